What follows belongs to an exercise in optimizing a design on an open flow for small area; a production flow would make more cautious choices. RTL that was checked went through simulation tests only; none was proved equivalent to the original. The runs stand in the order in which they began. Some may have run side by side, so a run need not build on the results above it, and the first need not be the original design. Some runs may be left out. An edit can pass the tests and still lose a function that they never use. Function not checked in runs 1 to 3: the RTL went through the layout flow alone.

<file path="design/flow/design.v">
module flip_flop
    #(
        parameter N = 16
    )(
        input  CLK,EN,NRST,
        input  [ N - 1 :0 ] in,
        output reg [ N - 1 : 0] out_reg
    );
        always@(posedge CLK or negedge NRST)
            if(!NRST) 
                out_reg <= 'b0;
            else if(EN)
                out_reg <= in  ;
            else
                out_reg <= out_reg;
endmodule
module MUL_sign 
#(
        parameter WIDTH = 16
)(
    input  signed  [ WIDTH   - 1 : 0 ] i_MUL_A,i_MUL_B,
    output signed  [ 2*WIDTH - 1 : 0 ] o_PRODUCT
);
    assign o_PRODUCT = i_MUL_A * i_MUL_B ;
endmodule
module Adder_sign#
    (
        parameter  WIDTH = 16
    )(
        input  signed [WIDTH -1 : 0 ] i_ADD_A,i_ADD_B,
        output signed [WIDTH -1 : 0 ] o_SUM
    );
    assign o_SUM =  i_ADD_A + i_ADD_B;
endmodule
module MatrixMultiplier
    #(
        parameter WIDTH = 16
    )(
        input                            NRST,CLK,START,
        input      signed [WIDTH - 1: 0] A,B,
        output     signed [2*WIDTH  : 0] OUT,
        output                           OUT_STROBE
    );
    localparam IDLE       = 4'b0000;
    localparam MUL_STAGE1 = 4'b0010;
    localparam MUL_STAGE2 = 4'b0100;
    localparam OUT_STAGE  = 4'b1000;
    reg [3:0] Current_State,Next_State;
    reg EN1,EN2,EN3 ;
    wire signed  [2*WIDTH - 1 : 0] MUL_PRODUCT ;
    wire signed  [2*WIDTH     : 0] SUM         ;
    wire  signed  [2*WIDTH - 1 : 0] MUL_PRODUCT_REG0,MUL_PRODUCT_REG1;
    reg out_valid ;
    reg out_strobe_q ;
    always@( posedge CLK or negedge NRST ) begin:Strobe_reg
        if(!NRST)
            out_strobe_q <= 1'b0 ;
        else
            out_strobe_q <= out_valid ;
    end
    assign OUT_STROBE = out_strobe_q;
    always@( posedge CLK or negedge NRST ) begin:State_transfer
        if(!NRST)
            Current_State <= IDLE ;
        else
            Current_State <= Next_State;
    end
    always @(*) begin:State_Comb
        case(Current_State)
        IDLE       : begin Next_State    = START ? MUL_STAGE1 : IDLE ;
            {EN1,EN2,EN3} = 3'b000 ;
            out_valid = 1'b0;
        end
        MUL_STAGE1 : begin Next_State    = MUL_STAGE2 ;
            {EN1,EN2,EN3} =  3'b100 ;
            out_valid = 1'b0;
        end
        MUL_STAGE2 :begin Next_State = OUT_STAGE ;
            {EN1,EN2,EN3} =  3'b110 ;
            out_valid = 1'b0;
        end
        OUT_STAGE  :begin Next_State = MUL_STAGE1 ;
            {EN1,EN2,EN3} =  3'b001 ;
            out_valid = 1'b1;
        end
        default    :begin Next_State = IDLE ;
            {EN1,EN2,EN3} =  3'b000 ;
            out_valid = 1'b0;
        end
        endcase
        end
    wire [ WIDTH   - 1 : 0 ] i_MUL_A;
    wire [ WIDTH   - 1 : 0 ] i_MUL_B;
    wire [ 2*WIDTH - 1 : 0 ] o_PRODUCT;
    assign {i_MUL_A,i_MUL_B} = {A,B};
    MUL_sign #(
        .WIDTH(WIDTH)
    )
    u_MUL_sign (
        .i_MUL_A  (i_MUL_A[WIDTH-1:0]),
        .i_MUL_B  (i_MUL_B[WIDTH-1:0]),
        .o_PRODUCT(o_PRODUCT[2*WIDTH-1:0])
    );
    assign MUL_PRODUCT = o_PRODUCT;
    localparam MUL_REG_N = 2*WIDTH;
    flip_flop #(
        .N(MUL_REG_N)
    )
    u_filp_flop_mulreg0 (
        .CLK    (CLK),
        .EN     (EN1),
        .NRST   (NRST),
        .in     (MUL_PRODUCT),
        .out_reg(MUL_PRODUCT_REG0)
    );
    flip_flop #(
        .N(MUL_REG_N)
    )
    u_filp_flop_mulreg1 (
        .CLK    (CLK),
        .EN     (EN2),
        .NRST   (NRST),
        .in     (MUL_PRODUCT_REG0),
        .out_reg(MUL_PRODUCT_REG1)
    );
    localparam ADD_WIDTH = 2*WIDTH + 1;
    Adder_sign #(
        .WIDTH(ADD_WIDTH)
    )
    u_Adder_sign (
        .i_ADD_A({MUL_PRODUCT_REG0[MUL_REG_N-1],MUL_PRODUCT_REG0}),
        .i_ADD_B({MUL_PRODUCT_REG1[MUL_REG_N-1],MUL_PRODUCT_REG1}),
        .o_SUM  (SUM)
    );
    flip_flop #(
        .N(ADD_WIDTH)
    )
    u_flip_flop (
        .CLK    (CLK),
        .EN     (EN3),
        .NRST   (NRST),
        .in     (SUM),
        .out_reg(OUT)
    );
endmodule
</file>
<file path="design/flow/run.sh">
#!/bin/bash
# synth_recipe.tcl (not shown) runs the flow's synth.tcl, then flattens the netlist and writes it again
# the make line also repeats each setting of config.mk as NAME=value (left out here)
make -C /OpenROAD-flow-scripts/flow DESIGN_CONFIG=/design/flow/config.mk WORK_HOME=/design/flow/orfs CLKGATE_MAP_FILE= SYNTH_SCRIPT=/design/flow/synth_recipe.tcl finish
</file>
<file path="design/flow/config.mk">
export PLATFORM = sky130hd
export DESIGN_NAME = MatrixMultiplier
export DESIGN_NICKNAME = MatrixMultiplier
export VERILOG_FILES = /design/flow/design.v
export SDC_FILE = /design/flow/constraint.sdc
export NUM_CORES = 4
export LEC_CHECK = 0
export CAP_MARGIN = 20
export CORE_MARGIN = 2
export CORE_UTILIZATION = 40
export SLEW_MARGIN = 20
</file>
<file path="design/flow/constraint.sdc">
create_clock -name core_clock -period 7.5 [get_ports {CLK}]
set_input_delay 1.5000 -clock core_clock [delete_from_list [all_inputs] [get_ports {CLK}]]
set_output_delay 1.5000 -clock core_clock [all_outputs]
set_load 0.01 [all_outputs]
</file>
==> results of run 1 <==
[placed cells by master, fill, tap and decap left out, drive strengths merged, types with 4 or more instances in the layout]
cell / instances
a31oi: 7
o21a: 11
buf: 99
and3: 8
inv: 302
a211oi: 15
nand2b: 7
o21bai: 9
clkbuf: 10
and2: 130
nand2: 200
a21oi: 51
fa: 263
dfrtp: 101
mux2: 32
ha: 114
o21ai: 61
xnor2: 31
nor3b: 7
a211o: 6
nor2: 48
o31ai: 11
nor4: 4
dlymetal6s2s: 5
a21o: 22
clkdlybuf4s50: 62
nand3: 17
xor2: 19
or3: 7
nor3: 8
nand4: 5
o211ai: 7
[how the worst max path moves through the flow]
| stage | from | end | slack, ns | cells past startpoint |
|---|---|---|---|---|
| after floorplan | A[15] | u_filp_flop_mulreg0.out_reg[31] | 0.33 | 19 |
| after global placement | B[6] | u_filp_flop_mulreg0.out_reg[28] | -0.06 | 21 |
| after detailed placement | B[4] | u_filp_flop_mulreg0.out_reg[24] | -0.18 | 21 |
| after CTS | B[4] | u_filp_flop_mulreg0.out_reg[24] | 0.17 | 21 |
| after global routing | B[4] | u_filp_flop_mulreg0.out_reg[26] | -0.08 | 22 |
| final | B[1] | u_filp_flop_mulreg0.out_reg[22] | 0.26 | 22 |
[critical path, stage by stage]
cell	delay (ns)
clkdlybuf4s50_1	0.51
buf_12	0.14
nand2_1	0.08
fa_1	0.52
fa_1	0.53
fa_1	0.54
inv_1	0.07
fa_1	0.48
fa_1	0.49
inv_1	0.05
fa_1	0.47
inv_1	0.04
ha_1	0.28
a21o_1	0.20
a21o_1	0.19
a221oi_2	0.27
o211ai_1	0.25
buf_4	0.21
a211o_1	0.25
a21oi_1	0.19
xnor2_1	0.14
o21ai_1	0.07
[what timing repair did]
item,in CTS,in global routing
resized for setup,0,9
endpoints found under the setup margin,0,7
setup buffers,0,2
[cell type report]
| type | instances | area (µm²) |
|---|---|---|
| Fill cell | 3606 | 19600 |
| Sequential cell | 101 | 2530 |
| Multi-Input combinational cell | 1134 | 11200 |
| Clock inverter | 6 | 86.3 |
| Tap cell | 468 | 586 |
| Clock buffer | 10 | 229 |
| Timing Repair Buffer | 166 | 1450 |
| Inverter | 302 | 1130 |
[kinds of logic after synthesis]
family / Yosys count / synth area share (%)
buf+inv: 354 / 8.87
mux: 32 / 2.40
compound gates: 223 / 9.67
simple gates: 452 / 14.8
xor+xnor: 50 / 2.92
flops: 101 / 16.8
fa+ha+maj: 377 / 44.6
[stage by stage]
step | instance area (µm²) | std cells | worst slack, ns | hold WS (ns) | util [%]
after floorplan | 15000 | 1589 | 0.329 | 0.441 | -
after global placement | 16800 | 2169 | -0.0579 | 0.460 | 45.8
after detailed placement | 16800 | 2169 | -0.181 | 0.465 | 45.8
after CTS | 17200 | 2185 | 0.173 | 0.481 | 46.6
after global routing | 17200 | 2187 | -0.0779 | 0.508 | 46.8
final | 17200 | 2187 | 0.258 | 0.472 | 46.8
[layer usage]
| metal | GRT usage, % | part of all wire, % |
|---|---|---|
| met1 | 26.1 | 50 |
| met4 | 3.06 | 1.1 |
| met5 | 0 | 0 |
| met3 | 1.92 | 3.0 |
| met2 | 30.2 | 46 |
==> results.ini, run 1 <==
[status]
status=finished clean

[sta]
report.final.hold_viol_count=0
final-setup-viol-count=0
timing_max_transition_violations_final=0
setup-tns-final_ns=0
clock_period_minus_worst_slack_ns=7.24
tightestPinTransition_ns=0.657
finalClockSkew_ns=0.00816
finalCritPeriodShare_pct=96.6
maxClockFrequency_ghz=0.138
relSlewSlack_pct=56.2

[floorplanning]
start_util_pct=40.8
core_region_area_um2=36800
die_w_um=198
die_outline_height_um=198
core.rowCount=70
design.die.area_um2=39100
design.portCount=69

[hold_path]
hold_end=u_flip_flop.out_reg[0]
min-delay-path-class=flip-flop to flip-flop
hp-start=u_flip_flop.out_reg[0]
worst_hold_path.num_cells=2

[global_route]
antenna_found_initial=0
grt_pass1_vias=11600
overflow=0
grt_use_total_pct=18.2
grt_first_pass_wirelength_um=57600
largest_net_degree_at_the_start_of_global_routing=68

[clock_tree]
cts_buffer_depth=2
cts_root_buffer=clkbuf_16
cts-hold-fix-buffers=0
htreeDepth=3
tritoncts=done
clock-sinks=101
clkSlewWorstSetupHoldPaths_ns=0.07
insertion_delay_ns=0.34
number_of_buffers_created_by_cts=9

[setup_path]
critical_path.max_fanout=10
timing.critical_path.to_type=flip-flop
critical_path_class=input port to flip-flop
worstSetupStartpointType=input port
critPathRequiredTime_ns=7.72
critical_path_arrival_ns=7.46
startpoint_of_the_most_critical_register_to_register_path=u_filp_flop_mulreg0.out_reg[0]
reg2reg_to=u_flip_flop.out_reg[30]
timing.reg2reg.worst_path_depth=11
setup.reg_to_reg.worst_slack_ns=4.71

[routing]
final_antenna_net_count=0
post_drt_wl_per_cell_um=15.3
overall_routed_net_length_um=33600
drc_violations_left=0
initial_drt_pass_iterations=6
routed_vias_inst=4.97
via_count=10900
detailedRoute.firstIterationViolations=494

[synth]
synth_edf_count=0
synthesis.area_per_instance_um2=9.45
synth_async_sr_flop_share_pct=100
post-synth-top-area-cell=fa_1
yosys_register_bits=101
yosys.cell_count.top_type=inv_1
post_synth_num_cell_types=65
seq_area_frac_synth_pct=16.8
synth_warnings=3
synthesis.instances=1589
ys.flop_type=dfrtp_1
yosys.area.top_type_share_pct=35.1
synth_top_cells_by_area=fa_1 35%, dfrtp_1 17%, ha_1 9.5%, inv_1 7.5%, and2_1 5.4%
mappedNetlistArea_um2=15000
ys_top_cells_by_count=301 x inv_1, 263 x fa_1, 200 x nand2_1, 130 x and2_1, 114 x ha_1

[cells_and_area]
inserted_diodes=0
synthToLayoutAreaGrowth_pct=14.5
fin_nets=2126
fraction_of_layout_cells_with_a_size_suffix_above_1_pct=9.66
largest_reg_flops=33

[placed_design]
detailed_placement_wirelength_estimate_um=28800
globalplace.congestion=0.884
place.port_buffers=68

[run]
max_cap_viol_count=0

Power of run 1 is left out: the tool's default activity adds up to more than one toggle a clock period on the data nets, which glitch-free logic cannot reach.
==> run 2, diff against run 1 <==
==> design/flow/design.v (replaced) <==
module MatrixMultiplier
    #(
        parameter WIDTH = 16
    )(
        input                            NRST,CLK,START,
        input      signed [WIDTH - 1: 0] A,B,
        output     signed [2*WIDTH  : 0] OUT,
        output                           OUT_STROBE
    );
  reg s1, s0;
  always @(posedge CLK or negedge NRST)
    if (!NRST) begin
      s1 <= 1'b0; s0 <= 1'b0;
    end else begin
      s1 <= s1 ^ s0;
      s0 <= s1 | (~s0 & START);
    end
  wire p1 = ~s1 & s0;
  assign OUT_STROBE = s1 & s0;
  reg [2*WIDTH:0] Q;
  wire pp1 = ~(A[0] & B[0]);
  wire pp2 = ~(A[0] & B[1]);
  wire pp3 = ~(A[0] & B[2]);
  wire pp4 = ~(A[0] & B[3]);
  wire pp5 = ~(A[0] & B[4]);
  wire pp6 = ~(A[0] & B[5]);
  wire pp7 = ~(A[0] & B[6]);
  wire pp8 = ~(A[0] & B[7]);
  wire pp9 = ~(A[0] & B[8]);
  wire pp10 = ~(A[0] & B[9]);
  wire pp11 = ~(A[0] & B[10]);
  wire pp12 = ~(A[0] & B[11]);
  wire pp13 = ~(A[0] & B[12]);
  wire pp14 = ~(A[0] & B[13]);
  wire pp15 = ~(A[0] & B[14]);
  wire pp16 = A[0] & B[15];
  wire pp17 = ~(A[1] & B[0]);
  wire pp18 = ~(A[1] & B[1]);
  wire pp19 = ~(A[1] & B[2]);
  wire pp20 = ~(A[1] & B[3]);
  wire pp21 = ~(A[1] & B[4]);
  wire pp22 = ~(A[1] & B[5]);
  wire pp23 = ~(A[1] & B[6]);
  wire pp24 = ~(A[1] & B[7]);
  wire pp25 = ~(A[1] & B[8]);
  wire pp26 = ~(A[1] & B[9]);
  wire pp27 = ~(A[1] & B[10]);
  wire pp28 = ~(A[1] & B[11]);
  wire pp29 = ~(A[1] & B[12]);
  wire pp30 = ~(A[1] & B[13]);
  wire pp31 = ~(A[1] & B[14]);
  wire pp32 = A[1] & B[15];
  wire pp33 = ~(A[2] & B[0]);
  wire pp34 = ~(A[2] & B[1]);
  wire pp35 = ~(A[2] & B[2]);
  wire pp36 = ~(A[2] & B[3]);
  wire pp37 = ~(A[2] & B[4]);
  wire pp38 = ~(A[2] & B[5]);
  wire pp39 = ~(A[2] & B[6]);
  wire pp40 = ~(A[2] & B[7]);
  wire pp41 = ~(A[2] & B[8]);
  wire pp42 = ~(A[2] & B[9]);
  wire pp43 = ~(A[2] & B[10]);
  wire pp44 = ~(A[2] & B[11]);
  wire pp45 = ~(A[2] & B[12]);
  wire pp46 = ~(A[2] & B[13]);
  wire pp47 = ~(A[2] & B[14]);
  wire pp48 = A[2] & B[15];
  wire pp49 = ~(A[3] & B[0]);
  wire pp50 = ~(A[3] & B[1]);
  wire pp51 = ~(A[3] & B[2]);
  wire pp52 = ~(A[3] & B[3]);
  wire pp53 = ~(A[3] & B[4]);
  wire pp54 = ~(A[3] & B[5]);
  wire pp55 = ~(A[3] & B[6]);
  wire pp56 = ~(A[3] & B[7]);
  wire pp57 = ~(A[3] & B[8]);
  wire pp58 = ~(A[3] & B[9]);
  wire pp59 = ~(A[3] & B[10]);
  wire pp60 = ~(A[3] & B[11]);
  wire pp61 = ~(A[3] & B[12]);
  wire pp62 = ~(A[3] & B[13]);
  wire pp63 = ~(A[3] & B[14]);
  wire pp64 = A[3] & B[15];
  wire pp65 = ~(A[4] & B[0]);
  wire pp66 = ~(A[4] & B[1]);
  wire pp67 = ~(A[4] & B[2]);
  wire pp68 = ~(A[4] & B[3]);
  wire pp69 = ~(A[4] & B[4]);
  wire pp70 = ~(A[4] & B[5]);
  wire pp71 = ~(A[4] & B[6]);
  wire pp72 = ~(A[4] & B[7]);
  wire pp73 = ~(A[4] & B[8]);
  wire pp74 = ~(A[4] & B[9]);
  wire pp75 = ~(A[4] & B[10]);
  wire pp76 = ~(A[4] & B[11]);
  wire pp77 = ~(A[4] & B[12]);
  wire pp78 = ~(A[4] & B[13]);
  wire pp79 = ~(A[4] & B[14]);
  wire pp80 = A[4] & B[15];
  wire pp81 = ~(A[5] & B[0]);
  wire pp82 = ~(A[5] & B[1]);
  wire pp83 = ~(A[5] & B[2]);
  wire pp84 = ~(A[5] & B[3]);
  wire pp85 = ~(A[5] & B[4]);
  wire pp86 = ~(A[5] & B[5]);
  wire pp87 = ~(A[5] & B[6]);
  wire pp88 = ~(A[5] & B[7]);
  wire pp89 = ~(A[5] & B[8]);
  wire pp90 = ~(A[5] & B[9]);
  wire pp91 = ~(A[5] & B[10]);
  wire pp92 = ~(A[5] & B[11]);
  wire pp93 = ~(A[5] & B[12]);
  wire pp94 = ~(A[5] & B[13]);
  wire pp95 = ~(A[5] & B[14]);
  wire pp96 = A[5] & B[15];
  wire pp97 = ~(A[6] & B[0]);
  wire pp98 = ~(A[6] & B[1]);
  wire pp99 = ~(A[6] & B[2]);
  wire pp100 = ~(A[6] & B[3]);
  wire pp101 = ~(A[6] & B[4]);
  wire pp102 = ~(A[6] & B[5]);
  wire pp103 = ~(A[6] & B[6]);
  wire pp104 = ~(A[6] & B[7]);
  wire pp105 = ~(A[6] & B[8]);
  wire pp106 = ~(A[6] & B[9]);
  wire pp107 = ~(A[6] & B[10]);
  wire pp108 = ~(A[6] & B[11]);
  wire pp109 = ~(A[6] & B[12]);
  wire pp110 = ~(A[6] & B[13]);
  wire pp111 = ~(A[6] & B[14]);
  wire pp112 = A[6] & B[15];
  wire pp113 = ~(A[7] & B[0]);
  wire pp114 = ~(A[7] & B[1]);
  wire pp115 = ~(A[7] & B[2]);
  wire pp116 = ~(A[7] & B[3]);
  wire pp117 = ~(A[7] & B[4]);
  wire pp118 = ~(A[7] & B[5]);
  wire pp119 = ~(A[7] & B[6]);
  wire pp120 = ~(A[7] & B[7]);
  wire pp121 = ~(A[7] & B[8]);
  wire pp122 = ~(A[7] & B[9]);
  wire pp123 = ~(A[7] & B[10]);
  wire pp124 = ~(A[7] & B[11]);
  wire pp125 = ~(A[7] & B[12]);
  wire pp126 = ~(A[7] & B[13]);
  wire pp127 = ~(A[7] & B[14]);
  wire pp128 = A[7] & B[15];
  wire pp129 = ~(A[8] & B[0]);
  wire pp130 = ~(A[8] & B[1]);
  wire pp131 = ~(A[8] & B[2]);
  wire pp132 = ~(A[8] & B[3]);
  wire pp133 = ~(A[8] & B[4]);
  wire pp134 = ~(A[8] & B[5]);
  wire pp135 = ~(A[8] & B[6]);
  wire pp136 = ~(A[8] & B[7]);
  wire pp137 = ~(A[8] & B[8]);
  wire pp138 = ~(A[8] & B[9]);
  wire pp139 = ~(A[8] & B[10]);
  wire pp140 = ~(A[8] & B[11]);
  wire pp141 = ~(A[8] & B[12]);
  wire pp142 = ~(A[8] & B[13]);
  wire pp143 = ~(A[8] & B[14]);
  wire pp144 = A[8] & B[15];
  wire pp145 = ~(A[9] & B[0]);
  wire pp146 = ~(A[9] & B[1]);
  wire pp147 = ~(A[9] & B[2]);
  wire pp148 = ~(A[9] & B[3]);
  wire pp149 = ~(A[9] & B[4]);
  wire pp150 = ~(A[9] & B[5]);
  wire pp151 = ~(A[9] & B[6]);
  wire pp152 = ~(A[9] & B[7]);
  wire pp153 = ~(A[9] & B[8]);
  wire pp154 = ~(A[9] & B[9]);
  wire pp155 = ~(A[9] & B[10]);
  wire pp156 = ~(A[9] & B[11]);
  wire pp157 = ~(A[9] & B[12]);
  wire pp158 = ~(A[9] & B[13]);
  wire pp159 = ~(A[9] & B[14]);
  wire pp160 = A[9] & B[15];
  wire pp161 = ~(A[10] & B[0]);
  wire pp162 = ~(A[10] & B[1]);
  wire pp163 = ~(A[10] & B[2]);
  wire pp164 = ~(A[10] & B[3]);
  wire pp165 = ~(A[10] & B[4]);
  wire pp166 = ~(A[10] & B[5]);
  wire pp167 = ~(A[10] & B[6]);
  wire pp168 = ~(A[10] & B[7]);
  wire pp169 = ~(A[10] & B[8]);
  wire pp170 = ~(A[10] & B[9]);
  wire pp171 = ~(A[10] & B[10]);
  wire pp172 = ~(A[10] & B[11]);
  wire pp173 = ~(A[10] & B[12]);
  wire pp174 = ~(A[10] & B[13]);
  wire pp175 = ~(A[10] & B[14]);
  wire pp176 = A[10] & B[15];
  wire pp177 = ~(A[11] & B[0]);
  wire pp178 = ~(A[11] & B[1]);
  wire pp179 = ~(A[11] & B[2]);
  wire pp180 = ~(A[11] & B[3]);
  wire pp181 = ~(A[11] & B[4]);
  wire pp182 = ~(A[11] & B[5]);
  wire pp183 = ~(A[11] & B[6]);
  wire pp184 = ~(A[11] & B[7]);
  wire pp185 = ~(A[11] & B[8]);
  wire pp186 = ~(A[11] & B[9]);
  wire pp187 = ~(A[11] & B[10]);
  wire pp188 = ~(A[11] & B[11]);
  wire pp189 = ~(A[11] & B[12]);
  wire pp190 = ~(A[11] & B[13]);
  wire pp191 = ~(A[11] & B[14]);
  wire pp192 = A[11] & B[15];
  wire pp193 = ~(A[12] & B[0]);
  wire pp194 = ~(A[12] & B[1]);
  wire pp195 = ~(A[12] & B[2]);
  wire pp196 = ~(A[12] & B[3]);
  wire pp197 = ~(A[12] & B[4]);
  wire pp198 = ~(A[12] & B[5]);
  wire pp199 = ~(A[12] & B[6]);
  wire pp200 = ~(A[12] & B[7]);
  wire pp201 = ~(A[12] & B[8]);
  wire pp202 = ~(A[12] & B[9]);
  wire pp203 = ~(A[12] & B[10]);
  wire pp204 = ~(A[12] & B[11]);
  wire pp205 = ~(A[12] & B[12]);
  wire pp206 = ~(A[12] & B[13]);
  wire pp207 = ~(A[12] & B[14]);
  wire pp208 = A[12] & B[15];
  wire pp209 = ~(A[13] & B[0]);
  wire pp210 = ~(A[13] & B[1]);
  wire pp211 = ~(A[13] & B[2]);
  wire pp212 = ~(A[13] & B[3]);
  wire pp213 = ~(A[13] & B[4]);
  wire pp214 = ~(A[13] & B[5]);
  wire pp215 = ~(A[13] & B[6]);
  wire pp216 = ~(A[13] & B[7]);
  wire pp217 = ~(A[13] & B[8]);
  wire pp218 = ~(A[13] & B[9]);
  wire pp219 = ~(A[13] & B[10]);
  wire pp220 = ~(A[13] & B[11]);
  wire pp221 = ~(A[13] & B[12]);
  wire pp222 = ~(A[13] & B[13]);
  wire pp223 = ~(A[13] & B[14]);
  wire pp224 = A[13] & B[15];
  wire pp225 = ~(A[14] & B[0]);
  wire pp226 = ~(A[14] & B[1]);
  wire pp227 = ~(A[14] & B[2]);
  wire pp228 = ~(A[14] & B[3]);
  wire pp229 = ~(A[14] & B[4]);
  wire pp230 = ~(A[14] & B[5]);
  wire pp231 = ~(A[14] & B[6]);
  wire pp232 = ~(A[14] & B[7]);
  wire pp233 = ~(A[14] & B[8]);
  wire pp234 = ~(A[14] & B[9]);
  wire pp235 = ~(A[14] & B[10]);
  wire pp236 = ~(A[14] & B[11]);
  wire pp237 = ~(A[14] & B[12]);
  wire pp238 = ~(A[14] & B[13]);
  wire pp239 = ~(A[14] & B[14]);
  wire pp240 = A[14] & B[15];
  wire pp241 = A[15] & B[0];
  wire pp242 = A[15] & B[1];
  wire pp243 = A[15] & B[2];
  wire pp244 = A[15] & B[3];
  wire pp245 = A[15] & B[4];
  wire pp246 = A[15] & B[5];
  wire pp247 = A[15] & B[6];
  wire pp248 = A[15] & B[7];
  wire pp249 = A[15] & B[8];
  wire pp250 = A[15] & B[9];
  wire pp251 = A[15] & B[10];
  wire pp252 = A[15] & B[11];
  wire pp253 = A[15] & B[12];
  wire pp254 = A[15] & B[13];
  wire pp255 = A[15] & B[14];
  wire pp256 = ~(A[15] & B[15]);
  wire m257 = p1 | ~Q[0];
  wire m258 = ~(p1 | Q[1]);
  wire m259 = p1 | ~Q[2];
  wire m260 = p1 | ~Q[3];
  wire m261 = p1 | ~Q[4];
  wire m262 = p1 | ~Q[5];
  wire m263 = p1 | ~Q[6];
  wire m264 = p1 | ~Q[7];
  wire m265 = p1 | ~Q[8];
  wire m266 = p1 | ~Q[9];
  wire m267 = p1 | ~Q[10];
  wire m268 = p1 | ~Q[11];
  wire m269 = p1 | ~Q[12];
  wire m270 = p1 | ~Q[13];
  wire m271 = p1 | ~Q[14];
  wire m272 = p1 | ~Q[15];
  wire m273 = p1 | ~Q[16];
  wire m274 = ~(p1 | Q[17]);
  wire m275 = ~(p1 | Q[18]);
  wire m276 = ~(p1 | Q[19]);
  wire m277 = ~(p1 | Q[20]);
  wire m278 = ~(p1 | Q[21]);
  wire m279 = ~(p1 | Q[22]);
  wire m280 = ~(p1 | Q[23]);
  wire m281 = ~(p1 | Q[24]);
  wire m282 = ~(p1 | Q[25]);
  wire m283 = ~(p1 | Q[26]);
  wire m284 = ~(p1 | Q[27]);
  wire m285 = ~(p1 | Q[28]);
  wire m286 = ~(p1 | Q[29]);
  wire m287 = ~(p1 | Q[30]);
  wire m288 = ~(p1 | Q[31]);
  wire m289 = p1 | ~Q[32];
  wire s290 = m269 ^ pp103;
  wire c291 = m269 & pp103;
  wire s292 = m270 ^ pp104 ^ pp119;
  wire c293 = (m270 & pp104) | (pp119 & (m270 ^ pp104));
  wire s294 = pp134 ^ pp14;
  wire c295 = pp134 & pp14;
  wire s296 = m271 ^ pp105 ^ pp120;
  wire c297 = (m271 & pp105) | (pp120 & (m271 ^ pp105));
  wire s298 = pp135 ^ pp15 ^ pp150;
  wire c299 = (pp135 & pp15) | (pp150 & (pp135 ^ pp15));
  wire s300 = pp165 ^ pp180;
  wire c301 = pp165 & pp180;
  wire s302 = m272 ^ pp106 ^ pp121;
  wire c303 = (m272 & pp106) | (pp121 & (m272 ^ pp106));
  wire s304 = pp136 ^ pp151 ^ pp16;
  wire c305 = (pp136 & pp151) | (pp16 & (pp136 ^ pp151));
  wire s306 = pp166 ^ pp181 ^ pp196;
  wire c307 = (pp166 & pp181) | (pp196 & (pp166 ^ pp181));
  wire s308 = pp211 ^ pp226;
  wire c309 = pp211 & pp226;
  wire s310 = m273 ^ pp107 ^ pp122;
  wire c311 = (m273 & pp107) | (pp122 & (m273 ^ pp107));
  wire s312 = pp137 ^ pp152 ^ pp167;
  wire c313 = (pp137 & pp152) | (pp167 & (pp137 ^ pp152));
  wire s314 = pp182 ^ pp197 ^ pp212;
  wire c315 = (pp182 & pp197) | (pp212 & (pp182 ^ pp197));
  wire s316 = pp227 ^ pp242;
  wire c317 = pp227 & pp242;
  wire s318 = m274 ^ pp108 ^ pp123;
  wire c319 = (m274 & pp108) | (pp123 & (m274 ^ pp108));
  wire s320 = pp138 ^ pp153 ^ pp168;
  wire c321 = (pp138 & pp153) | (pp168 & (pp138 ^ pp153));
  wire s322 = pp183 ^ pp198 ^ pp213;
  wire c323 = (pp183 & pp198) | (pp213 & (pp183 ^ pp198));
  wire s324 = m275 ^ pp109 ^ pp124;
  wire c325 = (m275 & pp109) | (pp124 & (m275 ^ pp109));
  wire s326 = pp139 ^ pp154 ^ pp169;
  wire c327 = (pp139 & pp154) | (pp169 & (pp139 ^ pp154));
  wire s328 = m276 ^ pp110 ^ pp125;
  wire c329 = (m276 & pp110) | (pp125 & (m276 ^ pp110));
  wire s330 = m265 ^ pp114;
  wire c331 = m265 & pp114;
  wire s332 = m266 ^ pp10 ^ pp100;
  wire c333 = (m266 & pp10) | (pp100 & (m266 ^ pp10));
  wire s334 = pp115 ^ pp130;
  wire c335 = pp115 & pp130;
  wire s336 = m267 ^ pp101 ^ pp11;
  wire c337 = (m267 & pp101) | (pp11 & (m267 ^ pp101));
  wire s338 = pp116 ^ pp131 ^ pp146;
  wire c339 = (pp116 & pp131) | (pp146 & (pp116 ^ pp131));
  wire s340 = pp161 ^ pp26;
  wire c341 = pp161 & pp26;
  wire s342 = m268 ^ pp102 ^ pp117;
  wire c343 = (m268 & pp102) | (pp117 & (m268 ^ pp102));
  wire s344 = pp12 ^ pp132 ^ pp147;
  wire c345 = (pp12 & pp132) | (pp147 & (pp12 ^ pp132));
  wire s346 = pp162 ^ pp177 ^ pp27;
  wire c347 = (pp162 & pp177) | (pp27 & (pp162 ^ pp177));
  wire s348 = pp42 ^ pp57;
  wire c349 = pp42 & pp57;
  wire s350 = pp118 ^ pp13 ^ pp133;
  wire c351 = (pp118 & pp13) | (pp133 & (pp118 ^ pp13));
  wire s352 = pp148 ^ pp163 ^ pp178;
  wire c353 = (pp148 & pp163) | (pp178 & (pp148 ^ pp163));
  wire s354 = pp193 ^ pp28 ^ pp43;
  wire c355 = (pp193 & pp28) | (pp43 & (pp193 ^ pp28));
  wire s356 = pp58 ^ pp73 ^ pp88;
  wire c357 = (pp58 & pp73) | (pp88 & (pp58 ^ pp73));
  wire s358 = pp149 ^ pp164 ^ pp179;
  wire c359 = (pp149 & pp164) | (pp179 & (pp149 ^ pp164));
  wire s360 = pp194 ^ pp209 ^ pp29;
  wire c361 = (pp194 & pp209) | (pp29 & (pp194 ^ pp209));
  wire s362 = pp44 ^ pp59 ^ pp74;
  wire c363 = (pp44 & pp59) | (pp74 & (pp44 ^ pp59));
  wire s364 = pp89 ^ c291 ^ s294;
  wire c365 = (pp89 & c291) | (s294 & (pp89 ^ c291));
  wire s366 = pp195 ^ pp210 ^ pp225;
  wire c367 = (pp195 & pp210) | (pp225 & (pp195 ^ pp210));
  wire s368 = pp30 ^ pp45 ^ pp60;
  wire c369 = (pp30 & pp45) | (pp60 & (pp30 ^ pp45));
  wire s370 = pp75 ^ pp90 ^ c295;
  wire c371 = (pp75 & pp90) | (c295 & (pp75 ^ pp90));
  wire s372 = s300 ^ c293 ^ s296;
  wire c373 = (s300 & c293) | (s296 & (s300 ^ c293));
  wire s374 = pp241 ^ pp31 ^ pp46;
  wire c375 = (pp241 & pp31) | (pp46 & (pp241 ^ pp31));
  wire s376 = pp61 ^ pp76 ^ pp91;
  wire c377 = (pp61 & pp76) | (pp91 & (pp61 ^ pp76));
  wire s378 = c301 ^ s308 ^ c297;
  wire c379 = (c301 & s308) | (c297 & (c301 ^ s308));
  wire s380 = c299 ^ s302 ^ s304;
  wire c381 = (c299 & s302) | (s304 & (c299 ^ s302));
  wire s382 = pp32 ^ pp47 ^ pp62;
  wire c383 = (pp32 & pp47) | (pp62 & (pp32 ^ pp47));
  wire s384 = pp77 ^ pp92 ^ c309;
  wire c385 = (pp77 & pp92) | (c309 & (pp77 ^ pp92));
  wire s386 = s316 ^ c303 ^ c305;
  wire c387 = (s316 & c303) | (c305 & (s316 ^ c303));
  wire s388 = c307 ^ s310 ^ s312;
  wire c389 = (c307 & s310) | (s312 & (c307 ^ s310));
  wire s390 = pp228 ^ pp243 ^ pp48;
  wire c391 = (pp228 & pp243) | (pp48 & (pp228 ^ pp243));
  wire s392 = pp63 ^ pp78 ^ pp93;
  wire c393 = (pp63 & pp78) | (pp93 & (pp63 ^ pp78));
  wire s394 = c317 ^ c311 ^ c313;
  wire c395 = (c317 & c311) | (c313 & (c317 ^ c311));
  wire s396 = c315 ^ s318 ^ s320;
  wire c397 = (c315 & s318) | (s320 & (c315 ^ s318));
  wire s398 = pp184 ^ pp199 ^ pp214;
  wire c399 = (pp184 & pp199) | (pp214 & (pp184 ^ pp199));
  wire s400 = pp229 ^ pp244 ^ pp64;
  wire c401 = (pp229 & pp244) | (pp64 & (pp229 ^ pp244));
  wire s402 = pp79 ^ pp94 ^ c319;
  wire c403 = (pp79 & pp94) | (c319 & (pp79 ^ pp94));
  wire s404 = c321 ^ c323 ^ s324;
  wire c405 = (c321 & c323) | (s324 & (c321 ^ c323));
  wire s406 = pp140 ^ pp155 ^ pp170;
  wire c407 = (pp140 & pp155) | (pp170 & (pp140 ^ pp155));
  wire s408 = pp185 ^ pp200 ^ pp215;
  wire c409 = (pp185 & pp200) | (pp215 & (pp185 ^ pp200));
  wire s410 = pp230 ^ pp245 ^ pp80;
  wire c411 = (pp230 & pp245) | (pp80 & (pp230 ^ pp245));
  wire s412 = pp95 ^ c325 ^ c327;
  wire c413 = (pp95 & c325) | (c327 & (pp95 ^ c325));
  wire s414 = m277 ^ pp111 ^ pp126;
  wire c415 = (m277 & pp111) | (pp126 & (m277 ^ pp111));
  wire s416 = pp141 ^ pp156 ^ pp171;
  wire c417 = (pp141 & pp156) | (pp171 & (pp141 ^ pp156));
  wire s418 = pp186 ^ pp201 ^ pp216;
  wire c419 = (pp186 & pp201) | (pp216 & (pp186 ^ pp201));
  wire s420 = pp231 ^ pp246 ^ pp96;
  wire c421 = (pp231 & pp246) | (pp96 & (pp231 ^ pp246));
  wire s422 = m278 ^ pp112 ^ pp127;
  wire c423 = (m278 & pp112) | (pp127 & (m278 ^ pp112));
  wire s424 = pp142 ^ pp157 ^ pp172;
  wire c425 = (pp142 & pp157) | (pp172 & (pp142 ^ pp157));
  wire s426 = pp187 ^ pp202 ^ pp217;
  wire c427 = (pp187 & pp202) | (pp217 & (pp187 ^ pp202));
  wire s428 = m279 ^ pp128 ^ pp143;
  wire c429 = (m279 & pp128) | (pp143 & (m279 ^ pp128));
  wire s430 = pp158 ^ pp173 ^ pp188;
  wire c431 = (pp158 & pp173) | (pp188 & (pp158 ^ pp173));
  wire s432 = m280 ^ pp144 ^ pp159;
  wire c433 = (m280 & pp144) | (pp159 & (m280 ^ pp144));
  wire s434 = m262 ^ pp21;
  wire c435 = m262 & pp21;
  wire s436 = m263 ^ pp22 ^ pp37;
  wire c437 = (m263 & pp22) | (pp37 & (m263 ^ pp22));
  wire s438 = pp52 ^ pp67;
  wire c439 = pp52 & pp67;
  wire s440 = m264 ^ pp113 ^ pp23;
  wire c441 = (m264 & pp113) | (pp23 & (m264 ^ pp113));
  wire s442 = pp38 ^ pp53 ^ pp68;
  wire c443 = (pp38 & pp53) | (pp68 & (pp38 ^ pp53));
  wire s444 = pp8 ^ pp83;
  wire c445 = pp8 & pp83;
  wire s446 = pp129 ^ pp24 ^ pp39;
  wire c447 = (pp129 & pp24) | (pp39 & (pp129 ^ pp24));
  wire s448 = pp54 ^ pp69 ^ pp84;
  wire c449 = (pp54 & pp69) | (pp84 & (pp54 ^ pp69));
  wire s450 = pp9 ^ pp99 ^ s330;
  wire c451 = (pp9 & pp99) | (s330 & (pp9 ^ pp99));
  wire s452 = pp145 ^ pp25 ^ pp40;
  wire c453 = (pp145 & pp25) | (pp40 & (pp145 ^ pp25));
  wire s454 = pp55 ^ pp70 ^ pp85;
  wire c455 = (pp55 & pp70) | (pp85 & (pp55 ^ pp70));
  wire s456 = c331 ^ s334 ^ s332;
  wire c457 = (c331 & s334) | (s332 & (c331 ^ s334));
  wire s458 = pp41 ^ pp56 ^ pp71;
  wire c459 = (pp41 & pp56) | (pp71 & (pp41 ^ pp56));
  wire s460 = pp86 ^ c335 ^ s340;
  wire c461 = (pp86 & c335) | (s340 & (pp86 ^ c335));
  wire s462 = c333 ^ s336 ^ s338;
  wire c463 = (c333 & s336) | (s338 & (c333 ^ s336));
  wire s464 = pp72 ^ pp87 ^ c341;
  wire c465 = (pp72 & pp87) | (c341 & (pp72 ^ pp87));
  wire s466 = s348 ^ c337 ^ c339;
  wire c467 = (s348 & c337) | (c339 & (s348 ^ c337));
  wire s468 = s342 ^ s344 ^ s346;
  wire c469 = (s342 & s344) | (s346 & (s342 ^ s344));
  wire s470 = c349 ^ s290 ^ c343;
  wire c471 = (c349 & s290) | (c343 & (c349 ^ s290));
  wire s472 = c345 ^ c347 ^ s350;
  wire c473 = (c345 & c347) | (s350 & (c345 ^ c347));
  wire s474 = s352 ^ s354 ^ s356;
  wire c475 = (s352 & s354) | (s356 & (s352 ^ s354));
  wire s476 = c351 ^ c353 ^ c355;
  wire c477 = (c351 & c353) | (c355 & (c351 ^ c353));
  wire s478 = c357 ^ s292 ^ s358;
  wire c479 = (c357 & s292) | (s358 & (c357 ^ s292));
  wire s480 = s360 ^ s362 ^ s364;
  wire c481 = (s360 & s362) | (s364 & (s360 ^ s362));
  wire s482 = c359 ^ c361 ^ c363;
  wire c483 = (c359 & c361) | (c363 & (c359 ^ c361));
  wire s484 = s298 ^ s366 ^ s368;
  wire c485 = (s298 & s366) | (s368 & (s298 ^ s366));
  wire s486 = c365 ^ s370 ^ s372;
  wire c487 = (c365 & s370) | (s372 & (c365 ^ s370));
  wire s488 = c367 ^ c369 ^ s306;
  wire c489 = (c367 & c369) | (s306 & (c367 ^ c369));
  wire s490 = s374 ^ s376 ^ c371;
  wire c491 = (s374 & s376) | (c371 & (s374 ^ s376));
  wire s492 = c373 ^ s378 ^ s380;
  wire c493 = (c373 & s378) | (s380 & (c373 ^ s378));
  wire s494 = c375 ^ c377 ^ s314;
  wire c495 = (c375 & c377) | (s314 & (c375 ^ c377));
  wire s496 = s382 ^ s384 ^ c379;
  wire c497 = (s382 & s384) | (c379 & (s382 ^ s384));
  wire s498 = c381 ^ s386 ^ s388;
  wire c499 = (c381 & s386) | (s388 & (c381 ^ s386));
  wire s500 = c383 ^ s322 ^ s390;
  wire c501 = (c383 & s322) | (s390 & (c383 ^ s322));
  wire s502 = s392 ^ c385 ^ c387;
  wire c503 = (s392 & c385) | (c387 & (s392 ^ c385));
  wire s504 = c389 ^ s394 ^ s396;
  wire c505 = (c389 & s394) | (s396 & (c389 ^ s394));
  wire s506 = c391 ^ c393 ^ s326;
  wire c507 = (c391 & c393) | (s326 & (c391 ^ c393));
  wire s508 = s398 ^ s400 ^ c395;
  wire c509 = (s398 & s400) | (c395 & (s398 ^ s400));
  wire s510 = c397 ^ s402 ^ s404;
  wire c511 = (c397 & s402) | (s404 & (c397 ^ s402));
  wire s512 = c399 ^ c401 ^ s328;
  wire c513 = (c399 & c401) | (s328 & (c399 ^ c401));
  wire s514 = s406 ^ s408 ^ s410;
  wire c515 = (s406 & s408) | (s410 & (s406 ^ s408));
  wire s516 = c403 ^ c405 ^ s412;
  wire c517 = (c403 & c405) | (s412 & (c403 ^ c405));
  wire s518 = c329 ^ c407 ^ c409;
  wire c519 = (c329 & c407) | (c409 & (c329 ^ c407));
  wire s520 = c411 ^ s414 ^ s416;
  wire c521 = (c411 & s414) | (s416 & (c411 ^ s414));
  wire s522 = s418 ^ s420 ^ c413;
  wire c523 = (s418 & s420) | (c413 & (s418 ^ s420));
  wire s524 = pp232 ^ pp247 ^ c415;
  wire c525 = (pp232 & pp247) | (c415 & (pp232 ^ pp247));
  wire s526 = c417 ^ c419 ^ c421;
  wire c527 = (c417 & c419) | (c421 & (c417 ^ c419));
  wire s528 = s422 ^ s424 ^ s426;
  wire c529 = (s422 & s424) | (s426 & (s422 ^ s424));
  wire s530 = pp203 ^ pp218 ^ pp233;
  wire c531 = (pp203 & pp218) | (pp233 & (pp203 ^ pp218));
  wire s532 = pp248 ^ c423 ^ c425;
  wire c533 = (pp248 & c423) | (c425 & (pp248 ^ c423));
  wire s534 = c427 ^ s428 ^ s430;
  wire c535 = (c427 & s428) | (s430 & (c427 ^ s428));
  wire s536 = pp174 ^ pp189 ^ pp204;
  wire c537 = (pp174 & pp189) | (pp204 & (pp174 ^ pp189));
  wire s538 = pp219 ^ pp234 ^ pp249;
  wire c539 = (pp219 & pp234) | (pp249 & (pp219 ^ pp234));
  wire s540 = c429 ^ c431 ^ s432;
  wire c541 = (c429 & c431) | (s432 & (c429 ^ c431));
  wire s542 = m281 ^ pp160 ^ pp175;
  wire c543 = (m281 & pp160) | (pp175 & (m281 ^ pp160));
  wire s544 = pp190 ^ pp205 ^ pp220;
  wire c545 = (pp190 & pp205) | (pp220 & (pp190 ^ pp205));
  wire s546 = pp235 ^ pp250 ^ c433;
  wire c547 = (pp235 & pp250) | (c433 & (pp235 ^ pp250));
  wire s548 = m282 ^ pp176 ^ pp191;
  wire c549 = (m282 & pp176) | (pp191 & (m282 ^ pp176));
  wire s550 = pp206 ^ pp221 ^ pp236;
  wire c551 = (pp206 & pp221) | (pp236 & (pp206 ^ pp221));
  wire s552 = m283 ^ pp192 ^ pp207;
  wire c553 = (m283 & pp192) | (pp207 & (m283 ^ pp192));
  wire s554 = m260 ^ pp19;
  wire c555 = m260 & pp19;
  wire s556 = m261 ^ pp20 ^ pp35;
  wire c557 = (m261 & pp20) | (pp35 & (m261 ^ pp20));
  wire s558 = pp5 ^ pp50;
  wire c559 = pp5 & pp50;
  wire s560 = pp36 ^ pp51 ^ pp6;
  wire c561 = (pp36 & pp51) | (pp6 & (pp36 ^ pp51));
  wire s562 = pp66 ^ pp81 ^ s434;
  wire c563 = (pp66 & pp81) | (s434 & (pp66 ^ pp81));
  wire s564 = pp7 ^ pp82 ^ pp97;
  wire c565 = (pp7 & pp82) | (pp97 & (pp7 ^ pp82));
  wire s566 = c435 ^ s438 ^ s436;
  wire c567 = (c435 & s438) | (s436 & (c435 ^ s438));
  wire s568 = pp98 ^ c439 ^ s444;
  wire c569 = (pp98 & c439) | (s444 & (pp98 ^ c439));
  wire s570 = c437 ^ s440 ^ s442;
  wire c571 = (c437 & s440) | (s442 & (c437 ^ s440));
  wire s572 = c445 ^ c441 ^ c443;
  wire c573 = (c445 & c441) | (c443 & (c445 ^ c441));
  wire s574 = s446 ^ s448 ^ s450;
  wire c575 = (s446 & s448) | (s450 & (s446 ^ s448));
  wire s576 = c447 ^ c449 ^ s452;
  wire c577 = (c447 & c449) | (s452 & (c447 ^ c449));
  wire s578 = s454 ^ c451 ^ s456;
  wire c579 = (s454 & c451) | (s456 & (s454 ^ c451));
  wire s580 = c453 ^ c455 ^ s458;
  wire c581 = (c453 & c455) | (s458 & (c453 ^ c455));
  wire s582 = s460 ^ c457 ^ s462;
  wire c583 = (s460 & c457) | (s462 & (s460 ^ c457));
  wire s584 = c459 ^ c461 ^ s464;
  wire c585 = (c459 & c461) | (s464 & (c459 ^ c461));
  wire s586 = c463 ^ s466 ^ s468;
  wire c587 = (c463 & s466) | (s468 & (c463 ^ s466));
  wire s588 = c465 ^ c467 ^ c469;
  wire c589 = (c465 & c467) | (c469 & (c465 ^ c467));
  wire s590 = s470 ^ s472 ^ s474;
  wire c591 = (s470 & s472) | (s474 & (s470 ^ s472));
  wire s592 = c471 ^ c473 ^ c475;
  wire c593 = (c471 & c473) | (c475 & (c471 ^ c473));
  wire s594 = s476 ^ s478 ^ s480;
  wire c595 = (s476 & s478) | (s480 & (s476 ^ s478));
  wire s596 = c477 ^ c479 ^ s482;
  wire c597 = (c477 & c479) | (s482 & (c477 ^ c479));
  wire s598 = s484 ^ c481 ^ s486;
  wire c599 = (s484 & c481) | (s486 & (s484 ^ c481));
  wire s600 = c483 ^ c485 ^ s488;
  wire c601 = (c483 & c485) | (s488 & (c483 ^ c485));
  wire s602 = s490 ^ c487 ^ s492;
  wire c603 = (s490 & c487) | (s492 & (s490 ^ c487));
  wire s604 = c489 ^ s494 ^ c491;
  wire c605 = (c489 & s494) | (c491 & (c489 ^ s494));
  wire s606 = s496 ^ c493 ^ s498;
  wire c607 = (s496 & c493) | (s498 & (s496 ^ c493));
  wire s608 = c495 ^ s500 ^ c497;
  wire c609 = (c495 & s500) | (c497 & (c495 ^ s500));
  wire s610 = s502 ^ c499 ^ s504;
  wire c611 = (s502 & c499) | (s504 & (s502 ^ c499));
  wire s612 = c501 ^ s506 ^ c503;
  wire c613 = (c501 & s506) | (c503 & (c501 ^ s506));
  wire s614 = s508 ^ c505 ^ s510;
  wire c615 = (s508 & c505) | (s510 & (s508 ^ c505));
  wire s616 = c507 ^ s512 ^ s514;
  wire c617 = (c507 & s512) | (s514 & (c507 ^ s512));
  wire s618 = c509 ^ c511 ^ s516;
  wire c619 = (c509 & c511) | (s516 & (c509 ^ c511));
  wire s620 = c513 ^ c515 ^ s518;
  wire c621 = (c513 & c515) | (s518 & (c513 ^ c515));
  wire s622 = s520 ^ c517 ^ s522;
  wire c623 = (s520 & c517) | (s522 & (s520 ^ c517));
  wire s624 = c519 ^ c521 ^ s524;
  wire c625 = (c519 & c521) | (s524 & (c519 ^ c521));
  wire s626 = s526 ^ s528 ^ c523;
  wire c627 = (s526 & s528) | (c523 & (s526 ^ s528));
  wire s628 = s530 ^ c525 ^ c527;
  wire c629 = (s530 & c525) | (c527 & (s530 ^ c525));
  wire s630 = c529 ^ s532 ^ s534;
  wire c631 = (c529 & s532) | (s534 & (c529 ^ s532));
  wire s632 = c531 ^ s536 ^ s538;
  wire c633 = (c531 & s536) | (s538 & (c531 ^ s536));
  wire s634 = c533 ^ c535 ^ s540;
  wire c635 = (c533 & c535) | (s540 & (c533 ^ c535));
  wire s636 = c537 ^ c539 ^ s542;
  wire c637 = (c537 & c539) | (s542 & (c537 ^ c539));
  wire s638 = s544 ^ c541 ^ s546;
  wire c639 = (s544 & c541) | (s546 & (s544 ^ c541));
  wire s640 = pp251 ^ c543 ^ c545;
  wire c641 = (pp251 & c543) | (c545 & (pp251 ^ c543));
  wire s642 = s548 ^ s550 ^ c547;
  wire c643 = (s548 & s550) | (c547 & (s548 ^ s550));
  wire s644 = pp222 ^ pp237 ^ pp252;
  wire c645 = (pp222 & pp237) | (pp252 & (pp222 ^ pp237));
  wire s646 = c549 ^ c551 ^ s552;
  wire c647 = (c549 & c551) | (s552 & (c549 ^ c551));
  wire s648 = m284 ^ pp208 ^ pp223;
  wire c649 = (m284 & pp208) | (pp223 & (m284 ^ pp208));
  wire s650 = pp238 ^ pp253 ^ c553;
  wire c651 = (pp238 & pp253) | (c553 & (pp238 ^ pp253));
  wire s652 = m285 ^ pp224 ^ pp239;
  wire c653 = (m285 & pp224) | (pp239 & (m285 ^ pp224));
  wire s654 = m259 ^ pp18;
  wire c655 = m259 & pp18;
  wire s656 = pp34 ^ pp4 ^ pp49;
  wire c657 = (pp34 & pp4) | (pp49 & (pp34 ^ pp4));
  wire s658 = pp65 ^ c555 ^ s558;
  wire c659 = (pp65 & c555) | (s558 & (pp65 ^ c555));
  wire s660 = c559 ^ c557 ^ s560;
  wire c661 = (c559 & c557) | (s560 & (c559 ^ c557));
  wire s662 = c561 ^ s564 ^ c563;
  wire c663 = (c561 & s564) | (c563 & (c561 ^ s564));
  wire s664 = c565 ^ s568 ^ c567;
  wire c665 = (c565 & s568) | (c567 & (c565 ^ s568));
  wire s666 = c569 ^ c571 ^ s572;
  wire c667 = (c569 & c571) | (s572 & (c569 ^ c571));
  wire s668 = c573 ^ s576 ^ c575;
  wire c669 = (c573 & s576) | (c575 & (c573 ^ s576));
  wire s670 = c577 ^ s580 ^ c579;
  wire c671 = (c577 & s580) | (c579 & (c577 ^ s580));
  wire s672 = c581 ^ s584 ^ c583;
  wire c673 = (c581 & s584) | (c583 & (c581 ^ s584));
  wire s674 = c585 ^ c587 ^ s588;
  wire c675 = (c585 & c587) | (s588 & (c585 ^ c587));
  wire s676 = c589 ^ c591 ^ s592;
  wire c677 = (c589 & c591) | (s592 & (c589 ^ c591));
  wire s678 = c593 ^ s596 ^ c595;
  wire c679 = (c593 & s596) | (c595 & (c593 ^ s596));
  wire s680 = c597 ^ s600 ^ c599;
  wire c681 = (c597 & s600) | (c599 & (c597 ^ s600));
  wire s682 = c601 ^ s604 ^ c603;
  wire c683 = (c601 & s604) | (c603 & (c601 ^ s604));
  wire s684 = c605 ^ s608 ^ c607;
  wire c685 = (c605 & s608) | (c607 & (c605 ^ s608));
  wire s686 = c609 ^ s612 ^ c611;
  wire c687 = (c609 & s612) | (c611 & (c609 ^ s612));
  wire s688 = s616 ^ c613 ^ c615;
  wire c689 = (s616 & c613) | (c615 & (s616 ^ c613));
  wire s690 = c617 ^ s620 ^ c619;
  wire c691 = (c617 & s620) | (c619 & (c617 ^ s620));
  wire s692 = c621 ^ s624 ^ c623;
  wire c693 = (c621 & s624) | (c623 & (c621 ^ s624));
  wire s694 = c625 ^ s628 ^ s630;
  wire c695 = (c625 & s628) | (s630 & (c625 ^ s628));
  wire s696 = s632 ^ c629 ^ c631;
  wire c697 = (s632 & c629) | (c631 & (s632 ^ c629));
  wire s698 = c633 ^ s636 ^ c635;
  wire c699 = (c633 & s636) | (c635 & (c633 ^ s636));
  wire s700 = c637 ^ s640 ^ c639;
  wire c701 = (c637 & s640) | (c639 & (c637 ^ s640));
  wire s702 = s644 ^ c641 ^ s646;
  wire c703 = (s644 & c641) | (s646 & (s644 ^ c641));
  wire s704 = c645 ^ s648 ^ c647;
  wire c705 = (c645 & s648) | (c647 & (c645 ^ s648));
  wire s706 = pp254 ^ c649 ^ s652;
  wire c707 = (pp254 & c649) | (s652 & (pp254 ^ c649));
  wire s708 = m286 ^ pp240 ^ pp255;
  wire c709 = (m286 & pp240) | (pp255 & (m286 ^ pp240));
  wire s710 = m258 ^ pp17;
  wire c711 = m258 & pp17;
  wire s712 = pp3 ^ pp33 ^ s654;
  wire c713 = (pp3 & pp33) | (s654 & (pp3 ^ pp33));
  wire s714 = c655 ^ s554 ^ s656;
  wire c715 = (c655 & s554) | (s656 & (c655 ^ s554));
  wire s716 = c657 ^ s556 ^ s658;
  wire c717 = (c657 & s556) | (s658 & (c657 ^ s556));
  wire s718 = c659 ^ s562 ^ s660;
  wire c719 = (c659 & s562) | (s660 & (c659 ^ s562));
  wire s720 = c661 ^ s566 ^ s662;
  wire c721 = (c661 & s566) | (s662 & (c661 ^ s566));
  wire s722 = s570 ^ c663 ^ s664;
  wire c723 = (s570 & c663) | (s664 & (s570 ^ c663));
  wire s724 = s574 ^ c665 ^ s666;
  wire c725 = (s574 & c665) | (s666 & (s574 ^ c665));
  wire s726 = c667 ^ s578 ^ s668;
  wire c727 = (c667 & s578) | (s668 & (c667 ^ s578));
  wire s728 = s582 ^ c669 ^ s670;
  wire c729 = (s582 & c669) | (s670 & (s582 ^ c669));
  wire s730 = s586 ^ c671 ^ s672;
  wire c731 = (s586 & c671) | (s672 & (s586 ^ c671));
  wire s732 = s590 ^ c673 ^ s674;
  wire c733 = (s590 & c673) | (s674 & (s590 ^ c673));
  wire s734 = s594 ^ c675 ^ s676;
  wire c735 = (s594 & c675) | (s676 & (s594 ^ c675));
  wire s736 = c677 ^ s598 ^ s678;
  wire c737 = (c677 & s598) | (s678 & (c677 ^ s598));
  wire s738 = s602 ^ c679 ^ s680;
  wire c739 = (s602 & c679) | (s680 & (s602 ^ c679));
  wire s740 = s606 ^ c681 ^ s682;
  wire c741 = (s606 & c681) | (s682 & (s606 ^ c681));
  wire s742 = s610 ^ c683 ^ s684;
  wire c743 = (s610 & c683) | (s684 & (s610 ^ c683));
  wire s744 = s614 ^ c685 ^ s686;
  wire c745 = (s614 & c685) | (s686 & (s614 ^ c685));
  wire s746 = s618 ^ c687 ^ s688;
  wire c747 = (s618 & c687) | (s688 & (s618 ^ c687));
  wire s748 = s622 ^ c689 ^ s690;
  wire c749 = (s622 & c689) | (s690 & (s622 ^ c689));
  wire s750 = s626 ^ c691 ^ s692;
  wire c751 = (s626 & c691) | (s692 & (s626 ^ c691));
  wire s752 = c627 ^ s694 ^ c693;
  wire c753 = (c627 & s694) | (c693 & (c627 ^ s694));
  wire s754 = s634 ^ c695 ^ s696;
  wire c755 = (s634 & c695) | (s696 & (s634 ^ c695));
  wire s756 = s638 ^ c697 ^ s698;
  wire c757 = (s638 & c697) | (s698 & (s638 ^ c697));
  wire s758 = s642 ^ c699 ^ s700;
  wire c759 = (s642 & c699) | (s700 & (s642 ^ c699));
  wire s760 = c643 ^ s702 ^ c701;
  wire c761 = (c643 & s702) | (c701 & (c643 ^ s702));
  wire s762 = s650 ^ c703 ^ s704;
  wire c763 = (s650 & c703) | (s704 & (s650 ^ c703));
  wire s764 = c651 ^ s706 ^ c705;
  wire c765 = (c651 & s706) | (c705 & (c651 ^ s706));
  wire s766 = c653 ^ s708 ^ c707;
  wire c767 = (c653 & s708) | (c707 & (c653 ^ s708));
  wire s768 = m287 ^ pp256 ^ c709;
  wire c769 = (m287 & pp256) | (c709 & (m287 ^ pp256));
  wire s770 = m257 ^ pp1;
  wire c771 = m257 & pp1;
  wire s772 = s710 ^ pp2;
  wire c773 = s710 & pp2;
  wire s774 = c711 ^ s712;
  wire c775 = c711 & s712;
  wire s776 = c713 ^ s714;
  wire c777 = c713 & s714;
  wire s778 = c715 ^ s716;
  wire c779 = c715 & s716;
  wire s780 = c717 ^ s718;
  wire c781 = c717 & s718;
  wire s782 = c719 ^ s720;
  wire c783 = c719 & s720;
  wire s784 = c721 ^ s722;
  wire c785 = c721 & s722;
  wire s786 = c723 ^ s724;
  wire c787 = c723 & s724;
  wire s788 = c725 ^ s726;
  wire c789 = c725 & s726;
  wire s790 = c727 ^ s728;
  wire c791 = c727 & s728;
  wire s792 = c729 ^ s730;
  wire c793 = c729 & s730;
  wire s794 = c731 ^ s732;
  wire c795 = c731 & s732;
  wire s796 = c733 ^ s734;
  wire c797 = c733 & s734;
  wire s798 = c735 ^ s736;
  wire c799 = c735 & s736;
  wire s800 = c737 ^ s738;
  wire c801 = c737 & s738;
  wire s802 = c739 ^ s740;
  wire c803 = c739 & s740;
  wire s804 = c741 ^ s742;
  wire c805 = c741 & s742;
  wire s806 = c743 ^ s744;
  wire c807 = c743 & s744;
  wire s808 = c745 ^ s746;
  wire c809 = c745 & s746;
  wire s810 = c747 ^ s748;
  wire c811 = c747 & s748;
  wire s812 = c749 ^ s750;
  wire c813 = c749 & s750;
  wire s814 = c751 ^ s752;
  wire c815 = c751 & s752;
  wire s816 = c753 ^ s754;
  wire c817 = c753 & s754;
  wire s818 = c755 ^ s756;
  wire c819 = c755 & s756;
  wire s820 = c757 ^ s758;
  wire c821 = c757 & s758;
  wire s822 = c759 ^ s760;
  wire c823 = c759 & s760;
  wire s824 = c761 ^ s762;
  wire c825 = c761 & s762;
  wire s826 = c763 ^ s764;
  wire c827 = c763 & s764;
  wire s828 = c765 ^ s766;
  wire c829 = c765 & s766;
  wire s830 = c767 ^ s768;
  wire c831 = c767 & s768;
  wire s832 = c769 ^ m288;
  wire c833 = c769 & m288;
  wire G834 = c773 | (s772 & c771);
  wire G835 = c777 | (s776 & c775);
  wire P836 = s776 & s774;
  wire G837 = c781 | (s780 & c779);
  wire P838 = s780 & s778;
  wire G839 = c785 | (s784 & c783);
  wire P840 = s784 & s782;
  wire G841 = c789 | (s788 & c787);
  wire P842 = s788 & s786;
  wire G843 = c793 | (s792 & c791);
  wire P844 = s792 & s790;
  wire G845 = c797 | (s796 & c795);
  wire P846 = s796 & s794;
  wire G847 = c801 | (s800 & c799);
  wire P848 = s800 & s798;
  wire G849 = c805 | (s804 & c803);
  wire P850 = s804 & s802;
  wire G851 = c809 | (s808 & c807);
  wire P852 = s808 & s806;
  wire G853 = c813 | (s812 & c811);
  wire P854 = s812 & s810;
  wire G855 = c817 | (s816 & c815);
  wire P856 = s816 & s814;
  wire G857 = c821 | (s820 & c819);
  wire P858 = s820 & s818;
  wire G859 = c825 | (s824 & c823);
  wire P860 = s824 & s822;
  wire G861 = c829 | (s828 & c827);
  wire P862 = s828 & s826;
  wire G863 = c833 | (s832 & c831);
  wire P864 = s832 & s830;
  wire G865 = c775 | (s774 & G834);
  wire G866 = G835 | (P836 & G834);
  wire G867 = c783 | (s782 & G837);
  wire P868 = s782 & P838;
  wire G869 = G839 | (P840 & G837);
  wire P870 = P840 & P838;
  wire G871 = c791 | (s790 & G841);
  wire P872 = s790 & P842;
  wire G873 = G843 | (P844 & G841);
  wire P874 = P844 & P842;
  wire G875 = c799 | (s798 & G845);
  wire P876 = s798 & P846;
  wire G877 = G847 | (P848 & G845);
  wire P878 = P848 & P846;
  wire G879 = c807 | (s806 & G849);
  wire P880 = s806 & P850;
  wire G881 = G851 | (P852 & G849);
  wire P882 = P852 & P850;
  wire G883 = c815 | (s814 & G853);
  wire P884 = s814 & P854;
  wire G885 = G855 | (P856 & G853);
  wire P886 = P856 & P854;
  wire G887 = c823 | (s822 & G857);
  wire P888 = s822 & P858;
  wire G889 = G859 | (P860 & G857);
  wire P890 = P860 & P858;
  wire G891 = c831 | (s830 & G861);
  wire P892 = s830 & P862;
  wire G893 = G863 | (P864 & G861);
  wire P894 = P864 & P862;
  wire G895 = c779 | (s778 & G866);
  wire G896 = G837 | (P838 & G866);
  wire G897 = G867 | (P868 & G866);
  wire G898 = G869 | (P870 & G866);
  wire G899 = c795 | (s794 & G873);
  wire P900 = s794 & P874;
  wire G901 = G845 | (P846 & G873);
  wire P902 = P846 & P874;
  wire G903 = G875 | (P876 & G873);
  wire P904 = P876 & P874;
  wire G905 = G877 | (P878 & G873);
  wire P906 = P878 & P874;
  wire G907 = c811 | (s810 & G881);
  wire P908 = s810 & P882;
  wire G909 = G853 | (P854 & G881);
  wire P910 = P854 & P882;
  wire G911 = G883 | (P884 & G881);
  wire P912 = P884 & P882;
  wire G913 = G885 | (P886 & G881);
  wire P914 = P886 & P882;
  wire G915 = c827 | (s826 & G889);
  wire P916 = s826 & P890;
  wire G917 = G861 | (P862 & G889);
  wire P918 = P862 & P890;
  wire G919 = G891 | (P892 & G889);
  wire P920 = P892 & P890;
  wire G921 = G893 | (P894 & G889);
  wire P922 = P894 & P890;
  wire G923 = c787 | (s786 & G898);
  wire G924 = G841 | (P842 & G898);
  wire G925 = G871 | (P872 & G898);
  wire G926 = G873 | (P874 & G898);
  wire G927 = G899 | (P900 & G898);
  wire G928 = G901 | (P902 & G898);
  wire G929 = G903 | (P904 & G898);
  wire G930 = G905 | (P906 & G898);
  wire G931 = c819 | (s818 & G913);
  wire P932 = s818 & P914;
  wire G933 = G857 | (P858 & G913);
  wire P934 = P858 & P914;
  wire G935 = G887 | (P888 & G913);
  wire P936 = P888 & P914;
  wire G937 = G889 | (P890 & G913);
  wire P938 = P890 & P914;
  wire G939 = G915 | (P916 & G913);
  wire P940 = P916 & P914;
  wire G941 = G917 | (P918 & G913);
  wire P942 = P918 & P914;
  wire G943 = G919 | (P920 & G913);
  wire P944 = P920 & P914;
  wire G945 = G921 | (P922 & G913);
  wire P946 = P922 & P914;
  wire G947 = c803 | (s802 & G930);
  wire G948 = G849 | (P850 & G930);
  wire G949 = G879 | (P880 & G930);
  wire G950 = G881 | (P882 & G930);
  wire G951 = G907 | (P908 & G930);
  wire G952 = G909 | (P910 & G930);
  wire G953 = G911 | (P912 & G930);
  wire G954 = G913 | (P914 & G930);
  wire G955 = G931 | (P932 & G930);
  wire G956 = G933 | (P934 & G930);
  wire G957 = G935 | (P936 & G930);
  wire G958 = G937 | (P938 & G930);
  wire G959 = G939 | (P940 & G930);
  wire G960 = G941 | (P942 & G930);
  wire G961 = G943 | (P944 & G930);
  wire G962 = G945 | (P946 & G930);
  wire G963 = 1'b0 | (m289 & G962);
  wire S964 = s772 ^ c771;
  wire S965 = s774 ^ G834;
  wire S966 = s776 ^ G865;
  wire S967 = s778 ^ G866;
  wire S968 = s780 ^ G895;
  wire S969 = s782 ^ G896;
  wire S970 = s784 ^ G897;
  wire S971 = s786 ^ G898;
  wire S972 = s788 ^ G923;
  wire S973 = s790 ^ G924;
  wire S974 = s792 ^ G925;
  wire S975 = s794 ^ G926;
  wire S976 = s796 ^ G927;
  wire S977 = s798 ^ G928;
  wire S978 = s800 ^ G929;
  wire S979 = s802 ^ G930;
  wire S980 = s804 ^ G947;
  wire S981 = s806 ^ G948;
  wire S982 = s808 ^ G949;
  wire S983 = s810 ^ G950;
  wire S984 = s812 ^ G951;
  wire S985 = s814 ^ G952;
  wire S986 = s816 ^ G953;
  wire S987 = s818 ^ G954;
  wire S988 = s820 ^ G955;
  wire S989 = s822 ^ G956;
  wire S990 = s824 ^ G957;
  wire S991 = s826 ^ G958;
  wire S992 = s828 ^ G959;
  wire S993 = s830 ^ G960;
  wire S994 = s832 ^ G961;
  wire S995 = m289 ^ G962;
  wire [2*WIDTH:0] S = {S995, S994, S993, S992, S991, S990, S989, S988, S987, S986, S985, S984, S983, S982, S981, S980, S979, S978, S977, S976, S975, S974, S973, S972, S971, S970, S969, S968, S967, S966, S965, S964, s770};
  always @(posedge CLK)
    Q <= ~S;
  assign OUT = Q;
endmodule
==> results.ini, run 2 <==
[synth]
synth_top_cells_by_area=fa_1 50%, inv_1 11%, dfxtp_1 7.2%, nand2_1 6.8%, and2_1 6.8%
post_synth_num_cell_types=35
synthesis.area_per_instance_um2=9.14
yosys.cell_count.top_type=inv_1
synthesis.instances=998
ys_top_cells_by_count=256 x inv_1, 229 x fa_1, 166 x nand2_1, 99 x and2_1, 49 x ha_1
mappedNetlistArea_um2=9120
synth_async_sr_flop_share_pct=5.71
yosys_register_bits=35
synth_warnings=1
ys.flop_type=dfxtp_1
seq_area_frac_synth_pct=7.79
post-synth-top-area-cell=fa_1
synth_edf_count=0
yosys.area.top_type_share_pct=50.3

[cells_and_area]
nFillCells=2198
largest_reg_flops=33
inserted_diodes=0
synthToLayoutAreaGrowth_pct=15.6
most-common-layout-cells=256 x inv_1, 229 x fa_1, 166 x nand2_1, 99 x and2_1, 67 x clkdlybuf4s50_1
final_cell_count_no_fill=1371
fin_nets=1398
layout_commonest_cell=inv_1
fraction_of_layout_cells_with_a_size_suffix_above_1_pct=6.72

[run]
max_cap_viol_count=0

[placed_design]
placedCellCount=1363
detailed_placement_wirelength_estimate_um=20000
globalplace.congestion=0.836
place.port_buffers=68

[global_route]
grt_first_pass_wirelength_um=38900
grt_use_total_pct=21.3
largest_net_degree_at_the_start_of_global_routing=19
antenna_found_initial=0
overflow=0
grt_pass1_vias=7320

[clock_tree]
cts_resized=0
insertion_delay_ns=0.31
tritoncts=done
cts_root_buffer=clkbuf_16
cts_buffer_depth=2
post-cts-setup-buffers=0
clock-sinks=35
cts-hold-fix-buffers=0
htreeDepth=2
clkSlewWorstSetupHoldPaths_ns=0.07
number_of_buffers_created_by_cts=5

[sta]
final-setup-viol-count=0
tightestPinTransition_ns=0.742
report.final.hold_viol_count=0
relSlewSlack_pct=50.5
finalClockSkew_ns=0.0123
setup-tns-final_ns=0
grt_setup_unrepaired=no
maxClockFrequency_ghz=0.140
clock_period_minus_worst_slack_ns=7.13
finalCritPeriodShare_pct=95.0
timing_max_transition_violations_final=0

[setup_path]
worstSetupStartpointType=input port
critical_path_arrival_ns=7.32
crit_path_cell_chain=clkdlybuf4s50_1, and2_1, fa_1, fa_1, inv_1, fa_1, inv_1, fa_1, fa_1, fa_1, inv_1, ha_1, nand4_1, nor2_1, nand2_1, a211o_1, a21boi_4, a31oi_4, o211ai_2, a21oi_1, xor2_1
critPathRequiredTime_ns=7.69
critPathMostFrequentCell=fa_1
timing.critical_path.to_type=flip-flop
critPathBufInv=4
cpPeakStageDelay_ns=0.63
cell_class_contributing_the_biggest_share_of_worst_path_delay=adder cells
critical_path.max_fanout=10
critical_path_class=input port to flip-flop
crit_slowest_cell=clkdlybuf4s50_1

[routing]
detailedRoute.firstIterationViolations=252
final_antenna_net_count=0
initial_drt_pass_iterations=6
drc_violations_left=0
overall_routed_net_length_um=23400
via_count=6539
routed_vias_inst=4.77
post_drt_wl_per_cell_um=17.1

[floorplanning]
die_w_um=155
design.die.area_um2=24000
core_region_area_um2=22500
die_outline_height_um=155
start_util_pct=40.5
core.rowCount=55
design.portCount=69

[status]
status=finished clean

[hold_path]
min-delay-path-class=flip-flop to flip-flop

==> run 2: cell count changes in the layout (fill, tap and decap cells not counted), sizes merged, moves of 34 or more <==
cell	previous run	this run
dfrtp	101	2
ha	114	49
o21ai	61	7
buf	99	47
inv	302	257
fa	263	229
nand2	200	166
==> run 2: final timing paths <==
check,slack [ns],end,depth (start not counted),from
worst max register to register,1.10,Q[31],23,s1
max in group asynchronous,6.03,s1,1,NRST
worst min-delay path,0.51,s0,1,s0
min in group asynchronous,1.35,s0,1,NRST
worst max-delay path,0.37,Q[31],21,A[7]
worst min register to register,0.51,s0,1,s0
==> run 2: stage by stage <==
| stage | hold slack [ns] | cell area [µm²] | setup WS [ns] | utilization [%] |
|---|---|---|---|---|
| after floorplan | 0.454 | 9120 | 0.938 | - |
| after global placement | 0.486 | 10400 | 0.0687 | 46.2 |
| after detailed placement | 0.510 | 10400 | 0.0119 | 46.2 |
| after CTS | 0.519 | 10500 | 0.313 | 46.8 |
| after global routing | 0.529 | 10500 | 0.0482 | 46.9 |
| final | 0.507 | 10500 | 0.375 | 46.9 |
==> run 2: layout make-up <==
class	count	area (µm²)	area share, %
clock inverter	3	23.8	0.225
clock buffer	5	125	1.19
timing repair buffer	115	1050	9.95
multi-input combinational	672	7320	69.4
tap	285	357	3.38
inverter	256	961	9.11
sequential	35	711	6.74
==> run 2: per-layer routing <==
layer  part of all wire (%)  routed length, µm  track usage [%]  vias up
li1                       -                  -                -     3010
met1                     44              10300             29.0     3339
met2                     49              11500             36.3      164
met3                    4.5               1050             2.79       26
met4                    1.9                451             5.16        0
met5                      0                  0                0        -
==> run 2: kinds of logic (layout without fill, tap and decap cells) <==
logic type / after synthesis / count (layout) / synth area share, %
adder cells (fa/ha/maj): 278 / 278 / 57.0
XOR/XNOR: 26 / 26 / 2.50
AND/OR/NAND/NOR: 321 / 321 / 17.0
AO/OA/AOI/OAI: 47 / 47 / 3.73
buffers and inverters: 291 / 379 / 12.0
flip-flops: 35 / 35 / 7.79
Power of run 2 is left out for the same reason.
==> run 3, diff against run 2 <==
--- a/design/flow/design.v
+++ b/design/flow/design.v
@@ -882,138 +882,92 @@
   wire P862 = s828 & s826;
   wire G863 = c833 | (s832 & c831);
   wire P864 = s832 & s830;
-  wire G865 = c775 | (s774 & G834);
-  wire G866 = G835 | (P836 & G834);
-  wire G867 = c783 | (s782 & G837);
-  wire P868 = s782 & P838;
-  wire G869 = G839 | (P840 & G837);
-  wire P870 = P840 & P838;
-  wire G871 = c791 | (s790 & G841);
-  wire P872 = s790 & P842;
-  wire G873 = G843 | (P844 & G841);
-  wire P874 = P844 & P842;
-  wire G875 = c799 | (s798 & G845);
-  wire P876 = s798 & P846;
-  wire G877 = G847 | (P848 & G845);
-  wire P878 = P848 & P846;
-  wire G879 = c807 | (s806 & G849);
-  wire P880 = s806 & P850;
-  wire G881 = G851 | (P852 & G849);
-  wire P882 = P852 & P850;
-  wire G883 = c815 | (s814 & G853);
-  wire P884 = s814 & P854;
-  wire G885 = G855 | (P856 & G853);
-  wire P886 = P856 & P854;
-  wire G887 = c823 | (s822 & G857);
-  wire P888 = s822 & P858;
-  wire G889 = G859 | (P860 & G857);
-  wire P890 = P860 & P858;
-  wire G891 = c831 | (s830 & G861);
-  wire P892 = s830 & P862;
-  wire G893 = G863 | (P864 & G861);
-  wire P894 = P864 & P862;
-  wire G895 = c779 | (s778 & G866);
-  wire G896 = G837 | (P838 & G866);
-  wire G897 = G867 | (P868 & G866);
-  wire G898 = G869 | (P870 & G866);
-  wire G899 = c795 | (s794 & G873);
-  wire P900 = s794 & P874;
-  wire G901 = G845 | (P846 & G873);
-  wire P902 = P846 & P874;
-  wire G903 = G875 | (P876 & G873);
-  wire P904 = P876 & P874;
-  wire G905 = G877 | (P878 & G873);
-  wire P906 = P878 & P874;
-  wire G907 = c811 | (s810 & G881);
-  wire P908 = s810 & P882;
-  wire G909 = G853 | (P854 & G881);
-  wire P910 = P854 & P882;
-  wire G911 = G883 | (P884 & G881);
-  wire P912 = P884 & P882;
-  wire G913 = G885 | (P886 & G881);
-  wire P914 = P886 & P882;
-  wire G915 = c827 | (s826 & G889);
-  wire P916 = s826 & P890;
-  wire G917 = G861 | (P862 & G889);
-  wire P918 = P862 & P890;
-  wire G919 = G891 | (P892 & G889);
-  wire P920 = P892 & P890;
-  wire G921 = G893 | (P894 & G889);
-  wire P922 = P894 & P890;
-  wire G923 = c787 | (s786 & G898);
-  wire G924 = G841 | (P842 & G898);
-  wire G925 = G871 | (P872 & G898);
-  wire G926 = G873 | (P874 & G898);
-  wire G927 = G899 | (P900 & G898);
-  wire G928 = G901 | (P902 & G898);
-  wire G929 = G903 | (P904 & G898);
-  wire G930 = G905 | (P906 & G898);
-  wire G931 = c819 | (s818 & G913);
-  wire P932 = s818 & P914;
-  wire G933 = G857 | (P858 & G913);
-  wire P934 = P858 & P914;
-  wire G935 = G887 | (P888 & G913);
-  wire P936 = P888 & P914;
-  wire G937 = G889 | (P890 & G913);
-  wire P938 = P890 & P914;
-  wire G939 = G915 | (P916 & G913);
-  wire P940 = P916 & P914;
-  wire G941 = G917 | (P918 & G913);
-  wire P942 = P918 & P914;
-  wire G943 = G919 | (P920 & G913);
-  wire P944 = P920 & P914;
-  wire G945 = G921 | (P922 & G913);
-  wire P946 = P922 & P914;
-  wire G947 = c803 | (s802 & G930);
-  wire G948 = G849 | (P850 & G930);
-  wire G949 = G879 | (P880 & G930);
-  wire G950 = G881 | (P882 & G930);
-  wire G951 = G907 | (P908 & G930);
-  wire G952 = G909 | (P910 & G930);
-  wire G953 = G911 | (P912 & G930);
-  wire G954 = G913 | (P914 & G930);
-  wire G955 = G931 | (P932 & G930);
-  wire G956 = G933 | (P934 & G930);
-  wire G957 = G935 | (P936 & G930);
-  wire G958 = G937 | (P938 & G930);
-  wire G959 = G939 | (P940 & G930);
-  wire G960 = G941 | (P942 & G930);
-  wire G961 = G943 | (P944 & G930);
-  wire G962 = G945 | (P946 & G930);
-  wire G963 = 1'b0 | (m289 & G962);
-  wire S964 = s772 ^ c771;
-  wire S965 = s774 ^ G834;
-  wire S966 = s776 ^ G865;
-  wire S967 = s778 ^ G866;
-  wire S968 = s780 ^ G895;
-  wire S969 = s782 ^ G896;
-  wire S970 = s784 ^ G897;
-  wire S971 = s786 ^ G898;
-  wire S972 = s788 ^ G923;
-  wire S973 = s790 ^ G924;
-  wire S974 = s792 ^ G925;
-  wire S975 = s794 ^ G926;
-  wire S976 = s796 ^ G927;
-  wire S977 = s798 ^ G928;
-  wire S978 = s800 ^ G929;
-  wire S979 = s802 ^ G930;
-  wire S980 = s804 ^ G947;
-  wire S981 = s806 ^ G948;
-  wire S982 = s808 ^ G949;
-  wire S983 = s810 ^ G950;
-  wire S984 = s812 ^ G951;
-  wire S985 = s814 ^ G952;
-  wire S986 = s816 ^ G953;
-  wire S987 = s818 ^ G954;
-  wire S988 = s820 ^ G955;
-  wire S989 = s822 ^ G956;
-  wire S990 = s824 ^ G957;
-  wire S991 = s826 ^ G958;
-  wire S992 = s828 ^ G959;
-  wire S993 = s830 ^ G960;
-  wire S994 = s832 ^ G961;
-  wire S995 = m289 ^ G962;
-  wire [2*WIDTH:0] S = {S995, S994, S993, S992, S991, S990, S989, S988, S987, S986, S985, S984, S983, S982, S981, S980, S979, S978, S977, S976, S975, S974, S973, S972, S971, S970, S969, S968, S967, S966, S965, S964, s770};
+  wire G865 = G835 | (P836 & G834);
+  wire G866 = G839 | (P840 & G837);
+  wire P867 = P840 & P838;
+  wire G868 = G843 | (P844 & G841);
+  wire P869 = P844 & P842;
+  wire G870 = G847 | (P848 & G845);
+  wire P871 = P848 & P846;
+  wire G872 = G851 | (P852 & G849);
+  wire P873 = P852 & P850;
+  wire G874 = G855 | (P856 & G853);
+  wire P875 = P856 & P854;
+  wire G876 = G859 | (P860 & G857);
+  wire P877 = P860 & P858;
+  wire G878 = G863 | (P864 & G861);
+  wire P879 = P864 & P862;
+  wire G880 = G866 | (P867 & G865);
+  wire G881 = G870 | (P871 & G868);
+  wire P882 = P871 & P869;
+  wire G883 = G874 | (P875 & G872);
+  wire P884 = P875 & P873;
+  wire G885 = G878 | (P879 & G876);
+  wire P886 = P879 & P877;
+  wire G887 = G881 | (P882 & G880);
+  wire G888 = G885 | (P886 & G883);
+  wire P889 = P886 & P884;
+  wire G890 = G888 | (P889 & G887);
+  wire G891 = G883 | (P884 & G887);
+  wire G892 = G868 | (P869 & G880);
+  wire G893 = G872 | (P873 & G887);
+  wire G894 = G876 | (P877 & G891);
+  wire G895 = G837 | (P838 & G865);
+  wire G896 = G841 | (P842 & G880);
+  wire G897 = G845 | (P846 & G892);
+  wire G898 = G849 | (P850 & G887);
+  wire G899 = G853 | (P854 & G893);
+  wire G900 = G857 | (P858 & G891);
+  wire G901 = G861 | (P862 & G894);
+  wire G902 = c775 | (s774 & G834);
+  wire G903 = c779 | (s778 & G865);
+  wire G904 = c783 | (s782 & G895);
+  wire G905 = c787 | (s786 & G880);
+  wire G906 = c791 | (s790 & G896);
+  wire G907 = c795 | (s794 & G892);
+  wire G908 = c799 | (s798 & G897);
+  wire G909 = c803 | (s802 & G887);
+  wire G910 = c807 | (s806 & G898);
+  wire G911 = c811 | (s810 & G893);
+  wire G912 = c815 | (s814 & G899);
+  wire G913 = c819 | (s818 & G891);
+  wire G914 = c823 | (s822 & G900);
+  wire G915 = c827 | (s826 & G894);
+  wire G916 = c831 | (s830 & G901);
+  wire G917 = 1'b0 | (m289 & G890);
+  wire S918 = s772 ^ c771;
+  wire S919 = s774 ^ G834;
+  wire S920 = s776 ^ G902;
+  wire S921 = s778 ^ G865;
+  wire S922 = s780 ^ G903;
+  wire S923 = s782 ^ G895;
+  wire S924 = s784 ^ G904;
+  wire S925 = s786 ^ G880;
+  wire S926 = s788 ^ G905;
+  wire S927 = s790 ^ G896;
+  wire S928 = s792 ^ G906;
+  wire S929 = s794 ^ G892;
+  wire S930 = s796 ^ G907;
+  wire S931 = s798 ^ G897;
+  wire S932 = s800 ^ G908;
+  wire S933 = s802 ^ G887;
+  wire S934 = s804 ^ G909;
+  wire S935 = s806 ^ G898;
+  wire S936 = s808 ^ G910;
+  wire S937 = s810 ^ G893;
+  wire S938 = s812 ^ G911;
+  wire S939 = s814 ^ G899;
+  wire S940 = s816 ^ G912;
+  wire S941 = s818 ^ G891;
+  wire S942 = s820 ^ G913;
+  wire S943 = s822 ^ G900;
+  wire S944 = s824 ^ G914;
+  wire S945 = s826 ^ G894;
+  wire S946 = s828 ^ G915;
+  wire S947 = s830 ^ G901;
+  wire S948 = s832 ^ G916;
+  wire S949 = m289 ^ G890;
+  wire [2*WIDTH:0] S = {S949, S948, S947, S946, S945, S944, S943, S942, S941, S940, S939, S938, S937, S936, S935, S934, S933, S932, S931, S930, S929, S928, S927, S926, S925, S924, S923, S922, S921, S920, S919, S918, s770};
   always @(posedge CLK)
     Q <= ~S;
   assign OUT = Q;
==> results.ini, run 3 <==
[hold_path]
min-delay-path-class=flip-flop to flip-flop
hp-start=s0
worst_hold_path.num_cells=1
hold_end=s0

[sta]
relSlewSlack_pct=66.4
final-setup-viol-count=0
finalCritPeriodShare_pct=95.8
maxClockFrequency_ghz=0.139
tightestPinTransition_ns=0.499
setup-tns-final_ns=0
grt_setup_unrepaired=no
finalClockSkew_ns=0.0162
report.final.hold_viol_count=0
timing_max_transition_violations_final=0
clock_period_minus_worst_slack_ns=7.19

[synth]
ys.flop_type=dfxtp_1
synth_top_cells_by_area=fa_1 52%, inv_1 11%, dfxtp_1 7.1%, and2_1 6.9%, ha_1 6.6%
ys_top_cells_by_count=269 x inv_1, 240 x fa_1, 163 x nand2_1, 103 x and2_1, 49 x ha_1
synth_edf_count=0
post-synth-top-area-cell=fa_1
synthesis.area_per_instance_um2=9.21
synthesis.instances=1009
yosys.area.top_type_share_pct=51.7
synth_async_sr_flop_share_pct=5.71
seq_area_frac_synth_pct=7.65
yosys.cell_count.top_type=inv_1
mappedNetlistArea_um2=9290
synth_warnings=1
yosys_register_bits=35
post_synth_num_cell_types=38

[setup_path]
worstSetupStartpointType=input port
critPathRequiredTime_ns=7.70
timing.reg2reg.worst_path_depth=22
reg2reg_to=Q[26]
critical_path_class=input port to flip-flop
cpPeakStageDelay_ns=0.65
critical_path_arrival_ns=7.38
critical_path.max_fanout=8
crit_slowest_cell=clkdlybuf4s50_1
timing.critical_path.to_type=flip-flop
crit_path_cell_chain=clkdlybuf4s50_1, and2_1, fa_1, fa_1, inv_1, fa_1, fa_1, inv_1, fa_1, fa_1, inv_1, ha_1, a21oi_1, o21ai_1, a221oi_2, buf_4, o31ai_4, buf_4, a31oi_1, fa_1
critPathBufInv=6
critPathMostFrequentCell=fa_1
cell_class_contributing_the_biggest_share_of_worst_path_delay=adder cells
setup.reg_to_reg.worst_slack_ns=1.06
startpoint_of_the_most_critical_register_to_register_path=s1

[cells_and_area]
fin_nets=1445
post-route-util_pct=48.1
largest_reg_flops=33
fraction_of_layout_cells_with_a_size_suffix_above_1_pct=8.65
nFillCells=2208
synthToLayoutAreaGrowth_pct=17.6
most-common-layout-cells=269 x inv_1, 240 x fa_1, 163 x nand2_1, 103 x and2_1, 71 x buf_4
layout_commonest_cell=inv_1

[clock_tree]
cts_buffer_depth=2
tritoncts=done
number_of_buffers_created_by_cts=5
insertion_delay_ns=0.31
htreeDepth=2
clock-sinks=35
cts_resized=0
clkSlewWorstSetupHoldPaths_ns=0.08
post-cts-setup-buffers=0
cts_root_buffer=clkbuf_16
cts-hold-fix-buffers=0

[global_route]
globalRouteMet1Util_pct=29.9
grt_first_pass_wirelength_um=40500
largest_net_degree_at_the_start_of_global_routing=16
grt_use_total_pct=22.1
gr-max-usage-layer=met2
overflow=0
met2_usage_pct=36.9
grt_use_met3_pct=2.85
grt_pass1_vias=7468
antenna_found_initial=1

[routing]
via_count=6834
drc_violations_left=0
initial_drt_pass_iterations=5
routed_vias_inst=4.85
post_drt_wl_per_cell_um=17.7
overall_routed_net_length_um=25000
detailedRoute.firstIterationViolations=416
final_antenna_net_count=0

[run]
max_cap_viol_count=0

[placed_design]
globalplace.congestion=0.911
place.port_buffers=68
detailed_placement_wirelength_estimate_um=21200

[floorplanning]
start_util_pct=40.9
core_region_area_um2=22700
core.rowCount=55
die_outline_height_um=156
design.die.area_um2=24500
die_w_um=156
design.portCount=69

[status]
status=finished clean

-- run 3: cell count changes in the layout (fill, tap and decap cells not counted), sizes merged, moves of 4 or more --
cell | before | now
a21oi | 19 | 15
xnor2 | 12 | 3
buf | 47 | 72
inv | 257 | 271
and2 | 99 | 103
fa | 229 | 240
-- run 3: per-layer routing --
metal | up-vias | wire length (µm) | part of all wire (%)
li1 | 3086 | - | -
met1 | 3506 | 10800 | 43
met2 | 201 | 11900 | 48
met3 | 41 | 1400 | 5.6
met4 | 0 | 844 | 3.4
met5 | - | 0 | 0
-- run 3: logic make-up after synthesis --
| family | count (synthesis) | share of synthesized area [%] |
|---|---|---|
| fa+ha+maj | 289 | 58.3 |
| compound gates | 45 | 3.45 |
| buf+inv | 305 | 12.3 |
| flops | 35 | 7.65 |
| xor+xnor | 16 | 1.51 |
| simple gates | 319 | 16.8 |
-- run 3: cell type report --
type,count,area [µm²],area share (%)
Inverter,270,1010,9.27
Clock inverter,3,47.5,0.435
Sequential cell,35,711,6.50
Tap cell,285,357,3.26
Timing Repair Buffer,140,1230,11.3
Antenna cell,1,2.50,0.0229
Clock buffer,5,125,1.14
Multi-Input combinational cell,669,7440,68.1
-- run 3: worst register-to-register path: stages, from the launching register on --
cell,delay [ns]
dfrtp_1,0.36
inv_1,0.06
ha_1,0.38
buf_4,0.26
or2_2,0.32
fa_1,0.54
inv_1,0.05
fa_1,0.50
fa_1,0.44
fa_1,0.37
inv_1,0.07
fa_1,0.42
fa_1,0.49
inv_1,0.04
ha_1,0.32
a21oi_1,0.16
o21ai_1,0.16
a221oi_2,0.30
buf_4,0.21
o31ai_4,0.11
buf_4,0.15
a31oi_1,0.19
fa_1,0.43
-- run 3: worst max-delay path by stage --
| stage | start | end | slack (ns) | cells after the start |
|---|---|---|---|---|
| global placement | A[11] | Q[26] | 0.03 | 20 |
| finish | A[11] | Q[26] | 0.31 | 20 |
| detailed placement | A[11] | Q[26] | 0.005 | 20 |
| CTS | A[11] | Q[26] | 0.33 | 20 |
| floorplan | A[8] | Q[31] | 0.84 | 22 |
| global route | A[6] | Q[31] | 0.01 | 22 |
-- run 3: through the flow --
stage	cell area, µm²	setup WS (ns)	std cells	hold slack (ns)
after floorplan	9290	0.844	1009	0.454
after global placement	10800	0.0344	1399	0.483
after detailed placement	10800	0.00457	1399	0.489
after CTS	10900	0.325	1407	0.499
after global routing	10900	0.0102	1408	0.551
final	10900	0.313	1408	0.495
Power of run 3 is left out for the same reason.
==> run 4, diff against run 3 <==
==> design/flow/design.v (replaced) <==
module mm_fa(input a, b, c, output s, co);
  assign s  = a ^ b ^ c;
  assign co = (a & b) | (c & (a ^ b));
endmodule
module mm_ha(input a, b, output s, co);
  assign s  = a ^ b;
  assign co = a & b;
endmodule
module MatrixMultiplier
    #(
        parameter WIDTH = 16
    )(
        input                            NRST,CLK,START,
        input      signed [WIDTH - 1: 0] A,B,
        output     signed [2*WIDTH  : 0] OUT,
        output                           OUT_STROBE
    );
  reg s1, s0;
  always @(posedge CLK or negedge NRST)
    if (!NRST) begin
      s1 <= 1'b0; s0 <= 1'b0;
    end else begin
      s1 <= s1 ^ s0;
      s0 <= s1 | (~s0 & START);
    end
  wire p1 = ~s1 & s0;
  assign OUT_STROBE = s1 & s0;
  reg [2*WIDTH:0] Q;
  wire [WIDTH-1:0] nA = ~A, nB = ~B;
  wire pp1 = nA[0] | nB[0];
  wire pp2 = nA[0] | nB[1];
  wire pp3 = nA[0] | nB[2];
  wire pp4 = nA[0] | nB[3];
  wire pp5 = nA[0] | nB[4];
  wire pp6 = nA[0] | nB[5];
  wire pp7 = nA[0] | nB[6];
  wire pp8 = nA[0] | nB[7];
  wire pp9 = nA[0] | nB[8];
  wire pp10 = nA[0] | nB[9];
  wire pp11 = nA[0] | nB[10];
  wire pp12 = nA[0] | nB[11];
  wire pp13 = nA[0] | nB[12];
  wire pp14 = nA[0] | nB[13];
  wire pp15 = nA[0] | nB[14];
  wire pp16 = A[0] & B[15];
  wire pp17 = nA[1] | nB[0];
  wire pp18 = nA[1] | nB[1];
  wire pp19 = nA[1] | nB[2];
  wire pp20 = nA[1] | nB[3];
  wire pp21 = nA[1] | nB[4];
  wire pp22 = nA[1] | nB[5];
  wire pp23 = nA[1] | nB[6];
  wire pp24 = nA[1] | nB[7];
  wire pp25 = nA[1] | nB[8];
  wire pp26 = nA[1] | nB[9];
  wire pp27 = nA[1] | nB[10];
  wire pp28 = nA[1] | nB[11];
  wire pp29 = nA[1] | nB[12];
  wire pp30 = nA[1] | nB[13];
  wire pp31 = nA[1] | nB[14];
  wire pp32 = A[1] & B[15];
  wire pp33 = nA[2] | nB[0];
  wire pp34 = nA[2] | nB[1];
  wire pp35 = nA[2] | nB[2];
  wire pp36 = nA[2] | nB[3];
  wire pp37 = nA[2] | nB[4];
  wire pp38 = nA[2] | nB[5];
  wire pp39 = nA[2] | nB[6];
  wire pp40 = nA[2] | nB[7];
  wire pp41 = nA[2] | nB[8];
  wire pp42 = nA[2] | nB[9];
  wire pp43 = nA[2] | nB[10];
  wire pp44 = nA[2] | nB[11];
  wire pp45 = nA[2] | nB[12];
  wire pp46 = nA[2] | nB[13];
  wire pp47 = nA[2] | nB[14];
  wire pp48 = A[2] & B[15];
  wire pp49 = nA[3] | nB[0];
  wire pp50 = nA[3] | nB[1];
  wire pp51 = nA[3] | nB[2];
  wire pp52 = nA[3] | nB[3];
  wire pp53 = nA[3] | nB[4];
  wire pp54 = nA[3] | nB[5];
  wire pp55 = nA[3] | nB[6];
  wire pp56 = nA[3] | nB[7];
  wire pp57 = nA[3] | nB[8];
  wire pp58 = nA[3] | nB[9];
  wire pp59 = nA[3] | nB[10];
  wire pp60 = nA[3] | nB[11];
  wire pp61 = nA[3] | nB[12];
  wire pp62 = nA[3] | nB[13];
  wire pp63 = nA[3] | nB[14];
  wire pp64 = A[3] & B[15];
  wire pp65 = nA[4] | nB[0];
  wire pp66 = nA[4] | nB[1];
  wire pp67 = nA[4] | nB[2];
  wire pp68 = nA[4] | nB[3];
  wire pp69 = nA[4] | nB[4];
  wire pp70 = nA[4] | nB[5];
  wire pp71 = nA[4] | nB[6];
  wire pp72 = nA[4] | nB[7];
  wire pp73 = nA[4] | nB[8];
  wire pp74 = nA[4] | nB[9];
  wire pp75 = nA[4] | nB[10];
  wire pp76 = nA[4] | nB[11];
  wire pp77 = nA[4] | nB[12];
  wire pp78 = nA[4] | nB[13];
  wire pp79 = nA[4] | nB[14];
  wire pp80 = A[4] & B[15];
  wire pp81 = nA[5] | nB[0];
  wire pp82 = nA[5] | nB[1];
  wire pp83 = nA[5] | nB[2];
  wire pp84 = nA[5] | nB[3];
  wire pp85 = nA[5] | nB[4];
  wire pp86 = nA[5] | nB[5];
  wire pp87 = nA[5] | nB[6];
  wire pp88 = nA[5] | nB[7];
  wire pp89 = nA[5] | nB[8];
  wire pp90 = nA[5] | nB[9];
  wire pp91 = nA[5] | nB[10];
  wire pp92 = nA[5] | nB[11];
  wire pp93 = nA[5] | nB[12];
  wire pp94 = nA[5] | nB[13];
  wire pp95 = nA[5] | nB[14];
  wire pp96 = A[5] & B[15];
  wire pp97 = nA[6] | nB[0];
  wire pp98 = nA[6] | nB[1];
  wire pp99 = nA[6] | nB[2];
  wire pp100 = nA[6] | nB[3];
  wire pp101 = nA[6] | nB[4];
  wire pp102 = nA[6] | nB[5];
  wire pp103 = nA[6] | nB[6];
  wire pp104 = nA[6] | nB[7];
  wire pp105 = nA[6] | nB[8];
  wire pp106 = nA[6] | nB[9];
  wire pp107 = nA[6] | nB[10];
  wire pp108 = nA[6] | nB[11];
  wire pp109 = nA[6] | nB[12];
  wire pp110 = nA[6] | nB[13];
  wire pp111 = nA[6] | nB[14];
  wire pp112 = A[6] & B[15];
  wire pp113 = nA[7] | nB[0];
  wire pp114 = nA[7] | nB[1];
  wire pp115 = nA[7] | nB[2];
  wire pp116 = nA[7] | nB[3];
  wire pp117 = nA[7] | nB[4];
  wire pp118 = nA[7] | nB[5];
  wire pp119 = nA[7] | nB[6];
  wire pp120 = nA[7] | nB[7];
  wire pp121 = nA[7] | nB[8];
  wire pp122 = nA[7] | nB[9];
  wire pp123 = nA[7] | nB[10];
  wire pp124 = nA[7] | nB[11];
  wire pp125 = nA[7] | nB[12];
  wire pp126 = nA[7] | nB[13];
  wire pp127 = nA[7] | nB[14];
  wire pp128 = A[7] & B[15];
  wire pp129 = nA[8] | nB[0];
  wire pp130 = nA[8] | nB[1];
  wire pp131 = nA[8] | nB[2];
  wire pp132 = nA[8] | nB[3];
  wire pp133 = nA[8] | nB[4];
  wire pp134 = nA[8] | nB[5];
  wire pp135 = nA[8] | nB[6];
  wire pp136 = nA[8] | nB[7];
  wire pp137 = nA[8] | nB[8];
  wire pp138 = nA[8] | nB[9];
  wire pp139 = nA[8] | nB[10];
  wire pp140 = nA[8] | nB[11];
  wire pp141 = nA[8] | nB[12];
  wire pp142 = nA[8] | nB[13];
  wire pp143 = nA[8] | nB[14];
  wire pp144 = A[8] & B[15];
  wire pp145 = nA[9] | nB[0];
  wire pp146 = nA[9] | nB[1];
  wire pp147 = nA[9] | nB[2];
  wire pp148 = nA[9] | nB[3];
  wire pp149 = nA[9] | nB[4];
  wire pp150 = nA[9] | nB[5];
  wire pp151 = nA[9] | nB[6];
  wire pp152 = nA[9] | nB[7];
  wire pp153 = nA[9] | nB[8];
  wire pp154 = nA[9] | nB[9];
  wire pp155 = nA[9] | nB[10];
  wire pp156 = nA[9] | nB[11];
  wire pp157 = nA[9] | nB[12];
  wire pp158 = nA[9] | nB[13];
  wire pp159 = nA[9] | nB[14];
  wire pp160 = A[9] & B[15];
  wire pp161 = nA[10] | nB[0];
  wire pp162 = nA[10] | nB[1];
  wire pp163 = nA[10] | nB[2];
  wire pp164 = nA[10] | nB[3];
  wire pp165 = nA[10] | nB[4];
  wire pp166 = nA[10] | nB[5];
  wire pp167 = nA[10] | nB[6];
  wire pp168 = nA[10] | nB[7];
  wire pp169 = nA[10] | nB[8];
  wire pp170 = nA[10] | nB[9];
  wire pp171 = nA[10] | nB[10];
  wire pp172 = nA[10] | nB[11];
  wire pp173 = nA[10] | nB[12];
  wire pp174 = nA[10] | nB[13];
  wire pp175 = nA[10] | nB[14];
  wire pp176 = A[10] & B[15];
  wire pp177 = nA[11] | nB[0];
  wire pp178 = nA[11] | nB[1];
  wire pp179 = nA[11] | nB[2];
  wire pp180 = nA[11] | nB[3];
  wire pp181 = nA[11] | nB[4];
  wire pp182 = nA[11] | nB[5];
  wire pp183 = nA[11] | nB[6];
  wire pp184 = nA[11] | nB[7];
  wire pp185 = nA[11] | nB[8];
  wire pp186 = nA[11] | nB[9];
  wire pp187 = nA[11] | nB[10];
  wire pp188 = nA[11] | nB[11];
  wire pp189 = nA[11] | nB[12];
  wire pp190 = nA[11] | nB[13];
  wire pp191 = nA[11] | nB[14];
  wire pp192 = A[11] & B[15];
  wire pp193 = nA[12] | nB[0];
  wire pp194 = nA[12] | nB[1];
  wire pp195 = nA[12] | nB[2];
  wire pp196 = nA[12] | nB[3];
  wire pp197 = nA[12] | nB[4];
  wire pp198 = nA[12] | nB[5];
  wire pp199 = nA[12] | nB[6];
  wire pp200 = nA[12] | nB[7];
  wire pp201 = nA[12] | nB[8];
  wire pp202 = nA[12] | nB[9];
  wire pp203 = nA[12] | nB[10];
  wire pp204 = nA[12] | nB[11];
  wire pp205 = nA[12] | nB[12];
  wire pp206 = nA[12] | nB[13];
  wire pp207 = nA[12] | nB[14];
  wire pp208 = A[12] & B[15];
  wire pp209 = nA[13] | nB[0];
  wire pp210 = nA[13] | nB[1];
  wire pp211 = nA[13] | nB[2];
  wire pp212 = nA[13] | nB[3];
  wire pp213 = nA[13] | nB[4];
  wire pp214 = nA[13] | nB[5];
  wire pp215 = nA[13] | nB[6];
  wire pp216 = nA[13] | nB[7];
  wire pp217 = nA[13] | nB[8];
  wire pp218 = nA[13] | nB[9];
  wire pp219 = nA[13] | nB[10];
  wire pp220 = nA[13] | nB[11];
  wire pp221 = nA[13] | nB[12];
  wire pp222 = nA[13] | nB[13];
  wire pp223 = nA[13] | nB[14];
  wire pp224 = A[13] & B[15];
  wire pp225 = nA[14] | nB[0];
  wire pp226 = nA[14] | nB[1];
  wire pp227 = nA[14] | nB[2];
  wire pp228 = nA[14] | nB[3];
  wire pp229 = nA[14] | nB[4];
  wire pp230 = nA[14] | nB[5];
  wire pp231 = nA[14] | nB[6];
  wire pp232 = nA[14] | nB[7];
  wire pp233 = nA[14] | nB[8];
  wire pp234 = nA[14] | nB[9];
  wire pp235 = nA[14] | nB[10];
  wire pp236 = nA[14] | nB[11];
  wire pp237 = nA[14] | nB[12];
  wire pp238 = nA[14] | nB[13];
  wire pp239 = nA[14] | nB[14];
  wire pp240 = A[14] & B[15];
  wire pp241 = A[15] & B[0];
  wire pp242 = A[15] & B[1];
  wire pp243 = A[15] & B[2];
  wire pp244 = A[15] & B[3];
  wire pp245 = A[15] & B[4];
  wire pp246 = A[15] & B[5];
  wire pp247 = A[15] & B[6];
  wire pp248 = A[15] & B[7];
  wire pp249 = A[15] & B[8];
  wire pp250 = A[15] & B[9];
  wire pp251 = A[15] & B[10];
  wire pp252 = A[15] & B[11];
  wire pp253 = A[15] & B[12];
  wire pp254 = A[15] & B[13];
  wire pp255 = A[15] & B[14];
  wire pp256 = nA[15] | nB[15];
  wire m257 = p1 | ~Q[0];
  wire m258 = ~(p1 | Q[1]);
  wire m259 = p1 | ~Q[2];
  wire m260 = p1 | ~Q[3];
  wire m261 = p1 | ~Q[4];
  wire m262 = p1 | ~Q[5];
  wire m263 = p1 | ~Q[6];
  wire m264 = p1 | ~Q[7];
  wire m265 = p1 | ~Q[8];
  wire m266 = p1 | ~Q[9];
  wire m267 = p1 | ~Q[10];
  wire m268 = p1 | ~Q[11];
  wire m269 = p1 | ~Q[12];
  wire m270 = p1 | ~Q[13];
  wire m271 = p1 | ~Q[14];
  wire m272 = p1 | ~Q[15];
  wire m273 = p1 | ~Q[16];
  wire m274 = ~(p1 | Q[17]);
  wire m275 = ~(p1 | Q[18]);
  wire m276 = ~(p1 | Q[19]);
  wire m277 = ~(p1 | Q[20]);
  wire m278 = ~(p1 | Q[21]);
  wire m279 = ~(p1 | Q[22]);
  wire m280 = ~(p1 | Q[23]);
  wire m281 = ~(p1 | Q[24]);
  wire m282 = ~(p1 | Q[25]);
  wire m283 = ~(p1 | Q[26]);
  wire m284 = ~(p1 | Q[27]);
  wire m285 = ~(p1 | Q[28]);
  wire m286 = ~(p1 | Q[29]);
  wire m287 = ~(p1 | Q[30]);
  wire m288 = ~(p1 | Q[31]);
  wire m289 = p1 | ~Q[32];
  wire s290, c291;
  mm_ha u_s290 (.a(m269), .b(pp103), .s(s290), .co(c291));
  wire s292, c293;
  mm_fa u_s292 (.a(m270), .b(pp104), .c(pp119), .s(s292), .co(c293));
  wire s294, c295;
  mm_ha u_s294 (.a(pp134), .b(pp14), .s(s294), .co(c295));
  wire s296, c297;
  mm_fa u_s296 (.a(m271), .b(pp105), .c(pp120), .s(s296), .co(c297));
  wire s298, c299;
  mm_fa u_s298 (.a(pp135), .b(pp15), .c(pp150), .s(s298), .co(c299));
  wire s300, c301;
  mm_ha u_s300 (.a(pp165), .b(pp180), .s(s300), .co(c301));
  wire s302, c303;
  mm_fa u_s302 (.a(m272), .b(pp106), .c(pp121), .s(s302), .co(c303));
  wire s304, c305;
  mm_fa u_s304 (.a(pp136), .b(pp151), .c(pp16), .s(s304), .co(c305));
  wire s306, c307;
  mm_fa u_s306 (.a(pp166), .b(pp181), .c(pp196), .s(s306), .co(c307));
  wire s308, c309;
  mm_ha u_s308 (.a(pp211), .b(pp226), .s(s308), .co(c309));
  wire s310, c311;
  mm_fa u_s310 (.a(m273), .b(pp107), .c(pp122), .s(s310), .co(c311));
  wire s312, c313;
  mm_fa u_s312 (.a(pp137), .b(pp152), .c(pp167), .s(s312), .co(c313));
  wire s314, c315;
  mm_fa u_s314 (.a(pp182), .b(pp197), .c(pp212), .s(s314), .co(c315));
  wire s316, c317;
  mm_ha u_s316 (.a(pp227), .b(pp242), .s(s316), .co(c317));
  wire s318, c319;
  mm_fa u_s318 (.a(m274), .b(pp108), .c(pp123), .s(s318), .co(c319));
  wire s320, c321;
  mm_fa u_s320 (.a(pp138), .b(pp153), .c(pp168), .s(s320), .co(c321));
  wire s322, c323;
  mm_fa u_s322 (.a(pp183), .b(pp198), .c(pp213), .s(s322), .co(c323));
  wire s324, c325;
  mm_fa u_s324 (.a(m275), .b(pp109), .c(pp124), .s(s324), .co(c325));
  wire s326, c327;
  mm_fa u_s326 (.a(pp139), .b(pp154), .c(pp169), .s(s326), .co(c327));
  wire s328, c329;
  mm_fa u_s328 (.a(m276), .b(pp110), .c(pp125), .s(s328), .co(c329));
  wire s330, c331;
  mm_ha u_s330 (.a(m265), .b(pp114), .s(s330), .co(c331));
  wire s332, c333;
  mm_fa u_s332 (.a(m266), .b(pp10), .c(pp100), .s(s332), .co(c333));
  wire s334, c335;
  mm_ha u_s334 (.a(pp115), .b(pp130), .s(s334), .co(c335));
  wire s336, c337;
  mm_fa u_s336 (.a(m267), .b(pp101), .c(pp11), .s(s336), .co(c337));
  wire s338, c339;
  mm_fa u_s338 (.a(pp116), .b(pp131), .c(pp146), .s(s338), .co(c339));
  wire s340, c341;
  mm_ha u_s340 (.a(pp161), .b(pp26), .s(s340), .co(c341));
  wire s342, c343;
  mm_fa u_s342 (.a(m268), .b(pp102), .c(pp117), .s(s342), .co(c343));
  wire s344, c345;
  mm_fa u_s344 (.a(pp12), .b(pp132), .c(pp147), .s(s344), .co(c345));
  wire s346, c347;
  mm_fa u_s346 (.a(pp162), .b(pp177), .c(pp27), .s(s346), .co(c347));
  wire s348, c349;
  mm_ha u_s348 (.a(pp42), .b(pp57), .s(s348), .co(c349));
  wire s350, c351;
  mm_fa u_s350 (.a(pp118), .b(pp13), .c(pp133), .s(s350), .co(c351));
  wire s352, c353;
  mm_fa u_s352 (.a(pp148), .b(pp163), .c(pp178), .s(s352), .co(c353));
  wire s354, c355;
  mm_fa u_s354 (.a(pp193), .b(pp28), .c(pp43), .s(s354), .co(c355));
  wire s356, c357;
  mm_fa u_s356 (.a(pp58), .b(pp73), .c(pp88), .s(s356), .co(c357));
  wire s358, c359;
  mm_fa u_s358 (.a(pp149), .b(pp164), .c(pp179), .s(s358), .co(c359));
  wire s360, c361;
  mm_fa u_s360 (.a(pp194), .b(pp209), .c(pp29), .s(s360), .co(c361));
  wire s362, c363;
  mm_fa u_s362 (.a(pp44), .b(pp59), .c(pp74), .s(s362), .co(c363));
  wire s364, c365;
  mm_fa u_s364 (.a(pp89), .b(c291), .c(s294), .s(s364), .co(c365));
  wire s366, c367;
  mm_fa u_s366 (.a(pp195), .b(pp210), .c(pp225), .s(s366), .co(c367));
  wire s368, c369;
  mm_fa u_s368 (.a(pp30), .b(pp45), .c(pp60), .s(s368), .co(c369));
  wire s370, c371;
  mm_fa u_s370 (.a(pp75), .b(pp90), .c(c295), .s(s370), .co(c371));
  wire s372, c373;
  mm_fa u_s372 (.a(s300), .b(c293), .c(s296), .s(s372), .co(c373));
  wire s374, c375;
  mm_fa u_s374 (.a(pp241), .b(pp31), .c(pp46), .s(s374), .co(c375));
  wire s376, c377;
  mm_fa u_s376 (.a(pp61), .b(pp76), .c(pp91), .s(s376), .co(c377));
  wire s378, c379;
  mm_fa u_s378 (.a(c301), .b(s308), .c(c297), .s(s378), .co(c379));
  wire s380, c381;
  mm_fa u_s380 (.a(c299), .b(s302), .c(s304), .s(s380), .co(c381));
  wire s382, c383;
  mm_fa u_s382 (.a(pp32), .b(pp47), .c(pp62), .s(s382), .co(c383));
  wire s384, c385;
  mm_fa u_s384 (.a(pp77), .b(pp92), .c(c309), .s(s384), .co(c385));
  wire s386, c387;
  mm_fa u_s386 (.a(s316), .b(c303), .c(c305), .s(s386), .co(c387));
  wire s388, c389;
  mm_fa u_s388 (.a(c307), .b(s310), .c(s312), .s(s388), .co(c389));
  wire s390, c391;
  mm_fa u_s390 (.a(pp228), .b(pp243), .c(pp48), .s(s390), .co(c391));
  wire s392, c393;
  mm_fa u_s392 (.a(pp63), .b(pp78), .c(pp93), .s(s392), .co(c393));
  wire s394, c395;
  mm_fa u_s394 (.a(c317), .b(c311), .c(c313), .s(s394), .co(c395));
  wire s396, c397;
  mm_fa u_s396 (.a(c315), .b(s318), .c(s320), .s(s396), .co(c397));
  wire s398, c399;
  mm_fa u_s398 (.a(pp184), .b(pp199), .c(pp214), .s(s398), .co(c399));
  wire s400, c401;
  mm_fa u_s400 (.a(pp229), .b(pp244), .c(pp64), .s(s400), .co(c401));
  wire s402, c403;
  mm_fa u_s402 (.a(pp79), .b(pp94), .c(c319), .s(s402), .co(c403));
  wire s404, c405;
  mm_fa u_s404 (.a(c321), .b(c323), .c(s324), .s(s404), .co(c405));
  wire s406, c407;
  mm_fa u_s406 (.a(pp140), .b(pp155), .c(pp170), .s(s406), .co(c407));
  wire s408, c409;
  mm_fa u_s408 (.a(pp185), .b(pp200), .c(pp215), .s(s408), .co(c409));
  wire s410, c411;
  mm_fa u_s410 (.a(pp230), .b(pp245), .c(pp80), .s(s410), .co(c411));
  wire s412, c413;
  mm_fa u_s412 (.a(pp95), .b(c325), .c(c327), .s(s412), .co(c413));
  wire s414, c415;
  mm_fa u_s414 (.a(m277), .b(pp111), .c(pp126), .s(s414), .co(c415));
  wire s416, c417;
  mm_fa u_s416 (.a(pp141), .b(pp156), .c(pp171), .s(s416), .co(c417));
  wire s418, c419;
  mm_fa u_s418 (.a(pp186), .b(pp201), .c(pp216), .s(s418), .co(c419));
  wire s420, c421;
  mm_fa u_s420 (.a(pp231), .b(pp246), .c(pp96), .s(s420), .co(c421));
  wire s422, c423;
  mm_fa u_s422 (.a(m278), .b(pp112), .c(pp127), .s(s422), .co(c423));
  wire s424, c425;
  mm_fa u_s424 (.a(pp142), .b(pp157), .c(pp172), .s(s424), .co(c425));
  wire s426, c427;
  mm_fa u_s426 (.a(pp187), .b(pp202), .c(pp217), .s(s426), .co(c427));
  wire s428, c429;
  mm_fa u_s428 (.a(m279), .b(pp128), .c(pp143), .s(s428), .co(c429));
  wire s430, c431;
  mm_fa u_s430 (.a(pp158), .b(pp173), .c(pp188), .s(s430), .co(c431));
  wire s432, c433;
  mm_fa u_s432 (.a(m280), .b(pp144), .c(pp159), .s(s432), .co(c433));
  wire s434, c435;
  mm_ha u_s434 (.a(m262), .b(pp21), .s(s434), .co(c435));
  wire s436, c437;
  mm_fa u_s436 (.a(m263), .b(pp22), .c(pp37), .s(s436), .co(c437));
  wire s438, c439;
  mm_ha u_s438 (.a(pp52), .b(pp67), .s(s438), .co(c439));
  wire s440, c441;
  mm_fa u_s440 (.a(m264), .b(pp113), .c(pp23), .s(s440), .co(c441));
  wire s442, c443;
  mm_fa u_s442 (.a(pp38), .b(pp53), .c(pp68), .s(s442), .co(c443));
  wire s444, c445;
  mm_ha u_s444 (.a(pp8), .b(pp83), .s(s444), .co(c445));
  wire s446, c447;
  mm_fa u_s446 (.a(pp129), .b(pp24), .c(pp39), .s(s446), .co(c447));
  wire s448, c449;
  mm_fa u_s448 (.a(pp54), .b(pp69), .c(pp84), .s(s448), .co(c449));
  wire s450, c451;
  mm_fa u_s450 (.a(pp9), .b(pp99), .c(s330), .s(s450), .co(c451));
  wire s452, c453;
  mm_fa u_s452 (.a(pp145), .b(pp25), .c(pp40), .s(s452), .co(c453));
  wire s454, c455;
  mm_fa u_s454 (.a(pp55), .b(pp70), .c(pp85), .s(s454), .co(c455));
  wire s456, c457;
  mm_fa u_s456 (.a(c331), .b(s334), .c(s332), .s(s456), .co(c457));
  wire s458, c459;
  mm_fa u_s458 (.a(pp41), .b(pp56), .c(pp71), .s(s458), .co(c459));
  wire s460, c461;
  mm_fa u_s460 (.a(pp86), .b(c335), .c(s340), .s(s460), .co(c461));
  wire s462, c463;
  mm_fa u_s462 (.a(c333), .b(s336), .c(s338), .s(s462), .co(c463));
  wire s464, c465;
  mm_fa u_s464 (.a(pp72), .b(pp87), .c(c341), .s(s464), .co(c465));
  wire s466, c467;
  mm_fa u_s466 (.a(s348), .b(c337), .c(c339), .s(s466), .co(c467));
  wire s468, c469;
  mm_fa u_s468 (.a(s342), .b(s344), .c(s346), .s(s468), .co(c469));
  wire s470, c471;
  mm_fa u_s470 (.a(c349), .b(s290), .c(c343), .s(s470), .co(c471));
  wire s472, c473;
  mm_fa u_s472 (.a(c345), .b(c347), .c(s350), .s(s472), .co(c473));
  wire s474, c475;
  mm_fa u_s474 (.a(s352), .b(s354), .c(s356), .s(s474), .co(c475));
  wire s476, c477;
  mm_fa u_s476 (.a(c351), .b(c353), .c(c355), .s(s476), .co(c477));
  wire s478, c479;
  mm_fa u_s478 (.a(c357), .b(s292), .c(s358), .s(s478), .co(c479));
  wire s480, c481;
  mm_fa u_s480 (.a(s360), .b(s362), .c(s364), .s(s480), .co(c481));
  wire s482, c483;
  mm_fa u_s482 (.a(c359), .b(c361), .c(c363), .s(s482), .co(c483));
  wire s484, c485;
  mm_fa u_s484 (.a(s298), .b(s366), .c(s368), .s(s484), .co(c485));
  wire s486, c487;
  mm_fa u_s486 (.a(c365), .b(s370), .c(s372), .s(s486), .co(c487));
  wire s488, c489;
  mm_fa u_s488 (.a(c367), .b(c369), .c(s306), .s(s488), .co(c489));
  wire s490, c491;
  mm_fa u_s490 (.a(s374), .b(s376), .c(c371), .s(s490), .co(c491));
  wire s492, c493;
  mm_fa u_s492 (.a(c373), .b(s378), .c(s380), .s(s492), .co(c493));
  wire s494, c495;
  mm_fa u_s494 (.a(c375), .b(c377), .c(s314), .s(s494), .co(c495));
  wire s496, c497;
  mm_fa u_s496 (.a(s382), .b(s384), .c(c379), .s(s496), .co(c497));
  wire s498, c499;
  mm_fa u_s498 (.a(c381), .b(s386), .c(s388), .s(s498), .co(c499));
  wire s500, c501;
  mm_fa u_s500 (.a(c383), .b(s322), .c(s390), .s(s500), .co(c501));
  wire s502, c503;
  mm_fa u_s502 (.a(s392), .b(c385), .c(c387), .s(s502), .co(c503));
  wire s504, c505;
  mm_fa u_s504 (.a(c389), .b(s394), .c(s396), .s(s504), .co(c505));
  wire s506, c507;
  mm_fa u_s506 (.a(c391), .b(c393), .c(s326), .s(s506), .co(c507));
  wire s508, c509;
  mm_fa u_s508 (.a(s398), .b(s400), .c(c395), .s(s508), .co(c509));
  wire s510, c511;
  mm_fa u_s510 (.a(c397), .b(s402), .c(s404), .s(s510), .co(c511));
  wire s512, c513;
  mm_fa u_s512 (.a(c399), .b(c401), .c(s328), .s(s512), .co(c513));
  wire s514, c515;
  mm_fa u_s514 (.a(s406), .b(s408), .c(s410), .s(s514), .co(c515));
  wire s516, c517;
  mm_fa u_s516 (.a(c403), .b(c405), .c(s412), .s(s516), .co(c517));
  wire s518, c519;
  mm_fa u_s518 (.a(c329), .b(c407), .c(c409), .s(s518), .co(c519));
  wire s520, c521;
  mm_fa u_s520 (.a(c411), .b(s414), .c(s416), .s(s520), .co(c521));
  wire s522, c523;
  mm_fa u_s522 (.a(s418), .b(s420), .c(c413), .s(s522), .co(c523));
  wire s524, c525;
  mm_fa u_s524 (.a(pp232), .b(pp247), .c(c415), .s(s524), .co(c525));
  wire s526, c527;
  mm_fa u_s526 (.a(c417), .b(c419), .c(c421), .s(s526), .co(c527));
  wire s528, c529;
  mm_fa u_s528 (.a(s422), .b(s424), .c(s426), .s(s528), .co(c529));
  wire s530, c531;
  mm_fa u_s530 (.a(pp203), .b(pp218), .c(pp233), .s(s530), .co(c531));
  wire s532, c533;
  mm_fa u_s532 (.a(pp248), .b(c423), .c(c425), .s(s532), .co(c533));
  wire s534, c535;
  mm_fa u_s534 (.a(c427), .b(s428), .c(s430), .s(s534), .co(c535));
  wire s536, c537;
  mm_fa u_s536 (.a(pp174), .b(pp189), .c(pp204), .s(s536), .co(c537));
  wire s538, c539;
  mm_fa u_s538 (.a(pp219), .b(pp234), .c(pp249), .s(s538), .co(c539));
  wire s540, c541;
  mm_fa u_s540 (.a(c429), .b(c431), .c(s432), .s(s540), .co(c541));
  wire s542, c543;
  mm_fa u_s542 (.a(m281), .b(pp160), .c(pp175), .s(s542), .co(c543));
  wire s544, c545;
  mm_fa u_s544 (.a(pp190), .b(pp205), .c(pp220), .s(s544), .co(c545));
  wire s546, c547;
  mm_fa u_s546 (.a(pp235), .b(pp250), .c(c433), .s(s546), .co(c547));
  wire s548, c549;
  mm_fa u_s548 (.a(m282), .b(pp176), .c(pp191), .s(s548), .co(c549));
  wire s550, c551;
  mm_fa u_s550 (.a(pp206), .b(pp221), .c(pp236), .s(s550), .co(c551));
  wire s552, c553;
  mm_fa u_s552 (.a(m283), .b(pp192), .c(pp207), .s(s552), .co(c553));
  wire s554, c555;
  mm_ha u_s554 (.a(m260), .b(pp19), .s(s554), .co(c555));
  wire s556, c557;
  mm_fa u_s556 (.a(m261), .b(pp20), .c(pp35), .s(s556), .co(c557));
  wire s558, c559;
  mm_ha u_s558 (.a(pp5), .b(pp50), .s(s558), .co(c559));
  wire s560, c561;
  mm_fa u_s560 (.a(pp36), .b(pp51), .c(pp6), .s(s560), .co(c561));
  wire s562, c563;
  mm_fa u_s562 (.a(pp66), .b(pp81), .c(s434), .s(s562), .co(c563));
  wire s564, c565;
  mm_fa u_s564 (.a(pp7), .b(pp82), .c(pp97), .s(s564), .co(c565));
  wire s566, c567;
  mm_fa u_s566 (.a(c435), .b(s438), .c(s436), .s(s566), .co(c567));
  wire s568, c569;
  mm_fa u_s568 (.a(pp98), .b(c439), .c(s444), .s(s568), .co(c569));
  wire s570, c571;
  mm_fa u_s570 (.a(c437), .b(s440), .c(s442), .s(s570), .co(c571));
  wire s572, c573;
  mm_fa u_s572 (.a(c445), .b(c441), .c(c443), .s(s572), .co(c573));
  wire s574, c575;
  mm_fa u_s574 (.a(s446), .b(s448), .c(s450), .s(s574), .co(c575));
  wire s576, c577;
  mm_fa u_s576 (.a(c447), .b(c449), .c(s452), .s(s576), .co(c577));
  wire s578, c579;
  mm_fa u_s578 (.a(s454), .b(c451), .c(s456), .s(s578), .co(c579));
  wire s580, c581;
  mm_fa u_s580 (.a(c453), .b(c455), .c(s458), .s(s580), .co(c581));
  wire s582, c583;
  mm_fa u_s582 (.a(s460), .b(c457), .c(s462), .s(s582), .co(c583));
  wire s584, c585;
  mm_fa u_s584 (.a(c459), .b(c461), .c(s464), .s(s584), .co(c585));
  wire s586, c587;
  mm_fa u_s586 (.a(c463), .b(s466), .c(s468), .s(s586), .co(c587));
  wire s588, c589;
  mm_fa u_s588 (.a(c465), .b(c467), .c(c469), .s(s588), .co(c589));
  wire s590, c591;
  mm_fa u_s590 (.a(s470), .b(s472), .c(s474), .s(s590), .co(c591));
  wire s592, c593;
  mm_fa u_s592 (.a(c471), .b(c473), .c(c475), .s(s592), .co(c593));
  wire s594, c595;
  mm_fa u_s594 (.a(s476), .b(s478), .c(s480), .s(s594), .co(c595));
  wire s596, c597;
  mm_fa u_s596 (.a(c477), .b(c479), .c(s482), .s(s596), .co(c597));
  wire s598, c599;
  mm_fa u_s598 (.a(s484), .b(c481), .c(s486), .s(s598), .co(c599));
  wire s600, c601;
  mm_fa u_s600 (.a(c483), .b(c485), .c(s488), .s(s600), .co(c601));
  wire s602, c603;
  mm_fa u_s602 (.a(s490), .b(c487), .c(s492), .s(s602), .co(c603));
  wire s604, c605;
  mm_fa u_s604 (.a(c489), .b(s494), .c(c491), .s(s604), .co(c605));
  wire s606, c607;
  mm_fa u_s606 (.a(s496), .b(c493), .c(s498), .s(s606), .co(c607));
  wire s608, c609;
  mm_fa u_s608 (.a(c495), .b(s500), .c(c497), .s(s608), .co(c609));
  wire s610, c611;
  mm_fa u_s610 (.a(s502), .b(c499), .c(s504), .s(s610), .co(c611));
  wire s612, c613;
  mm_fa u_s612 (.a(c501), .b(s506), .c(c503), .s(s612), .co(c613));
  wire s614, c615;
  mm_fa u_s614 (.a(s508), .b(c505), .c(s510), .s(s614), .co(c615));
  wire s616, c617;
  mm_fa u_s616 (.a(c507), .b(s512), .c(s514), .s(s616), .co(c617));
  wire s618, c619;
  mm_fa u_s618 (.a(c509), .b(c511), .c(s516), .s(s618), .co(c619));
  wire s620, c621;
  mm_fa u_s620 (.a(c513), .b(c515), .c(s518), .s(s620), .co(c621));
  wire s622, c623;
  mm_fa u_s622 (.a(s520), .b(c517), .c(s522), .s(s622), .co(c623));
  wire s624, c625;
  mm_fa u_s624 (.a(c519), .b(c521), .c(s524), .s(s624), .co(c625));
  wire s626, c627;
  mm_fa u_s626 (.a(s526), .b(s528), .c(c523), .s(s626), .co(c627));
  wire s628, c629;
  mm_fa u_s628 (.a(s530), .b(c525), .c(c527), .s(s628), .co(c629));
  wire s630, c631;
  mm_fa u_s630 (.a(c529), .b(s532), .c(s534), .s(s630), .co(c631));
  wire s632, c633;
  mm_fa u_s632 (.a(c531), .b(s536), .c(s538), .s(s632), .co(c633));
  wire s634, c635;
  mm_fa u_s634 (.a(c533), .b(c535), .c(s540), .s(s634), .co(c635));
  wire s636, c637;
  mm_fa u_s636 (.a(c537), .b(c539), .c(s542), .s(s636), .co(c637));
  wire s638, c639;
  mm_fa u_s638 (.a(s544), .b(c541), .c(s546), .s(s638), .co(c639));
  wire s640, c641;
  mm_fa u_s640 (.a(pp251), .b(c543), .c(c545), .s(s640), .co(c641));
  wire s642, c643;
  mm_fa u_s642 (.a(s548), .b(s550), .c(c547), .s(s642), .co(c643));
  wire s644, c645;
  mm_fa u_s644 (.a(pp222), .b(pp237), .c(pp252), .s(s644), .co(c645));
  wire s646, c647;
  mm_fa u_s646 (.a(c549), .b(c551), .c(s552), .s(s646), .co(c647));
  wire s648, c649;
  mm_fa u_s648 (.a(m284), .b(pp208), .c(pp223), .s(s648), .co(c649));
  wire s650, c651;
  mm_fa u_s650 (.a(pp238), .b(pp253), .c(c553), .s(s650), .co(c651));
  wire s652, c653;
  mm_fa u_s652 (.a(m285), .b(pp224), .c(pp239), .s(s652), .co(c653));
  wire s654, c655;
  mm_ha u_s654 (.a(m259), .b(pp18), .s(s654), .co(c655));
  wire s656, c657;
  mm_fa u_s656 (.a(pp34), .b(pp4), .c(pp49), .s(s656), .co(c657));
  wire s658, c659;
  mm_fa u_s658 (.a(pp65), .b(c555), .c(s558), .s(s658), .co(c659));
  wire s660, c661;
  mm_fa u_s660 (.a(c559), .b(c557), .c(s560), .s(s660), .co(c661));
  wire s662, c663;
  mm_fa u_s662 (.a(c561), .b(s564), .c(c563), .s(s662), .co(c663));
  wire s664, c665;
  mm_fa u_s664 (.a(c565), .b(s568), .c(c567), .s(s664), .co(c665));
  wire s666, c667;
  mm_fa u_s666 (.a(c569), .b(c571), .c(s572), .s(s666), .co(c667));
  wire s668, c669;
  mm_fa u_s668 (.a(c573), .b(s576), .c(c575), .s(s668), .co(c669));
  wire s670, c671;
  mm_fa u_s670 (.a(c577), .b(s580), .c(c579), .s(s670), .co(c671));
  wire s672, c673;
  mm_fa u_s672 (.a(c581), .b(s584), .c(c583), .s(s672), .co(c673));
  wire s674, c675;
  mm_fa u_s674 (.a(c585), .b(c587), .c(s588), .s(s674), .co(c675));
  wire s676, c677;
  mm_fa u_s676 (.a(c589), .b(c591), .c(s592), .s(s676), .co(c677));
  wire s678, c679;
  mm_fa u_s678 (.a(c593), .b(s596), .c(c595), .s(s678), .co(c679));
  wire s680, c681;
  mm_fa u_s680 (.a(c597), .b(s600), .c(c599), .s(s680), .co(c681));
  wire s682, c683;
  mm_fa u_s682 (.a(c601), .b(s604), .c(c603), .s(s682), .co(c683));
  wire s684, c685;
  mm_fa u_s684 (.a(c605), .b(s608), .c(c607), .s(s684), .co(c685));
  wire s686, c687;
  mm_fa u_s686 (.a(c609), .b(s612), .c(c611), .s(s686), .co(c687));
  wire s688, c689;
  mm_fa u_s688 (.a(s616), .b(c613), .c(c615), .s(s688), .co(c689));
  wire s690, c691;
  mm_fa u_s690 (.a(c617), .b(s620), .c(c619), .s(s690), .co(c691));
  wire s692, c693;
  mm_fa u_s692 (.a(c621), .b(s624), .c(c623), .s(s692), .co(c693));
  wire s694, c695;
  mm_fa u_s694 (.a(c625), .b(s628), .c(s630), .s(s694), .co(c695));
  wire s696, c697;
  mm_fa u_s696 (.a(s632), .b(c629), .c(c631), .s(s696), .co(c697));
  wire s698, c699;
  mm_fa u_s698 (.a(c633), .b(s636), .c(c635), .s(s698), .co(c699));
  wire s700, c701;
  mm_fa u_s700 (.a(c637), .b(s640), .c(c639), .s(s700), .co(c701));
  wire s702, c703;
  mm_fa u_s702 (.a(s644), .b(c641), .c(s646), .s(s702), .co(c703));
  wire s704, c705;
  mm_fa u_s704 (.a(c645), .b(s648), .c(c647), .s(s704), .co(c705));
  wire s706, c707;
  mm_fa u_s706 (.a(pp254), .b(c649), .c(s652), .s(s706), .co(c707));
  wire s708, c709;
  mm_fa u_s708 (.a(m286), .b(pp240), .c(pp255), .s(s708), .co(c709));
  wire s710, c711;
  mm_ha u_s710 (.a(m258), .b(pp17), .s(s710), .co(c711));
  wire s712, c713;
  mm_fa u_s712 (.a(pp3), .b(pp33), .c(s654), .s(s712), .co(c713));
  wire s714, c715;
  mm_fa u_s714 (.a(c655), .b(s554), .c(s656), .s(s714), .co(c715));
  wire s716, c717;
  mm_fa u_s716 (.a(c657), .b(s556), .c(s658), .s(s716), .co(c717));
  wire s718, c719;
  mm_fa u_s718 (.a(c659), .b(s562), .c(s660), .s(s718), .co(c719));
  wire s720, c721;
  mm_fa u_s720 (.a(c661), .b(s566), .c(s662), .s(s720), .co(c721));
  wire s722, c723;
  mm_fa u_s722 (.a(s570), .b(c663), .c(s664), .s(s722), .co(c723));
  wire s724, c725;
  mm_fa u_s724 (.a(s574), .b(c665), .c(s666), .s(s724), .co(c725));
  wire s726, c727;
  mm_fa u_s726 (.a(c667), .b(s578), .c(s668), .s(s726), .co(c727));
  wire s728, c729;
  mm_fa u_s728 (.a(s582), .b(c669), .c(s670), .s(s728), .co(c729));
  wire s730, c731;
  mm_fa u_s730 (.a(s586), .b(c671), .c(s672), .s(s730), .co(c731));
  wire s732, c733;
  mm_fa u_s732 (.a(s590), .b(c673), .c(s674), .s(s732), .co(c733));
  wire s734, c735;
  mm_fa u_s734 (.a(s594), .b(c675), .c(s676), .s(s734), .co(c735));
  wire s736, c737;
  mm_fa u_s736 (.a(c677), .b(s598), .c(s678), .s(s736), .co(c737));
  wire s738, c739;
  mm_fa u_s738 (.a(s602), .b(c679), .c(s680), .s(s738), .co(c739));
  wire s740, c741;
  mm_fa u_s740 (.a(s606), .b(c681), .c(s682), .s(s740), .co(c741));
  wire s742, c743;
  mm_fa u_s742 (.a(s610), .b(c683), .c(s684), .s(s742), .co(c743));
  wire s744, c745;
  mm_fa u_s744 (.a(s614), .b(c685), .c(s686), .s(s744), .co(c745));
  wire s746, c747;
  mm_fa u_s746 (.a(s618), .b(c687), .c(s688), .s(s746), .co(c747));
  wire s748, c749;
  mm_fa u_s748 (.a(s622), .b(c689), .c(s690), .s(s748), .co(c749));
  wire s750, c751;
  mm_fa u_s750 (.a(s626), .b(c691), .c(s692), .s(s750), .co(c751));
  wire s752, c753;
  mm_fa u_s752 (.a(c627), .b(s694), .c(c693), .s(s752), .co(c753));
  wire s754, c755;
  mm_fa u_s754 (.a(s634), .b(c695), .c(s696), .s(s754), .co(c755));
  wire s756, c757;
  mm_fa u_s756 (.a(s638), .b(c697), .c(s698), .s(s756), .co(c757));
  wire s758, c759;
  mm_fa u_s758 (.a(s642), .b(c699), .c(s700), .s(s758), .co(c759));
  wire s760, c761;
  mm_fa u_s760 (.a(c643), .b(s702), .c(c701), .s(s760), .co(c761));
  wire s762, c763;
  mm_fa u_s762 (.a(s650), .b(c703), .c(s704), .s(s762), .co(c763));
  wire s764, c765;
  mm_fa u_s764 (.a(c651), .b(s706), .c(c705), .s(s764), .co(c765));
  wire s766, c767;
  mm_fa u_s766 (.a(c653), .b(s708), .c(c707), .s(s766), .co(c767));
  wire s768, c769;
  mm_fa u_s768 (.a(m287), .b(pp256), .c(c709), .s(s768), .co(c769));
  wire s770, c771;
  mm_ha u_s770 (.a(m257), .b(pp1), .s(s770), .co(c771));
  wire s772, c773;
  mm_ha u_s772 (.a(s710), .b(pp2), .s(s772), .co(c773));
  wire s774, c775;
  mm_ha u_s774 (.a(c711), .b(s712), .s(s774), .co(c775));
  wire s776, c777;
  mm_ha u_s776 (.a(c713), .b(s714), .s(s776), .co(c777));
  wire s778, c779;
  mm_ha u_s778 (.a(c715), .b(s716), .s(s778), .co(c779));
  wire s780, c781;
  mm_ha u_s780 (.a(c717), .b(s718), .s(s780), .co(c781));
  wire s782, c783;
  mm_ha u_s782 (.a(c719), .b(s720), .s(s782), .co(c783));
  wire s784, c785;
  mm_ha u_s784 (.a(c721), .b(s722), .s(s784), .co(c785));
  wire s786, c787;
  mm_ha u_s786 (.a(c723), .b(s724), .s(s786), .co(c787));
  wire s788, c789;
  mm_ha u_s788 (.a(c725), .b(s726), .s(s788), .co(c789));
  wire s790, c791;
  mm_ha u_s790 (.a(c727), .b(s728), .s(s790), .co(c791));
  wire s792, c793;
  mm_ha u_s792 (.a(c729), .b(s730), .s(s792), .co(c793));
  wire s794, c795;
  mm_ha u_s794 (.a(c731), .b(s732), .s(s794), .co(c795));
  wire s796, c797;
  mm_ha u_s796 (.a(c733), .b(s734), .s(s796), .co(c797));
  wire s798, c799;
  mm_ha u_s798 (.a(c735), .b(s736), .s(s798), .co(c799));
  wire s800, c801;
  mm_ha u_s800 (.a(c737), .b(s738), .s(s800), .co(c801));
  wire s802, c803;
  mm_ha u_s802 (.a(c739), .b(s740), .s(s802), .co(c803));
  wire s804, c805;
  mm_ha u_s804 (.a(c741), .b(s742), .s(s804), .co(c805));
  wire s806, c807;
  mm_ha u_s806 (.a(c743), .b(s744), .s(s806), .co(c807));
  wire s808, c809;
  mm_ha u_s808 (.a(c745), .b(s746), .s(s808), .co(c809));
  wire s810, c811;
  mm_ha u_s810 (.a(c747), .b(s748), .s(s810), .co(c811));
  wire s812, c813;
  mm_ha u_s812 (.a(c749), .b(s750), .s(s812), .co(c813));
  wire s814, c815;
  mm_ha u_s814 (.a(c751), .b(s752), .s(s814), .co(c815));
  wire s816, c817;
  mm_ha u_s816 (.a(c753), .b(s754), .s(s816), .co(c817));
  wire s818, c819;
  mm_ha u_s818 (.a(c755), .b(s756), .s(s818), .co(c819));
  wire s820, c821;
  mm_ha u_s820 (.a(c757), .b(s758), .s(s820), .co(c821));
  wire s822, c823;
  mm_ha u_s822 (.a(c759), .b(s760), .s(s822), .co(c823));
  wire s824, c825;
  mm_ha u_s824 (.a(c761), .b(s762), .s(s824), .co(c825));
  wire s826, c827;
  mm_ha u_s826 (.a(c763), .b(s764), .s(s826), .co(c827));
  wire s828, c829;
  mm_ha u_s828 (.a(c765), .b(s766), .s(s828), .co(c829));
  wire s830, c831;
  mm_ha u_s830 (.a(c767), .b(s768), .s(s830), .co(c831));
  wire s832, c833;
  mm_ha u_s832 (.a(c769), .b(m288), .s(s832), .co(c833));
  wire G834 = c773 | (s772 & c771);
  wire G835 = c777 | (s776 & c775);
  wire P836 = s776 & s774;
  wire G837 = c781 | (s780 & c779);
  wire P838 = s780 & s778;
  wire G839 = c785 | (s784 & c783);
  wire P840 = s784 & s782;
  wire G841 = c789 | (s788 & c787);
  wire P842 = s788 & s786;
  wire G843 = c793 | (s792 & c791);
  wire P844 = s792 & s790;
  wire G845 = c797 | (s796 & c795);
  wire P846 = s796 & s794;
  wire G847 = c801 | (s800 & c799);
  wire P848 = s800 & s798;
  wire G849 = c805 | (s804 & c803);
  wire P850 = s804 & s802;
  wire G851 = c809 | (s808 & c807);
  wire P852 = s808 & s806;
  wire G853 = c813 | (s812 & c811);
  wire P854 = s812 & s810;
  wire G855 = c817 | (s816 & c815);
  wire P856 = s816 & s814;
  wire G857 = c821 | (s820 & c819);
  wire P858 = s820 & s818;
  wire G859 = c825 | (s824 & c823);
  wire P860 = s824 & s822;
  wire G861 = c829 | (s828 & c827);
  wire P862 = s828 & s826;
  wire G863 = c833 | (s832 & c831);
  wire P864 = s832 & s830;
  wire G865 = c775 | (s774 & G834);
  wire G866 = G835 | (P836 & G834);
  wire G867 = c783 | (s782 & G837);
  wire P868 = s782 & P838;
  wire G869 = G839 | (P840 & G837);
  wire P870 = P840 & P838;
  wire G871 = c791 | (s790 & G841);
  wire P872 = s790 & P842;
  wire G873 = G843 | (P844 & G841);
  wire P874 = P844 & P842;
  wire G875 = c799 | (s798 & G845);
  wire P876 = s798 & P846;
  wire G877 = G847 | (P848 & G845);
  wire P878 = P848 & P846;
  wire G879 = c807 | (s806 & G849);
  wire P880 = s806 & P850;
  wire G881 = G851 | (P852 & G849);
  wire P882 = P852 & P850;
  wire G883 = c815 | (s814 & G853);
  wire P884 = s814 & P854;
  wire G885 = G855 | (P856 & G853);
  wire P886 = P856 & P854;
  wire G887 = c823 | (s822 & G857);
  wire P888 = s822 & P858;
  wire G889 = G859 | (P860 & G857);
  wire P890 = P860 & P858;
  wire G891 = c831 | (s830 & G861);
  wire P892 = s830 & P862;
  wire G893 = G863 | (P864 & G861);
  wire P894 = P864 & P862;
  wire G895 = c779 | (s778 & G866);
  wire G896 = G837 | (P838 & G866);
  wire G897 = G867 | (P868 & G866);
  wire G898 = G869 | (P870 & G866);
  wire G899 = c795 | (s794 & G873);
  wire P900 = s794 & P874;
  wire G901 = G845 | (P846 & G873);
  wire P902 = P846 & P874;
  wire G903 = G875 | (P876 & G873);
  wire P904 = P876 & P874;
  wire G905 = G877 | (P878 & G873);
  wire P906 = P878 & P874;
  wire G907 = c811 | (s810 & G881);
  wire P908 = s810 & P882;
  wire G909 = G853 | (P854 & G881);
  wire P910 = P854 & P882;
  wire G911 = G883 | (P884 & G881);
  wire P912 = P884 & P882;
  wire G913 = G885 | (P886 & G881);
  wire P914 = P886 & P882;
  wire G915 = c827 | (s826 & G889);
  wire P916 = s826 & P890;
  wire G917 = G861 | (P862 & G889);
  wire P918 = P862 & P890;
  wire G919 = G891 | (P892 & G889);
  wire P920 = P892 & P890;
  wire G921 = G893 | (P894 & G889);
  wire P922 = P894 & P890;
  wire G923 = c787 | (s786 & G898);
  wire G924 = G841 | (P842 & G898);
  wire G925 = G871 | (P872 & G898);
  wire G926 = G873 | (P874 & G898);
  wire G927 = G899 | (P900 & G898);
  wire G928 = G901 | (P902 & G898);
  wire G929 = G903 | (P904 & G898);
  wire G930 = G905 | (P906 & G898);
  wire G931 = c819 | (s818 & G913);
  wire P932 = s818 & P914;
  wire G933 = G857 | (P858 & G913);
  wire P934 = P858 & P914;
  wire G935 = G887 | (P888 & G913);
  wire P936 = P888 & P914;
  wire G937 = G889 | (P890 & G913);
  wire P938 = P890 & P914;
  wire G939 = G915 | (P916 & G913);
  wire P940 = P916 & P914;
  wire G941 = G917 | (P918 & G913);
  wire P942 = P918 & P914;
  wire G943 = G919 | (P920 & G913);
  wire P944 = P920 & P914;
  wire G945 = G921 | (P922 & G913);
  wire P946 = P922 & P914;
  wire G947 = c803 | (s802 & G930);
  wire G948 = G849 | (P850 & G930);
  wire G949 = G879 | (P880 & G930);
  wire G950 = G881 | (P882 & G930);
  wire G951 = G907 | (P908 & G930);
  wire G952 = G909 | (P910 & G930);
  wire G953 = G911 | (P912 & G930);
  wire G954 = G913 | (P914 & G930);
  wire G955 = G931 | (P932 & G930);
  wire G956 = G933 | (P934 & G930);
  wire G957 = G935 | (P936 & G930);
  wire G958 = G937 | (P938 & G930);
  wire G959 = G939 | (P940 & G930);
  wire G960 = G941 | (P942 & G930);
  wire G961 = G943 | (P944 & G930);
  wire G962 = G945 | (P946 & G930);
  wire G963 = 1'b0 | (m289 & G962);
  wire S964 = s772 ^ c771;
  wire S965 = s774 ^ G834;
  wire S966 = s776 ^ G865;
  wire S967 = s778 ^ G866;
  wire S968 = s780 ^ G895;
  wire S969 = s782 ^ G896;
  wire S970 = s784 ^ G897;
  wire S971 = s786 ^ G898;
  wire S972 = s788 ^ G923;
  wire S973 = s790 ^ G924;
  wire S974 = s792 ^ G925;
  wire S975 = s794 ^ G926;
  wire S976 = s796 ^ G927;
  wire S977 = s798 ^ G928;
  wire S978 = s800 ^ G929;
  wire S979 = s802 ^ G930;
  wire S980 = s804 ^ G947;
  wire S981 = s806 ^ G948;
  wire S982 = s808 ^ G949;
  wire S983 = s810 ^ G950;
  wire S984 = s812 ^ G951;
  wire S985 = s814 ^ G952;
  wire S986 = s816 ^ G953;
  wire S987 = s818 ^ G954;
  wire S988 = s820 ^ G955;
  wire S989 = s822 ^ G956;
  wire S990 = s824 ^ G957;
  wire S991 = s826 ^ G958;
  wire S992 = s828 ^ G959;
  wire S993 = s830 ^ G960;
  wire S994 = s832 ^ G961;
  wire S995 = m289 ^ G962;
  wire [2*WIDTH:0] S = {S995, S994, S993, S992, S991, S990, S989, S988, S987, S986, S985, S984, S983, S982, S981, S980, S979, S978, S977, S976, S975, S974, S973, S972, S971, S970, S969, S968, S967, S966, S965, S964, s770};
  always @(posedge CLK)
    Q <= ~S;
  assign OUT = Q;
endmodule
--- a/design/flow/config.mk
+++ b/design/flow/config.mk
@@ -9,3 +9,4 @@
 export CORE_MARGIN = 2
 export CORE_UTILIZATION = 40
 export SLEW_MARGIN = 20
+export SYNTH_HIERARCHICAL = 1
==> results.ini, run 4 <==
[synth]
mappedNetlistArea_um2=8190
yosys_register_bits=35
synth_top_cells_by_area=fa_1 55%, nand2_1 11%, ha_1 8.4%, dfxtp_1 8.1%, and2_1 2.3%
yosys.area.top_type_share_pct=54.7
synthesis.instances=784
synthesis.area_per_instance_um2=10.4
synth_edf_count=0
seq_area_frac_synth_pct=8.68
post-synth-top-area-cell=fa_1
ys.flop_type=dfxtp_1
synth_warnings=7
post_synth_num_cell_types=48
ys_top_cells_by_count=243 x nand2_1, 224 x fa_1, 55 x ha_1, 35 x clkbuf_1, 33 x dfxtp_1
yosys.cell_count.top_type=nand2_1
synth_async_sr_flop_share_pct=5.71

[sta]
tightestPinTransition_ns=0.650
whs_ns=0.505
finalClockSkew_ns=0.0115
report.final.hold_viol_count=0
finalWorstSetupSlack_ns=0.577
finalCritPeriodShare_pct=92.3
final-setup-viol-count=0
clock_period_minus_worst_slack_ns=6.92
maxClockFrequency_ghz=0.144
setup-tns-final_ns=0
grt_setup_unrepaired=no
relSlewSlack_pct=56.6
timing_max_transition_violations_final=0

[routing]
detailedRoute.firstIterationViolations=471
final_antenna_net_count=0
via_count=6078
routed_vias_inst=5.31
post_drt_wl_per_cell_um=21.2
overall_routed_net_length_um=24300
drc_violations_left=0
initial_drt_pass_iterations=5

[clock_tree]
cts-hold-fix-buffers=0
cts_root_buffer=clkbuf_16
insertion_delay_ns=0.31
clock-sinks=35
number_of_buffers_created_by_cts=5
cts_resized=0
post-cts-setup-buffers=0
tritoncts=done
cts_buffer_depth=2
clkSlewWorstSetupHoldPaths_ns=0.07
htreeDepth=2

[cells_and_area]
nFillCells=1970
inserted_diodes=0
fin_nets=1187
fraction_of_layout_cells_with_a_size_suffix_above_1_pct=8.58
most-common-layout-cells=243 x nand2_1, 224 x fa_1, 68 x clkdlybuf4s50_1, 55 x ha_1, 49 x buf_4
post-route-util_pct=47.7
sequential_cell_area_um2=711
largest_reg_flops=33
multiInputGateArea_um2=7290
layout_commonest_cell=nand2_1
synthToLayoutAreaGrowth_pct=17.5

[setup_path]
setup.reg_to_reg.worst_slack_ns=1.64
crit_path_cell_chain=clkdlybuf4s50_1, buf_4, nand2_1, fa_1, fa_1, fa_1, fa_1, fa_1, fa_1, ha_1, a21oi_1, o211ai_1, nand2_1, a21oi_1, o311ai_4, o21ai_1, xnor2_1
reg2reg_to=Q[25]
critical_path_class=input port to flip-flop
critical_path.max_fanout=8
critPathMostFrequentCell=fa_1
worstSetupStartpointType=input port
cpPeakStageDelay_ns=0.79
timing.reg2reg.worst_path_depth=18
critical_path_arrival_ns=7.12
startpoint_of_the_most_critical_register_to_register_path=s1
timing.critical_path.to_type=flip-flop
crit_slowest_cell=clkdlybuf4s50_1
critPathRequiredTime_ns=7.69

[floorplanning]
core.rowCount=52
core_region_area_um2=20200
die_w_um=147
die_outline_height_um=147
start_util_pct=40.6
design.portCount=69
design.die.area_um2=21600

[hold_path]
hold_end=s0
worst_hold_path.num_cells=1
min-delay-path-class=flip-flop to flip-flop
hp-start=s0

[global_route]
grt_pass1_vias=6915
overflow=0
grt_use_total_pct=23.8
largest_net_degree_at_the_start_of_global_routing=34
antenna_found_initial=0
grt_first_pass_wirelength_um=38600

[placed_design]
place.port_buffers=68
globalplace.congestion=0.904
post-place-ws_ns=0.312
detailed_placement_wirelength_estimate_um=19900

[status]
status=finished clean

[run]
max_cap_viol_count=0

## run 4: worst max path at each step
stage	slack, ns	cells past startpoint	endpoint	start
after floorplan	1.30	15	Q[32]	A[11]
after global placement	0.32	16	Q[32]	A[7]
after detailed placement	0.31	17	Q[32]	A[7]
after CTS	0.62	17	Q[31]	A[7]
after global routing	0.37	17	Q[21]	A[6]
final	0.58	17	Q[32]	A[6]
## run 4: cells by family after synthesis
| family | Yosys count | share of synthesized area [%] |
|---|---|---|
| xor+xnor | 23 | 2.46 |
| fa+ha+maj | 279 | 63.1 |
| flops | 35 | 8.68 |
| simple gates | 344 | 18.1 |
| compound gates | 53 | 5.25 |
| buf+inv | 50 | 2.38 |
## run 4: worst max-delay path: cells and delay by family
family                     cells  cell delay (ns)
buffers and inverters          2             1.05
adders and majority gates      7             3.17
AOI/OAI and AO/OA              5             1.08
and+or+nand+nor                2             0.18
xor gates and xnor gates       1             0.13
## run 4: layout make-up
class                           instances  share of cell area [%]
Multi-Input combinational cell        699                    75.7
Tap cell                              270                    3.51
Clock buffer                            5                    1.30
Sequential cell                        35                    7.38
Clock inverter                          3                   0.494
Inverter                               14                   0.546
Timing Repair Buffer                  118                    11.1
## run 4: stage by stage
| step | instances | area (µm²) |
|---|---|---|
| finish | 1144 | 9630 |
| CTS | 1144 | 9630 |
| global route | 1144 | 9630 |
| floorplan | 784 | 8190 |
| global placement | 1136 | 9460 |
| detailed placement | 1136 | 9460 |
## run 4: modules after synthesis (local to each module, per instance)
| module | times used | cell area (µm²) | flip-flops and latches |
|---|---|---|---|
| MatrixMultiplier | 1 | 3110 | 35 |
| mm_ha | 48 | 12.5 | 0 |
| mm_fa | 224 | 20.0 | 0 |
## run 4: routing by layer
layer  wire length, µm  track usage, %  vias up
met3              1510            3.32       41
met2             12100            40.6      256
li1                  -               -     2637
met4               676            7.26        0
met5                 0               0        -
met1             10000            31.8     3144
Power of run 4 is left out for the same reason.
==> run 5, diff against run 4 <==
--- a/design/flow/design.v
+++ b/design/flow/design.v
@@ -799,15 +799,15 @@
   wire s770, c771;
   mm_ha u_s770 (.a(m257), .b(pp1), .s(s770), .co(c771));
   wire s772, c773;
-  mm_ha u_s772 (.a(s710), .b(pp2), .s(s772), .co(c773));
+  mm_fa u_s772 (.a(pp2), .b(c771), .c(s710), .s(s772), .co(c773));
   wire s774, c775;
-  mm_ha u_s774 (.a(c711), .b(s712), .s(s774), .co(c775));
+  mm_fa u_s774 (.a(c711), .b(c773), .c(s712), .s(s774), .co(c775));
   wire s776, c777;
-  mm_ha u_s776 (.a(c713), .b(s714), .s(s776), .co(c777));
+  mm_fa u_s776 (.a(c713), .b(s714), .c(c775), .s(s776), .co(c777));
   wire s778, c779;
-  mm_ha u_s778 (.a(c715), .b(s716), .s(s778), .co(c779));
+  mm_fa u_s778 (.a(c715), .b(s716), .c(c777), .s(s778), .co(c779));
   wire s780, c781;
-  mm_ha u_s780 (.a(c717), .b(s718), .s(s780), .co(c781));
+  mm_fa u_s780 (.a(c717), .b(s718), .c(c779), .s(s780), .co(c781));
   wire s782, c783;
   mm_ha u_s782 (.a(c719), .b(s720), .s(s782), .co(c783));
   wire s784, c785;
@@ -860,169 +860,103 @@
   mm_ha u_s830 (.a(c767), .b(s768), .s(s830), .co(c831));
   wire s832, c833;
   mm_ha u_s832 (.a(c769), .b(m288), .s(s832), .co(c833));
-  wire G834 = c773 | (s772 & c771);
-  wire G835 = c777 | (s776 & c775);
-  wire P836 = s776 & s774;
-  wire G837 = c781 | (s780 & c779);
-  wire P838 = s780 & s778;
-  wire G839 = c785 | (s784 & c783);
-  wire P840 = s784 & s782;
-  wire G841 = c789 | (s788 & c787);
-  wire P842 = s788 & s786;
-  wire G843 = c793 | (s792 & c791);
-  wire P844 = s792 & s790;
-  wire G845 = c797 | (s796 & c795);
-  wire P846 = s796 & s794;
-  wire G847 = c801 | (s800 & c799);
-  wire P848 = s800 & s798;
-  wire G849 = c805 | (s804 & c803);
-  wire P850 = s804 & s802;
-  wire G851 = c809 | (s808 & c807);
-  wire P852 = s808 & s806;
-  wire G853 = c813 | (s812 & c811);
-  wire P854 = s812 & s810;
-  wire G855 = c817 | (s816 & c815);
-  wire P856 = s816 & s814;
-  wire G857 = c821 | (s820 & c819);
-  wire P858 = s820 & s818;
-  wire G859 = c825 | (s824 & c823);
-  wire P860 = s824 & s822;
-  wire G861 = c829 | (s828 & c827);
-  wire P862 = s828 & s826;
-  wire G863 = c833 | (s832 & c831);
-  wire P864 = s832 & s830;
-  wire G865 = c775 | (s774 & G834);
-  wire G866 = G835 | (P836 & G834);
-  wire G867 = c783 | (s782 & G837);
-  wire P868 = s782 & P838;
-  wire G869 = G839 | (P840 & G837);
-  wire P870 = P840 & P838;
-  wire G871 = c791 | (s790 & G841);
-  wire P872 = s790 & P842;
-  wire G873 = G843 | (P844 & G841);
-  wire P874 = P844 & P842;
-  wire G875 = c799 | (s798 & G845);
-  wire P876 = s798 & P846;
-  wire G877 = G847 | (P848 & G845);
-  wire P878 = P848 & P846;
-  wire G879 = c807 | (s806 & G849);
-  wire P880 = s806 & P850;
-  wire G881 = G851 | (P852 & G849);
-  wire P882 = P852 & P850;
-  wire G883 = c815 | (s814 & G853);
-  wire P884 = s814 & P854;
-  wire G885 = G855 | (P856 & G853);
-  wire P886 = P856 & P854;
-  wire G887 = c823 | (s822 & G857);
-  wire P888 = s822 & P858;
-  wire G889 = G859 | (P860 & G857);
-  wire P890 = P860 & P858;
-  wire G891 = c831 | (s830 & G861);
-  wire P892 = s830 & P862;
-  wire G893 = G863 | (P864 & G861);
-  wire P894 = P864 & P862;
-  wire G895 = c779 | (s778 & G866);
-  wire G896 = G837 | (P838 & G866);
-  wire G897 = G867 | (P868 & G866);
-  wire G898 = G869 | (P870 & G866);
-  wire G899 = c795 | (s794 & G873);
-  wire P900 = s794 & P874;
-  wire G901 = G845 | (P846 & G873);
-  wire P902 = P846 & P874;
-  wire G903 = G875 | (P876 & G873);
-  wire P904 = P876 & P874;
-  wire G905 = G877 | (P878 & G873);
-  wire P906 = P878 & P874;
-  wire G907 = c811 | (s810 & G881);
-  wire P908 = s810 & P882;
-  wire G909 = G853 | (P854 & G881);
-  wire P910 = P854 & P882;
-  wire G911 = G883 | (P884 & G881);
-  wire P912 = P884 & P882;
-  wire G913 = G885 | (P886 & G881);
-  wire P914 = P886 & P882;
-  wire G915 = c827 | (s826 & G889);
-  wire P916 = s826 & P890;
-  wire G917 = G861 | (P862 & G889);
-  wire P918 = P862 & P890;
-  wire G919 = G891 | (P892 & G889);
-  wire P920 = P892 & P890;
-  wire G921 = G893 | (P894 & G889);
-  wire P922 = P894 & P890;
-  wire G923 = c787 | (s786 & G898);
-  wire G924 = G841 | (P842 & G898);
-  wire G925 = G871 | (P872 & G898);
-  wire G926 = G873 | (P874 & G898);
-  wire G927 = G899 | (P900 & G898);
-  wire G928 = G901 | (P902 & G898);
-  wire G929 = G903 | (P904 & G898);
-  wire G930 = G905 | (P906 & G898);
-  wire G931 = c819 | (s818 & G913);
-  wire P932 = s818 & P914;
-  wire G933 = G857 | (P858 & G913);
-  wire P934 = P858 & P914;
-  wire G935 = G887 | (P888 & G913);
-  wire P936 = P888 & P914;
-  wire G937 = G889 | (P890 & G913);
-  wire P938 = P890 & P914;
-  wire G939 = G915 | (P916 & G913);
-  wire P940 = P916 & P914;
-  wire G941 = G917 | (P918 & G913);
-  wire P942 = P918 & P914;
-  wire G943 = G919 | (P920 & G913);
-  wire P944 = P920 & P914;
-  wire G945 = G921 | (P922 & G913);
-  wire P946 = P922 & P914;
-  wire G947 = c803 | (s802 & G930);
-  wire G948 = G849 | (P850 & G930);
-  wire G949 = G879 | (P880 & G930);
-  wire G950 = G881 | (P882 & G930);
-  wire G951 = G907 | (P908 & G930);
-  wire G952 = G909 | (P910 & G930);
-  wire G953 = G911 | (P912 & G930);
-  wire G954 = G913 | (P914 & G930);
-  wire G955 = G931 | (P932 & G930);
-  wire G956 = G933 | (P934 & G930);
-  wire G957 = G935 | (P936 & G930);
-  wire G958 = G937 | (P938 & G930);
-  wire G959 = G939 | (P940 & G930);
-  wire G960 = G941 | (P942 & G930);
-  wire G961 = G943 | (P944 & G930);
-  wire G962 = G945 | (P946 & G930);
-  wire G963 = 1'b0 | (m289 & G962);
-  wire S964 = s772 ^ c771;
-  wire S965 = s774 ^ G834;
-  wire S966 = s776 ^ G865;
-  wire S967 = s778 ^ G866;
-  wire S968 = s780 ^ G895;
-  wire S969 = s782 ^ G896;
-  wire S970 = s784 ^ G897;
-  wire S971 = s786 ^ G898;
-  wire S972 = s788 ^ G923;
-  wire S973 = s790 ^ G924;
-  wire S974 = s792 ^ G925;
-  wire S975 = s794 ^ G926;
-  wire S976 = s796 ^ G927;
-  wire S977 = s798 ^ G928;
-  wire S978 = s800 ^ G929;
-  wire S979 = s802 ^ G930;
-  wire S980 = s804 ^ G947;
-  wire S981 = s806 ^ G948;
-  wire S982 = s808 ^ G949;
-  wire S983 = s810 ^ G950;
-  wire S984 = s812 ^ G951;
-  wire S985 = s814 ^ G952;
-  wire S986 = s816 ^ G953;
-  wire S987 = s818 ^ G954;
-  wire S988 = s820 ^ G955;
-  wire S989 = s822 ^ G956;
-  wire S990 = s824 ^ G957;
-  wire S991 = s826 ^ G958;
-  wire S992 = s828 ^ G959;
-  wire S993 = s830 ^ G960;
-  wire S994 = s832 ^ G961;
-  wire S995 = m289 ^ G962;
-  wire [2*WIDTH:0] S = {S995, S994, S993, S992, S991, S990, S989, S988, S987, S986, S985, S984, S983, S982, S981, S980, S979, S978, S977, S976, S975, S974, S973, S972, S971, S970, S969, S968, S967, S966, S965, S964, s770};
+  wire G834 = c783 | (s782 & c781);
+  wire G835 = c787 | (s786 & c785);
+  wire P836 = s786 & s784;
+  wire G837 = c791 | (s790 & c789);
+  wire P838 = s790 & s788;
+  wire G839 = c795 | (s794 & c793);
+  wire P840 = s794 & s792;
+  wire G841 = c799 | (s798 & c797);
+  wire P842 = s798 & s796;
+  wire G843 = c803 | (s802 & c801);
+  wire P844 = s802 & s800;
+  wire G845 = c807 | (s806 & c805);
+  wire P846 = s806 & s804;
+  wire G847 = c811 | (s810 & c809);
+  wire P848 = s810 & s808;
+  wire G849 = c815 | (s814 & c813);
+  wire P850 = s814 & s812;
+  wire G851 = c819 | (s818 & c817);
+  wire P852 = s818 & s816;
+  wire G853 = c823 | (s822 & c821);
+  wire P854 = s822 & s820;
+  wire G855 = c827 | (s826 & c825);
+  wire P856 = s826 & s824;
+  wire G857 = c831 | (s830 & c829);
+  wire P858 = s830 & s828;
+  wire G859 = 1'b0 | (m289 & c833);
+  wire P860 = m289 & s832;
+  wire G861 = G835 | (P836 & G834);
+  wire G862 = G839 | (P840 & G837);
+  wire P863 = P840 & P838;
+  wire G864 = G843 | (P844 & G841);
+  wire P865 = P844 & P842;
+  wire G866 = G847 | (P848 & G845);
+  wire P867 = P848 & P846;
+  wire G868 = G851 | (P852 & G849);
+  wire P869 = P852 & P850;
+  wire G870 = G855 | (P856 & G853);
+  wire P871 = P856 & P854;
+  wire G872 = G859 | (P860 & G857);
+  wire P873 = P860 & P858;
+  wire G874 = G862 | (P863 & G861);
+  wire G875 = G866 | (P867 & G864);
+  wire P876 = P867 & P865;
+  wire G877 = G870 | (P871 & G868);
+  wire P878 = P871 & P869;
+  wire G879 = G875 | (P876 & G874);
+  wire G880 = G877 | (P878 & G879);
+  wire G881 = G864 | (P865 & G874);
+  wire G882 = G868 | (P869 & G879);
+  wire G883 = G872 | (P873 & G880);
+  wire G884 = G837 | (P838 & G861);
+  wire G885 = G841 | (P842 & G874);
+  wire G886 = G845 | (P846 & G881);
+  wire G887 = G849 | (P850 & G879);
+  wire G888 = G853 | (P854 & G882);
+  wire G889 = G857 | (P858 & G880);
+  wire G890 = c785 | (s784 & G834);
+  wire G891 = c789 | (s788 & G861);
+  wire G892 = c793 | (s792 & G884);
+  wire G893 = c797 | (s796 & G874);
+  wire G894 = c801 | (s800 & G885);
+  wire G895 = c805 | (s804 & G881);
+  wire G896 = c809 | (s808 & G886);
+  wire G897 = c813 | (s812 & G879);
+  wire G898 = c817 | (s816 & G887);
+  wire G899 = c821 | (s820 & G882);
+  wire G900 = c825 | (s824 & G888);
+  wire G901 = c829 | (s828 & G880);
+  wire G902 = c833 | (s832 & G889);
+  wire S903 = s782 ^ c781;
+  wire S904 = s784 ^ G834;
+  wire S905 = s786 ^ G890;
+  wire S906 = s788 ^ G861;
+  wire S907 = s790 ^ G891;
+  wire S908 = s792 ^ G884;
+  wire S909 = s794 ^ G892;
+  wire S910 = s796 ^ G874;
+  wire S911 = s798 ^ G893;
+  wire S912 = s800 ^ G885;
+  wire S913 = s802 ^ G894;
+  wire S914 = s804 ^ G881;
+  wire S915 = s806 ^ G895;
+  wire S916 = s808 ^ G886;
+  wire S917 = s810 ^ G896;
+  wire S918 = s812 ^ G879;
+  wire S919 = s814 ^ G897;
+  wire S920 = s816 ^ G887;
+  wire S921 = s818 ^ G898;
+  wire S922 = s820 ^ G882;
+  wire S923 = s822 ^ G899;
+  wire S924 = s824 ^ G888;
+  wire S925 = s826 ^ G900;
+  wire S926 = s828 ^ G880;
+  wire S927 = s830 ^ G901;
+  wire S928 = s832 ^ G889;
+  wire S929 = m289 ^ G902;
+  wire [2*WIDTH:0] S = {S929, S928, S927, S926, S925, S924, S923, S922, S921, S920, S919, S918, S917, S916, S915, S914, S913, S912, S911, S910, S909, S908, S907, S906, S905, S904, S903, s780, s778, s776, s774, s772, s770};
   always @(posedge CLK)
     Q <= ~S;
   assign OUT = Q;
==> design/flow/flow/run.sh (new file) <==
#!/bin/bash
# The standard ORFS layout (standard.sh, standard synthesis unchanged), except that
# buffer_ports gives every input and output port a sky130_fd_sc_hd__buf_2 instead of the
# delay buffer it picks by default. The full make output goes to standard_flow.log here.
set -euo pipefail
bash standard.sh "BUFFER_PORTS_ARGS=-buffer_cell sky130_fd_sc_hd__buf_2" finish > standard_flow.log 2>&1
==> design/flow/standard.sh (new file) <==
#!/bin/bash
# synth_recipe.tcl (not shown) runs the flow's synth.tcl, then flattens the netlist and writes it again
# the make line also repeats each setting of config.mk as NAME=value (left out here)
make -C /OpenROAD-flow-scripts/flow DESIGN_CONFIG=/design/flow/config.mk WORK_HOME=/design/flow/orfs CLKGATE_MAP_FILE= SYNTH_SCRIPT=/design/flow/synth_recipe.tcl "${@:-finish}"
--- a/design/flow/config.mk
+++ b/design/flow/config.mk
@@ -8,5 +8,6 @@
 export CAP_MARGIN = 20
 export CORE_MARGIN = 2
 export CORE_UTILIZATION = 40
+export CTS_BUF_LIST = sky130_fd_sc_hd__clkbuf_4 sky130_fd_sc_hd__clkbuf_8
 export SLEW_MARGIN = 20
 export SYNTH_HIERARCHICAL = 1
removed: design/flow/run.sh
==> results.ini, run 5 <==
[placed_design]
place.port_buffers=68
globalplace.congestion=0.844
postPlaceCellArea_um2=8550
detailed_placement_wirelength_estimate_um=16700

[routing]
via_count=5573
initial_drt_pass_iterations=5
post_drt_wl_per_cell_um=19.8
routed_vias_inst=5.25
detailedRoute.firstIterationViolations=283
final_antenna_net_count=0
overall_routed_net_length_um=21000
drc_violations_left=0

[clock_tree]
cts_buffer_depth=2
cts_root_buffer=clkbuf_8
post-cts-setup-buffers=0
cts-hold-fix-buffers=0
tritoncts=done
insertion_delay_ns=0.34
htreeDepth=2
cts_resized=0
clkSlewWorstSetupHoldPaths_ns=0.10
number_of_buffers_created_by_cts=5
clock-sinks=35

[synth]
synthesis.instances=751
synth_warnings=7
yosys.cell_count.top_type=nand2_1
synth_async_sr_flop_share_pct=5.71
ys.flop_type=dfxtp_1
mappedNetlistArea_um2=7980
synth_top_cells_by_area=fa_1 57%, nand2_1 11%, ha_1 9.3%, dfxtp_1 8.3%, and2_1 2.4%
post-synth-top-area-cell=fa_1
ys_top_cells_by_count=232 x nand2_1, 229 x fa_1, 59 x ha_1, 35 x clkbuf_1, 34 x nor2_1
seq_area_frac_synth_pct=8.91
synth_edf_count=0
synthesis.area_per_instance_um2=10.6
yosys_register_bits=35
yosys.area.top_type_share_pct=57.5
post_synth_num_cell_types=34

[setup_path]
critical_path.max_fanout=16
worstSetupStartpointType=input port
timing.critical_path.to_type=flip-flop
critical_path_class=input port to flip-flop
critical_path_arrival_ns=6.65
critPathRequiredTime_ns=7.77

[floorplanning]
design.die.area_um2=21100
start_util_pct=40.8
die_outline_height_um=145
design.portCount=69
core.rowCount=51
core_region_area_um2=19500
die_w_um=145

[cells_and_area]
layout_commonest_cell=nand2_1
most-common-layout-cells=232 x nand2_1, 229 x fa_1, 68 x buf_2, 59 x ha_1, 34 x nor2_1
fraction_of_layout_cells_with_a_size_suffix_above_1_pct=11.3
synthToLayoutAreaGrowth_pct=8.60
inserted_diodes=0
fin_nets=1118
postLayoutCellArea_um2=8660
largest_reg_flops=33
post-route-util_pct=44.4

[sta]
tightestPinTransition_ns=0.802
report.final.hold_viol_count=0
relSlewSlack_pct=46.5
grt_setup_unrepaired=no
setup-tns-final_ns=0
timing_max_transition_violations_final=0
whs_ns=0.507
clock_period_minus_worst_slack_ns=6.39
finalCritPeriodShare_pct=85.1
maxClockFrequency_ghz=0.157
finalClockSkew_ns=0.0177
final-setup-viol-count=0

[global_route]
grt_use_total_pct=21.3
largest_net_degree_at_the_start_of_global_routing=22
antenna_found_initial=1
overflow=0
grt_pass1_vias=6372
grt_first_pass_wirelength_um=34800

[hold_path]
min-delay-path-class=flip-flop to flip-flop

[status]
status=finished clean

[run]
max_cap_viol_count=0

-- run 5: cell count changes in the layout (fill, tap and decap cells not counted), moves of 7 or more --
cell	before	now
buf_2	0	68
buf_4	49	4
clkdlybuf4s50_1	68	0
inv_1	14	28
nand2_1	243	232
nor2_1	27	34
xnor2_1	13	1
-- run 5: cell families (layout without fill, tap and decap cells) --
group | after synthesis | in the layout | share of synthesized area (%)
compound gates | 30 | 30 | 3.07
flops | 35 | 35 | 8.91
xor+xnor | 13 | 13 | 1.43
buf+inv | 63 | 108 | 2.96
fa+ha+maj | 288 | 288 | 66.7
simple gates | 322 | 322 | 16.9
-- run 5: cell type report --
class / instances / area (µm²)
clock buffer: 5 / 68.8
clock inverter: 3 / 46.3
fill: 1960 / 10900
inverter: 28 / 105
multi-input combinational: 653 / 7030
sequential: 35 / 711
tap: 265 / 332
timing repair buffer: 72 / 370
-- run 5: layer usage --
| layer | track usage, % | vias up | wire length [µm] |
|---|---|---|---|
| met3 | 3.65 | 41 | 1170 |
| met4 | 7.60 | 2 | 745 |
| li1 | - | 2397 | - |
| met1 | 28.2 | 2934 | 8950 |
| met2 | 35.5 | 199 | 10100 |
| met5 | 0 | - | 7 |
-- run 5: path summary, 6_finish.rpt --
kind	start	endpoint	slack [ns]	cells past startpoint
worst max-delay path	A[0]	Q[28]	1.11	18
worst min-delay path	s0	s0	0.51	1
worst max register to register	s1	Q[28]	1.44	19
worst min register to register	s0	s0	0.51	1
max in group asynchronous	NRST	s0	6.47	1
min in group asynchronous	NRST	s1	0.93	1
-- run 5: through the flow --
step	setup WS, ns	std cells
floorplan	1.16	751
global placement	0.793	1053
detailed placement	0.773	1053
CTS	1.12	1061
global route	0.849	1061
finish	1.11	1061
-- run 5: Yosys stat by module, one instance, submodules excluded --
module | flip-flops and latches | area, µm²
mm_ha | 0 | 12.5
mm_fa | 0 | 20.0
MatrixMultiplier | 35 | 2850
-- run 5: critical path, cell delays in order --
cell and delay (ns):
buf_2 0.33, nand2_1 0.21, fa_1 0.46, fa_1 0.56, fa_1 0.43, fa_1 0.40
fa_1 0.51, fa_1 0.41, ha_1 0.34, a21oi_2 0.20, o21bai_1 0.10, a211o_1 0.24
a31o_4 0.26, a21boi_2 0.16, o21ai_1 0.09, ha_1 0.18, nor2_1 0.12, xor2_1 0.14
Power of run 5 is left out for the same reason.
==> run 6, diff against run 5 <==
==> design/flow/design.v (replaced) <==
module mm_fa(input a, b, c, output s, co);
  assign s  = a ^ b ^ c;
  assign co = (a & b) | (c & (a ^ b));
endmodule
module mm_ha(input a, b, output s, co);
  assign s  = a ^ b;
  assign co = a & b;
endmodule
module mm_benc(input b1, b0, bm1, output one, two, neg, twop, ot);
  assign one  = b0 ^ bm1;
  assign two  = (b1 & ~b0 & ~bm1) | (~b1 & b0 & bm1);
  assign neg  = b1 | (~b0 & ~bm1);
  assign twop = ~b1 & b0 & bm1;
  assign ot   = one | two;
endmodule
module mm_xnor(input a, b, output y);
  assign y = ~(a ^ b);
endmodule
module mm_aoi(input p, x, q, z, output v);
  assign v = ~((p & x) | (q & z));
endmodule
module MatrixMultiplier
    #(
        parameter WIDTH = 16
    )(
        input                            NRST,CLK,START,
        input      signed [WIDTH - 1: 0] A,B,
        output     signed [2*WIDTH  : 0] OUT,
        output                           OUT_STROBE
    );
  reg s1, s0;
  always @(posedge CLK or negedge NRST)
    if (!NRST) begin
      s1 <= 1'b0; s0 <= 1'b0;
    end else begin
      s1 <= s1 ^ s0;
      s0 <= s1 | (~s0 & START);
    end
  wire p1 = ~s1 & s0;
  assign OUT_STROBE = s1 & s0;
  reg [2*WIDTH:0] Q;
  wire [WIDTH-1:0] nA = ~A, nB = ~B;
  wire one1, two2, neg3, twop4, ot5;
  mm_benc u_one1 (.b1(B[1]), .b0(B[0]), .bm1(1'b0), .one(one1), .two(two2), .neg(neg3), .twop(twop4), .ot(ot5));
  wire y6;
  mm_xnor u_y6 (.a(A[0]), .b(neg3), .y(y6));
  wire y7;
  mm_xnor u_y7 (.a(A[1]), .b(neg3), .y(y7));
  wire y8;
  mm_xnor u_y8 (.a(A[2]), .b(neg3), .y(y8));
  wire y9;
  mm_xnor u_y9 (.a(A[3]), .b(neg3), .y(y9));
  wire y10;
  mm_xnor u_y10 (.a(A[4]), .b(neg3), .y(y10));
  wire y11;
  mm_xnor u_y11 (.a(A[5]), .b(neg3), .y(y11));
  wire y12;
  mm_xnor u_y12 (.a(A[6]), .b(neg3), .y(y12));
  wire y13;
  mm_xnor u_y13 (.a(A[7]), .b(neg3), .y(y13));
  wire y14;
  mm_xnor u_y14 (.a(A[8]), .b(neg3), .y(y14));
  wire y15;
  mm_xnor u_y15 (.a(A[9]), .b(neg3), .y(y15));
  wire y16;
  mm_xnor u_y16 (.a(A[10]), .b(neg3), .y(y16));
  wire y17;
  mm_xnor u_y17 (.a(A[11]), .b(neg3), .y(y17));
  wire y18;
  mm_xnor u_y18 (.a(A[12]), .b(neg3), .y(y18));
  wire y19;
  mm_xnor u_y19 (.a(A[13]), .b(neg3), .y(y19));
  wire y20;
  mm_xnor u_y20 (.a(A[14]), .b(neg3), .y(y20));
  wire y21;
  mm_xnor u_y21 (.a(A[15]), .b(neg3), .y(y21));
  wire pp22;
  mm_aoi u_pp22 (.p(one1), .x(y6), .q(twop4), .z(1'b1), .v(pp22));
  wire pp23;
  mm_aoi u_pp23 (.p(one1), .x(y7), .q(two2), .z(y6), .v(pp23));
  wire pp24;
  mm_aoi u_pp24 (.p(one1), .x(y8), .q(two2), .z(y7), .v(pp24));
  wire pp25;
  mm_aoi u_pp25 (.p(one1), .x(y9), .q(two2), .z(y8), .v(pp25));
  wire pp26;
  mm_aoi u_pp26 (.p(one1), .x(y10), .q(two2), .z(y9), .v(pp26));
  wire pp27;
  mm_aoi u_pp27 (.p(one1), .x(y11), .q(two2), .z(y10), .v(pp27));
  wire pp28;
  mm_aoi u_pp28 (.p(one1), .x(y12), .q(two2), .z(y11), .v(pp28));
  wire pp29;
  mm_aoi u_pp29 (.p(one1), .x(y13), .q(two2), .z(y12), .v(pp29));
  wire pp30;
  mm_aoi u_pp30 (.p(one1), .x(y14), .q(two2), .z(y13), .v(pp30));
  wire pp31;
  mm_aoi u_pp31 (.p(one1), .x(y15), .q(two2), .z(y14), .v(pp31));
  wire pp32;
  mm_aoi u_pp32 (.p(one1), .x(y16), .q(two2), .z(y15), .v(pp32));
  wire pp33;
  mm_aoi u_pp33 (.p(one1), .x(y17), .q(two2), .z(y16), .v(pp33));
  wire pp34;
  mm_aoi u_pp34 (.p(one1), .x(y18), .q(two2), .z(y17), .v(pp34));
  wire pp35;
  mm_aoi u_pp35 (.p(one1), .x(y19), .q(two2), .z(y18), .v(pp35));
  wire pp36;
  mm_aoi u_pp36 (.p(one1), .x(y20), .q(two2), .z(y19), .v(pp36));
  wire pp37;
  mm_aoi u_pp37 (.p(one1), .x(y21), .q(two2), .z(y20), .v(pp37));
  wire pp38 = y21 & ot5;
  wire one39, two40, neg41, twop42, ot43;
  mm_benc u_one39 (.b1(B[3]), .b0(B[2]), .bm1(B[1]), .one(one39), .two(two40), .neg(neg41), .twop(twop42), .ot(ot43));
  wire y44;
  mm_xnor u_y44 (.a(A[0]), .b(neg41), .y(y44));
  wire y45;
  mm_xnor u_y45 (.a(A[1]), .b(neg41), .y(y45));
  wire y46;
  mm_xnor u_y46 (.a(A[2]), .b(neg41), .y(y46));
  wire y47;
  mm_xnor u_y47 (.a(A[3]), .b(neg41), .y(y47));
  wire y48;
  mm_xnor u_y48 (.a(A[4]), .b(neg41), .y(y48));
  wire y49;
  mm_xnor u_y49 (.a(A[5]), .b(neg41), .y(y49));
  wire y50;
  mm_xnor u_y50 (.a(A[6]), .b(neg41), .y(y50));
  wire y51;
  mm_xnor u_y51 (.a(A[7]), .b(neg41), .y(y51));
  wire y52;
  mm_xnor u_y52 (.a(A[8]), .b(neg41), .y(y52));
  wire y53;
  mm_xnor u_y53 (.a(A[9]), .b(neg41), .y(y53));
  wire y54;
  mm_xnor u_y54 (.a(A[10]), .b(neg41), .y(y54));
  wire y55;
  mm_xnor u_y55 (.a(A[11]), .b(neg41), .y(y55));
  wire y56;
  mm_xnor u_y56 (.a(A[12]), .b(neg41), .y(y56));
  wire y57;
  mm_xnor u_y57 (.a(A[13]), .b(neg41), .y(y57));
  wire y58;
  mm_xnor u_y58 (.a(A[14]), .b(neg41), .y(y58));
  wire y59;
  mm_xnor u_y59 (.a(A[15]), .b(neg41), .y(y59));
  wire pp60;
  mm_aoi u_pp60 (.p(one39), .x(y44), .q(twop42), .z(1'b1), .v(pp60));
  wire pp61;
  mm_aoi u_pp61 (.p(one39), .x(y45), .q(two40), .z(y44), .v(pp61));
  wire pp62;
  mm_aoi u_pp62 (.p(one39), .x(y46), .q(two40), .z(y45), .v(pp62));
  wire pp63;
  mm_aoi u_pp63 (.p(one39), .x(y47), .q(two40), .z(y46), .v(pp63));
  wire pp64;
  mm_aoi u_pp64 (.p(one39), .x(y48), .q(two40), .z(y47), .v(pp64));
  wire pp65;
  mm_aoi u_pp65 (.p(one39), .x(y49), .q(two40), .z(y48), .v(pp65));
  wire pp66;
  mm_aoi u_pp66 (.p(one39), .x(y50), .q(two40), .z(y49), .v(pp66));
  wire pp67;
  mm_aoi u_pp67 (.p(one39), .x(y51), .q(two40), .z(y50), .v(pp67));
  wire pp68;
  mm_aoi u_pp68 (.p(one39), .x(y52), .q(two40), .z(y51), .v(pp68));
  wire pp69;
  mm_aoi u_pp69 (.p(one39), .x(y53), .q(two40), .z(y52), .v(pp69));
  wire pp70;
  mm_aoi u_pp70 (.p(one39), .x(y54), .q(two40), .z(y53), .v(pp70));
  wire pp71;
  mm_aoi u_pp71 (.p(one39), .x(y55), .q(two40), .z(y54), .v(pp71));
  wire pp72;
  mm_aoi u_pp72 (.p(one39), .x(y56), .q(two40), .z(y55), .v(pp72));
  wire pp73;
  mm_aoi u_pp73 (.p(one39), .x(y57), .q(two40), .z(y56), .v(pp73));
  wire pp74;
  mm_aoi u_pp74 (.p(one39), .x(y58), .q(two40), .z(y57), .v(pp74));
  wire pp75;
  mm_aoi u_pp75 (.p(one39), .x(y59), .q(two40), .z(y58), .v(pp75));
  wire pp76 = y59 & ot43;
  wire one77, two78, neg79, twop80, ot81;
  mm_benc u_one77 (.b1(B[5]), .b0(B[4]), .bm1(B[3]), .one(one77), .two(two78), .neg(neg79), .twop(twop80), .ot(ot81));
  wire y82;
  mm_xnor u_y82 (.a(A[0]), .b(neg79), .y(y82));
  wire y83;
  mm_xnor u_y83 (.a(A[1]), .b(neg79), .y(y83));
  wire y84;
  mm_xnor u_y84 (.a(A[2]), .b(neg79), .y(y84));
  wire y85;
  mm_xnor u_y85 (.a(A[3]), .b(neg79), .y(y85));
  wire y86;
  mm_xnor u_y86 (.a(A[4]), .b(neg79), .y(y86));
  wire y87;
  mm_xnor u_y87 (.a(A[5]), .b(neg79), .y(y87));
  wire y88;
  mm_xnor u_y88 (.a(A[6]), .b(neg79), .y(y88));
  wire y89;
  mm_xnor u_y89 (.a(A[7]), .b(neg79), .y(y89));
  wire y90;
  mm_xnor u_y90 (.a(A[8]), .b(neg79), .y(y90));
  wire y91;
  mm_xnor u_y91 (.a(A[9]), .b(neg79), .y(y91));
  wire y92;
  mm_xnor u_y92 (.a(A[10]), .b(neg79), .y(y92));
  wire y93;
  mm_xnor u_y93 (.a(A[11]), .b(neg79), .y(y93));
  wire y94;
  mm_xnor u_y94 (.a(A[12]), .b(neg79), .y(y94));
  wire y95;
  mm_xnor u_y95 (.a(A[13]), .b(neg79), .y(y95));
  wire y96;
  mm_xnor u_y96 (.a(A[14]), .b(neg79), .y(y96));
  wire y97;
  mm_xnor u_y97 (.a(A[15]), .b(neg79), .y(y97));
  wire pp98;
  mm_aoi u_pp98 (.p(one77), .x(y82), .q(twop80), .z(1'b1), .v(pp98));
  wire pp99;
  mm_aoi u_pp99 (.p(one77), .x(y83), .q(two78), .z(y82), .v(pp99));
  wire pp100;
  mm_aoi u_pp100 (.p(one77), .x(y84), .q(two78), .z(y83), .v(pp100));
  wire pp101;
  mm_aoi u_pp101 (.p(one77), .x(y85), .q(two78), .z(y84), .v(pp101));
  wire pp102;
  mm_aoi u_pp102 (.p(one77), .x(y86), .q(two78), .z(y85), .v(pp102));
  wire pp103;
  mm_aoi u_pp103 (.p(one77), .x(y87), .q(two78), .z(y86), .v(pp103));
  wire pp104;
  mm_aoi u_pp104 (.p(one77), .x(y88), .q(two78), .z(y87), .v(pp104));
  wire pp105;
  mm_aoi u_pp105 (.p(one77), .x(y89), .q(two78), .z(y88), .v(pp105));
  wire pp106;
  mm_aoi u_pp106 (.p(one77), .x(y90), .q(two78), .z(y89), .v(pp106));
  wire pp107;
  mm_aoi u_pp107 (.p(one77), .x(y91), .q(two78), .z(y90), .v(pp107));
  wire pp108;
  mm_aoi u_pp108 (.p(one77), .x(y92), .q(two78), .z(y91), .v(pp108));
  wire pp109;
  mm_aoi u_pp109 (.p(one77), .x(y93), .q(two78), .z(y92), .v(pp109));
  wire pp110;
  mm_aoi u_pp110 (.p(one77), .x(y94), .q(two78), .z(y93), .v(pp110));
  wire pp111;
  mm_aoi u_pp111 (.p(one77), .x(y95), .q(two78), .z(y94), .v(pp111));
  wire pp112;
  mm_aoi u_pp112 (.p(one77), .x(y96), .q(two78), .z(y95), .v(pp112));
  wire pp113;
  mm_aoi u_pp113 (.p(one77), .x(y97), .q(two78), .z(y96), .v(pp113));
  wire pp114 = y97 & ot81;
  wire one115, two116, neg117, twop118, ot119;
  mm_benc u_one115 (.b1(B[7]), .b0(B[6]), .bm1(B[5]), .one(one115), .two(two116), .neg(neg117), .twop(twop118), .ot(ot119));
  wire y120;
  mm_xnor u_y120 (.a(A[0]), .b(neg117), .y(y120));
  wire y121;
  mm_xnor u_y121 (.a(A[1]), .b(neg117), .y(y121));
  wire y122;
  mm_xnor u_y122 (.a(A[2]), .b(neg117), .y(y122));
  wire y123;
  mm_xnor u_y123 (.a(A[3]), .b(neg117), .y(y123));
  wire y124;
  mm_xnor u_y124 (.a(A[4]), .b(neg117), .y(y124));
  wire y125;
  mm_xnor u_y125 (.a(A[5]), .b(neg117), .y(y125));
  wire y126;
  mm_xnor u_y126 (.a(A[6]), .b(neg117), .y(y126));
  wire y127;
  mm_xnor u_y127 (.a(A[7]), .b(neg117), .y(y127));
  wire y128;
  mm_xnor u_y128 (.a(A[8]), .b(neg117), .y(y128));
  wire y129;
  mm_xnor u_y129 (.a(A[9]), .b(neg117), .y(y129));
  wire y130;
  mm_xnor u_y130 (.a(A[10]), .b(neg117), .y(y130));
  wire y131;
  mm_xnor u_y131 (.a(A[11]), .b(neg117), .y(y131));
  wire y132;
  mm_xnor u_y132 (.a(A[12]), .b(neg117), .y(y132));
  wire y133;
  mm_xnor u_y133 (.a(A[13]), .b(neg117), .y(y133));
  wire y134;
  mm_xnor u_y134 (.a(A[14]), .b(neg117), .y(y134));
  wire y135;
  mm_xnor u_y135 (.a(A[15]), .b(neg117), .y(y135));
  wire pp136;
  mm_aoi u_pp136 (.p(one115), .x(y120), .q(twop118), .z(1'b1), .v(pp136));
  wire pp137;
  mm_aoi u_pp137 (.p(one115), .x(y121), .q(two116), .z(y120), .v(pp137));
  wire pp138;
  mm_aoi u_pp138 (.p(one115), .x(y122), .q(two116), .z(y121), .v(pp138));
  wire pp139;
  mm_aoi u_pp139 (.p(one115), .x(y123), .q(two116), .z(y122), .v(pp139));
  wire pp140;
  mm_aoi u_pp140 (.p(one115), .x(y124), .q(two116), .z(y123), .v(pp140));
  wire pp141;
  mm_aoi u_pp141 (.p(one115), .x(y125), .q(two116), .z(y124), .v(pp141));
  wire pp142;
  mm_aoi u_pp142 (.p(one115), .x(y126), .q(two116), .z(y125), .v(pp142));
  wire pp143;
  mm_aoi u_pp143 (.p(one115), .x(y127), .q(two116), .z(y126), .v(pp143));
  wire pp144;
  mm_aoi u_pp144 (.p(one115), .x(y128), .q(two116), .z(y127), .v(pp144));
  wire pp145;
  mm_aoi u_pp145 (.p(one115), .x(y129), .q(two116), .z(y128), .v(pp145));
  wire pp146;
  mm_aoi u_pp146 (.p(one115), .x(y130), .q(two116), .z(y129), .v(pp146));
  wire pp147;
  mm_aoi u_pp147 (.p(one115), .x(y131), .q(two116), .z(y130), .v(pp147));
  wire pp148;
  mm_aoi u_pp148 (.p(one115), .x(y132), .q(two116), .z(y131), .v(pp148));
  wire pp149;
  mm_aoi u_pp149 (.p(one115), .x(y133), .q(two116), .z(y132), .v(pp149));
  wire pp150;
  mm_aoi u_pp150 (.p(one115), .x(y134), .q(two116), .z(y133), .v(pp150));
  wire pp151;
  mm_aoi u_pp151 (.p(one115), .x(y135), .q(two116), .z(y134), .v(pp151));
  wire pp152 = y135 & ot119;
  wire one153, two154, neg155, twop156, ot157;
  mm_benc u_one153 (.b1(B[9]), .b0(B[8]), .bm1(B[7]), .one(one153), .two(two154), .neg(neg155), .twop(twop156), .ot(ot157));
  wire y158;
  mm_xnor u_y158 (.a(A[0]), .b(neg155), .y(y158));
  wire y159;
  mm_xnor u_y159 (.a(A[1]), .b(neg155), .y(y159));
  wire y160;
  mm_xnor u_y160 (.a(A[2]), .b(neg155), .y(y160));
  wire y161;
  mm_xnor u_y161 (.a(A[3]), .b(neg155), .y(y161));
  wire y162;
  mm_xnor u_y162 (.a(A[4]), .b(neg155), .y(y162));
  wire y163;
  mm_xnor u_y163 (.a(A[5]), .b(neg155), .y(y163));
  wire y164;
  mm_xnor u_y164 (.a(A[6]), .b(neg155), .y(y164));
  wire y165;
  mm_xnor u_y165 (.a(A[7]), .b(neg155), .y(y165));
  wire y166;
  mm_xnor u_y166 (.a(A[8]), .b(neg155), .y(y166));
  wire y167;
  mm_xnor u_y167 (.a(A[9]), .b(neg155), .y(y167));
  wire y168;
  mm_xnor u_y168 (.a(A[10]), .b(neg155), .y(y168));
  wire y169;
  mm_xnor u_y169 (.a(A[11]), .b(neg155), .y(y169));
  wire y170;
  mm_xnor u_y170 (.a(A[12]), .b(neg155), .y(y170));
  wire y171;
  mm_xnor u_y171 (.a(A[13]), .b(neg155), .y(y171));
  wire y172;
  mm_xnor u_y172 (.a(A[14]), .b(neg155), .y(y172));
  wire y173;
  mm_xnor u_y173 (.a(A[15]), .b(neg155), .y(y173));
  wire pp174;
  mm_aoi u_pp174 (.p(one153), .x(y158), .q(twop156), .z(1'b1), .v(pp174));
  wire pp175;
  mm_aoi u_pp175 (.p(one153), .x(y159), .q(two154), .z(y158), .v(pp175));
  wire pp176;
  mm_aoi u_pp176 (.p(one153), .x(y160), .q(two154), .z(y159), .v(pp176));
  wire pp177;
  mm_aoi u_pp177 (.p(one153), .x(y161), .q(two154), .z(y160), .v(pp177));
  wire pp178;
  mm_aoi u_pp178 (.p(one153), .x(y162), .q(two154), .z(y161), .v(pp178));
  wire pp179;
  mm_aoi u_pp179 (.p(one153), .x(y163), .q(two154), .z(y162), .v(pp179));
  wire pp180;
  mm_aoi u_pp180 (.p(one153), .x(y164), .q(two154), .z(y163), .v(pp180));
  wire pp181;
  mm_aoi u_pp181 (.p(one153), .x(y165), .q(two154), .z(y164), .v(pp181));
  wire pp182;
  mm_aoi u_pp182 (.p(one153), .x(y166), .q(two154), .z(y165), .v(pp182));
  wire pp183;
  mm_aoi u_pp183 (.p(one153), .x(y167), .q(two154), .z(y166), .v(pp183));
  wire pp184;
  mm_aoi u_pp184 (.p(one153), .x(y168), .q(two154), .z(y167), .v(pp184));
  wire pp185;
  mm_aoi u_pp185 (.p(one153), .x(y169), .q(two154), .z(y168), .v(pp185));
  wire pp186;
  mm_aoi u_pp186 (.p(one153), .x(y170), .q(two154), .z(y169), .v(pp186));
  wire pp187;
  mm_aoi u_pp187 (.p(one153), .x(y171), .q(two154), .z(y170), .v(pp187));
  wire pp188;
  mm_aoi u_pp188 (.p(one153), .x(y172), .q(two154), .z(y171), .v(pp188));
  wire pp189;
  mm_aoi u_pp189 (.p(one153), .x(y173), .q(two154), .z(y172), .v(pp189));
  wire pp190 = y173 & ot157;
  wire one191, two192, neg193, twop194, ot195;
  mm_benc u_one191 (.b1(B[11]), .b0(B[10]), .bm1(B[9]), .one(one191), .two(two192), .neg(neg193), .twop(twop194), .ot(ot195));
  wire y196;
  mm_xnor u_y196 (.a(A[0]), .b(neg193), .y(y196));
  wire y197;
  mm_xnor u_y197 (.a(A[1]), .b(neg193), .y(y197));
  wire y198;
  mm_xnor u_y198 (.a(A[2]), .b(neg193), .y(y198));
  wire y199;
  mm_xnor u_y199 (.a(A[3]), .b(neg193), .y(y199));
  wire y200;
  mm_xnor u_y200 (.a(A[4]), .b(neg193), .y(y200));
  wire y201;
  mm_xnor u_y201 (.a(A[5]), .b(neg193), .y(y201));
  wire y202;
  mm_xnor u_y202 (.a(A[6]), .b(neg193), .y(y202));
  wire y203;
  mm_xnor u_y203 (.a(A[7]), .b(neg193), .y(y203));
  wire y204;
  mm_xnor u_y204 (.a(A[8]), .b(neg193), .y(y204));
  wire y205;
  mm_xnor u_y205 (.a(A[9]), .b(neg193), .y(y205));
  wire y206;
  mm_xnor u_y206 (.a(A[10]), .b(neg193), .y(y206));
  wire y207;
  mm_xnor u_y207 (.a(A[11]), .b(neg193), .y(y207));
  wire y208;
  mm_xnor u_y208 (.a(A[12]), .b(neg193), .y(y208));
  wire y209;
  mm_xnor u_y209 (.a(A[13]), .b(neg193), .y(y209));
  wire y210;
  mm_xnor u_y210 (.a(A[14]), .b(neg193), .y(y210));
  wire y211;
  mm_xnor u_y211 (.a(A[15]), .b(neg193), .y(y211));
  wire pp212;
  mm_aoi u_pp212 (.p(one191), .x(y196), .q(twop194), .z(1'b1), .v(pp212));
  wire pp213;
  mm_aoi u_pp213 (.p(one191), .x(y197), .q(two192), .z(y196), .v(pp213));
  wire pp214;
  mm_aoi u_pp214 (.p(one191), .x(y198), .q(two192), .z(y197), .v(pp214));
  wire pp215;
  mm_aoi u_pp215 (.p(one191), .x(y199), .q(two192), .z(y198), .v(pp215));
  wire pp216;
  mm_aoi u_pp216 (.p(one191), .x(y200), .q(two192), .z(y199), .v(pp216));
  wire pp217;
  mm_aoi u_pp217 (.p(one191), .x(y201), .q(two192), .z(y200), .v(pp217));
  wire pp218;
  mm_aoi u_pp218 (.p(one191), .x(y202), .q(two192), .z(y201), .v(pp218));
  wire pp219;
  mm_aoi u_pp219 (.p(one191), .x(y203), .q(two192), .z(y202), .v(pp219));
  wire pp220;
  mm_aoi u_pp220 (.p(one191), .x(y204), .q(two192), .z(y203), .v(pp220));
  wire pp221;
  mm_aoi u_pp221 (.p(one191), .x(y205), .q(two192), .z(y204), .v(pp221));
  wire pp222;
  mm_aoi u_pp222 (.p(one191), .x(y206), .q(two192), .z(y205), .v(pp222));
  wire pp223;
  mm_aoi u_pp223 (.p(one191), .x(y207), .q(two192), .z(y206), .v(pp223));
  wire pp224;
  mm_aoi u_pp224 (.p(one191), .x(y208), .q(two192), .z(y207), .v(pp224));
  wire pp225;
  mm_aoi u_pp225 (.p(one191), .x(y209), .q(two192), .z(y208), .v(pp225));
  wire pp226;
  mm_aoi u_pp226 (.p(one191), .x(y210), .q(two192), .z(y209), .v(pp226));
  wire pp227;
  mm_aoi u_pp227 (.p(one191), .x(y211), .q(two192), .z(y210), .v(pp227));
  wire pp228 = y211 & ot195;
  wire one229, two230, neg231, twop232, ot233;
  mm_benc u_one229 (.b1(B[13]), .b0(B[12]), .bm1(B[11]), .one(one229), .two(two230), .neg(neg231), .twop(twop232), .ot(ot233));
  wire y234;
  mm_xnor u_y234 (.a(A[0]), .b(neg231), .y(y234));
  wire y235;
  mm_xnor u_y235 (.a(A[1]), .b(neg231), .y(y235));
  wire y236;
  mm_xnor u_y236 (.a(A[2]), .b(neg231), .y(y236));
  wire y237;
  mm_xnor u_y237 (.a(A[3]), .b(neg231), .y(y237));
  wire y238;
  mm_xnor u_y238 (.a(A[4]), .b(neg231), .y(y238));
  wire y239;
  mm_xnor u_y239 (.a(A[5]), .b(neg231), .y(y239));
  wire y240;
  mm_xnor u_y240 (.a(A[6]), .b(neg231), .y(y240));
  wire y241;
  mm_xnor u_y241 (.a(A[7]), .b(neg231), .y(y241));
  wire y242;
  mm_xnor u_y242 (.a(A[8]), .b(neg231), .y(y242));
  wire y243;
  mm_xnor u_y243 (.a(A[9]), .b(neg231), .y(y243));
  wire y244;
  mm_xnor u_y244 (.a(A[10]), .b(neg231), .y(y244));
  wire y245;
  mm_xnor u_y245 (.a(A[11]), .b(neg231), .y(y245));
  wire y246;
  mm_xnor u_y246 (.a(A[12]), .b(neg231), .y(y246));
  wire y247;
  mm_xnor u_y247 (.a(A[13]), .b(neg231), .y(y247));
  wire y248;
  mm_xnor u_y248 (.a(A[14]), .b(neg231), .y(y248));
  wire y249;
  mm_xnor u_y249 (.a(A[15]), .b(neg231), .y(y249));
  wire pp250;
  mm_aoi u_pp250 (.p(one229), .x(y234), .q(twop232), .z(1'b1), .v(pp250));
  wire pp251;
  mm_aoi u_pp251 (.p(one229), .x(y235), .q(two230), .z(y234), .v(pp251));
  wire pp252;
  mm_aoi u_pp252 (.p(one229), .x(y236), .q(two230), .z(y235), .v(pp252));
  wire pp253;
  mm_aoi u_pp253 (.p(one229), .x(y237), .q(two230), .z(y236), .v(pp253));
  wire pp254;
  mm_aoi u_pp254 (.p(one229), .x(y238), .q(two230), .z(y237), .v(pp254));
  wire pp255;
  mm_aoi u_pp255 (.p(one229), .x(y239), .q(two230), .z(y238), .v(pp255));
  wire pp256;
  mm_aoi u_pp256 (.p(one229), .x(y240), .q(two230), .z(y239), .v(pp256));
  wire pp257;
  mm_aoi u_pp257 (.p(one229), .x(y241), .q(two230), .z(y240), .v(pp257));
  wire pp258;
  mm_aoi u_pp258 (.p(one229), .x(y242), .q(two230), .z(y241), .v(pp258));
  wire pp259;
  mm_aoi u_pp259 (.p(one229), .x(y243), .q(two230), .z(y242), .v(pp259));
  wire pp260;
  mm_aoi u_pp260 (.p(one229), .x(y244), .q(two230), .z(y243), .v(pp260));
  wire pp261;
  mm_aoi u_pp261 (.p(one229), .x(y245), .q(two230), .z(y244), .v(pp261));
  wire pp262;
  mm_aoi u_pp262 (.p(one229), .x(y246), .q(two230), .z(y245), .v(pp262));
  wire pp263;
  mm_aoi u_pp263 (.p(one229), .x(y247), .q(two230), .z(y246), .v(pp263));
  wire pp264;
  mm_aoi u_pp264 (.p(one229), .x(y248), .q(two230), .z(y247), .v(pp264));
  wire pp265;
  mm_aoi u_pp265 (.p(one229), .x(y249), .q(two230), .z(y248), .v(pp265));
  wire pp266 = y249 & ot233;
  wire one267, two268, neg269, twop270, ot271;
  mm_benc u_one267 (.b1(B[15]), .b0(B[14]), .bm1(B[13]), .one(one267), .two(two268), .neg(neg269), .twop(twop270), .ot(ot271));
  wire y272;
  mm_xnor u_y272 (.a(A[0]), .b(neg269), .y(y272));
  wire y273;
  mm_xnor u_y273 (.a(A[1]), .b(neg269), .y(y273));
  wire y274;
  mm_xnor u_y274 (.a(A[2]), .b(neg269), .y(y274));
  wire y275;
  mm_xnor u_y275 (.a(A[3]), .b(neg269), .y(y275));
  wire y276;
  mm_xnor u_y276 (.a(A[4]), .b(neg269), .y(y276));
  wire y277;
  mm_xnor u_y277 (.a(A[5]), .b(neg269), .y(y277));
  wire y278;
  mm_xnor u_y278 (.a(A[6]), .b(neg269), .y(y278));
  wire y279;
  mm_xnor u_y279 (.a(A[7]), .b(neg269), .y(y279));
  wire y280;
  mm_xnor u_y280 (.a(A[8]), .b(neg269), .y(y280));
  wire y281;
  mm_xnor u_y281 (.a(A[9]), .b(neg269), .y(y281));
  wire y282;
  mm_xnor u_y282 (.a(A[10]), .b(neg269), .y(y282));
  wire y283;
  mm_xnor u_y283 (.a(A[11]), .b(neg269), .y(y283));
  wire y284;
  mm_xnor u_y284 (.a(A[12]), .b(neg269), .y(y284));
  wire y285;
  mm_xnor u_y285 (.a(A[13]), .b(neg269), .y(y285));
  wire y286;
  mm_xnor u_y286 (.a(A[14]), .b(neg269), .y(y286));
  wire y287;
  mm_xnor u_y287 (.a(A[15]), .b(neg269), .y(y287));
  wire pp288;
  mm_aoi u_pp288 (.p(one267), .x(y272), .q(twop270), .z(1'b1), .v(pp288));
  wire pp289;
  mm_aoi u_pp289 (.p(one267), .x(y273), .q(two268), .z(y272), .v(pp289));
  wire pp290;
  mm_aoi u_pp290 (.p(one267), .x(y274), .q(two268), .z(y273), .v(pp290));
  wire pp291;
  mm_aoi u_pp291 (.p(one267), .x(y275), .q(two268), .z(y274), .v(pp291));
  wire pp292;
  mm_aoi u_pp292 (.p(one267), .x(y276), .q(two268), .z(y275), .v(pp292));
  wire pp293;
  mm_aoi u_pp293 (.p(one267), .x(y277), .q(two268), .z(y276), .v(pp293));
  wire pp294;
  mm_aoi u_pp294 (.p(one267), .x(y278), .q(two268), .z(y277), .v(pp294));
  wire pp295;
  mm_aoi u_pp295 (.p(one267), .x(y279), .q(two268), .z(y278), .v(pp295));
  wire pp296;
  mm_aoi u_pp296 (.p(one267), .x(y280), .q(two268), .z(y279), .v(pp296));
  wire pp297;
  mm_aoi u_pp297 (.p(one267), .x(y281), .q(two268), .z(y280), .v(pp297));
  wire pp298;
  mm_aoi u_pp298 (.p(one267), .x(y282), .q(two268), .z(y281), .v(pp298));
  wire pp299;
  mm_aoi u_pp299 (.p(one267), .x(y283), .q(two268), .z(y282), .v(pp299));
  wire pp300;
  mm_aoi u_pp300 (.p(one267), .x(y284), .q(two268), .z(y283), .v(pp300));
  wire pp301;
  mm_aoi u_pp301 (.p(one267), .x(y285), .q(two268), .z(y284), .v(pp301));
  wire pp302;
  mm_aoi u_pp302 (.p(one267), .x(y286), .q(two268), .z(y285), .v(pp302));
  wire pp303;
  mm_aoi u_pp303 (.p(one267), .x(y287), .q(two268), .z(y286), .v(pp303));
  wire pp304 = y287 & ot271;
  wire m305 = ~p1 & Q[0];
  wire m306 = ~p1 & Q[1];
  wire m307 = ~p1 & Q[2];
  wire m308 = ~p1 & Q[3];
  wire m309 = ~p1 & Q[4];
  wire m310 = ~p1 & Q[5];
  wire m311 = ~p1 & Q[6];
  wire m312 = ~p1 & Q[7];
  wire m313 = ~p1 & Q[8];
  wire m314 = ~p1 & Q[9];
  wire m315 = ~p1 & Q[10];
  wire m316 = ~p1 & Q[11];
  wire m317 = ~p1 & Q[12];
  wire m318 = ~p1 & Q[13];
  wire m319 = ~p1 & Q[14];
  wire m320 = ~p1 & Q[15];
  wire m321 = ~p1 & Q[16];
  wire m322 = p1 | Q[17];
  wire m323 = p1 | Q[18];
  wire m324 = ~p1 & Q[19];
  wire m325 = p1 | Q[20];
  wire m326 = ~p1 & Q[21];
  wire m327 = p1 | Q[22];
  wire m328 = ~p1 & Q[23];
  wire m329 = p1 | Q[24];
  wire m330 = ~p1 & Q[25];
  wire m331 = p1 | Q[26];
  wire m332 = ~p1 & Q[27];
  wire m333 = p1 | Q[28];
  wire m334 = ~p1 & Q[29];
  wire m335 = p1 | Q[30];
  wire m336 = ~p1 & Q[31];
  wire m337 = p1 | Q[32];
  wire s338, c339;
  mm_ha u_s338 (.a(m319), .b(neg269), .s(s338), .co(c339));
  wire s340, c341;
  mm_ha u_s340 (.a(m320), .b(pp109), .s(s340), .co(c341));
  wire s342, c343;
  mm_ha u_s342 (.a(m321), .b(pp110), .s(s342), .co(c343));
  wire s344, c345;
  mm_ha u_s344 (.a(m313), .b(neg155), .s(s344), .co(c345));
  wire s346, c347;
  mm_ha u_s346 (.a(m314), .b(pp103), .s(s346), .co(c347));
  wire s348, c349;
  mm_fa u_s348 (.a(m315), .b(neg193), .c(pp104), .s(s348), .co(c349));
  wire s350, c351;
  mm_ha u_s350 (.a(pp140), .b(pp176), .s(s350), .co(c351));
  wire s352, c353;
  mm_fa u_s352 (.a(m316), .b(pp105), .c(pp141), .s(s352), .co(c353));
  wire s354, c355;
  mm_ha u_s354 (.a(pp177), .b(pp213), .s(s354), .co(c355));
  wire s356, c357;
  mm_fa u_s356 (.a(m317), .b(neg231), .c(pp106), .s(s356), .co(c357));
  wire s358, c359;
  mm_fa u_s358 (.a(pp142), .b(pp178), .c(pp214), .s(s358), .co(c359));
  wire s360, c361;
  mm_ha u_s360 (.a(pp250), .b(pp34), .s(s360), .co(c361));
  wire s362, c363;
  mm_fa u_s362 (.a(m318), .b(pp107), .c(pp143), .s(s362), .co(c363));
  wire s364, c365;
  mm_fa u_s364 (.a(pp179), .b(pp215), .c(pp251), .s(s364), .co(c365));
  wire s366, c367;
  mm_ha u_s366 (.a(pp35), .b(pp71), .s(s366), .co(c367));
  wire s368, c369;
  mm_fa u_s368 (.a(s338), .b(pp108), .c(pp144), .s(s368), .co(c369));
  wire s370, c371;
  mm_fa u_s370 (.a(pp180), .b(pp216), .c(pp252), .s(s370), .co(c371));
  wire s372, c373;
  mm_fa u_s372 (.a(pp288), .b(pp36), .c(pp72), .s(s372), .co(c373));
  wire s374, c375;
  mm_fa u_s374 (.a(c339), .b(pp145), .c(pp181), .s(s374), .co(c375));
  wire s376, c377;
  mm_fa u_s376 (.a(pp217), .b(pp253), .c(pp289), .s(s376), .co(c377));
  wire s378, c379;
  mm_fa u_s378 (.a(pp37), .b(pp73), .c(s340), .s(s378), .co(c379));
  wire s380, c381;
  mm_fa u_s380 (.a(pp146), .b(pp182), .c(pp218), .s(s380), .co(c381));
  wire s382, c383;
  mm_fa u_s382 (.a(pp254), .b(pp290), .c(pp38), .s(s382), .co(c383));
  wire s384, c385;
  mm_fa u_s384 (.a(pp74), .b(c341), .c(s342), .s(s384), .co(c385));
  wire s386, c387;
  mm_fa u_s386 (.a(m322), .b(pp111), .c(pp147), .s(s386), .co(c387));
  wire s388, c389;
  mm_fa u_s388 (.a(pp183), .b(pp219), .c(pp255), .s(s388), .co(c389));
  wire s390, c391;
  mm_fa u_s390 (.a(pp291), .b(pp75), .c(c343), .s(s390), .co(c391));
  wire s392, c393;
  mm_fa u_s392 (.a(m323), .b(pp112), .c(pp148), .s(s392), .co(c393));
  wire s394, c395;
  mm_fa u_s394 (.a(pp184), .b(pp220), .c(pp256), .s(s394), .co(c395));
  wire s396, c397;
  mm_ha u_s396 (.a(pp292), .b(pp76), .s(s396), .co(c397));
  wire s398, c399;
  mm_fa u_s398 (.a(m324), .b(pp113), .c(pp149), .s(s398), .co(c399));
  wire s400, c401;
  mm_fa u_s400 (.a(pp185), .b(pp221), .c(pp257), .s(s400), .co(c401));
  wire s402, c403;
  mm_fa u_s402 (.a(m325), .b(pp114), .c(pp150), .s(s402), .co(c403));
  wire s404, c405;
  mm_ha u_s404 (.a(pp186), .b(pp222), .s(s404), .co(c405));
  wire s406, c407;
  mm_fa u_s406 (.a(m326), .b(pp151), .c(pp187), .s(s406), .co(c407));
  wire s408, c409;
  mm_ha u_s408 (.a(m327), .b(pp152), .s(s408), .co(c409));
  wire s410, c411;
  mm_ha u_s410 (.a(m309), .b(neg79), .s(s410), .co(c411));
  wire s412, c413;
  mm_ha u_s412 (.a(m310), .b(pp27), .s(s412), .co(c413));
  wire s414, c415;
  mm_fa u_s414 (.a(m311), .b(neg117), .c(pp100), .s(s414), .co(c415));
  wire s416, c417;
  mm_ha u_s416 (.a(pp136), .b(pp28), .s(s416), .co(c417));
  wire s418, c419;
  mm_fa u_s418 (.a(m312), .b(pp101), .c(pp137), .s(s418), .co(c419));
  wire s420, c421;
  mm_ha u_s420 (.a(pp29), .b(pp65), .s(s420), .co(c421));
  wire s422, c423;
  mm_fa u_s422 (.a(s344), .b(pp102), .c(pp138), .s(s422), .co(c423));
  wire s424, c425;
  mm_fa u_s424 (.a(pp174), .b(pp30), .c(pp66), .s(s424), .co(c425));
  wire s426, c427;
  mm_fa u_s426 (.a(c345), .b(pp139), .c(pp175), .s(s426), .co(c427));
  wire s428, c429;
  mm_fa u_s428 (.a(pp31), .b(pp67), .c(s346), .s(s428), .co(c429));
  wire s430, c431;
  mm_fa u_s430 (.a(pp212), .b(pp32), .c(pp68), .s(s430), .co(c431));
  wire s432, c433;
  mm_fa u_s432 (.a(c347), .b(s350), .c(s348), .s(s432), .co(c433));
  wire s434, c435;
  mm_fa u_s434 (.a(pp33), .b(pp69), .c(c351), .s(s434), .co(c435));
  wire s436, c437;
  mm_fa u_s436 (.a(s354), .b(c349), .c(s352), .s(s436), .co(c437));
  wire s438, c439;
  mm_fa u_s438 (.a(pp70), .b(c355), .c(s360), .s(s438), .co(c439));
  wire s440, c441;
  mm_fa u_s440 (.a(c353), .b(s356), .c(s358), .s(s440), .co(c441));
  wire s442, c443;
  mm_fa u_s442 (.a(c361), .b(s366), .c(c357), .s(s442), .co(c443));
  wire s444, c445;
  mm_fa u_s444 (.a(c359), .b(s362), .c(s364), .s(s444), .co(c445));
  wire s446, c447;
  mm_fa u_s446 (.a(c367), .b(c363), .c(c365), .s(s446), .co(c447));
  wire s448, c449;
  mm_fa u_s448 (.a(s368), .b(s370), .c(s372), .s(s448), .co(c449));
  wire s450, c451;
  mm_fa u_s450 (.a(c369), .b(c371), .c(c373), .s(s450), .co(c451));
  wire s452, c453;
  mm_fa u_s452 (.a(s374), .b(s376), .c(s378), .s(s452), .co(c453));
  wire s454, c455;
  mm_fa u_s454 (.a(c375), .b(c377), .c(s380), .s(s454), .co(c455));
  wire s456, c457;
  mm_fa u_s456 (.a(s382), .b(c379), .c(s384), .s(s456), .co(c457));
  wire s458, c459;
  mm_fa u_s458 (.a(c381), .b(c383), .c(s386), .s(s458), .co(c459));
  wire s460, c461;
  mm_fa u_s460 (.a(s388), .b(c385), .c(s390), .s(s460), .co(c461));
  wire s462, c463;
  mm_fa u_s462 (.a(s396), .b(c387), .c(c389), .s(s462), .co(c463));
  wire s464, c465;
  mm_fa u_s464 (.a(s392), .b(s394), .c(c391), .s(s464), .co(c465));
  wire s466, c467;
  mm_fa u_s466 (.a(pp293), .b(c397), .c(c393), .s(s466), .co(c467));
  wire s468, c469;
  mm_fa u_s468 (.a(c395), .b(s398), .c(s400), .s(s468), .co(c469));
  wire s470, c471;
  mm_fa u_s470 (.a(pp258), .b(pp294), .c(s404), .s(s470), .co(c471));
  wire s472, c473;
  mm_fa u_s472 (.a(c399), .b(c401), .c(s402), .s(s472), .co(c473));
  wire s474, c475;
  mm_fa u_s474 (.a(pp223), .b(pp259), .c(pp295), .s(s474), .co(c475));
  wire s476, c477;
  mm_fa u_s476 (.a(c405), .b(c403), .c(s406), .s(s476), .co(c477));
  wire s478, c479;
  mm_fa u_s478 (.a(pp188), .b(pp224), .c(pp260), .s(s478), .co(c479));
  wire s480, c481;
  mm_fa u_s480 (.a(pp296), .b(s408), .c(c407), .s(s480), .co(c481));
  wire s482, c483;
  mm_fa u_s482 (.a(m328), .b(pp189), .c(pp225), .s(s482), .co(c483));
  wire s484, c485;
  mm_fa u_s484 (.a(pp261), .b(pp297), .c(c409), .s(s484), .co(c485));
  wire s486, c487;
  mm_fa u_s486 (.a(m329), .b(pp190), .c(pp226), .s(s486), .co(c487));
  wire s488, c489;
  mm_ha u_s488 (.a(pp262), .b(pp298), .s(s488), .co(c489));
  wire s490, c491;
  mm_fa u_s490 (.a(m330), .b(pp227), .c(pp263), .s(s490), .co(c491));
  wire s492, c493;
  mm_ha u_s492 (.a(m331), .b(pp228), .s(s492), .co(c493));
  wire s494, c495;
  mm_ha u_s494 (.a(m307), .b(neg41), .s(s494), .co(c495));
  wire s496, c497;
  mm_ha u_s496 (.a(m308), .b(pp25), .s(s496), .co(c497));
  wire s498, c499;
  mm_fa u_s498 (.a(s410), .b(pp26), .c(pp62), .s(s498), .co(c499));
  wire s500, c501;
  mm_fa u_s500 (.a(c411), .b(pp63), .c(pp99), .s(s500), .co(c501));
  wire s502, c503;
  mm_fa u_s502 (.a(pp64), .b(c413), .c(s416), .s(s502), .co(c503));
  wire s504, c505;
  mm_fa u_s504 (.a(c417), .b(s420), .c(c415), .s(s504), .co(c505));
  wire s506, c507;
  mm_fa u_s506 (.a(c421), .b(c419), .c(s422), .s(s506), .co(c507));
  wire s508, c509;
  mm_fa u_s508 (.a(c423), .b(c425), .c(s426), .s(s508), .co(c509));
  wire s510, c511;
  mm_fa u_s510 (.a(c427), .b(s430), .c(c429), .s(s510), .co(c511));
  wire s512, c513;
  mm_fa u_s512 (.a(c431), .b(s434), .c(c433), .s(s512), .co(c513));
  wire s514, c515;
  mm_fa u_s514 (.a(c435), .b(s438), .c(c437), .s(s514), .co(c515));
  wire s516, c517;
  mm_fa u_s516 (.a(c439), .b(c441), .c(s442), .s(s516), .co(c517));
  wire s518, c519;
  mm_fa u_s518 (.a(c443), .b(c445), .c(s446), .s(s518), .co(c519));
  wire s520, c521;
  mm_fa u_s520 (.a(c447), .b(c449), .c(s450), .s(s520), .co(c521));
  wire s522, c523;
  mm_fa u_s522 (.a(c451), .b(s454), .c(c453), .s(s522), .co(c523));
  wire s524, c525;
  mm_fa u_s524 (.a(c455), .b(s458), .c(c457), .s(s524), .co(c525));
  wire s526, c527;
  mm_fa u_s526 (.a(c459), .b(s462), .c(c461), .s(s526), .co(c527));
  wire s528, c529;
  mm_fa u_s528 (.a(c463), .b(s466), .c(s468), .s(s528), .co(c529));
  wire s530, c531;
  mm_fa u_s530 (.a(s470), .b(c467), .c(c469), .s(s530), .co(c531));
  wire s532, c533;
  mm_fa u_s532 (.a(s474), .b(c471), .c(c473), .s(s532), .co(c533));
  wire s534, c535;
  mm_fa u_s534 (.a(c475), .b(s478), .c(c477), .s(s534), .co(c535));
  wire s536, c537;
  mm_fa u_s536 (.a(c479), .b(s482), .c(s484), .s(s536), .co(c537));
  wire s538, c539;
  mm_fa u_s538 (.a(s488), .b(c483), .c(s486), .s(s538), .co(c539));
  wire s540, c541;
  mm_fa u_s540 (.a(pp299), .b(c489), .c(c487), .s(s540), .co(c541));
  wire s542, c543;
  mm_fa u_s542 (.a(pp264), .b(pp300), .c(s492), .s(s542), .co(c543));
  wire s544, c545;
  mm_fa u_s544 (.a(m332), .b(pp265), .c(pp301), .s(s544), .co(c545));
  wire s546, c547;
  mm_ha u_s546 (.a(m333), .b(pp266), .s(s546), .co(c547));
  wire s548, c549;
  mm_ha u_s548 (.a(m305), .b(neg3), .s(s548), .co(c549));
  wire s550, c551;
  mm_ha u_s550 (.a(m306), .b(pp23), .s(s550), .co(c551));
  wire s552, c553;
  mm_fa u_s552 (.a(s494), .b(pp24), .c(pp60), .s(s552), .co(c553));
  wire s554, c555;
  mm_fa u_s554 (.a(c495), .b(pp61), .c(s496), .s(s554), .co(c555));
  wire s556, c557;
  mm_fa u_s556 (.a(pp98), .b(c497), .c(s498), .s(s556), .co(c557));
  wire s558, c559;
  mm_fa u_s558 (.a(s412), .b(c499), .c(s500), .s(s558), .co(c559));
  wire s560, c561;
  mm_fa u_s560 (.a(c501), .b(s414), .c(s502), .s(s560), .co(c561));
  wire s562, c563;
  mm_fa u_s562 (.a(s418), .b(c503), .c(s504), .s(s562), .co(c563));
  wire s564, c565;
  mm_fa u_s564 (.a(s424), .b(c505), .c(s506), .s(s564), .co(c565));
  wire s566, c567;
  mm_fa u_s566 (.a(s428), .b(c507), .c(s508), .s(s566), .co(c567));
  wire s568, c569;
  mm_fa u_s568 (.a(c509), .b(s432), .c(s510), .s(s568), .co(c569));
  wire s570, c571;
  mm_fa u_s570 (.a(s436), .b(c511), .c(s512), .s(s570), .co(c571));
  wire s572, c573;
  mm_fa u_s572 (.a(s440), .b(c513), .c(s514), .s(s572), .co(c573));
  wire s574, c575;
  mm_fa u_s574 (.a(s444), .b(c515), .c(s516), .s(s574), .co(c575));
  wire s576, c577;
  mm_fa u_s576 (.a(s448), .b(c517), .c(s518), .s(s576), .co(c577));
  wire s578, c579;
  mm_fa u_s578 (.a(s452), .b(c519), .c(s520), .s(s578), .co(c579));
  wire s580, c581;
  mm_fa u_s580 (.a(s456), .b(c521), .c(s522), .s(s580), .co(c581));
  wire s582, c583;
  mm_fa u_s582 (.a(s460), .b(c523), .c(s524), .s(s582), .co(c583));
  wire s584, c585;
  mm_fa u_s584 (.a(s464), .b(c525), .c(s526), .s(s584), .co(c585));
  wire s586, c587;
  mm_fa u_s586 (.a(c465), .b(s528), .c(c527), .s(s586), .co(c587));
  wire s588, c589;
  mm_fa u_s588 (.a(s472), .b(c529), .c(s530), .s(s588), .co(c589));
  wire s590, c591;
  mm_fa u_s590 (.a(s476), .b(c531), .c(s532), .s(s590), .co(c591));
  wire s592, c593;
  mm_fa u_s592 (.a(s480), .b(c533), .c(s534), .s(s592), .co(c593));
  wire s594, c595;
  mm_fa u_s594 (.a(c481), .b(s536), .c(c535), .s(s594), .co(c595));
  wire s596, c597;
  mm_fa u_s596 (.a(c485), .b(s538), .c(c537), .s(s596), .co(c597));
  wire s598, c599;
  mm_fa u_s598 (.a(s490), .b(c539), .c(s540), .s(s598), .co(c599));
  wire s600, c601;
  mm_fa u_s600 (.a(c491), .b(s542), .c(c541), .s(s600), .co(c601));
  wire s602, c603;
  mm_fa u_s602 (.a(c493), .b(s544), .c(c543), .s(s602), .co(c603));
  wire s604, c605;
  mm_fa u_s604 (.a(pp302), .b(s546), .c(c545), .s(s604), .co(c605));
  wire s606, c607;
  mm_fa u_s606 (.a(m334), .b(pp303), .c(c547), .s(s606), .co(c607));
  wire s608, c609;
  mm_ha u_s608 (.a(m335), .b(pp304), .s(s608), .co(c609));
  wire s610, c611;
  mm_ha u_s610 (.a(s548), .b(pp22), .s(s610), .co(c611));
  wire s612, c613;
  mm_fa u_s612 (.a(c549), .b(c611), .c(s550), .s(s612), .co(c613));
  wire s614, c615;
  mm_fa u_s614 (.a(c551), .b(s552), .c(c613), .s(s614), .co(c615));
  wire s616, c617;
  mm_fa u_s616 (.a(c553), .b(s554), .c(c615), .s(s616), .co(c617));
  wire s618, c619;
  mm_fa u_s618 (.a(c555), .b(s556), .c(c617), .s(s618), .co(c619));
  wire s620, c621;
  mm_fa u_s620 (.a(c557), .b(s558), .c(c619), .s(s620), .co(c621));
  wire s622, c623;
  mm_ha u_s622 (.a(c559), .b(s560), .s(s622), .co(c623));
  wire s624, c625;
  mm_ha u_s624 (.a(c561), .b(s562), .s(s624), .co(c625));
  wire s626, c627;
  mm_ha u_s626 (.a(c563), .b(s564), .s(s626), .co(c627));
  wire s628, c629;
  mm_ha u_s628 (.a(c565), .b(s566), .s(s628), .co(c629));
  wire s630, c631;
  mm_ha u_s630 (.a(c567), .b(s568), .s(s630), .co(c631));
  wire s632, c633;
  mm_ha u_s632 (.a(c569), .b(s570), .s(s632), .co(c633));
  wire s634, c635;
  mm_ha u_s634 (.a(c571), .b(s572), .s(s634), .co(c635));
  wire s636, c637;
  mm_ha u_s636 (.a(c573), .b(s574), .s(s636), .co(c637));
  wire s638, c639;
  mm_ha u_s638 (.a(c575), .b(s576), .s(s638), .co(c639));
  wire s640, c641;
  mm_ha u_s640 (.a(c577), .b(s578), .s(s640), .co(c641));
  wire s642, c643;
  mm_ha u_s642 (.a(c579), .b(s580), .s(s642), .co(c643));
  wire s644, c645;
  mm_ha u_s644 (.a(c581), .b(s582), .s(s644), .co(c645));
  wire s646, c647;
  mm_ha u_s646 (.a(c583), .b(s584), .s(s646), .co(c647));
  wire s648, c649;
  mm_ha u_s648 (.a(c585), .b(s586), .s(s648), .co(c649));
  wire s650, c651;
  mm_ha u_s650 (.a(c587), .b(s588), .s(s650), .co(c651));
  wire s652, c653;
  mm_ha u_s652 (.a(c589), .b(s590), .s(s652), .co(c653));
  wire s654, c655;
  mm_ha u_s654 (.a(c591), .b(s592), .s(s654), .co(c655));
  wire s656, c657;
  mm_ha u_s656 (.a(c593), .b(s594), .s(s656), .co(c657));
  wire s658, c659;
  mm_ha u_s658 (.a(c595), .b(s596), .s(s658), .co(c659));
  wire s660, c661;
  mm_ha u_s660 (.a(c597), .b(s598), .s(s660), .co(c661));
  wire s662, c663;
  mm_ha u_s662 (.a(c599), .b(s600), .s(s662), .co(c663));
  wire s664, c665;
  mm_ha u_s664 (.a(c601), .b(s602), .s(s664), .co(c665));
  wire s666, c667;
  mm_ha u_s666 (.a(c603), .b(s604), .s(s666), .co(c667));
  wire s668, c669;
  mm_ha u_s668 (.a(c605), .b(s606), .s(s668), .co(c669));
  wire s670, c671;
  mm_ha u_s670 (.a(c607), .b(s608), .s(s670), .co(c671));
  wire s672, c673;
  mm_ha u_s672 (.a(c609), .b(m336), .s(s672), .co(c673));
  wire G674 = c623 | (s622 & c621);
  wire G675 = c627 | (s626 & c625);
  wire P676 = s626 & s624;
  wire G677 = c631 | (s630 & c629);
  wire P678 = s630 & s628;
  wire G679 = c635 | (s634 & c633);
  wire P680 = s634 & s632;
  wire G681 = c639 | (s638 & c637);
  wire P682 = s638 & s636;
  wire G683 = c643 | (s642 & c641);
  wire P684 = s642 & s640;
  wire G685 = c647 | (s646 & c645);
  wire P686 = s646 & s644;
  wire G687 = c651 | (s650 & c649);
  wire P688 = s650 & s648;
  wire G689 = c655 | (s654 & c653);
  wire P690 = s654 & s652;
  wire G691 = c659 | (s658 & c657);
  wire P692 = s658 & s656;
  wire G693 = c663 | (s662 & c661);
  wire P694 = s662 & s660;
  wire G695 = c667 | (s666 & c665);
  wire P696 = s666 & s664;
  wire G697 = c671 | (s670 & c669);
  wire P698 = s670 & s668;
  wire G699 = 1'b0 | (m337 & c673);
  wire P700 = m337 & s672;
  wire G701 = G675 | (P676 & G674);
  wire G702 = G679 | (P680 & G677);
  wire P703 = P680 & P678;
  wire G704 = G683 | (P684 & G681);
  wire P705 = P684 & P682;
  wire G706 = G687 | (P688 & G685);
  wire P707 = P688 & P686;
  wire G708 = G691 | (P692 & G689);
  wire P709 = P692 & P690;
  wire G710 = G695 | (P696 & G693);
  wire P711 = P696 & P694;
  wire G712 = G699 | (P700 & G697);
  wire P713 = P700 & P698;
  wire G714 = G702 | (P703 & G701);
  wire G715 = G706 | (P707 & G704);
  wire P716 = P707 & P705;
  wire G717 = G710 | (P711 & G708);
  wire P718 = P711 & P709;
  wire G719 = G715 | (P716 & G714);
  wire G720 = G717 | (P718 & G719);
  wire G721 = G704 | (P705 & G714);
  wire G722 = G708 | (P709 & G719);
  wire G723 = G712 | (P713 & G720);
  wire G724 = G677 | (P678 & G701);
  wire G725 = G681 | (P682 & G714);
  wire G726 = G685 | (P686 & G721);
  wire G727 = G689 | (P690 & G719);
  wire G728 = G693 | (P694 & G722);
  wire G729 = G697 | (P698 & G720);
  wire G730 = c625 | (s624 & G674);
  wire G731 = c629 | (s628 & G701);
  wire G732 = c633 | (s632 & G724);
  wire G733 = c637 | (s636 & G714);
  wire G734 = c641 | (s640 & G725);
  wire G735 = c645 | (s644 & G721);
  wire G736 = c649 | (s648 & G726);
  wire G737 = c653 | (s652 & G719);
  wire G738 = c657 | (s656 & G727);
  wire G739 = c661 | (s660 & G722);
  wire G740 = c665 | (s664 & G728);
  wire G741 = c669 | (s668 & G720);
  wire G742 = c673 | (s672 & G729);
  wire S743 = s622 ^ c621;
  wire S744 = s624 ^ G674;
  wire S745 = s626 ^ G730;
  wire S746 = s628 ^ G701;
  wire S747 = s630 ^ G731;
  wire S748 = s632 ^ G724;
  wire S749 = s634 ^ G732;
  wire S750 = s636 ^ G714;
  wire S751 = s638 ^ G733;
  wire S752 = s640 ^ G725;
  wire S753 = s642 ^ G734;
  wire S754 = s644 ^ G721;
  wire S755 = s646 ^ G735;
  wire S756 = s648 ^ G726;
  wire S757 = s650 ^ G736;
  wire S758 = s652 ^ G719;
  wire S759 = s654 ^ G737;
  wire S760 = s656 ^ G727;
  wire S761 = s658 ^ G738;
  wire S762 = s660 ^ G722;
  wire S763 = s662 ^ G739;
  wire S764 = s664 ^ G728;
  wire S765 = s666 ^ G740;
  wire S766 = s668 ^ G720;
  wire S767 = s670 ^ G741;
  wire S768 = s672 ^ G729;
  wire S769 = m337 ^ G742;
  wire [2*WIDTH:0] S = {S769, S768, S767, S766, S765, S764, S763, S762, S761, S760, S759, S758, S757, S756, S755, S754, S753, S752, S751, S750, S749, S748, S747, S746, S745, S744, S743, s620, s618, s616, s614, s612, s610};
  always @(posedge CLK)
    Q <= S;
  assign OUT = Q;
endmodule
==> design/flow/flow/run.sh (replaced) <==
#!/bin/bash
# Layout flow: the standard ORFS flow (standard.sh, standard synthesis unchanged) with two
# changes:
#  1. after synthesis, flow/downsize.py sets the combinational cells ABC upsized back to their
#     drive-strength-1 variant (same footprint and function); repair_design / repair_timing in
#     the later steps size up again where timing needs it. Flip-flops are not touched.
#  2. buffer_ports gives every input and output port a sky130_fd_sc_hd__buf_2 instead of the
#     delay buffer it picks by default.
# Each step's full output goes to a log file in this folder.
set -euo pipefail
ARGS=("BUFFER_PORTS_ARGS=-buffer_cell sky130_fd_sc_hd__buf_2")
R=orfs/results/${FLOW_PLATFORM:-sky130hd}/MatrixMultiplier/base
bash standard.sh "${ARGS[@]}" synth > flow_synth.log 2>&1
python3 flow/downsize.py "$FLOW_HOME/platforms/sky130hd/lib/sky130_fd_sc_hd__tt_025C_1v80.lib" \
  "$R/1_2_yosys.v" > flow_downsize.log 2>&1
rm -f "$R/1_synth.odb"
bash standard.sh "${ARGS[@]}" finish > flow_finish.log 2>&1
==> design/flow/flow/downsize.py (new file) <==
#!/usr/bin/env python3
"""Set every combinational cell of a Yosys netlist to the drive strength 1 (or 0) variant of
the same footprint in the liberty file: ABC sizes cells for a delay target far below the real
one. The flow's repair_design and repair_timing size cells up again where timing needs it.
Flip-flops, buffers, inverters and clock cells are left as they are.
usage: downsize.py LIBERTY NETLIST"""
import re, sys
lib, net = sys.argv[1], sys.argv[2]
txt = open(lib).read()
heads = list(re.finditer(r'\bcell\s*\(\s*"?(sky130_fd_sc_hd__\w+)"?\s*\)', txt))
foot = {}
for k, m in enumerate(heads):
    end = heads[k + 1].start() if k + 1 < len(heads) else len(txt)
    f = re.search(r'cell_footprint\s*:\s*"?([^";]+)', txt[m.end():end])
    if f:
        foot[m.group(1)] = f.group(1).strip()
SKIP = re.compile(r'sky130_fd_sc_hd__(df|sdf|edf|dl|sedf|clk|buf|inv|conb|tap|fill|decap|ha|fa)')
def smallest(cell):
    mm = re.match(r'(sky130_fd_sc_hd__[a-z0-9]+)_(\d+)$', cell)
    if not mm or cell not in foot or SKIP.match(cell):
        return cell
    for s in ('1', '0'):
        c = f"{mm.group(1)}_{s}"
        if int(s) < int(mm.group(2)) and c in foot and foot[c] == foot[cell]:
            return c
    return cell
src = open(net).read()
count = {}
def sub(m):
    c = m.group(2); n = smallest(c)
    if n != c:
        count[(c, n)] = count.get((c, n), 0) + 1
    return m.group(1) + n + m.group(3)
out = re.sub(r'^(\s*)(sky130_fd_sc_hd__\w+)(\s)', sub, src, flags=re.M)
for (c, n), k in sorted(count.items()):
    print(f"{c} -> {n}: {k}")
open(net, 'w').write(out)
==> results.ini, run 6 <==
[cells_and_area]
inserted_diodes=0
most-common-layout-cells=140 x xnor2_1, 128 x a22oi_1, 117 x fa_1, 75 x ha_1, 68 x buf_2
layout_commonest_cell=xnor2_1
largest_reg_flops=33
fin_nets=1012
nFillCells=1754
fraction_of_layout_cells_with_a_size_suffix_above_1_pct=12.1
synthToLayoutAreaGrowth_pct=12.2

[placed_design]
place.port_buffers=68
globalplace.congestion=0.878
detailed_placement_wirelength_estimate_um=16000

[sta]
report.final.hold_viol_count=0
tightestPinTransition_ns=0.928
relSlewSlack_pct=38.1
maxClockFrequency_ghz=0.148
final-setup-viol-count=0
clock_period_minus_worst_slack_ns=6.75
finalClockSkew_ns=0.00786
grt_setup_unrepaired=no
finalCritPeriodShare_pct=90.0
timing_max_transition_violations_final=0
setup-tns-final_ns=0

[synth]
synthesis.instances=685
synthesis.area_per_instance_um2=10.5
mappedNetlistArea_um2=7210
synth_warnings=7

[floorplanning]
die_w_um=138
core_region_area_um2=17800
design.portCount=69
die_outline_height_um=138
core.rowCount=49
start_util_pct=40.4
design.die.area_um2=19100

[setup_path]
critPathMostFrequentCell=fa_1
crit_path_cell_chain=buf_2, inv_1, ha_1, or2_0, buf_4, xnor2_1, a22oi_1, fa_1, fa_1, fa_1, fa_1, fa_1, ha_1, o211ai_1, nand2_1, a31o_1, a31o_1, a21oi_1, a31oi_1, ha_1, nor2_1, xor2_1
critical_path_arrival_ns=7.01
crit_slowest_cell=fa_1
timing.critical_path.to_type=flip-flop
startpoint_of_the_most_critical_register_to_register_path=s1
critical_path.max_fanout=14
cpPeakStageDelay_ns=0.51
worstSetupStartpointType=input port
critical_path_class=input port to flip-flop
source_of_the_critical_timing_path=B[0]
critPathRequiredTime_ns=7.76

[routing]
drc_violations_left=0
post_drt_wl_per_cell_um=19.3
overall_routed_net_length_um=19600
via_count=5600
initial_drt_pass_iterations=6
detailedRoute.firstIterationViolations=527
final_antenna_net_count=0
routed_vias_inst=5.52

[clock_tree]
clock-sinks=35
cts_buffer_depth=2
cts_root_buffer=clkbuf_8
tritoncts=done
cts_resized=0
cts-hold-fix-buffers=0
clkSlewWorstSetupHoldPaths_ns=0.08
htreeDepth=2
post-cts-setup-buffers=0
insertion_delay_ns=0.32
number_of_buffers_created_by_cts=5

[global_route]
largest_net_degree_at_the_start_of_global_routing=18
grt_use_total_pct=21.2
overflow=0
grt_first_pass_wirelength_um=32300
grt_pass1_vias=6080
antenna_found_initial=1

[run]
max_cap_viol_count=0

[hold_path]
hp-start=s0
min-delay-path-class=flip-flop to flip-flop

[status]
status=finished clean

-- run 6: layer usage --
layer  up-vias  share of wire, %  global-route usage (%)
met5         -             0.036                       0
met3        27               6.0                    3.60
met2       208                47                    34.5
met4         2               1.9                    5.37
li1       2643                 -                       -
met1      2720                45                    29.6
-- run 6: layout make-up --
type                    instances  area [µm²]  area share, %
inverters                      40         150           1.86
flip-flops and latches         35         711           8.78
repair buffers                 87         483           5.97
multi-input cells             616        6370           78.8
clock buffers                   5        68.8          0.851
well taps                     229         287           3.54
clock inverters                 3        20.0          0.247
-- run 6: stage by stage --
step,worst slack [ns],hold slack (ns),std cells,util (%),cell area (µm²)
floorplan,0.786,0.454,694,-,7240
global placement,0.407,0.479,1007,44.8,8000
detailed placement,0.427,0.482,1007,44.8,8000
CTS,0.736,0.495,1015,45.3,8090
global route,0.410,0.533,1015,45.3,8090
finish,0.749,0.494,1015,45.3,8090
-- run 6: path summary, 6_finish.rpt --
path                            endpoint  slack [ns]  depth (start not counted)
worst max-delay path               Q[32]        0.75                         22
max in group asynchronous             s0        6.47                          1
min in group asynchronous             s1        0.94                          1
worst min-delay path                  s0        0.49                          1
worst min register to register        s0        0.49                          1
worst max register to register     Q[32]        1.63                         20
-- run 6: worst max-delay path: cells and delay by family --
family / cells / cell delay, ns
buf+inv: 3 / 0.42
xor+xnor: 2 / 0.39
fa+ha+maj: 8 / 2.76
compound gates: 6 / 1.38
simple gates: 3 / 0.53
Power of run 6 is left out for the same reason.
==> run 7, diff against run 6 <==
--- a/design/flow/design.v
+++ b/design/flow/design.v
@@ -6,11 +6,11 @@
   assign s  = a ^ b;
   assign co = a & b;
 endmodule
-module mm_benc(input b1, b0, bm1, output one, two, neg, twop, ot);
+module mm_benc(input b1, b0, bm1, output one, two, neg, nneg, ot);
   assign one  = b0 ^ bm1;
   assign two  = (b1 & ~b0 & ~bm1) | (~b1 & b0 & bm1);
-  assign neg  = b1 | (~b0 & ~bm1);
-  assign twop = ~b1 & b0 & bm1;
+  assign neg  = ~b1 | (b0 & bm1);
+  assign nneg = b1 & ~(b0 & bm1);
   assign ot   = one | two;
 endmodule
 module mm_xnor(input a, b, output y);
@@ -19,6 +19,10 @@
 module mm_aoi(input p, x, q, z, output v);
   assign v = ~((p & x) | (q & z));
 endmodule
+module mm_phase(input s1, s0, output p1, np1);
+  assign p1  = ~s1 & s0;
+  assign np1 = ~p1;
+endmodule
 module MatrixMultiplier
     #(
         parameter WIDTH = 16
@@ -36,12 +40,16 @@
       s1 <= s1 ^ s0;
       s0 <= s1 | (~s0 & START);
     end
-  wire p1 = ~s1 & s0;
+  wire p1, np1;
+  mm_phase u_phase (.s1(s1), .s0(s0), .p1(p1), .np1(np1));
   assign OUT_STROBE = s1 & s0;
   reg [2*WIDTH:0] Q;
   wire [WIDTH-1:0] nA = ~A, nB = ~B;
-  wire one1, two2, neg3, twop4, ot5;
-  mm_benc u_one1 (.b1(B[1]), .b0(B[0]), .bm1(1'b0), .one(one1), .two(two2), .neg(neg3), .twop(twop4), .ot(ot5));
+  wire one1 = B[0];
+  wire two2 = B[1] & ~B[0];
+  wire neg3 = ~B[1];
+  wire twop4 = B[1];
+  wire ot5 = B[0] | B[1];
   wire y6;
   mm_xnor u_y6 (.a(A[0]), .b(neg3), .y(y6));
   wire y7;
@@ -74,8 +82,7 @@
   mm_xnor u_y20 (.a(A[14]), .b(neg3), .y(y20));
   wire y21;
   mm_xnor u_y21 (.a(A[15]), .b(neg3), .y(y21));
-  wire pp22;
-  mm_aoi u_pp22 (.p(one1), .x(y6), .q(twop4), .z(1'b1), .v(pp22));
+  wire pp22 = ~((one1 & y6) | (two2 & twop4));
   wire pp23;
   mm_aoi u_pp23 (.p(one1), .x(y7), .q(two2), .z(y6), .v(pp23));
   wire pp24;
@@ -108,7 +115,7 @@
   mm_aoi u_pp37 (.p(one1), .x(y21), .q(two2), .z(y20), .v(pp37));
   wire pp38 = y21 & ot5;
   wire one39, two40, neg41, twop42, ot43;
-  mm_benc u_one39 (.b1(B[3]), .b0(B[2]), .bm1(B[1]), .one(one39), .two(two40), .neg(neg41), .twop(twop42), .ot(ot43));
+  mm_benc u_one39 (.b1(B[3]), .b0(B[2]), .bm1(B[1]), .one(one39), .two(two40), .neg(neg41), .nneg(twop42), .ot(ot43));
   wire y44;
   mm_xnor u_y44 (.a(A[0]), .b(neg41), .y(y44));
   wire y45;
@@ -141,8 +148,7 @@
   mm_xnor u_y58 (.a(A[14]), .b(neg41), .y(y58));
   wire y59;
   mm_xnor u_y59 (.a(A[15]), .b(neg41), .y(y59));
-  wire pp60;
-  mm_aoi u_pp60 (.p(one39), .x(y44), .q(twop42), .z(1'b1), .v(pp60));
+  wire pp60 = ~((one39 & y44) | (two40 & twop42));
   wire pp61;
   mm_aoi u_pp61 (.p(one39), .x(y45), .q(two40), .z(y44), .v(pp61));
   wire pp62;
@@ -175,7 +181,7 @@
   mm_aoi u_pp75 (.p(one39), .x(y59), .q(two40), .z(y58), .v(pp75));
   wire pp76 = y59 & ot43;
   wire one77, two78, neg79, twop80, ot81;
-  mm_benc u_one77 (.b1(B[5]), .b0(B[4]), .bm1(B[3]), .one(one77), .two(two78), .neg(neg79), .twop(twop80), .ot(ot81));
+  mm_benc u_one77 (.b1(B[5]), .b0(B[4]), .bm1(B[3]), .one(one77), .two(two78), .neg(neg79), .nneg(twop80), .ot(ot81));
   wire y82;
   mm_xnor u_y82 (.a(A[0]), .b(neg79), .y(y82));
   wire y83;
@@ -208,8 +214,7 @@
   mm_xnor u_y96 (.a(A[14]), .b(neg79), .y(y96));
   wire y97;
   mm_xnor u_y97 (.a(A[15]), .b(neg79), .y(y97));
-  wire pp98;
-  mm_aoi u_pp98 (.p(one77), .x(y82), .q(twop80), .z(1'b1), .v(pp98));
+  wire pp98 = ~((one77 & y82) | (two78 & twop80));
   wire pp99;
   mm_aoi u_pp99 (.p(one77), .x(y83), .q(two78), .z(y82), .v(pp99));
   wire pp100;
@@ -242,7 +247,7 @@
   mm_aoi u_pp113 (.p(one77), .x(y97), .q(two78), .z(y96), .v(pp113));
   wire pp114 = y97 & ot81;
   wire one115, two116, neg117, twop118, ot119;
-  mm_benc u_one115 (.b1(B[7]), .b0(B[6]), .bm1(B[5]), .one(one115), .two(two116), .neg(neg117), .twop(twop118), .ot(ot119));
+  mm_benc u_one115 (.b1(B[7]), .b0(B[6]), .bm1(B[5]), .one(one115), .two(two116), .neg(neg117), .nneg(twop118), .ot(ot119));
   wire y120;
   mm_xnor u_y120 (.a(A[0]), .b(neg117), .y(y120));
   wire y121;
@@ -275,8 +280,7 @@
   mm_xnor u_y134 (.a(A[14]), .b(neg117), .y(y134));
   wire y135;
   mm_xnor u_y135 (.a(A[15]), .b(neg117), .y(y135));
-  wire pp136;
-  mm_aoi u_pp136 (.p(one115), .x(y120), .q(twop118), .z(1'b1), .v(pp136));
+  wire pp136 = ~((one115 & y120) | (two116 & twop118));
   wire pp137;
   mm_aoi u_pp137 (.p(one115), .x(y121), .q(two116), .z(y120), .v(pp137));
   wire pp138;
@@ -309,7 +313,7 @@
   mm_aoi u_pp151 (.p(one115), .x(y135), .q(two116), .z(y134), .v(pp151));
   wire pp152 = y135 & ot119;
   wire one153, two154, neg155, twop156, ot157;
-  mm_benc u_one153 (.b1(B[9]), .b0(B[8]), .bm1(B[7]), .one(one153), .two(two154), .neg(neg155), .twop(twop156), .ot(ot157));
+  mm_benc u_one153 (.b1(B[9]), .b0(B[8]), .bm1(B[7]), .one(one153), .two(two154), .neg(neg155), .nneg(twop156), .ot(ot157));
   wire y158;
   mm_xnor u_y158 (.a(A[0]), .b(neg155), .y(y158));
   wire y159;
@@ -342,8 +346,7 @@
   mm_xnor u_y172 (.a(A[14]), .b(neg155), .y(y172));
   wire y173;
   mm_xnor u_y173 (.a(A[15]), .b(neg155), .y(y173));
-  wire pp174;
-  mm_aoi u_pp174 (.p(one153), .x(y158), .q(twop156), .z(1'b1), .v(pp174));
+  wire pp174 = ~((one153 & y158) | (two154 & twop156));
   wire pp175;
   mm_aoi u_pp175 (.p(one153), .x(y159), .q(two154), .z(y158), .v(pp175));
   wire pp176;
@@ -376,7 +379,7 @@
   mm_aoi u_pp189 (.p(one153), .x(y173), .q(two154), .z(y172), .v(pp189));
   wire pp190 = y173 & ot157;
   wire one191, two192, neg193, twop194, ot195;
-  mm_benc u_one191 (.b1(B[11]), .b0(B[10]), .bm1(B[9]), .one(one191), .two(two192), .neg(neg193), .twop(twop194), .ot(ot195));
+  mm_benc u_one191 (.b1(B[11]), .b0(B[10]), .bm1(B[9]), .one(one191), .two(two192), .neg(neg193), .nneg(twop194), .ot(ot195));
   wire y196;
   mm_xnor u_y196 (.a(A[0]), .b(neg193), .y(y196));
   wire y197;
@@ -409,8 +412,7 @@
   mm_xnor u_y210 (.a(A[14]), .b(neg193), .y(y210));
   wire y211;
   mm_xnor u_y211 (.a(A[15]), .b(neg193), .y(y211));
-  wire pp212;
-  mm_aoi u_pp212 (.p(one191), .x(y196), .q(twop194), .z(1'b1), .v(pp212));
+  wire pp212 = ~((one191 & y196) | (two192 & twop194));
   wire pp213;
   mm_aoi u_pp213 (.p(one191), .x(y197), .q(two192), .z(y196), .v(pp213));
   wire pp214;
@@ -443,7 +445,7 @@
   mm_aoi u_pp227 (.p(one191), .x(y211), .q(two192), .z(y210), .v(pp227));
   wire pp228 = y211 & ot195;
   wire one229, two230, neg231, twop232, ot233;
-  mm_benc u_one229 (.b1(B[13]), .b0(B[12]), .bm1(B[11]), .one(one229), .two(two230), .neg(neg231), .twop(twop232), .ot(ot233));
+  mm_benc u_one229 (.b1(B[13]), .b0(B[12]), .bm1(B[11]), .one(one229), .two(two230), .neg(neg231), .nneg(twop232), .ot(ot233));
   wire y234;
   mm_xnor u_y234 (.a(A[0]), .b(neg231), .y(y234));
   wire y235;
@@ -476,8 +478,7 @@
   mm_xnor u_y248 (.a(A[14]), .b(neg231), .y(y248));
   wire y249;
   mm_xnor u_y249 (.a(A[15]), .b(neg231), .y(y249));
-  wire pp250;
-  mm_aoi u_pp250 (.p(one229), .x(y234), .q(twop232), .z(1'b1), .v(pp250));
+  wire pp250 = ~((one229 & y234) | (two230 & twop232));
   wire pp251;
   mm_aoi u_pp251 (.p(one229), .x(y235), .q(two230), .z(y234), .v(pp251));
   wire pp252;
@@ -510,7 +511,7 @@
   mm_aoi u_pp265 (.p(one229), .x(y249), .q(two230), .z(y248), .v(pp265));
   wire pp266 = y249 & ot233;
   wire one267, two268, neg269, twop270, ot271;
-  mm_benc u_one267 (.b1(B[15]), .b0(B[14]), .bm1(B[13]), .one(one267), .two(two268), .neg(neg269), .twop(twop270), .ot(ot271));
+  mm_benc u_one267 (.b1(B[15]), .b0(B[14]), .bm1(B[13]), .one(one267), .two(two268), .neg(neg269), .nneg(twop270), .ot(ot271));
   wire y272;
   mm_xnor u_y272 (.a(A[0]), .b(neg269), .y(y272));
   wire y273;
@@ -543,8 +544,7 @@
   mm_xnor u_y286 (.a(A[14]), .b(neg269), .y(y286));
   wire y287;
   mm_xnor u_y287 (.a(A[15]), .b(neg269), .y(y287));
-  wire pp288;
-  mm_aoi u_pp288 (.p(one267), .x(y272), .q(twop270), .z(1'b1), .v(pp288));
+  wire pp288 = ~((one267 & y272) | (two268 & twop270));
   wire pp289;
   mm_aoi u_pp289 (.p(one267), .x(y273), .q(two268), .z(y272), .v(pp289));
   wire pp290;
@@ -576,39 +576,39 @@
   wire pp303;
   mm_aoi u_pp303 (.p(one267), .x(y287), .q(two268), .z(y286), .v(pp303));
   wire pp304 = y287 & ot271;
-  wire m305 = ~p1 & Q[0];
-  wire m306 = ~p1 & Q[1];
-  wire m307 = ~p1 & Q[2];
-  wire m308 = ~p1 & Q[3];
-  wire m309 = ~p1 & Q[4];
-  wire m310 = ~p1 & Q[5];
-  wire m311 = ~p1 & Q[6];
-  wire m312 = ~p1 & Q[7];
-  wire m313 = ~p1 & Q[8];
-  wire m314 = ~p1 & Q[9];
-  wire m315 = ~p1 & Q[10];
-  wire m316 = ~p1 & Q[11];
-  wire m317 = ~p1 & Q[12];
-  wire m318 = ~p1 & Q[13];
-  wire m319 = ~p1 & Q[14];
-  wire m320 = ~p1 & Q[15];
-  wire m321 = ~p1 & Q[16];
-  wire m322 = p1 | Q[17];
-  wire m323 = p1 | Q[18];
-  wire m324 = ~p1 & Q[19];
-  wire m325 = p1 | Q[20];
-  wire m326 = ~p1 & Q[21];
-  wire m327 = p1 | Q[22];
-  wire m328 = ~p1 & Q[23];
-  wire m329 = p1 | Q[24];
-  wire m330 = ~p1 & Q[25];
-  wire m331 = p1 | Q[26];
-  wire m332 = ~p1 & Q[27];
-  wire m333 = p1 | Q[28];
-  wire m334 = ~p1 & Q[29];
-  wire m335 = p1 | Q[30];
-  wire m336 = ~p1 & Q[31];
-  wire m337 = p1 | Q[32];
+  wire m305 = ~(np1 & Q[0]);
+  wire m306 = ~(np1 & Q[1]);
+  wire m307 = ~(np1 & Q[2]);
+  wire m308 = ~(np1 & Q[3]);
+  wire m309 = ~(np1 & Q[4]);
+  wire m310 = ~(np1 & Q[5]);
+  wire m311 = ~(np1 & Q[6]);
+  wire m312 = ~(np1 & Q[7]);
+  wire m313 = ~(np1 & Q[8]);
+  wire m314 = ~(np1 & Q[9]);
+  wire m315 = ~(np1 & Q[10]);
+  wire m316 = ~(np1 & Q[11]);
+  wire m317 = ~(np1 & Q[12]);
+  wire m318 = ~(np1 & Q[13]);
+  wire m319 = ~(np1 & Q[14]);
+  wire m320 = ~(np1 & Q[15]);
+  wire m321 = ~(np1 & Q[16]);
+  wire m322 = ~(p1 | Q[17]);
+  wire m323 = ~(np1 & Q[18]);
+  wire m324 = ~(p1 | Q[19]);
+  wire m325 = ~(np1 & Q[20]);
+  wire m326 = ~(p1 | Q[21]);
+  wire m327 = ~(np1 & Q[22]);
+  wire m328 = ~(p1 | Q[23]);
+  wire m329 = ~(np1 & Q[24]);
+  wire m330 = ~(p1 | Q[25]);
+  wire m331 = ~(np1 & Q[26]);
+  wire m332 = ~(p1 | Q[27]);
+  wire m333 = ~(np1 & Q[28]);
+  wire m334 = ~(p1 | Q[29]);
+  wire m335 = ~(np1 & Q[30]);
+  wire m336 = ~(p1 | Q[31]);
+  wire m337 = ~(np1 & Q[32]);
   wire s338, c339;
   mm_ha u_s338 (.a(m319), .b(neg269), .s(s338), .co(c339));
   wire s340, c341;
@@ -1043,6 +1043,6 @@
   wire S769 = m337 ^ G742;
   wire [2*WIDTH:0] S = {S769, S768, S767, S766, S765, S764, S763, S762, S761, S760, S759, S758, S757, S756, S755, S754, S753, S752, S751, S750, S749, S748, S747, S746, S745, S744, S743, s620, s618, s616, s614, s612, s610};
   always @(posedge CLK)
-    Q <= S;
+    Q <= ~S;
   assign OUT = Q;
 endmodule
==> design/flow/flow/downsize.py (replaced) <==
#!/usr/bin/env python3
"""Set every combinational cell of a Yosys netlist to its drive strength 1 (or 0) variant of
the same footprint in the liberty file, where that variant is smaller: ABC sizes cells for a
delay target far below the real one. The flow's repair_design and repair_timing size cells up again where timing needs it.
Flip-flops, buffers, inverters and clock cells are left as they are.
usage: downsize.py LIBERTY NETLIST"""
import re, sys
lib, net = sys.argv[1], sys.argv[2]
txt = open(lib).read()
heads = list(re.finditer(r'\bcell\s*\(\s*"?(sky130_fd_sc_hd__\w+)"?\s*\)', txt))
foot = {}
area = {}
for k, m in enumerate(heads):
    end = heads[k + 1].start() if k + 1 < len(heads) else len(txt)
    f = re.search(r'cell_footprint\s*:\s*"?([^";]+)', txt[m.end():end])
    a = re.search(r'\barea\s*:\s*([0-9.]+)', txt[m.end():end])
    if f and a:
        foot[m.group(1)] = f.group(1).strip()
        area[m.group(1)] = float(a.group(1))
SKIP = re.compile(r'sky130_fd_sc_hd__(df|sdf|edf|dl|sedf|clk|buf|inv|conb|tap|fill|decap|ha|fa)')
def smallest(cell):
    mm = re.match(r'(sky130_fd_sc_hd__[a-z0-9]+)_(\d+)$', cell)
    if not mm or cell not in foot or SKIP.match(cell):
        return cell
    for s in ('1', '0'):
        c = f"{mm.group(1)}_{s}"
        if c in foot and foot[c] == foot[cell] and area[c] < area[cell]:
            return c
    return cell
src = open(net).read()
count = {}
def sub(m):
    c = m.group(2); n = smallest(c)
    if n != c:
        count[(c, n)] = count.get((c, n), 0) + 1
    return m.group(1) + n + m.group(3)
out = re.sub(r'^(\s*)(sky130_fd_sc_hd__\w+)(\s)', sub, src, flags=re.M)
for (c, n), k in sorted(count.items()):
    print(f"{c} -> {n}: {k}")
open(net, 'w').write(out)
==> results.ini, run 7 <==
[routing]
final_antenna_net_count=0
via_count=5806
initial_drt_pass_iterations=6
drc_violations_left=0
routed_vias_inst=5.79
overall_routed_net_length_um=20000
post_drt_wl_per_cell_um=20.0
detailedRoute.firstIterationViolations=544

[setup_path]
cpPeakStageDelay_ns=0.52
critical_path.max_fanout=14
critPathRequiredTime_ns=7.75
critPathMostFrequentCell=fa_1
critPathBufInv=2
critical_path_arrival_ns=7.06
timing.critical_path.to_type=flip-flop
crit_slowest_cell=inv_1
cell_class_contributing_the_biggest_share_of_worst_path_delay=adder cells
critical_path_class=input port to flip-flop
worstSetupStartpointType=input port
source_of_the_critical_timing_path=B[7]
startpoint_of_the_most_critical_register_to_register_path=s1
crit_path_cell_chain=buf_2, ha_1, and2b_1, inv_1, xnor2_1, a22oi_1, fa_1, fa_1, fa_1, fa_1, ha_1, a21oi_1, a21boi_0, a211o_1, a31o_1, a21oi_1, a311oi_1, ha_1, nor2_1, xor2_1

[sta]
maxClockFrequency_ghz=0.147
finalClockSkew_ns=0.0159
relSlewSlack_pct=41.3
final-setup-viol-count=0
finalCritPeriodShare_pct=90.8
clock_period_minus_worst_slack_ns=6.81
report.final.hold_viol_count=0
timing_max_transition_violations_final=0
tightestPinTransition_ns=0.878
setup-tns-final_ns=0
grt_setup_unrepaired=no

[floorplanning]
design.die.area_um2=18800
core.rowCount=48
design.portCount=69
start_util_pct=41.0
die_outline_height_um=137
core_region_area_um2=17300
die_w_um=137

[synth]
synth_warnings=7
synthesis.instances=681
synthesis.area_per_instance_um2=10.4
mappedNetlistArea_um2=7090

[global_route]
grt_first_pass_wirelength_um=31900
overflow=0
grt_pass1_vias=6009
antenna_found_initial=0
grt_use_total_pct=22.4
largest_net_degree_at_the_start_of_global_routing=19

[cells_and_area]
fraction_of_layout_cells_with_a_size_suffix_above_1_pct=13.0
layout_commonest_cell=xnor2_1
fin_nets=1001
synthToLayoutAreaGrowth_pct=12.6
inserted_diodes=0
most-common-layout-cells=128 x xnor2_1, 127 x a22oi_1, 117 x fa_1, 73 x ha_1, 68 x buf_2
largest_reg_flops=33

[clock_tree]
cts-hold-fix-buffers=0
clkSlewWorstSetupHoldPaths_ns=0.07
insertion_delay_ns=0.33
cts_buffer_depth=2
cts_root_buffer=clkbuf_8
cts_resized=0
clock-sinks=35
post-cts-setup-buffers=0
htreeDepth=2
number_of_buffers_created_by_cts=5
tritoncts=done

[run]
max_cap_viol_count=0

[placed_design]
place.port_buffers=68
globalplace.congestion=0.922
detailed_placement_wirelength_estimate_um=16300

[hold_path]
hp-start=Q[32]
min-delay-path-class=flip-flop to flip-flop

[status]
status=finished clean

## run 7: cell type report
type / instances / area (µm²)
Timing Repair Buffer: 92 / 520
Inverter: 41 / 154
Tap cell: 225 / 282
Multi-Input combinational cell: 601 / 6210
Fill cell: 1674 / 9320
Clock buffer: 8 / 104
Sequential cell: 35 / 711
## run 7: stage by stage
step | hold slack [ns] | util [%] | cells | instance area, µm² | worst slack (ns)
after floorplan | 0.469 | - | 681 | 7090 | 1.07
after global placement | 0.471 | 45.5 | 994 | 7880 | 0.469
after detailed placement | 0.470 | 45.5 | 994 | 7880 | 0.401
after CTS | 0.480 | 46.1 | 1002 | 7980 | 0.725
after global routing | 0.493 | 46.1 | 1002 | 7980 | 0.431
final | 0.474 | 46.1 | 1002 | 7980 | 0.693
## run 7: path summary, 6_finish.rpt
kind | slack [ns] | cells after the start | endpoint
max in group asynchronous | 6.45 | 1 | s1
max | 0.69 | 20 | Q[32]
min | 0.47 | 2 | Q[32]
min reg2reg | 0.47 | 2 | Q[32]
max reg2reg | 1.63 | 19 | Q[32]
min in group asynchronous | 0.96 | 1 | s0
## run 7: worst reg2reg max path, cell delays in order (launching register included)
cell	delay, ns
dfrtp_1	0.39
nand2b_1	0.59
nand2_1	0.12
ha_1	0.33
ha_1	0.22
fa_1	0.42
fa_1	0.41
fa_1	0.40
fa_1	0.40
fa_1	0.40
ha_1	0.22
o211ai_1	0.16
nand2_1	0.11
a31o_1	0.32
a31o_1	0.34
a21oi_1	0.32
a311oi_1	0.16
ha_1	0.22
nor2_1	0.15
xor2_1	0.14
## run 7: routing by layer
metal | routed length (µm) | track usage [%] | vias to the layer above | share of wire [%]
met5 | 0 | 0 | - | 0
met4 | 384 | 6.47 | 0 | 1.9
met1 | 8770 | 32.2 | 2875 | 44
met2 | 9310 | 35.5 | 280 | 47
li1 | - | - | 2623 | -
met3 | 1540 | 2.48 | 28 | 7.7
Power of run 7 is left out for the same reason.
==> run 8, diff against run 7 <==
--- a/design/flow/design.v
+++ b/design/flow/design.v
@@ -610,438 +610,482 @@
   wire m336 = ~(p1 | Q[31]);
   wire m337 = ~(np1 & Q[32]);
   wire s338, c339;
-  mm_ha u_s338 (.a(m319), .b(neg269), .s(s338), .co(c339));
+  mm_fa u_s338 (.a(m305), .b(neg3), .c(pp22), .s(s338), .co(c339));
   wire s340, c341;
-  mm_ha u_s340 (.a(m320), .b(pp109), .s(s340), .co(c341));
+  mm_fa u_s340 (.a(m306), .b(pp23), .c(c339), .s(s340), .co(c341));
   wire s342, c343;
-  mm_ha u_s342 (.a(m321), .b(pp110), .s(s342), .co(c343));
+  mm_fa u_s342 (.a(m307), .b(neg41), .c(pp24), .s(s342), .co(c343));
   wire s344, c345;
-  mm_ha u_s344 (.a(m313), .b(neg155), .s(s344), .co(c345));
+  mm_fa u_s344 (.a(pp60), .b(s342), .c(c341), .s(s344), .co(c345));
   wire s346, c347;
-  mm_ha u_s346 (.a(m314), .b(pp103), .s(s346), .co(c347));
+  mm_fa u_s346 (.a(m308), .b(pp25), .c(pp61), .s(s346), .co(c347));
   wire s348, c349;
-  mm_fa u_s348 (.a(m315), .b(neg193), .c(pp104), .s(s348), .co(c349));
+  mm_fa u_s348 (.a(c343), .b(s346), .c(c345), .s(s348), .co(c349));
   wire s350, c351;
-  mm_ha u_s350 (.a(pp140), .b(pp176), .s(s350), .co(c351));
+  mm_fa u_s350 (.a(m309), .b(neg79), .c(pp26), .s(s350), .co(c351));
   wire s352, c353;
-  mm_fa u_s352 (.a(m316), .b(pp105), .c(pp141), .s(s352), .co(c353));
+  mm_fa u_s352 (.a(pp62), .b(pp98), .c(c347), .s(s352), .co(c353));
   wire s354, c355;
-  mm_ha u_s354 (.a(pp177), .b(pp213), .s(s354), .co(c355));
+  mm_fa u_s354 (.a(s350), .b(s352), .c(c349), .s(s354), .co(c355));
   wire s356, c357;
-  mm_fa u_s356 (.a(m317), .b(neg231), .c(pp106), .s(s356), .co(c357));
+  mm_fa u_s356 (.a(m310), .b(pp27), .c(pp63), .s(s356), .co(c357));
   wire s358, c359;
-  mm_fa u_s358 (.a(pp142), .b(pp178), .c(pp214), .s(s358), .co(c359));
+  mm_fa u_s358 (.a(pp99), .b(c351), .c(s356), .s(s358), .co(c359));
   wire s360, c361;
-  mm_ha u_s360 (.a(pp250), .b(pp34), .s(s360), .co(c361));
+  mm_ha u_s360 (.a(c353), .b(s358), .s(s360), .co(c361));
   wire s362, c363;
-  mm_fa u_s362 (.a(m318), .b(pp107), .c(pp143), .s(s362), .co(c363));
+  mm_fa u_s362 (.a(m311), .b(neg117), .c(pp100), .s(s362), .co(c363));
   wire s364, c365;
-  mm_fa u_s364 (.a(pp179), .b(pp215), .c(pp251), .s(s364), .co(c365));
+  mm_fa u_s364 (.a(pp136), .b(pp28), .c(pp64), .s(s364), .co(c365));
   wire s366, c367;
-  mm_ha u_s366 (.a(pp35), .b(pp71), .s(s366), .co(c367));
+  mm_fa u_s366 (.a(c357), .b(s362), .c(s364), .s(s366), .co(c367));
   wire s368, c369;
-  mm_fa u_s368 (.a(s338), .b(pp108), .c(pp144), .s(s368), .co(c369));
+  mm_fa u_s368 (.a(c359), .b(s366), .c(c361), .s(s368), .co(c369));
   wire s370, c371;
-  mm_fa u_s370 (.a(pp180), .b(pp216), .c(pp252), .s(s370), .co(c371));
+  mm_fa u_s370 (.a(m312), .b(pp101), .c(pp137), .s(s370), .co(c371));
   wire s372, c373;
-  mm_fa u_s372 (.a(pp288), .b(pp36), .c(pp72), .s(s372), .co(c373));
+  mm_fa u_s372 (.a(pp29), .b(pp65), .c(c363), .s(s372), .co(c373));
   wire s374, c375;
-  mm_fa u_s374 (.a(c339), .b(pp145), .c(pp181), .s(s374), .co(c375));
+  mm_fa u_s374 (.a(c365), .b(s370), .c(c367), .s(s374), .co(c375));
   wire s376, c377;
-  mm_fa u_s376 (.a(pp217), .b(pp253), .c(pp289), .s(s376), .co(c377));
+  mm_fa u_s376 (.a(s372), .b(s374), .c(c369), .s(s376), .co(c377));
   wire s378, c379;
-  mm_fa u_s378 (.a(pp37), .b(pp73), .c(s340), .s(s378), .co(c379));
+  mm_fa u_s378 (.a(m313), .b(neg155), .c(pp102), .s(s378), .co(c379));
   wire s380, c381;
-  mm_fa u_s380 (.a(pp146), .b(pp182), .c(pp218), .s(s380), .co(c381));
+  mm_fa u_s380 (.a(pp138), .b(pp174), .c(pp30), .s(s380), .co(c381));
   wire s382, c383;
-  mm_fa u_s382 (.a(pp254), .b(pp290), .c(pp38), .s(s382), .co(c383));
+  mm_fa u_s382 (.a(pp66), .b(c371), .c(s378), .s(s382), .co(c383));
   wire s384, c385;
-  mm_fa u_s384 (.a(pp74), .b(c341), .c(s342), .s(s384), .co(c385));
+  mm_fa u_s384 (.a(s380), .b(c373), .c(s382), .s(s384), .co(c385));
   wire s386, c387;
-  mm_fa u_s386 (.a(m322), .b(pp111), .c(pp147), .s(s386), .co(c387));
+  mm_fa u_s386 (.a(c375), .b(s384), .c(c377), .s(s386), .co(c387));
   wire s388, c389;
-  mm_fa u_s388 (.a(pp183), .b(pp219), .c(pp255), .s(s388), .co(c389));
+  mm_fa u_s388 (.a(m314), .b(pp103), .c(pp139), .s(s388), .co(c389));
   wire s390, c391;
-  mm_fa u_s390 (.a(pp291), .b(pp75), .c(c343), .s(s390), .co(c391));
+  mm_fa u_s390 (.a(pp175), .b(pp31), .c(pp67), .s(s390), .co(c391));
   wire s392, c393;
-  mm_fa u_s392 (.a(m323), .b(pp112), .c(pp148), .s(s392), .co(c393));
+  mm_fa u_s392 (.a(c379), .b(c381), .c(s388), .s(s392), .co(c393));
   wire s394, c395;
-  mm_fa u_s394 (.a(pp184), .b(pp220), .c(pp256), .s(s394), .co(c395));
+  mm_fa u_s394 (.a(s390), .b(c383), .c(s392), .s(s394), .co(c395));
   wire s396, c397;
-  mm_ha u_s396 (.a(pp292), .b(pp76), .s(s396), .co(c397));
+  mm_fa u_s396 (.a(c385), .b(s394), .c(c387), .s(s396), .co(c397));
   wire s398, c399;
-  mm_fa u_s398 (.a(m324), .b(pp113), .c(pp149), .s(s398), .co(c399));
+  mm_fa u_s398 (.a(m315), .b(neg193), .c(pp104), .s(s398), .co(c399));
   wire s400, c401;
-  mm_fa u_s400 (.a(pp185), .b(pp221), .c(pp257), .s(s400), .co(c401));
+  mm_fa u_s400 (.a(pp140), .b(pp176), .c(pp212), .s(s400), .co(c401));
   wire s402, c403;
-  mm_fa u_s402 (.a(m325), .b(pp114), .c(pp150), .s(s402), .co(c403));
+  mm_fa u_s402 (.a(pp32), .b(pp68), .c(c389), .s(s402), .co(c403));
   wire s404, c405;
-  mm_ha u_s404 (.a(pp186), .b(pp222), .s(s404), .co(c405));
+  mm_fa u_s404 (.a(c391), .b(s398), .c(s400), .s(s404), .co(c405));
   wire s406, c407;
-  mm_fa u_s406 (.a(m326), .b(pp151), .c(pp187), .s(s406), .co(c407));
+  mm_fa u_s406 (.a(c393), .b(s402), .c(s404), .s(s406), .co(c407));
   wire s408, c409;
-  mm_ha u_s408 (.a(m327), .b(pp152), .s(s408), .co(c409));
+  mm_ha u_s408 (.a(c395), .b(s406), .s(s408), .co(c409));
   wire s410, c411;
-  mm_ha u_s410 (.a(m309), .b(neg79), .s(s410), .co(c411));
+  mm_fa u_s410 (.a(m316), .b(pp105), .c(pp141), .s(s410), .co(c411));
   wire s412, c413;
-  mm_ha u_s412 (.a(m310), .b(pp27), .s(s412), .co(c413));
+  mm_fa u_s412 (.a(pp177), .b(pp213), .c(pp33), .s(s412), .co(c413));
   wire s414, c415;
-  mm_fa u_s414 (.a(m311), .b(neg117), .c(pp100), .s(s414), .co(c415));
+  mm_fa u_s414 (.a(pp69), .b(c399), .c(c401), .s(s414), .co(c415));
   wire s416, c417;
-  mm_ha u_s416 (.a(pp136), .b(pp28), .s(s416), .co(c417));
+  mm_fa u_s416 (.a(s410), .b(s412), .c(c403), .s(s416), .co(c417));
   wire s418, c419;
-  mm_fa u_s418 (.a(m312), .b(pp101), .c(pp137), .s(s418), .co(c419));
+  mm_fa u_s418 (.a(c405), .b(s414), .c(s416), .s(s418), .co(c419));
   wire s420, c421;
-  mm_ha u_s420 (.a(pp29), .b(pp65), .s(s420), .co(c421));
+  mm_fa u_s420 (.a(c407), .b(c409), .c(s418), .s(s420), .co(c421));
   wire s422, c423;
-  mm_fa u_s422 (.a(s344), .b(pp102), .c(pp138), .s(s422), .co(c423));
+  mm_fa u_s422 (.a(m317), .b(neg231), .c(pp106), .s(s422), .co(c423));
   wire s424, c425;
-  mm_fa u_s424 (.a(pp174), .b(pp30), .c(pp66), .s(s424), .co(c425));
+  mm_fa u_s424 (.a(pp142), .b(pp178), .c(pp214), .s(s424), .co(c425));
   wire s426, c427;
-  mm_fa u_s426 (.a(c345), .b(pp139), .c(pp175), .s(s426), .co(c427));
+  mm_fa u_s426 (.a(pp250), .b(pp34), .c(pp70), .s(s426), .co(c427));
   wire s428, c429;
-  mm_fa u_s428 (.a(pp31), .b(pp67), .c(s346), .s(s428), .co(c429));
+  mm_fa u_s428 (.a(c411), .b(c413), .c(s422), .s(s428), .co(c429));
   wire s430, c431;
-  mm_fa u_s430 (.a(pp212), .b(pp32), .c(pp68), .s(s430), .co(c431));
+  mm_fa u_s430 (.a(s424), .b(s426), .c(c415), .s(s430), .co(c431));
   wire s432, c433;
-  mm_fa u_s432 (.a(c347), .b(s350), .c(s348), .s(s432), .co(c433));
+  mm_fa u_s432 (.a(s428), .b(c417), .c(s430), .s(s432), .co(c433));
   wire s434, c435;
-  mm_fa u_s434 (.a(pp33), .b(pp69), .c(c351), .s(s434), .co(c435));
+  mm_fa u_s434 (.a(c419), .b(s432), .c(c421), .s(s434), .co(c435));
   wire s436, c437;
-  mm_fa u_s436 (.a(s354), .b(c349), .c(s352), .s(s436), .co(c437));
+  mm_fa u_s436 (.a(m318), .b(pp107), .c(pp143), .s(s436), .co(c437));
   wire s438, c439;
-  mm_fa u_s438 (.a(pp70), .b(c355), .c(s360), .s(s438), .co(c439));
+  mm_fa u_s438 (.a(pp179), .b(pp215), .c(pp251), .s(s438), .co(c439));
   wire s440, c441;
-  mm_fa u_s440 (.a(c353), .b(s356), .c(s358), .s(s440), .co(c441));
+  mm_fa u_s440 (.a(pp35), .b(pp71), .c(c423), .s(s440), .co(c441));
   wire s442, c443;
-  mm_fa u_s442 (.a(c361), .b(s366), .c(c357), .s(s442), .co(c443));
+  mm_fa u_s442 (.a(c425), .b(c427), .c(s436), .s(s442), .co(c443));
   wire s444, c445;
-  mm_fa u_s444 (.a(c359), .b(s362), .c(s364), .s(s444), .co(c445));
+  mm_fa u_s444 (.a(s438), .b(c429), .c(s440), .s(s444), .co(c445));
   wire s446, c447;
-  mm_fa u_s446 (.a(c367), .b(c363), .c(c365), .s(s446), .co(c447));
+  mm_fa u_s446 (.a(s442), .b(c431), .c(s444), .s(s446), .co(c447));
   wire s448, c449;
-  mm_fa u_s448 (.a(s368), .b(s370), .c(s372), .s(s448), .co(c449));
+  mm_fa u_s448 (.a(c433), .b(s446), .c(c435), .s(s448), .co(c449));
   wire s450, c451;
-  mm_fa u_s450 (.a(c369), .b(c371), .c(c373), .s(s450), .co(c451));
+  mm_fa u_s450 (.a(m319), .b(neg269), .c(pp108), .s(s450), .co(c451));
   wire s452, c453;
-  mm_fa u_s452 (.a(s374), .b(s376), .c(s378), .s(s452), .co(c453));
+  mm_fa u_s452 (.a(pp144), .b(pp180), .c(pp216), .s(s452), .co(c453));
   wire s454, c455;
-  mm_fa u_s454 (.a(c375), .b(c377), .c(s380), .s(s454), .co(c455));
+  mm_fa u_s454 (.a(pp252), .b(pp288), .c(pp36), .s(s454), .co(c455));
   wire s456, c457;
-  mm_fa u_s456 (.a(s382), .b(c379), .c(s384), .s(s456), .co(c457));
+  mm_fa u_s456 (.a(pp72), .b(c437), .c(c439), .s(s456), .co(c457));
   wire s458, c459;
-  mm_fa u_s458 (.a(c381), .b(c383), .c(s386), .s(s458), .co(c459));
+  mm_fa u_s458 (.a(s450), .b(s452), .c(s454), .s(s458), .co(c459));
   wire s460, c461;
-  mm_fa u_s460 (.a(s388), .b(c385), .c(s390), .s(s460), .co(c461));
+  mm_fa u_s460 (.a(c441), .b(c443), .c(s456), .s(s460), .co(c461));
   wire s462, c463;
-  mm_fa u_s462 (.a(s396), .b(c387), .c(c389), .s(s462), .co(c463));
+  mm_fa u_s462 (.a(s458), .b(c445), .c(s460), .s(s462), .co(c463));
   wire s464, c465;
-  mm_fa u_s464 (.a(s392), .b(s394), .c(c391), .s(s464), .co(c465));
+  mm_ha u_s464 (.a(c447), .b(s462), .s(s464), .co(c465));
   wire s466, c467;
-  mm_fa u_s466 (.a(pp293), .b(c397), .c(c393), .s(s466), .co(c467));
+  mm_fa u_s466 (.a(m320), .b(pp109), .c(pp145), .s(s466), .co(c467));
   wire s468, c469;
-  mm_fa u_s468 (.a(c395), .b(s398), .c(s400), .s(s468), .co(c469));
+  mm_fa u_s468 (.a(pp181), .b(pp217), .c(pp253), .s(s468), .co(c469));
   wire s470, c471;
-  mm_fa u_s470 (.a(pp258), .b(pp294), .c(s404), .s(s470), .co(c471));
+  mm_fa u_s470 (.a(pp289), .b(pp37), .c(pp73), .s(s470), .co(c471));
   wire s472, c473;
-  mm_fa u_s472 (.a(c399), .b(c401), .c(s402), .s(s472), .co(c473));
+  mm_fa u_s472 (.a(c451), .b(c453), .c(c455), .s(s472), .co(c473));
   wire s474, c475;
-  mm_fa u_s474 (.a(pp223), .b(pp259), .c(pp295), .s(s474), .co(c475));
+  mm_fa u_s474 (.a(s466), .b(s468), .c(s470), .s(s474), .co(c475));
   wire s476, c477;
-  mm_fa u_s476 (.a(c405), .b(c403), .c(s406), .s(s476), .co(c477));
+  mm_fa u_s476 (.a(c457), .b(c459), .c(s472), .s(s476), .co(c477));
   wire s478, c479;
-  mm_fa u_s478 (.a(pp188), .b(pp224), .c(pp260), .s(s478), .co(c479));
+  mm_fa u_s478 (.a(s474), .b(c461), .c(s476), .s(s478), .co(c479));
   wire s480, c481;
-  mm_fa u_s480 (.a(pp296), .b(s408), .c(c407), .s(s480), .co(c481));
+  mm_fa u_s480 (.a(c463), .b(s478), .c(c465), .s(s480), .co(c481));
   wire s482, c483;
-  mm_fa u_s482 (.a(m328), .b(pp189), .c(pp225), .s(s482), .co(c483));
+  mm_fa u_s482 (.a(m321), .b(pp110), .c(pp146), .s(s482), .co(c483));
   wire s484, c485;
-  mm_fa u_s484 (.a(pp261), .b(pp297), .c(c409), .s(s484), .co(c485));
+  mm_fa u_s484 (.a(pp182), .b(pp218), .c(pp254), .s(s484), .co(c485));
   wire s486, c487;
-  mm_fa u_s486 (.a(m329), .b(pp190), .c(pp226), .s(s486), .co(c487));
+  mm_fa u_s486 (.a(pp290), .b(pp38), .c(pp74), .s(s486), .co(c487));
   wire s488, c489;
-  mm_ha u_s488 (.a(pp262), .b(pp298), .s(s488), .co(c489));
+  mm_fa u_s488 (.a(c467), .b(c469), .c(c471), .s(s488), .co(c489));
   wire s490, c491;
-  mm_fa u_s490 (.a(m330), .b(pp227), .c(pp263), .s(s490), .co(c491));
+  mm_fa u_s490 (.a(s482), .b(s484), .c(s486), .s(s490), .co(c491));
   wire s492, c493;
-  mm_ha u_s492 (.a(m331), .b(pp228), .s(s492), .co(c493));
+  mm_fa u_s492 (.a(c473), .b(c475), .c(s488), .s(s492), .co(c493));
   wire s494, c495;
-  mm_ha u_s494 (.a(m307), .b(neg41), .s(s494), .co(c495));
+  mm_fa u_s494 (.a(s490), .b(c477), .c(s492), .s(s494), .co(c495));
   wire s496, c497;
-  mm_ha u_s496 (.a(m308), .b(pp25), .s(s496), .co(c497));
+  mm_fa u_s496 (.a(c479), .b(s494), .c(c481), .s(s496), .co(c497));
   wire s498, c499;
-  mm_fa u_s498 (.a(s410), .b(pp26), .c(pp62), .s(s498), .co(c499));
+  mm_fa u_s498 (.a(m322), .b(pp111), .c(pp147), .s(s498), .co(c499));
   wire s500, c501;
-  mm_fa u_s500 (.a(c411), .b(pp63), .c(pp99), .s(s500), .co(c501));
+  mm_fa u_s500 (.a(pp183), .b(pp219), .c(pp255), .s(s500), .co(c501));
   wire s502, c503;
-  mm_fa u_s502 (.a(pp64), .b(c413), .c(s416), .s(s502), .co(c503));
+  mm_fa u_s502 (.a(pp291), .b(pp75), .c(c483), .s(s502), .co(c503));
   wire s504, c505;
-  mm_fa u_s504 (.a(c417), .b(s420), .c(c415), .s(s504), .co(c505));
+  mm_fa u_s504 (.a(c485), .b(c487), .c(s498), .s(s504), .co(c505));
   wire s506, c507;
-  mm_fa u_s506 (.a(c421), .b(c419), .c(s422), .s(s506), .co(c507));
+  mm_fa u_s506 (.a(s500), .b(c489), .c(c491), .s(s506), .co(c507));
   wire s508, c509;
-  mm_fa u_s508 (.a(c423), .b(c425), .c(s426), .s(s508), .co(c509));
+  mm_fa u_s508 (.a(s502), .b(s504), .c(c493), .s(s508), .co(c509));
   wire s510, c511;
-  mm_fa u_s510 (.a(c427), .b(s430), .c(c429), .s(s510), .co(c511));
+  mm_fa u_s510 (.a(s506), .b(c495), .c(s508), .s(s510), .co(c511));
   wire s512, c513;
-  mm_fa u_s512 (.a(c431), .b(s434), .c(c433), .s(s512), .co(c513));
+  mm_fa u_s512 (.a(m323), .b(pp112), .c(pp148), .s(s512), .co(c513));
   wire s514, c515;
-  mm_fa u_s514 (.a(c435), .b(s438), .c(c437), .s(s514), .co(c515));
+  mm_fa u_s514 (.a(pp184), .b(pp220), .c(pp256), .s(s514), .co(c515));
   wire s516, c517;
-  mm_fa u_s516 (.a(c439), .b(c441), .c(s442), .s(s516), .co(c517));
+  mm_fa u_s516 (.a(pp292), .b(pp76), .c(c499), .s(s516), .co(c517));
   wire s518, c519;
-  mm_fa u_s518 (.a(c443), .b(c445), .c(s446), .s(s518), .co(c519));
+  mm_fa u_s518 (.a(c501), .b(s512), .c(s514), .s(s518), .co(c519));
   wire s520, c521;
-  mm_fa u_s520 (.a(c447), .b(c449), .c(s450), .s(s520), .co(c521));
+  mm_fa u_s520 (.a(c503), .b(c505), .c(s516), .s(s520), .co(c521));
   wire s522, c523;
-  mm_fa u_s522 (.a(c451), .b(s454), .c(c453), .s(s522), .co(c523));
+  mm_fa u_s522 (.a(s518), .b(c507), .c(s520), .s(s522), .co(c523));
   wire s524, c525;
-  mm_fa u_s524 (.a(c455), .b(s458), .c(c457), .s(s524), .co(c525));
+  mm_fa u_s524 (.a(c509), .b(s522), .c(c511), .s(s524), .co(c525));
   wire s526, c527;
-  mm_fa u_s526 (.a(c459), .b(s462), .c(c461), .s(s526), .co(c527));
+  mm_fa u_s526 (.a(m324), .b(pp113), .c(pp149), .s(s526), .co(c527));
   wire s528, c529;
-  mm_fa u_s528 (.a(c463), .b(s466), .c(s468), .s(s528), .co(c529));
+  mm_fa u_s528 (.a(pp185), .b(pp221), .c(pp257), .s(s528), .co(c529));
   wire s530, c531;
-  mm_fa u_s530 (.a(s470), .b(c467), .c(c469), .s(s530), .co(c531));
+  mm_fa u_s530 (.a(pp293), .b(c513), .c(c515), .s(s530), .co(c531));
   wire s532, c533;
-  mm_fa u_s532 (.a(s474), .b(c471), .c(c473), .s(s532), .co(c533));
+  mm_fa u_s532 (.a(s526), .b(s528), .c(c517), .s(s532), .co(c533));
   wire s534, c535;
-  mm_fa u_s534 (.a(c475), .b(s478), .c(c477), .s(s534), .co(c535));
+  mm_fa u_s534 (.a(c519), .b(s530), .c(c521), .s(s534), .co(c535));
   wire s536, c537;
-  mm_fa u_s536 (.a(c479), .b(s482), .c(s484), .s(s536), .co(c537));
+  mm_fa u_s536 (.a(s532), .b(c523), .c(s534), .s(s536), .co(c537));
   wire s538, c539;
-  mm_fa u_s538 (.a(s488), .b(c483), .c(s486), .s(s538), .co(c539));
+  mm_fa u_s538 (.a(m325), .b(pp114), .c(pp150), .s(s538), .co(c539));
   wire s540, c541;
-  mm_fa u_s540 (.a(pp299), .b(c489), .c(c487), .s(s540), .co(c541));
+  mm_fa u_s540 (.a(pp186), .b(pp222), .c(pp258), .s(s540), .co(c541));
   wire s542, c543;
-  mm_fa u_s542 (.a(pp264), .b(pp300), .c(s492), .s(s542), .co(c543));
+  mm_fa u_s542 (.a(pp294), .b(c527), .c(c529), .s(s542), .co(c543));
   wire s544, c545;
-  mm_fa u_s544 (.a(m332), .b(pp265), .c(pp301), .s(s544), .co(c545));
+  mm_fa u_s544 (.a(s538), .b(s540), .c(c531), .s(s544), .co(c545));
   wire s546, c547;
-  mm_ha u_s546 (.a(m333), .b(pp266), .s(s546), .co(c547));
+  mm_fa u_s546 (.a(s542), .b(c533), .c(s544), .s(s546), .co(c547));
   wire s548, c549;
-  mm_ha u_s548 (.a(m305), .b(neg3), .s(s548), .co(c549));
+  mm_fa u_s548 (.a(c535), .b(s546), .c(c537), .s(s548), .co(c549));
   wire s550, c551;
-  mm_ha u_s550 (.a(m306), .b(pp23), .s(s550), .co(c551));
+  mm_fa u_s550 (.a(m326), .b(pp151), .c(pp187), .s(s550), .co(c551));
   wire s552, c553;
-  mm_fa u_s552 (.a(s494), .b(pp24), .c(pp60), .s(s552), .co(c553));
+  mm_fa u_s552 (.a(pp223), .b(pp259), .c(pp295), .s(s552), .co(c553));
   wire s554, c555;
-  mm_fa u_s554 (.a(c495), .b(pp61), .c(s496), .s(s554), .co(c555));
+  mm_fa u_s554 (.a(c539), .b(c541), .c(s550), .s(s554), .co(c555));
   wire s556, c557;
-  mm_fa u_s556 (.a(pp98), .b(c497), .c(s498), .s(s556), .co(c557));
+  mm_fa u_s556 (.a(s552), .b(c543), .c(s554), .s(s556), .co(c557));
   wire s558, c559;
-  mm_fa u_s558 (.a(s412), .b(c499), .c(s500), .s(s558), .co(c559));
+  mm_fa u_s558 (.a(c545), .b(s556), .c(c547), .s(s558), .co(c559));
   wire s560, c561;
-  mm_fa u_s560 (.a(c501), .b(s414), .c(s502), .s(s560), .co(c561));
+  mm_fa u_s560 (.a(m327), .b(pp152), .c(pp188), .s(s560), .co(c561));
   wire s562, c563;
-  mm_fa u_s562 (.a(s418), .b(c503), .c(s504), .s(s562), .co(c563));
+  mm_fa u_s562 (.a(pp224), .b(pp260), .c(pp296), .s(s562), .co(c563));
   wire s564, c565;
-  mm_fa u_s564 (.a(s424), .b(c505), .c(s506), .s(s564), .co(c565));
+  mm_fa u_s564 (.a(c551), .b(c553), .c(s560), .s(s564), .co(c565));
   wire s566, c567;
-  mm_fa u_s566 (.a(s428), .b(c507), .c(s508), .s(s566), .co(c567));
+  mm_fa u_s566 (.a(s562), .b(c555), .c(s564), .s(s566), .co(c567));
   wire s568, c569;
-  mm_fa u_s568 (.a(c509), .b(s432), .c(s510), .s(s568), .co(c569));
+  mm_fa u_s568 (.a(c557), .b(s566), .c(c559), .s(s568), .co(c569));
   wire s570, c571;
-  mm_fa u_s570 (.a(s436), .b(c511), .c(s512), .s(s570), .co(c571));
+  mm_fa u_s570 (.a(m328), .b(pp189), .c(pp225), .s(s570), .co(c571));
   wire s572, c573;
-  mm_fa u_s572 (.a(s440), .b(c513), .c(s514), .s(s572), .co(c573));
+  mm_fa u_s572 (.a(pp261), .b(pp297), .c(c561), .s(s572), .co(c573));
   wire s574, c575;
-  mm_fa u_s574 (.a(s444), .b(c515), .c(s516), .s(s574), .co(c575));
+  mm_fa u_s574 (.a(c563), .b(s570), .c(c565), .s(s574), .co(c575));
   wire s576, c577;
-  mm_fa u_s576 (.a(s448), .b(c517), .c(s518), .s(s576), .co(c577));
+  mm_fa u_s576 (.a(s572), .b(c567), .c(s574), .s(s576), .co(c577));
   wire s578, c579;
-  mm_fa u_s578 (.a(s452), .b(c519), .c(s520), .s(s578), .co(c579));
+  mm_fa u_s578 (.a(m329), .b(pp190), .c(pp226), .s(s578), .co(c579));
   wire s580, c581;
-  mm_fa u_s580 (.a(s456), .b(c521), .c(s522), .s(s580), .co(c581));
+  mm_fa u_s580 (.a(pp262), .b(pp298), .c(c571), .s(s580), .co(c581));
   wire s582, c583;
-  mm_fa u_s582 (.a(s460), .b(c523), .c(s524), .s(s582), .co(c583));
+  mm_fa u_s582 (.a(s578), .b(c573), .c(s580), .s(s582), .co(c583));
   wire s584, c585;
-  mm_fa u_s584 (.a(s464), .b(c525), .c(s526), .s(s584), .co(c585));
+  mm_fa u_s584 (.a(c575), .b(s582), .c(c577), .s(s584), .co(c585));
   wire s586, c587;
-  mm_fa u_s586 (.a(c465), .b(s528), .c(c527), .s(s586), .co(c587));
+  mm_fa u_s586 (.a(m330), .b(pp227), .c(pp263), .s(s586), .co(c587));
   wire s588, c589;
-  mm_fa u_s588 (.a(s472), .b(c529), .c(s530), .s(s588), .co(c589));
+  mm_fa u_s588 (.a(pp299), .b(c579), .c(s586), .s(s588), .co(c589));
   wire s590, c591;
-  mm_fa u_s590 (.a(s476), .b(c531), .c(s532), .s(s590), .co(c591));
+  mm_fa u_s590 (.a(c581), .b(s588), .c(c583), .s(s590), .co(c591));
   wire s592, c593;
-  mm_fa u_s592 (.a(s480), .b(c533), .c(s534), .s(s592), .co(c593));
+  mm_fa u_s592 (.a(m331), .b(pp228), .c(pp264), .s(s592), .co(c593));
   wire s594, c595;
-  mm_fa u_s594 (.a(c481), .b(s536), .c(c535), .s(s594), .co(c595));
+  mm_fa u_s594 (.a(pp300), .b(c587), .c(s592), .s(s594), .co(c595));
   wire s596, c597;
-  mm_fa u_s596 (.a(c485), .b(s538), .c(c537), .s(s596), .co(c597));
+  mm_fa u_s596 (.a(c589), .b(s594), .c(c591), .s(s596), .co(c597));
   wire s598, c599;
-  mm_fa u_s598 (.a(s490), .b(c539), .c(s540), .s(s598), .co(c599));
+  mm_fa u_s598 (.a(m332), .b(pp265), .c(pp301), .s(s598), .co(c599));
   wire s600, c601;
-  mm_fa u_s600 (.a(c491), .b(s542), .c(c541), .s(s600), .co(c601));
+  mm_fa u_s600 (.a(c593), .b(s598), .c(c595), .s(s600), .co(c601));
   wire s602, c603;
-  mm_fa u_s602 (.a(c493), .b(s544), .c(c543), .s(s602), .co(c603));
+  mm_fa u_s602 (.a(m333), .b(pp266), .c(pp302), .s(s602), .co(c603));
   wire s604, c605;
-  mm_fa u_s604 (.a(pp302), .b(s546), .c(c545), .s(s604), .co(c605));
+  mm_fa u_s604 (.a(c599), .b(s602), .c(c601), .s(s604), .co(c605));
   wire s606, c607;
-  mm_fa u_s606 (.a(m334), .b(pp303), .c(c547), .s(s606), .co(c607));
+  mm_fa u_s606 (.a(m334), .b(pp303), .c(c603), .s(s606), .co(c607));
   wire s608, c609;
-  mm_ha u_s608 (.a(m335), .b(pp304), .s(s608), .co(c609));
+  mm_fa u_s608 (.a(m335), .b(pp304), .c(c607), .s(s608), .co(c609));
   wire s610, c611;
-  mm_ha u_s610 (.a(s548), .b(pp22), .s(s610), .co(c611));
+  mm_ha u_s610 (.a(s360), .b(c355), .s(s610), .co(c611));
   wire s612, c613;
-  mm_fa u_s612 (.a(c549), .b(c611), .c(s550), .s(s612), .co(c613));
+  mm_ha u_s612 (.a(s408), .b(c397), .s(s612), .co(c613));
   wire s614, c615;
-  mm_fa u_s614 (.a(c551), .b(s552), .c(c613), .s(s614), .co(c615));
+  mm_ha u_s614 (.a(s464), .b(c449), .s(s614), .co(c615));
   wire s616, c617;
-  mm_fa u_s616 (.a(c553), .b(s554), .c(c615), .s(s616), .co(c617));
+  mm_ha u_s616 (.a(s510), .b(c497), .s(s616), .co(c617));
   wire s618, c619;
-  mm_fa u_s618 (.a(c555), .b(s556), .c(c617), .s(s618), .co(c619));
+  mm_ha u_s618 (.a(s536), .b(c525), .s(s618), .co(c619));
   wire s620, c621;
-  mm_fa u_s620 (.a(c557), .b(s558), .c(c619), .s(s620), .co(c621));
+  mm_ha u_s620 (.a(s558), .b(c549), .s(s620), .co(c621));
   wire s622, c623;
-  mm_ha u_s622 (.a(c559), .b(s560), .s(s622), .co(c623));
+  mm_ha u_s622 (.a(s576), .b(c569), .s(s622), .co(c623));
   wire s624, c625;
-  mm_ha u_s624 (.a(c561), .b(s562), .s(s624), .co(c625));
+  mm_ha u_s624 (.a(s590), .b(c585), .s(s624), .co(c625));
   wire s626, c627;
-  mm_ha u_s626 (.a(c563), .b(s564), .s(s626), .co(c627));
+  mm_ha u_s626 (.a(s600), .b(c597), .s(s626), .co(c627));
   wire s628, c629;
-  mm_ha u_s628 (.a(c565), .b(s566), .s(s628), .co(c629));
+  mm_ha u_s628 (.a(s606), .b(c605), .s(s628), .co(c629));
   wire s630, c631;
-  mm_ha u_s630 (.a(c567), .b(s568), .s(s630), .co(c631));
-  wire s632, c633;
-  mm_ha u_s632 (.a(c569), .b(s570), .s(s632), .co(c633));
-  wire s634, c635;
-  mm_ha u_s634 (.a(c571), .b(s572), .s(s634), .co(c635));
-  wire s636, c637;
-  mm_ha u_s636 (.a(c573), .b(s574), .s(s636), .co(c637));
-  wire s638, c639;
-  mm_ha u_s638 (.a(c575), .b(s576), .s(s638), .co(c639));
-  wire s640, c641;
-  mm_ha u_s640 (.a(c577), .b(s578), .s(s640), .co(c641));
-  wire s642, c643;
-  mm_ha u_s642 (.a(c579), .b(s580), .s(s642), .co(c643));
-  wire s644, c645;
-  mm_ha u_s644 (.a(c581), .b(s582), .s(s644), .co(c645));
-  wire s646, c647;
-  mm_ha u_s646 (.a(c583), .b(s584), .s(s646), .co(c647));
-  wire s648, c649;
-  mm_ha u_s648 (.a(c585), .b(s586), .s(s648), .co(c649));
-  wire s650, c651;
-  mm_ha u_s650 (.a(c587), .b(s588), .s(s650), .co(c651));
-  wire s652, c653;
-  mm_ha u_s652 (.a(c589), .b(s590), .s(s652), .co(c653));
-  wire s654, c655;
-  mm_ha u_s654 (.a(c591), .b(s592), .s(s654), .co(c655));
-  wire s656, c657;
-  mm_ha u_s656 (.a(c593), .b(s594), .s(s656), .co(c657));
-  wire s658, c659;
-  mm_ha u_s658 (.a(c595), .b(s596), .s(s658), .co(c659));
-  wire s660, c661;
-  mm_ha u_s660 (.a(c597), .b(s598), .s(s660), .co(c661));
-  wire s662, c663;
-  mm_ha u_s662 (.a(c599), .b(s600), .s(s662), .co(c663));
-  wire s664, c665;
-  mm_ha u_s664 (.a(c601), .b(s602), .s(s664), .co(c665));
-  wire s666, c667;
-  mm_ha u_s666 (.a(c603), .b(s604), .s(s666), .co(c667));
-  wire s668, c669;
-  mm_ha u_s668 (.a(c605), .b(s606), .s(s668), .co(c669));
-  wire s670, c671;
-  mm_ha u_s670 (.a(c607), .b(s608), .s(s670), .co(c671));
-  wire s672, c673;
-  mm_ha u_s672 (.a(c609), .b(m336), .s(s672), .co(c673));
-  wire G674 = c623 | (s622 & c621);
-  wire G675 = c627 | (s626 & c625);
-  wire P676 = s626 & s624;
-  wire G677 = c631 | (s630 & c629);
-  wire P678 = s630 & s628;
-  wire G679 = c635 | (s634 & c633);
-  wire P680 = s634 & s632;
-  wire G681 = c639 | (s638 & c637);
-  wire P682 = s638 & s636;
-  wire G683 = c643 | (s642 & c641);
-  wire P684 = s642 & s640;
-  wire G685 = c647 | (s646 & c645);
-  wire P686 = s646 & s644;
-  wire G687 = c651 | (s650 & c649);
-  wire P688 = s650 & s648;
-  wire G689 = c655 | (s654 & c653);
-  wire P690 = s654 & s652;
-  wire G691 = c659 | (s658 & c657);
-  wire P692 = s658 & s656;
-  wire G693 = c663 | (s662 & c661);
-  wire P694 = s662 & s660;
-  wire G695 = c667 | (s666 & c665);
-  wire P696 = s666 & s664;
-  wire G697 = c671 | (s670 & c669);
-  wire P698 = s670 & s668;
-  wire G699 = 1'b0 | (m337 & c673);
-  wire P700 = m337 & s672;
-  wire G701 = G675 | (P676 & G674);
-  wire G702 = G679 | (P680 & G677);
-  wire P703 = P680 & P678;
-  wire G704 = G683 | (P684 & G681);
-  wire P705 = P684 & P682;
-  wire G706 = G687 | (P688 & G685);
-  wire P707 = P688 & P686;
-  wire G708 = G691 | (P692 & G689);
-  wire P709 = P692 & P690;
-  wire G710 = G695 | (P696 & G693);
-  wire P711 = P696 & P694;
-  wire G712 = G699 | (P700 & G697);
-  wire P713 = P700 & P698;
-  wire G714 = G702 | (P703 & G701);
-  wire G715 = G706 | (P707 & G704);
-  wire P716 = P707 & P705;
-  wire G717 = G710 | (P711 & G708);
-  wire P718 = P711 & P709;
-  wire G719 = G715 | (P716 & G714);
-  wire G720 = G717 | (P718 & G719);
-  wire G721 = G704 | (P705 & G714);
-  wire G722 = G708 | (P709 & G719);
-  wire G723 = G712 | (P713 & G720);
-  wire G724 = G677 | (P678 & G701);
-  wire G725 = G681 | (P682 & G714);
-  wire G726 = G685 | (P686 & G721);
-  wire G727 = G689 | (P690 & G719);
-  wire G728 = G693 | (P694 & G722);
-  wire G729 = G697 | (P698 & G720);
-  wire G730 = c625 | (s624 & G674);
-  wire G731 = c629 | (s628 & G701);
-  wire G732 = c633 | (s632 & G724);
-  wire G733 = c637 | (s636 & G714);
-  wire G734 = c641 | (s640 & G725);
-  wire G735 = c645 | (s644 & G721);
-  wire G736 = c649 | (s648 & G726);
-  wire G737 = c653 | (s652 & G719);
-  wire G738 = c657 | (s656 & G727);
-  wire G739 = c661 | (s660 & G722);
-  wire G740 = c665 | (s664 & G728);
-  wire G741 = c669 | (s668 & G720);
-  wire G742 = c673 | (s672 & G729);
-  wire S743 = s622 ^ c621;
-  wire S744 = s624 ^ G674;
-  wire S745 = s626 ^ G730;
-  wire S746 = s628 ^ G701;
-  wire S747 = s630 ^ G731;
-  wire S748 = s632 ^ G724;
-  wire S749 = s634 ^ G732;
-  wire S750 = s636 ^ G714;
-  wire S751 = s638 ^ G733;
-  wire S752 = s640 ^ G725;
-  wire S753 = s642 ^ G734;
-  wire S754 = s644 ^ G721;
-  wire S755 = s646 ^ G735;
-  wire S756 = s648 ^ G726;
-  wire S757 = s650 ^ G736;
-  wire S758 = s652 ^ G719;
-  wire S759 = s654 ^ G737;
-  wire S760 = s656 ^ G727;
-  wire S761 = s658 ^ G738;
-  wire S762 = s660 ^ G722;
-  wire S763 = s662 ^ G739;
-  wire S764 = s664 ^ G728;
-  wire S765 = s666 ^ G740;
-  wire S766 = s668 ^ G720;
-  wire S767 = s670 ^ G741;
-  wire S768 = s672 ^ G729;
-  wire S769 = m337 ^ G742;
-  wire [2*WIDTH:0] S = {S769, S768, S767, S766, S765, S764, S763, S762, S761, S760, S759, S758, S757, S756, S755, S754, S753, S752, S751, S750, S749, S748, S747, S746, S745, S744, S743, s620, s618, s616, s614, s612, s610};
+  mm_ha u_s630 (.a(m336), .b(c609), .s(s630), .co(c631));
+  wire G632 = 1'b0 | (s368 & c611);
+  wire G633 = 1'b0 | (s386 & 1'b0);
+  wire P634 = s386 & s376;
+  wire G635 = c613 | (s612 & 1'b0);
+  wire P636 = s612 & s396;
+  wire G637 = 1'b0 | (s434 & 1'b0);
+  wire P638 = s434 & s420;
+  wire G639 = c615 | (s614 & 1'b0);
+  wire P640 = s614 & s448;
+  wire G641 = 1'b0 | (s496 & 1'b0);
+  wire P642 = s496 & s480;
+  wire G643 = 1'b0 | (s524 & c617);
+  wire P644 = s524 & s616;
+  wire G645 = 1'b0 | (s548 & c619);
+  wire P646 = s548 & s618;
+  wire G647 = 1'b0 | (s568 & c621);
+  wire P648 = s568 & s620;
+  wire G649 = 1'b0 | (s584 & c623);
+  wire P650 = s584 & s622;
+  wire G651 = 1'b0 | (s596 & c625);
+  wire P652 = s596 & s624;
+  wire G653 = 1'b0 | (s604 & c627);
+  wire P654 = s604 & s626;
+  wire G655 = 1'b0 | (s608 & c629);
+  wire P656 = s608 & s628;
+  wire G657 = 1'b0 | (m337 & c631);
+  wire P658 = m337 & s630;
+  wire G659 = 1'b0 | (s376 & G632);
+  wire G660 = G633 | (P634 & G632);
+  wire G661 = 1'b0 | (s420 & G635);
+  wire P662 = s420 & P636;
+  wire G663 = G637 | (P638 & G635);
+  wire P664 = P638 & P636;
+  wire G665 = 1'b0 | (s480 & G639);
+  wire P666 = s480 & P640;
+  wire G667 = G641 | (P642 & G639);
+  wire P668 = P642 & P640;
+  wire G669 = c619 | (s618 & G643);
+  wire P670 = s618 & P644;
+  wire G671 = G645 | (P646 & G643);
+  wire P672 = P646 & P644;
+  wire G673 = c623 | (s622 & G647);
+  wire P674 = s622 & P648;
+  wire G675 = G649 | (P650 & G647);
+  wire P676 = P650 & P648;
+  wire G677 = c627 | (s626 & G651);
+  wire P678 = s626 & P652;
+  wire G679 = G653 | (P654 & G651);
+  wire P680 = P654 & P652;
+  wire G681 = c631 | (s630 & G655);
+  wire P682 = s630 & P656;
+  wire G683 = G657 | (P658 & G655);
+  wire P684 = P658 & P656;
+  wire G685 = 1'b0 | (s396 & G660);
+  wire G686 = G635 | (P636 & G660);
+  wire G687 = G661 | (P662 & G660);
+  wire G688 = G663 | (P664 & G660);
+  wire G689 = c617 | (s616 & G667);
+  wire P690 = s616 & P668;
+  wire G691 = G643 | (P644 & G667);
+  wire P692 = P644 & P668;
+  wire G693 = G669 | (P670 & G667);
+  wire P694 = P670 & P668;
+  wire G695 = G671 | (P672 & G667);
+  wire P696 = P672 & P668;
+  wire G697 = c625 | (s624 & G675);
+  wire P698 = s624 & P676;
+  wire G699 = G651 | (P652 & G675);
+  wire P700 = P652 & P676;
+  wire G701 = G677 | (P678 & G675);
+  wire P702 = P678 & P676;
+  wire G703 = G679 | (P680 & G675);
+  wire P704 = P680 & P676;
+  wire G705 = 1'b0 | (s448 & G688);
+  wire G706 = G639 | (P640 & G688);
+  wire G707 = G665 | (P666 & G688);
+  wire G708 = G667 | (P668 & G688);
+  wire G709 = G689 | (P690 & G688);
+  wire G710 = G691 | (P692 & G688);
+  wire G711 = G693 | (P694 & G688);
+  wire G712 = G695 | (P696 & G688);
+  wire G713 = c629 | (s628 & G703);
+  wire P714 = s628 & P704;
+  wire G715 = G655 | (P656 & G703);
+  wire P716 = P656 & P704;
+  wire G717 = G681 | (P682 & G703);
+  wire P718 = P682 & P704;
+  wire G719 = G683 | (P684 & G703);
+  wire P720 = P684 & P704;
+  wire G721 = c621 | (s620 & G712);
+  wire G722 = G647 | (P648 & G712);
+  wire G723 = G673 | (P674 & G712);
+  wire G724 = G675 | (P676 & G712);
+  wire G725 = G697 | (P698 & G712);
+  wire G726 = G699 | (P700 & G712);
+  wire G727 = G701 | (P702 & G712);
+  wire G728 = G703 | (P704 & G712);
+  wire G729 = G713 | (P714 & G712);
+  wire G730 = G715 | (P716 & G712);
+  wire G731 = G717 | (P718 & G712);
+  wire G732 = G719 | (P720 & G712);
+  wire xn734;
+  mm_xnor u_xn734 (.a(s368), .b(c611), .y(xn734));
+  wire S733 = ~xn734;
+  wire xn736;
+  mm_xnor u_xn736 (.a(s376), .b(G632), .y(xn736));
+  wire S735 = ~xn736;
+  wire xn738;
+  mm_xnor u_xn738 (.a(s386), .b(G659), .y(xn738));
+  wire S737 = ~xn738;
+  wire xn740;
+  mm_xnor u_xn740 (.a(s396), .b(G660), .y(xn740));
+  wire S739 = ~xn740;
+  wire xn742;
+  mm_xnor u_xn742 (.a(s612), .b(G685), .y(xn742));
+  wire S741 = ~xn742;
+  wire xn744;
+  mm_xnor u_xn744 (.a(s420), .b(G686), .y(xn744));
+  wire S743 = ~xn744;
+  wire xn746;
+  mm_xnor u_xn746 (.a(s434), .b(G687), .y(xn746));
+  wire S745 = ~xn746;
+  wire xn748;
+  mm_xnor u_xn748 (.a(s448), .b(G688), .y(xn748));
+  wire S747 = ~xn748;
+  wire xn750;
+  mm_xnor u_xn750 (.a(s614), .b(G705), .y(xn750));
+  wire S749 = ~xn750;
+  wire xn752;
+  mm_xnor u_xn752 (.a(s480), .b(G706), .y(xn752));
+  wire S751 = ~xn752;
+  wire xn754;
+  mm_xnor u_xn754 (.a(s496), .b(G707), .y(xn754));
+  wire S753 = ~xn754;
+  wire xn756;
+  mm_xnor u_xn756 (.a(s616), .b(G708), .y(xn756));
+  wire S755 = ~xn756;
+  wire xn758;
+  mm_xnor u_xn758 (.a(s524), .b(G709), .y(xn758));
+  wire S757 = ~xn758;
+  wire xn760;
+  mm_xnor u_xn760 (.a(s618), .b(G710), .y(xn760));
+  wire S759 = ~xn760;
+  wire xn762;
+  mm_xnor u_xn762 (.a(s548), .b(G711), .y(xn762));
+  wire S761 = ~xn762;
+  wire xn764;
+  mm_xnor u_xn764 (.a(s620), .b(G712), .y(xn764));
+  wire S763 = ~xn764;
+  wire xn766;
+  mm_xnor u_xn766 (.a(s568), .b(G721), .y(xn766));
+  wire S765 = ~xn766;
+  wire xn768;
+  mm_xnor u_xn768 (.a(s622), .b(G722), .y(xn768));
+  wire S767 = ~xn768;
+  wire xn770;
+  mm_xnor u_xn770 (.a(s584), .b(G723), .y(xn770));
+  wire S769 = ~xn770;
+  wire xn772;
+  mm_xnor u_xn772 (.a(s624), .b(G724), .y(xn772));
+  wire S771 = ~xn772;
+  wire xn774;
+  mm_xnor u_xn774 (.a(s596), .b(G725), .y(xn774));
+  wire S773 = ~xn774;
+  wire xn776;
+  mm_xnor u_xn776 (.a(s626), .b(G726), .y(xn776));
+  wire S775 = ~xn776;
+  wire xn778;
+  mm_xnor u_xn778 (.a(s604), .b(G727), .y(xn778));
+  wire S777 = ~xn778;
+  wire xn780;
+  mm_xnor u_xn780 (.a(s628), .b(G728), .y(xn780));
+  wire S779 = ~xn780;
+  wire xn782;
+  mm_xnor u_xn782 (.a(s608), .b(G729), .y(xn782));
+  wire S781 = ~xn782;
+  wire xn784;
+  mm_xnor u_xn784 (.a(s630), .b(G730), .y(xn784));
+  wire S783 = ~xn784;
+  wire xn786;
+  mm_xnor u_xn786 (.a(m337), .b(G731), .y(xn786));
+  wire S785 = ~xn786;
+  wire [2*WIDTH:0] S = {S785, S783, S781, S779, S777, S775, S773, S771, S769, S767, S765, S763, S761, S759, S757, S755, S753, S751, S749, S747, S745, S743, S741, S739, S737, S735, S733, s610, s354, s348, s344, s340, s338};
   always @(posedge CLK)
     Q <= ~S;
   assign OUT = Q;
--- a/design/flow/config.mk
+++ b/design/flow/config.mk
@@ -7,7 +7,7 @@
 export LEC_CHECK = 0
 export CAP_MARGIN = 20
 export CORE_MARGIN = 2
-export CORE_UTILIZATION = 40
+export CORE_UTILIZATION = 60
 export CTS_BUF_LIST = sky130_fd_sc_hd__clkbuf_4 sky130_fd_sc_hd__clkbuf_8
 export SLEW_MARGIN = 20
 export SYNTH_HIERARCHICAL = 1
==> results.ini, run 8 <==
[setup_path]
critPathRequiredTime_ns=7.73
crit_slowest_cell=o21ai_0
critical_path_class=input port to flip-flop
critical_path_arrival_ns=7.44
startpoint_of_the_most_critical_register_to_register_path=s1
critPathBufInv=4
crit_path_cell_chain=buf_2, ha_1, and2b_1, inv_1, buf_4, buf_4, xnor2_1, a22oi_1, fa_1, fa_1, fa_1, fa_1, fa_1, fa_1, ha_1, and3_1, o21ai_0, o21ai_1, o21ai_1, o21ai_1, xnor2_1
cpPeakStageDelay_ns=0.48
setup.reg_to_reg.worst_slack_ns=1.33
critPathMostFrequentCell=fa_1
critical_path.max_fanout=8
cell_class_contributing_the_biggest_share_of_worst_path_delay=adder cells
timing.reg2reg.worst_path_depth=18
worstSetupStartpointType=input port
timing.critical_path.to_type=flip-flop
reg2reg_to=Q[24]

[clock_tree]
clock-sinks=35
tritoncts=done
post-cts-setup-buffers=0
clkSlewWorstSetupHoldPaths_ns=0.07
cts-hold-fix-buffers=0
htreeDepth=2
insertion_delay_ns=0.32
cts_resized=0
number_of_buffers_created_by_cts=5
cts_root_buffer=clkbuf_8
cts_buffer_depth=2

[run]
max_cap_viol_count=0

[synth]
synthesis.instances=633
synth_warnings=7
mappedNetlistArea_um2=6820
synthesis.area_per_instance_um2=10.8

[hold_path]
min-delay-path-class=flip-flop to flip-flop
hp-start=Q[32]
hold_end=Q[32]
worst_hold_path.num_cells=2

[routing]
overall_routed_net_length_um=19300
routed_vias_inst=6.27
drc_violations_left=0
initial_drt_pass_iterations=6
detailedRoute.firstIterationViolations=420
final_antenna_net_count=0
via_count=5516
post_drt_wl_per_cell_um=22.0

[cells_and_area]
inserted_diodes=0
most-common-layout-cells=155 x xnor2_1, 133 x fa_1, 127 x a22oi_1, 68 x buf_2, 38 x nand2_1
largest_reg_flops=33
fin_nets=929
synthToLayoutAreaGrowth_pct=13.4
layout_commonest_cell=xnor2_1
fraction_of_layout_cells_with_a_size_suffix_above_1_pct=15.7

[floorplanning]
core_region_area_um2=11000
die_w_um=111
design.portCount=69
design.die.area_um2=12200
die_outline_height_um=111
core.rowCount=38
start_util_pct=62.1

[placed_design]
detailed_placement_wirelength_estimate_um=16000
place.port_buffers=68
globalplace.congestion=0.929

[status]
status=finished clean

[sta]
maxClockFrequency_ghz=0.139
timing_max_transition_violations_final=0
setup-tns-final_ns=0
clock_period_minus_worst_slack_ns=7.21
report.final.hold_viol_count=0
finalCritPeriodShare_pct=96.1
final-setup-viol-count=0
relSlewSlack_pct=38.8
grt_setup_unrepaired=no
tightestPinTransition_ns=0.918
finalClockSkew_ns=0.0144

[global_route]
grt_pass1_vias=5860
antenna_found_initial=0
largest_net_degree_at_the_start_of_global_routing=19
overflow=0
grt_first_pass_wirelength_um=31300
grt_use_total_pct=33.2

## run 8: cell type report
type                            instances  area [µm²]
Multi-Input combinational cell        568        5990
Tap cell                              140         175
Clock buffer                            6        76.3
Inverter                               26        97.6
Clock inverter                          2        60.1
Sequential cell                        35         711
Timing Repair Buffer                  103         616
Fill cell                             888        3260
## run 8: routing by layer
metal	vias to the layer above	track usage, %	routed length, µm
li1	2470	-	-
met1	2791	43.8	7880
met5	-	0	0
met4	0	9.58	567
met3	38	4.23	1030
met2	217	57.8	9860
## run 8: stage by stage
| stage | hold WS, ns | cells | util [%] | setup slack [ns] | cell area [µm²] |
|---|---|---|---|---|---|
| final | 0.489 | 880 | 70.4 | 0.295 | 7730 |
| after global routing | 0.537 | 880 | 70.4 | 0.123 | 7730 |
| after CTS | 0.491 | 880 | 70.4 | 0.418 | 7730 |
| after detailed placement | 0.480 | 872 | 69.1 | 0.0972 | 7590 |
| after global placement | 0.469 | 872 | 69.1 | 0.123 | 7590 |
| after floorplan | 0.469 | 633 | - | 0.612 | 6820 |
## run 8: worst max path at each step
| stage | startpoint | slack [ns] | cells after the start | endpoint |
|---|---|---|---|---|
| 2_1_floorplan | B[6] | 0.61 | 19 | Q[24] |
| 3_3_place_gp | B[7] | 0.12 | 20 | Q[28] |
| 3_5_place_dp | B[7] | 0.1 | 20 | Q[28] |
| 4_1_cts | B[5] | 0.42 | 21 | Q[24] |
| 5_1_grt | B[5] | 0.12 | 21 | Q[24] |
| 6_report | B[10] | 0.29 | 21 | Q[28] |
## run 8: worst reg2reg max path, cell delays in order (launching register included)
cell	delay, ns
dfrtp_1	0.38
nand2b_1	0.73
buf_4	0.34
nand2_1	0.12
fa_1	0.45
fa_1	0.42
fa_1	0.56
fa_1	0.41
ha_1	0.21
fa_1	0.37
fa_1	0.37
ha_1	0.31
and3_1	0.19
a41oi_1	0.30
o31ai_1	0.13
buf_4	0.18
a31oi_1	0.30
o21bai_1	0.13
xnor2_1	0.14
Power of run 8 is left out for the same reason.
==> run 9, diff against run 8 <==
--- a/design/flow/design.v
+++ b/design/flow/design.v
@@ -16,6 +16,9 @@
 module mm_xnor(input a, b, output y);
   assign y = ~(a ^ b);
 endmodule
+module mm_xor(input a, b, output y);
+  assign y = a ^ b;
+endmodule
 module mm_aoi(input p, x, q, z, output v);
   assign v = ~((p & x) | (q & z));
 endmodule
@@ -51,37 +54,37 @@
   wire twop4 = B[1];
   wire ot5 = B[0] | B[1];
   wire y6;
-  mm_xnor u_y6 (.a(A[0]), .b(neg3), .y(y6));
+  mm_xor u_y6 (.a(A[0]), .b(twop4), .y(y6));
   wire y7;
-  mm_xnor u_y7 (.a(A[1]), .b(neg3), .y(y7));
+  mm_xor u_y7 (.a(A[1]), .b(twop4), .y(y7));
   wire y8;
-  mm_xnor u_y8 (.a(A[2]), .b(neg3), .y(y8));
+  mm_xor u_y8 (.a(A[2]), .b(twop4), .y(y8));
   wire y9;
-  mm_xnor u_y9 (.a(A[3]), .b(neg3), .y(y9));
+  mm_xor u_y9 (.a(A[3]), .b(twop4), .y(y9));
   wire y10;
-  mm_xnor u_y10 (.a(A[4]), .b(neg3), .y(y10));
+  mm_xor u_y10 (.a(A[4]), .b(twop4), .y(y10));
   wire y11;
-  mm_xnor u_y11 (.a(A[5]), .b(neg3), .y(y11));
+  mm_xor u_y11 (.a(A[5]), .b(twop4), .y(y11));
   wire y12;
-  mm_xnor u_y12 (.a(A[6]), .b(neg3), .y(y12));
+  mm_xor u_y12 (.a(A[6]), .b(twop4), .y(y12));
   wire y13;
-  mm_xnor u_y13 (.a(A[7]), .b(neg3), .y(y13));
+  mm_xor u_y13 (.a(A[7]), .b(twop4), .y(y13));
   wire y14;
-  mm_xnor u_y14 (.a(A[8]), .b(neg3), .y(y14));
+  mm_xor u_y14 (.a(A[8]), .b(twop4), .y(y14));
   wire y15;
-  mm_xnor u_y15 (.a(A[9]), .b(neg3), .y(y15));
+  mm_xor u_y15 (.a(A[9]), .b(twop4), .y(y15));
   wire y16;
-  mm_xnor u_y16 (.a(A[10]), .b(neg3), .y(y16));
+  mm_xor u_y16 (.a(A[10]), .b(twop4), .y(y16));
   wire y17;
-  mm_xnor u_y17 (.a(A[11]), .b(neg3), .y(y17));
+  mm_xor u_y17 (.a(A[11]), .b(twop4), .y(y17));
   wire y18;
-  mm_xnor u_y18 (.a(A[12]), .b(neg3), .y(y18));
+  mm_xor u_y18 (.a(A[12]), .b(twop4), .y(y18));
   wire y19;
-  mm_xnor u_y19 (.a(A[13]), .b(neg3), .y(y19));
+  mm_xor u_y19 (.a(A[13]), .b(twop4), .y(y19));
   wire y20;
-  mm_xnor u_y20 (.a(A[14]), .b(neg3), .y(y20));
+  mm_xor u_y20 (.a(A[14]), .b(twop4), .y(y20));
   wire y21;
-  mm_xnor u_y21 (.a(A[15]), .b(neg3), .y(y21));
+  mm_xor u_y21 (.a(A[15]), .b(twop4), .y(y21));
   wire pp22 = ~((one1 & y6) | (two2 & twop4));
   wire pp23;
   mm_aoi u_pp23 (.p(one1), .x(y7), .q(two2), .z(y6), .v(pp23));
@@ -117,37 +120,37 @@
   wire one39, two40, neg41, twop42, ot43;
   mm_benc u_one39 (.b1(B[3]), .b0(B[2]), .bm1(B[1]), .one(one39), .two(two40), .neg(neg41), .nneg(twop42), .ot(ot43));
   wire y44;
-  mm_xnor u_y44 (.a(A[0]), .b(neg41), .y(y44));
+  mm_xor u_y44 (.a(A[0]), .b(twop42), .y(y44));
   wire y45;
-  mm_xnor u_y45 (.a(A[1]), .b(neg41), .y(y45));
+  mm_xor u_y45 (.a(A[1]), .b(twop42), .y(y45));
   wire y46;
-  mm_xnor u_y46 (.a(A[2]), .b(neg41), .y(y46));
+  mm_xor u_y46 (.a(A[2]), .b(twop42), .y(y46));
   wire y47;
-  mm_xnor u_y47 (.a(A[3]), .b(neg41), .y(y47));
+  mm_xor u_y47 (.a(A[3]), .b(twop42), .y(y47));
   wire y48;
-  mm_xnor u_y48 (.a(A[4]), .b(neg41), .y(y48));
+  mm_xor u_y48 (.a(A[4]), .b(twop42), .y(y48));
   wire y49;
-  mm_xnor u_y49 (.a(A[5]), .b(neg41), .y(y49));
+  mm_xor u_y49 (.a(A[5]), .b(twop42), .y(y49));
   wire y50;
-  mm_xnor u_y50 (.a(A[6]), .b(neg41), .y(y50));
+  mm_xor u_y50 (.a(A[6]), .b(twop42), .y(y50));
   wire y51;
-  mm_xnor u_y51 (.a(A[7]), .b(neg41), .y(y51));
+  mm_xor u_y51 (.a(A[7]), .b(twop42), .y(y51));
   wire y52;
-  mm_xnor u_y52 (.a(A[8]), .b(neg41), .y(y52));
+  mm_xor u_y52 (.a(A[8]), .b(twop42), .y(y52));
   wire y53;
-  mm_xnor u_y53 (.a(A[9]), .b(neg41), .y(y53));
+  mm_xor u_y53 (.a(A[9]), .b(twop42), .y(y53));
   wire y54;
-  mm_xnor u_y54 (.a(A[10]), .b(neg41), .y(y54));
+  mm_xor u_y54 (.a(A[10]), .b(twop42), .y(y54));
   wire y55;
-  mm_xnor u_y55 (.a(A[11]), .b(neg41), .y(y55));
+  mm_xor u_y55 (.a(A[11]), .b(twop42), .y(y55));
   wire y56;
-  mm_xnor u_y56 (.a(A[12]), .b(neg41), .y(y56));
+  mm_xor u_y56 (.a(A[12]), .b(twop42), .y(y56));
   wire y57;
-  mm_xnor u_y57 (.a(A[13]), .b(neg41), .y(y57));
+  mm_xor u_y57 (.a(A[13]), .b(twop42), .y(y57));
   wire y58;
-  mm_xnor u_y58 (.a(A[14]), .b(neg41), .y(y58));
+  mm_xor u_y58 (.a(A[14]), .b(twop42), .y(y58));
   wire y59;
-  mm_xnor u_y59 (.a(A[15]), .b(neg41), .y(y59));
+  mm_xor u_y59 (.a(A[15]), .b(twop42), .y(y59));
   wire pp60 = ~((one39 & y44) | (two40 & twop42));
   wire pp61;
   mm_aoi u_pp61 (.p(one39), .x(y45), .q(two40), .z(y44), .v(pp61));
@@ -183,37 +186,37 @@
   wire one77, two78, neg79, twop80, ot81;
   mm_benc u_one77 (.b1(B[5]), .b0(B[4]), .bm1(B[3]), .one(one77), .two(two78), .neg(neg79), .nneg(twop80), .ot(ot81));
   wire y82;
-  mm_xnor u_y82 (.a(A[0]), .b(neg79), .y(y82));
+  mm_xor u_y82 (.a(A[0]), .b(twop80), .y(y82));
   wire y83;
-  mm_xnor u_y83 (.a(A[1]), .b(neg79), .y(y83));
+  mm_xor u_y83 (.a(A[1]), .b(twop80), .y(y83));
   wire y84;
-  mm_xnor u_y84 (.a(A[2]), .b(neg79), .y(y84));
+  mm_xor u_y84 (.a(A[2]), .b(twop80), .y(y84));
   wire y85;
-  mm_xnor u_y85 (.a(A[3]), .b(neg79), .y(y85));
+  mm_xor u_y85 (.a(A[3]), .b(twop80), .y(y85));
   wire y86;
-  mm_xnor u_y86 (.a(A[4]), .b(neg79), .y(y86));
+  mm_xor u_y86 (.a(A[4]), .b(twop80), .y(y86));
   wire y87;
-  mm_xnor u_y87 (.a(A[5]), .b(neg79), .y(y87));
+  mm_xor u_y87 (.a(A[5]), .b(twop80), .y(y87));
   wire y88;
-  mm_xnor u_y88 (.a(A[6]), .b(neg79), .y(y88));
+  mm_xor u_y88 (.a(A[6]), .b(twop80), .y(y88));
   wire y89;
-  mm_xnor u_y89 (.a(A[7]), .b(neg79), .y(y89));
+  mm_xor u_y89 (.a(A[7]), .b(twop80), .y(y89));
   wire y90;
-  mm_xnor u_y90 (.a(A[8]), .b(neg79), .y(y90));
+  mm_xor u_y90 (.a(A[8]), .b(twop80), .y(y90));
   wire y91;
-  mm_xnor u_y91 (.a(A[9]), .b(neg79), .y(y91));
+  mm_xor u_y91 (.a(A[9]), .b(twop80), .y(y91));
   wire y92;
-  mm_xnor u_y92 (.a(A[10]), .b(neg79), .y(y92));
+  mm_xor u_y92 (.a(A[10]), .b(twop80), .y(y92));
   wire y93;
-  mm_xnor u_y93 (.a(A[11]), .b(neg79), .y(y93));
+  mm_xor u_y93 (.a(A[11]), .b(twop80), .y(y93));
   wire y94;
-  mm_xnor u_y94 (.a(A[12]), .b(neg79), .y(y94));
+  mm_xor u_y94 (.a(A[12]), .b(twop80), .y(y94));
   wire y95;
-  mm_xnor u_y95 (.a(A[13]), .b(neg79), .y(y95));
+  mm_xor u_y95 (.a(A[13]), .b(twop80), .y(y95));
   wire y96;
-  mm_xnor u_y96 (.a(A[14]), .b(neg79), .y(y96));
+  mm_xor u_y96 (.a(A[14]), .b(twop80), .y(y96));
   wire y97;
-  mm_xnor u_y97 (.a(A[15]), .b(neg79), .y(y97));
+  mm_xor u_y97 (.a(A[15]), .b(twop80), .y(y97));
   wire pp98 = ~((one77 & y82) | (two78 & twop80));
   wire pp99;
   mm_aoi u_pp99 (.p(one77), .x(y83), .q(two78), .z(y82), .v(pp99));
@@ -249,37 +252,37 @@
   wire one115, two116, neg117, twop118, ot119;
   mm_benc u_one115 (.b1(B[7]), .b0(B[6]), .bm1(B[5]), .one(one115), .two(two116), .neg(neg117), .nneg(twop118), .ot(ot119));
   wire y120;
-  mm_xnor u_y120 (.a(A[0]), .b(neg117), .y(y120));
+  mm_xor u_y120 (.a(A[0]), .b(twop118), .y(y120));
   wire y121;
-  mm_xnor u_y121 (.a(A[1]), .b(neg117), .y(y121));
+  mm_xor u_y121 (.a(A[1]), .b(twop118), .y(y121));
   wire y122;
-  mm_xnor u_y122 (.a(A[2]), .b(neg117), .y(y122));
+  mm_xor u_y122 (.a(A[2]), .b(twop118), .y(y122));
   wire y123;
-  mm_xnor u_y123 (.a(A[3]), .b(neg117), .y(y123));
+  mm_xor u_y123 (.a(A[3]), .b(twop118), .y(y123));
   wire y124;
-  mm_xnor u_y124 (.a(A[4]), .b(neg117), .y(y124));
+  mm_xor u_y124 (.a(A[4]), .b(twop118), .y(y124));
   wire y125;
-  mm_xnor u_y125 (.a(A[5]), .b(neg117), .y(y125));
+  mm_xor u_y125 (.a(A[5]), .b(twop118), .y(y125));
   wire y126;
-  mm_xnor u_y126 (.a(A[6]), .b(neg117), .y(y126));
+  mm_xor u_y126 (.a(A[6]), .b(twop118), .y(y126));
   wire y127;
-  mm_xnor u_y127 (.a(A[7]), .b(neg117), .y(y127));
+  mm_xor u_y127 (.a(A[7]), .b(twop118), .y(y127));
   wire y128;
-  mm_xnor u_y128 (.a(A[8]), .b(neg117), .y(y128));
+  mm_xor u_y128 (.a(A[8]), .b(twop118), .y(y128));
   wire y129;
-  mm_xnor u_y129 (.a(A[9]), .b(neg117), .y(y129));
+  mm_xor u_y129 (.a(A[9]), .b(twop118), .y(y129));
   wire y130;
-  mm_xnor u_y130 (.a(A[10]), .b(neg117), .y(y130));
+  mm_xor u_y130 (.a(A[10]), .b(twop118), .y(y130));
   wire y131;
-  mm_xnor u_y131 (.a(A[11]), .b(neg117), .y(y131));
+  mm_xor u_y131 (.a(A[11]), .b(twop118), .y(y131));
   wire y132;
-  mm_xnor u_y132 (.a(A[12]), .b(neg117), .y(y132));
+  mm_xor u_y132 (.a(A[12]), .b(twop118), .y(y132));
   wire y133;
-  mm_xnor u_y133 (.a(A[13]), .b(neg117), .y(y133));
+  mm_xor u_y133 (.a(A[13]), .b(twop118), .y(y133));
   wire y134;
-  mm_xnor u_y134 (.a(A[14]), .b(neg117), .y(y134));
+  mm_xor u_y134 (.a(A[14]), .b(twop118), .y(y134));
   wire y135;
-  mm_xnor u_y135 (.a(A[15]), .b(neg117), .y(y135));
+  mm_xor u_y135 (.a(A[15]), .b(twop118), .y(y135));
   wire pp136 = ~((one115 & y120) | (two116 & twop118));
   wire pp137;
   mm_aoi u_pp137 (.p(one115), .x(y121), .q(two116), .z(y120), .v(pp137));
@@ -315,37 +318,37 @@
   wire one153, two154, neg155, twop156, ot157;
   mm_benc u_one153 (.b1(B[9]), .b0(B[8]), .bm1(B[7]), .one(one153), .two(two154), .neg(neg155), .nneg(twop156), .ot(ot157));
   wire y158;
-  mm_xnor u_y158 (.a(A[0]), .b(neg155), .y(y158));
+  mm_xor u_y158 (.a(A[0]), .b(twop156), .y(y158));
   wire y159;
-  mm_xnor u_y159 (.a(A[1]), .b(neg155), .y(y159));
+  mm_xor u_y159 (.a(A[1]), .b(twop156), .y(y159));
   wire y160;
-  mm_xnor u_y160 (.a(A[2]), .b(neg155), .y(y160));
+  mm_xor u_y160 (.a(A[2]), .b(twop156), .y(y160));
   wire y161;
-  mm_xnor u_y161 (.a(A[3]), .b(neg155), .y(y161));
+  mm_xor u_y161 (.a(A[3]), .b(twop156), .y(y161));
   wire y162;
-  mm_xnor u_y162 (.a(A[4]), .b(neg155), .y(y162));
+  mm_xor u_y162 (.a(A[4]), .b(twop156), .y(y162));
   wire y163;
-  mm_xnor u_y163 (.a(A[5]), .b(neg155), .y(y163));
+  mm_xor u_y163 (.a(A[5]), .b(twop156), .y(y163));
   wire y164;
-  mm_xnor u_y164 (.a(A[6]), .b(neg155), .y(y164));
+  mm_xor u_y164 (.a(A[6]), .b(twop156), .y(y164));
   wire y165;
-  mm_xnor u_y165 (.a(A[7]), .b(neg155), .y(y165));
+  mm_xor u_y165 (.a(A[7]), .b(twop156), .y(y165));
   wire y166;
-  mm_xnor u_y166 (.a(A[8]), .b(neg155), .y(y166));
+  mm_xor u_y166 (.a(A[8]), .b(twop156), .y(y166));
   wire y167;
-  mm_xnor u_y167 (.a(A[9]), .b(neg155), .y(y167));
+  mm_xor u_y167 (.a(A[9]), .b(twop156), .y(y167));
   wire y168;
-  mm_xnor u_y168 (.a(A[10]), .b(neg155), .y(y168));
+  mm_xor u_y168 (.a(A[10]), .b(twop156), .y(y168));
   wire y169;
-  mm_xnor u_y169 (.a(A[11]), .b(neg155), .y(y169));
+  mm_xor u_y169 (.a(A[11]), .b(twop156), .y(y169));
   wire y170;
-  mm_xnor u_y170 (.a(A[12]), .b(neg155), .y(y170));
+  mm_xor u_y170 (.a(A[12]), .b(twop156), .y(y170));
   wire y171;
-  mm_xnor u_y171 (.a(A[13]), .b(neg155), .y(y171));
+  mm_xor u_y171 (.a(A[13]), .b(twop156), .y(y171));
   wire y172;
-  mm_xnor u_y172 (.a(A[14]), .b(neg155), .y(y172));
+  mm_xor u_y172 (.a(A[14]), .b(twop156), .y(y172));
   wire y173;
-  mm_xnor u_y173 (.a(A[15]), .b(neg155), .y(y173));
+  mm_xor u_y173 (.a(A[15]), .b(twop156), .y(y173));
   wire pp174 = ~((one153 & y158) | (two154 & twop156));
   wire pp175;
   mm_aoi u_pp175 (.p(one153), .x(y159), .q(two154), .z(y158), .v(pp175));
@@ -381,37 +384,37 @@
   wire one191, two192, neg193, twop194, ot195;
   mm_benc u_one191 (.b1(B[11]), .b0(B[10]), .bm1(B[9]), .one(one191), .two(two192), .neg(neg193), .nneg(twop194), .ot(ot195));
   wire y196;
-  mm_xnor u_y196 (.a(A[0]), .b(neg193), .y(y196));
+  mm_xor u_y196 (.a(A[0]), .b(twop194), .y(y196));
   wire y197;
-  mm_xnor u_y197 (.a(A[1]), .b(neg193), .y(y197));
+  mm_xor u_y197 (.a(A[1]), .b(twop194), .y(y197));
   wire y198;
-  mm_xnor u_y198 (.a(A[2]), .b(neg193), .y(y198));
+  mm_xor u_y198 (.a(A[2]), .b(twop194), .y(y198));
   wire y199;
-  mm_xnor u_y199 (.a(A[3]), .b(neg193), .y(y199));
+  mm_xor u_y199 (.a(A[3]), .b(twop194), .y(y199));
   wire y200;
-  mm_xnor u_y200 (.a(A[4]), .b(neg193), .y(y200));
+  mm_xor u_y200 (.a(A[4]), .b(twop194), .y(y200));
   wire y201;
-  mm_xnor u_y201 (.a(A[5]), .b(neg193), .y(y201));
+  mm_xor u_y201 (.a(A[5]), .b(twop194), .y(y201));
   wire y202;
-  mm_xnor u_y202 (.a(A[6]), .b(neg193), .y(y202));
+  mm_xor u_y202 (.a(A[6]), .b(twop194), .y(y202));
   wire y203;
-  mm_xnor u_y203 (.a(A[7]), .b(neg193), .y(y203));
+  mm_xor u_y203 (.a(A[7]), .b(twop194), .y(y203));
   wire y204;
-  mm_xnor u_y204 (.a(A[8]), .b(neg193), .y(y204));
+  mm_xor u_y204 (.a(A[8]), .b(twop194), .y(y204));
   wire y205;
-  mm_xnor u_y205 (.a(A[9]), .b(neg193), .y(y205));
+  mm_xor u_y205 (.a(A[9]), .b(twop194), .y(y205));
   wire y206;
-  mm_xnor u_y206 (.a(A[10]), .b(neg193), .y(y206));
+  mm_xor u_y206 (.a(A[10]), .b(twop194), .y(y206));
   wire y207;
-  mm_xnor u_y207 (.a(A[11]), .b(neg193), .y(y207));
+  mm_xor u_y207 (.a(A[11]), .b(twop194), .y(y207));
   wire y208;
-  mm_xnor u_y208 (.a(A[12]), .b(neg193), .y(y208));
+  mm_xor u_y208 (.a(A[12]), .b(twop194), .y(y208));
   wire y209;
-  mm_xnor u_y209 (.a(A[13]), .b(neg193), .y(y209));
+  mm_xor u_y209 (.a(A[13]), .b(twop194), .y(y209));
   wire y210;
-  mm_xnor u_y210 (.a(A[14]), .b(neg193), .y(y210));
+  mm_xor u_y210 (.a(A[14]), .b(twop194), .y(y210));
   wire y211;
-  mm_xnor u_y211 (.a(A[15]), .b(neg193), .y(y211));
+  mm_xor u_y211 (.a(A[15]), .b(twop194), .y(y211));
   wire pp212 = ~((one191 & y196) | (two192 & twop194));
   wire pp213;
   mm_aoi u_pp213 (.p(one191), .x(y197), .q(two192), .z(y196), .v(pp213));
@@ -447,37 +450,37 @@
   wire one229, two230, neg231, twop232, ot233;
   mm_benc u_one229 (.b1(B[13]), .b0(B[12]), .bm1(B[11]), .one(one229), .two(two230), .neg(neg231), .nneg(twop232), .ot(ot233));
   wire y234;
-  mm_xnor u_y234 (.a(A[0]), .b(neg231), .y(y234));
+  mm_xor u_y234 (.a(A[0]), .b(twop232), .y(y234));
   wire y235;
-  mm_xnor u_y235 (.a(A[1]), .b(neg231), .y(y235));
+  mm_xor u_y235 (.a(A[1]), .b(twop232), .y(y235));
   wire y236;
-  mm_xnor u_y236 (.a(A[2]), .b(neg231), .y(y236));
+  mm_xor u_y236 (.a(A[2]), .b(twop232), .y(y236));
   wire y237;
-  mm_xnor u_y237 (.a(A[3]), .b(neg231), .y(y237));
+  mm_xor u_y237 (.a(A[3]), .b(twop232), .y(y237));
   wire y238;
-  mm_xnor u_y238 (.a(A[4]), .b(neg231), .y(y238));
+  mm_xor u_y238 (.a(A[4]), .b(twop232), .y(y238));
   wire y239;
-  mm_xnor u_y239 (.a(A[5]), .b(neg231), .y(y239));
+  mm_xor u_y239 (.a(A[5]), .b(twop232), .y(y239));
   wire y240;
-  mm_xnor u_y240 (.a(A[6]), .b(neg231), .y(y240));
+  mm_xor u_y240 (.a(A[6]), .b(twop232), .y(y240));
   wire y241;
-  mm_xnor u_y241 (.a(A[7]), .b(neg231), .y(y241));
+  mm_xor u_y241 (.a(A[7]), .b(twop232), .y(y241));
   wire y242;
-  mm_xnor u_y242 (.a(A[8]), .b(neg231), .y(y242));
+  mm_xor u_y242 (.a(A[8]), .b(twop232), .y(y242));
   wire y243;
-  mm_xnor u_y243 (.a(A[9]), .b(neg231), .y(y243));
+  mm_xor u_y243 (.a(A[9]), .b(twop232), .y(y243));
   wire y244;
-  mm_xnor u_y244 (.a(A[10]), .b(neg231), .y(y244));
+  mm_xor u_y244 (.a(A[10]), .b(twop232), .y(y244));
   wire y245;
-  mm_xnor u_y245 (.a(A[11]), .b(neg231), .y(y245));
+  mm_xor u_y245 (.a(A[11]), .b(twop232), .y(y245));
   wire y246;
-  mm_xnor u_y246 (.a(A[12]), .b(neg231), .y(y246));
+  mm_xor u_y246 (.a(A[12]), .b(twop232), .y(y246));
   wire y247;
-  mm_xnor u_y247 (.a(A[13]), .b(neg231), .y(y247));
+  mm_xor u_y247 (.a(A[13]), .b(twop232), .y(y247));
   wire y248;
-  mm_xnor u_y248 (.a(A[14]), .b(neg231), .y(y248));
+  mm_xor u_y248 (.a(A[14]), .b(twop232), .y(y248));
   wire y249;
-  mm_xnor u_y249 (.a(A[15]), .b(neg231), .y(y249));
+  mm_xor u_y249 (.a(A[15]), .b(twop232), .y(y249));
   wire pp250 = ~((one229 & y234) | (two230 & twop232));
   wire pp251;
   mm_aoi u_pp251 (.p(one229), .x(y235), .q(two230), .z(y234), .v(pp251));
@@ -513,37 +516,37 @@
   wire one267, two268, neg269, twop270, ot271;
   mm_benc u_one267 (.b1(B[15]), .b0(B[14]), .bm1(B[13]), .one(one267), .two(two268), .neg(neg269), .nneg(twop270), .ot(ot271));
   wire y272;
-  mm_xnor u_y272 (.a(A[0]), .b(neg269), .y(y272));
+  mm_xor u_y272 (.a(A[0]), .b(twop270), .y(y272));
   wire y273;
-  mm_xnor u_y273 (.a(A[1]), .b(neg269), .y(y273));
+  mm_xor u_y273 (.a(A[1]), .b(twop270), .y(y273));
   wire y274;
-  mm_xnor u_y274 (.a(A[2]), .b(neg269), .y(y274));
+  mm_xor u_y274 (.a(A[2]), .b(twop270), .y(y274));
   wire y275;
-  mm_xnor u_y275 (.a(A[3]), .b(neg269), .y(y275));
+  mm_xor u_y275 (.a(A[3]), .b(twop270), .y(y275));
   wire y276;
-  mm_xnor u_y276 (.a(A[4]), .b(neg269), .y(y276));
+  mm_xor u_y276 (.a(A[4]), .b(twop270), .y(y276));
   wire y277;
-  mm_xnor u_y277 (.a(A[5]), .b(neg269), .y(y277));
+  mm_xor u_y277 (.a(A[5]), .b(twop270), .y(y277));
   wire y278;
-  mm_xnor u_y278 (.a(A[6]), .b(neg269), .y(y278));
+  mm_xor u_y278 (.a(A[6]), .b(twop270), .y(y278));
   wire y279;
-  mm_xnor u_y279 (.a(A[7]), .b(neg269), .y(y279));
+  mm_xor u_y279 (.a(A[7]), .b(twop270), .y(y279));
   wire y280;
-  mm_xnor u_y280 (.a(A[8]), .b(neg269), .y(y280));
+  mm_xor u_y280 (.a(A[8]), .b(twop270), .y(y280));
   wire y281;
-  mm_xnor u_y281 (.a(A[9]), .b(neg269), .y(y281));
+  mm_xor u_y281 (.a(A[9]), .b(twop270), .y(y281));
   wire y282;
-  mm_xnor u_y282 (.a(A[10]), .b(neg269), .y(y282));
+  mm_xor u_y282 (.a(A[10]), .b(twop270), .y(y282));
   wire y283;
-  mm_xnor u_y283 (.a(A[11]), .b(neg269), .y(y283));
+  mm_xor u_y283 (.a(A[11]), .b(twop270), .y(y283));
   wire y284;
-  mm_xnor u_y284 (.a(A[12]), .b(neg269), .y(y284));
+  mm_xor u_y284 (.a(A[12]), .b(twop270), .y(y284));
   wire y285;
-  mm_xnor u_y285 (.a(A[13]), .b(neg269), .y(y285));
+  mm_xor u_y285 (.a(A[13]), .b(twop270), .y(y285));
   wire y286;
-  mm_xnor u_y286 (.a(A[14]), .b(neg269), .y(y286));
+  mm_xor u_y286 (.a(A[14]), .b(twop270), .y(y286));
   wire y287;
-  mm_xnor u_y287 (.a(A[15]), .b(neg269), .y(y287));
+  mm_xor u_y287 (.a(A[15]), .b(twop270), .y(y287));
   wire pp288 = ~((one267 & y272) | (two268 & twop270));
   wire pp289;
   mm_aoi u_pp289 (.p(one267), .x(y273), .q(two268), .z(y272), .v(pp289));
@@ -632,7 +635,7 @@
   wire s358, c359;
   mm_fa u_s358 (.a(pp99), .b(c351), .c(s356), .s(s358), .co(c359));
   wire s360, c361;
-  mm_ha u_s360 (.a(c353), .b(s358), .s(s360), .co(c361));
+  mm_fa u_s360 (.a(c353), .b(s358), .c(c355), .s(s360), .co(c361));
   wire s362, c363;
   mm_fa u_s362 (.a(m311), .b(neg117), .c(pp100), .s(s362), .co(c363));
   wire s364, c365;
@@ -648,7 +651,7 @@
   wire s374, c375;
   mm_fa u_s374 (.a(c365), .b(s370), .c(c367), .s(s374), .co(c375));
   wire s376, c377;
-  mm_fa u_s376 (.a(s372), .b(s374), .c(c369), .s(s376), .co(c377));
+  mm_ha u_s376 (.a(s372), .b(s374), .s(s376), .co(c377));
   wire s378, c379;
   mm_fa u_s378 (.a(m313), .b(neg155), .c(pp102), .s(s378), .co(c379));
   wire s380, c381;
@@ -680,7 +683,7 @@
   wire s406, c407;
   mm_fa u_s406 (.a(c393), .b(s402), .c(s404), .s(s406), .co(c407));
   wire s408, c409;
-  mm_ha u_s408 (.a(c395), .b(s406), .s(s408), .co(c409));
+  mm_fa u_s408 (.a(c395), .b(s406), .c(c397), .s(s408), .co(c409));
   wire s410, c411;
   mm_fa u_s410 (.a(m316), .b(pp105), .c(pp141), .s(s410), .co(c411));
   wire s412, c413;
@@ -692,7 +695,7 @@
   wire s418, c419;
   mm_fa u_s418 (.a(c405), .b(s414), .c(s416), .s(s418), .co(c419));
   wire s420, c421;
-  mm_fa u_s420 (.a(c407), .b(c409), .c(s418), .s(s420), .co(c421));
+  mm_ha u_s420 (.a(c407), .b(s418), .s(s420), .co(c421));
   wire s422, c423;
   mm_fa u_s422 (.a(m317), .b(neg231), .c(pp106), .s(s422), .co(c423));
   wire s424, c425;
@@ -806,9 +809,9 @@
   wire s532, c533;
   mm_fa u_s532 (.a(s526), .b(s528), .c(c517), .s(s532), .co(c533));
   wire s534, c535;
-  mm_fa u_s534 (.a(c519), .b(s530), .c(c521), .s(s534), .co(c535));
+  mm_fa u_s534 (.a(c519), .b(s530), .c(s532), .s(s534), .co(c535));
   wire s536, c537;
-  mm_fa u_s536 (.a(s532), .b(c523), .c(s534), .s(s536), .co(c537));
+  mm_fa u_s536 (.a(c521), .b(s534), .c(c523), .s(s536), .co(c537));
   wire s538, c539;
   mm_fa u_s538 (.a(m325), .b(pp114), .c(pp150), .s(s538), .co(c539));
   wire s540, c541;
@@ -882,9 +885,9 @@
   wire s608, c609;
   mm_fa u_s608 (.a(m335), .b(pp304), .c(c607), .s(s608), .co(c609));
   wire s610, c611;
-  mm_ha u_s610 (.a(s360), .b(c355), .s(s610), .co(c611));
+  mm_ha u_s610 (.a(s376), .b(c369), .s(s610), .co(c611));
   wire s612, c613;
-  mm_ha u_s612 (.a(s408), .b(c397), .s(s612), .co(c613));
+  mm_ha u_s612 (.a(s420), .b(c409), .s(s612), .co(c613));
   wire s614, c615;
   mm_ha u_s614 (.a(s464), .b(c449), .s(s614), .co(c615));
   wire s616, c617;
@@ -903,189 +906,179 @@
   mm_ha u_s628 (.a(s606), .b(c605), .s(s628), .co(c629));
   wire s630, c631;
   mm_ha u_s630 (.a(m336), .b(c609), .s(s630), .co(c631));
-  wire G632 = 1'b0 | (s368 & c611);
-  wire G633 = 1'b0 | (s386 & 1'b0);
-  wire P634 = s386 & s376;
+  wire G632 = c611 | (s610 & 1'b0);
+  wire G633 = 1'b0 | (s396 & 1'b0);
+  wire P634 = s396 & s386;
   wire G635 = c613 | (s612 & 1'b0);
-  wire P636 = s612 & s396;
-  wire G637 = 1'b0 | (s434 & 1'b0);
-  wire P638 = s434 & s420;
-  wire G639 = c615 | (s614 & 1'b0);
-  wire P640 = s614 & s448;
-  wire G641 = 1'b0 | (s496 & 1'b0);
-  wire P642 = s496 & s480;
-  wire G643 = 1'b0 | (s524 & c617);
-  wire P644 = s524 & s616;
-  wire G645 = 1'b0 | (s548 & c619);
-  wire P646 = s548 & s618;
-  wire G647 = 1'b0 | (s568 & c621);
-  wire P648 = s568 & s620;
-  wire G649 = 1'b0 | (s584 & c623);
-  wire P650 = s584 & s622;
-  wire G651 = 1'b0 | (s596 & c625);
-  wire P652 = s596 & s624;
-  wire G653 = 1'b0 | (s604 & c627);
-  wire P654 = s604 & s626;
-  wire G655 = 1'b0 | (s608 & c629);
-  wire P656 = s608 & s628;
-  wire G657 = 1'b0 | (m337 & c631);
-  wire P658 = m337 & s630;
-  wire G659 = 1'b0 | (s376 & G632);
-  wire G660 = G633 | (P634 & G632);
-  wire G661 = 1'b0 | (s420 & G635);
-  wire P662 = s420 & P636;
-  wire G663 = G637 | (P638 & G635);
-  wire P664 = P638 & P636;
-  wire G665 = 1'b0 | (s480 & G639);
-  wire P666 = s480 & P640;
-  wire G667 = G641 | (P642 & G639);
-  wire P668 = P642 & P640;
-  wire G669 = c619 | (s618 & G643);
-  wire P670 = s618 & P644;
-  wire G671 = G645 | (P646 & G643);
-  wire P672 = P646 & P644;
-  wire G673 = c623 | (s622 & G647);
-  wire P674 = s622 & P648;
-  wire G675 = G649 | (P650 & G647);
-  wire P676 = P650 & P648;
-  wire G677 = c627 | (s626 & G651);
-  wire P678 = s626 & P652;
-  wire G679 = G653 | (P654 & G651);
-  wire P680 = P654 & P652;
-  wire G681 = c631 | (s630 & G655);
-  wire P682 = s630 & P656;
-  wire G683 = G657 | (P658 & G655);
-  wire P684 = P658 & P656;
-  wire G685 = 1'b0 | (s396 & G660);
-  wire G686 = G635 | (P636 & G660);
-  wire G687 = G661 | (P662 & G660);
-  wire G688 = G663 | (P664 & G660);
-  wire G689 = c617 | (s616 & G667);
-  wire P690 = s616 & P668;
-  wire G691 = G643 | (P644 & G667);
-  wire P692 = P644 & P668;
-  wire G693 = G669 | (P670 & G667);
-  wire P694 = P670 & P668;
-  wire G695 = G671 | (P672 & G667);
-  wire P696 = P672 & P668;
-  wire G697 = c625 | (s624 & G675);
-  wire P698 = s624 & P676;
-  wire G699 = G651 | (P652 & G675);
-  wire P700 = P652 & P676;
-  wire G701 = G677 | (P678 & G675);
-  wire P702 = P678 & P676;
-  wire G703 = G679 | (P680 & G675);
-  wire P704 = P680 & P676;
-  wire G705 = 1'b0 | (s448 & G688);
-  wire G706 = G639 | (P640 & G688);
-  wire G707 = G665 | (P666 & G688);
-  wire G708 = G667 | (P668 & G688);
-  wire G709 = G689 | (P690 & G688);
-  wire G710 = G691 | (P692 & G688);
-  wire G711 = G693 | (P694 & G688);
-  wire G712 = G695 | (P696 & G688);
-  wire G713 = c629 | (s628 & G703);
-  wire P714 = s628 & P704;
-  wire G715 = G655 | (P656 & G703);
-  wire P716 = P656 & P704;
-  wire G717 = G681 | (P682 & G703);
-  wire P718 = P682 & P704;
-  wire G719 = G683 | (P684 & G703);
-  wire P720 = P684 & P704;
-  wire G721 = c621 | (s620 & G712);
-  wire G722 = G647 | (P648 & G712);
-  wire G723 = G673 | (P674 & G712);
-  wire G724 = G675 | (P676 & G712);
-  wire G725 = G697 | (P698 & G712);
-  wire G726 = G699 | (P700 & G712);
-  wire G727 = G701 | (P702 & G712);
-  wire G728 = G703 | (P704 & G712);
-  wire G729 = G713 | (P714 & G712);
-  wire G730 = G715 | (P716 & G712);
-  wire G731 = G717 | (P718 & G712);
-  wire G732 = G719 | (P720 & G712);
-  wire xn734;
-  mm_xnor u_xn734 (.a(s368), .b(c611), .y(xn734));
-  wire S733 = ~xn734;
-  wire xn736;
-  mm_xnor u_xn736 (.a(s376), .b(G632), .y(xn736));
-  wire S735 = ~xn736;
-  wire xn738;
-  mm_xnor u_xn738 (.a(s386), .b(G659), .y(xn738));
-  wire S737 = ~xn738;
-  wire xn740;
-  mm_xnor u_xn740 (.a(s396), .b(G660), .y(xn740));
-  wire S739 = ~xn740;
-  wire xn742;
-  mm_xnor u_xn742 (.a(s612), .b(G685), .y(xn742));
-  wire S741 = ~xn742;
-  wire xn744;
-  mm_xnor u_xn744 (.a(s420), .b(G686), .y(xn744));
-  wire S743 = ~xn744;
-  wire xn746;
-  mm_xnor u_xn746 (.a(s434), .b(G687), .y(xn746));
-  wire S745 = ~xn746;
-  wire xn748;
-  mm_xnor u_xn748 (.a(s448), .b(G688), .y(xn748));
-  wire S747 = ~xn748;
-  wire xn750;
-  mm_xnor u_xn750 (.a(s614), .b(G705), .y(xn750));
-  wire S749 = ~xn750;
-  wire xn752;
-  mm_xnor u_xn752 (.a(s480), .b(G706), .y(xn752));
-  wire S751 = ~xn752;
-  wire xn754;
-  mm_xnor u_xn754 (.a(s496), .b(G707), .y(xn754));
-  wire S753 = ~xn754;
-  wire xn756;
-  mm_xnor u_xn756 (.a(s616), .b(G708), .y(xn756));
-  wire S755 = ~xn756;
-  wire xn758;
-  mm_xnor u_xn758 (.a(s524), .b(G709), .y(xn758));
-  wire S757 = ~xn758;
-  wire xn760;
-  mm_xnor u_xn760 (.a(s618), .b(G710), .y(xn760));
-  wire S759 = ~xn760;
-  wire xn762;
-  mm_xnor u_xn762 (.a(s548), .b(G711), .y(xn762));
-  wire S761 = ~xn762;
-  wire xn764;
-  mm_xnor u_xn764 (.a(s620), .b(G712), .y(xn764));
-  wire S763 = ~xn764;
-  wire xn766;
-  mm_xnor u_xn766 (.a(s568), .b(G721), .y(xn766));
-  wire S765 = ~xn766;
-  wire xn768;
-  mm_xnor u_xn768 (.a(s622), .b(G722), .y(xn768));
-  wire S767 = ~xn768;
-  wire xn770;
-  mm_xnor u_xn770 (.a(s584), .b(G723), .y(xn770));
-  wire S769 = ~xn770;
-  wire xn772;
-  mm_xnor u_xn772 (.a(s624), .b(G724), .y(xn772));
-  wire S771 = ~xn772;
-  wire xn774;
-  mm_xnor u_xn774 (.a(s596), .b(G725), .y(xn774));
-  wire S773 = ~xn774;
-  wire xn776;
-  mm_xnor u_xn776 (.a(s626), .b(G726), .y(xn776));
-  wire S775 = ~xn776;
-  wire xn778;
-  mm_xnor u_xn778 (.a(s604), .b(G727), .y(xn778));
-  wire S777 = ~xn778;
-  wire xn780;
-  mm_xnor u_xn780 (.a(s628), .b(G728), .y(xn780));
-  wire S779 = ~xn780;
-  wire xn782;
-  mm_xnor u_xn782 (.a(s608), .b(G729), .y(xn782));
-  wire S781 = ~xn782;
-  wire xn784;
-  mm_xnor u_xn784 (.a(s630), .b(G730), .y(xn784));
-  wire S783 = ~xn784;
-  wire xn786;
-  mm_xnor u_xn786 (.a(m337), .b(G731), .y(xn786));
-  wire S785 = ~xn786;
-  wire [2*WIDTH:0] S = {S785, S783, S781, S779, S777, S775, S773, S771, S769, S767, S765, S763, S761, S759, S757, S755, S753, S751, S749, S747, S745, S743, S741, S739, S737, S735, S733, s610, s354, s348, s344, s340, s338};
+  wire P636 = s612 & s408;
+  wire G637 = 1'b0 | (s448 & 1'b0);
+  wire P638 = s448 & s434;
+  wire G639 = 1'b0 | (s480 & c615);
+  wire P640 = s480 & s614;
+  wire G641 = c617 | (s616 & 1'b0);
+  wire P642 = s616 & s496;
+  wire G643 = c619 | (s618 & 1'b0);
+  wire P644 = s618 & s524;
+  wire G645 = c621 | (s620 & 1'b0);
+  wire P646 = s620 & s548;
+  wire G647 = c623 | (s622 & 1'b0);
+  wire P648 = s622 & s568;
+  wire G649 = c625 | (s624 & 1'b0);
+  wire P650 = s624 & s584;
+  wire G651 = c627 | (s626 & 1'b0);
+  wire P652 = s626 & s596;
+  wire G653 = c629 | (s628 & 1'b0);
+  wire P654 = s628 & s604;
+  wire G655 = c631 | (s630 & 1'b0);
+  wire P656 = s630 & s608;
+  wire G657 = 1'b0 | (s386 & G632);
+  wire G658 = G633 | (P634 & G632);
+  wire G659 = 1'b0 | (s434 & G635);
+  wire P660 = s434 & P636;
+  wire G661 = G637 | (P638 & G635);
+  wire P662 = P638 & P636;
+  wire G663 = 1'b0 | (s496 & G639);
+  wire P664 = s496 & P640;
+  wire G665 = G641 | (P642 & G639);
+  wire P666 = P642 & P640;
+  wire G667 = 1'b0 | (s548 & G643);
+  wire P668 = s548 & P644;
+  wire G669 = G645 | (P646 & G643);
+  wire P670 = P646 & P644;
+  wire G671 = 1'b0 | (s584 & G647);
+  wire P672 = s584 & P648;
+  wire G673 = G649 | (P650 & G647);
+  wire P674 = P650 & P648;
+  wire G675 = 1'b0 | (s604 & G651);
+  wire P676 = s604 & P652;
+  wire G677 = G653 | (P654 & G651);
+  wire P678 = P654 & P652;
+  wire G679 = 1'b0 | (m337 & G655);
+  wire P680 = m337 & P656;
+  wire G681 = 1'b0 | (s408 & G658);
+  wire G682 = G635 | (P636 & G658);
+  wire G683 = G659 | (P660 & G658);
+  wire G684 = G661 | (P662 & G658);
+  wire G685 = 1'b0 | (s524 & G665);
+  wire P686 = s524 & P666;
+  wire G687 = G643 | (P644 & G665);
+  wire P688 = P644 & P666;
+  wire G689 = G667 | (P668 & G665);
+  wire P690 = P668 & P666;
+  wire G691 = G669 | (P670 & G665);
+  wire P692 = P670 & P666;
+  wire G693 = 1'b0 | (s596 & G673);
+  wire P694 = s596 & P674;
+  wire G695 = G651 | (P652 & G673);
+  wire P696 = P652 & P674;
+  wire G697 = G675 | (P676 & G673);
+  wire P698 = P676 & P674;
+  wire G699 = G677 | (P678 & G673);
+  wire P700 = P678 & P674;
+  wire G701 = c615 | (s614 & G684);
+  wire G702 = G639 | (P640 & G684);
+  wire G703 = G663 | (P664 & G684);
+  wire G704 = G665 | (P666 & G684);
+  wire G705 = G685 | (P686 & G684);
+  wire G706 = G687 | (P688 & G684);
+  wire G707 = G689 | (P690 & G684);
+  wire G708 = G691 | (P692 & G684);
+  wire G709 = 1'b0 | (s608 & G699);
+  wire P710 = s608 & P700;
+  wire G711 = G655 | (P656 & G699);
+  wire P712 = P656 & P700;
+  wire G713 = G679 | (P680 & G699);
+  wire P714 = P680 & P700;
+  wire G715 = 1'b0 | (s568 & G708);
+  wire G716 = G647 | (P648 & G708);
+  wire G717 = G671 | (P672 & G708);
+  wire G718 = G673 | (P674 & G708);
+  wire G719 = G693 | (P694 & G708);
+  wire G720 = G695 | (P696 & G708);
+  wire G721 = G697 | (P698 & G708);
+  wire G722 = G699 | (P700 & G708);
+  wire G723 = G709 | (P710 & G708);
+  wire G724 = G711 | (P712 & G708);
+  wire G725 = G713 | (P714 & G708);
+  wire xn727;
+  mm_xnor u_xn727 (.a(s610), .b(1'b0), .y(xn727));
+  wire S726 = ~xn727;
+  wire xn729;
+  mm_xnor u_xn729 (.a(s386), .b(G632), .y(xn729));
+  wire S728 = ~xn729;
+  wire xn731;
+  mm_xnor u_xn731 (.a(s396), .b(G657), .y(xn731));
+  wire S730 = ~xn731;
+  wire xn733;
+  mm_xnor u_xn733 (.a(s408), .b(G658), .y(xn733));
+  wire S732 = ~xn733;
+  wire xn735;
+  mm_xnor u_xn735 (.a(s612), .b(G681), .y(xn735));
+  wire S734 = ~xn735;
+  wire xn737;
+  mm_xnor u_xn737 (.a(s434), .b(G682), .y(xn737));
+  wire S736 = ~xn737;
+  wire xn739;
+  mm_xnor u_xn739 (.a(s448), .b(G683), .y(xn739));
+  wire S738 = ~xn739;
+  wire xn741;
+  mm_xnor u_xn741 (.a(s614), .b(G684), .y(xn741));
+  wire S740 = ~xn741;
+  wire xn743;
+  mm_xnor u_xn743 (.a(s480), .b(G701), .y(xn743));
+  wire S742 = ~xn743;
+  wire xn745;
+  mm_xnor u_xn745 (.a(s496), .b(G702), .y(xn745));
+  wire S744 = ~xn745;
+  wire xn747;
+  mm_xnor u_xn747 (.a(s616), .b(G703), .y(xn747));
+  wire S746 = ~xn747;
+  wire xn749;
+  mm_xnor u_xn749 (.a(s524), .b(G704), .y(xn749));
+  wire S748 = ~xn749;
+  wire xn751;
+  mm_xnor u_xn751 (.a(s618), .b(G705), .y(xn751));
+  wire S750 = ~xn751;
+  wire xn753;
+  mm_xnor u_xn753 (.a(s548), .b(G706), .y(xn753));
+  wire S752 = ~xn753;
+  wire xn755;
+  mm_xnor u_xn755 (.a(s620), .b(G707), .y(xn755));
+  wire S754 = ~xn755;
+  wire xn757;
+  mm_xnor u_xn757 (.a(s568), .b(G708), .y(xn757));
+  wire S756 = ~xn757;
+  wire xn759;
+  mm_xnor u_xn759 (.a(s622), .b(G715), .y(xn759));
+  wire S758 = ~xn759;
+  wire xn761;
+  mm_xnor u_xn761 (.a(s584), .b(G716), .y(xn761));
+  wire S760 = ~xn761;
+  wire xn763;
+  mm_xnor u_xn763 (.a(s624), .b(G717), .y(xn763));
+  wire S762 = ~xn763;
+  wire xn765;
+  mm_xnor u_xn765 (.a(s596), .b(G718), .y(xn765));
+  wire S764 = ~xn765;
+  wire xn767;
+  mm_xnor u_xn767 (.a(s626), .b(G719), .y(xn767));
+  wire S766 = ~xn767;
+  wire xn769;
+  mm_xnor u_xn769 (.a(s604), .b(G720), .y(xn769));
+  wire S768 = ~xn769;
+  wire xn771;
+  mm_xnor u_xn771 (.a(s628), .b(G721), .y(xn771));
+  wire S770 = ~xn771;
+  wire xn773;
+  mm_xnor u_xn773 (.a(s608), .b(G722), .y(xn773));
+  wire S772 = ~xn773;
+  wire xn775;
+  mm_xnor u_xn775 (.a(s630), .b(G723), .y(xn775));
+  wire S774 = ~xn775;
+  wire xn777;
+  mm_xnor u_xn777 (.a(m337), .b(G724), .y(xn777));
+  wire S776 = ~xn777;
+  wire [2*WIDTH:0] S = {S776, S774, S772, S770, S768, S766, S764, S762, S760, S758, S756, S754, S752, S750, S748, S746, S744, S742, S740, S738, S736, S734, S732, S730, S728, S726, s368, s360, s354, s348, s344, s340, s338};
   always @(posedge CLK)
     Q <= ~S;
   assign OUT = Q;
==> results.ini, run 9 <==
[sta]
clock_period_minus_worst_slack_ns=7.10
relSlewSlack_pct=39.2
finalClockSkew_ns=0.00954
whs_ns=0.503
finalCritPeriodShare_pct=94.6
timing_max_transition_violations_final=0
tightestPinTransition_ns=0.912
maxClockFrequency_ghz=0.141
report.final.hold_viol_count=0
grt_setup_unrepaired=no
setup-tns-final_ns=0
final-setup-viol-count=0

[placed_design]
place.port_buffers=68
globalplace.congestion=0.988
postPlaceCellArea_um2=7490
detailed_placement_wirelength_estimate_um=15300

[setup_path]
reg2reg_to=Q[32]
critical_path.max_fanout=10
cpPeakStageDelay_ns=0.52
critPathRequiredTime_ns=7.75
timing.reg2reg.worst_path_depth=17
startpoint_of_the_most_critical_register_to_register_path=s1
setup.reg_to_reg.worst_slack_ns=1.59
crit_slowest_cell=and2b_1
timing.critical_path.to_type=flip-flop
critPathMostFrequentCell=fa_1
critical_path_arrival_ns=7.35
crit_path_cell_chain=buf_2, ha_1, and2b_1, buf_4, xor2_1, a22oi_1, fa_1, fa_1, fa_1, fa_1, ha_1, fa_1, fa_1, ha_1, nand4_1, o211ai_1, a41oi_1, o21bai_1, and2_1, xnor2_1
critical_path_class=input port to flip-flop
worstSetupStartpointType=input port

[clock_tree]
cts-hold-fix-buffers=0
clock-sinks=35
cts_resized=0
cts_buffer_depth=2
htreeDepth=2
tritoncts=done
insertion_delay_ns=0.33
post-cts-setup-buffers=0
clkSlewWorstSetupHoldPaths_ns=0.08
number_of_buffers_created_by_cts=5
cts_root_buffer=clkbuf_8

[hold_path]
hold_end=Q[32]
hp-start=Q[32]
min-delay-path-class=flip-flop to flip-flop
worst_hold_path.num_cells=2

[synth]
synthesis.instances=630
synth_warnings=7
mappedNetlistArea_um2=6780
synthesis.area_per_instance_um2=10.8

[global_route]
antenna_found_initial=0
grt_first_pass_wirelength_um=29900
grt_use_total_pct=33.5
largest_net_degree_at_the_start_of_global_routing=22
overflow=0
grt_pass1_vias=5778

[status]
status=finished clean

[routing]
routed_vias_inst=6.25
post_drt_wl_per_cell_um=21.4
detailedRoute.firstIterationViolations=376
via_count=5436
overall_routed_net_length_um=18600
initial_drt_pass_iterations=5
final_antenna_net_count=0
drc_violations_left=0

[cells_and_area]
postLayoutCellArea_um2=7580
inserted_diodes=0
fraction_of_layout_cells_with_a_size_suffix_above_1_pct=14.4
synthToLayoutAreaGrowth_pct=11.8
most-common-layout-cells=133 x fa_1, 128 x xor2_1, 127 x a22oi_1, 68 x buf_2, 37 x nand2_1
layout_commonest_cell=fa_1
fin_nets=919
largest_reg_flops=33

[run]
max_cap_viol_count=0

[floorplanning]
die_w_um=110
core.rowCount=38
die_outline_height_um=110
design.die.area_um2=12200
start_util_pct=62.0
core_region_area_um2=10900
design.portCount=69

## run 9: area by class of cell
| cell class | count | area, µm² |
|---|---|---|
| multi-input combinational | 564 | 5950 |
| inverter | 27 | 101 |
| fill | 892 | 3360 |
| clock inverter | 2 | 12.5 |
| timing repair buffer | 96 | 551 |
| tap | 140 | 175 |
| clock buffer | 6 | 76.3 |
| sequential | 35 | 711 |
## run 9: worst max-delay path, delay by kind of cell
family	cells	cell delay, ns
xor gates and xnor gates	2	0.33
AOI/OAI and AO/OA	4	1.05
buffers and inverters	2	0.37
and+or+nand+nor	3	0.81
adders and majority gates	9	3.27
## run 9: per-stage QoR
step | util [%] | cells | worst slack, ns
6_report | 69.3 | 870 | 0.402
5_1_grt | 69.3 | 870 | 0.108
4_1_cts | 69.3 | 870 | 0.498
3_5_place_dp | 68.5 | 862 | 0.191
3_3_place_gp | 68.5 | 862 | 0.335
2_1_floorplan | - | 630 | 0.443
## run 9: layer usage
| layer | track usage, % | wire length (µm) | vias up |
|---|---|---|---|
| met5 | 0 | 0 | - |
| met4 | 14.1 | 675 | 0 |
| met3 | 4.17 | 982 | 49 |
| met2 | 57.4 | 9470 | 217 |
| met1 | 43.2 | 7490 | 2748 |
| li1 | - | - | 2422 |
## run 9: worst max path at each step
stage	slack [ns]	start	to	cells past startpoint
2_1_floorplan	0.44	B[6]	Q[32]	18
3_3_place_gp	0.34	B[5]	Q[21]	20
3_5_place_dp	0.19	B[5]	Q[21]	20
4_1_cts	0.50	B[5]	Q[21]	20
5_1_grt	0.11	B[5]	Q[21]	20
6_report	0.40	B[5]	Q[21]	20
Power of run 9 is left out for the same reason.
==> run 10, diff against run 9 <==
==> design/flow/flow/run.sh (replaced) <==
#!/bin/bash
# Layout flow: the standard ORFS flow (standard.sh, standard synthesis unchanged) with
# these changes:
#  1. after synthesis, flow/downsize.py sets the combinational cells ABC upsized back to their
#     drive-strength-1 variant (same footprint and function); repair_design / repair_timing in
#     the later steps size up again where timing needs it. Flip-flops are not touched.
#  2. buffer_ports gives every input and output port a sky130_fd_sc_hd__buf_2 instead of the
#     delay buffer it picks by default; after global placement, flow/portbuf.tcl sets the
#     output port buffers, and the input port buffers that feed few cells, to buf_1.
# Each step's full output goes to a log file in this folder.
set -euo pipefail
ARGS=("BUFFER_PORTS_ARGS=-buffer_cell sky130_fd_sc_hd__buf_2")
R=orfs/results/${FLOW_PLATFORM:-sky130hd}/MatrixMultiplier/base
bash standard.sh "${ARGS[@]}" synth > flow_synth.log 2>&1
python3 flow/downsize.py "$FLOW_HOME/platforms/sky130hd/lib/sky130_fd_sc_hd__tt_025C_1v80.lib" \
  "$R/1_2_yosys.v" > flow_downsize.log 2>&1
rm -f "$R/1_synth.odb"
bash standard.sh "${ARGS[@]}" 3_3_place_gp > flow_place_gp.log 2>&1
PORTBUF_ODB="$R/3_3_place_gp.odb" openroad -no_init -exit flow/portbuf.tcl > flow_portbuf.log 2>&1
bash standard.sh "${ARGS[@]}" finish > flow_finish.log 2>&1
==> design/flow/flow/portbuf.tcl (new file) <==
# Gives the port buffers that buffer_ports inserted (all sky130_fd_sc_hd__buf_2) a smaller
# drive where a smaller one does: sky130_fd_sc_hd__buf_1 on every output port (each drives only
# the port's load) and on the inputs that feed few cells. The following repair_design and
# repair_timing steps size them up again where needed. Every port keeps its buffer.
# usage: openroad -no_init -exit portbuf.tcl  (env PORTBUF_ODB = the odb to edit in place)
set odb $::env(PORTBUF_ODB)
read_db $odb
set db [ord::get_db]
set block [ord::get_db_block]
set small [$db findMaster sky130_fd_sc_hd__buf_1]
set n 0
foreach inst [$block getInsts] {
  set name [$inst getName]
  set master [[$inst getMaster] getName]
  if { $master ne "sky130_fd_sc_hd__buf_2" } { continue }
  if { [string match "output*" $name] } {
    $inst swapMaster $small
    incr n
  } elseif { [string match "input*" $name] } {
    set out [$inst findITerm X]
    set net [$out getNet]
    if { $net ne "NULL" && [llength [$net getITerms]] <= 5 } {
      $inst swapMaster $small
      incr n
    }
  }
}
puts "portbuf: $n port buffers set to sky130_fd_sc_hd__buf_1"
write_db $odb
==> results.ini, run 10 <==
[routing]
post_drt_wl_per_cell_um=21.6
initial_drt_pass_iterations=5
overall_routed_net_length_um=18800
final_antenna_net_count=0
routed_vias_inst=6.34
drc_violations_left=0
via_count=5514
detailedRoute.firstIterationViolations=431

[sta]
grt_setup_unrepaired=no
setup-tns-final_ns=0
finalCritPeriodShare_pct=94.4
tightestPinTransition_ns=0.891
timing_max_transition_violations_final=0
clock_period_minus_worst_slack_ns=7.08
report.final.hold_viol_count=0
final-setup-viol-count=0
maxClockFrequency_ghz=0.141
finalClockSkew_ns=0.00845
relSlewSlack_pct=40.6

[clock_tree]
tritoncts=done
post-cts-setup-buffers=0
cts-hold-fix-buffers=0
cts_root_buffer=clkbuf_8
cts_buffer_depth=2
clock-sinks=35
number_of_buffers_created_by_cts=5
cts_resized=0
insertion_delay_ns=0.33
htreeDepth=2
clkSlewWorstSetupHoldPaths_ns=0.08

[setup_path]
timing.critical_path.depth=20
critical_path_arrival_ns=7.33
worstSetupStartpointType=input port
crit_path_cell_chain=buf_2, ha_1, and2b_1, buf_4, xor2_1, a22oi_1, fa_1, fa_1, fa_1, fa_1, ha_1, fa_1, fa_1, ha_1, nand4_1, o211ai_1, a41oi_1, o21bai_1, and2_1, xnor2_1
critical_path_class=input port to flip-flop
critPathBufInv=2
timing.critical_path.to_type=flip-flop
cell_class_contributing_the_biggest_share_of_worst_path_delay=adder cells
crit_slowest_cell=and2b_1
critical_path.max_fanout=10
critPathRequiredTime_ns=7.75
cpPeakStageDelay_ns=0.51
critPathMostFrequentCell=fa_1
timing.reg2reg.worst_path_depth=17

[floorplanning]
design.die.area_um2=12200
core.rowCount=38
die_w_um=110
core_region_area_um2=10900
start_util_pct=62.0
die_outline_height_um=110
design.portCount=69

[placed_design]
place.port_buffers=68
postPlaceCellArea_um2=7430
globalplace.congestion=0.988
detailed_placement_wirelength_estimate_um=15300
placedCellCount=862

[cells_and_area]
largest_reg_flops=33
sequential_cell_area_um2=711
fraction_of_layout_cells_with_a_size_suffix_above_1_pct=8.22
final_cell_count_no_fill=870
most-common-layout-cells=133 x fa_1, 128 x xor2_1, 127 x a22oi_1, 45 x buf_1, 37 x nand2_1
layout_commonest_cell=fa_1
inserted_diodes=0
multiInputGateArea_um2=5950
fin_nets=919
postLayoutCellArea_um2=7520
synthToLayoutAreaGrowth_pct=11.0
nFillCells=918

[hold_path]
min-delay-path-class=flip-flop to flip-flop
worst_hold_path.num_cells=2

[global_route]
largest_net_degree_at_the_start_of_global_routing=22
antenna_found_initial=0
grt_use_total_pct=33.8
overflow=0
grt_first_pass_wirelength_um=30000
grt_pass1_vias=5731

[status]
status=finished clean

[synth]
synthesis.area_per_instance_um2=10.8
synthesis.instances=630
mappedNetlistArea_um2=6780
synth_warnings=7

[run]
max_cap_viol_count=0

-- run 10: routing by layer --
| layer | track usage (%) | up-vias | share of wire, % |
|---|---|---|---|
| li1 | - | 2427 | - |
| met1 | 43.5 | 2815 | 40 |
| met2 | 56.6 | 230 | 50 |
| met3 | 6.00 | 42 | 5.8 |
| met4 | 13.6 | 0 | 3.6 |
| met5 | 0 | - | 0 |
-- run 10: through the flow --
stage | util, % | worst slack [ns] | hold slack, ns
final | 68.8 | 0.421 | 0.497
after global routing | 68.8 | 0.149 | 0.511
after CTS | 68.8 | 0.487 | 0.499
after detailed placement | 68.0 | 0.162 | 0.487
after global placement | 68.5 | 0.335 | 0.479
after floorplan | - | 0.443 | 0.469
-- run 10: final timing paths --
kind | slack, ns | end | startpoint
setup reg to reg | 1.57 | Q[32] | s1
setup / recovery | 0.42 | Q[21] | B[5]
min in group asynchronous | 0.95 | s1 | NRST
hold / removal | 0.50 | Q[32] | Q[32]
hold reg to reg | 0.50 | Q[32] | Q[32]
max in group asynchronous | 6.43 | s0 | NRST
-- run 10: tightest hold or removal path, cell delays in order (launching register included) --
cell and delay, ns:
dfxtp_1 0.32, nand2_1 0.08, xnor2_1 0.06
-- run 10: cell type report --
type	instances	area share [%]
multi-input combinational	564	79.1
clock inverter	2	0.166
clock buffer	6	1.01
inverter	27	1.35
tap	140	2.33
timing repair buffer	96	6.57
sequential	35	9.45
Power of run 10 is left out for the same reason.
==> run 11, diff against run 10 <==
--- a/design/flow/config.mk
+++ b/design/flow/config.mk
@@ -9,5 +9,6 @@
 export CORE_MARGIN = 2
 export CORE_UTILIZATION = 60
 export CTS_BUF_LIST = sky130_fd_sc_hd__clkbuf_4 sky130_fd_sc_hd__clkbuf_8
+export GPL_TIMING_DRIVEN = 0
 export SLEW_MARGIN = 20
 export SYNTH_HIERARCHICAL = 1
==> results.ini, run 11 <==
[status]
status=finished clean

[setup_path]
critPathMostFrequentCell=fa_1
critical_path.max_fanout=22
critical_path_arrival_ns=7.39
crit_path_cell_chain=clkbuf_4, ha_1, and2b_2, xor2_1, a22oi_1, fa_1, fa_1, fa_1, ha_1, fa_1, fa_1, fa_1, ha_1, nand4_1, o21ai_1, a211oi_4, o21ai_1, a31o_1, xnor2_1
cpPeakStageDelay_ns=0.51
critPathRequiredTime_ns=7.71
critical_path_class=input port to flip-flop
timing.critical_path.to_type=flip-flop
crit_slowest_cell=and2b_2
cell_class_contributing_the_biggest_share_of_worst_path_delay=adder cells
critPathBufInv=1
worstSetupStartpointType=input port

[global_route]
overflow=0
grt_first_pass_wirelength_um=28000
largest_net_degree_at_the_start_of_global_routing=23
grt_pass1_vias=5595
grt_use_total_pct=31.2
antenna_found_initial=0

[sta]
maxClockFrequency_ghz=0.139
tightestPinTransition_ns=0.903
finalCritPeriodShare_pct=95.8
timing_max_transition_violations_final=0
relSlewSlack_pct=39.8
final-setup-viol-count=0
clock_period_minus_worst_slack_ns=7.18
grt_setup_unrepaired=no
whs_ns=0.490
report.final.hold_viol_count=0
finalClockSkew_ns=0.00362

[synth]
synthesis.instances=630
mappedNetlistArea_um2=6780
synthesis.area_per_instance_um2=10.8
synth_warnings=7

[placed_design]
place.port_buffers=68
globalplace.congestion=0.906
detailed_placement_wirelength_estimate_um=14000
placedCellCount=838

[hold_path]
min-delay-path-class=flip-flop to flip-flop

[floorplanning]
start_util_pct=62.0
die_outline_height_um=110
design.die.area_um2=12200
core.rowCount=38
die_w_um=110
design.portCount=69
core_region_area_um2=10900

[cells_and_area]
fraction_of_layout_cells_with_a_size_suffix_above_1_pct=6.81
largest_reg_flops=33
inserted_diodes=0
fin_nets=895
most-common-layout-cells=133 x fa_1, 128 x xor2_1, 127 x a22oi_1, 44 x buf_1, 37 x nand2_1
layout_commonest_cell=fa_1
final_cell_count_no_fill=845
synthToLayoutAreaGrowth_pct=9.39
post-route-util_pct=67.8

[clock_tree]
cts_root_buffer=clkbuf_8
cts-hold-fix-buffers=0
clock-sinks=35
insertion_delay_ns=0.32
number_of_buffers_created_by_cts=5
htreeDepth=2
cts_buffer_depth=2
clkSlewWorstSetupHoldPaths_ns=0.08
tritoncts=done

[run]
max_cap_viol_count=0

[routing]
final_antenna_net_count=0
drc_violations_left=0
post_drt_wl_per_cell_um=20.9
routed_vias_inst=6.27
detailedRoute.firstIterationViolations=601
via_count=5296
initial_drt_pass_iterations=7
overall_routed_net_length_um=17600

==> run 11: cell type report <==
type | instances | area [µm²]
Clock buffer | 6 | 76.3
Clock inverter | 1 | 30.0
Inverter | 27 | 101
Tap cell | 140 | 175
Multi-Input combinational cell | 564 | 6020
Buffer | 4 | 15.0
Sequential cell | 35 | 711
Timing Repair Buffer | 68 | 288
Fill cell | 912 | 3520
==> run 11: worst paths after layout <==
check | startpoint | end | slack [ns] | cells after the start
setup / recovery | B[1] | Q[32] | 0.32 | 19
hold / removal | Q[32] | Q[32] | 0.49 | 2
setup reg to reg | s1 | Q[32] | 1.16 | 18
hold reg to reg | Q[32] | Q[32] | 0.49 | 2
max in group asynchronous | NRST | s1 | 6.43 | 1
min in group asynchronous | NRST | s0 | 0.95 | 1
==> run 11: tightest hold or removal path: stages (launching register included) <==
cell and delay [ns]:
dfxtp_1 0.31, nand2_1 0.08, xnor2_1 0.06
==> run 11: what timing repair did <==
item | in CTS | in global routing
pin swaps | 0 | 1
setup endpoints to repair | 12 | 9
gates resized for setup | 5 | 7
setup buffers | 0 | 0
==> run 11: layer usage <==
layer / track usage [%] / vias to the layer above / routed length, µm
li1: - / 2374 / -
met1: 40.5 / 2655 / 7140
met2: 52.9 / 220 / 8790
met3: 5.23 / 47 / 1150
met4: 11.2 / 0 / 552
met5: 0 / - / 0
==> run 11: stage by stage <==
step                      TNS (ns)  instance area, µm²  setup slack, ns
after floorplan                  0                6780            0.443
after global placement       -5.85                7300           -0.728
after detailed placement     -7.59                7270           -0.877
after CTS                        0                7390          0.00289
after global routing             0                7420           0.0729
final                            0                7420            0.317
Power of run 11 is left out for the same reason.
==> run 12, diff against run 11 <==
--- a/design/flow/config.mk
+++ b/design/flow/config.mk
@@ -10,5 +10,6 @@
 export CORE_UTILIZATION = 60
 export CTS_BUF_LIST = sky130_fd_sc_hd__clkbuf_4 sky130_fd_sc_hd__clkbuf_8
 export GPL_TIMING_DRIVEN = 0
+export PLACE_DENSITY = 0.8
 export SLEW_MARGIN = 20
 export SYNTH_HIERARCHICAL = 1
==> results.ini, run 12 <==
[setup_path]
cpPeakStageDelay_ns=0.56
critical_path_arrival_ns=7.52
timing.critical_path.to_type=flip-flop
worstSetupStartpointType=input port
critical_path.max_fanout=22
critPathMostFrequentCell=fa_1
cell_class_contributing_the_biggest_share_of_worst_path_delay=adder cells
reg2reg_to=Q[32]
crit_path_cell_chain=clkbuf_4, ha_1, and2b_2, xor2_1, a22oi_1, fa_1, fa_1, fa_1, fa_1, ha_1, fa_1, fa_1, ha_1, nand3_1, nor3_1, a211oi_2, o21ai_1, a31o_1, xnor2_1
critPathRequiredTime_ns=7.72
critical_path_class=input port to flip-flop
setup.reg_to_reg.worst_slack_ns=1.14
critPathBufInv=1
startpoint_of_the_most_critical_register_to_register_path=s1
timing.reg2reg.worst_path_depth=18
crit_slowest_cell=a211oi_2

[global_route]
overflow=0
grt_use_total_pct=31.8
largest_net_degree_at_the_start_of_global_routing=23
antenna_found_initial=0
grt_pass1_vias=5827
grt_first_pass_wirelength_um=28800

[synth]
synthesis.instances=630
synth_warnings=7
synthesis.area_per_instance_um2=10.8
mappedNetlistArea_um2=6780

[sta]
finalWorstSetupSlack_ns=0.202
setup-tns-final_ns=0
tightestPinTransition_ns=0.841
grt_setup_unrepaired=no
clock_period_minus_worst_slack_ns=7.30
timing_max_transition_violations_final=0
final-setup-viol-count=0
finalClockSkew_ns=0.00989
maxClockFrequency_ghz=0.137
finalCritPeriodShare_pct=97.3
relSlewSlack_pct=43.9
report.final.hold_viol_count=0

[placed_design]
detailed_placement_wirelength_estimate_um=14400
post-place-ws_ns=-0.851
place.port_buffers=68
postPlaceCellArea_um2=7270
globalplace.congestion=0.949

[floorplanning]
core_region_area_um2=10900
start_util_pct=62.0
design.portCount=69
die_outline_height_um=110
die_w_um=110
design.die.area_um2=12200
core.rowCount=38

[routing]
final_antenna_net_count=0
routed_vias_inst=6.55
initial_drt_pass_iterations=7
overall_routed_net_length_um=18100
detailedRoute.firstIterationViolations=649
post_drt_wl_per_cell_um=21.4
via_count=5541
drc_violations_left=0

[clock_tree]
cts-hold-fix-buffers=0
clkSlewWorstSetupHoldPaths_ns=0.08
htreeDepth=2
cts_buffer_depth=2
post-cts-setup-buffers=0
cts_resized=5
number_of_buffers_created_by_cts=5
clock-sinks=35
insertion_delay_ns=0.32
cts_root_buffer=clkbuf_8
tritoncts=done

[hold_path]
worst_hold_path.num_cells=2
hp-start=Q[32]
min-delay-path-class=flip-flop to flip-flop
hold_end=Q[32]

[cells_and_area]
most-common-layout-cells=133 x fa_1, 128 x xor2_1, 127 x a22oi_1, 44 x buf_1, 37 x nand2_1
inserted_diodes=0
largest_reg_flops=33
postLayoutCellArea_um2=7390
post-route-util_pct=67.6
synthToLayoutAreaGrowth_pct=9.02
fin_nets=895
fraction_of_layout_cells_with_a_size_suffix_above_1_pct=6.94
layout_commonest_cell=fa_1

[status]
status=finished clean

[run]
max_cap_viol_count=0

run 12: stage by stage:
step	std cells	hold WS [ns]
6_report	846	0.486
5_1_grt	846	0.504
4_1_cts	846	0.490
3_5_place_dp	838	0.477
3_3_place_gp	838	0.466
2_1_floorplan	630	0.469
run 12: worst max path at each step:
stage | endpoint | startpoint | cells after the start
after floorplan | Q[32] | B[6] | 18
after CTS | Q[32] | B[1] | 18
after global routing | Q[32] | B[5] | 19
final | Q[32] | B[1] | 19
after detailed placement | Q[32] | B[1] | 18
after global placement | Q[32] | B[1] | 18
run 12: area by class of cell:
class	instances	area, µm²
plain buffers	4	15.0
clock buffers	6	76.3
clock inverters	2	12.5
fillers	890	3540
inverters	27	101
multi-input cells	564	6010
flip-flops and latches	35	711
well taps	140	175
repair buffers	68	288
run 12: routing by layer:
layer / share of wire [%] / track usage (%) / up-vias
met4: 3.9 / 14.3 / 0
met2: 50 / 53.3 / 315
met3: 8.2 / 6.82 / 56
met1: 38 / 39.5 / 2789
li1: - / - / 2381
met5: 0 / 0 / -
run 12: tightest hold or removal path: stages (launching register included):
cell     delay, ns
dfxtp_1       0.32
nand2_1       0.07
xnor2_1       0.05
Power of run 12 is left out for the same reason.

[what the ideal ports hide]
The flow's constraints put no driver on any port. The routed layouts listed below were extracted and timed again, unchanged, in two steps. Step 1, drivers: a clkbuf_16 drives CLK and a buf_2 each remaining input, both assumed. Step 2, shift: input delay + t, output delay - t, t = (earliest + latest rising clock arrival at the registers) / 2. This alone moves slack from input paths to output paths. Slacks: ideal ports / drivers / drivers and shift; pairs: ideal ports / drivers.
run	t (ns)	slack for setup (ns)	worst setup path after step 2
run 1	0.383	0.258 / 0.276 / -0.107	input to register
run 2	0.344	0.375 / 0.387 / 0.044	input to register
run 3	0.352	0.313 / 0.336 / -0.016	input to register
run 4	0.347	0.577 / 0.602 / 0.255	input to register
run 5	0.366	1.115 / 1.129 / 0.762	input to register
run 6	0.357	0.749 / 0.753 / 0.396	input to register
run 7	0.359	0.693 / 0.705 / 0.346	input to register
run 8	0.351	0.295 / 0.303 / -0.047	input to register
run 9	0.358	0.402 / 0.414 / 0.056	input to register
run 10	0.356	0.421 / 0.432 / 0.075	input to register
run 11	0.351	0.317 / 0.332 / -0.019	input to register
run 12	0.350	0.202 / 0.211 / -0.139	input to register
Met with ideal ports but missed after step 2: setup timing in 5 of these runs. For run 1, which loses most, drivers alone change the setup slack by +0.018 ns; drivers and shift together by -0.365 ns.
